What follows belongs to an exercise in optimizing a design on an open flow for small area and a short achievable clock period; a production flow would make more cautious choices.
At most, simulation tests tie the RTL to the original design; equivalence was not proved.
Runs are listed by start time; runs that overlapped did not see each other's results, and the first one shown may already differ from the original design.
Not every run is shown, and edits may drop behaviour that the tests do not exercise.
Only the layout flow was run in runs 4 to 9; the RTL was not checked for function there.

`flow/design.v`:
```
module nn #(parameter SIZE = 32) (
    input [SIZE-1:0] input_1,
    input [SIZE-1:0] input_2,
    input clk,
    input resetn,
    input enable,
    output reg [SIZE-1:0] final_output,
    output reg total_ovf,
    output reg total_zero,
    output reg [2:0] ovf_fsm_stage,
    output reg [2:0] zero_fsm_stage
);
    localparam [4:0] S_PRE = 5'd0, S_IN = 5'd1, S_OUT = 5'd2, S_POST = 5'd3,
                     S_IDLE = 5'd4, S_DEACT = 5'd8, S_LOAD = 5'd15;
    reg [4:0] st, nst;
    wire loaded = final_output[2];
    always @(*) begin
        case (st)
            S_DEACT: nst = enable ? (loaded ? S_PRE : S_LOAD) : S_DEACT;
            S_IDLE:  nst = enable ? S_PRE : S_DEACT;
            S_PRE:   nst = S_IN;
            S_IN:    nst = S_OUT;
            S_OUT:   nst = S_POST;
            S_POST:  nst = S_IDLE;
            default: nst = st + 5'd1;
        endcase
    end
    always @(posedge clk or negedge resetn)
        if (!resetn) st <= S_DEACT;
        else         st <= nst;
    reg signed [29:0] X;
    reg signed [30:0] Y;
    reg zxy;
    wire zin = ~|input_1[31:2] | ~|input_2[31:1];
    always @(posedge clk) begin
        zxy <= zin;
        if (st == S_PRE) begin
            X <= input_1[31:2];
            Y <= input_2[31:1];
        end
    end
    wire x3 = (X >= -30'sd357913940) && (X <= 30'sd357913941);
    wire y3 = (Y >= -31'sd429496729) && (Y <= 31'sd429496729);
    wire x4 = (X >= -30'sd44739242)  && (X <= 30'sd44739243);
    wire y4 = (Y >= -31'sd42949672)  && (Y <= 31'sd42949673);
    wire xq = (X >= -30'sd59652322)  && (X <= 30'sd59652324);
    wire yq = (Y >= -31'sd107374181) && (Y <= 31'sd107374183);
    wire signed [27:0] c = $signed(X[26:0]) + $signed(Y[26:0]);
    wire signed [33:0] s = ($signed(c) <<< 5) + ($signed(c) <<< 4) + ($signed(Y[26:0]) <<< 1) - 34'sd67;
    wire s_ok32 = (s[33:31] == 3'b000) || (s[33:31] == 3'b111);
    wire s_ok30 = (s[33:29] == 5'b00000) || (s[33:29] == 5'b11111);
    wire signed [31:0] v = ($signed(X[26:0]) <<< 3) + $signed(X[26:0])
                         - ($signed(Y[27:0]) <<< 2) - $signed(Y[27:0]) - 32'sd2;
    wire v_ok = (v[31:29] == 3'b000) || (v[31:29] == 3'b111);
    reg qovf, qzero;
    wire ovf3 = ~(x3 & y3);
    wire quirk = ~ovf_fsm_stage[2];    
    wire ovf4 = quirk ? qovf : ~(x4 & y4 & s_ok32);
    wire zero4 = quirk & qzero;         
    wire ovf5 = total_ovf | ~s_ok30;
    always @(posedge clk or negedge resetn) begin
        if (!resetn) begin
            total_ovf <= 1'b0;
            total_zero <= 1'b0;
            ovf_fsm_stage <= 3'd7;
            zero_fsm_stage <= 3'd7;
            final_output <= 0;
            qovf <= 1'b0;
            qzero <= 1'b1;
        end else begin
            case (st)
                S_DEACT: if (enable) begin
                    total_ovf <= 1'b0; total_zero <= 1'b0;
                    ovf_fsm_stage <= 3'd7; zero_fsm_stage <= 3'd7;
                end
                S_PRE: if (zin) begin
                    total_zero <= 1'b1; zero_fsm_stage <= 3'd2;
                end
                S_IN: if (ovf3) begin
                    total_ovf <= 1'b1; ovf_fsm_stage <= 3'd3;
                end else begin
                    if (zxy) begin total_zero <= 1'b1; zero_fsm_stage <= 3'd3; end
                    qovf <= ~(xq & yq & v_ok);
                    qzero <= 1'b0;
                end
                S_OUT: if (ovf4) begin
                    total_ovf <= 1'b1; ovf_fsm_stage <= 3'd4;
                end else if (zero4) begin
                    total_zero <= 1'b1; zero_fsm_stage <= 3'd4;
                end
                S_POST: if (ovf5) begin
                    total_ovf <= 1'b1; ovf_fsm_stage <= 3'd5;
                    final_output <= 32'hffffffff;
                end else begin
                    final_output <= {s[29:0], 2'b00};
                end
                default: ;
            endcase
        end
    end
endmodule
```
`flow/run.sh`:
```
#!/bin/bash
# synth_recipe.tcl (not shown) runs the flow's synth.tcl, then flattens the netlist and writes it again
# the make line also repeats each setting of config.mk as NAME=value (left out here)
make -C /OpenROAD-flow-scripts/flow DESIGN_CONFIG=/design/flow/config.mk WORK_HOME=/design/flow/orfs CLKGATE_MAP_FILE= SYNTH_SCRIPT=/design/flow/synth_recipe.tcl finish
```
`flow/constraint.sdc`:
```
create_clock -name core_clock -period 21.0 [get_ports {clk}]
set_input_delay 4.2000 -clock core_clock [delete_from_list [all_inputs] [get_ports {clk}]]
set_output_delay 4.2000 -clock core_clock [all_outputs]
set_load 0.01 [all_outputs]
```
`flow/config.mk`:
```
export PLATFORM = sky130hd
export DESIGN_NAME = nn
export DESIGN_NICKNAME = nn
export VERILOG_FILES = /design/flow/design.v
export SDC_FILE = /design/flow/constraint.sdc
export NUM_CORES = 4
export LEC_CHECK = 0
export CAP_MARGIN = 20
export CORE_MARGIN = 2
export CORE_UTILIZATION = 40
export SLEW_MARGIN = 20
```
==> flow_summary.yaml, run 1 <==
worst_setup_path:
  endpoint_kind: "register"
  worstSetupPathType: "reg2reg"
  cp_max_fo: 29
  arrival_ns: 7.87
  critPathLaunchType: "register"
  critPathRequiredTime_ns: 21.25
  slowest_delay_ns: 0.70
  slowest_stage: "edfxtp_1"
  r2r_cells: 28
detailed_routing:
  drcViolationCount: 0
  wl_per_cell_um: 18.6
  drt_pass1_iterations: 6
  met2WireLength_mm: 14.0
  wl_met3_mm: 1.43
  via_per_inst: 5.70
  top_layer_used: "met4"
  drt_iter0_drc: 617
  finalWirelength_mm: 30.7
  dr_total_vias: 9400
  routedLengthMet1_mm: 14.7
  ant_nets: 0
sta:
  final-setup-viol-count: 0
  worst_clock_skew_ns: 0.0181
  tns_ns: 0
  post-route-period-util: 0.363
  clock.fmax_mhz: 131
  slew_violations: 0
  period_minus_slack_ns: 7.62
  worst_pin_slew_ns: 0.895
  rsz0062_at_grt: "no"
  finalHoldViolCount: 0
  setup_ws_ns: 13.38
  maxSlewHeadroom: 0.398
grt:
  grt_max_degree: 66
  grt_pass1_wl_mm: 49.9
  grt_overflow_total: 0
  antenna_found_initial: 0
  grt_use_total: 0.208
  grt_pass1_vias: 9607
placement:
  hpwl_mm: 25.0
  place.port_buffers: 103
  pre_cts_ws_ns: 13.46
  place_congestion: 0.899
  dp_cells: 1632
logic_synthesis:
  synth_top_area_share: 0.161
  synth_nets: 1453
  synth_cells: 1176
  ys_seq_elements: 108
  async_flop_share: 0.426
  mappedNetlistArea_mm2: 0.0114
  yosysTopAreaCell: "edfxtp_1"
  synth_edf_count: 61
  synth_cell_types: 79
  ys_seq_area_frac: 0.265
  yosys_warnings: 1
  synthTopCellsByArea: "edfxtp_1 (16%), fa_1 (14%), ha_1 (14%), dfrtp_1 (8.4%), inv_1 (3.9%)"
  synth_top_flop_cell: "edfxtp_1"
  synth.avg_cell_area_um2: 9.67
layout:
  stdcell_count: 1648
  diodes: 0
  final_util: 0.471
  mostFrequentLayoutCells: "ha_1 (128), inv_1 (117), clkdlybuf4s50_1 (102), fa_1 (82), a21oi_1 (79)"
  mostFrequentLayoutCell: "ha_1"
  fin_nets: 1542
  syn_to_final_growth_pct: 15.2
  drive_gt1_frac: 0.0394
floorplanning:
  die-area_mm2: 0.0298
  coreArea_mm2: 0.0279
  die_y_um: 173
  rows: 61
  start_util: 0.408
  die_w_um: 173
  io_pins: 107
min_path:
  hp-class: "reg2reg"
  whs_path_depth: 1
cts:
  numClockSinks: 108
  clkTransAtPathRegs_ns: 0.08
  insertion_delay_ns: 0.37
  cts_made_buffers: 9
  htreeDepth: 3
  tritoncts: "built"
  cts_buffer_depth: 2
  hold_buffers: 0
  root_buffer: "clkbuf_16"
  post_cts_buffers: 0
  ctsResizeCount: 0
run_status:
  status: "complete, no violations"
job:
  max_cap_viol_count: 0
==> worst paths after layout <==
check,start,end,slack [ns]
worst max-delay path,Y[0],final_output[14],13.38
worst min-delay path,qzero,qzero,0.50
worst max register to register,Y[0],final_output[14],13.38
worst min register to register,qzero,qzero,0.50
max in group asynchronous,resetn,final_output[13],16.74
min in group asynchronous,resetn,final_output[1],3.84
==> worst max-delay path, delay by kind of cell, from the launching register on <==
family          cells  cell delay [ns]
xor+xnor            1             0.12
flops               1             0.70
buf+inv             4             0.46
compound gates     14             3.84
simple gates        4             0.48
fa+ha+maj           5             1.87
==> synth_stat cells (24+ instances only) <==
library cell,number
ha_1,128
inv_1,117
fa_1,82
a21oi_1,79
nand2_1,68
edfxtp_1,61
o21ai_0,59
nor2_1,46
dfrtp_1,38
nand3_1,35
nor3_1,33
nand4_1,31
nor4_1,31
o22a_1,30
xnor2_1,27
a21o_1,25
clkbuf_1,24
xor2_1,24
==> area by class of cell <==
class,count,area (µm²)
clock buffer,9,225
clock inverter,7,82.6
fill,2726,14800
inverter,117,439
multi-input combinational,922,7820
sequential,108,3010
tap,378,473
timing repair buffer,107,1060
==> routing by layer <==
layer	vias up	track usage
li1	4575	-
met1	4501	0.290
met2	284	0.342
met3	40	0.0226
met4	0	0.0595
met5	-	0
==> through the flow <==
| stage | hold slack (ns) | instance area, µm² |
|---|---|---|
| finish | 0.498 | 13100 |
| global route | 0.506 | 13100 |
| CTS | 0.498 | 13100 |
| detailed placement | 0.486 | 12800 |
| global placement | 0.480 | 12800 |
| floorplan | 0.474 | 11400 |
==> sequential cells by signal, summed over array words and instances (netlist names) <==
register        cells
zxy                 1
st                  5
Y                  31
X                  30
ovf_fsm_stage       3
qzero               1
total_ovf           1
zero_fsm_stage      3
total_zero          1
final_output       31
qovf                1
==> cell families (layout without fill, tap and decap cells) <==
group	count (synthesis)	count (layout)	share of synthesized area
AO/OA/AOI/OAI	325	325	0.198
XOR/XNOR	51	51	0.0393
adder cells (fa/ha/maj)	210	210	0.285
buffers and inverters	146	240	0.0492
flip-flops	108	108	0.265
multiplexers	5	5	0.00550
AND/OR/NAND/NOR	331	331	0.158
Power of run 1 is left out: the tool's default activity adds up to more than one toggle a clock period on the data nets, which glitch-free logic cannot reach.
==> run 2: changes to the inputs <==
==> flow/flow/run.sh (new file) <==
#!/bin/bash
# Standard layout, with timing repair aimed below the clock period.
export SETUP_SLACK_MARGIN=15
bash standard.sh > standard.log 2>&1
==> flow/standard.sh (new file) <==
#!/bin/bash
# synth_recipe.tcl (not shown) runs the flow's synth.tcl, then flattens the netlist and writes it again
# the make line also repeats each setting of config.mk as NAME=value (left out here)
make -C /OpenROAD-flow-scripts/flow DESIGN_CONFIG=/design/flow/config.mk WORK_HOME=/design/flow/orfs CLKGATE_MAP_FILE= SYNTH_SCRIPT=/design/flow/synth_recipe.tcl "${@:-finish}"
removed: flow/run.sh
==> run 2 against run 1 <==
  * Clock skew decreased by 0.00098 ns
  * Non-clock buffer count is 57 higher
  * Critical path depth down 5
  * Synthesized cell count is the same
  * First-iteration DRC count grew 17%
  * Largest cell class unchanged
  * Utilization increased by 3.5 points
  * Routed wire length rose by 7.6%
  * Fmax grew 21%
  * Setup slack improved by 1.3 ns
  * Design area rose by 7.4%
  * Critical path type unchanged
  * Cell count up 3.5%
  * Die area is the same
==> flow_summary.yaml, run 2 <==
run_status:
  status: "complete, no violations"
sta:
  maxSlewHeadroom: 0.473
  rsz0062_at_grt: "yes"
  post-route-period-util: 0.300
  clock.fmax_mhz: 159
  worst_clock_skew_ns: 0.0171
  worst_pin_slew_ns: 0.791
  tns_ns: 0
  period_minus_slack_ns: 6.31
  slew_violations: 0
  final-setup-viol-count: 0
  finalHoldViolCount: 0
grt:
  grt_max_degree: 66
  grt_overflow_total: 0
  grt_pass1_wl_mm: 52.5
  grt_pass1_vias: 9690
  antenna_found_initial: 0
  grt_use_total: 0.222
detailed_routing:
  finalWirelength_mm: 33.0
  met2WireLength_mm: 14.6
  ant_nets: 0
  via_per_inst: 5.72
  drt_iter0_drc: 721
  routedLengthMet1_mm: 15.4
  drt_pass1_iterations: 5
  drcViolationCount: 0
  top_layer_used: "met4"
  wl_met3_mm: 2.09
  dr_total_vias: 9760
  wl_per_cell_um: 19.4
layout:
  diodes: 0
  syn_to_final_growth_pct: 23.8
  multi_input_area_mm2: 0.00834
  mostFrequentLayoutCells: "inv_1 (109), ha_1 (104), clkdlybuf4s50_1 (102), fa_1 (80), a21oi_1 (73)"
  fin_nets: 1599
  mostFrequentLayoutCell: "inv_1"
  fill_cells: 2582
  top_regs: "Y (31), final_output (31), X (30)"
  drive_gt1_frac: 0.138
  seq_area_mm2: 0.00301
placement:
  hpwl_mm: 25.4
  place.port_buffers: 103
  place_congestion: 0.893
floorplanning:
  die_w_um: 173
  die_y_um: 173
  start_util: 0.408
  coreArea_mm2: 0.0279
  die-area_mm2: 0.0298
  rows: 61
  io_pins: 107
cts:
  numClockSinks: 108
  cts_buffer_depth: 2
  hold_buffers: 0
  root_buffer: "clkbuf_16"
  cts_made_buffers: 9
  htreeDepth: 3
  clkTransAtPathRegs_ns: 0.09
  tritoncts: "built"
  insertion_delay_ns: 0.38
logic_synthesis:
  async_flop_share: 0.426
  yosysMostFrequentCell: "ha_1"
  yosysTopAreaCell: "edfxtp_1"
  synth_cell_types: 79
  synthTopCellsByCount: "ha_1 (128), inv_1 (117), fa_1 (82)"
  synthTopCellsByArea: "edfxtp_1 (16%), fa_1 (14%), ha_1 (14%), dfrtp_1 (8.4%), inv_1 (3.9%)"
  synth_top_family_by_area: "adder cells"
  synth.avg_cell_area_um2: 9.67
  ys_seq_elements: 108
  muxShareOfSynthArea: 0.00550
  synth_edf_count: 61
  yosys_warnings: 1
  synth_cells: 1176
  yosys.area_share.simple: 0.158
  synth_nets: 1453
  synthXorXnorAreaFrac: 0.0393
  synth_top_area_share: 0.161
  synth_compound_area_frac: 0.198
  mappedNetlistArea_mm2: 0.0114
  ys_seq_area_frac: 0.265
  synthAdderAreaFrac: 0.285
  synth_top_flop_cell: "edfxtp_1"
worst_setup_path:
  cp_max_fo: 7
  rrSetupSlack_ns: 14.69
  crit_top_cell: "ha_4"
  arrival_ns: 6.61
  worstSetupPathType: "reg2reg"
  slowest_delay_ns: 0.58
  slowest_stage: "edfxtp_1"
  endpoint_kind: "register"
  critPathRequiredTime_ns: 21.31
  path_cells: "ha_4 -> and3_4 -> a21boi_0 -> nor2_2 -> a41oi_2 -> o2111ai_2 -> nand3_2 -> a211o_1 -> a21oi_2 -> xor2_2 -> ha_4 -> fa_1 -> inv_2 -> ha_4 -> nand4_1 -> nor4_2 -> o311a_1 -> a211oi_4 -> or3_4 -> and2_4 -> o31a_1 -> o311ai_4 -> mux2_4"
  critPathLaunchType: "register"
min_path:
  hp-class: "reg2reg"
job:
  max_cap_viol_count: 0
## run 2: metal layers
layer	vias to the layer above	global-route usage
met5	-	0
met4	0	0.0726
met3	50	0.0374
met2	337	0.351
met1	4694	0.311
li1	4679	-
## run 2: cell families (layout without fill, tap and decap cells)
family	Yosys count	in the layout
simple gates	331	331
compound gates	325	325
fa+ha+maj	210	210
buf+inv	146	297
flops	108	108
xor+xnor	51	51
mux	5	5
## run 2: path summary, 6_finish.rpt
check                            from                to  depth (start not counted)
min in group asynchronous      resetn   final_output[1]                          1
min reg2reg                total_zero        total_zero                          1
min                        total_zero        total_zero                          1
max reg2reg                      Y[9]  ovf_fsm_stage[0]                         23
max in group asynchronous      resetn   final_output[7]                          1
max                              Y[9]  ovf_fsm_stage[0]                         23
## run 2: layout make-up
cell class | count | area share
clock buffers | 9 | 0.0160
clock inverters | 7 | 0.00604
inverters | 117 | 0.0312
multi-input cells | 922 | 0.592
flip-flops and latches | 108 | 0.214
well taps | 378 | 0.0336
repair buffers | 164 | 0.107
## run 2: stage by stage
stage | hold WS [ns] | utilization | instances | setup WS (ns) | area, µm²
after floorplan | 0.474 | - | 1176 | 15.00 | 11600
after global placement | 0.481 | 0.467 | 1632 | 14.03 | 13000
after detailed placement | 0.485 | 0.467 | 1632 | 13.95 | 13000
after CTS | 0.510 | 0.494 | 1679 | 14.66 | 13800
after global routing | 0.524 | 0.506 | 1705 | 14.43 | 14100
final | 0.503 | 0.506 | 1705 | 14.69 | 14100
## run 2: critical path: cells and delay by family, from the launching register on
kind,cells,cell delay [ns]
buffers and inverters,1,0.06
XOR/XNOR,1,0.26
multiplexers,1,0.34
AND/OR/NAND/NOR,7,1.60
adder cells (fa/ha/maj),4,1.37
flip-flops,1,0.58
AO/OA/AOI/OAI,9,2.01
## run 2: repair_timing
action,in CTS,in global routing
resized for setup,43,24
setup buffers,31,26
pin swaps,32,31
endpoints found under the hold margin,0,0
gates cloned,0,0
setup endpoints to repair,38,38
Power of run 2 is left out for the same reason.
==> run 3: changes to the inputs <==
==> flow/flow/run.sh (replaced) <==
#!/bin/bash
# Standard layout, with timing repair aimed below the clock period.
export SETUP_SLACK_MARGIN=16.5
bash standard.sh > standard.log 2>&1
==> run 3 against run 2 <==
  * Synthesized cell count did not move
  * Design area rose by 3.1%
  * Fmax rose by 0.20%
  * Critical path type unchanged
  * Largest cell class unchanged
  * Highest routed layer unchanged
==> flow_summary.yaml, run 3 <==
run_status:
  status: "complete, no violations"
grt:
  use_met2: 0.353
  use_met1: 0.315
  grt_most_used_layer: "met2"
  use_met3: 0.0446
  grt_use_total: 0.222
  antenna_found_initial: 0
  grt_pass1_vias: 9923
  grt_max_degree: 65
  grt_overflow_total: 0
  grt_pass1_wl_mm: 53.0
worst_setup_path:
  worstSetupPathType: "reg2reg"
  critPathRequiredTime_ns: 21.30
  crit_top_cell: "buf_4"
  slowest_delay_ns: 0.53
  arrival_ns: 6.60
  worst-path-buf-inv: 5
  endpoint_kind: "register"
  cp_top_family: "compound AO/OA/AOI/OAI gates"
  slowest_stage: "fa_1"
  cp_max_fo: 9
  critPathLaunchType: "register"
detailed_routing:
  wl_per_cell_um: 18.7
  drcViolationCount: 0
  finalWirelength_mm: 33.0
  drt_pass1_iterations: 6
  drt_iter0_drc: 698
  dr_total_vias: 9940
  ant_nets: 0
  via_per_inst: 5.65
sta:
  worst_pin_slew_ns: 0.781
  final-setup-viol-count: 0
  tns_ns: 0
  maxSlewHeadroom: 0.480
  post-route-period-util: 0.300
  finalHoldViolCount: 0
  period_minus_slack_ns: 6.29
  clock.fmax_mhz: 159
  worst_clock_skew_ns: 0.0206
  rsz0062_at_grt: "yes"
  slew_violations: 0
logic_synthesis:
  synth_cell_types: 79
  synthTopCellsByCount: "ha_1 (128), inv_1 (117), fa_1 (82)"
  ys_seq_area_frac: 0.265
  synth_top_flop_cell: "edfxtp_1"
  async_flop_share: 0.426
  synth_top_area_share: 0.161
  synth_edf_count: 61
  synthTopCellsByArea: "edfxtp_1 (16%), fa_1 (14%), ha_1 (14%), dfrtp_1 (8.4%), inv_1 (3.9%)"
  synth_nets: 1453
  yosysTopAreaCell: "edfxtp_1"
  synth_cells: 1176
  yosys_warnings: 1
  synth.avg_cell_area_um2: 9.67
  mappedNetlistArea_mm2: 0.0114
  ys_seq_elements: 108
  yosysMostFrequentCell: "ha_1"
cts:
  insertion_delay_ns: 0.38
  cts_made_buffers: 9
  tritoncts: "built"
  root_buffer: "clkbuf_16"
  cts_buffer_depth: 2
  htreeDepth: 3
  clkTransAtPathRegs_ns: 0.08
  numClockSinks: 108
layout:
  mostFrequentLayoutCell: "buf_4"
  mostFrequentLayoutCells: "buf_4 (111), inv_1 (109), ha_1 (105), fa_1 (79), a21oi_1 (72)"
  drive_gt1_frac: 0.226
  fin_nets: 1654
  top_regs: "Y (31), final_output (31), X (30)"
  diodes: 0
  syn_to_final_growth_pct: 27.6
placement:
  hpwl_mm: 25.1
  place.port_buffers: 103
  place_congestion: 0.920
floorplanning:
  die-area_mm2: 0.0298
  io_pins: 107
  coreArea_mm2: 0.0279
  die_w_um: 173
  die_y_um: 173
  start_util: 0.408
  rows: 61
min_path:
  hp-class: "reg2reg"
job:
  max_cap_viol_count: 0
[run 3: cell counts after synthesis]
No cell type changed its count.
[run 3: layout make-up]
type	count	area (µm²)
well taps	378	473
multi-input cells	922	8560
repair buffers	219	1730
clock inverters	7	82.6
clock buffers	9	225
inverters	117	443
flip-flops and latches	108	3010
fillers	2582	13300
[run 3: per-stage QoR]
stage	setup slack, ns	hold WS [ns]	utilization	area, µm²	cells
CTS	14.73	0.508	0.504	14000	1715
global route	14.39	0.519	0.521	14500	1760
global placement	14.07	0.480	0.471	13100	1633
detailed placement	14.10	0.482	0.471	13100	1633
finish	14.71	0.500	0.521	14500	1760
floorplan	15.03	0.474	-	11800	1176
[run 3: cell families (layout without fill, tap and decap cells)]
group,count (synthesis),count (layout),synth area share
and+or+nand+nor,331,331,0.158
muxes,5,5,0.00550
adders and majority gates,210,210,0.285
AOI/OAI and AO/OA,325,325,0.198
buffers and inverters,146,352,0.0492
DFF,108,108,0.265
xor gates and xnor gates,51,51,0.0393
[run 3: path summary, 6_finish.rpt]
check                                 startpoint          endpoint  slack, ns  depth (start not counted)
worst min register to register  final_output[18]  final_output[18]       0.50                          1
worst min-delay path            final_output[18]  final_output[18]       0.50                          1
min in group asynchronous                 resetn  final_output[10]       3.92                          2
worst max-delay path                        X[0]  ovf_fsm_stage[1]      14.71                         29
max in group asynchronous                 resetn  final_output[14]      16.67                          2
worst max register to register              X[0]  ovf_fsm_stage[1]      14.71                         29
[run 3: repair_timing]
item                                    4_1_cts  5_1_grt
endpoints found under the setup margin      125       83
hold buffers                                  0        0
buffers inserted                             66       45
cloned                                        0        0
resized for setup                           348       33
pin swaps                                    57       31
[run 3: routing by layer]
metal  vias to the layer above  part of all wire  routed length (µm)
met3                        41             0.061                2010
met5                         -                 0                   0
met1                      4778              0.47               15700
met4                         0             0.016                 530
met2                       355              0.45               14800
li1                       4766                 -                   -
Power of run 3 is left out for the same reason.
==> run 4: changes to the inputs <==
==> flow/design.v (replaced) <==
module nn #(parameter SIZE = 32) (
    input [SIZE-1:0] input_1,
    input [SIZE-1:0] input_2,
    input clk,
    input resetn,
    input enable,
    output [SIZE-1:0] final_output,
    output reg total_ovf,
    output reg total_zero,
    output [2:0] ovf_fsm_stage,
    output [2:0] zero_fsm_stage
);
    reg [2:0] ostg_n, zstg_n;
    assign ovf_fsm_stage = ~ostg_n;
    assign zero_fsm_stage = ~zstg_n;
    localparam [4:0] S_PRE = 5'd0, S_IN = 5'd1, S_OUT = 5'd2, S_POST = 5'd3,
                     S_IDLE = 5'd4, S_DEACT = 5'd8, S_LOAD = 5'd15;
    reg [4:0] st, nst;
    reg [28:0] fo_hi;    
    reg fo_2;            
    reg fo_lo;           
    assign final_output = {fo_hi, fo_2, fo_lo, fo_lo};
    always @(*) begin
        case (st)
            S_DEACT: nst = enable ? (fo_2 ? S_PRE : S_LOAD) : S_DEACT;
            S_IDLE:  nst = enable ? S_PRE : S_DEACT;
            S_PRE:   nst = S_IN;
            S_IN:    nst = S_OUT;
            S_OUT:   nst = S_POST;
            S_POST:  nst = S_IDLE;
            default: nst = st + 5'd1;
        endcase
    end
    always @(posedge clk or negedge resetn)
        if (!resetn) st <= S_DEACT;
        else         st <= nst;
    reg signed [29:0] X;
    reg signed [30:0] Y;
    reg zxy;
    wire zin = ~|input_1[31:2] | ~|input_2[31:1];
    always @(posedge clk) begin
        zxy <= zin;
        if (st == S_PRE) begin
            X <= input_1[31:2];
            Y <= input_2[31:1];
        end
    end
    wire x3, y3, x4, y4, xq, yq;
    assign x3 = (~X[29] | (X[28] | (X[27] & (X[26] | (X[25] & (X[24] | (X[23] & (X[22] | (X[21] & (X[20] | (X[19] & (X[18] | (X[17] & (X[16] | (X[15] & (X[14] | (X[13] & (X[12] | (X[11] & (X[10] | (X[9] & (X[8] | (X[7] & (X[6] | (X[5] & (X[4] | (X[3] & (X[2] & (X[1] | (X[0] | 1'b1))))))))))))))))))))))))))))))
        & (X[29] | (~X[28] | (~X[27] & (~X[26] | (~X[25] & (~X[24] | (~X[23] & (~X[22] | (~X[21] & (~X[20] | (~X[19] & (~X[18] | (~X[17] & (~X[16] | (~X[15] & (~X[14] | (~X[13] & (~X[12] | (~X[11] & (~X[10] | (~X[9] & (~X[8] | (~X[7] & (~X[6] | (~X[5] & (~X[4] | (~X[3] & (~X[2] | (~X[1] & (~X[0] | 1'b1))))))))))))))))))))))))))))));
    assign y3 = (~Y[30] | (Y[29] & (Y[28] | (Y[27] | (Y[26] & (Y[25] & (Y[24] | (Y[23] | (Y[22] & (Y[21] & (Y[20] | (Y[19] | (Y[18] & (Y[17] & (Y[16] | (Y[15] | (Y[14] & (Y[13] & (Y[12] | (Y[11] | (Y[10] & (Y[9] & (Y[8] | (Y[7] | (Y[6] & (Y[5] & (Y[4] | (Y[3] | (Y[2] & (Y[1] & (Y[0] & 1'b1)))))))))))))))))))))))))))))))
        & (Y[30] | (~Y[29] & (~Y[28] | (~Y[27] | (~Y[26] & (~Y[25] & (~Y[24] | (~Y[23] | (~Y[22] & (~Y[21] & (~Y[20] | (~Y[19] | (~Y[18] & (~Y[17] & (~Y[16] | (~Y[15] | (~Y[14] & (~Y[13] & (~Y[12] | (~Y[11] | (~Y[10] & (~Y[9] & (~Y[8] | (~Y[7] | (~Y[6] & (~Y[5] & (~Y[4] | (~Y[3] | (~Y[2] & (~Y[1] & (~Y[0] | 1'b1)))))))))))))))))))))))))))))));
    assign x4 = (~X[29] | (X[28] & (X[27] & (X[26] & (X[25] | (X[24] & (X[23] | (X[22] & (X[21] | (X[20] & (X[19] | (X[18] & (X[17] | (X[16] & (X[15] | (X[14] & (X[13] | (X[12] & (X[11] | (X[10] & (X[9] | (X[8] & (X[7] | (X[6] & (X[5] | (X[4] & (X[3] | (X[2] & (X[1] & (X[0] | 1'b1))))))))))))))))))))))))))))))
        & (X[29] | (~X[28] & (~X[27] & (~X[26] & (~X[25] | (~X[24] & (~X[23] | (~X[22] & (~X[21] | (~X[20] & (~X[19] | (~X[18] & (~X[17] | (~X[16] & (~X[15] | (~X[14] & (~X[13] | (~X[12] & (~X[11] | (~X[10] & (~X[9] | (~X[8] & (~X[7] | (~X[6] & (~X[5] | (~X[4] & (~X[3] | (~X[2] & (~X[1] | (~X[0] | 1'b1))))))))))))))))))))))))))))));
    assign y4 = (~Y[30] | (Y[29] & (Y[28] & (Y[27] & (Y[26] & (Y[25] | (Y[24] & (Y[23] | (Y[22] & (Y[21] & (Y[20] & (Y[19] | (Y[18] | (Y[17] | (Y[16] | (Y[15] & (Y[14] | (Y[13] & (Y[12] | (Y[11] | (Y[10] | (Y[9] & (Y[8] & (Y[7] & (Y[6] & (Y[5] | (Y[4] & (Y[3] & (Y[2] | (Y[1] | (Y[0] | 1'b1)))))))))))))))))))))))))))))))
        & (Y[30] | (~Y[29] & (~Y[28] & (~Y[27] & (~Y[26] & (~Y[25] | (~Y[24] & (~Y[23] | (~Y[22] & (~Y[21] & (~Y[20] & (~Y[19] | (~Y[18] | (~Y[17] | (~Y[16] | (~Y[15] & (~Y[14] | (~Y[13] & (~Y[12] | (~Y[11] | (~Y[10] | (~Y[9] & (~Y[8] & (~Y[7] & (~Y[6] & (~Y[5] | (~Y[4] & (~Y[3] | (~Y[2] & (~Y[1] & (~Y[0] | 1'b1)))))))))))))))))))))))))))))));
    assign xq = (~X[29] | (X[28] & (X[27] & (X[26] & (X[25] | (X[24] | (X[23] | (X[22] & (X[21] & (X[20] & (X[19] | (X[18] | (X[17] | (X[16] & (X[15] & (X[14] & (X[13] | (X[12] | (X[11] | (X[10] & (X[9] & (X[8] & (X[7] | (X[6] | (X[5] | (X[4] & (X[3] & (X[2] & (X[1] & (X[0] | 1'b1))))))))))))))))))))))))))))))
        & (X[29] | (~X[28] & (~X[27] & (~X[26] & (~X[25] | (~X[24] | (~X[23] | (~X[22] & (~X[21] & (~X[20] & (~X[19] | (~X[18] | (~X[17] | (~X[16] & (~X[15] & (~X[14] & (~X[13] | (~X[12] | (~X[11] | (~X[10] & (~X[9] & (~X[8] & (~X[7] | (~X[6] | (~X[5] | (~X[4] & (~X[3] & (~X[2] | (~X[1] & (~X[0] & 1'b1))))))))))))))))))))))))))))));
    assign yq = (~Y[30] | (Y[29] & (Y[28] & (Y[27] & (Y[26] | (Y[25] | (Y[24] & (Y[23] & (Y[22] | (Y[21] | (Y[20] & (Y[19] & (Y[18] | (Y[17] | (Y[16] & (Y[15] & (Y[14] | (Y[13] | (Y[12] & (Y[11] & (Y[10] | (Y[9] | (Y[8] & (Y[7] & (Y[6] | (Y[5] | (Y[4] & (Y[3] & (Y[2] | (Y[1] & (Y[0] & 1'b1)))))))))))))))))))))))))))))))
        & (Y[30] | (~Y[29] & (~Y[28] & (~Y[27] & (~Y[26] | (~Y[25] | (~Y[24] & (~Y[23] & (~Y[22] | (~Y[21] | (~Y[20] & (~Y[19] & (~Y[18] | (~Y[17] | (~Y[16] & (~Y[15] & (~Y[14] | (~Y[13] | (~Y[12] & (~Y[11] & (~Y[10] | (~Y[9] | (~Y[8] & (~Y[7] & (~Y[6] | (~Y[5] | (~Y[4] & (~Y[3] & (~Y[2] | (~Y[1] | (~Y[0] | 1'b1)))))))))))))))))))))))))))))));
    wire [26:0] xs = X[26:0];
    wire [26:0] ys = Y[26:0];
    wire [27:0] yv = Y[27:0];
    wire [31:0] wsum;    
    wire [31:0] vsum;    
    wire ok32 = (wsum[31:30] == 2'b00) || (wsum[31:30] == 2'b11);   
    wire ok30 = (wsum[31:28] == 4'h0) || (wsum[31:28] == 4'hf);     
    wire v_ok = (vsum[31:29] == 3'b000) || (vsum[31:29] == 3'b111);
    reg qovf, qzero, ok30r;
    wire ovf3 = ~(x3 & y3);
    wire quirk = ostg_n[2];    
    wire ovf4 = quirk ? qovf : ~(x4 & y4 & ok32);
    wire zero4 = quirk & qzero;         
    wire ovf5 = total_ovf | ~ok30r;
    always @(posedge clk or negedge resetn) begin
        if (!resetn) begin
            total_ovf <= 1'b0;
            total_zero <= 1'b0;
            ostg_n <= 3'd0;
            zstg_n <= 3'd0;
            fo_hi <= 29'd0;
            fo_2 <= 1'b0;
            fo_lo <= 1'b0;
            qovf <= 1'b0;
            qzero <= 1'b1;
        end else begin
            case (st)
                S_DEACT: if (enable) begin
                    total_ovf <= 1'b0; total_zero <= 1'b0;
                    ostg_n <= 3'd0; zstg_n <= 3'd0;
                end
                S_PRE: if (zin) begin
                    total_zero <= 1'b1; zstg_n <= ~3'd2;
                end
                S_IN: if (ovf3) begin
                    total_ovf <= 1'b1; ostg_n <= ~3'd3;
                end else begin
                    if (zxy) begin total_zero <= 1'b1; zstg_n <= ~3'd3; end
                    qovf <= ~(xq & yq & v_ok);
                    qzero <= 1'b0;
                end
                S_OUT: if (ovf4) begin
                    total_ovf <= 1'b1; ostg_n <= ~3'd4;
                end else if (zero4) begin
                    total_zero <= 1'b1; zstg_n <= ~3'd4;
                end
                S_POST: begin
                    fo_2 <= 1'b1;
                    if (ovf5) begin
                        total_ovf <= 1'b1; ostg_n <= ~3'd5;
                        fo_hi <= {29{1'b1}};
                        fo_lo <= 1'b1;
                    end else begin
                        fo_hi <= wsum[28:0];
                        fo_lo <= 1'b0;
                    end
                end
                default: ;
            endcase
        end
    end
    always @(posedge clk)
        if (st == S_OUT) ok30r <= ok30;
  wire wS_1;
  wire wS_2;
  assign wS_1 = xs[0] ^ xs[1];
  assign wS_2 = xs[0] | xs[1];
  wire wS_3;
  wire wS_4;
  wS_fa uwS_3 (xs[1], xs[2], ys[1], wS_3, wS_4);
  wire wS_5;
  wire wS_6;
  assign wS_5 = xs[2] ^ xs[3];
  assign wS_6 = xs[2] | xs[3];
  wire wS_7;
  wire wS_8;
  wS_ha uwS_7 (ys[2], ys[3], wS_7, wS_8);
  wire wS_9;
  wire wS_10;
  assign wS_9 = xs[3] ^ xs[4];
  assign wS_10 = xs[3] | xs[4];
  wire wS_11;
  wire wS_12;
  wS_fa uwS_11 (ys[3], ys[4], ys[7], wS_11, wS_12);
  wire wS_13;
  wire wS_14;
  assign wS_13 = xs[4] ^ xs[5];
  assign wS_14 = xs[4] | xs[5];
  wire wS_15;
  wire wS_16;
  wS_fa uwS_15 (ys[4], ys[5], ys[8], wS_15, wS_16);
  wire wS_17;
  wire wS_18;
  assign wS_17 = xs[5] ^ xs[6];
  assign wS_18 = xs[5] | xs[6];
  wire wS_19;
  wire wS_20;
  wS_fa uwS_19 (ys[5], ys[6], ys[9], wS_19, wS_20);
  wire wS_21;
  wire wS_22;
  assign wS_21 = xs[6] ^ xs[7];
  assign wS_22 = xs[6] | xs[7];
  wire wS_23;
  wire wS_24;
  wS_fa uwS_23 (ys[6], ys[7], ys[10], wS_23, wS_24);
  wire wS_25;
  wire wS_26;
  assign wS_25 = xs[7] ^ xs[8];
  assign wS_26 = xs[7] | xs[8];
  wire wS_27;
  wire wS_28;
  wS_fa uwS_27 (ys[7], ys[8], ys[11], wS_27, wS_28);
  wire wS_29;
  wire wS_30;
  assign wS_29 = xs[8] ^ xs[9];
  assign wS_30 = xs[8] | xs[9];
  wire wS_31;
  wire wS_32;
  wS_fa uwS_31 (ys[8], ys[9], ys[12], wS_31, wS_32);
  wire wS_33;
  wire wS_34;
  assign wS_33 = xs[9] ^ xs[10];
  assign wS_34 = xs[9] | xs[10];
  wire wS_35;
  wire wS_36;
  wS_fa uwS_35 (ys[9], ys[10], ys[13], wS_35, wS_36);
  wire wS_37;
  wire wS_38;
  assign wS_37 = xs[10] ^ xs[11];
  assign wS_38 = xs[10] | xs[11];
  wire wS_39;
  wire wS_40;
  wS_fa uwS_39 (ys[10], ys[11], ys[14], wS_39, wS_40);
  wire wS_41;
  wire wS_42;
  assign wS_41 = xs[11] ^ xs[12];
  assign wS_42 = xs[11] | xs[12];
  wire wS_43;
  wire wS_44;
  wS_fa uwS_43 (ys[11], ys[12], ys[15], wS_43, wS_44);
  wire wS_45;
  wire wS_46;
  assign wS_45 = xs[12] ^ xs[13];
  assign wS_46 = xs[12] | xs[13];
  wire wS_47;
  wire wS_48;
  wS_fa uwS_47 (ys[12], ys[13], ys[16], wS_47, wS_48);
  wire wS_49;
  wire wS_50;
  assign wS_49 = xs[13] ^ xs[14];
  assign wS_50 = xs[13] | xs[14];
  wire wS_51;
  wire wS_52;
  wS_fa uwS_51 (ys[13], ys[14], ys[17], wS_51, wS_52);
  wire wS_53;
  wire wS_54;
  assign wS_53 = xs[14] ^ xs[15];
  assign wS_54 = xs[14] | xs[15];
  wire wS_55;
  wire wS_56;
  wS_fa uwS_55 (ys[14], ys[15], ys[18], wS_55, wS_56);
  wire wS_57;
  wire wS_58;
  assign wS_57 = xs[15] ^ xs[16];
  assign wS_58 = xs[15] | xs[16];
  wire wS_59;
  wire wS_60;
  wS_fa uwS_59 (ys[15], ys[16], ys[19], wS_59, wS_60);
  wire wS_61;
  wire wS_62;
  assign wS_61 = xs[16] ^ xs[17];
  assign wS_62 = xs[16] | xs[17];
  wire wS_63;
  wire wS_64;
  wS_fa uwS_63 (ys[16], ys[17], ys[20], wS_63, wS_64);
  wire wS_65;
  wire wS_66;
  assign wS_65 = xs[17] ^ xs[18];
  assign wS_66 = xs[17] | xs[18];
  wire wS_67;
  wire wS_68;
  wS_fa uwS_67 (ys[17], ys[18], ys[21], wS_67, wS_68);
  wire wS_69;
  wire wS_70;
  assign wS_69 = xs[18] ^ xs[19];
  assign wS_70 = xs[18] | xs[19];
  wire wS_71;
  wire wS_72;
  wS_fa uwS_71 (ys[18], ys[19], ys[22], wS_71, wS_72);
  wire wS_73;
  wire wS_74;
  assign wS_73 = xs[19] ^ xs[20];
  assign wS_74 = xs[19] | xs[20];
  wire wS_75;
  wire wS_76;
  wS_fa uwS_75 (ys[19], ys[20], ys[23], wS_75, wS_76);
  wire wS_77;
  wire wS_78;
  assign wS_77 = xs[20] ^ xs[21];
  assign wS_78 = xs[20] | xs[21];
  wire wS_79;
  wire wS_80;
  wS_fa uwS_79 (ys[20], ys[21], ys[24], wS_79, wS_80);
  wire wS_81;
  wire wS_82;
  assign wS_81 = xs[21] ^ xs[22];
  assign wS_82 = xs[21] | xs[22];
  wire wS_83;
  wire wS_84;
  wS_fa uwS_83 (ys[21], ys[22], ys[25], wS_83, wS_84);
  wire wS_85;
  wire wS_86;
  wS_fa uwS_85 (xs[22], xs[23], ys[22], wS_85, wS_86);
  wire wS_87;
  wire wS_88;
  assign wS_87 = ys[23] ^ ys[26];
  assign wS_88 = ys[23] & ~ys[26];
  wire wS_89;
  wire wS_90;
  assign wS_89 = xs[23] ^ xs[24];
  assign wS_90 = xs[23] | xs[24];
  wire wS_91;
  wire wS_92;
  wS_ha uwS_91 (ys[23], ys[24], wS_91, wS_92);
  wire wS_93;
  wire wS_94;
  assign wS_93 = xs[24] ^ xs[25];
  assign wS_94 = xs[24] | xs[25];
  wire wS_95;
  wire wS_96;
  wS_ha uwS_95 (ys[24], ys[25], wS_95, wS_96);
  wire wS_97;
  wire wS_98;
  assign wS_97 = xs[25] ^ ys[25];
  assign wS_98 = xs[25] | ys[25];
  wire wS_99;
  wire wS_100;
  assign wS_99 = xs[26] ^ ys[26];
  assign wS_100 = xs[26] | ys[26];
  wire wS_101;
  wire wS_102;
  assign wS_101 = xs[0] ^ ys[0];
  assign wS_102 = xs[0] | ys[0];
  wire wS_103;
  wire wS_104;
  wS_fa uwS_103 (ys[0], ys[1], ys[4], wS_103, wS_104);
  wire wS_105;
  wire wS_106;
  wS_fa uwS_105 (ys[2], ys[5], wS_3, wS_105, wS_106);
  wire wS_107;
  wire wS_108;
  wS_fa uwS_107 (ys[6], wS_7, wS_4, wS_107, wS_108);
  wire wS_109;
  wire wS_110;
  wS_fa uwS_109 (wS_11, wS_6, wS_8, wS_109, wS_110);
  wire wS_111;
  wire wS_112;
  wS_fa uwS_111 (wS_15, wS_10, wS_12, wS_111, wS_112);
  wire wS_113;
  wire wS_114;
  wS_fa uwS_113 (wS_19, wS_14, wS_16, wS_113, wS_114);
  wire wS_115;
  wire wS_116;
  wS_fa uwS_115 (wS_23, wS_18, wS_20, wS_115, wS_116);
  wire wS_117;
  wire wS_118;
  wS_fa uwS_117 (wS_27, wS_22, wS_24, wS_117, wS_118);
  wire wS_119;
  wire wS_120;
  wS_fa uwS_119 (wS_31, wS_26, wS_28, wS_119, wS_120);
  wire wS_121;
  wire wS_122;
  wS_fa uwS_121 (wS_35, wS_30, wS_32, wS_121, wS_122);
  wire wS_123;
  wire wS_124;
  wS_fa uwS_123 (wS_39, wS_34, wS_36, wS_123, wS_124);
  wire wS_125;
  wire wS_126;
  wS_fa uwS_125 (wS_43, wS_38, wS_40, wS_125, wS_126);
  wire wS_127;
  wire wS_128;
  wS_fa uwS_127 (wS_47, wS_42, wS_44, wS_127, wS_128);
  wire wS_129;
  wire wS_130;
  wS_fa uwS_129 (wS_51, wS_46, wS_48, wS_129, wS_130);
  wire wS_131;
  wire wS_132;
  wS_fa uwS_131 (wS_55, wS_50, wS_52, wS_131, wS_132);
  wire wS_133;
  wire wS_134;
  wS_fa uwS_133 (wS_59, wS_54, wS_56, wS_133, wS_134);
  wire wS_135;
  wire wS_136;
  wS_fa uwS_135 (wS_63, wS_58, wS_60, wS_135, wS_136);
  wire wS_137;
  wire wS_138;
  wS_fa uwS_137 (wS_67, wS_62, wS_64, wS_137, wS_138);
  wire wS_139;
  wire wS_140;
  wS_fa uwS_139 (wS_71, wS_66, wS_68, wS_139, wS_140);
  wire wS_141;
  wire wS_142;
  wS_fa uwS_141 (wS_75, wS_70, wS_72, wS_141, wS_142);
  wire wS_143;
  wire wS_144;
  wS_fa uwS_143 (wS_79, wS_74, wS_76, wS_143, wS_144);
  wire wS_145;
  wire wS_146;
  wS_fa uwS_145 (wS_83, wS_78, wS_80, wS_145, wS_146);
  wire wS_147;
  wire wS_148;
  wS_fa uwS_147 (wS_85, wS_82, wS_84, wS_147, wS_148);
  wire wS_149;
  wire wS_150;
  wS_fa uwS_149 (wS_91, wS_86, wS_88, wS_149, wS_150);
  wire wS_151;
  wire wS_152;
  wS_fa uwS_151 (wS_95, wS_90, wS_92, wS_151, wS_152);
  wire wS_153;
  wire wS_154;
  wS_fa uwS_153 (wS_99, wS_94, wS_96, wS_153, wS_154);
  wire wS_155;
  wire wS_156;
  wS_fa uwS_155 (~wS_98, xs[26], ys[26], wS_155, wS_156);
  wire wS_157;
  wire wS_158;
  wS_ha uwS_157 (wS_103, wS_102, wS_157, wS_158);
  wire wS_159;
  wire wS_160;
  wS_fa uwS_159 (wS_2, wS_105, wS_104, wS_159, wS_160);
  wire wS_161;
  wire wS_162;
  wS_fa uwS_161 (wS_107, wS_106, ~wS_5, wS_161, wS_162);
  wire wS_163;
  wire wS_164;
  wS_fa uwS_163 (wS_109, wS_108, ~wS_9, wS_163, wS_164);
  wire wS_165;
  wire wS_166;
  wS_fa uwS_165 (wS_111, wS_110, ~wS_13, wS_165, wS_166);
  wire wS_167;
  wire wS_168;
  wS_fa uwS_167 (wS_113, wS_112, ~wS_17, wS_167, wS_168);
  wire wS_169;
  wire wS_170;
  wS_fa uwS_169 (wS_115, wS_114, ~wS_21, wS_169, wS_170);
  wire wS_171;
  wire wS_172;
  wS_fa uwS_171 (wS_117, wS_116, ~wS_25, wS_171, wS_172);
  wire wS_173;
  wire wS_174;
  wS_fa uwS_173 (wS_119, wS_118, ~wS_29, wS_173, wS_174);
  wire wS_175;
  wire wS_176;
  wS_fa uwS_175 (wS_121, wS_120, ~wS_33, wS_175, wS_176);
  wire wS_177;
  wire wS_178;
  wS_fa uwS_177 (wS_123, wS_122, ~wS_37, wS_177, wS_178);
  wire wS_179;
  wire wS_180;
  wS_fa uwS_179 (wS_125, wS_124, ~wS_41, wS_179, wS_180);
  wire wS_181;
  wire wS_182;
  wS_fa uwS_181 (wS_127, wS_126, ~wS_45, wS_181, wS_182);
  wire wS_183;
  wire wS_184;
  wS_fa uwS_183 (wS_129, wS_128, ~wS_49, wS_183, wS_184);
  wire wS_185;
  wire wS_186;
  wS_fa uwS_185 (wS_131, wS_130, ~wS_53, wS_185, wS_186);
  wire wS_187;
  wire wS_188;
  wS_fa uwS_187 (wS_133, wS_132, ~wS_57, wS_187, wS_188);
  wire wS_189;
  wire wS_190;
  wS_fa uwS_189 (wS_135, wS_134, ~wS_61, wS_189, wS_190);
  wire wS_191;
  wire wS_192;
  wS_fa uwS_191 (wS_137, wS_136, ~wS_65, wS_191, wS_192);
  wire wS_193;
  wire wS_194;
  wS_fa uwS_193 (wS_139, wS_138, ~wS_69, wS_193, wS_194);
  wire wS_195;
  wire wS_196;
  wS_fa uwS_195 (wS_141, wS_140, ~wS_73, wS_195, wS_196);
  wire wS_197;
  wire wS_198;
  wS_fa uwS_197 (wS_143, wS_142, ~wS_77, wS_197, wS_198);
  wire wS_199;
  wire wS_200;
  wS_fa uwS_199 (wS_145, wS_144, ~wS_81, wS_199, wS_200);
  wire wS_201;
  wire wS_202;
  wS_fa uwS_201 (wS_147, wS_146, ~wS_87, wS_201, wS_202);
  wire wS_203;
  wire wS_204;
  wS_fa uwS_203 (wS_149, wS_148, ~wS_89, wS_203, wS_204);
  wire wS_205;
  wire wS_206;
  wS_fa uwS_205 (wS_151, wS_150, ~wS_93, wS_205, wS_206);
  wire wS_207;
  wire wS_208;
  wS_fa uwS_207 (wS_153, wS_152, ~wS_97, wS_207, wS_208);
  wire wS_209;
  wire wS_210;
  wS_fa uwS_209 (~wS_154, wS_100, wS_155, wS_209, wS_210);
  wire [31:0] wS_a = {~wS_156, ~wS_209, wS_207, wS_205, wS_203, wS_201, wS_199, wS_197, wS_195, wS_193, wS_191, wS_189, wS_187, wS_185, wS_183, wS_181, wS_179, wS_177, wS_175, wS_173, wS_171, wS_169, wS_167, wS_165, wS_163, wS_161, wS_159, ~wS_1, ys[3], ys[2], ys[1], ys[0]};
  wire [31:0] wS_b = {~wS_210, wS_208, wS_206, wS_204, wS_202, wS_200, wS_198, wS_196, wS_194, wS_192, wS_190, wS_188, wS_186, wS_184, wS_182, wS_180, wS_178, wS_176, wS_174, wS_172, wS_170, wS_168, wS_166, wS_164, wS_162, wS_160, wS_158, wS_157, ~wS_101, 1'b1, 1'b1, 1'b0};
  wire [31:0] wS_p0 = wS_a ^ wS_b;
  wire [31:0] wS_g0 = wS_a & wS_b;
  wire wS_G0_1 = wS_g0[1] | (wS_p0[1] & wS_g0[0]);
  wire wS_P0_1 = wS_p0[1] & wS_p0[0];
  wire wS_G0_3 = wS_g0[3] | (wS_p0[3] & wS_g0[2]);
  wire wS_P0_3 = wS_p0[3] & wS_p0[2];
  wire wS_G0_5 = wS_g0[5] | (wS_p0[5] & wS_g0[4]);
  wire wS_P0_5 = wS_p0[5] & wS_p0[4];
  wire wS_G0_7 = wS_g0[7] | (wS_p0[7] & wS_g0[6]);
  wire wS_P0_7 = wS_p0[7] & wS_p0[6];
  wire wS_G0_9 = wS_g0[9] | (wS_p0[9] & wS_g0[8]);
  wire wS_P0_9 = wS_p0[9] & wS_p0[8];
  wire wS_G0_11 = wS_g0[11] | (wS_p0[11] & wS_g0[10]);
  wire wS_P0_11 = wS_p0[11] & wS_p0[10];
  wire wS_G0_13 = wS_g0[13] | (wS_p0[13] & wS_g0[12]);
  wire wS_P0_13 = wS_p0[13] & wS_p0[12];
  wire wS_G0_15 = wS_g0[15] | (wS_p0[15] & wS_g0[14]);
  wire wS_P0_15 = wS_p0[15] & wS_p0[14];
  wire wS_G0_17 = wS_g0[17] | (wS_p0[17] & wS_g0[16]);
  wire wS_P0_17 = wS_p0[17] & wS_p0[16];
  wire wS_G0_19 = wS_g0[19] | (wS_p0[19] & wS_g0[18]);
  wire wS_P0_19 = wS_p0[19] & wS_p0[18];
  wire wS_G0_21 = wS_g0[21] | (wS_p0[21] & wS_g0[20]);
  wire wS_P0_21 = wS_p0[21] & wS_p0[20];
  wire wS_G0_23 = wS_g0[23] | (wS_p0[23] & wS_g0[22]);
  wire wS_P0_23 = wS_p0[23] & wS_p0[22];
  wire wS_G0_25 = wS_g0[25] | (wS_p0[25] & wS_g0[24]);
  wire wS_P0_25 = wS_p0[25] & wS_p0[24];
  wire wS_G0_27 = wS_g0[27] | (wS_p0[27] & wS_g0[26]);
  wire wS_P0_27 = wS_p0[27] & wS_p0[26];
  wire wS_G0_29 = wS_g0[29] | (wS_p0[29] & wS_g0[28]);
  wire wS_P0_29 = wS_p0[29] & wS_p0[28];
  wire wS_G0_31 = wS_g0[31] | (wS_p0[31] & wS_g0[30]);
  wire wS_P0_31 = wS_p0[31] & wS_p0[30];
  wire wS_G1_3 = wS_G0_3 | (wS_P0_3 & wS_G0_1);
  wire wS_P1_3 = wS_P0_3 & wS_P0_1;
  wire wS_G1_7 = wS_G0_7 | (wS_P0_7 & wS_G0_5);
  wire wS_P1_7 = wS_P0_7 & wS_P0_5;
  wire wS_G1_11 = wS_G0_11 | (wS_P0_11 & wS_G0_9);
  wire wS_P1_11 = wS_P0_11 & wS_P0_9;
  wire wS_G1_15 = wS_G0_15 | (wS_P0_15 & wS_G0_13);
  wire wS_P1_15 = wS_P0_15 & wS_P0_13;
  wire wS_G1_19 = wS_G0_19 | (wS_P0_19 & wS_G0_17);
  wire wS_P1_19 = wS_P0_19 & wS_P0_17;
  wire wS_G1_23 = wS_G0_23 | (wS_P0_23 & wS_G0_21);
  wire wS_P1_23 = wS_P0_23 & wS_P0_21;
  wire wS_G1_27 = wS_G0_27 | (wS_P0_27 & wS_G0_25);
  wire wS_P1_27 = wS_P0_27 & wS_P0_25;
  wire wS_G1_31 = wS_G0_31 | (wS_P0_31 & wS_G0_29);
  wire wS_P1_31 = wS_P0_31 & wS_P0_29;
  wire wS_G2_7 = wS_G1_7 | (wS_P1_7 & wS_G1_3);
  wire wS_P2_7 = wS_P1_7 & wS_P1_3;
  wire wS_G2_15 = wS_G1_15 | (wS_P1_15 & wS_G1_11);
  wire wS_P2_15 = wS_P1_15 & wS_P1_11;
  wire wS_G2_23 = wS_G1_23 | (wS_P1_23 & wS_G1_19);
  wire wS_P2_23 = wS_P1_23 & wS_P1_19;
  wire wS_G2_31 = wS_G1_31 | (wS_P1_31 & wS_G1_27);
  wire wS_P2_31 = wS_P1_31 & wS_P1_27;
  wire wS_G3_15 = wS_G2_15 | (wS_P2_15 & wS_G2_7);
  wire wS_P3_15 = wS_P2_15 & wS_P2_7;
  wire wS_G3_31 = wS_G2_31 | (wS_P2_31 & wS_G2_23);
  wire wS_P3_31 = wS_P2_31 & wS_P2_23;
  wire wS_G4_31 = wS_G3_31 | (wS_P3_31 & wS_G3_15);
  wire wS_P4_31 = wS_P3_31 & wS_P3_15;
  wire wS_G5_23 = wS_G2_23 | (wS_P2_23 & wS_G3_15);
  wire wS_P5_23 = wS_P2_23 & wS_P3_15;
  wire wS_G6_11 = wS_G1_11 | (wS_P1_11 & wS_G2_7);
  wire wS_P6_11 = wS_P1_11 & wS_P2_7;
  wire wS_G6_19 = wS_G1_19 | (wS_P1_19 & wS_G3_15);
  wire wS_P6_19 = wS_P1_19 & wS_P3_15;
  wire wS_G6_27 = wS_G1_27 | (wS_P1_27 & wS_G5_23);
  wire wS_P6_27 = wS_P1_27 & wS_P5_23;
  wire wS_G7_5 = wS_G0_5 | (wS_P0_5 & wS_G1_3);
  wire wS_P7_5 = wS_P0_5 & wS_P1_3;
  wire wS_G7_9 = wS_G0_9 | (wS_P0_9 & wS_G2_7);
  wire wS_P7_9 = wS_P0_9 & wS_P2_7;
  wire wS_G7_13 = wS_G0_13 | (wS_P0_13 & wS_G6_11);
  wire wS_P7_13 = wS_P0_13 & wS_P6_11;
  wire wS_G7_17 = wS_G0_17 | (wS_P0_17 & wS_G3_15);
  wire wS_P7_17 = wS_P0_17 & wS_P3_15;
  wire wS_G7_21 = wS_G0_21 | (wS_P0_21 & wS_G6_19);
  wire wS_P7_21 = wS_P0_21 & wS_P6_19;
  wire wS_G7_25 = wS_G0_25 | (wS_P0_25 & wS_G5_23);
  wire wS_P7_25 = wS_P0_25 & wS_P5_23;
  wire wS_G7_29 = wS_G0_29 | (wS_P0_29 & wS_G6_27);
  wire wS_P7_29 = wS_P0_29 & wS_P6_27;
  wire wS_G8_2 = wS_g0[2] | (wS_p0[2] & wS_G0_1);
  wire wS_P8_2 = wS_p0[2] & wS_P0_1;
  wire wS_G8_4 = wS_g0[4] | (wS_p0[4] & wS_G1_3);
  wire wS_P8_4 = wS_p0[4] & wS_P1_3;
  wire wS_G8_6 = wS_g0[6] | (wS_p0[6] & wS_G7_5);
  wire wS_P8_6 = wS_p0[6] & wS_P7_5;
  wire wS_G8_8 = wS_g0[8] | (wS_p0[8] & wS_G2_7);
  wire wS_P8_8 = wS_p0[8] & wS_P2_7;
  wire wS_G8_10 = wS_g0[10] | (wS_p0[10] & wS_G7_9);
  wire wS_P8_10 = wS_p0[10] & wS_P7_9;
  wire wS_G8_12 = wS_g0[12] | (wS_p0[12] & wS_G6_11);
  wire wS_P8_12 = wS_p0[12] & wS_P6_11;
  wire wS_G8_14 = wS_g0[14] | (wS_p0[14] & wS_G7_13);
  wire wS_P8_14 = wS_p0[14] & wS_P7_13;
  wire wS_G8_16 = wS_g0[16] | (wS_p0[16] & wS_G3_15);
  wire wS_P8_16 = wS_p0[16] & wS_P3_15;
  wire wS_G8_18 = wS_g0[18] | (wS_p0[18] & wS_G7_17);
  wire wS_P8_18 = wS_p0[18] & wS_P7_17;
  wire wS_G8_20 = wS_g0[20] | (wS_p0[20] & wS_G6_19);
  wire wS_P8_20 = wS_p0[20] & wS_P6_19;
  wire wS_G8_22 = wS_g0[22] | (wS_p0[22] & wS_G7_21);
  wire wS_P8_22 = wS_p0[22] & wS_P7_21;
  wire wS_G8_24 = wS_g0[24] | (wS_p0[24] & wS_G5_23);
  wire wS_P8_24 = wS_p0[24] & wS_P5_23;
  wire wS_G8_26 = wS_g0[26] | (wS_p0[26] & wS_G7_25);
  wire wS_P8_26 = wS_p0[26] & wS_P7_25;
  wire wS_G8_28 = wS_g0[28] | (wS_p0[28] & wS_G6_27);
  wire wS_P8_28 = wS_p0[28] & wS_P6_27;
  wire wS_G8_30 = wS_g0[30] | (wS_p0[30] & wS_G7_29);
  wire wS_P8_30 = wS_p0[30] & wS_P7_29;
  wire [31:0] wsum_t;
  assign wsum_t[0] = wS_p0[0];
  assign wsum_t[1] = wS_p0[1] ^ wS_g0[0];
  assign wsum_t[2] = wS_p0[2] ^ wS_G0_1;
  assign wsum_t[3] = wS_p0[3] ^ wS_G8_2;
  assign wsum_t[4] = wS_p0[4] ^ wS_G1_3;
  assign wsum_t[5] = wS_p0[5] ^ wS_G8_4;
  assign wsum_t[6] = wS_p0[6] ^ wS_G7_5;
  assign wsum_t[7] = wS_p0[7] ^ wS_G8_6;
  assign wsum_t[8] = wS_p0[8] ^ wS_G2_7;
  assign wsum_t[9] = wS_p0[9] ^ wS_G8_8;
  assign wsum_t[10] = wS_p0[10] ^ wS_G7_9;
  assign wsum_t[11] = wS_p0[11] ^ wS_G8_10;
  assign wsum_t[12] = wS_p0[12] ^ wS_G6_11;
  assign wsum_t[13] = wS_p0[13] ^ wS_G8_12;
  assign wsum_t[14] = wS_p0[14] ^ wS_G7_13;
  assign wsum_t[15] = wS_p0[15] ^ wS_G8_14;
  assign wsum_t[16] = wS_p0[16] ^ wS_G3_15;
  assign wsum_t[17] = wS_p0[17] ^ wS_G8_16;
  assign wsum_t[18] = wS_p0[18] ^ wS_G7_17;
  assign wsum_t[19] = wS_p0[19] ^ wS_G8_18;
  assign wsum_t[20] = wS_p0[20] ^ wS_G6_19;
  assign wsum_t[21] = wS_p0[21] ^ wS_G8_20;
  assign wsum_t[22] = wS_p0[22] ^ wS_G7_21;
  assign wsum_t[23] = wS_p0[23] ^ wS_G8_22;
  assign wsum_t[24] = wS_p0[24] ^ wS_G5_23;
  assign wsum_t[25] = wS_p0[25] ^ wS_G8_24;
  assign wsum_t[26] = wS_p0[26] ^ wS_G7_25;
  assign wsum_t[27] = wS_p0[27] ^ wS_G8_26;
  assign wsum_t[28] = wS_p0[28] ^ wS_G6_27;
  assign wsum_t[29] = wS_p0[29] ^ wS_G8_28;
  assign wsum_t[30] = wS_p0[30] ^ wS_G7_29;
  assign wsum_t[31] = wS_p0[31] ^ wS_G8_30;
    assign wsum = wsum_t;
  wire vS_1;
  wire vS_2;
  assign vS_1 = xs[23] ^ xs[26];
  assign vS_2 = xs[23] | ~xs[26];
  wire vS_3;
  wire vS_4;
  vS_ha uvS_3 (xs[0], xs[3], vS_3, vS_4);
  wire vS_5;
  wire vS_6;
  vS_fa uvS_5 (xs[1], xs[4], ~yv[2], vS_5, vS_6);
  wire vS_7;
  wire vS_8;
  vS_fa uvS_7 (xs[2], xs[5], ~yv[3], vS_7, vS_8);
  wire vS_9;
  wire vS_10;
  vS_fa uvS_9 (xs[3], xs[6], ~yv[4], vS_9, vS_10);
  wire vS_11;
  wire vS_12;
  vS_fa uvS_11 (xs[4], xs[7], ~yv[5], vS_11, vS_12);
  wire vS_13;
  wire vS_14;
  vS_fa uvS_13 (xs[5], xs[8], ~yv[6], vS_13, vS_14);
  wire vS_15;
  wire vS_16;
  vS_fa uvS_15 (xs[6], xs[9], ~yv[7], vS_15, vS_16);
  wire vS_17;
  wire vS_18;
  vS_fa uvS_17 (xs[7], xs[10], ~yv[8], vS_17, vS_18);
  wire vS_19;
  wire vS_20;
  vS_fa uvS_19 (xs[8], xs[11], ~yv[9], vS_19, vS_20);
  wire vS_21;
  wire vS_22;
  vS_fa uvS_21 (xs[9], xs[12], ~yv[10], vS_21, vS_22);
  wire vS_23;
  wire vS_24;
  vS_fa uvS_23 (xs[10], xs[13], ~yv[11], vS_23, vS_24);
  wire vS_25;
  wire vS_26;
  vS_fa uvS_25 (xs[11], xs[14], ~yv[12], vS_25, vS_26);
  wire vS_27;
  wire vS_28;
  vS_fa uvS_27 (xs[12], xs[15], ~yv[13], vS_27, vS_28);
  wire vS_29;
  wire vS_30;
  vS_fa uvS_29 (xs[13], xs[16], ~yv[14], vS_29, vS_30);
  wire vS_31;
  wire vS_32;
  vS_fa uvS_31 (xs[14], xs[17], ~yv[15], vS_31, vS_32);
  wire vS_33;
  wire vS_34;
  vS_fa uvS_33 (xs[15], xs[18], ~yv[16], vS_33, vS_34);
  wire vS_35;
  wire vS_36;
  vS_fa uvS_35 (xs[16], xs[19], ~yv[17], vS_35, vS_36);
  wire vS_37;
  wire vS_38;
  vS_fa uvS_37 (xs[17], xs[20], ~yv[18], vS_37, vS_38);
  wire vS_39;
  wire vS_40;
  vS_fa uvS_39 (xs[18], xs[21], ~yv[19], vS_39, vS_40);
  wire vS_41;
  wire vS_42;
  vS_fa uvS_41 (xs[19], xs[22], ~yv[20], vS_41, vS_42);
  wire vS_43;
  wire vS_44;
  vS_fa uvS_43 (xs[20], xs[23], ~yv[21], vS_43, vS_44);
  wire vS_45;
  wire vS_46;
  vS_fa uvS_45 (xs[21], xs[24], ~yv[22], vS_45, vS_46);
  wire vS_47;
  wire vS_48;
  vS_fa uvS_47 (xs[22], xs[25], ~yv[23], vS_47, vS_48);
  wire vS_49;
  wire vS_50;
  assign vS_49 = vS_1 ^ yv[24];
  assign vS_50 = vS_1 & ~yv[24];
  wire vS_51;
  wire vS_52;
  vS_fa uvS_51 (xs[24], yv[27], vS_2, vS_51, vS_52);
  wire vS_53;
  wire vS_54;
  assign vS_53 = xs[25] ^ yv[26];
  assign vS_54 = xs[25] | ~yv[26];
  wire vS_55;
  wire vS_56;
  assign vS_55 = yv[27] ^ xs[26];
  assign vS_56 = yv[27] | ~xs[26];
  wire vS_57;
  wire vS_58;
  assign vS_57 = xs[0] ^ yv[0];
  assign vS_58 = xs[0] | ~yv[0];
  wire vS_59;
  wire vS_60;
  assign vS_59 = xs[1] ^ yv[1];
  assign vS_60 = xs[1] | ~yv[1];
  wire vS_61;
  wire vS_62;
  vS_fa uvS_61 (~xs[2], yv[0], yv[2], vS_61, vS_62);
  wire vS_63;
  wire vS_64;
  vS_fa uvS_63 (~vS_3, yv[1], yv[3], vS_63, vS_64);
  wire vS_65;
  wire vS_66;
  vS_fa uvS_65 (vS_5, vS_4, ~yv[4], vS_65, vS_66);
  wire vS_67;
  wire vS_68;
  vS_fa uvS_67 (vS_7, vS_6, ~yv[5], vS_67, vS_68);
  wire vS_69;
  wire vS_70;
  vS_fa uvS_69 (vS_9, vS_8, ~yv[6], vS_69, vS_70);
  wire vS_71;
  wire vS_72;
  vS_fa uvS_71 (vS_11, vS_10, ~yv[7], vS_71, vS_72);
  wire vS_73;
  wire vS_74;
  vS_fa uvS_73 (vS_13, vS_12, ~yv[8], vS_73, vS_74);
  wire vS_75;
  wire vS_76;
  vS_fa uvS_75 (vS_15, vS_14, ~yv[9], vS_75, vS_76);
  wire vS_77;
  wire vS_78;
  vS_fa uvS_77 (vS_17, vS_16, ~yv[10], vS_77, vS_78);
  wire vS_79;
  wire vS_80;
  vS_fa uvS_79 (vS_19, vS_18, ~yv[11], vS_79, vS_80);
  wire vS_81;
  wire vS_82;
  vS_fa uvS_81 (vS_21, vS_20, ~yv[12], vS_81, vS_82);
  wire vS_83;
  wire vS_84;
  vS_fa uvS_83 (vS_23, vS_22, ~yv[13], vS_83, vS_84);
  wire vS_85;
  wire vS_86;
  vS_fa uvS_85 (vS_25, vS_24, ~yv[14], vS_85, vS_86);
  wire vS_87;
  wire vS_88;
  vS_fa uvS_87 (vS_27, vS_26, ~yv[15], vS_87, vS_88);
  wire vS_89;
  wire vS_90;
  vS_fa uvS_89 (vS_29, vS_28, ~yv[16], vS_89, vS_90);
  wire vS_91;
  wire vS_92;
  vS_fa uvS_91 (vS_31, vS_30, ~yv[17], vS_91, vS_92);
  wire vS_93;
  wire vS_94;
  vS_fa uvS_93 (vS_33, vS_32, ~yv[18], vS_93, vS_94);
  wire vS_95;
  wire vS_96;
  vS_fa uvS_95 (vS_35, vS_34, ~yv[19], vS_95, vS_96);
  wire vS_97;
  wire vS_98;
  vS_fa uvS_97 (vS_37, vS_36, ~yv[20], vS_97, vS_98);
  wire vS_99;
  wire vS_100;
  vS_fa uvS_99 (vS_39, vS_38, ~yv[21], vS_99, vS_100);
  wire vS_101;
  wire vS_102;
  vS_fa uvS_101 (vS_41, vS_40, ~yv[22], vS_101, vS_102);
  wire vS_103;
  wire vS_104;
  vS_fa uvS_103 (vS_43, vS_42, ~yv[23], vS_103, vS_104);
  wire vS_105;
  wire vS_106;
  vS_fa uvS_105 (vS_45, vS_44, ~yv[24], vS_105, vS_106);
  wire vS_107;
  wire vS_108;
  vS_fa uvS_107 (vS_47, vS_46, ~yv[25], vS_107, vS_108);
  wire vS_109;
  wire vS_110;
  vS_fa uvS_109 (~vS_48, yv[26], vS_49, vS_109, vS_110);
  wire vS_111;
  wire vS_112;
  vS_fa uvS_111 (vS_51, vS_50, ~yv[25], vS_111, vS_112);
  wire vS_113;
  wire vS_114;
  vS_ha uvS_113 (vS_53, vS_52, vS_113, vS_114);
  wire vS_115;
  wire vS_116;
  vS_ha uvS_115 (vS_55, vS_54, vS_115, vS_116);
  wire [31:0] vS_a = {1'b1, vS_56, vS_115, vS_113, vS_111, ~vS_109, vS_107, vS_105, vS_103, vS_101, vS_99, vS_97, vS_95, vS_93, vS_91, vS_89, vS_87, vS_85, vS_83, vS_81, vS_79, vS_77, vS_75, vS_73, vS_71, vS_69, vS_67, vS_65, ~vS_63, ~vS_61, vS_59, vS_57};
  wire [31:0] vS_b = {1'b0, vS_116, vS_114, vS_112, ~vS_110, vS_108, vS_106, vS_104, vS_102, vS_100, vS_98, vS_96, vS_94, vS_92, vS_90, vS_88, vS_86, vS_84, vS_82, vS_80, vS_78, vS_76, vS_74, vS_72, vS_70, vS_68, vS_66, ~vS_64, ~vS_62, vS_60, vS_58, 1'b0};
  wire [31:0] vS_p0 = vS_a ^ vS_b;
  wire [31:0] vS_g0 = vS_a & vS_b;
  wire vS_G0_1 = vS_g0[1] | (vS_p0[1] & vS_g0[0]);
  wire vS_P0_1 = vS_p0[1] & vS_p0[0];
  wire vS_G0_3 = vS_g0[3] | (vS_p0[3] & vS_g0[2]);
  wire vS_P0_3 = vS_p0[3] & vS_p0[2];
  wire vS_G0_5 = vS_g0[5] | (vS_p0[5] & vS_g0[4]);
  wire vS_P0_5 = vS_p0[5] & vS_p0[4];
  wire vS_G0_7 = vS_g0[7] | (vS_p0[7] & vS_g0[6]);
  wire vS_P0_7 = vS_p0[7] & vS_p0[6];
  wire vS_G0_9 = vS_g0[9] | (vS_p0[9] & vS_g0[8]);
  wire vS_P0_9 = vS_p0[9] & vS_p0[8];
  wire vS_G0_11 = vS_g0[11] | (vS_p0[11] & vS_g0[10]);
  wire vS_P0_11 = vS_p0[11] & vS_p0[10];
  wire vS_G0_13 = vS_g0[13] | (vS_p0[13] & vS_g0[12]);
  wire vS_P0_13 = vS_p0[13] & vS_p0[12];
  wire vS_G0_15 = vS_g0[15] | (vS_p0[15] & vS_g0[14]);
  wire vS_P0_15 = vS_p0[15] & vS_p0[14];
  wire vS_G0_17 = vS_g0[17] | (vS_p0[17] & vS_g0[16]);
  wire vS_P0_17 = vS_p0[17] & vS_p0[16];
  wire vS_G0_19 = vS_g0[19] | (vS_p0[19] & vS_g0[18]);
  wire vS_P0_19 = vS_p0[19] & vS_p0[18];
  wire vS_G0_21 = vS_g0[21] | (vS_p0[21] & vS_g0[20]);
  wire vS_P0_21 = vS_p0[21] & vS_p0[20];
  wire vS_G0_23 = vS_g0[23] | (vS_p0[23] & vS_g0[22]);
  wire vS_P0_23 = vS_p0[23] & vS_p0[22];
  wire vS_G0_25 = vS_g0[25] | (vS_p0[25] & vS_g0[24]);
  wire vS_P0_25 = vS_p0[25] & vS_p0[24];
  wire vS_G0_27 = vS_g0[27] | (vS_p0[27] & vS_g0[26]);
  wire vS_P0_27 = vS_p0[27] & vS_p0[26];
  wire vS_G0_29 = vS_g0[29] | (vS_p0[29] & vS_g0[28]);
  wire vS_P0_29 = vS_p0[29] & vS_p0[28];
  wire vS_G0_31 = vS_g0[31] | (vS_p0[31] & vS_g0[30]);
  wire vS_P0_31 = vS_p0[31] & vS_p0[30];
  wire vS_G1_3 = vS_G0_3 | (vS_P0_3 & vS_G0_1);
  wire vS_P1_3 = vS_P0_3 & vS_P0_1;
  wire vS_G1_7 = vS_G0_7 | (vS_P0_7 & vS_G0_5);
  wire vS_P1_7 = vS_P0_7 & vS_P0_5;
  wire vS_G1_11 = vS_G0_11 | (vS_P0_11 & vS_G0_9);
  wire vS_P1_11 = vS_P0_11 & vS_P0_9;
  wire vS_G1_15 = vS_G0_15 | (vS_P0_15 & vS_G0_13);
  wire vS_P1_15 = vS_P0_15 & vS_P0_13;
  wire vS_G1_19 = vS_G0_19 | (vS_P0_19 & vS_G0_17);
  wire vS_P1_19 = vS_P0_19 & vS_P0_17;
  wire vS_G1_23 = vS_G0_23 | (vS_P0_23 & vS_G0_21);
  wire vS_P1_23 = vS_P0_23 & vS_P0_21;
  wire vS_G1_27 = vS_G0_27 | (vS_P0_27 & vS_G0_25);
  wire vS_P1_27 = vS_P0_27 & vS_P0_25;
  wire vS_G1_31 = vS_G0_31 | (vS_P0_31 & vS_G0_29);
  wire vS_P1_31 = vS_P0_31 & vS_P0_29;
  wire vS_G2_7 = vS_G1_7 | (vS_P1_7 & vS_G1_3);
  wire vS_P2_7 = vS_P1_7 & vS_P1_3;
  wire vS_G2_15 = vS_G1_15 | (vS_P1_15 & vS_G1_11);
  wire vS_P2_15 = vS_P1_15 & vS_P1_11;
  wire vS_G2_23 = vS_G1_23 | (vS_P1_23 & vS_G1_19);
  wire vS_P2_23 = vS_P1_23 & vS_P1_19;
  wire vS_G2_31 = vS_G1_31 | (vS_P1_31 & vS_G1_27);
  wire vS_P2_31 = vS_P1_31 & vS_P1_27;
  wire vS_G3_15 = vS_G2_15 | (vS_P2_15 & vS_G2_7);
  wire vS_P3_15 = vS_P2_15 & vS_P2_7;
  wire vS_G3_31 = vS_G2_31 | (vS_P2_31 & vS_G2_23);
  wire vS_P3_31 = vS_P2_31 & vS_P2_23;
  wire vS_G4_31 = vS_G3_31 | (vS_P3_31 & vS_G3_15);
  wire vS_P4_31 = vS_P3_31 & vS_P3_15;
  wire vS_G5_23 = vS_G2_23 | (vS_P2_23 & vS_G3_15);
  wire vS_P5_23 = vS_P2_23 & vS_P3_15;
  wire vS_G6_11 = vS_G1_11 | (vS_P1_11 & vS_G2_7);
  wire vS_P6_11 = vS_P1_11 & vS_P2_7;
  wire vS_G6_19 = vS_G1_19 | (vS_P1_19 & vS_G3_15);
  wire vS_P6_19 = vS_P1_19 & vS_P3_15;
  wire vS_G6_27 = vS_G1_27 | (vS_P1_27 & vS_G5_23);
  wire vS_P6_27 = vS_P1_27 & vS_P5_23;
  wire vS_G7_5 = vS_G0_5 | (vS_P0_5 & vS_G1_3);
  wire vS_P7_5 = vS_P0_5 & vS_P1_3;
  wire vS_G7_9 = vS_G0_9 | (vS_P0_9 & vS_G2_7);
  wire vS_P7_9 = vS_P0_9 & vS_P2_7;
  wire vS_G7_13 = vS_G0_13 | (vS_P0_13 & vS_G6_11);
  wire vS_P7_13 = vS_P0_13 & vS_P6_11;
  wire vS_G7_17 = vS_G0_17 | (vS_P0_17 & vS_G3_15);
  wire vS_P7_17 = vS_P0_17 & vS_P3_15;
  wire vS_G7_21 = vS_G0_21 | (vS_P0_21 & vS_G6_19);
  wire vS_P7_21 = vS_P0_21 & vS_P6_19;
  wire vS_G7_25 = vS_G0_25 | (vS_P0_25 & vS_G5_23);
  wire vS_P7_25 = vS_P0_25 & vS_P5_23;
  wire vS_G7_29 = vS_G0_29 | (vS_P0_29 & vS_G6_27);
  wire vS_P7_29 = vS_P0_29 & vS_P6_27;
  wire vS_G8_2 = vS_g0[2] | (vS_p0[2] & vS_G0_1);
  wire vS_P8_2 = vS_p0[2] & vS_P0_1;
  wire vS_G8_4 = vS_g0[4] | (vS_p0[4] & vS_G1_3);
  wire vS_P8_4 = vS_p0[4] & vS_P1_3;
  wire vS_G8_6 = vS_g0[6] | (vS_p0[6] & vS_G7_5);
  wire vS_P8_6 = vS_p0[6] & vS_P7_5;
  wire vS_G8_8 = vS_g0[8] | (vS_p0[8] & vS_G2_7);
  wire vS_P8_8 = vS_p0[8] & vS_P2_7;
  wire vS_G8_10 = vS_g0[10] | (vS_p0[10] & vS_G7_9);
  wire vS_P8_10 = vS_p0[10] & vS_P7_9;
  wire vS_G8_12 = vS_g0[12] | (vS_p0[12] & vS_G6_11);
  wire vS_P8_12 = vS_p0[12] & vS_P6_11;
  wire vS_G8_14 = vS_g0[14] | (vS_p0[14] & vS_G7_13);
  wire vS_P8_14 = vS_p0[14] & vS_P7_13;
  wire vS_G8_16 = vS_g0[16] | (vS_p0[16] & vS_G3_15);
  wire vS_P8_16 = vS_p0[16] & vS_P3_15;
  wire vS_G8_18 = vS_g0[18] | (vS_p0[18] & vS_G7_17);
  wire vS_P8_18 = vS_p0[18] & vS_P7_17;
  wire vS_G8_20 = vS_g0[20] | (vS_p0[20] & vS_G6_19);
  wire vS_P8_20 = vS_p0[20] & vS_P6_19;
  wire vS_G8_22 = vS_g0[22] | (vS_p0[22] & vS_G7_21);
  wire vS_P8_22 = vS_p0[22] & vS_P7_21;
  wire vS_G8_24 = vS_g0[24] | (vS_p0[24] & vS_G5_23);
  wire vS_P8_24 = vS_p0[24] & vS_P5_23;
  wire vS_G8_26 = vS_g0[26] | (vS_p0[26] & vS_G7_25);
  wire vS_P8_26 = vS_p0[26] & vS_P7_25;
  wire vS_G8_28 = vS_g0[28] | (vS_p0[28] & vS_G6_27);
  wire vS_P8_28 = vS_p0[28] & vS_P6_27;
  wire vS_G8_30 = vS_g0[30] | (vS_p0[30] & vS_G7_29);
  wire vS_P8_30 = vS_p0[30] & vS_P7_29;
  wire [31:0] vsum_t;
  assign vsum_t[0] = vS_p0[0];
  assign vsum_t[1] = vS_p0[1] ^ vS_g0[0];
  assign vsum_t[2] = vS_p0[2] ^ vS_G0_1;
  assign vsum_t[3] = vS_p0[3] ^ vS_G8_2;
  assign vsum_t[4] = vS_p0[4] ^ vS_G1_3;
  assign vsum_t[5] = vS_p0[5] ^ vS_G8_4;
  assign vsum_t[6] = vS_p0[6] ^ vS_G7_5;
  assign vsum_t[7] = vS_p0[7] ^ vS_G8_6;
  assign vsum_t[8] = vS_p0[8] ^ vS_G2_7;
  assign vsum_t[9] = vS_p0[9] ^ vS_G8_8;
  assign vsum_t[10] = vS_p0[10] ^ vS_G7_9;
  assign vsum_t[11] = vS_p0[11] ^ vS_G8_10;
  assign vsum_t[12] = vS_p0[12] ^ vS_G6_11;
  assign vsum_t[13] = vS_p0[13] ^ vS_G8_12;
  assign vsum_t[14] = vS_p0[14] ^ vS_G7_13;
  assign vsum_t[15] = vS_p0[15] ^ vS_G8_14;
  assign vsum_t[16] = vS_p0[16] ^ vS_G3_15;
  assign vsum_t[17] = vS_p0[17] ^ vS_G8_16;
  assign vsum_t[18] = vS_p0[18] ^ vS_G7_17;
  assign vsum_t[19] = vS_p0[19] ^ vS_G8_18;
  assign vsum_t[20] = vS_p0[20] ^ vS_G6_19;
  assign vsum_t[21] = vS_p0[21] ^ vS_G8_20;
  assign vsum_t[22] = vS_p0[22] ^ vS_G7_21;
  assign vsum_t[23] = vS_p0[23] ^ vS_G8_22;
  assign vsum_t[24] = vS_p0[24] ^ vS_G5_23;
  assign vsum_t[25] = vS_p0[25] ^ vS_G8_24;
  assign vsum_t[26] = vS_p0[26] ^ vS_G7_25;
  assign vsum_t[27] = vS_p0[27] ^ vS_G8_26;
  assign vsum_t[28] = vS_p0[28] ^ vS_G6_27;
  assign vsum_t[29] = vS_p0[29] ^ vS_G8_28;
  assign vsum_t[30] = vS_p0[30] ^ vS_G7_29;
  assign vsum_t[31] = vS_p0[31] ^ vS_G8_30;
    assign vsum = vsum_t;
endmodule
module wS_fa(input a, input b, input c, output s, output co);
  assign s = a ^ b ^ c;
  assign co = (a & b) | (a & c) | (b & c);
endmodule
module wS_ha(input a, input b, output s, output co);
  assign s = a ^ b;
  assign co = a & b;
endmodule
module vS_fa(input a, input b, input c, output s, output co);
  assign s = a ^ b ^ c;
  assign co = (a & b) | (a & c) | (b & c);
endmodule
module vS_ha(input a, input b, output s, output co);
  assign s = a ^ b;
  assign co = a & b;
endmodule
==> flow/flow/run.sh (replaced) <==
#!/bin/bash
# Standard ORFS layout (standard.sh), with two changes to how it is made:
#  - port buffers are sky130_fd_sc_hd__buf_2 instead of the resizer's default pick
#    (a slow delay buffer), so the input and output paths are not padded;
#  - timing repair aims at a setup margin below the clock period, so paths are
#    repaired toward the period the design can reach rather than only to 21 ns.
# Synthesis is the standard one, unchanged. Each tool's log stays under orfs/logs.
set -euo pipefail
bash standard.sh synth > make_synth.log 2>&1
export BUFFER_PORTS_ARGS="-buffer_cell sky130_fd_sc_hd__buf_2"
export SETUP_SLACK_MARGIN=15.5
bash standard.sh > make_layout.log 2>&1
--- a/flow/config.mk
+++ b/flow/config.mk
@@ -9,3 +9,4 @@
 export CORE_MARGIN = 2
 export CORE_UTILIZATION = 40
 export SLEW_MARGIN = 20
+export SYNTH_HIERARCHICAL = 1
==> run 4 against run 3 <==
  * Routed wire length fell by 24%
  * Still clean on timing, DRC and antenna
  * Largest cell class unchanged
  * Setup slack better by 0.52 ns
  * Register-to-register slack gained 0.52 ns
  * Hold slack got worse by 0.010 ns
  * Global-route usage is 1.9 points lower
  * Sequential share of layout area is 4.7 points higher
==> flow_summary.yaml, run 4 <==
layout:
  mostFrequentLayoutCell: "inv_1"
  syn_to_final_growth_pct: 17.6
  mostFrequentLayoutCells: "inv_1 (139), fa_1 (132), ha_1 (99), buf_2 (99), edfxtp_1 (62)"
  largest_register_ffs: 31
  multi_input_area_mm2: 0.00674
  top_regs: "Y (31), X (30), fo_hi (29)"
  seq_area_mm2: 0.00304
  diodes: 0
  drive_gt1_frac: 0.205
  fin_nets: 1337
  fill_cells: 2316
  regMostFlops: "Y"
min_path:
  min_to: "total_zero"
  whs_path_depth: 1
  holdCritStartpoint: "total_zero"
  hp-class: "reg2reg"
logic_synthesis:
  synth_cells: 891
  synth_edf_count: 62
  synth_compound_area_frac: 0.124
  ys_seq_elements: 109
  synthTopCellsByCount: "inv_1 (142), fa_1 (138), ha_1 (103)"
  ys_seq_area_frac: 0.300
  synth_top_area_share: 0.273
  yosys.area_share.simple: 0.0963
  yosysTopAreaCell: "fa_1"
  synth_cell_types: 79
  yosys_warnings: 7
  async_flop_share: 0.422
  yosysMostFrequentCell: "inv_1"
  synthXorXnorAreaFrac: 0.0182
  synthAdderAreaFrac: 0.400
  synthTopCellsByArea: "fa_1 (27%), edfxtp_1 (18%), ha_1 (13%), dfrtp_1 (11%), inv_1 (5.3%)"
  synth_nets: 1199
  synth_top_family_by_area: "adder cells"
  mappedNetlistArea_mm2: 0.0101
  muxShareOfSynthArea: 0.00296
  synth.avg_cell_area_um2: 11.4
  synth_top_flop_cell: "edfxtp_1"
sta:
  rsz0062_at_grt: "yes"
  final-setup-viol-count: 0
  period_minus_slack_ns: 5.78
  post-route-period-util: 0.275
  maxSlewHeadroom: 0.416
  tns_ns: 0
  worst_pin_slew_ns: 0.873
  clock.fmax_mhz: 173
  slew_violations: 0
  worst_clock_skew_ns: 0.00874
  finalHoldViolCount: 0
worst_setup_path:
  critPathLaunchType: "register"
  startpoint: "X[1]"
  slowest_stage: "fa_1"
  rrSetupSlack_ns: 15.22
  endpoint_kind: "register"
  critPathRequiredTime_ns: 21.26
  cp_top_family: "adder cells"
  cp_max_fo: 3
  arrival_ns: 6.03
  worst-path-buf-inv: 1
  r2r-start: "X[1]"
  worstSetupPathType: "reg2reg"
  r2r_end: "total_ovf"
  slowest_delay_ns: 0.55
  path_cells: "fa_1 -> fa_1 -> fa_1 -> ha_1 -> or3_1 -> o221ai_2 -> o22ai_4 -> nand2_2 -> a31oi_4 -> a221o_1 -> a41oi_2 -> a21oi_2 -> fa_2 -> inv_2 -> ha_4 -> nor3_4 -> and4_1 -> a32oi_2 -> a21oi_4 -> nor3_4 -> o21a_1"
  crit_top_cell: "fa_1"
  r2r_cells: 21
cts:
  numClockSinks: 109
  clkTransAtPathRegs_ns: 0.08
  root_buffer: "clkbuf_16"
  cts_buffer_depth: 2
  hold_buffers: 0
  insertion_delay_ns: 0.36
  tritoncts: "built"
  htreeDepth: 3
  cts_made_buffers: 9
floorplanning:
  die_w_um: 163
  rows: 58
  die_y_um: 163
  coreArea_mm2: 0.0250
  io_pins: 107
  die-area_mm2: 0.0266
  start_util: 0.405
detailed_routing:
  wl_met3_mm: 1.15
  via_per_inst: 5.34
  ant_nets: 0
  drt_pass1_iterations: 8
  drcViolationCount: 0
  met2WireLength_mm: 12.7
  top_layer_used: "met4"
  wl_per_cell_um: 18.4
  finalWirelength_mm: 25.2
  dr_total_vias: 7278
  drt_iter0_drc: 405
  routedLengthMet1_mm: 10.7
grt:
  grt_pass1_vias: 8012
  grt_use_total: 0.203
  grt_max_degree: 62
  antenna_found_initial: 0
  grt_overflow_total: 0
  grt_pass1_wl_mm: 41.6
placement:
  place_congestion: 0.900
  hpwl_mm: 20.1
  place.port_buffers: 103
job:
  max_cap_viol_count: 0
run_status:
  status: "complete, no violations"
==> run 4: timing repair <==
| item | 4_1_cts | 5_1_grt |
|---|---|---|
| setup endpoints to repair | 8 | 8 |
| gates resized for setup | 26 | 13 |
| pin swaps | 30 | 13 |
| setup buffers | 31 | 2 |
==> run 4: metrics by stage <==
stage                     setup WS [ns]  hold slack, ns  instances  area (µm²)   util
after floorplan                   15.52           0.489        891       10200      -
after global placement            14.79           0.476       1315       11100  0.442
after detailed placement          14.76           0.479       1315       11100  0.442
after CTS                         15.10           0.496       1362       11800  0.472
after global routing              14.92           0.526       1364       11900  0.476
final                             15.22           0.490       1364       11900  0.476
==> run 4: layout make-up <==
cell class / instances / area share
sequential: 109 / 0.255
timing repair buffer: 139 / 0.0694
tap: 330 / 0.0346
clock inverter: 7 / 0.0122
clock buffer: 9 / 0.0189
inverter: 143 / 0.0450
multi-input combinational: 627 / 0.565
==> run 4: worst max-delay path by stage <==
| stage | end | slack, ns | cells after the start |
|---|---|---|---|
| final | total_ovf | 15.22 | 21 |
| after global placement | total_ovf | 14.79 | 22 |
| after detailed placement | total_ovf | 14.76 | 22 |
| after global routing | ostg_n[0] | 14.92 | 22 |
| after CTS | ostg_n[2] | 15.10 | 22 |
| after floorplan | total_ovf | 15.52 | 21 |
==> run 4: routing by layer <==
metal  up-vias  global-route usage
met4         0              0.0684
li1       3393                   -
met2       203               0.354
met1      3646               0.260
met3        36              0.0310
met5         -                   0
==> run 4: logic make-up after synthesis <==
group,count (synthesis)
AND/OR/NAND/NOR,186
flip-flops,109
buffers and inverters,155
multiplexers,3
AO/OA/AOI/OAI,176
adder cells (fa/ha/maj),241
XOR/XNOR,21
==> run 4: Yosys stat by module, one instance, submodules excluded <==
module	flops+latches	times used	cells	cell area (µm²)
vS_fa	0	49	1	20.0
wS_fa	0	74	1	20.0
nn	109	1	761	7580
wS_ha	0	4	1	12.5
vS_ha	0	3	1	12.5
Power of run 4 is left out for the same reason.
==> run 5: changes to the inputs <==
--- a/flow/config.mk
+++ b/flow/config.mk
@@ -9,4 +9,3 @@
 export CORE_MARGIN = 2
 export CORE_UTILIZATION = 40
 export SLEW_MARGIN = 20
-export SYNTH_HIERARCHICAL = 1
==> run 5 against run 4 <==
  * Synthesized cell count up 13%
  * Hold slack better by 0.00064 ns
  * Cell count up 9.0%
  * Flip-flop and latch count unchanged
  * Design area up 1.9%
  * Fmax down 6.5%
  * Die area up 3.3%
  * Synthesized area up 3.4%
  * First-iteration DRC count down 7.7%
  * Clock skew up 0.0065 ns
  * Via count up 4.4%
==> flow_summary.yaml, run 5 <==
cts:
  htreeDepth: 3
  numClockSinks: 109
  root_buffer: "clkbuf_16"
  cts_made_buffers: 9
  cts_buffer_depth: 2
  clkTransAtPathRegs_ns: 0.08
  tritoncts: "built"
  insertion_delay_ns: 0.36
  hold_buffers: 0
logic_synthesis:
  synth_top_flop_cell: "edfxtp_1"
  ys_seq_area_frac: 0.290
  yosysMostFrequentCell: "inv_1"
  yosys_warnings: 1
  synthTopCellsByArea: "fa_1 (26%), edfxtp_1 (18%), ha_1 (13%), dfrtp_1 (11%), inv_1 (8.9%)"
  synth_top_area_share: 0.264
  synth_nets: 1315
  yosysTopAreaCell: "fa_1"
  ys_seq_elements: 109
  async_flop_share: 0.422
  synth_edf_count: 62
  mappedNetlistArea_mm2: 0.0105
  synth_cell_types: 70
  synth_cells: 1003
  synth.avg_cell_area_um2: 10.4
  synthTopCellsByCount: "inv_1 (249), fa_1 (138), ha_1 (107)"
sta:
  slew_violations: 0
  worst_pin_slew_ns: 0.879
  rsz0062_at_grt: "yes"
  maxSlewHeadroom: 0.414
  finalHoldViolCount: 0
  period_minus_slack_ns: 6.18
  final-setup-viol-count: 0
  tns_ns: 0
  clock.fmax_mhz: 162
  worst_clock_skew_ns: 0.0152
  post-route-period-util: 0.294
detailed_routing:
  via_per_inst: 5.11
  ant_nets: 0
  drt_iter0_drc: 374
  drcViolationCount: 0
  finalWirelength_mm: 24.8
  wl_per_cell_um: 16.7
  drt_pass1_iterations: 7
  dr_total_vias: 7597
layout:
  mostFrequentLayoutCell: "inv_1"
  fin_nets: 1459
  largest_register_ffs: 31
  regMostFlops: "Y"
  syn_to_final_growth_pct: 16.0
  diodes: 0
  top_regs: "Y (31), X (30), fo_hi (29)"
  mostFrequentLayoutCells: "inv_1 (247), fa_1 (137), buf_2 (102), ha_1 (100), edfxtp_1 (62)"
  drive_gt1_frac: 0.174
placement:
  place_congestion: 0.919
  place.port_buffers: 103
  hpwl_mm: 19.7
grt:
  grt_pass1_vias: 7853
  grt_use_total: 0.187
  antenna_found_initial: 0
  grt_overflow_total: 0
  grt_max_degree: 62
  grt_pass1_wl_mm: 41.0
worst_setup_path:
  cp_max_fo: 5
  slowest_stage: "fa_1"
  critPathLaunchType: "register"
  crit_top_cell: "fa_1"
  worstSetupPathType: "reg2reg"
  arrival_ns: 6.43
  critPathRequiredTime_ns: 21.25
  r2r_cells: 26
  slowest_delay_ns: 0.58
  endpoint_kind: "register"
floorplanning:
  start_util: 0.404
  coreArea_mm2: 0.0259
  io_pins: 107
  die_w_um: 166
  die_y_um: 166
  die-area_mm2: 0.0275
  rows: 59
min_path:
  whs_path_depth: 1
  hp-class: "reg2reg"
job:
  max_cap_viol_count: 0
run_status:
  status: "complete, no violations"
## run 5: changes by cell type after synthesis, sizes merged, moves of 5 or more
cell	previous run	this run
o21a	9	4
nand2b	8	3
nand3	13	23
inv	143	250
nand2	32	37
a21oi	54	62
xnor2	18	11
o211ai	10	16
## run 5: repair_timing
| action | in CTS | in global routing |
|---|---|---|
| endpoints found under the hold margin | 0 | 0 |
| pin swaps | 10 | 4 |
| endpoints found under the setup margin | 10 | 5 |
| resized for setup | 14 | 13 |
| buffers inserted | 33 | 6 |
## run 5: area by class of cell
type / instances / area, µm²
sequential: 109 / 3040
fill: 2453 / 13800
inverter: 250 / 938
clock buffer: 11 / 233
multi-input combinational: 633 / 6640
timing repair buffer: 144 / 846
clock inverter: 5 / 35.0
tap: 335 / 419
## run 5: per-stage QoR
step / setup WS, ns / instance area (µm²) / hold slack [ns] / cells / utilization
floorplan: 15.10 / 10500 / 0.466 / 1003 / -
global placement: 14.38 / 11400 / 0.474 / 1432 / 0.440
detailed placement: 14.35 / 11400 / 0.474 / 1432 / 0.440
CTS: 14.75 / 12000 / 0.489 / 1481 / 0.464
global route: 14.48 / 12100 / 0.490 / 1487 / 0.469
finish: 14.82 / 12100 / 0.491 / 1487 / 0.469
## run 5: path summary, 6_finish.rpt
path                             start   endpoint  slack [ns]
worst max-delay path             Y[11]  total_ovf       14.82
worst min-delay path             qzero      qzero        0.49
worst max register to register   Y[11]  total_ovf       14.82
worst min register to register   qzero      qzero        0.49
max in group asynchronous       resetn  fo_hi[11]       16.72
min in group asynchronous       resetn      st[2]        3.83
## run 5: routing by layer
metal  GRT usage  part of all wire
met4      0.0658             0.026
met3      0.0200             0.042
met1       0.288              0.51
met5           0                 0
met2       0.273              0.43
## run 5: kinds of logic (layout without fill, tap and decap cells)
| logic type | Yosys count | count (layout) | share of synthesized area |
|---|---|---|---|
| compound gates | 182 | 182 | 0.117 |
| simple gates | 185 | 185 | 0.0872 |
| xor+xnor | 18 | 18 | 0.0151 |
| flops | 109 | 109 | 0.290 |
| fa+ha+maj | 245 | 245 | 0.392 |
| mux | 3 | 3 | 0.00335 |
| buf+inv | 261 | 410 | 0.0955 |
## run 5: critical path, delay by kind of cell (launching register included)
kind / cells / cell delay, ns
multiplexers: 1 / 0.32
AND/OR/NAND/NOR: 5 / 0.47
adder cells (fa/ha/maj): 6 / 2.44
buffers and inverters: 3 / 0.17
XOR/XNOR: 2 / 0.33
AO/OA/AOI/OAI: 9 / 1.85
flip-flops: 1 / 0.51
Power of run 5 is not shown: the default activity estimate is doubtful for this run.
==> run 6: changes to the inputs <==
==> flow/design.v (replaced) <==
module nn #(parameter SIZE = 32) (
    input [SIZE-1:0] input_1,
    input [SIZE-1:0] input_2,
    input clk,
    input resetn,
    input enable,
    output [SIZE-1:0] final_output,
    output reg total_ovf,
    output reg total_zero,
    output [2:0] ovf_fsm_stage,
    output [2:0] zero_fsm_stage
);
    localparam [4:0] S_PRE = 5'd0, S_IN = 5'd1, S_OUT = 5'd2, S_POST = 5'd3,
                     S_IDLE = 5'd4, S_DEACT = 5'd8, S_LOAD = 5'd15;
    reg [4:0] st, nst;
    reg is_pre;          
    reg md;              
    reg [28:0] fo_hi;    
    reg fo_2;            
    reg fo_lo;           
    assign final_output = {fo_hi, fo_2, fo_lo, fo_lo};
    reg [2:0] ostg_n, zstg_n;
    assign ovf_fsm_stage = ~ostg_n;
    assign zero_fsm_stage = ~zstg_n;
    always @(*) begin
        case (st)
            S_DEACT: nst = enable ? (fo_2 ? S_PRE : S_LOAD) : S_DEACT;
            S_IDLE:  nst = enable ? S_PRE : S_DEACT;
            S_PRE:   nst = S_IN;
            S_IN:    nst = S_OUT;
            S_OUT:   nst = S_POST;
            S_POST:  nst = S_IDLE;
            default: nst = st + 5'd1;
        endcase
    end
    always @(posedge clk or negedge resetn)
        if (!resetn) begin
            st <= S_DEACT;
            is_pre <= 1'b0;
            md <= 1'b0;
        end else begin
            st <= nst;
            is_pre <= (nst == S_PRE);
            md <= (st == S_POST);
        end
    reg signed [29:0] X;
    reg signed [30:0] Y;
    reg zxy;
    wire zin = ~|input_1[31:2] | ~|input_2[31:1];
    always @(posedge clk) begin
        zxy <= zin;
        if (is_pre) begin
            X <= input_1[31:2];
            Y <= input_2[31:1];
        end
    end
    wire x3, y3, x4, y4, xq, yq;
    assign x3 = (~X[29] | (X[28] | (X[27] & (X[26] | (X[25] & (X[24] | (X[23] & (X[22] | (X[21] & (X[20] | (X[19] & (X[18] | (X[17] & (X[16] | (X[15] & (X[14] | (X[13] & (X[12] | (X[11] & (X[10] | (X[9] & (X[8] | (X[7] & (X[6] | (X[5] & (X[4] | (X[3] & (X[2] & (X[1] | (X[0] | 1'b1))))))))))))))))))))))))))))))
        & (X[29] | (~X[28] | (~X[27] & (~X[26] | (~X[25] & (~X[24] | (~X[23] & (~X[22] | (~X[21] & (~X[20] | (~X[19] & (~X[18] | (~X[17] & (~X[16] | (~X[15] & (~X[14] | (~X[13] & (~X[12] | (~X[11] & (~X[10] | (~X[9] & (~X[8] | (~X[7] & (~X[6] | (~X[5] & (~X[4] | (~X[3] & (~X[2] | (~X[1] & (~X[0] | 1'b1))))))))))))))))))))))))))))));
    assign y3 = (~Y[30] | (Y[29] & (Y[28] | (Y[27] | (Y[26] & (Y[25] & (Y[24] | (Y[23] | (Y[22] & (Y[21] & (Y[20] | (Y[19] | (Y[18] & (Y[17] & (Y[16] | (Y[15] | (Y[14] & (Y[13] & (Y[12] | (Y[11] | (Y[10] & (Y[9] & (Y[8] | (Y[7] | (Y[6] & (Y[5] & (Y[4] | (Y[3] | (Y[2] & (Y[1] & (Y[0] & 1'b1)))))))))))))))))))))))))))))))
        & (Y[30] | (~Y[29] & (~Y[28] | (~Y[27] | (~Y[26] & (~Y[25] & (~Y[24] | (~Y[23] | (~Y[22] & (~Y[21] & (~Y[20] | (~Y[19] | (~Y[18] & (~Y[17] & (~Y[16] | (~Y[15] | (~Y[14] & (~Y[13] & (~Y[12] | (~Y[11] | (~Y[10] & (~Y[9] & (~Y[8] | (~Y[7] | (~Y[6] & (~Y[5] & (~Y[4] | (~Y[3] | (~Y[2] & (~Y[1] & (~Y[0] | 1'b1)))))))))))))))))))))))))))))));
    assign x4 = (~X[29] | (X[28] & (X[27] & (X[26] & (X[25] | (X[24] & (X[23] | (X[22] & (X[21] | (X[20] & (X[19] | (X[18] & (X[17] | (X[16] & (X[15] | (X[14] & (X[13] | (X[12] & (X[11] | (X[10] & (X[9] | (X[8] & (X[7] | (X[6] & (X[5] | (X[4] & (X[3] | (X[2] & (X[1] & (X[0] | 1'b1))))))))))))))))))))))))))))))
        & (X[29] | (~X[28] & (~X[27] & (~X[26] & (~X[25] | (~X[24] & (~X[23] | (~X[22] & (~X[21] | (~X[20] & (~X[19] | (~X[18] & (~X[17] | (~X[16] & (~X[15] | (~X[14] & (~X[13] | (~X[12] & (~X[11] | (~X[10] & (~X[9] | (~X[8] & (~X[7] | (~X[6] & (~X[5] | (~X[4] & (~X[3] | (~X[2] & (~X[1] | (~X[0] | 1'b1))))))))))))))))))))))))))))));
    assign y4 = (~Y[30] | (Y[29] & (Y[28] & (Y[27] & (Y[26] & (Y[25] | (Y[24] & (Y[23] | (Y[22] & (Y[21] & (Y[20] & (Y[19] | (Y[18] | (Y[17] | (Y[16] | (Y[15] & (Y[14] | (Y[13] & (Y[12] | (Y[11] | (Y[10] | (Y[9] & (Y[8] & (Y[7] & (Y[6] & (Y[5] | (Y[4] & (Y[3] & (Y[2] | (Y[1] | (Y[0] | 1'b1)))))))))))))))))))))))))))))))
        & (Y[30] | (~Y[29] & (~Y[28] & (~Y[27] & (~Y[26] & (~Y[25] | (~Y[24] & (~Y[23] | (~Y[22] & (~Y[21] & (~Y[20] & (~Y[19] | (~Y[18] | (~Y[17] | (~Y[16] | (~Y[15] & (~Y[14] | (~Y[13] & (~Y[12] | (~Y[11] | (~Y[10] | (~Y[9] & (~Y[8] & (~Y[7] & (~Y[6] & (~Y[5] | (~Y[4] & (~Y[3] | (~Y[2] & (~Y[1] & (~Y[0] | 1'b1)))))))))))))))))))))))))))))));
    assign xq = (~X[29] | (X[28] & (X[27] & (X[26] & (X[25] | (X[24] | (X[23] | (X[22] & (X[21] & (X[20] & (X[19] | (X[18] | (X[17] | (X[16] & (X[15] & (X[14] & (X[13] | (X[12] | (X[11] | (X[10] & (X[9] & (X[8] & (X[7] | (X[6] | (X[5] | (X[4] & (X[3] & (X[2] & (X[1] & (X[0] | 1'b1))))))))))))))))))))))))))))))
        & (X[29] | (~X[28] & (~X[27] & (~X[26] & (~X[25] | (~X[24] | (~X[23] | (~X[22] & (~X[21] & (~X[20] & (~X[19] | (~X[18] | (~X[17] | (~X[16] & (~X[15] & (~X[14] & (~X[13] | (~X[12] | (~X[11] | (~X[10] & (~X[9] & (~X[8] & (~X[7] | (~X[6] | (~X[5] | (~X[4] & (~X[3] & (~X[2] | (~X[1] & (~X[0] & 1'b1))))))))))))))))))))))))))))));
    assign yq = (~Y[30] | (Y[29] & (Y[28] & (Y[27] & (Y[26] | (Y[25] | (Y[24] & (Y[23] & (Y[22] | (Y[21] | (Y[20] & (Y[19] & (Y[18] | (Y[17] | (Y[16] & (Y[15] & (Y[14] | (Y[13] | (Y[12] & (Y[11] & (Y[10] | (Y[9] | (Y[8] & (Y[7] & (Y[6] | (Y[5] | (Y[4] & (Y[3] & (Y[2] | (Y[1] & (Y[0] & 1'b1)))))))))))))))))))))))))))))))
        & (Y[30] | (~Y[29] & (~Y[28] & (~Y[27] & (~Y[26] | (~Y[25] | (~Y[24] & (~Y[23] & (~Y[22] | (~Y[21] | (~Y[20] & (~Y[19] & (~Y[18] | (~Y[17] | (~Y[16] & (~Y[15] & (~Y[14] | (~Y[13] | (~Y[12] & (~Y[11] & (~Y[10] | (~Y[9] | (~Y[8] & (~Y[7] & (~Y[6] | (~Y[5] | (~Y[4] & (~Y[3] & (~Y[2] | (~Y[1] | (~Y[0] | 1'b1)))))))))))))))))))))))))))))));
    wire [26:0] xs = X[26:0];
    wire [27:0] yv = Y[27:0];
    wire [31:0] ssum;             
    wire ok32 = (ssum[31:30] == 2'b00) || (ssum[31:30] == 2'b11);   
    wire ok30 = (ssum[31:28] == 4'h0) || (ssum[31:28] == 4'hf);     
    wire v_ok = (ssum[31:29] == 3'b000) || (ssum[31:29] == 3'b111);
    reg qovf, qzero, ok32r, ok30r, n3;
    wire ovf3 = ~(x3 & y3);
    wire quirk = ostg_n[2];    
    wire ovf4 = quirk ? qovf : ~(x4 & y4 & ok32r);
    wire zero4 = quirk & qzero;         
    wire ovf5 = total_ovf | ~ok30r;
    wire zpre = is_pre & zin;
    always @(posedge clk)
        if (st == S_IN) begin
            ok32r <= ok32;
            ok30r <= ok30;
            n3 <= ~ovf3;
        end
    always @(posedge clk or negedge resetn) begin
        if (!resetn) begin
            total_ovf <= 1'b0;
            total_zero <= 1'b0;
            ostg_n <= 3'd0;
            zstg_n <= 3'd0;
        end else if (zpre) begin
            total_zero <= 1'b1; zstg_n <= ~3'd2;
        end else begin
            case (st)
                S_DEACT: if (enable) begin
                    total_ovf <= 1'b0; total_zero <= 1'b0;
                    ostg_n <= 3'd0; zstg_n <= 3'd0;
                end
                S_IN: if (ovf3) begin
                    total_ovf <= 1'b1; ostg_n <= ~3'd3;
                end else if (zxy) begin
                    total_zero <= 1'b1; zstg_n <= ~3'd3;
                end
                S_OUT: if (ovf4) begin
                    total_ovf <= 1'b1; ostg_n <= ~3'd4;
                end else if (zero4) begin
                    total_zero <= 1'b1; zstg_n <= ~3'd4;
                end
                S_POST: if (ovf5) begin
                    total_ovf <= 1'b1; ostg_n <= ~3'd5;
                end
                default: ;
            endcase
        end
    end
    always @(posedge clk or negedge resetn) begin
        if (!resetn) begin
            fo_hi <= 29'd0;
            fo_2 <= 1'b0;
            fo_lo <= 1'b0;
        end else if (st == S_POST) begin
            fo_2 <= 1'b1;
            fo_hi <= ovf5 ? {29{1'b1}} : ssum[28:0];
            fo_lo <= ovf5;
        end
    end
    always @(posedge clk or negedge resetn) begin
        if (!resetn) begin
            qovf <= 1'b0;
            qzero <= 1'b1;
        end else if (md && n3) begin
            qovf <= ~(xq & yq & v_ok);
            qzero <= 1'b0;
        end
    end
  wire sS_1;
  assign sS_1 = yv[0] ^ md;
  wire sS_2;
  assign sS_2 = md & xs[0];
  wire sS_3;
  assign sS_3 = yv[1] ^ md;
  wire sS_4;
  assign sS_4 = md & xs[1];
  wire sS_5;
  assign sS_5 = yv[2] ^ md;
  wire sS_6;
  assign sS_6 = md & xs[2];
  wire sS_7;
  assign sS_7 = md & ~yv[0];
  wire sS_8;
  assign sS_8 = yv[3] ^ md;
  wire sS_9;
  assign sS_9 = md ? xs[3] : yv[0];
  wire sS_10;
  assign sS_10 = md & ~yv[1];
  wire sS_11;
  assign sS_11 = yv[4] ^ md;
  wire sS_12;
  assign sS_12 = md ? xs[4] : xs[0];
  wire sS_13;
  assign sS_13 = md ? ~yv[2] : yv[0];
  wire sS_14;
  assign sS_14 = ~md & yv[1];
  wire sS_15;
  assign sS_15 = yv[5] ^ md;
  wire sS_16;
  assign sS_16 = md ? xs[5] : xs[1];
  wire sS_17;
  assign sS_17 = md ? ~yv[3] : yv[1];
  wire sS_18;
  assign sS_18 = ~md & yv[2];
  wire sS_19;
  assign sS_19 = yv[6] ^ md;
  wire sS_20;
  assign sS_20 = md ? xs[6] : xs[2];
  wire sS_21;
  assign sS_21 = md ? ~yv[4] : yv[2];
  wire sS_22;
  assign sS_22 = ~md & yv[3];
  wire sS_23;
  assign sS_23 = yv[7] ^ md;
  wire sS_24;
  assign sS_24 = md ? xs[7] : xs[3];
  wire sS_25;
  assign sS_25 = md ? ~yv[5] : yv[3];
  wire sS_26;
  assign sS_26 = ~md & yv[4];
  wire sS_27;
  assign sS_27 = yv[8] ^ md;
  wire sS_28;
  assign sS_28 = md ? xs[8] : xs[4];
  wire sS_29;
  assign sS_29 = md ? ~yv[6] : yv[4];
  wire sS_30;
  assign sS_30 = ~md & yv[5];
  wire sS_31;
  assign sS_31 = yv[9] ^ md;
  wire sS_32;
  assign sS_32 = md ? xs[9] : xs[5];
  wire sS_33;
  assign sS_33 = md ? ~yv[7] : yv[5];
  wire sS_34;
  assign sS_34 = ~md & yv[6];
  wire sS_35;
  assign sS_35 = yv[10] ^ md;
  wire sS_36;
  assign sS_36 = md ? xs[10] : xs[6];
  wire sS_37;
  assign sS_37 = md ? ~yv[8] : yv[6];
  wire sS_38;
  assign sS_38 = ~md & yv[7];
  wire sS_39;
  assign sS_39 = yv[11] ^ md;
  wire sS_40;
  assign sS_40 = md ? xs[11] : xs[7];
  wire sS_41;
  assign sS_41 = md ? ~yv[9] : yv[7];
  wire sS_42;
  assign sS_42 = ~md & yv[8];
  wire sS_43;
  assign sS_43 = yv[12] ^ md;
  wire sS_44;
  assign sS_44 = md ? xs[12] : xs[8];
  wire sS_45;
  assign sS_45 = md ? ~yv[10] : yv[8];
  wire sS_46;
  assign sS_46 = ~md & yv[9];
  wire sS_47;
  assign sS_47 = yv[13] ^ md;
  wire sS_48;
  assign sS_48 = md ? xs[13] : xs[9];
  wire sS_49;
  assign sS_49 = md ? ~yv[11] : yv[9];
  wire sS_50;
  assign sS_50 = ~md & yv[10];
  wire sS_51;
  assign sS_51 = yv[14] ^ md;
  wire sS_52;
  assign sS_52 = md ? xs[14] : xs[10];
  wire sS_53;
  assign sS_53 = md ? ~yv[12] : yv[10];
  wire sS_54;
  assign sS_54 = ~md & yv[11];
  wire sS_55;
  assign sS_55 = yv[15] ^ md;
  wire sS_56;
  assign sS_56 = md ? xs[15] : xs[11];
  wire sS_57;
  assign sS_57 = md ? ~yv[13] : yv[11];
  wire sS_58;
  assign sS_58 = ~md & yv[12];
  wire sS_59;
  assign sS_59 = yv[16] ^ md;
  wire sS_60;
  assign sS_60 = md ? xs[16] : xs[12];
  wire sS_61;
  assign sS_61 = md ? ~yv[14] : yv[12];
  wire sS_62;
  assign sS_62 = ~md & yv[13];
  wire sS_63;
  assign sS_63 = yv[17] ^ md;
  wire sS_64;
  assign sS_64 = md ? xs[17] : xs[13];
  wire sS_65;
  assign sS_65 = md ? ~yv[15] : yv[13];
  wire sS_66;
  assign sS_66 = ~md & yv[14];
  wire sS_67;
  assign sS_67 = yv[18] ^ md;
  wire sS_68;
  assign sS_68 = md ? xs[18] : xs[14];
  wire sS_69;
  assign sS_69 = md ? ~yv[16] : yv[14];
  wire sS_70;
  assign sS_70 = ~md & yv[15];
  wire sS_71;
  assign sS_71 = yv[19] ^ md;
  wire sS_72;
  assign sS_72 = md ? xs[19] : xs[15];
  wire sS_73;
  assign sS_73 = md ? ~yv[17] : yv[15];
  wire sS_74;
  assign sS_74 = ~md & yv[16];
  wire sS_75;
  assign sS_75 = yv[20] ^ md;
  wire sS_76;
  assign sS_76 = md ? xs[20] : xs[16];
  wire sS_77;
  assign sS_77 = md ? ~yv[18] : yv[16];
  wire sS_78;
  assign sS_78 = ~md & yv[17];
  wire sS_79;
  assign sS_79 = yv[21] ^ md;
  wire sS_80;
  assign sS_80 = md ? xs[21] : xs[17];
  wire sS_81;
  assign sS_81 = md ? ~yv[19] : yv[17];
  wire sS_82;
  assign sS_82 = ~md & yv[18];
  wire sS_83;
  assign sS_83 = yv[22] ^ md;
  wire sS_84;
  assign sS_84 = md ? xs[22] : xs[18];
  wire sS_85;
  assign sS_85 = md ? ~yv[20] : yv[18];
  wire sS_86;
  assign sS_86 = ~md & yv[19];
  wire sS_87;
  assign sS_87 = yv[23] ^ md;
  wire sS_88;
  assign sS_88 = md ? xs[23] : xs[19];
  wire sS_89;
  assign sS_89 = md ? ~yv[21] : yv[19];
  wire sS_90;
  assign sS_90 = ~md & yv[20];
  wire sS_91;
  assign sS_91 = yv[24] ^ md;
  wire sS_92;
  assign sS_92 = md ? xs[24] : xs[20];
  wire sS_93;
  assign sS_93 = md ? ~yv[22] : yv[20];
  wire sS_94;
  assign sS_94 = ~md & yv[21];
  wire sS_95;
  assign sS_95 = yv[25] ^ md;
  wire sS_96;
  assign sS_96 = md ? xs[25] : xs[21];
  wire sS_97;
  assign sS_97 = md ? ~yv[23] : yv[21];
  wire sS_98;
  assign sS_98 = ~md & yv[22];
  wire sS_99;
  assign sS_99 = yv[26] ^ md;
  wire sS_100;
  assign sS_100 = md ? ~xs[26] : xs[22];
  wire sS_101;
  assign sS_101 = md ? ~yv[24] : yv[22];
  wire sS_102;
  assign sS_102 = ~md & yv[23];
  wire sS_103;
  assign sS_103 = yv[27] ^ md;
  wire sS_104;
  assign sS_104 = md ? ~yv[25] : xs[23];
  wire sS_105;
  assign sS_105 = ~md & yv[23];
  wire sS_106;
  assign sS_106 = ~md & yv[24];
  wire sS_107;
  assign sS_107 = md ? ~yv[26] : xs[24];
  wire sS_108;
  assign sS_108 = ~md & yv[24];
  wire sS_109;
  assign sS_109 = ~md & yv[25];
  wire sS_110;
  assign sS_110 = md ? yv[27] : xs[25];
  wire sS_111;
  assign sS_111 = ~md & yv[25];
  wire sS_112;
  assign sS_112 = ~md & yv[26];
  wire sS_113;
  assign sS_113 = ~md & ~xs[26];
  wire sS_114;
  assign sS_114 = ~md & yv[26];
  wire sS_115;
  assign sS_115 = ~md & ~yv[27];
  wire sS_116;
  assign sS_116 = ~md & ~yv[27];
  wire sS_117;
  wire sS_118;
  sS_ha usS_117 (xs[0], sS_8, sS_117, sS_118);
  wire sS_119;
  wire sS_120;
  sS_fa usS_119 (xs[1], sS_11, sS_12, sS_119, sS_120);
  wire sS_121;
  wire sS_122;
  sS_ha usS_121 (sS_13, sS_14, sS_121, sS_122);
  wire sS_123;
  wire sS_124;
  sS_fa usS_123 (xs[2], sS_15, sS_16, sS_123, sS_124);
  wire sS_125;
  wire sS_126;
  sS_ha usS_125 (sS_17, sS_18, sS_125, sS_126);
  wire sS_127;
  wire sS_128;
  sS_fa usS_127 (xs[3], sS_19, sS_20, sS_127, sS_128);
  wire sS_129;
  wire sS_130;
  sS_fa usS_129 (sS_21, sS_22, ~md, sS_129, sS_130);
  wire sS_131;
  wire sS_132;
  sS_fa usS_131 (xs[4], sS_23, sS_24, sS_131, sS_132);
  wire sS_133;
  wire sS_134;
  sS_fa usS_133 (sS_25, sS_26, ~md, sS_133, sS_134);
  wire sS_135;
  wire sS_136;
  sS_fa usS_135 (xs[5], sS_27, sS_28, sS_135, sS_136);
  wire sS_137;
  wire sS_138;
  sS_fa usS_137 (sS_29, sS_30, ~md, sS_137, sS_138);
  wire sS_139;
  wire sS_140;
  sS_fa usS_139 (xs[6], sS_31, sS_32, sS_139, sS_140);
  wire sS_141;
  wire sS_142;
  sS_fa usS_141 (sS_33, sS_34, ~md, sS_141, sS_142);
  wire sS_143;
  wire sS_144;
  sS_fa usS_143 (xs[7], sS_35, sS_36, sS_143, sS_144);
  wire sS_145;
  wire sS_146;
  sS_fa usS_145 (sS_37, sS_38, ~md, sS_145, sS_146);
  wire sS_147;
  wire sS_148;
  sS_fa usS_147 (xs[8], sS_39, sS_40, sS_147, sS_148);
  wire sS_149;
  wire sS_150;
  sS_fa usS_149 (sS_41, sS_42, ~md, sS_149, sS_150);
  wire sS_151;
  wire sS_152;
  sS_fa usS_151 (xs[9], sS_43, sS_44, sS_151, sS_152);
  wire sS_153;
  wire sS_154;
  sS_fa usS_153 (sS_45, sS_46, ~md, sS_153, sS_154);
  wire sS_155;
  wire sS_156;
  sS_fa usS_155 (xs[10], sS_47, sS_48, sS_155, sS_156);
  wire sS_157;
  wire sS_158;
  sS_fa usS_157 (sS_49, sS_50, ~md, sS_157, sS_158);
  wire sS_159;
  wire sS_160;
  sS_fa usS_159 (xs[11], sS_51, sS_52, sS_159, sS_160);
  wire sS_161;
  wire sS_162;
  sS_fa usS_161 (sS_53, sS_54, ~md, sS_161, sS_162);
  wire sS_163;
  wire sS_164;
  sS_fa usS_163 (xs[12], sS_55, sS_56, sS_163, sS_164);
  wire sS_165;
  wire sS_166;
  sS_fa usS_165 (sS_57, sS_58, ~md, sS_165, sS_166);
  wire sS_167;
  wire sS_168;
  sS_fa usS_167 (xs[13], sS_59, sS_60, sS_167, sS_168);
  wire sS_169;
  wire sS_170;
  sS_fa usS_169 (sS_61, sS_62, ~md, sS_169, sS_170);
  wire sS_171;
  wire sS_172;
  sS_fa usS_171 (xs[14], sS_63, sS_64, sS_171, sS_172);
  wire sS_173;
  wire sS_174;
  sS_fa usS_173 (sS_65, sS_66, ~md, sS_173, sS_174);
  wire sS_175;
  wire sS_176;
  sS_fa usS_175 (xs[15], sS_67, sS_68, sS_175, sS_176);
  wire sS_177;
  wire sS_178;
  sS_fa usS_177 (sS_69, sS_70, ~md, sS_177, sS_178);
  wire sS_179;
  wire sS_180;
  sS_fa usS_179 (xs[16], sS_71, sS_72, sS_179, sS_180);
  wire sS_181;
  wire sS_182;
  sS_fa usS_181 (sS_73, sS_74, ~md, sS_181, sS_182);
  wire sS_183;
  wire sS_184;
  sS_fa usS_183 (xs[17], sS_75, sS_76, sS_183, sS_184);
  wire sS_185;
  wire sS_186;
  sS_fa usS_185 (sS_77, sS_78, ~md, sS_185, sS_186);
  wire sS_187;
  wire sS_188;
  sS_fa usS_187 (xs[18], sS_79, sS_80, sS_187, sS_188);
  wire sS_189;
  wire sS_190;
  sS_fa usS_189 (sS_81, sS_82, ~md, sS_189, sS_190);
  wire sS_191;
  wire sS_192;
  sS_fa usS_191 (xs[19], sS_83, sS_84, sS_191, sS_192);
  wire sS_193;
  wire sS_194;
  sS_fa usS_193 (sS_85, sS_86, ~md, sS_193, sS_194);
  wire sS_195;
  wire sS_196;
  sS_fa usS_195 (xs[20], sS_87, sS_88, sS_195, sS_196);
  wire sS_197;
  wire sS_198;
  sS_fa usS_197 (sS_89, sS_90, ~md, sS_197, sS_198);
  wire sS_199;
  wire sS_200;
  sS_fa usS_199 (xs[21], sS_91, sS_92, sS_199, sS_200);
  wire sS_201;
  wire sS_202;
  sS_fa usS_201 (sS_93, sS_94, ~md, sS_201, sS_202);
  wire sS_203;
  wire sS_204;
  sS_fa usS_203 (xs[22], sS_95, sS_96, sS_203, sS_204);
  wire sS_205;
  wire sS_206;
  sS_fa usS_205 (sS_97, sS_98, ~md, sS_205, sS_206);
  wire sS_207;
  wire sS_208;
  assign sS_207 = xs[23] ^ sS_99;
  assign sS_208 = xs[23] | sS_99;
  wire sS_209;
  wire sS_210;
  sS_fa usS_209 (sS_100, sS_101, sS_102, sS_209, sS_210);
  wire sS_211;
  wire sS_212;
  sS_fa usS_211 (xs[24], sS_104, sS_105, sS_211, sS_212);
  wire sS_213;
  wire sS_214;
  assign sS_213 = sS_106 ^ sS_103;
  assign sS_214 = sS_106 & ~sS_103;
  wire sS_215;
  wire sS_216;
  assign sS_215 = xs[25] ^ sS_107;
  assign sS_216 = xs[25] | sS_107;
  wire sS_217;
  wire sS_218;
  sS_ha usS_217 (sS_108, sS_109, sS_217, sS_218);
  wire sS_219;
  wire sS_220;
  sS_fa usS_219 (sS_110, sS_111, sS_112, sS_219, sS_220);
  wire sS_221;
  wire sS_222;
  assign sS_221 = md ^ xs[26];
  assign sS_222 = md & ~xs[26];
  wire sS_223;
  wire sS_224;
  sS_fa usS_223 (sS_113, sS_114, sS_115, sS_223, sS_224);
  wire sS_225;
  wire sS_226;
  sS_ha usS_225 (sS_5, sS_6, sS_225, sS_226);
  wire sS_227;
  wire sS_228;
  sS_fa usS_227 (sS_9, sS_10, sS_117, sS_227, sS_228);
  wire sS_229;
  wire sS_230;
  sS_fa usS_229 (sS_119, sS_121, sS_118, sS_229, sS_230);
  wire sS_231;
  wire sS_232;
  sS_fa usS_231 (sS_123, sS_125, sS_120, sS_231, sS_232);
  wire sS_233;
  wire sS_234;
  sS_fa usS_233 (sS_127, sS_129, sS_124, sS_233, sS_234);
  wire sS_235;
  wire sS_236;
  sS_fa usS_235 (sS_131, sS_133, sS_128, sS_235, sS_236);
  wire sS_237;
  wire sS_238;
  sS_fa usS_237 (sS_135, sS_137, sS_132, sS_237, sS_238);
  wire sS_239;
  wire sS_240;
  sS_fa usS_239 (sS_139, sS_141, sS_136, sS_239, sS_240);
  wire sS_241;
  wire sS_242;
  sS_fa usS_241 (sS_143, sS_145, sS_140, sS_241, sS_242);
  wire sS_243;
  wire sS_244;
  sS_fa usS_243 (sS_147, sS_149, sS_144, sS_243, sS_244);
  wire sS_245;
  wire sS_246;
  sS_fa usS_245 (sS_151, sS_153, sS_148, sS_245, sS_246);
  wire sS_247;
  wire sS_248;
  sS_fa usS_247 (sS_155, sS_157, sS_152, sS_247, sS_248);
  wire sS_249;
  wire sS_250;
  sS_fa usS_249 (sS_159, sS_161, sS_156, sS_249, sS_250);
  wire sS_251;
  wire sS_252;
  sS_fa usS_251 (sS_163, sS_165, sS_160, sS_251, sS_252);
  wire sS_253;
  wire sS_254;
  sS_fa usS_253 (sS_167, sS_169, sS_164, sS_253, sS_254);
  wire sS_255;
  wire sS_256;
  sS_fa usS_255 (sS_171, sS_173, sS_168, sS_255, sS_256);
  wire sS_257;
  wire sS_258;
  sS_fa usS_257 (sS_175, sS_177, sS_172, sS_257, sS_258);
  wire sS_259;
  wire sS_260;
  sS_fa usS_259 (sS_179, sS_181, sS_176, sS_259, sS_260);
  wire sS_261;
  wire sS_262;
  sS_fa usS_261 (sS_183, sS_185, sS_180, sS_261, sS_262);
  wire sS_263;
  wire sS_264;
  sS_fa usS_263 (sS_187, sS_189, sS_184, sS_263, sS_264);
  wire sS_265;
  wire sS_266;
  sS_fa usS_265 (sS_191, sS_193, sS_188, sS_265, sS_266);
  wire sS_267;
  wire sS_268;
  sS_fa usS_267 (sS_195, sS_197, sS_192, sS_267, sS_268);
  wire sS_269;
  wire sS_270;
  sS_fa usS_269 (sS_199, sS_201, sS_196, sS_269, sS_270);
  wire sS_271;
  wire sS_272;
  sS_fa usS_271 (sS_203, sS_205, sS_200, sS_271, sS_272);
  wire sS_273;
  wire sS_274;
  sS_fa usS_273 (sS_209, sS_204, sS_206, sS_273, sS_274);
  wire sS_275;
  wire sS_276;
  sS_fa usS_275 (sS_211, sS_208, sS_210, sS_275, sS_276);
  wire sS_277;
  wire sS_278;
  sS_fa usS_277 (sS_217, sS_212, sS_214, sS_277, sS_278);
  wire sS_279;
  wire sS_280;
  sS_fa usS_279 (sS_219, sS_216, sS_218, sS_279, sS_280);
  wire sS_281;
  wire sS_282;
  sS_fa usS_281 (sS_223, sS_220, sS_222, sS_281, sS_282);
  wire sS_283;
  wire sS_284;
  assign sS_283 = sS_116 ^ sS_224;
  assign sS_284 = sS_116 | sS_224;
  wire sS_285;
  wire sS_286;
  sS_ha usS_285 (sS_1, sS_2, sS_285, sS_286);
  wire sS_287;
  wire sS_288;
  assign sS_287 = sS_3 ^ sS_4;
  assign sS_288 = sS_3 | sS_4;
  wire sS_289;
  wire sS_290;
  sS_fa usS_289 (sS_7, sS_225, ~md, sS_289, sS_290);
  wire sS_291;
  wire sS_292;
  sS_fa usS_291 (sS_227, sS_226, ~md, sS_291, sS_292);
  wire sS_293;
  wire sS_294;
  sS_fa usS_293 (sS_229, sS_228, ~md, sS_293, sS_294);
  wire sS_295;
  wire sS_296;
  sS_fa usS_295 (sS_122, sS_231, sS_230, sS_295, sS_296);
  wire sS_297;
  wire sS_298;
  sS_fa usS_297 (sS_126, sS_233, sS_232, sS_297, sS_298);
  wire sS_299;
  wire sS_300;
  sS_fa usS_299 (sS_130, sS_235, sS_234, sS_299, sS_300);
  wire sS_301;
  wire sS_302;
  sS_fa usS_301 (sS_134, sS_237, sS_236, sS_301, sS_302);
  wire sS_303;
  wire sS_304;
  sS_fa usS_303 (sS_138, sS_239, sS_238, sS_303, sS_304);
  wire sS_305;
  wire sS_306;
  sS_fa usS_305 (sS_142, sS_241, sS_240, sS_305, sS_306);
  wire sS_307;
  wire sS_308;
  sS_fa usS_307 (sS_146, sS_243, sS_242, sS_307, sS_308);
  wire sS_309;
  wire sS_310;
  sS_fa usS_309 (sS_150, sS_245, sS_244, sS_309, sS_310);
  wire sS_311;
  wire sS_312;
  sS_fa usS_311 (sS_154, sS_247, sS_246, sS_311, sS_312);
  wire sS_313;
  wire sS_314;
  sS_fa usS_313 (sS_158, sS_249, sS_248, sS_313, sS_314);
  wire sS_315;
  wire sS_316;
  sS_fa usS_315 (sS_162, sS_251, sS_250, sS_315, sS_316);
  wire sS_317;
  wire sS_318;
  sS_fa usS_317 (sS_166, sS_253, sS_252, sS_317, sS_318);
  wire sS_319;
  wire sS_320;
  sS_fa usS_319 (sS_170, sS_255, sS_254, sS_319, sS_320);
  wire sS_321;
  wire sS_322;
  sS_fa usS_321 (sS_174, sS_257, sS_256, sS_321, sS_322);
  wire sS_323;
  wire sS_324;
  sS_fa usS_323 (sS_178, sS_259, sS_258, sS_323, sS_324);
  wire sS_325;
  wire sS_326;
  sS_fa usS_325 (sS_182, sS_261, sS_260, sS_325, sS_326);
  wire sS_327;
  wire sS_328;
  sS_fa usS_327 (sS_186, sS_263, sS_262, sS_327, sS_328);
  wire sS_329;
  wire sS_330;
  sS_fa usS_329 (sS_190, sS_265, sS_264, sS_329, sS_330);
  wire sS_331;
  wire sS_332;
  sS_fa usS_331 (sS_194, sS_267, sS_266, sS_331, sS_332);
  wire sS_333;
  wire sS_334;
  sS_fa usS_333 (sS_198, sS_269, sS_268, sS_333, sS_334);
  wire sS_335;
  wire sS_336;
  sS_fa usS_335 (sS_202, sS_271, sS_270, sS_335, sS_336);
  wire sS_337;
  wire sS_338;
  sS_fa usS_337 (sS_273, sS_272, ~sS_207, sS_337, sS_338);
  wire sS_339;
  wire sS_340;
  sS_fa usS_339 (sS_275, sS_274, ~sS_213, sS_339, sS_340);
  wire sS_341;
  wire sS_342;
  sS_fa usS_341 (sS_277, sS_276, ~sS_215, sS_341, sS_342);
  wire sS_343;
  wire sS_344;
  sS_fa usS_343 (sS_279, sS_278, ~sS_221, sS_343, sS_344);
  wire sS_345;
  wire sS_346;
  sS_fa usS_345 (sS_281, sS_280, ~md, sS_345, sS_346);
  wire sS_347;
  wire sS_348;
  assign sS_347 = sS_282 ^ sS_283;
  assign sS_348 = sS_282 & ~sS_283;
  wire [31:0] sS_a = {~sS_347, sS_345, sS_343, sS_341, sS_339, sS_337, sS_335, sS_333, sS_331, sS_329, sS_327, sS_325, sS_323, sS_321, sS_319, sS_317, sS_315, sS_313, sS_311, sS_309, sS_307, sS_305, sS_303, sS_301, sS_299, sS_297, sS_295, sS_293, sS_291, sS_289, ~sS_287, md};
  wire [31:0] sS_b = {sS_346, sS_344, sS_342, sS_340, sS_338, sS_336, sS_334, sS_332, sS_330, sS_328, sS_326, sS_324, sS_322, sS_320, sS_318, sS_316, sS_314, sS_312, sS_310, sS_308, sS_306, sS_304, sS_302, sS_300, sS_298, sS_296, sS_294, sS_292, sS_290, sS_288, sS_286, sS_285};
  wire [31:0] sS_p0 = sS_a ^ sS_b;
  wire [31:0] sS_g0 = sS_a & sS_b;
  wire sS_G0_1 = sS_g0[1] | (sS_p0[1] & sS_g0[0]);
  wire sS_P0_1 = sS_p0[1] & sS_p0[0];
  wire sS_G0_3 = sS_g0[3] | (sS_p0[3] & sS_g0[2]);
  wire sS_P0_3 = sS_p0[3] & sS_p0[2];
  wire sS_G0_5 = sS_g0[5] | (sS_p0[5] & sS_g0[4]);
  wire sS_P0_5 = sS_p0[5] & sS_p0[4];
  wire sS_G0_7 = sS_g0[7] | (sS_p0[7] & sS_g0[6]);
  wire sS_P0_7 = sS_p0[7] & sS_p0[6];
  wire sS_G0_9 = sS_g0[9] | (sS_p0[9] & sS_g0[8]);
  wire sS_P0_9 = sS_p0[9] & sS_p0[8];
  wire sS_G0_11 = sS_g0[11] | (sS_p0[11] & sS_g0[10]);
  wire sS_P0_11 = sS_p0[11] & sS_p0[10];
  wire sS_G0_13 = sS_g0[13] | (sS_p0[13] & sS_g0[12]);
  wire sS_P0_13 = sS_p0[13] & sS_p0[12];
  wire sS_G0_15 = sS_g0[15] | (sS_p0[15] & sS_g0[14]);
  wire sS_P0_15 = sS_p0[15] & sS_p0[14];
  wire sS_G0_17 = sS_g0[17] | (sS_p0[17] & sS_g0[16]);
  wire sS_P0_17 = sS_p0[17] & sS_p0[16];
  wire sS_G0_19 = sS_g0[19] | (sS_p0[19] & sS_g0[18]);
  wire sS_P0_19 = sS_p0[19] & sS_p0[18];
  wire sS_G0_21 = sS_g0[21] | (sS_p0[21] & sS_g0[20]);
  wire sS_P0_21 = sS_p0[21] & sS_p0[20];
  wire sS_G0_23 = sS_g0[23] | (sS_p0[23] & sS_g0[22]);
  wire sS_P0_23 = sS_p0[23] & sS_p0[22];
  wire sS_G0_25 = sS_g0[25] | (sS_p0[25] & sS_g0[24]);
  wire sS_P0_25 = sS_p0[25] & sS_p0[24];
  wire sS_G0_27 = sS_g0[27] | (sS_p0[27] & sS_g0[26]);
  wire sS_P0_27 = sS_p0[27] & sS_p0[26];
  wire sS_G0_29 = sS_g0[29] | (sS_p0[29] & sS_g0[28]);
  wire sS_P0_29 = sS_p0[29] & sS_p0[28];
  wire sS_G0_31 = sS_g0[31] | (sS_p0[31] & sS_g0[30]);
  wire sS_P0_31 = sS_p0[31] & sS_p0[30];
  wire sS_G1_3 = sS_G0_3 | (sS_P0_3 & sS_G0_1);
  wire sS_P1_3 = sS_P0_3 & sS_P0_1;
  wire sS_G1_7 = sS_G0_7 | (sS_P0_7 & sS_G0_5);
  wire sS_P1_7 = sS_P0_7 & sS_P0_5;
  wire sS_G1_11 = sS_G0_11 | (sS_P0_11 & sS_G0_9);
  wire sS_P1_11 = sS_P0_11 & sS_P0_9;
  wire sS_G1_15 = sS_G0_15 | (sS_P0_15 & sS_G0_13);
  wire sS_P1_15 = sS_P0_15 & sS_P0_13;
  wire sS_G1_19 = sS_G0_19 | (sS_P0_19 & sS_G0_17);
  wire sS_P1_19 = sS_P0_19 & sS_P0_17;
  wire sS_G1_23 = sS_G0_23 | (sS_P0_23 & sS_G0_21);
  wire sS_P1_23 = sS_P0_23 & sS_P0_21;
  wire sS_G1_27 = sS_G0_27 | (sS_P0_27 & sS_G0_25);
  wire sS_P1_27 = sS_P0_27 & sS_P0_25;
  wire sS_G1_31 = sS_G0_31 | (sS_P0_31 & sS_G0_29);
  wire sS_P1_31 = sS_P0_31 & sS_P0_29;
  wire sS_G2_7 = sS_G1_7 | (sS_P1_7 & sS_G1_3);
  wire sS_P2_7 = sS_P1_7 & sS_P1_3;
  wire sS_G2_15 = sS_G1_15 | (sS_P1_15 & sS_G1_11);
  wire sS_P2_15 = sS_P1_15 & sS_P1_11;
  wire sS_G2_23 = sS_G1_23 | (sS_P1_23 & sS_G1_19);
  wire sS_P2_23 = sS_P1_23 & sS_P1_19;
  wire sS_G2_31 = sS_G1_31 | (sS_P1_31 & sS_G1_27);
  wire sS_P2_31 = sS_P1_31 & sS_P1_27;
  wire sS_G3_15 = sS_G2_15 | (sS_P2_15 & sS_G2_7);
  wire sS_P3_15 = sS_P2_15 & sS_P2_7;
  wire sS_G3_31 = sS_G2_31 | (sS_P2_31 & sS_G2_23);
  wire sS_P3_31 = sS_P2_31 & sS_P2_23;
  wire sS_G4_31 = sS_G3_31 | (sS_P3_31 & sS_G3_15);
  wire sS_P4_31 = sS_P3_31 & sS_P3_15;
  wire sS_G5_23 = sS_G2_23 | (sS_P2_23 & sS_G3_15);
  wire sS_P5_23 = sS_P2_23 & sS_P3_15;
  wire sS_G6_11 = sS_G1_11 | (sS_P1_11 & sS_G2_7);
  wire sS_P6_11 = sS_P1_11 & sS_P2_7;
  wire sS_G6_19 = sS_G1_19 | (sS_P1_19 & sS_G3_15);
  wire sS_P6_19 = sS_P1_19 & sS_P3_15;
  wire sS_G6_27 = sS_G1_27 | (sS_P1_27 & sS_G5_23);
  wire sS_P6_27 = sS_P1_27 & sS_P5_23;
  wire sS_G7_5 = sS_G0_5 | (sS_P0_5 & sS_G1_3);
  wire sS_P7_5 = sS_P0_5 & sS_P1_3;
  wire sS_G7_9 = sS_G0_9 | (sS_P0_9 & sS_G2_7);
  wire sS_P7_9 = sS_P0_9 & sS_P2_7;
  wire sS_G7_13 = sS_G0_13 | (sS_P0_13 & sS_G6_11);
  wire sS_P7_13 = sS_P0_13 & sS_P6_11;
  wire sS_G7_17 = sS_G0_17 | (sS_P0_17 & sS_G3_15);
  wire sS_P7_17 = sS_P0_17 & sS_P3_15;
  wire sS_G7_21 = sS_G0_21 | (sS_P0_21 & sS_G6_19);
  wire sS_P7_21 = sS_P0_21 & sS_P6_19;
  wire sS_G7_25 = sS_G0_25 | (sS_P0_25 & sS_G5_23);
  wire sS_P7_25 = sS_P0_25 & sS_P5_23;
  wire sS_G7_29 = sS_G0_29 | (sS_P0_29 & sS_G6_27);
  wire sS_P7_29 = sS_P0_29 & sS_P6_27;
  wire sS_G8_2 = sS_g0[2] | (sS_p0[2] & sS_G0_1);
  wire sS_P8_2 = sS_p0[2] & sS_P0_1;
  wire sS_G8_4 = sS_g0[4] | (sS_p0[4] & sS_G1_3);
  wire sS_P8_4 = sS_p0[4] & sS_P1_3;
  wire sS_G8_6 = sS_g0[6] | (sS_p0[6] & sS_G7_5);
  wire sS_P8_6 = sS_p0[6] & sS_P7_5;
  wire sS_G8_8 = sS_g0[8] | (sS_p0[8] & sS_G2_7);
  wire sS_P8_8 = sS_p0[8] & sS_P2_7;
  wire sS_G8_10 = sS_g0[10] | (sS_p0[10] & sS_G7_9);
  wire sS_P8_10 = sS_p0[10] & sS_P7_9;
  wire sS_G8_12 = sS_g0[12] | (sS_p0[12] & sS_G6_11);
  wire sS_P8_12 = sS_p0[12] & sS_P6_11;
  wire sS_G8_14 = sS_g0[14] | (sS_p0[14] & sS_G7_13);
  wire sS_P8_14 = sS_p0[14] & sS_P7_13;
  wire sS_G8_16 = sS_g0[16] | (sS_p0[16] & sS_G3_15);
  wire sS_P8_16 = sS_p0[16] & sS_P3_15;
  wire sS_G8_18 = sS_g0[18] | (sS_p0[18] & sS_G7_17);
  wire sS_P8_18 = sS_p0[18] & sS_P7_17;
  wire sS_G8_20 = sS_g0[20] | (sS_p0[20] & sS_G6_19);
  wire sS_P8_20 = sS_p0[20] & sS_P6_19;
  wire sS_G8_22 = sS_g0[22] | (sS_p0[22] & sS_G7_21);
  wire sS_P8_22 = sS_p0[22] & sS_P7_21;
  wire sS_G8_24 = sS_g0[24] | (sS_p0[24] & sS_G5_23);
  wire sS_P8_24 = sS_p0[24] & sS_P5_23;
  wire sS_G8_26 = sS_g0[26] | (sS_p0[26] & sS_G7_25);
  wire sS_P8_26 = sS_p0[26] & sS_P7_25;
  wire sS_G8_28 = sS_g0[28] | (sS_p0[28] & sS_G6_27);
  wire sS_P8_28 = sS_p0[28] & sS_P6_27;
  wire sS_G8_30 = sS_g0[30] | (sS_p0[30] & sS_G7_29);
  wire sS_P8_30 = sS_p0[30] & sS_P7_29;
  wire [31:0] ssum_t;
  assign ssum_t[0] = sS_p0[0];
  assign ssum_t[1] = sS_p0[1] ^ sS_g0[0];
  assign ssum_t[2] = sS_p0[2] ^ sS_G0_1;
  assign ssum_t[3] = sS_p0[3] ^ sS_G8_2;
  assign ssum_t[4] = sS_p0[4] ^ sS_G1_3;
  assign ssum_t[5] = sS_p0[5] ^ sS_G8_4;
  assign ssum_t[6] = sS_p0[6] ^ sS_G7_5;
  assign ssum_t[7] = sS_p0[7] ^ sS_G8_6;
  assign ssum_t[8] = sS_p0[8] ^ sS_G2_7;
  assign ssum_t[9] = sS_p0[9] ^ sS_G8_8;
  assign ssum_t[10] = sS_p0[10] ^ sS_G7_9;
  assign ssum_t[11] = sS_p0[11] ^ sS_G8_10;
  assign ssum_t[12] = sS_p0[12] ^ sS_G6_11;
  assign ssum_t[13] = sS_p0[13] ^ sS_G8_12;
  assign ssum_t[14] = sS_p0[14] ^ sS_G7_13;
  assign ssum_t[15] = sS_p0[15] ^ sS_G8_14;
  assign ssum_t[16] = sS_p0[16] ^ sS_G3_15;
  assign ssum_t[17] = sS_p0[17] ^ sS_G8_16;
  assign ssum_t[18] = sS_p0[18] ^ sS_G7_17;
  assign ssum_t[19] = sS_p0[19] ^ sS_G8_18;
  assign ssum_t[20] = sS_p0[20] ^ sS_G6_19;
  assign ssum_t[21] = sS_p0[21] ^ sS_G8_20;
  assign ssum_t[22] = sS_p0[22] ^ sS_G7_21;
  assign ssum_t[23] = sS_p0[23] ^ sS_G8_22;
  assign ssum_t[24] = sS_p0[24] ^ sS_G5_23;
  assign ssum_t[25] = sS_p0[25] ^ sS_G8_24;
  assign ssum_t[26] = sS_p0[26] ^ sS_G7_25;
  assign ssum_t[27] = sS_p0[27] ^ sS_G8_26;
  assign ssum_t[28] = sS_p0[28] ^ sS_G6_27;
  assign ssum_t[29] = sS_p0[29] ^ sS_G8_28;
  assign ssum_t[30] = sS_p0[30] ^ sS_G7_29;
  assign ssum_t[31] = sS_p0[31] ^ sS_G8_30;
    assign ssum = ssum_t;
endmodule
module sS_fa(input a, input b, input c, output s, output co);
  assign s = a ^ b ^ c;
  assign co = (a & b) | (a & c) | (b & c);
endmodule
module sS_ha(input a, input b, output s, output co);
  assign s = a ^ b;
  assign co = a & b;
endmodule
==> run 6 against run 5 <==
  * Register-to-register slack gained 0.24 ns
  * Synthesized cell count shrank 4.1%
  * Utilization grew 2.1 points
  * Global-route usage grew 1.4 points
  * Cell count shrank 3.8%
  * Synthesized area shrank 2.4%
  * Design area grew 1.3%
  * Routed wire length grew 3.9%
  * Critical path depth shrank 1
==> flow_summary.yaml, run 6 <==
run_status:
  status: "complete, no violations"
layout:
  drive_gt1_frac: 0.233
  mostFrequentLayoutCells: "inv_1 (159), buf_2 (101), fa_1 (95), ha_1 (84), edfxtp_1 (64)"
  top_regs: "Y (31), X (30), fo_hi (29)"
  regMostFlops: "Y"
  diodes: 0
  mostFrequentLayoutCell: "inv_1"
  fin_nets: 1351
  syn_to_final_growth_pct: 20.4
  fill_cells: 2332
  largest_register_ffs: 31
  seq_area_mm2: 0.00315
  multi_input_area_mm2: 0.00665
  final_area_mm2: 0.0123
worst_setup_path:
  startpoint: "md"
  cp_top_family: "adder cells"
  arrival_ns: 6.09
  cp_max_fo: 7
  slowest_stage: "fa_2"
  endpoint_kind: "register"
  worstSetupPathType: "reg2reg"
  r2r_end: "ok30r"
  rrSetupSlack_ns: 15.07
  r2r-start: "md"
  critPathLaunchType: "register"
  critPathRequiredTime_ns: 21.16
  worst-path-buf-inv: 5
  r2r_cells: 25
  slowest_delay_ns: 0.56
sta:
  rsz0062_at_grt: "yes"
  tns_ns: 0
  period_minus_slack_ns: 5.93
  finalHoldViolCount: 0
  clock.fmax_mhz: 169
  slew_violations: 0
  post-route-period-util: 0.283
  worst_pin_slew_ns: 1.09
  worst_clock_skew_ns: 0.0136
  maxSlewHeadroom: 0.267
  final-setup-viol-count: 0
min_path:
  holdCritStartpoint: "qzero"
  whs_path_depth: 1
  hp-class: "reg2reg"
  min_to: "qzero"
grt:
  grt_use_total: 0.200
  grt_pass1_wl_mm: 41.4
  grt_pass1_vias: 7703
  antenna_found_initial: 0
  grt_max_degree: 63
  grt_overflow_total: 0
logic_synthesis:
  async_flop_share: 0.425
  mappedNetlistArea_mm2: 0.0102
  yosys_warnings: 1
  synth.avg_cell_area_um2: 10.6
  synth_top_flop_cell: "edfxtp_1"
  synth_top_area_share: 0.194
  synth_cells: 962
  ys_seq_elements: 113
  synth_edf_count: 64
  synth_nets: 1225
  synthTopCellsByCount: "inv_1 (165), fa_1 (99), ha_1 (97)"
  ys_seq_area_frac: 0.308
  synth_cell_types: 76
  yosysTopAreaCell: "fa_1"
  yosysMostFrequentCell: "inv_1"
  synthTopCellsByArea: "fa_1 (19%), edfxtp_1 (19%), ha_1 (12%), dfrtp_1 (11%), inv_1 (6.1%)"
floorplanning:
  die-area_mm2: 0.0268
  start_util: 0.407
  rows: 58
  die_y_um: 164
  die_w_um: 164
  coreArea_mm2: 0.0251
  io_pins: 107
detailed_routing:
  dr_total_vias: 7434
  finalWirelength_mm: 25.7
  via_per_inst: 5.19
  drt_iter0_drc: 546
  wl_per_cell_um: 18.0
  drcViolationCount: 0
  ant_nets: 0
  drt_pass1_iterations: 5
cts:
  cts_made_buffers: 17
  root_buffer: "clkbuf_16"
  clkTransAtPathRegs_ns: 0.06
  cts_buffer_depth: 2
  htreeDepth: 4
  hold_buffers: 0
  numClockSinks: 113
  tritoncts: "built"
  insertion_delay_ns: 0.42
placement:
  hpwl_mm: 19.1
  place.port_buffers: 103
  place_area_mm2: 0.0112
  place_congestion: 0.881
job:
  max_cap_viol_count: 0
[run 6: cell types whose count changed in the layout (fill, tap and decap cells not counted), sizes merged, moves of 8 or more]
cell    before  now
nor2        54   64
mux2i        2   21
buf        144  130
nand3       23   15
ha         107   97
a21oi       62   50
inv        251  170
xnor2       11   32
fa         138   99
clkbuf      11   24
mux2         1   22
nand2       37   28
[run 6: cell families (layout without fill, tap and decap cells)]
kind of cell | Yosys count | in the layout | synth area share
AOI/OAI and AO/OA | 173 | 173 | 0.119
xor gates and xnor gates | 40 | 40 | 0.0343
adders and majority gates | 196 | 196 | 0.313
buffers and inverters | 193 | 332 | 0.0754
DFF | 113 | 113 | 0.308
muxes | 43 | 43 | 0.0448
and+or+nand+nor | 204 | 204 | 0.106
[run 6: area by class of cell]
type | instances | share of cell area
timing repair inverter | 2 | 0.00142
inverter | 167 | 0.0523
multi-input combinational | 656 | 0.541
sequential | 113 | 0.256
clock buffer | 24 | 0.0417
tap | 330 | 0.0336
timing repair buffer | 131 | 0.0685
clock inverter | 8 | 0.00610
[run 6: worst max path at each step]
stage | to | slack [ns] | depth (start not counted)
5_1_grt | qovf | 14.79 | 25
3_3_place_gp | qovf | 14.13 | 27
3_5_place_dp | qovf | 14.08 | 27
6_report | ok30r | 15.07 | 25
4_1_cts | qovf | 15.07 | 25
2_1_floorplan | ok32r | 15.18 | 26
[run 6: layer usage]
metal / vias to the layer above / wire [µm] / global-route usage
met3: 25 / 1120 / 0.0311
li1: 3577 / - / -
met4: 0 / 280 / 0.0467
met5: - / 0 / 0
met1: 3617 / 13000 / 0.302
met2: 215 / 11400 / 0.303
[run 6: what timing repair did]
item                       CTS  global route
pin swaps                   18            14
setup endpoints to repair   21             9
resized for setup           38             9
buffers inserted            15             7
hold endpoints to repair     0             0
gates cloned                 5             0
[run 6: per-stage QoR]
step	instances	utilization	setup slack, ns	hold WS, ns
after floorplan	962	-	15.18	0.473
after global placement	1372	0.446	14.13	0.480
after detailed placement	1372	0.446	14.08	0.483
after CTS	1424	0.486	15.07	0.491
after global routing	1431	0.490	14.79	0.509
final	1431	0.490	15.07	0.490
[run 6: worst register-to-register path, cell delays in order, from the launching register on]
cell and delay (ns):
dfrtp_2 0.44, buf_16 0.17, mux2_4 0.32, fa_1 0.53, inv_1 0.05, fa_1 0.47
inv_1 0.05, fa_2 0.57, ha_4 0.21, o21a_1 0.19, o211ai_2 0.20, nor3_2 0.08
a211o_4 0.37, a2111oi_4 0.34, o311a_1 0.24, o21bai_1 0.09, a21oi_2 0.16, fa_2 0.21
xor2_1 0.17, xnor2_1 0.15, xnor2_1 0.12, buf_4 0.14, buf_4 0.12, ha_1 0.17
nand2b_1 0.07, o21ai_1 0.05
Power of run 6 is not shown: default switching activity piles up to over one toggle a cycle in this logic, so the estimate is an artifact.
==> run 7: changes to the inputs <==
--- a/flow/config.mk
+++ b/flow/config.mk
@@ -9,3 +9,4 @@
 export CORE_MARGIN = 2
 export CORE_UTILIZATION = 40
 export SLEW_MARGIN = 20
+export SYNTH_HIERARCHICAL = 1
==> run 7 against run 6 <==
  * Still clean
  * Global-route usage grew 1.2 points
  * Via count fell by 2.8%
  * Design area up 1.1%
  * Non-clock buffer count grew 31
  * Count of clock-buffer cells in the layout is 5 lower
  * Die area down 6.4%
  * Synthesized cell count shrank 13%
  * Cell count fell by 7.2%
  * Register-to-register slack better by 0.05 ns
==> flow_summary.yaml, run 7 <==
run_status:
  status: "complete, no violations"
sta:
  maxSlewHeadroom: 0.345
  slew_violations: 0
  post-route-period-util: 0.280
  tns_ns: 0
  rsz0062_at_grt: "yes"
  worst_pin_slew_ns: 0.981
  final-setup-viol-count: 0
  clock.fmax_mhz: 170
  finalHoldViolCount: 0
  worst_clock_skew_ns: 0.0142
  period_minus_slack_ns: 5.89
  setup_ws_ns: 15.11
worst_setup_path:
  cp_max_fo: 4
  endpoint_kind: "register"
  slowest_delay_ns: 0.54
  critPathRequiredTime_ns: 21.17
  slowest_stage: "fa_1"
  startpoint: "md"
  r2r-start: "md"
  path_cells: "buf_12 -> buf_12 -> buf_12 -> mux2_4 -> fa_1 -> fa_1 -> fa_1 -> ha_1 -> nand4_1 -> a211oi_2 -> o211ai_1 -> nand3_1 -> o31a_1 -> a31o_1 -> a31oi_2 -> o21a_1 -> fa_2 -> xnor2_2 -> xnor2_2 -> xnor2_2 -> inv_2 -> ha_4 -> nand3_2 -> o21ai_2"
  arrival_ns: 6.06
  worstSetupPathType: "reg2reg"
  critPathLaunchType: "register"
cts:
  root_buffer: "clkbuf_16"
  cts_buffer_depth: 2
  insertion_delay_ns: 0.43
  cts_made_buffers: 17
  clkTransAtPathRegs_ns: 0.06
  numClockSinks: 113
  tritoncts: "built"
  htreeDepth: 4
placement:
  place_congestion: 0.840
  place.port_buffers: 103
  pre_cts_ws_ns: 14.07
  hpwl_mm: 18.1
layout:
  largest_register_ffs: 31
  diodes: 0
  syn_to_final_growth_pct: 30.4
  regMostFlops: "Y"
  fin_nets: 1258
  drive_gt1_frac: 0.321
  mostFrequentLayoutCells: "fa_1 (99), buf_2 (99), inv_1 (65), edfxtp_1 (64), nor2_1 (57)"
  final_util: 0.530
  top_regs: "Y (31), X (30), fo_hi (29)"
  fill_cells: 2029
detailed_routing:
  wl_per_cell_um: 19.4
  drt_pass1_iterations: 5
  via_per_inst: 5.44
  drt_iter0_drc: 445
  finalWirelength_mm: 25.7
  drcViolationCount: 0
  ant_nets: 0
  dr_total_vias: 7224
logic_synthesis:
  yosys_warnings: 7
  mappedNetlistArea_mm2: 0.00954
  synth_top_flop_cell: "edfxtp_1"
  yosysMostFrequentCell: "fa_1"
  synth_edf_count: 64
  synth_nets: 1099
  synth_cell_types: 69
  synth.avg_cell_area_um2: 11.4
  ys_seq_area_frac: 0.330
  yosysTopAreaCell: "fa_1"
  synth_top_area_share: 0.250
  synth_cells: 837
  ys_seq_elements: 113
  synthTopCellsByCount: "fa_1 (119), ha_1 (76), inv_1 (69)"
  async_flop_share: 0.425
  synthTopCellsByArea: "fa_1 (25%), edfxtp_1 (20%), dfrtp_1 (12%), ha_1 (10%), a21oi_1 (2.8%)"
grt:
  grt_use_total: 0.212
  grt_overflow_total: 0
  antenna_found_initial: 0
  grt_pass1_vias: 7285
  grt_pass1_wl_mm: 40.1
  grt_max_degree: 63
job:
  max_cap_viol_count: 0
floorplanning:
  start_util: 0.407
  coreArea_mm2: 0.0235
  io_pins: 107
  rows: 56
  die_w_um: 158
  die-area_mm2: 0.0251
  die_y_um: 158
min_path:
  hp-class: "reg2reg"
  holdCritStartpoint: "qzero"
[run 7: changes by cell type after synthesis, moves of 9 or more]
cell,previous run,this run
xnor2_1,32,17
ha_1,97,76
nand2_1,28,46
o21ai_0,28,37
fa_1,99,119
inv_1,165,69
mux2i_1,21,3
[run 7: logic make-up (layout without fill, tap and decap cells)]
logic type / after synthesis / count (layout) / share of synthesized area
compound gates: 198 / 198 / 0.141
xor+xnor: 19 / 19 / 0.0174
fa+ha+maj: 195 / 195 / 0.349
buf+inv: 93 / 265 / 0.0379
flops: 113 / 113 / 0.330
mux: 23 / 23 / 0.0267
simple gates: 196 / 196 / 0.0986
[run 7: critical path, delay by kind of cell (launching register included)]
| family | cells | cell delay [ns] |
|---|---|---|
| muxes | 1 | 0.31 |
| and+or+nand+nor | 3 | 0.36 |
| AOI/OAI and AO/OA | 7 | 1.13 |
| xor gates and xnor gates | 3 | 0.56 |
| buffers and inverters | 4 | 0.49 |
| DFF | 1 | 0.44 |
| adders and majority gates | 6 | 2.34 |
[run 7: final timing paths]
kind / end / slack (ns) / cells past startpoint
max in group asynchronous: is_pre / 16.67 / 2
hold / removal: qzero / 0.49 / 1
min in group asynchronous: fo_hi[2] / 3.85 / 2
setup reg to reg: ok30r / 15.11 / 24
setup / recovery: ok30r / 15.11 / 24
hold reg to reg: qzero / 0.49 / 1
[run 7: final cells by class]
cell class	instances	area, µm²	share of cell area
clock buffers	19	443	0.0356
clock inverters	13	160	0.0129
inverters	69	275	0.0221
multi-input cells	631	6760	0.543
flip-flops and latches	113	3150	0.253
well taps	319	399	0.0321
repair buffers	162	1220	0.0983
repair inverters	2	36.3	0.00292
[run 7: metrics by stage]
| step | instances | hold slack, ns | area (µm²) |
|---|---|---|---|
| after global routing | 1328 | 0.510 | 12400 |
| after floorplan | 837 | 0.471 | 9940 |
| after detailed placement | 1239 | 0.486 | 10800 |
| after global placement | 1239 | 0.486 | 10800 |
| after CTS | 1320 | 0.498 | 12100 |
| final | 1328 | 0.493 | 12400 |
[run 7: Yosys stat by module (local to each module, per instance)]
module	area, µm²	flops+latches	cells inside
sS_ha	12.5	0	1
nn	7410	113	728
sS_fa	20.0	0	1
[run 7: repair_timing]
action                                  CTS  global route
pin swaps                                44            59
endpoints found under the setup margin   21            19
hold buffers                              0             0
setup buffers                            43             8
gates cloned                              6             0
gates resized for setup                  56            64
[run 7: layer usage]
metal / global-route usage / up-vias / routed length (µm)
met4: 0.0622 / 0 / 482
met5: 0 / - / 0
li1: - / 3345 / -
met1: 0.323 / 3594 / 12600
met2: 0.312 / 251 / 11100
met3: 0.0332 / 34 / 1550
Power of run 7 is left out for the same reason.
==> run 8: changes to the inputs <==
==> flow/design.v (replaced) <==
module nn #(parameter SIZE = 32) (
    input [SIZE-1:0] input_1,
    input [SIZE-1:0] input_2,
    input clk,
    input resetn,
    input enable,
    output [SIZE-1:0] final_output,
    output reg total_ovf,
    output reg total_zero,
    output [2:0] ovf_fsm_stage,
    output [2:0] zero_fsm_stage
);
    localparam [4:0] S_PRE = 5'd0, S_IN = 5'd1, S_OUT = 5'd2, S_POST = 5'd3,
                     S_IDLE = 5'd4, S_DEACT = 5'd8, S_LOAD = 5'd15;
    reg [4:0] st, nst;
    reg is_pre;          
    reg [28:0] fo_hi;    
    reg fo_2;            
    reg fo_lo;           
    assign final_output = {fo_hi, fo_2, fo_lo, fo_lo};
    reg [2:0] ostg_n, zstg_n;
    assign ovf_fsm_stage = ~ostg_n;
    assign zero_fsm_stage = ~zstg_n;
    always @(*) begin
        case (st)
            S_DEACT: nst = enable ? (fo_2 ? S_PRE : S_LOAD) : S_DEACT;
            S_IDLE:  nst = enable ? S_PRE : S_DEACT;
            S_PRE:   nst = S_IN;
            S_IN:    nst = S_OUT;
            S_OUT:   nst = S_POST;
            S_POST:  nst = S_IDLE;
            default: nst = st + 5'd1;
        endcase
    end
    always @(posedge clk or negedge resetn)
        if (!resetn) begin
            st <= S_DEACT;
            is_pre <= 1'b0;
        end else begin
            st <= nst;
            is_pre <= (nst == S_PRE);
        end
    reg signed [29:0] X;
    reg signed [30:0] Y;
    reg zxy;
    wire zin = ~|input_1[31:2] | ~|input_2[31:1];
    always @(posedge clk) begin
        zxy <= zin;
        if (is_pre) begin
            X <= input_1[31:2];
            Y <= input_2[31:1];
        end
    end
    wire x3, y3, x4, y4, xq, yq;
    assign x3 = (~X[29] | (X[28] | (X[27] & (X[26] | (X[25] & (X[24] | (X[23] & (X[22] | (X[21] & (X[20] | (X[19] & (X[18] | (X[17] & (X[16] | (X[15] & (X[14] | (X[13] & (X[12] | (X[11] & (X[10] | (X[9] & (X[8] | (X[7] & (X[6] | (X[5] & (X[4] | (X[3] & (X[2] & (X[1] | (X[0] | 1'b1))))))))))))))))))))))))))))))
        & (X[29] | (~X[28] | (~X[27] & (~X[26] | (~X[25] & (~X[24] | (~X[23] & (~X[22] | (~X[21] & (~X[20] | (~X[19] & (~X[18] | (~X[17] & (~X[16] | (~X[15] & (~X[14] | (~X[13] & (~X[12] | (~X[11] & (~X[10] | (~X[9] & (~X[8] | (~X[7] & (~X[6] | (~X[5] & (~X[4] | (~X[3] & (~X[2] | (~X[1] & (~X[0] | 1'b1))))))))))))))))))))))))))))));
    assign y3 = (~Y[30] | (Y[29] & (Y[28] | (Y[27] | (Y[26] & (Y[25] & (Y[24] | (Y[23] | (Y[22] & (Y[21] & (Y[20] | (Y[19] | (Y[18] & (Y[17] & (Y[16] | (Y[15] | (Y[14] & (Y[13] & (Y[12] | (Y[11] | (Y[10] & (Y[9] & (Y[8] | (Y[7] | (Y[6] & (Y[5] & (Y[4] | (Y[3] | (Y[2] & (Y[1] & (Y[0] & 1'b1)))))))))))))))))))))))))))))))
        & (Y[30] | (~Y[29] & (~Y[28] | (~Y[27] | (~Y[26] & (~Y[25] & (~Y[24] | (~Y[23] | (~Y[22] & (~Y[21] & (~Y[20] | (~Y[19] | (~Y[18] & (~Y[17] & (~Y[16] | (~Y[15] | (~Y[14] & (~Y[13] & (~Y[12] | (~Y[11] | (~Y[10] & (~Y[9] & (~Y[8] | (~Y[7] | (~Y[6] & (~Y[5] & (~Y[4] | (~Y[3] | (~Y[2] & (~Y[1] & (~Y[0] | 1'b1)))))))))))))))))))))))))))))));
    assign x4 = (~X[29] | (X[28] & (X[27] & (X[26] & (X[25] | (X[24] & (X[23] | (X[22] & (X[21] | (X[20] & (X[19] | (X[18] & (X[17] | (X[16] & (X[15] | (X[14] & (X[13] | (X[12] & (X[11] | (X[10] & (X[9] | (X[8] & (X[7] | (X[6] & (X[5] | (X[4] & (X[3] | (X[2] & (X[1] & (X[0] | 1'b1))))))))))))))))))))))))))))))
        & (X[29] | (~X[28] & (~X[27] & (~X[26] & (~X[25] | (~X[24] & (~X[23] | (~X[22] & (~X[21] | (~X[20] & (~X[19] | (~X[18] & (~X[17] | (~X[16] & (~X[15] | (~X[14] & (~X[13] | (~X[12] & (~X[11] | (~X[10] & (~X[9] | (~X[8] & (~X[7] | (~X[6] & (~X[5] | (~X[4] & (~X[3] | (~X[2] & (~X[1] | (~X[0] | 1'b1))))))))))))))))))))))))))))));
    assign y4 = (~Y[30] | (Y[29] & (Y[28] & (Y[27] & (Y[26] & (Y[25] | (Y[24] & (Y[23] | (Y[22] & (Y[21] & (Y[20] & (Y[19] | (Y[18] | (Y[17] | (Y[16] | (Y[15] & (Y[14] | (Y[13] & (Y[12] | (Y[11] | (Y[10] | (Y[9] & (Y[8] & (Y[7] & (Y[6] & (Y[5] | (Y[4] & (Y[3] & (Y[2] | (Y[1] | (Y[0] | 1'b1)))))))))))))))))))))))))))))))
        & (Y[30] | (~Y[29] & (~Y[28] & (~Y[27] & (~Y[26] & (~Y[25] | (~Y[24] & (~Y[23] | (~Y[22] & (~Y[21] & (~Y[20] & (~Y[19] | (~Y[18] | (~Y[17] | (~Y[16] | (~Y[15] & (~Y[14] | (~Y[13] & (~Y[12] | (~Y[11] | (~Y[10] | (~Y[9] & (~Y[8] & (~Y[7] & (~Y[6] & (~Y[5] | (~Y[4] & (~Y[3] | (~Y[2] & (~Y[1] & (~Y[0] | 1'b1)))))))))))))))))))))))))))))));
    assign xq = (~X[29] | (X[28] & (X[27] & (X[26] & (X[25] | (X[24] | (X[23] | (X[22] & (X[21] & (X[20] & (X[19] | (X[18] | (X[17] | (X[16] & (X[15] & (X[14] & (X[13] | (X[12] | (X[11] | (X[10] & (X[9] & (X[8] & (X[7] | (X[6] | (X[5] | (X[4] & (X[3] & (X[2] & (X[1] & (X[0] | 1'b1))))))))))))))))))))))))))))))
        & (X[29] | (~X[28] & (~X[27] & (~X[26] & (~X[25] | (~X[24] | (~X[23] | (~X[22] & (~X[21] & (~X[20] & (~X[19] | (~X[18] | (~X[17] | (~X[16] & (~X[15] & (~X[14] & (~X[13] | (~X[12] | (~X[11] | (~X[10] & (~X[9] & (~X[8] & (~X[7] | (~X[6] | (~X[5] | (~X[4] & (~X[3] & (~X[2] | (~X[1] & (~X[0] & 1'b1))))))))))))))))))))))))))))));
    assign yq = (~Y[30] | (Y[29] & (Y[28] & (Y[27] & (Y[26] | (Y[25] | (Y[24] & (Y[23] & (Y[22] | (Y[21] | (Y[20] & (Y[19] & (Y[18] | (Y[17] | (Y[16] & (Y[15] & (Y[14] | (Y[13] | (Y[12] & (Y[11] & (Y[10] | (Y[9] | (Y[8] & (Y[7] & (Y[6] | (Y[5] | (Y[4] & (Y[3] & (Y[2] | (Y[1] & (Y[0] & 1'b1)))))))))))))))))))))))))))))))
        & (Y[30] | (~Y[29] & (~Y[28] & (~Y[27] & (~Y[26] | (~Y[25] | (~Y[24] & (~Y[23] & (~Y[22] | (~Y[21] | (~Y[20] & (~Y[19] & (~Y[18] | (~Y[17] | (~Y[16] & (~Y[15] & (~Y[14] | (~Y[13] | (~Y[12] & (~Y[11] & (~Y[10] | (~Y[9] | (~Y[8] & (~Y[7] & (~Y[6] | (~Y[5] | (~Y[4] & (~Y[3] & (~Y[2] | (~Y[1] | (~Y[0] | 1'b1)))))))))))))))))))))))))))))));
    wire [26:0] xs = X[26:0];
    wire [27:0] yv = Y[27:0];
    wire [31:0] ssum;             
    wire [31:0] vsum;             
    wire ok32 = (ssum[31:30] == 2'b00) || (ssum[31:30] == 2'b11);   
    wire ok30 = (ssum[31:28] == 4'h0) || (ssum[31:28] == 4'hf);     
    wire v_ok = (vsum[31:29] == 3'b000) || (vsum[31:29] == 3'b111);
    reg qovf, qzero, ok32r, ok30r;
    wire ovf3 = ~(x3 & y3);
    wire quirk = ostg_n[2];    
    wire ovf4 = quirk ? qovf : ~(x4 & y4 & ok32r);
    wire zero4 = quirk & qzero;         
    wire ovf5 = total_ovf | ~ok30r;
    wire zpre = is_pre & zin;
    always @(posedge clk)
        if (st == S_IN) begin
            ok32r <= ok32;
            ok30r <= ok30;
        end
    always @(posedge clk or negedge resetn) begin
        if (!resetn) begin
            total_ovf <= 1'b0;
            total_zero <= 1'b0;
            ostg_n <= 3'd0;
            zstg_n <= 3'd0;
        end else if (zpre) begin
            total_zero <= 1'b1; zstg_n <= ~3'd2;
        end else begin
            case (st)
                S_DEACT: if (enable) begin
                    total_ovf <= 1'b0; total_zero <= 1'b0;
                    ostg_n <= 3'd0; zstg_n <= 3'd0;
                end
                S_IN: if (ovf3) begin
                    total_ovf <= 1'b1; ostg_n <= ~3'd3;
                end else if (zxy) begin
                    total_zero <= 1'b1; zstg_n <= ~3'd3;
                end
                S_OUT: if (ovf4) begin
                    total_ovf <= 1'b1; ostg_n <= ~3'd4;
                end else if (zero4) begin
                    total_zero <= 1'b1; zstg_n <= ~3'd4;
                end
                S_POST: if (ovf5) begin
                    total_ovf <= 1'b1; ostg_n <= ~3'd5;
                end
                default: ;
            endcase
        end
    end
    always @(posedge clk or negedge resetn) begin
        if (!resetn) begin
            fo_hi <= 29'd0;
            fo_2 <= 1'b0;
            fo_lo <= 1'b0;
        end else if (st == S_POST) begin
            fo_2 <= 1'b1;
            fo_hi <= ovf5 ? {29{1'b1}} : ssum[28:0];
            fo_lo <= ovf5;
        end
    end
    always @(posedge clk or negedge resetn) begin
        if (!resetn) begin
            qovf <= 1'b0;
            qzero <= 1'b1;
        end else if (st == S_IN && !ovf3) begin
            qovf <= ~(xq & yq & v_ok);
            qzero <= 1'b0;
        end
    end
  wire wS_1;
  wire wS_2;
  assign wS_1 = xs[0] ^ xs[1];
  assign wS_2 = xs[0] | xs[1];
  wire wS_3;
  wire wS_4;
  wS_fa uwS_3 (xs[1], xs[2], yv[1], wS_3, wS_4);
  wire wS_5;
  wire wS_6;
  assign wS_5 = xs[2] ^ xs[3];
  assign wS_6 = xs[2] | xs[3];
  wire wS_7;
  wire wS_8;
  wS_ha uwS_7 (yv[2], yv[3], wS_7, wS_8);
  wire wS_9;
  wire wS_10;
  assign wS_9 = xs[3] ^ xs[4];
  assign wS_10 = xs[3] | xs[4];
  wire wS_11;
  wire wS_12;
  wS_fa uwS_11 (yv[3], yv[4], yv[7], wS_11, wS_12);
  wire wS_13;
  wire wS_14;
  assign wS_13 = xs[4] ^ xs[5];
  assign wS_14 = xs[4] | xs[5];
  wire wS_15;
  wire wS_16;
  wS_fa uwS_15 (yv[4], yv[5], yv[8], wS_15, wS_16);
  wire wS_17;
  wire wS_18;
  assign wS_17 = xs[5] ^ xs[6];
  assign wS_18 = xs[5] | xs[6];
  wire wS_19;
  wire wS_20;
  wS_fa uwS_19 (yv[5], yv[6], yv[9], wS_19, wS_20);
  wire wS_21;
  wire wS_22;
  assign wS_21 = xs[6] ^ xs[7];
  assign wS_22 = xs[6] | xs[7];
  wire wS_23;
  wire wS_24;
  wS_fa uwS_23 (yv[6], yv[7], yv[10], wS_23, wS_24);
  wire wS_25;
  wire wS_26;
  assign wS_25 = xs[7] ^ xs[8];
  assign wS_26 = xs[7] | xs[8];
  wire wS_27;
  wire wS_28;
  wS_fa uwS_27 (yv[7], yv[8], yv[11], wS_27, wS_28);
  wire wS_29;
  wire wS_30;
  assign wS_29 = xs[8] ^ xs[9];
  assign wS_30 = xs[8] | xs[9];
  wire wS_31;
  wire wS_32;
  wS_fa uwS_31 (yv[8], yv[9], yv[12], wS_31, wS_32);
  wire wS_33;
  wire wS_34;
  assign wS_33 = xs[9] ^ xs[10];
  assign wS_34 = xs[9] | xs[10];
  wire wS_35;
  wire wS_36;
  wS_fa uwS_35 (yv[9], yv[10], yv[13], wS_35, wS_36);
  wire wS_37;
  wire wS_38;
  assign wS_37 = xs[10] ^ xs[11];
  assign wS_38 = xs[10] | xs[11];
  wire wS_39;
  wire wS_40;
  wS_fa uwS_39 (yv[10], yv[11], yv[14], wS_39, wS_40);
  wire wS_41;
  wire wS_42;
  assign wS_41 = xs[11] ^ xs[12];
  assign wS_42 = xs[11] | xs[12];
  wire wS_43;
  wire wS_44;
  wS_fa uwS_43 (yv[11], yv[12], yv[15], wS_43, wS_44);
  wire wS_45;
  wire wS_46;
  assign wS_45 = xs[12] ^ xs[13];
  assign wS_46 = xs[12] | xs[13];
  wire wS_47;
  wire wS_48;
  wS_fa uwS_47 (yv[12], yv[13], yv[16], wS_47, wS_48);
  wire wS_49;
  wire wS_50;
  assign wS_49 = xs[13] ^ xs[14];
  assign wS_50 = xs[13] | xs[14];
  wire wS_51;
  wire wS_52;
  wS_fa uwS_51 (yv[13], yv[14], yv[17], wS_51, wS_52);
  wire wS_53;
  wire wS_54;
  assign wS_53 = xs[14] ^ xs[15];
  assign wS_54 = xs[14] | xs[15];
  wire wS_55;
  wire wS_56;
  wS_fa uwS_55 (yv[14], yv[15], yv[18], wS_55, wS_56);
  wire wS_57;
  wire wS_58;
  assign wS_57 = xs[15] ^ xs[16];
  assign wS_58 = xs[15] | xs[16];
  wire wS_59;
  wire wS_60;
  wS_fa uwS_59 (yv[15], yv[16], yv[19], wS_59, wS_60);
  wire wS_61;
  wire wS_62;
  assign wS_61 = xs[16] ^ xs[17];
  assign wS_62 = xs[16] | xs[17];
  wire wS_63;
  wire wS_64;
  wS_fa uwS_63 (yv[16], yv[17], yv[20], wS_63, wS_64);
  wire wS_65;
  wire wS_66;
  assign wS_65 = xs[17] ^ xs[18];
  assign wS_66 = xs[17] | xs[18];
  wire wS_67;
  wire wS_68;
  wS_fa uwS_67 (yv[17], yv[18], yv[21], wS_67, wS_68);
  wire wS_69;
  wire wS_70;
  assign wS_69 = xs[18] ^ xs[19];
  assign wS_70 = xs[18] | xs[19];
  wire wS_71;
  wire wS_72;
  wS_fa uwS_71 (yv[18], yv[19], yv[22], wS_71, wS_72);
  wire wS_73;
  wire wS_74;
  assign wS_73 = xs[19] ^ xs[20];
  assign wS_74 = xs[19] | xs[20];
  wire wS_75;
  wire wS_76;
  wS_fa uwS_75 (yv[19], yv[20], yv[23], wS_75, wS_76);
  wire wS_77;
  wire wS_78;
  assign wS_77 = xs[20] ^ xs[21];
  assign wS_78 = xs[20] | xs[21];
  wire wS_79;
  wire wS_80;
  wS_fa uwS_79 (yv[20], yv[21], yv[24], wS_79, wS_80);
  wire wS_81;
  wire wS_82;
  assign wS_81 = xs[21] ^ xs[22];
  assign wS_82 = xs[21] | xs[22];
  wire wS_83;
  wire wS_84;
  wS_fa uwS_83 (yv[21], yv[22], yv[25], wS_83, wS_84);
  wire wS_85;
  wire wS_86;
  assign wS_85 = xs[22] ^ xs[23];
  assign wS_86 = xs[22] | xs[23];
  wire wS_87;
  wire wS_88;
  wS_fa uwS_87 (yv[22], yv[23], yv[26], wS_87, wS_88);
  wire wS_89;
  wire wS_90;
  wS_fa uwS_89 (xs[23], xs[24], yv[23], wS_89, wS_90);
  wire wS_91;
  wire wS_92;
  assign wS_91 = yv[24] ^ yv[27];
  assign wS_92 = yv[24] & ~yv[27];
  wire wS_93;
  wire wS_94;
  assign wS_93 = xs[24] ^ xs[25];
  assign wS_94 = xs[24] | xs[25];
  wire wS_95;
  wire wS_96;
  wS_ha uwS_95 (yv[24], yv[25], wS_95, wS_96);
  wire wS_97;
  wire wS_98;
  wS_fa uwS_97 (xs[25], yv[25], yv[26], wS_97, wS_98);
  wire wS_99;
  wire wS_100;
  assign wS_99 = yv[26] ^ xs[26];
  assign wS_100 = yv[26] | ~xs[26];
  wire wS_101;
  wire wS_102;
  assign wS_101 = xs[0] ^ yv[0];
  assign wS_102 = xs[0] | yv[0];
  wire wS_103;
  wire wS_104;
  wS_fa uwS_103 (yv[0], yv[1], yv[4], wS_103, wS_104);
  wire wS_105;
  wire wS_106;
  wS_fa uwS_105 (yv[2], yv[5], wS_3, wS_105, wS_106);
  wire wS_107;
  wire wS_108;
  wS_fa uwS_107 (yv[6], wS_7, wS_4, wS_107, wS_108);
  wire wS_109;
  wire wS_110;
  wS_fa uwS_109 (wS_11, wS_6, wS_8, wS_109, wS_110);
  wire wS_111;
  wire wS_112;
  wS_fa uwS_111 (wS_15, wS_10, wS_12, wS_111, wS_112);
  wire wS_113;
  wire wS_114;
  wS_fa uwS_113 (wS_19, wS_14, wS_16, wS_113, wS_114);
  wire wS_115;
  wire wS_116;
  wS_fa uwS_115 (wS_23, wS_18, wS_20, wS_115, wS_116);
  wire wS_117;
  wire wS_118;
  wS_fa uwS_117 (wS_27, wS_22, wS_24, wS_117, wS_118);
  wire wS_119;
  wire wS_120;
  wS_fa uwS_119 (wS_31, wS_26, wS_28, wS_119, wS_120);
  wire wS_121;
  wire wS_122;
  wS_fa uwS_121 (wS_35, wS_30, wS_32, wS_121, wS_122);
  wire wS_123;
  wire wS_124;
  wS_fa uwS_123 (wS_39, wS_34, wS_36, wS_123, wS_124);
  wire wS_125;
  wire wS_126;
  wS_fa uwS_125 (wS_43, wS_38, wS_40, wS_125, wS_126);
  wire wS_127;
  wire wS_128;
  wS_fa uwS_127 (wS_47, wS_42, wS_44, wS_127, wS_128);
  wire wS_129;
  wire wS_130;
  wS_fa uwS_129 (wS_51, wS_46, wS_48, wS_129, wS_130);
  wire wS_131;
  wire wS_132;
  wS_fa uwS_131 (wS_55, wS_50, wS_52, wS_131, wS_132);
  wire wS_133;
  wire wS_134;
  wS_fa uwS_133 (wS_59, wS_54, wS_56, wS_133, wS_134);
  wire wS_135;
  wire wS_136;
  wS_fa uwS_135 (wS_63, wS_58, wS_60, wS_135, wS_136);
  wire wS_137;
  wire wS_138;
  wS_fa uwS_137 (wS_67, wS_62, wS_64, wS_137, wS_138);
  wire wS_139;
  wire wS_140;
  wS_fa uwS_139 (wS_71, wS_66, wS_68, wS_139, wS_140);
  wire wS_141;
  wire wS_142;
  wS_fa uwS_141 (wS_75, wS_70, wS_72, wS_141, wS_142);
  wire wS_143;
  wire wS_144;
  wS_fa uwS_143 (wS_79, wS_74, wS_76, wS_143, wS_144);
  wire wS_145;
  wire wS_146;
  wS_fa uwS_145 (wS_83, wS_78, wS_80, wS_145, wS_146);
  wire wS_147;
  wire wS_148;
  wS_fa uwS_147 (wS_87, wS_82, wS_84, wS_147, wS_148);
  wire wS_149;
  wire wS_150;
  wS_fa uwS_149 (wS_89, wS_86, wS_88, wS_149, wS_150);
  wire wS_151;
  wire wS_152;
  wS_fa uwS_151 (wS_95, wS_90, wS_92, wS_151, wS_152);
  wire wS_153;
  wire wS_154;
  wS_fa uwS_153 (wS_97, wS_94, wS_96, wS_153, wS_154);
  wire wS_155;
  wire wS_156;
  wS_ha uwS_155 (wS_99, wS_98, wS_155, wS_156);
  wire wS_157;
  wire wS_158;
  assign wS_157 = wS_100 ^ yv[27];
  assign wS_158 = wS_100 | ~yv[27];
  wire wS_159;
  wire wS_160;
  wS_ha uwS_159 (wS_103, wS_102, wS_159, wS_160);
  wire wS_161;
  wire wS_162;
  wS_fa uwS_161 (wS_2, wS_105, wS_104, wS_161, wS_162);
  wire wS_163;
  wire wS_164;
  wS_fa uwS_163 (wS_107, wS_106, ~wS_5, wS_163, wS_164);
  wire wS_165;
  wire wS_166;
  wS_fa uwS_165 (wS_109, wS_108, ~wS_9, wS_165, wS_166);
  wire wS_167;
  wire wS_168;
  wS_fa uwS_167 (wS_111, wS_110, ~wS_13, wS_167, wS_168);
  wire wS_169;
  wire wS_170;
  wS_fa uwS_169 (wS_113, wS_112, ~wS_17, wS_169, wS_170);
  wire wS_171;
  wire wS_172;
  wS_fa uwS_171 (wS_115, wS_114, ~wS_21, wS_171, wS_172);
  wire wS_173;
  wire wS_174;
  wS_fa uwS_173 (wS_117, wS_116, ~wS_25, wS_173, wS_174);
  wire wS_175;
  wire wS_176;
  wS_fa uwS_175 (wS_119, wS_118, ~wS_29, wS_175, wS_176);
  wire wS_177;
  wire wS_178;
  wS_fa uwS_177 (wS_121, wS_120, ~wS_33, wS_177, wS_178);
  wire wS_179;
  wire wS_180;
  wS_fa uwS_179 (wS_123, wS_122, ~wS_37, wS_179, wS_180);
  wire wS_181;
  wire wS_182;
  wS_fa uwS_181 (wS_125, wS_124, ~wS_41, wS_181, wS_182);
  wire wS_183;
  wire wS_184;
  wS_fa uwS_183 (wS_127, wS_126, ~wS_45, wS_183, wS_184);
  wire wS_185;
  wire wS_186;
  wS_fa uwS_185 (wS_129, wS_128, ~wS_49, wS_185, wS_186);
  wire wS_187;
  wire wS_188;
  wS_fa uwS_187 (wS_131, wS_130, ~wS_53, wS_187, wS_188);
  wire wS_189;
  wire wS_190;
  wS_fa uwS_189 (wS_133, wS_132, ~wS_57, wS_189, wS_190);
  wire wS_191;
  wire wS_192;
  wS_fa uwS_191 (wS_135, wS_134, ~wS_61, wS_191, wS_192);
  wire wS_193;
  wire wS_194;
  wS_fa uwS_193 (wS_137, wS_136, ~wS_65, wS_193, wS_194);
  wire wS_195;
  wire wS_196;
  wS_fa uwS_195 (wS_139, wS_138, ~wS_69, wS_195, wS_196);
  wire wS_197;
  wire wS_198;
  wS_fa uwS_197 (wS_141, wS_140, ~wS_73, wS_197, wS_198);
  wire wS_199;
  wire wS_200;
  wS_fa uwS_199 (wS_143, wS_142, ~wS_77, wS_199, wS_200);
  wire wS_201;
  wire wS_202;
  wS_fa uwS_201 (wS_145, wS_144, ~wS_81, wS_201, wS_202);
  wire wS_203;
  wire wS_204;
  wS_fa uwS_203 (wS_147, wS_146, ~wS_85, wS_203, wS_204);
  wire wS_205;
  wire wS_206;
  wS_fa uwS_205 (wS_149, wS_148, ~wS_91, wS_205, wS_206);
  wire wS_207;
  wire wS_208;
  wS_fa uwS_207 (wS_151, wS_150, ~wS_93, wS_207, wS_208);
  wire wS_209;
  wire wS_210;
  wS_fa uwS_209 (wS_153, wS_152, ~xs[26], wS_209, wS_210);
  wire wS_211;
  wire wS_212;
  wS_fa uwS_211 (wS_155, wS_154, ~yv[27], wS_211, wS_212);
  wire wS_213;
  wire wS_214;
  wS_ha uwS_213 (wS_157, wS_156, wS_213, wS_214);
  wire [31:0] wS_a = {wS_213, wS_211, wS_209, wS_207, wS_205, wS_203, wS_201, wS_199, wS_197, wS_195, wS_193, wS_191, wS_189, wS_187, wS_185, wS_183, wS_181, wS_179, wS_177, wS_175, wS_173, wS_171, wS_169, wS_167, wS_165, wS_163, wS_161, ~wS_1, yv[3], yv[2], yv[1], yv[0]};
  wire [31:0] wS_b = {wS_212, wS_210, wS_208, wS_206, wS_204, wS_202, wS_200, wS_198, wS_196, wS_194, wS_192, wS_190, wS_188, wS_186, wS_184, wS_182, wS_180, wS_178, wS_176, wS_174, wS_172, wS_170, wS_168, wS_166, wS_164, wS_162, wS_160, wS_159, ~wS_101, 1'b1, 1'b1, 1'b0};
  wire [31:0] wS_p0 = wS_a ^ wS_b;
  wire [31:0] wS_g0 = wS_a & wS_b;
  wire wS_G0_1 = wS_g0[1] | (wS_p0[1] & wS_g0[0]);
  wire wS_P0_1 = wS_p0[1] & wS_p0[0];
  wire wS_G0_3 = wS_g0[3] | (wS_p0[3] & wS_g0[2]);
  wire wS_P0_3 = wS_p0[3] & wS_p0[2];
  wire wS_G0_5 = wS_g0[5] | (wS_p0[5] & wS_g0[4]);
  wire wS_P0_5 = wS_p0[5] & wS_p0[4];
  wire wS_G0_7 = wS_g0[7] | (wS_p0[7] & wS_g0[6]);
  wire wS_P0_7 = wS_p0[7] & wS_p0[6];
  wire wS_G0_9 = wS_g0[9] | (wS_p0[9] & wS_g0[8]);
  wire wS_P0_9 = wS_p0[9] & wS_p0[8];
  wire wS_G0_11 = wS_g0[11] | (wS_p0[11] & wS_g0[10]);
  wire wS_P0_11 = wS_p0[11] & wS_p0[10];
  wire wS_G0_13 = wS_g0[13] | (wS_p0[13] & wS_g0[12]);
  wire wS_P0_13 = wS_p0[13] & wS_p0[12];
  wire wS_G0_15 = wS_g0[15] | (wS_p0[15] & wS_g0[14]);
  wire wS_P0_15 = wS_p0[15] & wS_p0[14];
  wire wS_G0_17 = wS_g0[17] | (wS_p0[17] & wS_g0[16]);
  wire wS_P0_17 = wS_p0[17] & wS_p0[16];
  wire wS_G0_19 = wS_g0[19] | (wS_p0[19] & wS_g0[18]);
  wire wS_P0_19 = wS_p0[19] & wS_p0[18];
  wire wS_G0_21 = wS_g0[21] | (wS_p0[21] & wS_g0[20]);
  wire wS_P0_21 = wS_p0[21] & wS_p0[20];
  wire wS_G0_23 = wS_g0[23] | (wS_p0[23] & wS_g0[22]);
  wire wS_P0_23 = wS_p0[23] & wS_p0[22];
  wire wS_G0_25 = wS_g0[25] | (wS_p0[25] & wS_g0[24]);
  wire wS_P0_25 = wS_p0[25] & wS_p0[24];
  wire wS_G0_27 = wS_g0[27] | (wS_p0[27] & wS_g0[26]);
  wire wS_P0_27 = wS_p0[27] & wS_p0[26];
  wire wS_G0_29 = wS_g0[29] | (wS_p0[29] & wS_g0[28]);
  wire wS_P0_29 = wS_p0[29] & wS_p0[28];
  wire wS_G0_31 = wS_g0[31] | (wS_p0[31] & wS_g0[30]);
  wire wS_P0_31 = wS_p0[31] & wS_p0[30];
  wire wS_G1_3 = wS_G0_3 | (wS_P0_3 & wS_G0_1);
  wire wS_P1_3 = wS_P0_3 & wS_P0_1;
  wire wS_G1_7 = wS_G0_7 | (wS_P0_7 & wS_G0_5);
  wire wS_P1_7 = wS_P0_7 & wS_P0_5;
  wire wS_G1_11 = wS_G0_11 | (wS_P0_11 & wS_G0_9);
  wire wS_P1_11 = wS_P0_11 & wS_P0_9;
  wire wS_G1_15 = wS_G0_15 | (wS_P0_15 & wS_G0_13);
  wire wS_P1_15 = wS_P0_15 & wS_P0_13;
  wire wS_G1_19 = wS_G0_19 | (wS_P0_19 & wS_G0_17);
  wire wS_P1_19 = wS_P0_19 & wS_P0_17;
  wire wS_G1_23 = wS_G0_23 | (wS_P0_23 & wS_G0_21);
  wire wS_P1_23 = wS_P0_23 & wS_P0_21;
  wire wS_G1_27 = wS_G0_27 | (wS_P0_27 & wS_G0_25);
  wire wS_P1_27 = wS_P0_27 & wS_P0_25;
  wire wS_G1_31 = wS_G0_31 | (wS_P0_31 & wS_G0_29);
  wire wS_P1_31 = wS_P0_31 & wS_P0_29;
  wire wS_G2_7 = wS_G1_7 | (wS_P1_7 & wS_G1_3);
  wire wS_P2_7 = wS_P1_7 & wS_P1_3;
  wire wS_G2_15 = wS_G1_15 | (wS_P1_15 & wS_G1_11);
  wire wS_P2_15 = wS_P1_15 & wS_P1_11;
  wire wS_G2_23 = wS_G1_23 | (wS_P1_23 & wS_G1_19);
  wire wS_P2_23 = wS_P1_23 & wS_P1_19;
  wire wS_G2_31 = wS_G1_31 | (wS_P1_31 & wS_G1_27);
  wire wS_P2_31 = wS_P1_31 & wS_P1_27;
  wire wS_G3_15 = wS_G2_15 | (wS_P2_15 & wS_G2_7);
  wire wS_P3_15 = wS_P2_15 & wS_P2_7;
  wire wS_G3_31 = wS_G2_31 | (wS_P2_31 & wS_G2_23);
  wire wS_P3_31 = wS_P2_31 & wS_P2_23;
  wire wS_G4_31 = wS_G3_31 | (wS_P3_31 & wS_G3_15);
  wire wS_P4_31 = wS_P3_31 & wS_P3_15;
  wire wS_G5_23 = wS_G2_23 | (wS_P2_23 & wS_G3_15);
  wire wS_P5_23 = wS_P2_23 & wS_P3_15;
  wire wS_G6_11 = wS_G1_11 | (wS_P1_11 & wS_G2_7);
  wire wS_P6_11 = wS_P1_11 & wS_P2_7;
  wire wS_G6_19 = wS_G1_19 | (wS_P1_19 & wS_G3_15);
  wire wS_P6_19 = wS_P1_19 & wS_P3_15;
  wire wS_G6_27 = wS_G1_27 | (wS_P1_27 & wS_G5_23);
  wire wS_P6_27 = wS_P1_27 & wS_P5_23;
  wire wS_G7_5 = wS_G0_5 | (wS_P0_5 & wS_G1_3);
  wire wS_P7_5 = wS_P0_5 & wS_P1_3;
  wire wS_G7_9 = wS_G0_9 | (wS_P0_9 & wS_G2_7);
  wire wS_P7_9 = wS_P0_9 & wS_P2_7;
  wire wS_G7_13 = wS_G0_13 | (wS_P0_13 & wS_G6_11);
  wire wS_P7_13 = wS_P0_13 & wS_P6_11;
  wire wS_G7_17 = wS_G0_17 | (wS_P0_17 & wS_G3_15);
  wire wS_P7_17 = wS_P0_17 & wS_P3_15;
  wire wS_G7_21 = wS_G0_21 | (wS_P0_21 & wS_G6_19);
  wire wS_P7_21 = wS_P0_21 & wS_P6_19;
  wire wS_G7_25 = wS_G0_25 | (wS_P0_25 & wS_G5_23);
  wire wS_P7_25 = wS_P0_25 & wS_P5_23;
  wire wS_G7_29 = wS_G0_29 | (wS_P0_29 & wS_G6_27);
  wire wS_P7_29 = wS_P0_29 & wS_P6_27;
  wire wS_G8_2 = wS_g0[2] | (wS_p0[2] & wS_G0_1);
  wire wS_P8_2 = wS_p0[2] & wS_P0_1;
  wire wS_G8_4 = wS_g0[4] | (wS_p0[4] & wS_G1_3);
  wire wS_P8_4 = wS_p0[4] & wS_P1_3;
  wire wS_G8_6 = wS_g0[6] | (wS_p0[6] & wS_G7_5);
  wire wS_P8_6 = wS_p0[6] & wS_P7_5;
  wire wS_G8_8 = wS_g0[8] | (wS_p0[8] & wS_G2_7);
  wire wS_P8_8 = wS_p0[8] & wS_P2_7;
  wire wS_G8_10 = wS_g0[10] | (wS_p0[10] & wS_G7_9);
  wire wS_P8_10 = wS_p0[10] & wS_P7_9;
  wire wS_G8_12 = wS_g0[12] | (wS_p0[12] & wS_G6_11);
  wire wS_P8_12 = wS_p0[12] & wS_P6_11;
  wire wS_G8_14 = wS_g0[14] | (wS_p0[14] & wS_G7_13);
  wire wS_P8_14 = wS_p0[14] & wS_P7_13;
  wire wS_G8_16 = wS_g0[16] | (wS_p0[16] & wS_G3_15);
  wire wS_P8_16 = wS_p0[16] & wS_P3_15;
  wire wS_G8_18 = wS_g0[18] | (wS_p0[18] & wS_G7_17);
  wire wS_P8_18 = wS_p0[18] & wS_P7_17;
  wire wS_G8_20 = wS_g0[20] | (wS_p0[20] & wS_G6_19);
  wire wS_P8_20 = wS_p0[20] & wS_P6_19;
  wire wS_G8_22 = wS_g0[22] | (wS_p0[22] & wS_G7_21);
  wire wS_P8_22 = wS_p0[22] & wS_P7_21;
  wire wS_G8_24 = wS_g0[24] | (wS_p0[24] & wS_G5_23);
  wire wS_P8_24 = wS_p0[24] & wS_P5_23;
  wire wS_G8_26 = wS_g0[26] | (wS_p0[26] & wS_G7_25);
  wire wS_P8_26 = wS_p0[26] & wS_P7_25;
  wire wS_G8_28 = wS_g0[28] | (wS_p0[28] & wS_G6_27);
  wire wS_P8_28 = wS_p0[28] & wS_P6_27;
  wire wS_G8_30 = wS_g0[30] | (wS_p0[30] & wS_G7_29);
  wire wS_P8_30 = wS_p0[30] & wS_P7_29;
  wire [31:0] wsum_t;
  assign wsum_t[0] = wS_p0[0];
  assign wsum_t[1] = wS_p0[1] ^ wS_g0[0];
  assign wsum_t[2] = wS_p0[2] ^ wS_G0_1;
  assign wsum_t[3] = wS_p0[3] ^ wS_G8_2;
  assign wsum_t[4] = wS_p0[4] ^ wS_G1_3;
  assign wsum_t[5] = wS_p0[5] ^ wS_G8_4;
  assign wsum_t[6] = wS_p0[6] ^ wS_G7_5;
  assign wsum_t[7] = wS_p0[7] ^ wS_G8_6;
  assign wsum_t[8] = wS_p0[8] ^ wS_G2_7;
  assign wsum_t[9] = wS_p0[9] ^ wS_G8_8;
  assign wsum_t[10] = wS_p0[10] ^ wS_G7_9;
  assign wsum_t[11] = wS_p0[11] ^ wS_G8_10;
  assign wsum_t[12] = wS_p0[12] ^ wS_G6_11;
  assign wsum_t[13] = wS_p0[13] ^ wS_G8_12;
  assign wsum_t[14] = wS_p0[14] ^ wS_G7_13;
  assign wsum_t[15] = wS_p0[15] ^ wS_G8_14;
  assign wsum_t[16] = wS_p0[16] ^ wS_G3_15;
  assign wsum_t[17] = wS_p0[17] ^ wS_G8_16;
  assign wsum_t[18] = wS_p0[18] ^ wS_G7_17;
  assign wsum_t[19] = wS_p0[19] ^ wS_G8_18;
  assign wsum_t[20] = wS_p0[20] ^ wS_G6_19;
  assign wsum_t[21] = wS_p0[21] ^ wS_G8_20;
  assign wsum_t[22] = wS_p0[22] ^ wS_G7_21;
  assign wsum_t[23] = wS_p0[23] ^ wS_G8_22;
  assign wsum_t[24] = wS_p0[24] ^ wS_G5_23;
  assign wsum_t[25] = wS_p0[25] ^ wS_G8_24;
  assign wsum_t[26] = wS_p0[26] ^ wS_G7_25;
  assign wsum_t[27] = wS_p0[27] ^ wS_G8_26;
  assign wsum_t[28] = wS_p0[28] ^ wS_G6_27;
  assign wsum_t[29] = wS_p0[29] ^ wS_G8_28;
  assign wsum_t[30] = wS_p0[30] ^ wS_G7_29;
  assign wsum_t[31] = wS_p0[31] ^ wS_G8_30;
    assign ssum = wsum_t;
  wire vS_1;
  wire vS_2;
  assign vS_1 = xs[23] ^ xs[26];
  assign vS_2 = xs[23] | ~xs[26];
  wire vS_3;
  wire vS_4;
  vS_ha uvS_3 (xs[0], xs[3], vS_3, vS_4);
  wire vS_5;
  wire vS_6;
  vS_fa uvS_5 (xs[1], xs[4], ~yv[2], vS_5, vS_6);
  wire vS_7;
  wire vS_8;
  vS_fa uvS_7 (xs[2], xs[5], ~yv[3], vS_7, vS_8);
  wire vS_9;
  wire vS_10;
  vS_fa uvS_9 (xs[3], xs[6], ~yv[4], vS_9, vS_10);
  wire vS_11;
  wire vS_12;
  vS_fa uvS_11 (xs[4], xs[7], ~yv[5], vS_11, vS_12);
  wire vS_13;
  wire vS_14;
  vS_fa uvS_13 (xs[5], xs[8], ~yv[6], vS_13, vS_14);
  wire vS_15;
  wire vS_16;
  vS_fa uvS_15 (xs[6], xs[9], ~yv[7], vS_15, vS_16);
  wire vS_17;
  wire vS_18;
  vS_fa uvS_17 (xs[7], xs[10], ~yv[8], vS_17, vS_18);
  wire vS_19;
  wire vS_20;
  vS_fa uvS_19 (xs[8], xs[11], ~yv[9], vS_19, vS_20);
  wire vS_21;
  wire vS_22;
  vS_fa uvS_21 (xs[9], xs[12], ~yv[10], vS_21, vS_22);
  wire vS_23;
  wire vS_24;
  vS_fa uvS_23 (xs[10], xs[13], ~yv[11], vS_23, vS_24);
  wire vS_25;
  wire vS_26;
  vS_fa uvS_25 (xs[11], xs[14], ~yv[12], vS_25, vS_26);
  wire vS_27;
  wire vS_28;
  vS_fa uvS_27 (xs[12], xs[15], ~yv[13], vS_27, vS_28);
  wire vS_29;
  wire vS_30;
  vS_fa uvS_29 (xs[13], xs[16], ~yv[14], vS_29, vS_30);
  wire vS_31;
  wire vS_32;
  vS_fa uvS_31 (xs[14], xs[17], ~yv[15], vS_31, vS_32);
  wire vS_33;
  wire vS_34;
  vS_fa uvS_33 (xs[15], xs[18], ~yv[16], vS_33, vS_34);
  wire vS_35;
  wire vS_36;
  vS_fa uvS_35 (xs[16], xs[19], ~yv[17], vS_35, vS_36);
  wire vS_37;
  wire vS_38;
  vS_fa uvS_37 (xs[17], xs[20], ~yv[18], vS_37, vS_38);
  wire vS_39;
  wire vS_40;
  vS_fa uvS_39 (xs[18], xs[21], ~yv[19], vS_39, vS_40);
  wire vS_41;
  wire vS_42;
  vS_fa uvS_41 (xs[19], xs[22], ~yv[20], vS_41, vS_42);
  wire vS_43;
  wire vS_44;
  vS_fa uvS_43 (xs[20], xs[23], ~yv[21], vS_43, vS_44);
  wire vS_45;
  wire vS_46;
  vS_fa uvS_45 (xs[21], xs[24], ~yv[22], vS_45, vS_46);
  wire vS_47;
  wire vS_48;
  vS_fa uvS_47 (xs[22], xs[25], ~yv[23], vS_47, vS_48);
  wire vS_49;
  wire vS_50;
  assign vS_49 = vS_1 ^ yv[24];
  assign vS_50 = vS_1 & ~yv[24];
  wire vS_51;
  wire vS_52;
  vS_fa uvS_51 (xs[24], yv[27], vS_2, vS_51, vS_52);
  wire vS_53;
  wire vS_54;
  assign vS_53 = xs[25] ^ yv[26];
  assign vS_54 = xs[25] | ~yv[26];
  wire vS_55;
  wire vS_56;
  assign vS_55 = yv[27] ^ xs[26];
  assign vS_56 = yv[27] | ~xs[26];
  wire vS_57;
  wire vS_58;
  assign vS_57 = xs[0] ^ yv[0];
  assign vS_58 = xs[0] | ~yv[0];
  wire vS_59;
  wire vS_60;
  assign vS_59 = xs[1] ^ yv[1];
  assign vS_60 = xs[1] | ~yv[1];
  wire vS_61;
  wire vS_62;
  vS_fa uvS_61 (~xs[2], yv[0], yv[2], vS_61, vS_62);
  wire vS_63;
  wire vS_64;
  vS_fa uvS_63 (~vS_3, yv[1], yv[3], vS_63, vS_64);
  wire vS_65;
  wire vS_66;
  vS_fa uvS_65 (vS_5, vS_4, ~yv[4], vS_65, vS_66);
  wire vS_67;
  wire vS_68;
  vS_fa uvS_67 (vS_7, vS_6, ~yv[5], vS_67, vS_68);
  wire vS_69;
  wire vS_70;
  vS_fa uvS_69 (vS_9, vS_8, ~yv[6], vS_69, vS_70);
  wire vS_71;
  wire vS_72;
  vS_fa uvS_71 (vS_11, vS_10, ~yv[7], vS_71, vS_72);
  wire vS_73;
  wire vS_74;
  vS_fa uvS_73 (vS_13, vS_12, ~yv[8], vS_73, vS_74);
  wire vS_75;
  wire vS_76;
  vS_fa uvS_75 (vS_15, vS_14, ~yv[9], vS_75, vS_76);
  wire vS_77;
  wire vS_78;
  vS_fa uvS_77 (vS_17, vS_16, ~yv[10], vS_77, vS_78);
  wire vS_79;
  wire vS_80;
  vS_fa uvS_79 (vS_19, vS_18, ~yv[11], vS_79, vS_80);
  wire vS_81;
  wire vS_82;
  vS_fa uvS_81 (vS_21, vS_20, ~yv[12], vS_81, vS_82);
  wire vS_83;
  wire vS_84;
  vS_fa uvS_83 (vS_23, vS_22, ~yv[13], vS_83, vS_84);
  wire vS_85;
  wire vS_86;
  vS_fa uvS_85 (vS_25, vS_24, ~yv[14], vS_85, vS_86);
  wire vS_87;
  wire vS_88;
  vS_fa uvS_87 (vS_27, vS_26, ~yv[15], vS_87, vS_88);
  wire vS_89;
  wire vS_90;
  vS_fa uvS_89 (vS_29, vS_28, ~yv[16], vS_89, vS_90);
  wire vS_91;
  wire vS_92;
  vS_fa uvS_91 (vS_31, vS_30, ~yv[17], vS_91, vS_92);
  wire vS_93;
  wire vS_94;
  vS_fa uvS_93 (vS_33, vS_32, ~yv[18], vS_93, vS_94);
  wire vS_95;
  wire vS_96;
  vS_fa uvS_95 (vS_35, vS_34, ~yv[19], vS_95, vS_96);
  wire vS_97;
  wire vS_98;
  vS_fa uvS_97 (vS_37, vS_36, ~yv[20], vS_97, vS_98);
  wire vS_99;
  wire vS_100;
  vS_fa uvS_99 (vS_39, vS_38, ~yv[21], vS_99, vS_100);
  wire vS_101;
  wire vS_102;
  vS_fa uvS_101 (vS_41, vS_40, ~yv[22], vS_101, vS_102);
  wire vS_103;
  wire vS_104;
  vS_fa uvS_103 (vS_43, vS_42, ~yv[23], vS_103, vS_104);
  wire vS_105;
  wire vS_106;
  vS_fa uvS_105 (vS_45, vS_44, ~yv[24], vS_105, vS_106);
  wire vS_107;
  wire vS_108;
  vS_fa uvS_107 (vS_47, vS_46, ~yv[25], vS_107, vS_108);
  wire vS_109;
  wire vS_110;
  vS_fa uvS_109 (~vS_48, yv[26], vS_49, vS_109, vS_110);
  wire vS_111;
  wire vS_112;
  vS_fa uvS_111 (vS_51, vS_50, ~yv[25], vS_111, vS_112);
  wire vS_113;
  wire vS_114;
  vS_ha uvS_113 (vS_53, vS_52, vS_113, vS_114);
  wire vS_115;
  wire vS_116;
  vS_ha uvS_115 (vS_55, vS_54, vS_115, vS_116);
  wire [31:0] vS_a = {1'b1, vS_56, vS_115, vS_113, vS_111, ~vS_109, vS_107, vS_105, vS_103, vS_101, vS_99, vS_97, vS_95, vS_93, vS_91, vS_89, vS_87, vS_85, vS_83, vS_81, vS_79, vS_77, vS_75, vS_73, vS_71, vS_69, vS_67, vS_65, ~vS_63, ~vS_61, vS_59, vS_57};
  wire [31:0] vS_b = {1'b0, vS_116, vS_114, vS_112, ~vS_110, vS_108, vS_106, vS_104, vS_102, vS_100, vS_98, vS_96, vS_94, vS_92, vS_90, vS_88, vS_86, vS_84, vS_82, vS_80, vS_78, vS_76, vS_74, vS_72, vS_70, vS_68, vS_66, ~vS_64, ~vS_62, vS_60, vS_58, 1'b0};
  wire [31:0] vS_p0 = vS_a ^ vS_b;
  wire [31:0] vS_g0 = vS_a & vS_b;
  wire vS_G0_1 = vS_g0[1] | (vS_p0[1] & vS_g0[0]);
  wire vS_P0_1 = vS_p0[1] & vS_p0[0];
  wire vS_G0_3 = vS_g0[3] | (vS_p0[3] & vS_g0[2]);
  wire vS_P0_3 = vS_p0[3] & vS_p0[2];
  wire vS_G0_5 = vS_g0[5] | (vS_p0[5] & vS_g0[4]);
  wire vS_P0_5 = vS_p0[5] & vS_p0[4];
  wire vS_G0_7 = vS_g0[7] | (vS_p0[7] & vS_g0[6]);
  wire vS_P0_7 = vS_p0[7] & vS_p0[6];
  wire vS_G0_9 = vS_g0[9] | (vS_p0[9] & vS_g0[8]);
  wire vS_P0_9 = vS_p0[9] & vS_p0[8];
  wire vS_G0_11 = vS_g0[11] | (vS_p0[11] & vS_g0[10]);
  wire vS_P0_11 = vS_p0[11] & vS_p0[10];
  wire vS_G0_13 = vS_g0[13] | (vS_p0[13] & vS_g0[12]);
  wire vS_P0_13 = vS_p0[13] & vS_p0[12];
  wire vS_G0_15 = vS_g0[15] | (vS_p0[15] & vS_g0[14]);
  wire vS_P0_15 = vS_p0[15] & vS_p0[14];
  wire vS_G0_17 = vS_g0[17] | (vS_p0[17] & vS_g0[16]);
  wire vS_P0_17 = vS_p0[17] & vS_p0[16];
  wire vS_G0_19 = vS_g0[19] | (vS_p0[19] & vS_g0[18]);
  wire vS_P0_19 = vS_p0[19] & vS_p0[18];
  wire vS_G0_21 = vS_g0[21] | (vS_p0[21] & vS_g0[20]);
  wire vS_P0_21 = vS_p0[21] & vS_p0[20];
  wire vS_G0_23 = vS_g0[23] | (vS_p0[23] & vS_g0[22]);
  wire vS_P0_23 = vS_p0[23] & vS_p0[22];
  wire vS_G0_25 = vS_g0[25] | (vS_p0[25] & vS_g0[24]);
  wire vS_P0_25 = vS_p0[25] & vS_p0[24];
  wire vS_G0_27 = vS_g0[27] | (vS_p0[27] & vS_g0[26]);
  wire vS_P0_27 = vS_p0[27] & vS_p0[26];
  wire vS_G0_29 = vS_g0[29] | (vS_p0[29] & vS_g0[28]);
  wire vS_P0_29 = vS_p0[29] & vS_p0[28];
  wire vS_G0_31 = vS_g0[31] | (vS_p0[31] & vS_g0[30]);
  wire vS_P0_31 = vS_p0[31] & vS_p0[30];
  wire vS_G1_3 = vS_G0_3 | (vS_P0_3 & vS_G0_1);
  wire vS_P1_3 = vS_P0_3 & vS_P0_1;
  wire vS_G1_7 = vS_G0_7 | (vS_P0_7 & vS_G0_5);
  wire vS_P1_7 = vS_P0_7 & vS_P0_5;
  wire vS_G1_11 = vS_G0_11 | (vS_P0_11 & vS_G0_9);
  wire vS_P1_11 = vS_P0_11 & vS_P0_9;
  wire vS_G1_15 = vS_G0_15 | (vS_P0_15 & vS_G0_13);
  wire vS_P1_15 = vS_P0_15 & vS_P0_13;
  wire vS_G1_19 = vS_G0_19 | (vS_P0_19 & vS_G0_17);
  wire vS_P1_19 = vS_P0_19 & vS_P0_17;
  wire vS_G1_23 = vS_G0_23 | (vS_P0_23 & vS_G0_21);
  wire vS_P1_23 = vS_P0_23 & vS_P0_21;
  wire vS_G1_27 = vS_G0_27 | (vS_P0_27 & vS_G0_25);
  wire vS_P1_27 = vS_P0_27 & vS_P0_25;
  wire vS_G1_31 = vS_G0_31 | (vS_P0_31 & vS_G0_29);
  wire vS_P1_31 = vS_P0_31 & vS_P0_29;
  wire vS_G2_7 = vS_G1_7 | (vS_P1_7 & vS_G1_3);
  wire vS_P2_7 = vS_P1_7 & vS_P1_3;
  wire vS_G2_15 = vS_G1_15 | (vS_P1_15 & vS_G1_11);
  wire vS_P2_15 = vS_P1_15 & vS_P1_11;
  wire vS_G2_23 = vS_G1_23 | (vS_P1_23 & vS_G1_19);
  wire vS_P2_23 = vS_P1_23 & vS_P1_19;
  wire vS_G2_31 = vS_G1_31 | (vS_P1_31 & vS_G1_27);
  wire vS_P2_31 = vS_P1_31 & vS_P1_27;
  wire vS_G3_15 = vS_G2_15 | (vS_P2_15 & vS_G2_7);
  wire vS_P3_15 = vS_P2_15 & vS_P2_7;
  wire vS_G3_31 = vS_G2_31 | (vS_P2_31 & vS_G2_23);
  wire vS_P3_31 = vS_P2_31 & vS_P2_23;
  wire vS_G4_31 = vS_G3_31 | (vS_P3_31 & vS_G3_15);
  wire vS_P4_31 = vS_P3_31 & vS_P3_15;
  wire vS_G5_23 = vS_G2_23 | (vS_P2_23 & vS_G3_15);
  wire vS_P5_23 = vS_P2_23 & vS_P3_15;
  wire vS_G6_11 = vS_G1_11 | (vS_P1_11 & vS_G2_7);
  wire vS_P6_11 = vS_P1_11 & vS_P2_7;
  wire vS_G6_19 = vS_G1_19 | (vS_P1_19 & vS_G3_15);
  wire vS_P6_19 = vS_P1_19 & vS_P3_15;
  wire vS_G6_27 = vS_G1_27 | (vS_P1_27 & vS_G5_23);
  wire vS_P6_27 = vS_P1_27 & vS_P5_23;
  wire vS_G7_5 = vS_G0_5 | (vS_P0_5 & vS_G1_3);
  wire vS_P7_5 = vS_P0_5 & vS_P1_3;
  wire vS_G7_9 = vS_G0_9 | (vS_P0_9 & vS_G2_7);
  wire vS_P7_9 = vS_P0_9 & vS_P2_7;
  wire vS_G7_13 = vS_G0_13 | (vS_P0_13 & vS_G6_11);
  wire vS_P7_13 = vS_P0_13 & vS_P6_11;
  wire vS_G7_17 = vS_G0_17 | (vS_P0_17 & vS_G3_15);
  wire vS_P7_17 = vS_P0_17 & vS_P3_15;
  wire vS_G7_21 = vS_G0_21 | (vS_P0_21 & vS_G6_19);
  wire vS_P7_21 = vS_P0_21 & vS_P6_19;
  wire vS_G7_25 = vS_G0_25 | (vS_P0_25 & vS_G5_23);
  wire vS_P7_25 = vS_P0_25 & vS_P5_23;
  wire vS_G7_29 = vS_G0_29 | (vS_P0_29 & vS_G6_27);
  wire vS_P7_29 = vS_P0_29 & vS_P6_27;
  wire vS_G8_2 = vS_g0[2] | (vS_p0[2] & vS_G0_1);
  wire vS_P8_2 = vS_p0[2] & vS_P0_1;
  wire vS_G8_4 = vS_g0[4] | (vS_p0[4] & vS_G1_3);
  wire vS_P8_4 = vS_p0[4] & vS_P1_3;
  wire vS_G8_6 = vS_g0[6] | (vS_p0[6] & vS_G7_5);
  wire vS_P8_6 = vS_p0[6] & vS_P7_5;
  wire vS_G8_8 = vS_g0[8] | (vS_p0[8] & vS_G2_7);
  wire vS_P8_8 = vS_p0[8] & vS_P2_7;
  wire vS_G8_10 = vS_g0[10] | (vS_p0[10] & vS_G7_9);
  wire vS_P8_10 = vS_p0[10] & vS_P7_9;
  wire vS_G8_12 = vS_g0[12] | (vS_p0[12] & vS_G6_11);
  wire vS_P8_12 = vS_p0[12] & vS_P6_11;
  wire vS_G8_14 = vS_g0[14] | (vS_p0[14] & vS_G7_13);
  wire vS_P8_14 = vS_p0[14] & vS_P7_13;
  wire vS_G8_16 = vS_g0[16] | (vS_p0[16] & vS_G3_15);
  wire vS_P8_16 = vS_p0[16] & vS_P3_15;
  wire vS_G8_18 = vS_g0[18] | (vS_p0[18] & vS_G7_17);
  wire vS_P8_18 = vS_p0[18] & vS_P7_17;
  wire vS_G8_20 = vS_g0[20] | (vS_p0[20] & vS_G6_19);
  wire vS_P8_20 = vS_p0[20] & vS_P6_19;
  wire vS_G8_22 = vS_g0[22] | (vS_p0[22] & vS_G7_21);
  wire vS_P8_22 = vS_p0[22] & vS_P7_21;
  wire vS_G8_24 = vS_g0[24] | (vS_p0[24] & vS_G5_23);
  wire vS_P8_24 = vS_p0[24] & vS_P5_23;
  wire vS_G8_26 = vS_g0[26] | (vS_p0[26] & vS_G7_25);
  wire vS_P8_26 = vS_p0[26] & vS_P7_25;
  wire vS_G8_28 = vS_g0[28] | (vS_p0[28] & vS_G6_27);
  wire vS_P8_28 = vS_p0[28] & vS_P6_27;
  wire vS_G8_30 = vS_g0[30] | (vS_p0[30] & vS_G7_29);
  wire vS_P8_30 = vS_p0[30] & vS_P7_29;
  wire [31:0] vsum_t;
  assign vsum_t[0] = vS_p0[0];
  assign vsum_t[1] = vS_p0[1] ^ vS_g0[0];
  assign vsum_t[2] = vS_p0[2] ^ vS_G0_1;
  assign vsum_t[3] = vS_p0[3] ^ vS_G8_2;
  assign vsum_t[4] = vS_p0[4] ^ vS_G1_3;
  assign vsum_t[5] = vS_p0[5] ^ vS_G8_4;
  assign vsum_t[6] = vS_p0[6] ^ vS_G7_5;
  assign vsum_t[7] = vS_p0[7] ^ vS_G8_6;
  assign vsum_t[8] = vS_p0[8] ^ vS_G2_7;
  assign vsum_t[9] = vS_p0[9] ^ vS_G8_8;
  assign vsum_t[10] = vS_p0[10] ^ vS_G7_9;
  assign vsum_t[11] = vS_p0[11] ^ vS_G8_10;
  assign vsum_t[12] = vS_p0[12] ^ vS_G6_11;
  assign vsum_t[13] = vS_p0[13] ^ vS_G8_12;
  assign vsum_t[14] = vS_p0[14] ^ vS_G7_13;
  assign vsum_t[15] = vS_p0[15] ^ vS_G8_14;
  assign vsum_t[16] = vS_p0[16] ^ vS_G3_15;
  assign vsum_t[17] = vS_p0[17] ^ vS_G8_16;
  assign vsum_t[18] = vS_p0[18] ^ vS_G7_17;
  assign vsum_t[19] = vS_p0[19] ^ vS_G8_18;
  assign vsum_t[20] = vS_p0[20] ^ vS_G6_19;
  assign vsum_t[21] = vS_p0[21] ^ vS_G8_20;
  assign vsum_t[22] = vS_p0[22] ^ vS_G7_21;
  assign vsum_t[23] = vS_p0[23] ^ vS_G8_22;
  assign vsum_t[24] = vS_p0[24] ^ vS_G5_23;
  assign vsum_t[25] = vS_p0[25] ^ vS_G8_24;
  assign vsum_t[26] = vS_p0[26] ^ vS_G7_25;
  assign vsum_t[27] = vS_p0[27] ^ vS_G8_26;
  assign vsum_t[28] = vS_p0[28] ^ vS_G6_27;
  assign vsum_t[29] = vS_p0[29] ^ vS_G8_28;
  assign vsum_t[30] = vS_p0[30] ^ vS_G7_29;
  assign vsum_t[31] = vS_p0[31] ^ vS_G8_30;
    assign vsum = vsum_t;
endmodule
module wS_fa(input a, input b, input c, output s, output co);
  assign s = a ^ b ^ c;
  assign co = (a & b) | (a & c) | (b & c);
endmodule
module wS_ha(input a, input b, output s, output co);
  assign s = a ^ b;
  assign co = a & b;
endmodule
module vS_fa(input a, input b, input c, output s, output co);
  assign s = a ^ b ^ c;
  assign co = (a & b) | (a & c) | (b & c);
endmodule
module vS_ha(input a, input b, output s, output co);
  assign s = a ^ b;
  assign co = a & b;
endmodule
==> run 8 against run 7 <==
  * Sequential share of layout area increased by 0.72 points
  * Count of clock-buffer cells in the layout is 10 lower
  * Largest cell class unchanged
  * Clock skew is 0.0028 ns higher
  * Routed wire length shrank 3.2%
  * Global-route usage decreased by 1.5 points
  * Utilization decreased by 5.6 points
  * Critical path depth down 16
  * Still clean on timing, DRC and antenna
  * Non-clock buffer count fell by 24
  * Flip-flop and latch count is 2 lower
  * Register-to-register slack gained 0.55 ns
==> flow_summary.yaml, run 8 <==
run_status:
  status: "complete, no violations"
logic_synthesis:
  synth_top_area_share: 0.274
  synth_cells: 891
  ys_seq_elements: 111
  synth_cell_types: 67
  synth.avg_cell_area_um2: 11.4
  yosysTopAreaCell: "fa_1"
  synth_top_flop_cell: "edfxtp_1"
  ys_seq_area_frac: 0.304
  async_flop_share: 0.423
  synthTopCellsByCount: "inv_1 (141), fa_1 (139), ha_1 (103)"
  mappedNetlistArea_mm2: 0.0102
  synth_nets: 1200
  yosysMostFrequentCell: "inv_1"
  synthTopCellsByArea: "fa_1 (27%), edfxtp_1 (19%), ha_1 (13%), dfrtp_1 (11%), inv_1 (5.2%)"
  yosys_warnings: 7
  synth_edf_count: 63
detailed_routing:
  finalWirelength_mm: 24.9
  drt_pass1_iterations: 5
  drcViolationCount: 0
  ant_nets: 0
  drt_iter0_drc: 397
  via_per_inst: 5.34
  wl_per_cell_um: 18.3
  dr_total_vias: 7279
grt:
  grt_overflow_total: 0
  grt_use_total: 0.197
  grt_pass1_vias: 7565
  grt_max_degree: 63
  grt_pass1_wl_mm: 40.5
  antenna_found_initial: 0
floorplanning:
  rows: 58
  coreArea_mm2: 0.0250
  start_util: 0.406
  io_pins: 107
  die-area_mm2: 0.0267
  die_y_um: 163
  die_w_um: 163
min_path:
  hp-class: "reg2reg"
layout:
  seq_area_mm2: 0.00309
  largest_register_ffs: 31
  drive_gt1_frac: 0.191
  mostFrequentLayoutCells: "inv_1 (141), fa_1 (134), buf_2 (99), ha_1 (97), edfxtp_1 (63)"
  stdcell_count: 1364
  top_regs: "Y (31), X (30), fo_hi (29)"
  syn_to_final_growth_pct: 17.0
  diodes: 0
  fill_cells: 2275
  multi_input_area_mm2: 0.00674
  regMostFlops: "Y"
  mostFrequentLayoutCell: "inv_1"
  fin_nets: 1338
sta:
  tns_ns: 0
  post-route-period-util: 0.265
  worst_pin_slew_ns: 1.04
  clock.fmax_mhz: 180
  worst_clock_skew_ns: 0.0170
  final-setup-viol-count: 0
  maxSlewHeadroom: 0.303
  finalHoldViolCount: 0
  period_minus_slack_ns: 5.57
  slew_violations: 0
  rsz0062_at_grt: "yes"
worst_setup_path:
  critPathLaunchType: "primary input"
  critPathRequiredTime_ns: 21.26
  endpoint_kind: "register"
  arrival_ns: 5.82
  worstSetupPathType: "in2reg"
  cp_max_fo: 6
cts:
  numClockSinks: 111
  root_buffer: "clkbuf_16"
  clkTransAtPathRegs_ns: 0.09
  htreeDepth: 3
  cts_buffer_depth: 2
  insertion_delay_ns: 0.38
  cts_made_buffers: 9
  tritoncts: "built"
placement:
  place_congestion: 0.846
  place.port_buffers: 103
  dp_cells: 1316
  hpwl_mm: 19.9
job:
  max_cap_viol_count: 0
run 8: changes by cell type after synthesis, moves of 7 or more:
| cell | before | now |
|---|---|---|
| a21o_1 | 18 | 10 |
| clkbuf_1 | 17 | 8 |
| mux2_2 | 20 | 0 |
| ha_1 | 76 | 103 |
| inv_1 | 69 | 141 |
| a21oi_1 | 54 | 42 |
| nor2_1 | 60 | 41 |
| fa_1 | 119 | 139 |
| nand2_1 | 46 | 32 |
| o21ai_0 | 37 | 21 |
| nor2b_1 | 1 | 8 |
run 8: what timing repair did:
| action | in CTS | in global routing |
|---|---|---|
| buffers inserted | 16 | 16 |
| cloned | 0 | 0 |
| resized for setup | 20 | 23 |
| hold buffers | 0 | 0 |
| endpoints found under the setup margin | 10 | 7 |
| pin swaps | 12 | 27 |
run 8: worst max-delay path: stages:
cell,delay [ns]
buf_2,0.11
nor4_2,0.29
nand4_1,0.32
o22ai_2,0.33
nand2_2,0.16
o2111ai_4,0.17
a211oi_4,0.09
mux2i_1,0.15
run 8: cells by family (layout without fill, tap and decap cells):
| kind of cell | Yosys count | count (layout) | share of synthesized area |
|---|---|---|---|
| multiplexers | 2 | 2 | 0.00197 |
| AND/OR/NAND/NOR | 187 | 187 | 0.0961 |
| XOR/XNOR | 21 | 21 | 0.0181 |
| buffers and inverters | 154 | 297 | 0.0580 |
| adder cells (fa/ha/maj) | 242 | 242 | 0.401 |
| AO/OA/AOI/OAI | 174 | 174 | 0.121 |
| flip-flops | 111 | 111 | 0.304 |
run 8: cell type report:
cell class | instances | share of cell area
Tap cell | 330 | 0.0347
Clock inverter | 7 | 0.00611
Multi-Input combinational cell | 626 | 0.567
Timing Repair Buffer | 138 | 0.0682
Clock buffer | 9 | 0.0189
Inverter | 143 | 0.0452
Sequential cell | 111 | 0.260
run 8: modules after synthesis, one instance, submodules excluded:
module / cell area (µm²) / copies in the design / cells
wS_ha: 12.5 / 5 / 1
vS_fa: 20.0 / 49 / 1
nn: 7580 / 1 / 759
vS_ha: 12.5 / 3 / 1
wS_fa: 20.0 / 75 / 1
run 8: worst paths after layout:
check,end,from,cells past startpoint,slack (ns)
max,ostg_n[2],input_2[10],8,15.43
min,qzero,qzero,1,0.49
max reg2reg,ok30r,Y[11],20,15.66
min reg2reg,qzero,qzero,1,0.49
max in group asynchronous,is_pre,resetn,2,16.59
min in group asynchronous,fo_hi[3],resetn,2,3.90
run 8: layer usage:
layer	global-route usage	routed length, µm	share of wire	vias up
met5	0	0	0	-
met2	0.306	11400	0.46	168
li1	-	-	-	3414
met4	0.0716	554	0.022	0
met3	0.0226	967	0.039	30
met1	0.285	12000	0.48	3667
run 8: through the flow:
step	utilization	setup slack (ns)	hold slack, ns	cell area, µm²
floorplan	-	15.50	0.466	10200
global placement	0.442	14.39	0.473	11100
finish	0.475	15.43	0.488	11900
global route	0.475	15.38	0.490	11900
CTS	0.464	15.46	0.488	11600
detailed placement	0.442	14.37	0.476	11100
Power of run 8 is not shown: the default activity estimate is doubtful for this run.
==> run 9: changes to the inputs <==
--- a/flow/flow/run.sh
+++ b/flow/flow/run.sh
@@ -8,5 +8,5 @@
 set -euo pipefail
 bash standard.sh synth > make_synth.log 2>&1
 export BUFFER_PORTS_ARGS="-buffer_cell sky130_fd_sc_hd__buf_2"
-export SETUP_SLACK_MARGIN=15.5
+export SETUP_SLACK_MARGIN=15.8
 bash standard.sh > make_layout.log 2>&1
==> run 9 against run 8 <==
  * Fmax is 0.41% higher
  * Non-clock buffer count is 21 higher
  * Register-to-register slack better by 0.02 ns
  * Largest cell class unchanged
  * Critical path depth stayed put
  * Die area stayed put
  * Via count is 2.4% higher
  * Critical path type unchanged
  * Synthesized area stayed put
  * First-iteration DRC count is 16% higher
  * Global-route usage is 0.90 points higher
  * Utilization is 0.81 points higher
  * Clock skew is 0.0033 ns higher
==> flow_summary.yaml, run 9 <==
worst_setup_path:
  worstSetupPathType: "in2reg"
  startpoint: "input_2[1]"
  cp_max_fo: 5
  cp.depth: 8
  r2r-start: "Y[8]"
  slowest_delay_ns: 0.36
  arrival_ns: 5.81
  critPathLaunchType: "primary input"
  critPathRequiredTime_ns: 21.27
  worst-path-buf-inv: 1
  cp_top_family: "simple AND/OR/NAND/NOR gates"
  slowest_stage: "nor4_4"
  rrSetupSlack_ns: 15.68
  r2r_cells: 20
  r2r_end: "ok30r"
  endpoint_kind: "register"
  path_cells: "buf_8 -> nor4_4 -> nand4_1 -> o22ai_2 -> nand2_2 -> o2111ai_4 -> a211oi_4 -> a2bb2oi_1"
placement:
  hpwl_mm: 20.2
  place_congestion: 0.884
  place.port_buffers: 103
sta:
  tns_ns: 0
  worst_clock_skew_ns: 0.0203
  slew_violations: 0
  finalHoldViolCount: 0
  rsz0062_at_grt: "yes"
  worst_pin_slew_ns: 0.854
  maxSlewHeadroom: 0.429
  final-setup-viol-count: 0
  period_minus_slack_ns: 5.54
  clock.fmax_mhz: 180
  post-route-period-util: 0.264
layout:
  mostFrequentLayoutCell: "inv_1"
  fin_nets: 1359
  syn_to_final_growth_pct: 19.0
  largest_register_ffs: 31
  fill_cells: 2329
  diodes: 0
  multi_input_area_mm2: 0.00676
  mostFrequentLayoutCells: "inv_1 (137), fa_1 (132), buf_2 (100), ha_1 (96), edfxtp_1 (63)"
  regMostFlops: "Y"
  seq_area_mm2: 0.00309
  drive_gt1_frac: 0.216
  top_regs: "Y (31), X (30), fo_hi (29)"
detailed_routing:
  via_per_inst: 5.38
  drcViolationCount: 0
  wl_per_cell_um: 18.8
  finalWirelength_mm: 26.1
  drt_iter0_drc: 462
  dr_total_vias: 7457
  ant_nets: 0
  drt_pass1_iterations: 5
cts:
  htreeDepth: 3
  root_buffer: "clkbuf_16"
  numClockSinks: 111
  cts_made_buffers: 9
  tritoncts: "built"
  insertion_delay_ns: 0.38
  clkTransAtPathRegs_ns: 0.09
  cts_buffer_depth: 2
min_path:
  whs_path_depth: 1
  min_to: "qzero"
  hp-class: "reg2reg"
  holdCritStartpoint: "qzero"
floorplanning:
  die_y_um: 163
  coreArea_mm2: 0.0250
  die-area_mm2: 0.0267
  start_util: 0.406
  io_pins: 107
  rows: 58
  die_w_um: 163
logic_synthesis:
  synthTopCellsByCount: "inv_1 (141), fa_1 (139), ha_1 (103)"
  async_flop_share: 0.423
  synth_cells: 891
  synthTopCellsByArea: "fa_1 (27%), edfxtp_1 (19%), ha_1 (13%), dfrtp_1 (11%), inv_1 (5.2%)"
  yosysTopAreaCell: "fa_1"
  synth_edf_count: 63
  ys_seq_elements: 111
  synth_top_area_share: 0.274
  synth_cell_types: 67
  mappedNetlistArea_mm2: 0.0102
  ys_seq_area_frac: 0.304
  synth.avg_cell_area_um2: 11.4
  yosysMostFrequentCell: "inv_1"
  yosys_warnings: 7
  synth_top_flop_cell: "edfxtp_1"
  synth_nets: 1200
grt:
  grt_use_total: 0.206
  grt_pass1_vias: 7652
  antenna_found_initial: 0
  grt_pass1_wl_mm: 41.9
  grt_overflow_total: 0
  grt_max_degree: 63
job:
  max_cap_viol_count: 0
run_status:
  status: "complete, no violations"
[run 9: cell counts after synthesis]
Identical to the previous run, type by type.
[run 9: worst max-delay path by stage]
stage / end / slack [ns]
floorplan: total_ovf / 15.57
global placement: total_ovf / 14.34
detailed placement: total_ovf / 14.32
CTS: ostg_n[1] / 15.40
global route: ostg_n[1] / 15.36
finish: ostg_n[1] / 15.46
[run 9: repair_timing]
item | CTS | global route
hold buffers | 0 | 0
gates cloned | 0 | 0
buffers inserted | 35 | 17
endpoints found under the setup margin | 13 | 15
resized for setup | 34 | 10
pin swaps | 36 | 25
[run 9: stage by stage]
stage                     hold WS, ns  setup slack [ns]  area (µm²)   util  std cells
after floorplan                 0.466             15.57       10200      -        891
after global placement          0.475             14.34       11100  0.444       1317
after detailed placement        0.478             14.32       11100  0.444       1317
after CTS                       0.491             15.40       11900  0.477       1368
after global routing            0.501             15.36       12100  0.483       1385
final                           0.488             15.46       12100  0.483       1385
[run 9: worst reg2reg max path: stages, from the launching register on]
cell and delay (ns):
edfxtp_1 0.47, buf_4 0.18, fa_1 0.47, fa_1 0.54
fa_1 0.47, ha_4 0.30, o21a_1 0.17, o2111ai_2 0.15
o22ai_4 0.22, nand2_2 0.11, a31oi_4 0.21, a221o_1 0.24
a41oi_2 0.15, a211o_1 0.31, fa_2 0.36, xnor2_2 0.18
xor2_1 0.21, inv_1 0.07, ha_1 0.18, nand3_1 0.07
o21ai_1 0.06
[run 9: cells by family (layout without fill, tap and decap cells)]
family,after synthesis,in the layout,share of synthesized area
buffers and inverters,154,318,0.0580
AND/OR/NAND/NOR,187,187,0.0961
AO/OA/AOI/OAI,174,174,0.121
multiplexers,2,2,0.00197
adder cells (fa/ha/maj),242,242,0.401
flip-flops,111,111,0.304
XOR/XNOR,21,21,0.0181
[run 9: routing by layer]
metal | track usage | up-vias | part of all wire
met1 | 0.298 | 3738 | 0.47
met4 | 0.0708 | 0 | 0.022
met5 | 0 | - | 0
met3 | 0.0343 | 34 | 0.053
li1 | - | 3459 | -
met2 | 0.314 | 226 | 0.45
[run 9: Yosys stat by module (local to each module, per instance)]
module	flops+latches	times used
nn	111	1
vS_fa	0	49
wS_fa	0	75
wS_ha	0	5
vS_ha	0	3
[run 9: final cells by class]
class | count | area share
clock buffer | 10 | 0.0207
timing repair buffer | 159 | 0.0793
multi-input combinational | 626 | 0.559
tap | 330 | 0.0342
sequential | 111 | 0.256
inverter | 143 | 0.0444
clock inverter | 6 | 0.00662
Power of run 9 is not shown: the default activity estimate is doubtful for this run.
==> run 10: changes to the inputs <==
--- a/flow/design.v
+++ b/flow/design.v
@@ -21,24 +21,27 @@
     reg [2:0] ostg_n, zstg_n;
     assign ovf_fsm_stage = ~ostg_n;
     assign zero_fsm_stage = ~zstg_n;
+    reg [4:0] nst0, nst1;
     always @(*) begin
         case (st)
-            S_DEACT: nst = enable ? (fo_2 ? S_PRE : S_LOAD) : S_DEACT;
-            S_IDLE:  nst = enable ? S_PRE : S_DEACT;
-            S_PRE:   nst = S_IN;
-            S_IN:    nst = S_OUT;
-            S_OUT:   nst = S_POST;
-            S_POST:  nst = S_IDLE;
-            default: nst = st + 5'd1;
+            S_DEACT: begin nst0 = S_DEACT; nst1 = fo_2 ? S_PRE : S_LOAD; end
+            S_IDLE:  begin nst0 = S_DEACT; nst1 = S_PRE; end
+            S_PRE:   begin nst0 = S_IN;    nst1 = S_IN; end
+            S_IN:    begin nst0 = S_OUT;   nst1 = S_OUT; end
+            S_OUT:   begin nst0 = S_POST;  nst1 = S_POST; end
+            S_POST:  begin nst0 = S_IDLE;  nst1 = S_IDLE; end
+            default: begin nst0 = st + 5'd1; nst1 = st + 5'd1; end
         endcase
     end
+    always @(*) nst = enable ? nst1 : nst0;
+    wire pre0 = (nst0 == S_PRE), pre1 = (nst1 == S_PRE);
     always @(posedge clk or negedge resetn)
         if (!resetn) begin
             st <= S_DEACT;
             is_pre <= 1'b0;
         end else begin
             st <= nst;
-            is_pre <= (nst == S_PRE);
+            is_pre <= enable ? pre1 : pre0;
         end
     reg signed [29:0] X;
     reg signed [30:0] Y;
@@ -77,43 +80,48 @@
     wire ovf4 = quirk ? qovf : ~(x4 & y4 & ok32r);
     wire zero4 = quirk & qzero;         
     wire ovf5 = total_ovf | ~ok30r;
-    wire zpre = is_pre & zin;
-    always @(posedge clk)
-        if (st == S_IN) begin
-            ok32r <= ok32;
-            ok30r <= ok30;
-        end
+    always @(posedge clk) begin
+        ok32r <= ok32;
+        ok30r <= ok30;
+    end
     always @(posedge clk or negedge resetn) begin
         if (!resetn) begin
             total_ovf <= 1'b0;
-            total_zero <= 1'b0;
             ostg_n <= 3'd0;
-            zstg_n <= 3'd0;
-        end else if (zpre) begin
-            total_zero <= 1'b1; zstg_n <= ~3'd2;
         end else begin
             case (st)
                 S_DEACT: if (enable) begin
-                    total_ovf <= 1'b0; total_zero <= 1'b0;
-                    ostg_n <= 3'd0; zstg_n <= 3'd0;
-                end
-                S_IN: if (ovf3) begin
-                    total_ovf <= 1'b1; ostg_n <= ~3'd3;
-                end else if (zxy) begin
-                    total_zero <= 1'b1; zstg_n <= ~3'd3;
-                end
-                S_OUT: if (ovf4) begin
-                    total_ovf <= 1'b1; ostg_n <= ~3'd4;
-                end else if (zero4) begin
-                    total_zero <= 1'b1; zstg_n <= ~3'd4;
-                end
-                S_POST: if (ovf5) begin
-                    total_ovf <= 1'b1; ostg_n <= ~3'd5;
+                    total_ovf <= 1'b0; ostg_n <= 3'd0;
                 end
+                S_IN:   if (ovf3) begin total_ovf <= 1'b1; ostg_n <= ~3'd3; end
+                S_OUT:  if (ovf4) begin total_ovf <= 1'b1; ostg_n <= ~3'd4; end
+                S_POST: if (ovf5) begin total_ovf <= 1'b1; ostg_n <= ~3'd5; end
                 default: ;
             endcase
         end
     end
+    reg tz_o;
+    reg [2:0] zs_o;
+    always @(*) begin
+        tz_o = total_zero;
+        zs_o = zstg_n;
+        case (st)
+            S_DEACT: if (enable) begin tz_o = 1'b0; zs_o = 3'd0; end
+            S_IN:    if (!ovf3 && zxy) begin tz_o = 1'b1; zs_o = ~3'd3; end
+            S_OUT:   if (!ovf4 && zero4) begin tz_o = 1'b1; zs_o = ~3'd4; end
+            default: ;
+        endcase
+    end
+    wire zpre = is_pre & zin;
+    always @(posedge clk or negedge resetn) begin
+        if (!resetn) begin
+            total_zero <= 1'b0;
+            zstg_n <= 3'd0;
+        end else begin
+            total_zero <= zpre | tz_o;
+            zstg_n <= zpre ? ~3'd2 : zs_o;
+        end
+    end
     always @(posedge clk or negedge resetn) begin
         if (!resetn) begin
             fo_hi <= 29'd0;
--- a/flow/flow/run.sh
+++ b/flow/flow/run.sh
@@ -8,5 +8,5 @@
 set -euo pipefail
 bash standard.sh synth > make_synth.log 2>&1
 export BUFFER_PORTS_ARGS="-buffer_cell sky130_fd_sc_hd__buf_2"
-export SETUP_SLACK_MARGIN=15.8
+export SETUP_SLACK_MARGIN=15.5
 bash standard.sh > make_layout.log 2>&1
==> run 10 against run 9 <==
  * Die area is 0.35% lower
  * Routed wire length is 6.6% lower
  * Utilization is 1.8 points lower
  * Highest routed layer unchanged
  * Still clean on timing, DRC and antenna
  * Critical path type unchanged
  * Count of clock-buffer cells in the layout stayed put
  * Non-clock buffer count is 23 lower
  * Critical path depth stayed put
==> flow_summary.yaml, run 10 <==
run_status:
  status: "complete, no violations"
layout:
  diodes: 0
  mostFrequentLayoutCells: "inv_1 (140), fa_1 (134), buf_2 (103), ha_1 (99), edfxtp_1 (61)"
  syn_to_final_growth_pct: 14.9
  regMostFlops: "Y"
  drive_gt1_frac: 0.178
  fin_nets: 1341
  mostFrequentLayoutCell: "inv_1"
  top_regs: "Y (31), X (30), fo_hi (29)"
  largest_register_ffs: 31
  fill_cells: 2368
  stdcell_count: 1367
  final_area_mm2: 0.0116
worst_setup_path:
  startpoint: "input_2[7]"
  r2r_end: "ok30r"
  cp_max_fo: 3
  critPathRequiredTime_ns: 21.28
  critPathLaunchType: "primary input"
  endpoint_kind: "register"
  worstSetupPathType: "in2reg"
  arrival_ns: 5.69
  r2r_cells: 19
  r2r-start: "Y[9]"
  rrSetupSlack_ns: 15.75
grt:
  grt_pass1_wl_mm: 39.3
  grt_pass1_vias: 7260
  grt_use_total: 0.193
  grt_max_degree: 64
  antenna_found_initial: 0
  grt_overflow_total: 0
min_path:
  whs_path_depth: 1
  min_to: "qzero"
  holdCritStartpoint: "qzero"
  hp-class: "reg2reg"
sta:
  worst_pin_slew_ns: 0.901
  clock.fmax_mhz: 185
  maxSlewHeadroom: 0.399
  post-route-period-util: 0.258
  period_minus_slack_ns: 5.41
  hold_ws_ns: 0.487
  worst_clock_skew_ns: 0.0149
  final-setup-viol-count: 0
  slew_violations: 0
  finalHoldViolCount: 0
  rsz0062_at_grt: "yes"
  tns_ns: 0
logic_synthesis:
  muxShareOfSynthArea: 0.00396
  ys_seq_elements: 111
  synthTopCellsByCount: "inv_1 (140), fa_1 (139), ha_1 (103)"
  synth_cell_types: 66
  synth_nets: 1205
  synthAdderAreaFrac: 0.402
  synth_cells: 896
  synth_compound_area_frac: 0.122
  synthXorXnorAreaFrac: 0.0164
  synthTopCellsByArea: "fa_1 (27%), edfxtp_1 (18%), ha_1 (13%), dfrtp_1 (11%), inv_1 (5.2%)"
  ys_seq_area_frac: 0.303
  synth_top_flop_cell: "edfxtp_1"
  yosys_warnings: 7
  synth.avg_cell_area_um2: 11.3
  synth_top_area_share: 0.275
  async_flop_share: 0.423
  synth_edf_count: 61
  synth_top_family_by_area: "adder cells"
  yosysMostFrequentCell: "inv_1"
  mappedNetlistArea_mm2: 0.0101
  yosysTopAreaCell: "fa_1"
  yosys.area_share.simple: 0.0954
placement:
  place_congestion: 0.877
  dp_cells: 1321
  place_area_mm2: 0.0110
  place.port_buffers: 103
  hpwl_mm: 19.6
cts:
  clkTransAtPathRegs_ns: 0.08
  htreeDepth: 3
  insertion_delay_ns: 0.37
  numClockSinks: 111
  cts_buffer_depth: 2
  tritoncts: "built"
  root_buffer: "clkbuf_16"
  hold_buffers: 0
  cts_made_buffers: 9
floorplanning:
  rows: 58
  start_util: 0.404
  io_pins: 107
  die_w_um: 163
  die-area_mm2: 0.0266
  coreArea_mm2: 0.0250
  die_y_um: 163
detailed_routing:
  wl_per_cell_um: 17.8
  dr_total_vias: 7226
  drt_pass1_iterations: 5
  ant_nets: 0
  finalWirelength_mm: 24.4
  via_per_inst: 5.29
  drcViolationCount: 0
  drt_iter0_drc: 543
job:
  max_cap_viol_count: 0
[run 10: cell count changes after synthesis, sizes merged, moves of 4 or more]
| cell | change |
|---|---|
| a21oi | +10 |
| a21o | +5 |
| nor2 | +5 |
| nor2b | -4 |
| o211ai | +6 |
| a211o | -4 |
| o21ai | +13 |
| nand2 | +6 |
[run 10: metrics by stage]
stage	setup WS, ns	utilization
global placement	15.06	0.440
floorplan	15.79	-
CTS	15.49	0.454
finish	15.59	0.465
detailed placement	15.09	0.440
global route	15.45	0.465
[run 10: area by class of cell]
class,count,area (µm²),area share
repair buffers,136,763,0.0656
flip-flops and latches,111,3070,0.264
multi-input cells,634,6580,0.565
well taps,330,413,0.0355
clock inverters,6,53.8,0.00463
inverters,140,526,0.0452
clock buffers,10,229,0.0197
[run 10: what timing repair did]
action / in CTS / in global routing
setup endpoints to repair: 3 / 5
resized for setup: 3 / 17
setup buffers: 6 / 24
hold endpoints to repair: 0 / 0
pin swaps: 0 / 20
[run 10: worst max path at each step]
stage,cells past startpoint,slack (ns),endpoint
floorplan,7,15.79,total_zero
global placement,8,15.06,total_zero
detailed placement,8,15.09,total_zero
CTS,19,15.49,ok30r
global route,19,15.45,ok30r
finish,8,15.59,total_zero
[run 10: cell families after synthesis]
group | Yosys count
XOR/XNOR | 19
AO/OA/AOI/OAI | 181
multiplexers | 4
AND/OR/NAND/NOR | 188
buffers and inverters | 151
flip-flops | 111
adder cells (fa/ha/maj) | 242
[run 10: Yosys stat by module (local to each module, per instance)]
module / cell area [µm²] / times used / cells
nn: 7540 / 1 / 764
vS_fa: 20.0 / 49 / 1
vS_ha: 12.5 / 3 / 1
wS_fa: 20.0 / 75 / 1
wS_ha: 12.5 / 5 / 1
[run 10: layer usage]
metal	global-route usage	wire length [µm]	part of all wire	up-vias
li1	-	-	-	3412
met1	0.289	11800	0.48	3615
met2	0.299	11100	0.46	176
met3	0.0190	1010	0.041	23
met4	0.0539	405	0.017	0
met5	0	0	0	-
[run 10: critical path: stages]
cell	delay, ns
buf_2	0.12
nor4_1	0.37
nand4_1	0.31
o22ai_2	0.31
nand2_1	0.14
nand2_1	0.11
a21oi_1	0.04
o31ai_1	0.08
Power of run 10 is not shown: the default activity estimate is doubtful for this run.
==> run 11: changes to the inputs <==
--- a/flow/config.mk
+++ b/flow/config.mk
@@ -7,6 +7,6 @@
 export LEC_CHECK = 0
 export CAP_MARGIN = 20
 export CORE_MARGIN = 2
-export CORE_UTILIZATION = 40
+export CORE_UTILIZATION = 60
 export SLEW_MARGIN = 20
 export SYNTH_HIERARCHICAL = 1
==> run 11 against run 10 <==
  * Global-route usage rose by 9.1 points
  * Still clean
  * Non-clock buffer count fell by 12
  * Flip-flop and latch count stayed put
==> flow_summary.yaml, run 11 <==
run_status:
  status: "complete, no violations"
floorplanning:
  start_util: 0.613
  die_y_um: 134
  die-area_mm2: 0.0179
  die_w_um: 134
  coreArea_mm2: 0.0165
  io_pins: 107
  rows: 47
logic_synthesis:
  ys_seq_area_frac: 0.303
  synth_cell_types: 66
  yosys_warnings: 7
  synth_edf_count: 61
  synth_nets: 1205
  synthTopCellsByCount: "inv_1 (140), fa_1 (139), ha_1 (103)"
  async_flop_share: 0.423
  synthTopCellsByArea: "fa_1 (27%), edfxtp_1 (18%), ha_1 (13%), dfrtp_1 (11%), inv_1 (5.2%)"
  synth_cells: 896
  yosysMostFrequentCell: "inv_1"
  synth_top_area_share: 0.275
  mappedNetlistArea_mm2: 0.0101
  synth.avg_cell_area_um2: 11.3
  ys_seq_elements: 111
  synth_top_flop_cell: "edfxtp_1"
  yosysTopAreaCell: "fa_1"
cts:
  clkTransAtPathRegs_ns: 0.08
  cts_made_buffers: 9
  insertion_delay_ns: 0.36
  cts_buffer_depth: 2
  root_buffer: "clkbuf_16"
  tritoncts: "built"
  htreeDepth: 3
  hold_buffers: 0
  numClockSinks: 111
placement:
  dp_cells: 1210
  place_congestion: 0.886
  place.port_buffers: 103
  place_area_mm2: 0.0109
  hpwl_mm: 19.5
layout:
  drive_gt1_frac: 0.165
  top_regs: "Y (31), X (30), fo_hi (29)"
  diodes: 0
  mostFrequentLayoutCell: "inv_1"
  fin_nets: 1329
  syn_to_final_growth_pct: 12.9
  stdcell_count: 1245
  regMostFlops: "Y"
  largest_register_ffs: 31
  mostFrequentLayoutCells: "inv_1 (140), fa_1 (138), ha_1 (101), buf_2 (101), edfxtp_1 (61)"
  final_util: 0.692
  final_area_mm2: 0.0114
min_path:
  hp-class: "reg2reg"
  whs_path_depth: 1
  holdCritStartpoint: "qzero"
  min_to: "qzero"
detailed_routing:
  drt_pass1_iterations: 5
  wl_per_cell_um: 19.3
  via_per_inst: 5.92
  ant_nets: 0
  finalWirelength_mm: 24.0
  drt_iter0_drc: 475
  dr_total_vias: 7372
  drcViolationCount: 0
grt:
  grt_overflow_total: 0
  antenna_found_initial: 0
  grt_pass1_wl_mm: 39.4
  grt_use_total: 0.284
  grt_pass1_vias: 7768
  grt_max_degree: 64
job:
  max_cap_viol_count: 0
sta:
  worst_pin_slew_ns: 0.829
  tns_ns: 0
  finalHoldViolCount: 0
  rsz0062_at_grt: "no"
  maxSlewHeadroom: 0.447
  period_minus_slack_ns: 5.39
  final-setup-viol-count: 0
  slew_violations: 0
  post-route-period-util: 0.257
  clock.fmax_mhz: 186
  worst_clock_skew_ns: 0.0122
worst_setup_path:
  critPathLaunchType: "primary input"
  arrival_ns: 5.67
  r2r_cells: 18
  r2r_end: "ok30r"
  critPathRequiredTime_ns: 21.28
  cp_max_fo: 3
  endpoint_kind: "register"
  r2r-start: "Y[16]"
  worstSetupPathType: "in2reg"
  rrSetupSlack_ns: 15.80
## run 11: cell count changes in the layout (fill, tap and decap cells not counted), sizes merged
cell	before	now
buf	136	124
clkinv	1	2
clkinvlp	1	2
inv	144	142
## run 11: cells by family (layout without fill, tap and decap cells)
family / after synthesis / in the layout / synth area share
compound gates: 181 / 181 / 0.122
xor+xnor: 19 / 19 / 0.0164
fa+ha+maj: 242 / 242 / 0.402
buf+inv: 151 / 280 / 0.0571
flops: 111 / 111 / 0.303
mux: 4 / 4 / 0.00396
simple gates: 188 / 188 / 0.0954
## run 11: stage by stage
step	worst slack [ns]	hold WS, ns
3_5_place_dp	14.79	0.472
2_1_floorplan	15.79	0.451
6_report	15.61	0.490
4_1_cts	15.48	0.487
3_3_place_gp	14.78	0.467
5_1_grt	15.47	0.495
## run 11: timing repair
action                     in CTS  in global routing
resized for setup               5                 16
pin swaps                       2                 16
buffers inserted                7                 12
setup endpoints to repair       7                  3
## run 11: worst max path at each step
stage | start | to | slack, ns | cells past startpoint
after global routing | input_2[13] | total_zero | 15.47 | 8
after global placement | input_2[7] | total_zero | 14.78 | 8
after detailed placement | input_2[7] | total_zero | 14.79 | 8
after CTS | input_2[7] | total_zero | 15.48 | 8
after floorplan | input_2[10] | total_zero | 15.79 | 7
final | input_2[13] | total_zero | 15.61 | 8
## run 11: per-layer routing
layer  vias to the layer above  part of all wire  track usage
met5                         -                 0            0
met4                         0             0.026        0.100
met3                        41             0.065       0.0351
met2                       296              0.47        0.463
met1                      3646              0.44        0.399
li1                       3389                 -            -
## run 11: modules after synthesis, one instance, submodules excluded
module | cells inside | flops+latches | area (µm²) | times used
wS_ha | 1 | 0 | 12.5 | 5
nn | 764 | 111 | 7540 | 1
vS_ha | 1 | 0 | 12.5 | 3
wS_fa | 1 | 0 | 20.0 | 75
vS_fa | 1 | 0 | 20.0 | 49
## run 11: worst max-delay path, cell delays in order
cell and delay, ns:
buf_6 0.10, nor4_4 0.33, nand4_1 0.33, o22ai_4 0.35, nand2_2 0.12, nand2_2 0.12
a21oi_2 0.04, o31ai_1 0.07
## run 11: cell type report
cell class / count / area (µm²)
multi-input cells: 634 / 6580
fillers: 1242 / 5100
flip-flops and latches: 111 / 3070
repair buffers: 124 / 698
inverters: 140 / 526
well taps: 220 / 275
clock buffers: 10 / 229
clock inverters: 6 / 45.0
Power of run 11 is not shown: the default activity estimate is doubtful for this run.
==> run 12: changes to the inputs <==
--- a/flow/design.v
+++ b/flow/design.v
@@ -14,6 +14,7 @@
                      S_IDLE = 5'd4, S_DEACT = 5'd8, S_LOAD = 5'd15;
     reg [4:0] st, nst;
     reg is_pre;          
+    reg is_idle;         
     reg [28:0] fo_hi;    
     reg fo_2;            
     reg fo_lo;           
@@ -39,14 +40,17 @@
         if (!resetn) begin
             st <= S_DEACT;
             is_pre <= 1'b0;
+            is_idle <= 1'b0;
         end else begin
             st <= nst;
             is_pre <= enable ? pre1 : pre0;
+            is_idle <= (st == S_POST);
         end
     reg signed [29:0] X;
     reg signed [30:0] Y;
     reg zxy;
-    wire zin = ~|input_1[31:2] | ~|input_2[31:1];
+    wire zin, zpre;
+    nn_zdet ZD (.a(input_1[31:2]), .b(input_2[31:1]), .en(is_pre), .z(zin), .zen(zpre));
     always @(posedge clk) begin
         zxy <= zin;
         if (is_pre) begin
@@ -70,11 +74,11 @@
     wire [26:0] xs = X[26:0];
     wire [27:0] yv = Y[27:0];
     wire [31:0] ssum;             
-    wire [31:0] vsum;             
+    wire [31:29] vsum;
     wire ok32 = (ssum[31:30] == 2'b00) || (ssum[31:30] == 2'b11);   
     wire ok30 = (ssum[31:28] == 4'h0) || (ssum[31:28] == 4'hf);     
     wire v_ok = (vsum[31:29] == 3'b000) || (vsum[31:29] == 3'b111);
-    reg qovf, qzero, ok32r, ok30r;
+    reg qovf, qzero, ok32r, ok30r, n3;
     wire ovf3 = ~(x3 & y3);
     wire quirk = ostg_n[2];    
     wire ovf4 = quirk ? qovf : ~(x4 & y4 & ok32r);
@@ -112,7 +116,6 @@
             default: ;
         endcase
     end
-    wire zpre = is_pre & zin;
     always @(posedge clk or negedge resetn) begin
         if (!resetn) begin
             total_zero <= 1'b0;
@@ -133,11 +136,13 @@
             fo_lo <= ovf5;
         end
     end
+    always @(posedge clk)
+        if (st == S_IN) n3 <= ~ovf3;
     always @(posedge clk or negedge resetn) begin
         if (!resetn) begin
             qovf <= 1'b0;
             qzero <= 1'b1;
-        end else if (st == S_IN && !ovf3) begin
+        end else if (is_idle && n3) begin
             qovf <= ~(xq & yq & v_ok);
             qzero <= 1'b0;
         end
@@ -822,158 +827,51 @@
   wire vS_115;
   wire vS_116;
   vS_ha uvS_115 (vS_55, vS_54, vS_115, vS_116);
-  wire [31:0] vS_a = {1'b1, vS_56, vS_115, vS_113, vS_111, ~vS_109, vS_107, vS_105, vS_103, vS_101, vS_99, vS_97, vS_95, vS_93, vS_91, vS_89, vS_87, vS_85, vS_83, vS_81, vS_79, vS_77, vS_75, vS_73, vS_71, vS_69, vS_67, vS_65, ~vS_63, ~vS_61, vS_59, vS_57};
-  wire [31:0] vS_b = {1'b0, vS_116, vS_114, vS_112, ~vS_110, vS_108, vS_106, vS_104, vS_102, vS_100, vS_98, vS_96, vS_94, vS_92, vS_90, vS_88, vS_86, vS_84, vS_82, vS_80, vS_78, vS_76, vS_74, vS_72, vS_70, vS_68, vS_66, ~vS_64, ~vS_62, vS_60, vS_58, 1'b0};
-  wire [31:0] vS_p0 = vS_a ^ vS_b;
-  wire [31:0] vS_g0 = vS_a & vS_b;
-  wire vS_G0_1 = vS_g0[1] | (vS_p0[1] & vS_g0[0]);
-  wire vS_P0_1 = vS_p0[1] & vS_p0[0];
-  wire vS_G0_3 = vS_g0[3] | (vS_p0[3] & vS_g0[2]);
-  wire vS_P0_3 = vS_p0[3] & vS_p0[2];
-  wire vS_G0_5 = vS_g0[5] | (vS_p0[5] & vS_g0[4]);
-  wire vS_P0_5 = vS_p0[5] & vS_p0[4];
-  wire vS_G0_7 = vS_g0[7] | (vS_p0[7] & vS_g0[6]);
-  wire vS_P0_7 = vS_p0[7] & vS_p0[6];
-  wire vS_G0_9 = vS_g0[9] | (vS_p0[9] & vS_g0[8]);
-  wire vS_P0_9 = vS_p0[9] & vS_p0[8];
-  wire vS_G0_11 = vS_g0[11] | (vS_p0[11] & vS_g0[10]);
-  wire vS_P0_11 = vS_p0[11] & vS_p0[10];
-  wire vS_G0_13 = vS_g0[13] | (vS_p0[13] & vS_g0[12]);
-  wire vS_P0_13 = vS_p0[13] & vS_p0[12];
-  wire vS_G0_15 = vS_g0[15] | (vS_p0[15] & vS_g0[14]);
-  wire vS_P0_15 = vS_p0[15] & vS_p0[14];
-  wire vS_G0_17 = vS_g0[17] | (vS_p0[17] & vS_g0[16]);
-  wire vS_P0_17 = vS_p0[17] & vS_p0[16];
-  wire vS_G0_19 = vS_g0[19] | (vS_p0[19] & vS_g0[18]);
-  wire vS_P0_19 = vS_p0[19] & vS_p0[18];
-  wire vS_G0_21 = vS_g0[21] | (vS_p0[21] & vS_g0[20]);
-  wire vS_P0_21 = vS_p0[21] & vS_p0[20];
-  wire vS_G0_23 = vS_g0[23] | (vS_p0[23] & vS_g0[22]);
-  wire vS_P0_23 = vS_p0[23] & vS_p0[22];
-  wire vS_G0_25 = vS_g0[25] | (vS_p0[25] & vS_g0[24]);
-  wire vS_P0_25 = vS_p0[25] & vS_p0[24];
-  wire vS_G0_27 = vS_g0[27] | (vS_p0[27] & vS_g0[26]);
-  wire vS_P0_27 = vS_p0[27] & vS_p0[26];
-  wire vS_G0_29 = vS_g0[29] | (vS_p0[29] & vS_g0[28]);
-  wire vS_P0_29 = vS_p0[29] & vS_p0[28];
-  wire vS_G0_31 = vS_g0[31] | (vS_p0[31] & vS_g0[30]);
-  wire vS_P0_31 = vS_p0[31] & vS_p0[30];
-  wire vS_G1_3 = vS_G0_3 | (vS_P0_3 & vS_G0_1);
-  wire vS_P1_3 = vS_P0_3 & vS_P0_1;
-  wire vS_G1_7 = vS_G0_7 | (vS_P0_7 & vS_G0_5);
-  wire vS_P1_7 = vS_P0_7 & vS_P0_5;
-  wire vS_G1_11 = vS_G0_11 | (vS_P0_11 & vS_G0_9);
-  wire vS_P1_11 = vS_P0_11 & vS_P0_9;
-  wire vS_G1_15 = vS_G0_15 | (vS_P0_15 & vS_G0_13);
-  wire vS_P1_15 = vS_P0_15 & vS_P0_13;
-  wire vS_G1_19 = vS_G0_19 | (vS_P0_19 & vS_G0_17);
-  wire vS_P1_19 = vS_P0_19 & vS_P0_17;
-  wire vS_G1_23 = vS_G0_23 | (vS_P0_23 & vS_G0_21);
-  wire vS_P1_23 = vS_P0_23 & vS_P0_21;
-  wire vS_G1_27 = vS_G0_27 | (vS_P0_27 & vS_G0_25);
-  wire vS_P1_27 = vS_P0_27 & vS_P0_25;
-  wire vS_G1_31 = vS_G0_31 | (vS_P0_31 & vS_G0_29);
-  wire vS_P1_31 = vS_P0_31 & vS_P0_29;
-  wire vS_G2_7 = vS_G1_7 | (vS_P1_7 & vS_G1_3);
-  wire vS_P2_7 = vS_P1_7 & vS_P1_3;
-  wire vS_G2_15 = vS_G1_15 | (vS_P1_15 & vS_G1_11);
-  wire vS_P2_15 = vS_P1_15 & vS_P1_11;
-  wire vS_G2_23 = vS_G1_23 | (vS_P1_23 & vS_G1_19);
-  wire vS_P2_23 = vS_P1_23 & vS_P1_19;
-  wire vS_G2_31 = vS_G1_31 | (vS_P1_31 & vS_G1_27);
-  wire vS_P2_31 = vS_P1_31 & vS_P1_27;
-  wire vS_G3_15 = vS_G2_15 | (vS_P2_15 & vS_G2_7);
-  wire vS_P3_15 = vS_P2_15 & vS_P2_7;
-  wire vS_G3_31 = vS_G2_31 | (vS_P2_31 & vS_G2_23);
-  wire vS_P3_31 = vS_P2_31 & vS_P2_23;
-  wire vS_G4_31 = vS_G3_31 | (vS_P3_31 & vS_G3_15);
-  wire vS_P4_31 = vS_P3_31 & vS_P3_15;
-  wire vS_G5_23 = vS_G2_23 | (vS_P2_23 & vS_G3_15);
-  wire vS_P5_23 = vS_P2_23 & vS_P3_15;
-  wire vS_G6_11 = vS_G1_11 | (vS_P1_11 & vS_G2_7);
-  wire vS_P6_11 = vS_P1_11 & vS_P2_7;
-  wire vS_G6_19 = vS_G1_19 | (vS_P1_19 & vS_G3_15);
-  wire vS_P6_19 = vS_P1_19 & vS_P3_15;
-  wire vS_G6_27 = vS_G1_27 | (vS_P1_27 & vS_G5_23);
-  wire vS_P6_27 = vS_P1_27 & vS_P5_23;
-  wire vS_G7_5 = vS_G0_5 | (vS_P0_5 & vS_G1_3);
-  wire vS_P7_5 = vS_P0_5 & vS_P1_3;
-  wire vS_G7_9 = vS_G0_9 | (vS_P0_9 & vS_G2_7);
-  wire vS_P7_9 = vS_P0_9 & vS_P2_7;
-  wire vS_G7_13 = vS_G0_13 | (vS_P0_13 & vS_G6_11);
-  wire vS_P7_13 = vS_P0_13 & vS_P6_11;
-  wire vS_G7_17 = vS_G0_17 | (vS_P0_17 & vS_G3_15);
-  wire vS_P7_17 = vS_P0_17 & vS_P3_15;
-  wire vS_G7_21 = vS_G0_21 | (vS_P0_21 & vS_G6_19);
-  wire vS_P7_21 = vS_P0_21 & vS_P6_19;
-  wire vS_G7_25 = vS_G0_25 | (vS_P0_25 & vS_G5_23);
-  wire vS_P7_25 = vS_P0_25 & vS_P5_23;
-  wire vS_G7_29 = vS_G0_29 | (vS_P0_29 & vS_G6_27);
-  wire vS_P7_29 = vS_P0_29 & vS_P6_27;
-  wire vS_G8_2 = vS_g0[2] | (vS_p0[2] & vS_G0_1);
-  wire vS_P8_2 = vS_p0[2] & vS_P0_1;
-  wire vS_G8_4 = vS_g0[4] | (vS_p0[4] & vS_G1_3);
-  wire vS_P8_4 = vS_p0[4] & vS_P1_3;
-  wire vS_G8_6 = vS_g0[6] | (vS_p0[6] & vS_G7_5);
-  wire vS_P8_6 = vS_p0[6] & vS_P7_5;
-  wire vS_G8_8 = vS_g0[8] | (vS_p0[8] & vS_G2_7);
-  wire vS_P8_8 = vS_p0[8] & vS_P2_7;
-  wire vS_G8_10 = vS_g0[10] | (vS_p0[10] & vS_G7_9);
-  wire vS_P8_10 = vS_p0[10] & vS_P7_9;
-  wire vS_G8_12 = vS_g0[12] | (vS_p0[12] & vS_G6_11);
-  wire vS_P8_12 = vS_p0[12] & vS_P6_11;
-  wire vS_G8_14 = vS_g0[14] | (vS_p0[14] & vS_G7_13);
-  wire vS_P8_14 = vS_p0[14] & vS_P7_13;
-  wire vS_G8_16 = vS_g0[16] | (vS_p0[16] & vS_G3_15);
-  wire vS_P8_16 = vS_p0[16] & vS_P3_15;
-  wire vS_G8_18 = vS_g0[18] | (vS_p0[18] & vS_G7_17);
-  wire vS_P8_18 = vS_p0[18] & vS_P7_17;
-  wire vS_G8_20 = vS_g0[20] | (vS_p0[20] & vS_G6_19);
-  wire vS_P8_20 = vS_p0[20] & vS_P6_19;
-  wire vS_G8_22 = vS_g0[22] | (vS_p0[22] & vS_G7_21);
-  wire vS_P8_22 = vS_p0[22] & vS_P7_21;
-  wire vS_G8_24 = vS_g0[24] | (vS_p0[24] & vS_G5_23);
-  wire vS_P8_24 = vS_p0[24] & vS_P5_23;
-  wire vS_G8_26 = vS_g0[26] | (vS_p0[26] & vS_G7_25);
-  wire vS_P8_26 = vS_p0[26] & vS_P7_25;
-  wire vS_G8_28 = vS_g0[28] | (vS_p0[28] & vS_G6_27);
-  wire vS_P8_28 = vS_p0[28] & vS_P6_27;
-  wire vS_G8_30 = vS_g0[30] | (vS_p0[30] & vS_G7_29);
-  wire vS_P8_30 = vS_p0[30] & vS_P7_29;
-  wire [31:0] vsum_t;
-  assign vsum_t[0] = vS_p0[0];
-  assign vsum_t[1] = vS_p0[1] ^ vS_g0[0];
-  assign vsum_t[2] = vS_p0[2] ^ vS_G0_1;
-  assign vsum_t[3] = vS_p0[3] ^ vS_G8_2;
-  assign vsum_t[4] = vS_p0[4] ^ vS_G1_3;
-  assign vsum_t[5] = vS_p0[5] ^ vS_G8_4;
-  assign vsum_t[6] = vS_p0[6] ^ vS_G7_5;
-  assign vsum_t[7] = vS_p0[7] ^ vS_G8_6;
-  assign vsum_t[8] = vS_p0[8] ^ vS_G2_7;
-  assign vsum_t[9] = vS_p0[9] ^ vS_G8_8;
-  assign vsum_t[10] = vS_p0[10] ^ vS_G7_9;
-  assign vsum_t[11] = vS_p0[11] ^ vS_G8_10;
-  assign vsum_t[12] = vS_p0[12] ^ vS_G6_11;
-  assign vsum_t[13] = vS_p0[13] ^ vS_G8_12;
-  assign vsum_t[14] = vS_p0[14] ^ vS_G7_13;
-  assign vsum_t[15] = vS_p0[15] ^ vS_G8_14;
-  assign vsum_t[16] = vS_p0[16] ^ vS_G3_15;
-  assign vsum_t[17] = vS_p0[17] ^ vS_G8_16;
-  assign vsum_t[18] = vS_p0[18] ^ vS_G7_17;
-  assign vsum_t[19] = vS_p0[19] ^ vS_G8_18;
-  assign vsum_t[20] = vS_p0[20] ^ vS_G6_19;
-  assign vsum_t[21] = vS_p0[21] ^ vS_G8_20;
-  assign vsum_t[22] = vS_p0[22] ^ vS_G7_21;
-  assign vsum_t[23] = vS_p0[23] ^ vS_G8_22;
-  assign vsum_t[24] = vS_p0[24] ^ vS_G5_23;
-  assign vsum_t[25] = vS_p0[25] ^ vS_G8_24;
-  assign vsum_t[26] = vS_p0[26] ^ vS_G7_25;
-  assign vsum_t[27] = vS_p0[27] ^ vS_G8_26;
-  assign vsum_t[28] = vS_p0[28] ^ vS_G6_27;
-  assign vsum_t[29] = vS_p0[29] ^ vS_G8_28;
-  assign vsum_t[30] = vS_p0[30] ^ vS_G7_29;
-  assign vsum_t[31] = vS_p0[31] ^ vS_G8_30;
-    assign vsum = vsum_t;
+  wire vS_c1 = (vS_57 & 1'b0) | (vS_57 & 1'b0) | (1'b0 & 1'b0);
+  wire vS_c2 = (vS_59 & vS_58) | (vS_59 & vS_c1) | (vS_58 & vS_c1);
+  wire vS_c3 = (~vS_61 & vS_60) | (~vS_61 & vS_c2) | (vS_60 & vS_c2);
+  wire vS_c4 = (~vS_63 & ~vS_62) | (~vS_63 & vS_c3) | (~vS_62 & vS_c3);
+  wire vS_c5 = (vS_65 & ~vS_64) | (vS_65 & vS_c4) | (~vS_64 & vS_c4);
+  wire vS_c6 = (vS_67 & vS_66) | (vS_67 & vS_c5) | (vS_66 & vS_c5);
+  wire vS_c7 = (vS_69 & vS_68) | (vS_69 & vS_c6) | (vS_68 & vS_c6);
+  wire vS_c8 = (vS_71 & vS_70) | (vS_71 & vS_c7) | (vS_70 & vS_c7);
+  reg vS_cr8;
+  always @(posedge clk) vS_cr8 <= vS_c8;
+  wire vS_c9 = (vS_73 & vS_72) | (vS_73 & vS_cr8) | (vS_72 & vS_cr8);
+  wire vS_c10 = (vS_75 & vS_74) | (vS_75 & vS_c9) | (vS_74 & vS_c9);
+  wire vS_c11 = (vS_77 & vS_76) | (vS_77 & vS_c10) | (vS_76 & vS_c10);
+  wire vS_c12 = (vS_79 & vS_78) | (vS_79 & vS_c11) | (vS_78 & vS_c11);
+  wire vS_c13 = (vS_81 & vS_80) | (vS_81 & vS_c12) | (vS_80 & vS_c12);
+  wire vS_c14 = (vS_83 & vS_82) | (vS_83 & vS_c13) | (vS_82 & vS_c13);
+  wire vS_c15 = (vS_85 & vS_84) | (vS_85 & vS_c14) | (vS_84 & vS_c14);
+  wire vS_c16 = (vS_87 & vS_86) | (vS_87 & vS_c15) | (vS_86 & vS_c15);
+  reg vS_cr16;
+  always @(posedge clk) vS_cr16 <= vS_c16;
+  wire vS_c17 = (vS_89 & vS_88) | (vS_89 & vS_cr16) | (vS_88 & vS_cr16);
+  wire vS_c18 = (vS_91 & vS_90) | (vS_91 & vS_c17) | (vS_90 & vS_c17);
+  wire vS_c19 = (vS_93 & vS_92) | (vS_93 & vS_c18) | (vS_92 & vS_c18);
+  wire vS_c20 = (vS_95 & vS_94) | (vS_95 & vS_c19) | (vS_94 & vS_c19);
+  wire vS_c21 = (vS_97 & vS_96) | (vS_97 & vS_c20) | (vS_96 & vS_c20);
+  wire vS_c22 = (vS_99 & vS_98) | (vS_99 & vS_c21) | (vS_98 & vS_c21);
+  wire vS_c23 = (vS_101 & vS_100) | (vS_101 & vS_c22) | (vS_100 & vS_c22);
+  wire vS_c24 = (vS_103 & vS_102) | (vS_103 & vS_c23) | (vS_102 & vS_c23);
+  reg vS_cr24;
+  always @(posedge clk) vS_cr24 <= vS_c24;
+  wire vS_c25 = (vS_105 & vS_104) | (vS_105 & vS_cr24) | (vS_104 & vS_cr24);
+  wire vS_c26 = (vS_107 & vS_106) | (vS_107 & vS_c25) | (vS_106 & vS_c25);
+  wire vS_c27 = (~vS_109 & vS_108) | (~vS_109 & vS_c26) | (vS_108 & vS_c26);
+  wire vS_c28 = (vS_111 & ~vS_110) | (vS_111 & vS_c27) | (~vS_110 & vS_c27);
+  wire vS_c29 = (vS_113 & vS_112) | (vS_113 & vS_c28) | (vS_112 & vS_c28);
+  wire vS_s29 = vS_115 ^ vS_114 ^ vS_c29;
+  wire vS_c30 = (vS_115 & vS_114) | (vS_115 & vS_c29) | (vS_114 & vS_c29);
+  wire vS_s30 = vS_56 ^ vS_116 ^ vS_c30;
+  wire vS_c31 = (vS_56 & vS_116) | (vS_56 & vS_c30) | (vS_116 & vS_c30);
+  wire vS_s31 = 1'b1 ^ 1'b0 ^ vS_c31;
+    assign vsum = {vS_s31, vS_s30, vS_s29};
+endmodule
+module nn_zdet(input [29:0] a, input [30:0] b, input en, output z, output zen);
+  assign z = ~|a | ~|b;
+  assign zen = en & z;
 endmodule
 module wS_fa(input a, input b, input c, output s, output co);
   assign s = a ^ b ^ c;
==> run 12 against run 11 <==
  * Still clean on timing, DRC and antenna
  * Global-route usage up 0.43 points
  * Critical path depth down 1
  * Flip-flop and latch count up 5
  * Hold slack better by 0.013 ns
  * Die area down 1.8%
  * Count of clock-buffer cells in the layout up 7
  * Synthesized area down 1.8%
  * Routed wire length up 1.5%
  * Clock skew up 0.0057 ns
  * Critical endpoint is now zstg_n[0]
==> flow_summary.yaml, run 12 <==
sta:
  slew_violations: 0
  period_minus_slack_ns: 5.43
  clock.fmax_mhz: 184
  maxSlewHeadroom: 0.417
  worst_pin_slew_ns: 0.869
  tns_ns: 0
  worst_clock_skew_ns: 0.0180
  rsz0062_at_grt: "yes"
  final-setup-viol-count: 0
  finalHoldViolCount: 0
  post-route-period-util: 0.258
logic_synthesis:
  synthXorXnorAreaFrac: 0.0176
  synthTopCellsByArea: "fa_1 (28%), edfxtp_1 (19%), dfrtp_1 (12%), ha_1 (9.4%), inv_1 (5.3%)"
  synthAdderAreaFrac: 0.395
  synth.avg_cell_area_um2: 11.5
  synth_top_family_by_area: "adder cells"
  mappedNetlistArea_mm2: 0.00994
  synth_nets: 1149
  synthTopCellsByCount: "fa_1 (140), inv_1 (139), ha_1 (75)"
  synth_top_flop_cell: "edfxtp_1"
  synth_top_area_share: 0.282
  synth_cells: 867
  synth_edf_count: 62
  ys_seq_area_frac: 0.321
  yosysTopAreaCell: "fa_1"
  synth_compound_area_frac: 0.115
  muxShareOfSynthArea: 0.00302
  synth_cell_types: 66
  ys_seq_elements: 116
  yosys.area_share.simple: 0.0888
  yosys_warnings: 7
  async_flop_share: 0.414
  yosysMostFrequentCell: "fa_1"
worst_setup_path:
  slowest_delay_ns: 0.37
  arrival_ns: 5.76
  cp_max_fo: 5
  cp_top_family: "simple AND/OR/NAND/NOR gates"
  slowest_stage: "nor4_2"
  r2r-start: "Y[10]"
  critPathRequiredTime_ns: 21.33
  endpoint_kind: "register"
  r2r_cells: 20
  worst-path-buf-inv: 1
  worstSetupPathType: "in2reg"
  r2r_end: "ok30r"
  rrSetupSlack_ns: 15.69
  critPathLaunchType: "primary input"
  path_cells: "buf_2 -> nor4_2 -> nand4_1 -> o22ai_2 -> and2_1 -> nor2_1 -> a22oi_1"
cts:
  hold_buffers: 0
  numClockSinks: 116
  htreeDepth: 4
  insertion_delay_ns: 0.43
  tritoncts: "built"
  root_buffer: "clkbuf_16"
  cts_buffer_depth: 2
  clkTransAtPathRegs_ns: 0.06
  cts_made_buffers: 17
layout:
  multi_input_area_mm2: 0.00629
  diodes: 0
  syn_to_final_growth_pct: 16.8
  regMostFlops: "Y"
  seq_area_mm2: 0.00319
  mostFrequentLayoutCells: "inv_1 (139), fa_1 (137), buf_2 (103), ha_1 (71), edfxtp_1 (62)"
  top_regs: "Y (31), X (30), fo_hi (29)"
  fin_nets: 1292
  drive_gt1_frac: 0.204
  largest_register_ffs: 31
  fill_cells: 1228
  mostFrequentLayoutCell: "inv_1"
detailed_routing:
  dr_total_vias: 7409
  wl_per_cell_um: 19.6
  finalWirelength_mm: 24.4
  drcViolationCount: 0
  via_per_inst: 5.96
  drt_iter0_drc: 591
  ant_nets: 0
  drt_pass1_iterations: 5
placement:
  place_congestion: 0.925
  place.port_buffers: 103
  hpwl_mm: 18.4
floorplanning:
  start_util: 0.606
  rows: 47
  coreArea_mm2: 0.0164
  die-area_mm2: 0.0176
  die_w_um: 133
  die_y_um: 133
  io_pins: 107
grt:
  grt_use_total: 0.288
  grt_overflow_total: 0
  grt_pass1_wl_mm: 39.3
  antenna_found_initial: 1
  grt_pass1_vias: 7657
  grt_max_degree: 63
min_path:
  hp-class: "reg2reg"
  holdCritStartpoint: "qzero"
  min_to: "qzero"
  whs_path_depth: 1
run_status:
  status: "complete, no violations"
job:
  max_cap_viol_count: 0
[run 12: cell types whose count changed after synthesis, moves of 5 or more]
cell,delta
o21ai_0,-15
maj3_2,+12
o221ai_1,+5
nand2_1,-14
nor4_1,-6
a21o_1,-6
maj3_1,+5
nor2_1,+6
nor3_1,+7
ha_1,-28
[run 12: worst max path at each step]
stage                           start         to  slack, ns  cells past startpoint
after CTS                        Y[5]      ok30r      15.50                     19
after global routing             Y[9]      ok30r      15.42                     20
final                      input_2[2]  zstg_n[0]      15.57                      7
after global placement    input_1[27]  zstg_n[0]      14.74                      7
after floorplan           input_2[10]  zstg_n[0]      15.73                      6
after detailed placement  input_1[27]  zstg_n[0]      14.78                      7
[run 12: layout make-up]
type                            instances  share of cell area
Clock buffer                           17              0.0367
Clock inverter                         15              0.0114
Inverter                              143              0.0463
Multi-Input combinational cell        597               0.542
Sequential cell                       116               0.275
Tap cell                              220              0.0237
Timing Repair Buffer                  135              0.0654
[run 12: cell families (layout without fill, tap and decap cells)]
| logic type | after synthesis | after routing |
|---|---|---|
| muxes | 3 | 3 |
| adders and majority gates | 232 | 232 |
| xor gates and xnor gates | 20 | 20 |
| buffers and inverters | 154 | 310 |
| DFF | 116 | 116 |
| and+or+nand+nor | 177 | 177 |
| AOI/OAI and AO/OA | 165 | 165 |
[run 12: stage by stage]
stage	hold slack [ns]	cells	area (µm²)	utilization	worst slack, ns
3_3_place_gp	0.483	1181	10700	0.652	14.74
4_1_cts	0.507	1225	11400	0.694	15.50
2_1_floorplan	0.473	867	9940	-	15.73
5_1_grt	0.512	1243	11600	0.707	15.42
6_report	0.503	1243	11600	0.707	15.57
3_5_place_dp	0.497	1181	10700	0.652	14.78
[run 12: metal layers]
layer	routed length (µm)	GRT usage
met1	10800	0.415
met2	11400	0.451
met3	1560	0.0487
met4	577	0.0992
met5	0	0
[run 12: Yosys stat by module, one instance, submodules excluded]
module | cell area (µm²) | cells | copies in the design | flops+latches
nn | 7210 | 713 | 1 | 116
nn_zdet | 146 | 22 | 1 | 0
vS_fa | 20.0 | 1 | 49 | 0
wS_fa | 20.0 | 1 | 75 | 0
vS_ha | 12.5 | 1 | 3 | 0
wS_ha | 12.5 | 1 | 5 | 0
[run 12: worst register-to-register path: stages, from the launching register on]
cell and delay, ns:
edfxtp_1 0.50, buf_4 0.19, fa_1 0.50, fa_1 0.58
fa_2 0.48, ha_1 0.30, and2_1 0.18, a221oi_2 0.28
o21bai_1 0.11, a21oi_2 0.20, a31oi_4 0.13, a221o_1 0.36
a41oi_2 0.25, a211o_1 0.17, fa_2 0.22, xnor2_2 0.12
xor2_1 0.20, inv_1 0.06, ha_1 0.18, nand3_1 0.07
o21ai_0 0.08
[run 12: repair_timing]
| action | CTS | global route |
|---|---|---|
| pin swaps | 1 | 16 |
| resized for setup | 7 | 13 |
| buffers inserted | 12 | 18 |
| endpoints found under the setup margin | 6 | 2 |
Power of run 12 is not shown: the default activity estimate is doubtful for this run.
==> run 13: changes to the inputs <==
--- a/flow/flow/run.sh
+++ b/flow/flow/run.sh
@@ -8,5 +8,5 @@
 set -euo pipefail
 bash standard.sh synth > make_synth.log 2>&1
 export BUFFER_PORTS_ARGS="-buffer_cell sky130_fd_sc_hd__buf_2"
-export SETUP_SLACK_MARGIN=15.5
+export SETUP_SLACK_MARGIN=15.75
 bash standard.sh > make_layout.log 2>&1
==> run 13 against run 12 <==
  * Via count hardly changed
  * First-iteration DRC count is 14% higher
  * Synthesized cell count stayed put
  * Die area stayed put
  * Cell count is 0.32% higher
  * Synthesized area stayed put
  * Sequential share of layout area is 0.35 points lower
  * Critical path depth stayed put
  * Hold slack worse by 0.0062 ns
  * Clock skew is 0.00071 ns lower
  * Utilization is 0.95 points higher
==> flow_summary.yaml, run 13 <==
logic_synthesis:
  synthTopCellsByCount: "fa_1 (140), inv_1 (139), ha_1 (75)"
  synth.avg_cell_area_um2: 11.5
  ys_seq_area_frac: 0.321
  yosysMostFrequentCell: "fa_1"
  yosys_warnings: 7
  synth_top_area_share: 0.282
  ys_seq_elements: 116
  synth_nets: 1149
  synth_edf_count: 62
  synth_cells: 867
  async_flop_share: 0.414
  yosysTopAreaCell: "fa_1"
  mappedNetlistArea_mm2: 0.00994
  synthTopCellsByArea: "fa_1 (28%), edfxtp_1 (19%), dfrtp_1 (12%), ha_1 (9.4%), inv_1 (5.3%)"
  synth_cell_types: 66
  synth_top_flop_cell: "edfxtp_1"
detailed_routing:
  drt_pass1_iterations: 6
  finalWirelength_mm: 24.6
  via_per_inst: 5.94
  ant_nets: 0
  dr_total_vias: 7403
  drcViolationCount: 0
  drt_iter0_drc: 675
  wl_per_cell_um: 19.8
placement:
  hpwl_mm: 18.3
  pre_cts_ws_ns: 14.73
  place.port_buffers: 103
  place_congestion: 0.926
sta:
  maxSlewHeadroom: 0.425
  finalHoldViolCount: 0
  post-route-period-util: 0.249
  rsz0062_at_grt: "yes"
  setup_ws_ns: 15.77
  worst_clock_skew_ns: 0.0173
  worst_pin_slew_ns: 0.857
  clock.fmax_mhz: 191
  tns_ns: 0
  final-setup-viol-count: 0
  slew_violations: 0
  period_minus_slack_ns: 5.23
worst_setup_path:
  r2r-start: "Y[8]"
  arrival_ns: 5.55
  critPathLaunchType: "primary input"
  endpoint_kind: "register"
  worstSetupPathType: "in2reg"
  cp_max_fo: 5
  startpoint: "input_1[3]"
  critPathRequiredTime_ns: 21.33
layout:
  final_util: 0.717
  drive_gt1_frac: 0.228
  largest_register_ffs: 31
  syn_to_final_growth_pct: 18.4
  fin_nets: 1296
  regMostFlops: "Y"
  mostFrequentLayoutCells: "inv_1 (136), fa_1 (135), buf_2 (101), ha_1 (68), edfxtp_1 (62)"
  fill_cells: 1175
  mostFrequentLayoutCell: "inv_1"
  top_regs: "Y (31), X (30), fo_hi (29)"
  diodes: 0
cts:
  numClockSinks: 116
  clkTransAtPathRegs_ns: 0.06
  cts_made_buffers: 17
  tritoncts: "built"
  cts_buffer_depth: 2
  root_buffer: "clkbuf_16"
  insertion_delay_ns: 0.43
  htreeDepth: 4
grt:
  use_met1: 0.425
  grt_use_total: 0.298
  grt_pass1_wl_mm: 40.4
  grt_most_used_layer: "met2"
  antenna_found_initial: 0
  use_met3: 0.0594
  use_met2: 0.455
  grt_overflow_total: 0
  grt_max_degree: 63
  grt_pass1_vias: 7843
job:
  max_cap_viol_count: 0
floorplanning:
  die-area_mm2: 0.0176
  coreArea_mm2: 0.0164
  start_util: 0.606
  rows: 47
  die_y_um: 133
  die_w_um: 133
  io_pins: 107
min_path:
  hp-class: "reg2reg"
  holdCritStartpoint: "qzero"
run_status:
  status: "complete, no violations"
[run 13: changes by cell type in the layout (fill, tap and decap cells not counted), moves of 3 or more]
cell	previous run	this run
buf_6	1	5
inv_2	3	6
ha_4	4	7
ha_1	71	68
nor4_1	18	12
nor4_2	2	7
inv_1	139	136
[run 13: cell type report]
type / instances / area (µm²) / area share
clock buffers: 17 / 425 / 0.0362
clock inverters: 15 / 108 / 0.00915
inverters: 143 / 537 / 0.0456
multi-input cells: 597 / 6420 / 0.546
flip-flops and latches: 116 / 3190 / 0.271
well taps: 220 / 275 / 0.0234
repair buffers: 139 / 810 / 0.0688
[run 13: repair_timing]
item | CTS | global route
buffers inserted | 28 | 6
resized for setup | 33 | 12
pin swaps | 25 | 27
hold buffers | 0 | 0
setup endpoints to repair | 8 | 6
[run 13: critical path, stage by stage]
cell and delay (ns):
buf_6 0.10, nor4_4 0.36, nand4_1 0.24, o22ai_4 0.23, and2_4 0.21, nor2_1 0.05, a22oi_1 0.16
[run 13: per-layer routing]
metal / wire length [µm] / share of wire / vias to the layer above
met1: 11100 / 0.45 / 3661
met4: 667 / 0.027 / 0
met3: 1690 / 0.068 / 57
met5: 0 / 0 / -
met2: 11200 / 0.46 / 346
li1: - / - / 3339
[run 13: path summary, 6_finish.rpt]
check                            end  slack (ns)  depth (start not counted)
setup / recovery           zstg_n[0]       15.77                          7
hold / removal                 qzero        0.50                          1
setup reg to reg               ok30r       15.85                         20
hold reg to reg                qzero        0.50                          1
max in group asynchronous     is_pre       16.68                          2
min in group asynchronous   fo_hi[7]        3.87                          2
[run 13: Yosys stat by module, one instance, submodules excluded]
module	cells	cell area [µm²]	flops+latches	times used
wS_ha	1	12.5	0	5
wS_fa	1	20.0	0	75
nn	713	7210	116	1
vS_ha	1	12.5	0	3
nn_zdet	22	146	0	1
vS_fa	1	20.0	0	49
[run 13: through the flow]
| step | instances | hold slack, ns | area [µm²] |
|---|---|---|---|
| after CTS | 1241 | 0.501 | 11700 |
| after global placement | 1181 | 0.483 | 10700 |
| after global routing | 1247 | 0.513 | 11800 |
| after floorplan | 867 | 0.473 | 9960 |
| final | 1247 | 0.497 | 11800 |
| after detailed placement | 1181 | 0.491 | 10700 |
[run 13: cell families after synthesis]
logic type	after synthesis	share of synthesized area
fa+ha+maj	232	0.395
simple gates	177	0.0888
compound gates	165	0.115
buf+inv	154	0.0593
flops	116	0.321
xor+xnor	20	0.0176
mux	3	0.00302
Power of run 13 is not shown: the default activity estimate is doubtful for this run.
==> run 14: changes to the inputs <==
==> flow/design.v: back to that of run 10 <==
==> flow/flow/run.sh (replaced) <==
#!/bin/bash
# Standard ORFS layout (standard.sh), with changes to how it is made only:
#  - port buffers: buf_1 on inputs, buf_2 on outputs (flow/ports.tcl) instead of
#    the resizer's default pick (a slow delay buffer);
#  - timing repair aims at a setup margin below the clock period, so paths are
#    repaired toward the period the design can reach rather than only to 21 ns.
# Synthesis is the standard one, unchanged. Each tool's log stays under orfs/logs;
# make's own output goes to make_*.log here.
set -euo pipefail
here=$(pwd)
bash standard.sh synth > make_synth.log 2>&1
export DONT_BUFFER_PORTS=1
export PRE_GLOBAL_PLACE_TCL=$here/flow/ports.tcl
export SETUP_SLACK_MARGIN=15.75
bash standard.sh > make_layout.log 2>&1
==> flow/flow/ports.tcl (new file) <==
# Port buffers (sourced before global placement, in place of ORFS's own
# buffer_ports call): every input and output port still gets a buffer.
buffer_ports -inputs -buffer_cell sky130_fd_sc_hd__buf_1
buffer_ports -outputs -buffer_cell sky130_fd_sc_hd__buf_2
--- a/flow/config.mk
+++ b/flow/config.mk
@@ -8,5 +8,8 @@
 export CAP_MARGIN = 20
 export CORE_MARGIN = 2
 export CORE_UTILIZATION = 60
+export CTS_BUF_LIST = sky130_fd_sc_hd__clkbuf_8
+export CTS_CLUSTER_DIAMETER = 100
+export CTS_CLUSTER_SIZE = 40
 export SLEW_MARGIN = 20
 export SYNTH_HIERARCHICAL = 1
==> run 14 against run 13 <==
  * Hold slack lost 0.0049 ns
  * Critical path type unchanged
  * Highest routed layer unchanged
  * Sequential share of layout area grew 1.0 points
  * Design area decreased by 7.2%
  * Setup slack worse by 0.052 ns
  * First-iteration DRC count fell by 25%
  * Non-clock buffer count down 107
  * Clock skew is 0.0011 ns lower
  * Largest cell class unchanged
==> flow_summary.yaml, run 14 <==
floorplanning:
  die_y_um: 134
  die-area_mm2: 0.0179
  die_w_um: 134
  coreArea_mm2: 0.0165
  start_util: 0.613
  io_pins: 107
  rows: 47
cts:
  hold_buffers: 0
  htreeDepth: 3
  insertion_delay_ns: 0.40
  cts_made_buffers: 9
  tritoncts: "built"
  root_buffer: "clkbuf_8"
  numClockSinks: 111
  clkTransAtPathRegs_ns: 0.12
  cts_buffer_depth: 2
grt:
  grt_use_total: 0.284
  grt_pass1_vias: 7572
  grt_max_degree: 64
  grt_overflow_total: 0
  antenna_found_initial: 0
  grt_pass1_wl_mm: 39.0
detailed_routing:
  routedLengthMet1_mm: 10.8
  drcViolationCount: 0
  drt_iter0_drc: 504
  ant_nets: 0
  finalWirelength_mm: 23.9
  wl_per_cell_um: 20.8
  drt_pass1_iterations: 5
  met2WireLength_mm: 11.1
  top_layer_used: "met4"
  dr_total_vias: 7081
  via_per_inst: 6.14
  wl_met3_mm: 1.51
worst_setup_path:
  cp.depth: 7
  critPathRequiredTime_ns: 21.31
  critPathLaunchType: "primary input"
  endpoint: "total_zero"
  r2r_cells: 19
  worstSetupPathType: "in2reg"
  r2r_end: "ok30r"
  rrSetupSlack_ns: 15.92
  cp_max_fo: 3
  worst-path-buf-inv: 0
  arrival_ns: 5.59
  slowest_delay_ns: 0.49
  startpoint: "input_2[23]"
  cp_top_family: "simple AND/OR/NAND/NOR gates"
  r2r-start: "Y[6]"
  endpoint_kind: "register"
  path_cells: "nor4_1 -> nand4_1 -> o22ai_4 -> nand2_2 -> nand2_1 -> a21oi_1 -> o31ai_1"
  slowest_stage: "nor4_1"
layout:
  fill_cells: 1291
  drive_gt1_frac: 0.0857
  mostFrequentLayoutCells: "inv_1 (141), fa_1 (136), ha_1 (100), edfxtp_1 (61), a21oi_1 (50)"
  stdcell_count: 1153
  diodes: 0
  syn_to_final_growth_pct: 7.79
  top_regs: "Y (31), X (30), fo_hi (29)"
  regMostFlops: "Y"
  seq_area_mm2: 0.00307
  fin_nets: 1237
  multi_input_area_mm2: 0.00660
  largest_register_ffs: 31
  mostFrequentLayoutCell: "inv_1"
placement:
  hpwl_mm: 19.2
  pre_cts_ws_ns: 14.73
  place.port_buffers: 103
  dp_cells: 1106
  place_congestion: 0.943
logic_synthesis:
  synth_nets: 1205
  mappedNetlistArea_mm2: 0.0101
  synthTopCellsByArea: "fa_1 (27%), edfxtp_1 (18%), ha_1 (13%), dfrtp_1 (11%), inv_1 (5.2%)"
  ys_seq_area_frac: 0.303
  synth_cell_types: 66
  synth_cells: 896
  yosys_warnings: 7
  yosysTopAreaCell: "fa_1"
  synth_top_area_share: 0.275
  synth_edf_count: 61
  yosysMostFrequentCell: "inv_1"
  synthTopCellsByCount: "inv_1 (140), fa_1 (139), ha_1 (103)"
  ys_seq_elements: 111
  synth_top_flop_cell: "edfxtp_1"
  async_flop_share: 0.423
  synth.avg_cell_area_um2: 11.3
sta:
  setup_ws_ns: 15.72
  period_minus_slack_ns: 5.28
  final-setup-viol-count: 0
  clock.fmax_mhz: 190
  maxSlewHeadroom: 0.465
  rsz0062_at_grt: "yes"
  finalHoldViolCount: 0
  worst_clock_skew_ns: 0.0162
  post-route-period-util: 0.251
  worst_pin_slew_ns: 0.802
  tns_ns: 0
  slew_violations: 0
run_status:
  status: "complete, no violations"
min_path:
  hp-class: "reg2reg"
job:
  max_cap_viol_count: 0
## run 14: repair_timing
item                                    CTS  global route
pin swaps                                18             3
resized for setup                        13             8
setup buffers                            20            11
endpoints found under the setup margin    7             6
## run 14: Yosys stat by module (local to each module, per instance)
module	flops+latches	cells	times used
nn	111	764	1
vS_fa	0	1	49
wS_fa	0	1	75
vS_ha	0	1	3
wS_ha	0	1	5
## run 14: cells by family (layout without fill, tap and decap cells)
kind of cell	Yosys count	after routing	share of synthesized area
AOI/OAI and AO/OA	181	181	0.122
xor gates and xnor gates	19	19	0.0164
adders and majority gates	242	242	0.402
buffers and inverters	151	188	0.0571
DFF	111	111	0.303
muxes	4	4	0.00396
and+or+nand+nor	188	188	0.0954
## run 14: area by class of cell
class	instances	share of cell area
well taps	220	0.0252
clock inverters	7	0.00722
inverters	140	0.0482
flip-flops and latches	111	0.282
multi-input cells	634	0.604
clock buffers	9	0.0114
repair buffers	32	0.0220
## run 14: stage by stage
step / utilization / hold WS, ns / instance area, µm²
floorplan: - / 0.451 / 10100
global placement: 0.627 / 0.472 / 10400
detailed placement: 0.627 / 0.474 / 10400
CTS: 0.653 / 0.491 / 10800
global route: 0.660 / 0.498 / 10900
finish: 0.660 / 0.492 / 10900
## run 14: layer usage
layer,track usage,vias up
met4,0.0810,0
li1,-,3192
met1,0.410,3556
met3,0.0408,37
met2,0.455,296
met5,0,-
## run 14: worst min-delay path by stage
stage / start / endpoint / slack [ns] / cells past startpoint
after floorplan: fo_2 / fo_2 / 0.45 / 1
after global placement: qzero / qzero / 0.47 / 1
after detailed placement: qzero / qzero / 0.47 / 1
after CTS: qzero / qzero / 0.49 / 1
after global routing: qzero / qzero / 0.50 / 1
final: qzero / qzero / 0.49 / 1
Power of run 14 is not shown: the default activity estimate is doubtful for this run.
==> run 15: changes to the inputs <==
==> flow/design.v: back to that of run 12 <==
==> run 15 against run 14 <==
  * Hold slack better by 0.0052 ns
  * Count of clock-buffer cells in the layout is 8 higher
  * Non-clock buffer count is 1 higher
  * First-iteration DRC count is 14% higher
  * Synthesized cell count is 3.2% lower
  * Routed wire length is 2.0% lower
  * Critical path type unchanged
  * Critical endpoint is now zstg_n[0]
==> flow_summary.yaml, run 15 <==
sta:
  worst_pin_slew_ns: 0.831
  clock.fmax_mhz: 193
  setup_ws_ns: 15.81
  finalHoldViolCount: 0
  final-setup-viol-count: 0
  rsz0062_at_grt: "yes"
  post-route-period-util: 0.247
  worst_clock_skew_ns: 0.0281
  slew_violations: 0
  period_minus_slack_ns: 5.19
  tns_ns: 0
  maxSlewHeadroom: 0.442
logic_synthesis:
  synth_nets: 1149
  yosysTopAreaCell: "fa_1"
  synth_top_area_share: 0.282
  yosysMostFrequentCell: "fa_1"
  synth_top_flop_cell: "edfxtp_1"
  synth_cells: 867
  synth_cell_types: 66
  synth_edf_count: 62
  synth.avg_cell_area_um2: 11.5
  mappedNetlistArea_mm2: 0.00994
  async_flop_share: 0.414
  ys_seq_elements: 116
  yosys_warnings: 7
  ys_seq_area_frac: 0.321
  synthTopCellsByCount: "fa_1 (140), inv_1 (139), ha_1 (75)"
  synthTopCellsByArea: "fa_1 (28%), edfxtp_1 (19%), dfrtp_1 (12%), ha_1 (9.4%), inv_1 (5.3%)"
layout:
  largest_register_ffs: 31
  syn_to_final_growth_pct: 10.9
  diodes: 0
  drive_gt1_frac: 0.131
  final_area_mm2: 0.0110
  mostFrequentLayoutCell: "inv_1"
  multi_input_area_mm2: 0.00637
  regMostFlops: "Y"
  fill_cells: 1224
  seq_area_mm2: 0.00319
  fin_nets: 1190
  mostFrequentLayoutCells: "inv_1 (138), fa_1 (133), ha_1 (68), edfxtp_1 (62), nor2_1 (53)"
  top_regs: "Y (31), X (30), fo_hi (29)"
  final_util: 0.671
placement:
  hpwl_mm: 18.1
  place.port_buffers: 103
  pre_cts_ws_ns: 14.82
  place_congestion: 0.902
  place_area_mm2: 0.0102
detailed_routing:
  drt_pass1_iterations: 6
  ant_nets: 0
  dr_total_vias: 6849
  drt_iter0_drc: 576
  via_per_inst: 6.00
  wl_per_cell_um: 20.6
  drcViolationCount: 0
  finalWirelength_mm: 23.5
worst_setup_path:
  critPathRequiredTime_ns: 21.35
  arrival_ns: 5.54
  cp_max_fo: 5
  endpoint_kind: "register"
  critPathLaunchType: "primary input"
  r2r_cells: 19
  worstSetupPathType: "in2reg"
cts:
  cts_made_buffers: 17
  numClockSinks: 116
  cts_buffer_depth: 2
  root_buffer: "clkbuf_8"
  htreeDepth: 4
  clkTransAtPathRegs_ns: 0.08
  insertion_delay_ns: 0.46
  tritoncts: "built"
  hold_buffers: 0
job:
  max_cap_viol_count: 0
grt:
  grt_use_total: 0.281
  antenna_found_initial: 0
  use_met1: 0.409
  grt_pass1_vias: 7415
  grt_pass1_wl_mm: 38.3
  grt_overflow_total: 0
  grt_max_degree: 63
  use_met2: 0.427
  grt_most_used_layer: "met2"
  use_met3: 0.0724
min_path:
  whs_path_depth: 1
  hp-class: "reg2reg"
run_status:
  status: "complete, no violations"
floorplanning:
  die_y_um: 133
  die_w_um: 133
  rows: 47
  start_util: 0.606
  io_pins: 107
  die-area_mm2: 0.0176
  coreArea_mm2: 0.0164
-- run 15: cell count changes in the layout (fill, tap and decap cells not counted), sizes merged, moves of 9 or more --
| cell | before | now |
|---|---|---|
| a21o | 15 | 6 |
| maj3 | 0 | 17 |
| clkinv | 0 | 9 |
| nand2 | 38 | 24 |
| o21ai | 36 | 19 |
| ha | 103 | 75 |
-- run 15: layout make-up --
type                    instances  share of cell area
inverters                     143              0.0487
well taps                     220              0.0250
clock inverters                15              0.0141
repair buffers                 33              0.0232
clock buffers                  17              0.0212
flip-flops and latches        116               0.289
multi-input cells             597               0.578
-- run 15: final timing paths --
check | from | endpoint | slack, ns
max | input_1[2] | zstg_n[0] | 15.81
min reg2reg | qzero | qzero | 0.50
max in group asynchronous | resetn | st[3] | 17.37
min | qzero | qzero | 0.50
max reg2reg | Y[8] | ok30r | 15.84
min in group asynchronous | resetn | fo_hi[6] | 3.42
-- run 15: metrics by stage --
step           hold WS [ns]  cells
6_report              0.497   1141
5_1_grt               0.511   1141
4_1_cts               0.500   1131
3_5_place_dp          0.491   1077
3_3_place_gp          0.483   1077
2_1_floorplan         0.473    867
-- run 15: repair_timing --
action / in CTS / in global routing
hold endpoints to repair: 0 / 0
resized for setup: 12 / 22
buffers inserted: 22 / 10
pin swaps: 6 / 32
endpoints found under the setup margin: 7 / 4
-- run 15: per-layer routing --
layer  up-vias  share of wire
li1       3114              -
met5         -              0
met2       283           0.44
met4         0          0.017
met1      3421           0.46
met3        31          0.076
-- run 15: worst max-delay path, cell delays in order --
cell	delay, ns
nor4_1	0.37
nand4_1	0.26
o22ai_4	0.23
and2_2	0.25
nor2_1	0.05
a22oi_1	0.17
-- run 15: logic make-up (layout without fill, tap and decap cells) --
family / count (synthesis) / after routing / share of synthesized area
mux: 3 / 3 / 0.00302
xor+xnor: 20 / 20 / 0.0176
fa+ha+maj: 232 / 232 / 0.395
buf+inv: 154 / 208 / 0.0593
compound gates: 165 / 165 / 0.115
simple gates: 177 / 177 / 0.0888
flops: 116 / 116 / 0.321
-- run 15: per-module statistics from Yosys, one instance, submodules excluded --
module | times used | flops+latches | cells inside | area [µm²]
wS_ha | 5 | 0 | 1 | 12.5
nn | 1 | 116 | 713 | 7210
vS_ha | 3 | 0 | 1 | 12.5
vS_fa | 49 | 0 | 1 | 20.0
nn_zdet | 1 | 0 | 22 | 146
wS_fa | 75 | 0 | 1 | 20.0
Power of run 15 is not shown: the default activity estimate is doubtful for this run.
==> run 16: changes to the inputs <==
--- a/flow/flow/run.sh
+++ b/flow/flow/run.sh
@@ -11,5 +11,5 @@
 bash standard.sh synth > make_synth.log 2>&1
 export DONT_BUFFER_PORTS=1
 export PRE_GLOBAL_PLACE_TCL=$here/flow/ports.tcl
-export SETUP_SLACK_MARGIN=15.75
+export SETUP_SLACK_MARGIN=15.85
 bash standard.sh > make_layout.log 2>&1
==> run 16 against run 15 <==
  * Count of clock-buffer cells in the layout stayed put
  * Non-clock buffer count is 10 higher
  * Cell count is 0.88% higher
  * Hold slack better by 0.0045 ns
  * Die area stayed put
==> flow_summary.yaml, run 16 <==
placement:
  hpwl_mm: 18.3
  place.port_buffers: 103
  place_congestion: 0.896
  place_area_mm2: 0.0102
layout:
  regMostFlops: "Y"
  final_util: 0.677
  largest_register_ffs: 31
  fin_nets: 1200
  top_regs: "Y (31), X (30), fo_hi (29)"
  syn_to_final_growth_pct: 11.9
  mostFrequentLayoutCells: "fa_1 (135), inv_1 (133), ha_1 (67), edfxtp_1 (62), nor2_1 (53)"
  final_area_mm2: 0.0111
  drive_gt1_frac: 0.150
  mostFrequentLayoutCell: "fa_1"
  diodes: 0
grt:
  grt_pass1_vias: 7608
  grt_use_total: 0.292
  grt_overflow_total: 0
  grt_max_degree: 63
  antenna_found_initial: 0
  grt_pass1_wl_mm: 39.6
cts:
  insertion_delay_ns: 0.45
  numClockSinks: 116
  cts_buffer_depth: 2
  tritoncts: "built"
  htreeDepth: 4
  hold_buffers: 0
  cts_made_buffers: 17
  clkTransAtPathRegs_ns: 0.08
  root_buffer: "clkbuf_8"
logic_synthesis:
  yosys_warnings: 7
  synth_edf_count: 62
  synth_cells: 867
  synthTopCellsByArea: "fa_1 (28%), edfxtp_1 (19%), dfrtp_1 (12%), ha_1 (9.4%), inv_1 (5.3%)"
  ys_seq_area_frac: 0.321
  synth_top_area_share: 0.282
  synth.avg_cell_area_um2: 11.5
  mappedNetlistArea_mm2: 0.00994
  yosysMostFrequentCell: "fa_1"
  yosysTopAreaCell: "fa_1"
  synth_cell_types: 66
  synth_nets: 1149
  synth_top_flop_cell: "edfxtp_1"
  async_flop_share: 0.414
  synthTopCellsByCount: "fa_1 (140), inv_1 (139), ha_1 (75)"
  ys_seq_elements: 116
detailed_routing:
  met2WireLength_mm: 11.1
  wl_per_cell_um: 20.8
  finalWirelength_mm: 24.0
  drt_iter0_drc: 583
  drt_pass1_iterations: 5
  dr_total_vias: 6941
  top_layer_used: "met4"
  via_per_inst: 6.03
  wl_met3_mm: 1.71
  ant_nets: 0
  routedLengthMet1_mm: 10.7
  drcViolationCount: 0
sta:
  slew_violations: 0
  clock.fmax_mhz: 192
  tns_ns: 0
  worst_pin_slew_ns: 0.816
  finalHoldViolCount: 0
  post-route-period-util: 0.248
  maxSlewHeadroom: 0.453
  worst_clock_skew_ns: 0.0284
  rsz0062_at_grt: "yes"
  final-setup-viol-count: 0
  period_minus_slack_ns: 5.21
floorplanning:
  coreArea_mm2: 0.0164
  io_pins: 107
  start_util: 0.606
  die_y_um: 133
  die_w_um: 133
  rows: 47
  die-area_mm2: 0.0176
worst_setup_path:
  worstSetupPathType: "reg2reg"
  rrSetupSlack_ns: 15.79
  critPathLaunchType: "register"
  arrival_ns: 5.52
  endpoint_kind: "register"
  cp_max_fo: 3
  critPathRequiredTime_ns: 21.31
job:
  max_cap_viol_count: 0
run_status:
  status: "complete, no violations"
min_path:
  hp-class: "reg2reg"
-- run 16: cell counts after synthesis --
Identical to the previous run, type by type.
-- run 16: cells by family (layout without fill, tap and decap cells) --
family / Yosys count / after routing / synth area share
AND/OR/NAND/NOR: 177 / 177 / 0.0888
adder cells (fa/ha/maj): 232 / 232 / 0.395
flip-flops: 116 / 116 / 0.321
AO/OA/AOI/OAI: 165 / 165 / 0.115
XOR/XNOR: 20 / 20 / 0.0176
buffers and inverters: 154 / 218 / 0.0593
multiplexers: 3 / 3 / 0.00302
-- run 16: final cells by class --
| cell class | count | area (µm²) |
|---|---|---|
| clock buffer | 17 | 234 |
| clock inverter | 15 | 134 |
| fill | 1226 | 5290 |
| multi-input combinational | 597 | 6410 |
| tap | 220 | 275 |
| sequential | 116 | 3190 |
| timing repair buffer | 43 | 334 |
| inverter | 143 | 537 |
-- run 16: worst paths after layout --
kind	start	endpoint	depth (start not counted)
worst min register to register	qzero	qzero	1
max in group asynchronous	resetn	st[3]	0
worst max-delay path	Y[9]	ok30r	20
worst min-delay path	qzero	qzero	1
min in group asynchronous	resetn	fo_lo	0
worst max register to register	Y[9]	ok30r	20
-- run 16: routing by layer --
layer	GRT usage	vias to the layer above
met5	0	-
met4	0.0920	0
met3	0.0632	30
met2	0.453	249
met1	0.418	3531
li1	-	3131
-- run 16: per-module statistics from Yosys, one instance, submodules excluded --
module   cell area (µm²)  copies in the design
wS_fa               20.0                    75
wS_ha               12.5                     5
nn                  7210                     1
vS_fa               20.0                    49
vS_ha               12.5                     3
nn_zdet              146                     1
-- run 16: per-stage QoR --
stage / worst slack [ns] / hold WS (ns) / instances
finish: 15.79 / 0.501 / 1151
global route: 15.57 / 0.514 / 1151
CTS: 15.81 / 0.501 / 1146
detailed placement: 14.87 / 0.489 / 1077
global placement: 14.90 / 0.483 / 1077
floorplan: 15.77 / 0.473 / 867
-- run 16: repair_timing --
action / CTS / global route
pin swaps: 28 / 24
setup buffers: 37 / 5
endpoints found under the setup margin: 9 / 11
resized for setup: 28 / 16
hold endpoints to repair: 0 / 0
-- run 16: critical path: stages (launching register included) --
cell      delay [ns]
edfxtp_1        0.49
buf_6           0.17
fa_1            0.47
fa_1            0.52
fa_2            0.59
ha_4            0.21
a21o_1          0.18
a221oi_2        0.26
o21bai_1        0.14
a21oi_2         0.23
a31oi_4         0.12
a221o_1         0.39
a41oi_2         0.19
a211o_1         0.18
fa_2            0.22
xnor2_2         0.11
xor2_1          0.22
inv_1           0.11
ha_4            0.17
nand3_2         0.06
o21ai_2         0.05
Power of run 16 is not shown: the default activity estimate is doubtful for this run.
==> run 17: changes to the inputs <==
--- a/flow/flow/run.sh
+++ b/flow/flow/run.sh
@@ -11,5 +11,5 @@
 bash standard.sh synth > make_synth.log 2>&1
 export DONT_BUFFER_PORTS=1
 export PRE_GLOBAL_PLACE_TCL=$here/flow/ports.tcl
-export SETUP_SLACK_MARGIN=15.85
+export SETUP_SLACK_MARGIN=15.65
 bash standard.sh > make_layout.log 2>&1
==> run 17 against run 16 <==
  * Die area is the same
  * Utilization up 0.20 points
  * Design area grew 0.29%
  * Synthesized area stayed put
  * Non-clock buffer count rose by 1
  * Sequential share of layout area decreased by 0.11 points
  * Via count grew 0.98%
  * Routed wire length up 1.5%
  * Register-to-register slack got worse by 0.07 ns
  * Synthesized cell count unchanged
  * Global-route usage about the same
  * Flip-flop and latch count unchanged
  * Critical path type unchanged
  * Highest routed layer is now met5
==> flow_summary.yaml, run 17 <==
run_status:
  status: "complete, no violations"
worst_setup_path:
  crit_top_cell: "fa_1"
  path_cells: "fa_1 -> fa_1 -> fa_1 -> ha_4 -> o21a_1 -> o221ai_1 -> o22ai_2 -> nand2_2 -> a31oi_4 -> a221o_1 -> a41oi_2 -> a211o_1 -> fa_2 -> xnor2_2 -> xor2_1 -> inv_1 -> ha_4 -> nand3_2 -> o21ai_2"
  cp.depth: 19
  worst-path-buf-inv: 1
  r2r_cells: 19
  r2r-start: "X[1]"
  slowest_stage: "fa_1"
  arrival_ns: 5.60
  endpoint_kind: "register"
  cp_top_family: "adder cells"
  worstSetupPathType: "reg2reg"
  r2r_end: "ok30r"
  endpoint: "ok30r"
  critPathRequiredTime_ns: 21.32
  cp_max_fo: 5
  slowest_delay_ns: 0.59
  critPathLaunchType: "register"
  rrSetupSlack_ns: 15.72
  startpoint: "X[1]"
logic_synthesis:
  yosysTopAreaCell: "fa_1"
  yosys_warnings: 7
  synth_top_flop_cell: "edfxtp_1"
  synthTopCellsByArea: "fa_1 (28%), edfxtp_1 (19%), dfrtp_1 (12%), ha_1 (9.4%), inv_1 (5.3%)"
  ys_seq_area_frac: 0.321
  synth_edf_count: 62
  mappedNetlistArea_mm2: 0.00994
  async_flop_share: 0.414
  synth_cells: 867
  ys_seq_elements: 116
  synth.avg_cell_area_um2: 11.5
  yosysMostFrequentCell: "fa_1"
  synth_cell_types: 66
  synth_nets: 1149
  synthTopCellsByCount: "fa_1 (140), inv_1 (139), ha_1 (75)"
  synth_top_area_share: 0.282
layout:
  mostFrequentLayoutCells: "inv_1 (138), fa_1 (133), ha_1 (67), edfxtp_1 (62), nor2_1 (53)"
  top_regs: "Y (31), X (30), fo_hi (29)"
  final_area_mm2: 0.0111
  diodes: 0
  fill_cells: 1220
  multi_input_area_mm2: 0.00638
  mostFrequentLayoutCell: "inv_1"
  seq_area_mm2: 0.00319
  drive_gt1_frac: 0.141
  fin_nets: 1201
  syn_to_final_growth_pct: 12.2
  largest_register_ffs: 31
  regMostFlops: "Y"
floorplanning:
  die-area_mm2: 0.0176
  die_y_um: 133
  coreArea_mm2: 0.0164
  rows: 47
  start_util: 0.606
  die_w_um: 133
  io_pins: 107
cts:
  clkTransAtPathRegs_ns: 0.08
  htreeDepth: 4
  cts_made_buffers: 17
  numClockSinks: 116
  insertion_delay_ns: 0.45
  tritoncts: "built"
  root_buffer: "clkbuf_8"
  hold_buffers: 0
  cts_buffer_depth: 2
sta:
  rsz0062_at_grt: "yes"
  tns_ns: 0
  period_minus_slack_ns: 5.28
  final-setup-viol-count: 0
  maxSlewHeadroom: 0.439
  post-route-period-util: 0.251
  hold_ws_ns: 0.496
  finalHoldViolCount: 0
  worst_clock_skew_ns: 0.0232
  slew_violations: 0
  worst_pin_slew_ns: 0.837
  clock.fmax_mhz: 189
detailed_routing:
  drcViolationCount: 0
  via_per_inst: 6.08
  ant_nets: 0
  wl_per_cell_um: 21.1
  dr_total_vias: 7009
  finalWirelength_mm: 24.3
  drt_pass1_iterations: 4
  drt_iter0_drc: 565
grt:
  grt_overflow_total: 0
  grt_use_total: 0.293
  grt_pass1_wl_mm: 39.5
  grt_max_degree: 63
  antenna_found_initial: 1
  grt_pass1_vias: 7679
min_path:
  hp-class: "reg2reg"
placement:
  hpwl_mm: 18.6
  place_area_mm2: 0.0102
  place_congestion: 0.890
  place.port_buffers: 103
job:
  max_cap_viol_count: 0
==> run 17: cell count changes in the layout (fill, tap and decap cells not counted), moves of 2 or more <==
cell	before	now
nor4_4	4	2
nor4_2	4	1
inv_1	133	138
fa_1	135	133
bufinv_16	1	3
nor4_1	13	18
inv_2	9	4
fa_2	5	7
dfrtp_2	3	1
dfrtp_1	43	45
clkinv_2	4	0
==> run 17: per-layer routing <==
| layer | track usage | vias up | share of wire |
|---|---|---|---|
| met4 | 0.0908 | 2 | 0.018 |
| met5 | 0 | - | 0.00049 |
| met1 | 0.416 | 3522 | 0.45 |
| li1 | - | 3137 | - |
| met2 | 0.452 | 309 | 0.46 |
| met3 | 0.0693 | 39 | 0.067 |
==> run 17: logic make-up after synthesis <==
logic type,synth area share
XOR/XNOR,0.0176
AND/OR/NAND/NOR,0.0888
AO/OA/AOI/OAI,0.115
flip-flops,0.321
buffers and inverters,0.0593
multiplexers,0.00302
adder cells (fa/ha/maj),0.395
==> run 17: cell type report <==
type / count / area share
multi-input cells: 597 / 0.573
inverters: 143 / 0.0482
clock buffers: 18 / 0.0222
repair buffers: 44 / 0.0306
clock inverters: 14 / 0.0158
flip-flops and latches: 116 / 0.286
well taps: 220 / 0.0247
==> run 17: worst min path at each step <==
stage / start / end / slack, ns / depth (start not counted)
after global routing: qzero / qzero / 0.50 / 1
final: qzero / qzero / 0.50 / 1
after CTS: qzero / qzero / 0.50 / 1
after global placement: qzero / qzero / 0.48 / 1
after floorplan: qzero / qzero / 0.47 / 1
after detailed placement: qzero / qzero / 0.49 / 1
==> run 17: per-stage QoR <==
stage,instances,utilization,worst slack [ns]
6_report,1152,0.679,15.72
3_5_place_dp,1077,0.620,14.82
2_1_floorplan,867,-,15.73
4_1_cts,1134,0.664,15.65
5_1_grt,1152,0.679,15.53
3_3_place_gp,1077,0.620,14.86
==> run 17: repair_timing <==
action                     4_1_cts  5_1_grt
setup endpoints to repair        6        3
gates resized for setup         18       21
pin swaps                       18       33
setup buffers                   25       18
==> run 17: per-module statistics from Yosys, one instance, submodules excluded <==
module | copies in the design | cells | flip-flops and latches
nn | 1 | 713 | 116
vS_ha | 3 | 1 | 0
nn_zdet | 1 | 22 | 0
wS_fa | 75 | 1 | 0
wS_ha | 5 | 1 | 0
vS_fa | 49 | 1 | 0
Power of run 17 is not shown: the default activity estimate is doubtful for this run.
==> run 18: changes to the inputs <==
--- a/flow/flow/run.sh
+++ b/flow/flow/run.sh
@@ -11,5 +11,5 @@
 bash standard.sh synth > make_synth.log 2>&1
 export DONT_BUFFER_PORTS=1
 export PRE_GLOBAL_PLACE_TCL=$here/flow/ports.tcl
-export SETUP_SLACK_MARGIN=15.65
+export SETUP_SLACK_MARGIN=15.75
 bash standard.sh > make_layout.log 2>&1
--- a/flow/config.mk
+++ b/flow/config.mk
@@ -7,7 +7,7 @@
 export LEC_CHECK = 0
 export CAP_MARGIN = 20
 export CORE_MARGIN = 2
-export CORE_UTILIZATION = 60
+export CORE_UTILIZATION = 70
 export CTS_BUF_LIST = sky130_fd_sc_hd__clkbuf_8
 export CTS_CLUSTER_DIAMETER = 100
 export CTS_CLUSTER_SIZE = 40
==> run 18 against run 17 <==
  * First-iteration DRC count grew 13%
  * Fmax grew 1.2%
  * Hold slack gained 0.0097 ns
  * Highest routed layer is now met4
==> flow_summary.yaml, run 18 <==
detailed_routing:
  drt_iter0_drc: 640
  finalWirelength_mm: 25.1
  drcViolationCount: 0
  ant_nets: 0
  dr_total_vias: 7166
  via_per_inst: 6.51
  wl_per_cell_um: 22.8
  drt_pass1_iterations: 6
logic_synthesis:
  yosysMostFrequentCell: "fa_1"
  yosysTopAreaCell: "fa_1"
  synth_edf_count: 62
  ys_seq_elements: 116
  synth_cells: 867
  mappedNetlistArea_mm2: 0.00994
  synthTopCellsByArea: "fa_1 (28%), edfxtp_1 (19%), dfrtp_1 (12%), ha_1 (9.4%), inv_1 (5.3%)"
  synth_nets: 1149
  synth_top_flop_cell: "edfxtp_1"
  async_flop_share: 0.414
  synth_top_area_share: 0.282
  synth.avg_cell_area_um2: 11.5
  synth_cell_types: 66
  ys_seq_area_frac: 0.321
  yosys_warnings: 7
  synthTopCellsByCount: "fa_1 (140), inv_1 (139), ha_1 (75)"
job:
  max_cap_viol_count: 0
layout:
  final_util: 0.786
  drive_gt1_frac: 0.127
  fin_nets: 1190
  regMostFlops: "Y"
  mostFrequentLayoutCells: "inv_1 (139), fa_1 (134), ha_1 (70), edfxtp_1 (62), nor2_1 (53)"
  multi_input_area_mm2: 0.00634
  fill_cells: 815
  mostFrequentLayoutCell: "inv_1"
  top_regs: "Y (31), X (30), fo_hi (29)"
  syn_to_final_growth_pct: 9.81
  largest_register_ffs: 31
  diodes: 0
  seq_area_mm2: 0.00319
worst_setup_path:
  arrival_ns: 5.55
  critPathRequiredTime_ns: 21.33
  critPathLaunchType: "register"
  endpoint_kind: "register"
  cp_max_fo: 4
  worstSetupPathType: "reg2reg"
floorplanning:
  rows: 43
  die_y_um: 123
  start_util: 0.716
  die-area_mm2: 0.0152
  coreArea_mm2: 0.0139
  die_w_um: 123
  io_pins: 107
sta:
  slew_violations: 0
  worst_clock_skew_ns: 0.0222
  clock.fmax_mhz: 192
  maxSlewHeadroom: 0.405
  post-route-period-util: 0.248
  final-setup-viol-count: 0
  period_minus_slack_ns: 5.22
  worst_pin_slew_ns: 0.887
  finalHoldViolCount: 0
  rsz0062_at_grt: "yes"
  tns_ns: 0
cts:
  root_buffer: "clkbuf_8"
  insertion_delay_ns: 0.46
  numClockSinks: 116
  cts_made_buffers: 17
  clkTransAtPathRegs_ns: 0.09
  htreeDepth: 4
  tritoncts: "built"
  cts_buffer_depth: 2
placement:
  place.port_buffers: 103
  place_congestion: 0.912
  hpwl_mm: 18.5
min_path:
  hp-class: "reg2reg"
grt:
  antenna_found_initial: 0
  grt_max_degree: 63
  grt_pass1_vias: 7562
  grt_overflow_total: 0
  grt_use_total: 0.348
  grt_pass1_wl_mm: 39.0
run_status:
  status: "complete, no violations"
-- run 18: critical path, stage by stage (launching register included) --
cell and delay [ns]:
edfxtp_1 0.54, buf_6 0.19, fa_1 0.45, fa_1 0.47, fa_1 0.60, ha_1 0.26
and2_1 0.19, a221oi_2 0.27, o21bai_1 0.12, a21oi_2 0.21, a31oi_4 0.11, a221o_1 0.38
a41oi_2 0.20, a211o_1 0.17, fa_2 0.22, xnor2_2 0.12, xor2_1 0.19, inv_1 0.06
ha_1 0.18, nand3_1 0.07, o21ai_0 0.08
-- run 18: per-module statistics from Yosys, one instance, submodules excluded --
module	copies in the design	area, µm²	cells	flip-flops and latches
wS_ha	5	12.5	1	0
vS_ha	3	12.5	1	0
wS_fa	75	20.0	1	0
vS_fa	49	20.0	1	0
nn_zdet	1	146	22	0
nn	1	7210	713	116
-- run 18: through the flow --
| step | hold slack (ns) | cell area [µm²] | setup slack [ns] | cells |
|---|---|---|---|---|
| 2_1_floorplan | 0.473 | 9960 | 15.75 | 867 |
| 3_3_place_gp | 0.482 | 10100 | 14.94 | 1037 |
| 3_5_place_dp | 0.494 | 10100 | 14.90 | 1037 |
| 4_1_cts | 0.507 | 10800 | 15.72 | 1092 |
| 5_1_grt | 0.517 | 10900 | 15.58 | 1101 |
| 6_report | 0.506 | 10900 | 15.78 | 1101 |
-- run 18: path summary, 6_finish.rpt --
path                       endpoint  cells after the start   start  slack (ns)
min in group asynchronous  fo_hi[0]                      0  resetn        3.42
hold / removal                qzero                      1   qzero        0.51
hold reg to reg               qzero                      1   qzero        0.51
setup reg to reg              ok30r                     20    Y[8]       15.78
setup / recovery              ok30r                     20    Y[8]       15.78
max in group asynchronous     st[3]                      0  resetn       17.37
-- run 18: kinds of logic after synthesis --
kind of cell | after synthesis | synth area share
compound gates | 165 | 0.115
xor+xnor | 20 | 0.0176
fa+ha+maj | 232 | 0.395
buf+inv | 154 | 0.0593
flops | 116 | 0.321
mux | 3 | 0.00302
simple gates | 177 | 0.0888
-- run 18: what timing repair did --
item,4_1_cts,5_1_grt
hold buffers,0,0
buffers inserted,23,9
gates resized for setup,12,15
setup endpoints to repair,6,4
pin swaps,4,25
-- run 18: area by class of cell --
| type | instances | area share |
|---|---|---|
| repair buffers | 33 | 0.0234 |
| flip-flops and latches | 116 | 0.292 |
| clock inverters | 15 | 0.0119 |
| clock buffers | 17 | 0.0214 |
| multi-input cells | 597 | 0.581 |
| well taps | 180 | 0.0206 |
| inverters | 143 | 0.0492 |
-- run 18: routing by layer --
metal  vias up  GRT usage  routed length (µm)
li1       3110          -                   -
met1      3547      0.467               10200
met5         -          0                   0
met3        72      0.109                2460
met4         0      0.107                 672
met2       437      0.549               11800
Power of run 18 is not shown: the default activity estimate is doubtful for this run.
==> run 19: changes to the inputs <==
--- a/flow/config.mk
+++ b/flow/config.mk
@@ -7,7 +7,7 @@
 export LEC_CHECK = 0
 export CAP_MARGIN = 20
 export CORE_MARGIN = 2
-export CORE_UTILIZATION = 70
+export CORE_UTILIZATION = 50
 export CTS_BUF_LIST = sky130_fd_sc_hd__clkbuf_8
 export CTS_CLUSTER_DIAMETER = 100
 export CTS_CLUSTER_SIZE = 40
==> run 19 against run 18 <==
  * Synthesized cell count unchanged
  * Fmax shrank 2.3%
  * Utilization down 22 points
  * Setup slack got worse by 0.12 ns
  * Sequential share of layout area down 0.44 points
  * Global-route usage is 11 points lower
  * Flip-flop and latch count unchanged
  * Critical endpoint is now ok32r
  * First-iteration DRC count is 19% lower
  * Hold slack got worse by 0.0080 ns
==> flow_summary.yaml, run 19 <==
floorplanning:
  die_w_um: 145
  rows: 51
  io_pins: 107
  coreArea_mm2: 0.0195
  die-area_mm2: 0.0210
  start_util: 0.511
  die_y_um: 145
run_status:
  status: "complete, no violations"
logic_synthesis:
  yosysTopAreaCell: "fa_1"
  ys_seq_elements: 116
  yosys.area_share.simple: 0.0888
  synthXorXnorAreaFrac: 0.0176
  synthTopCellsByCount: "fa_1 (140), inv_1 (139), ha_1 (75)"
  synth.avg_cell_area_um2: 11.5
  yosysMostFrequentCell: "fa_1"
  synthAdderAreaFrac: 0.395
  synth_top_family_by_area: "adder cells"
  synth_top_area_share: 0.282
  muxShareOfSynthArea: 0.00302
  mappedNetlistArea_mm2: 0.00994
  synthTopCellsByArea: "fa_1 (28%), edfxtp_1 (19%), dfrtp_1 (12%), ha_1 (9.4%), inv_1 (5.3%)"
  yosys_warnings: 7
  ys_seq_area_frac: 0.321
  synth_cells: 867
  synth_compound_area_frac: 0.115
  async_flop_share: 0.414
  synth_cell_types: 66
  synth_top_flop_cell: "edfxtp_1"
  synth_nets: 1149
  synth_edf_count: 62
sta:
  final-setup-viol-count: 0
  post-route-period-util: 0.254
  period_minus_slack_ns: 5.34
  worst_clock_skew_ns: 0.0223
  rsz0062_at_grt: "yes"
  clock.fmax_mhz: 187
  maxSlewHeadroom: 0.395
  finalHoldViolCount: 0
  worst_pin_slew_ns: 0.902
  slew_violations: 0
  tns_ns: 0
layout:
  fin_nets: 1198
  syn_to_final_growth_pct: 11.5
  fill_cells: 1647
  mostFrequentLayoutCell: "inv_1"
  multi_input_area_mm2: 0.00635
  mostFrequentLayoutCells: "inv_1 (140), fa_1 (136), ha_1 (69), edfxtp_1 (62), nor2_1 (53)"
  drive_gt1_frac: 0.132
  stdcell_count: 1194
  largest_register_ffs: 31
  top_regs: "Y (31), X (30), fo_hi (29)"
  seq_area_mm2: 0.00319
  regMostFlops: "Y"
  diodes: 0
worst_setup_path:
  crit_top_cell: "fa_1"
  slowest_stage: "fa_1"
  rrSetupSlack_ns: 15.66
  arrival_ns: 5.68
  path_cells: "buf_4 -> fa_1 -> fa_1 -> fa_1 -> ha_4 -> o21a_1 -> o2111ai_2 -> o22ai_2 -> nand2_2 -> a31oi_4 -> a221o_1 -> a41oi_2 -> a211o_1 -> fa_2 -> xnor2_2 -> xor2_1 -> inv_1 -> ha_2 -> inv_1"
  worstSetupPathType: "reg2reg"
  cp_top_family: "adder cells"
  critPathLaunchType: "register"
  slowest_delay_ns: 0.55
  critPathRequiredTime_ns: 21.34
  cp_max_fo: 4
  endpoint_kind: "register"
  worst-path-buf-inv: 3
detailed_routing:
  via_per_inst: 5.81
  drcViolationCount: 0
  ant_nets: 0
  drt_pass1_iterations: 7
  finalWirelength_mm: 24.1
  dr_total_vias: 6935
  drt_iter0_drc: 518
  wl_per_cell_um: 20.2
cts:
  tritoncts: "built"
  htreeDepth: 4
  numClockSinks: 116
  insertion_delay_ns: 0.45
  cts_made_buffers: 17
  hold_buffers: 0
  cts_buffer_depth: 2
  root_buffer: "clkbuf_8"
  clkTransAtPathRegs_ns: 0.07
grt:
  antenna_found_initial: 0
  grt_overflow_total: 0
  grt_use_total: 0.240
  grt_pass1_vias: 7247
  grt_pass1_wl_mm: 39.4
  grt_max_degree: 63
placement:
  dp_cells: 1122
  hpwl_mm: 18.6
  place_congestion: 0.899
  place.port_buffers: 103
job:
  max_cap_viol_count: 0
min_path:
  hp-class: "reg2reg"
## run 19: cell counts after synthesis
No cell type changed its count.
## run 19: what timing repair did
| item | 4_1_cts | 5_1_grt |
|---|---|---|
| endpoints found under the setup margin | 7 | 4 |
| buffers inserted | 25 | 15 |
| pin swaps | 28 | 18 |
| gates resized for setup | 24 | 7 |
## run 19: kinds of logic (layout without fill, tap and decap cells)
logic type | count (synthesis) | count (layout)
mux | 3 | 3
compound gates | 165 | 165
xor+xnor | 20 | 20
flops | 116 | 116
simple gates | 177 | 177
fa+ha+maj | 232 | 232
buf+inv | 154 | 216
## run 19: path summary, 6_finish.rpt
path                       startpoint   endpoint  cells past startpoint
min in group asynchronous      resetn  fo_hi[10]                      0
max reg2reg                      Y[8]      ok32r                     19
min reg2reg                     qzero      qzero                      1
min                             qzero      qzero                      1
max                              Y[8]      ok32r                     19
max in group asynchronous      resetn      qzero                      0
## run 19: final cells by class
cell class / count / share of cell area
flip-flops and latches: 116 / 0.288
multi-input cells: 597 / 0.573
repair buffers: 41 / 0.0291
well taps: 265 / 0.0299
clock inverters: 15 / 0.0104
clock buffers: 17 / 0.0211
inverters: 143 / 0.0485
## run 19: stage by stage
stage	utilization	setup WS [ns]	area [µm²]	hold slack, ns
floorplan	-	15.75	9960	0.473
global placement	0.527	14.83	10200	0.483
detailed placement	0.527	14.77	10200	0.490
CTS	0.563	15.68	10900	0.501
global route	0.569	15.46	11100	0.504
finish	0.569	15.66	11100	0.498
## run 19: per-module statistics from Yosys, one instance, submodules excluded
module   area, µm²  times used  cells  flip-flops and latches
wS_ha         12.5           5      1                       0
wS_fa         20.0          75      1                       0
nn            7210           1    713                     116
vS_ha         12.5           3      1                       0
nn_zdet        146           1     22                       0
vS_fa         20.0          49      1                       0
## run 19: per-layer routing
| metal | vias up | routed length, µm | GRT usage |
|---|---|---|---|
| met4 | 0 | 518 | 0.0767 |
| met5 | - | 0 | 0 |
| met3 | 38 | 1830 | 0.0528 |
| met2 | 295 | 10600 | 0.350 |
| met1 | 3468 | 11200 | 0.359 |
| li1 | 3134 | - | - |
Power of run 19 is not shown: the default activity estimate is doubtful for this run.
==> run 20: changes to the inputs <==
--- a/flow/flow/run.sh
+++ b/flow/flow/run.sh
@@ -12,4 +12,6 @@
 export DONT_BUFFER_PORTS=1
 export PRE_GLOBAL_PLACE_TCL=$here/flow/ports.tcl
 export SETUP_SLACK_MARGIN=15.75
+# Clock tree without dummy balancing loads.
+export CTS_ARGS="-sink_clustering_enable -repair_clock_nets -sink_clustering_size 40 -sink_clustering_max_diameter 100 -buf_list sky130_fd_sc_hd__clkbuf_8 -root_buf sky130_fd_sc_hd__clkbuf_8 -dont_use_dummy_load"
 bash standard.sh > make_layout.log 2>&1
--- a/flow/config.mk
+++ b/flow/config.mk
@@ -7,7 +7,7 @@
 export LEC_CHECK = 0
 export CAP_MARGIN = 20
 export CORE_MARGIN = 2
-export CORE_UTILIZATION = 50
+export CORE_UTILIZATION = 60
 export CTS_BUF_LIST = sky130_fd_sc_hd__clkbuf_8
 export CTS_CLUSTER_DIAMETER = 100
 export CTS_CLUSTER_SIZE = 40
==> run 20 against run 19 <==
  * Still clean on timing, DRC and antenna
  * Synthesized area unchanged
  * Flip-flop and latch count is the same
  * Register-to-register slack gained 0.16 ns
  * Sequential share of layout area rose by 0.49 points
  * Synthesized cell count stayed put
  * Via count decreased by 1.1%
  * Setup slack better by 0.16 ns
  * Global-route usage increased by 4.2 points
  * Die area fell by 16%
  * Routed wire length shrank 1.4%
  * Utilization up 9.5 points
  * Design area decreased by 1.7%
==> flow_summary.yaml, run 20 <==
grt:
  grt_use_total: 0.281
  grt_max_degree: 63
  grt_pass1_wl_mm: 38.3
  antenna_found_initial: 0
  grt_overflow_total: 0
  grt_pass1_vias: 7410
worst_setup_path:
  slowest_stage: "fa_2"
  arrival_ns: 5.48
  critPathRequiredTime_ns: 21.30
  worstSetupPathType: "reg2reg"
  cp_max_fo: 4
  critPathLaunchType: "register"
  slowest_delay_ns: 0.58
  path_cells: "buf_6 -> fa_1 -> fa_1 -> fa_2 -> ha_4 -> a21o_1 -> a221oi_2 -> o21bai_1 -> a21oi_2 -> a31oi_4 -> a221o_1 -> a41oi_2 -> a211o_1 -> fa_2 -> xnor2_2 -> xor2_1 -> inv_1 -> ha_1 -> nand3_1 -> o21ai_1"
  endpoint_kind: "register"
sta:
  period_minus_slack_ns: 5.18
  tns_ns: 0
  slew_violations: 0
  finalHoldViolCount: 0
  worst_pin_slew_ns: 0.838
  maxSlewHeadroom: 0.438
  worst_clock_skew_ns: 0.0343
  hold_ws_ns: 0.496
  post-route-period-util: 0.247
  clock.fmax_mhz: 193
  rsz0062_at_grt: "yes"
  setup_ws_ns: 15.82
  final-setup-viol-count: 0
logic_synthesis:
  synth.avg_cell_area_um2: 11.5
  yosys_warnings: 7
  synth_cell_types: 66
  synth_top_area_share: 0.282
  ys_seq_area_frac: 0.321
  mappedNetlistArea_mm2: 0.00994
  synth_cells: 867
  yosysMostFrequentCell: "fa_1"
  synthTopCellsByCount: "fa_1 (140), inv_1 (139), ha_1 (75)"
  yosysTopAreaCell: "fa_1"
  synth_top_flop_cell: "edfxtp_1"
  async_flop_share: 0.414
  synth_edf_count: 62
  synth_nets: 1149
  synthTopCellsByArea: "fa_1 (28%), edfxtp_1 (19%), dfrtp_1 (12%), ha_1 (9.4%), inv_1 (5.3%)"
  ys_seq_elements: 116
layout:
  mostFrequentLayoutCells: "inv_1 (139), fa_1 (133), ha_1 (68), edfxtp_1 (62), nor2_1 (53)"
  drive_gt1_frac: 0.120
  diodes: 0
  syn_to_final_growth_pct: 9.62
  mostFrequentLayoutCell: "inv_1"
  top_regs: "Y (31), X (30), fo_hi (29)"
  largest_register_ffs: 31
  regMostFlops: "Y"
  fin_nets: 1191
floorplanning:
  die-area_mm2: 0.0176
  io_pins: 107
  coreArea_mm2: 0.0164
  rows: 47
  start_util: 0.606
  die_y_um: 133
  die_w_um: 133
cts:
  tritoncts: "built"
  root_buffer: "clkbuf_8"
  cts_buffer_depth: 2
  insertion_delay_ns: 0.44
  cts_made_buffers: 17
  numClockSinks: 116
  htreeDepth: 4
  clkTransAtPathRegs_ns: 0.07
detailed_routing:
  finalWirelength_mm: 23.8
  drt_iter0_drc: 592
  drt_pass1_iterations: 5
  wl_per_cell_um: 21.1
  dr_total_vias: 6859
  via_per_inst: 6.09
  ant_nets: 0
  drcViolationCount: 0
placement:
  pre_cts_ws_ns: 14.82
  place.port_buffers: 103
  place_congestion: 0.902
  hpwl_mm: 18.1
run_status:
  status: "complete, no violations"
min_path:
  hp-class: "reg2reg"
job:
  max_cap_viol_count: 0
==> run 20: repair_timing <==
| item | CTS | global route |
|---|---|---|
| buffers inserted | 24 | 9 |
| endpoints found under the setup margin | 7 | 3 |
| gates resized for setup | 13 | 24 |
| pin swaps | 6 | 38 |
| hold buffers | 0 | 0 |
| hold endpoints to repair | 0 | 0 |
==> run 20: critical path: cells and delay by family, from the launching register on <==
kind	cells	cell delay, ns
buffers and inverters	2	0.24
DFF	1	0.52
and+or+nand+nor	1	0.07
AOI/OAI and AO/OA	9	1.71
adders and majority gates	6	2.19
xor gates and xnor gates	2	0.32
==> run 20: worst paths after layout <==
| path | from | endpoint | slack (ns) | cells after the start |
|---|---|---|---|---|
| setup / recovery | Y[9] | ok30r | 15.82 | 20 |
| hold / removal | qzero | qzero | 0.50 | 1 |
| setup reg to reg | Y[9] | ok30r | 15.82 | 20 |
| hold reg to reg | qzero | qzero | 0.50 | 1 |
| max in group asynchronous | resetn | qzero | 17.35 | 0 |
| min in group asynchronous | resetn | fo_hi[6] | 3.44 | 0 |
==> run 20: stage by stage <==
step           std cells   util  cell area, µm²
4_1_cts             1118  0.651           10700
3_5_place_dp        1077  0.621           10200
2_1_floorplan        867      -            9960
6_report            1127  0.664           10900
5_1_grt             1127  0.664           10900
3_3_place_gp        1077  0.621           10200
==> run 20: kinds of logic (layout without fill, tap and decap cells) <==
group	after synthesis	in the layout	synth area share
compound gates	165	165	0.115
fa+ha+maj	232	232	0.395
mux	3	3	0.00302
flops	116	116	0.321
simple gates	177	177	0.0888
xor+xnor	20	20	0.0176
buf+inv	154	194	0.0593
==> run 20: area by class of cell <==
class | count | area, µm²
clock buffer | 17 | 234
fill | 1245 | 5520
inverter | 143 | 537
multi-input combinational | 597 | 6390
sequential | 116 | 3190
tap | 220 | 275
timing repair buffer | 34 | 270
==> run 20: Yosys stat by module (local to each module, per instance) <==
module / area, µm² / flip-flops and latches
vS_fa: 20.0 / 0
vS_ha: 12.5 / 0
wS_fa: 20.0 / 0
wS_ha: 12.5 / 0
nn_zdet: 146 / 0
nn: 7210 / 116
==> run 20: metal layers <==
layer  wire [µm]  track usage  up-vias
met5           0            0        -
met4         453       0.0842        0
met3        1920       0.0713       40
met2       10600        0.424      300
met1       10800        0.408     3426
li1            -            -     3093
Power of run 20 is not shown: the default activity estimate is doubtful for this run.
==> run 21: changes to the inputs <==
--- a/flow/flow/run.sh
+++ b/flow/flow/run.sh
@@ -13,5 +13,5 @@
 export PRE_GLOBAL_PLACE_TCL=$here/flow/ports.tcl
 export SETUP_SLACK_MARGIN=15.75
 # Clock tree without dummy balancing loads.
-export CTS_ARGS="-sink_clustering_enable -repair_clock_nets -sink_clustering_size 40 -sink_clustering_max_diameter 100 -buf_list sky130_fd_sc_hd__clkbuf_8 -root_buf sky130_fd_sc_hd__clkbuf_8 -dont_use_dummy_load"
+export CTS_ARGS="-sink_clustering_enable -repair_clock_nets -sink_clustering_size 40 -sink_clustering_max_diameter 100 -buf_list {sky130_fd_sc_hd__clkbuf_4 sky130_fd_sc_hd__clkbuf_8} -root_buf sky130_fd_sc_hd__clkbuf_8 -dont_use_dummy_load"
 bash standard.sh > make_layout.log 2>&1
==> run 21 against run 20 <==
  * Still clean
  * Via count is the same
  * Fmax did not move
  * Critical path type unchanged
  * Sequential share of layout area is the same
  * Critical endpoint unchanged
  * Die area stayed put
==> flow_summary.yaml, run 21 <==
logic_synthesis:
  synthTopCellsByCount: "fa_1 (140), inv_1 (139), ha_1 (75)"
  yosysMostFrequentCell: "fa_1"
  ys_seq_elements: 116
  yosysTopAreaCell: "fa_1"
  ys_seq_area_frac: 0.321
  synth_top_area_share: 0.282
  synth_nets: 1149
  synth_top_flop_cell: "edfxtp_1"
  synth_cells: 867
  synth_edf_count: 62
  yosys_warnings: 7
  synthTopCellsByArea: "fa_1 (28%), edfxtp_1 (19%), dfrtp_1 (12%), ha_1 (9.4%), inv_1 (5.3%)"
  mappedNetlistArea_mm2: 0.00994
  synth_cell_types: 66
  synth.avg_cell_area_um2: 11.5
  async_flop_share: 0.414
worst_setup_path:
  slowest_stage: "fa_2"
  arrival_ns: 5.48
  path_cells: "buf_6 -> fa_1 -> fa_1 -> fa_2 -> ha_4 -> a21o_1 -> a221oi_2 -> o21bai_1 -> a21oi_2 -> a31oi_4 -> a221o_1 -> a41oi_2 -> a211o_1 -> fa_2 -> xnor2_2 -> xor2_1 -> inv_1 -> ha_1 -> nand3_1 -> o21ai_1"
  critPathLaunchType: "register"
  worstSetupPathType: "reg2reg"
  critPathRequiredTime_ns: 21.30
  endpoint_kind: "register"
  slowest_delay_ns: 0.58
  cp_max_fo: 4
layout:
  largest_register_ffs: 31
  syn_to_final_growth_pct: 9.62
  mostFrequentLayoutCell: "inv_1"
  top_regs: "Y (31), X (30), fo_hi (29)"
  drive_gt1_frac: 0.120
  diodes: 0
  fin_nets: 1191
  regMostFlops: "Y"
  mostFrequentLayoutCells: "inv_1 (139), fa_1 (133), ha_1 (68), edfxtp_1 (62), nor2_1 (53)"
floorplanning:
  die-area_mm2: 0.0176
  io_pins: 107
  start_util: 0.606
  die_y_um: 133
  coreArea_mm2: 0.0164
  rows: 47
  die_w_um: 133
cts:
  cts_buffer_depth: 2
  clkTransAtPathRegs_ns: 0.07
  numClockSinks: 116
  hold_buffers: 0
  cts_made_buffers: 17
  htreeDepth: 4
  root_buffer: "clkbuf_8"
  tritoncts: "built"
  insertion_delay_ns: 0.44
sta:
  period_minus_slack_ns: 5.18
  slew_violations: 0
  post-route-period-util: 0.247
  worst_pin_slew_ns: 0.838
  maxSlewHeadroom: 0.438
  worst_clock_skew_ns: 0.0343
  tns_ns: 0
  rsz0062_at_grt: "yes"
  finalHoldViolCount: 0
  clock.fmax_mhz: 193
  final-setup-viol-count: 0
detailed_routing:
  wl_per_cell_um: 21.1
  drcViolationCount: 0
  drt_pass1_iterations: 5
  dr_total_vias: 6859
  drt_iter0_drc: 592
  finalWirelength_mm: 23.8
  via_per_inst: 6.09
  ant_nets: 0
grt:
  grt_use_total: 0.281
  antenna_found_initial: 0
  grt_pass1_vias: 7410
  grt_overflow_total: 0
  grt_pass1_wl_mm: 38.3
  grt_max_degree: 63
min_path:
  hp-class: "reg2reg"
placement:
  place_congestion: 0.902
  hpwl_mm: 18.1
  place.port_buffers: 103
run_status:
  status: "complete, no violations"
job:
  max_cap_viol_count: 0
[run 21: cell counts in the layout (fill, tap and decap cells not counted)]
Identical to the previous run, type by type.
[run 21: repair_timing]
item	in CTS	in global routing
resized for setup	13	24
pin swaps	6	38
gates cloned	0	0
endpoints found under the setup margin	7	3
buffers inserted	24	9
[run 21: worst max-delay path, delay by kind of cell (launching register included)]
family | cells | cell delay [ns]
flops | 1 | 0.52
buf+inv | 2 | 0.24
compound gates | 9 | 1.71
simple gates | 1 | 0.07
xor+xnor | 2 | 0.32
fa+ha+maj | 6 | 2.19
[run 21: per-module statistics from Yosys, one instance, submodules excluded]
| module | cell area, µm² | flip-flops and latches | cells inside | times used |
|---|---|---|---|---|
| nn | 7210 | 116 | 713 | 1 |
| nn_zdet | 146 | 0 | 22 | 1 |
| vS_fa | 20.0 | 0 | 1 | 49 |
| wS_fa | 20.0 | 0 | 1 | 75 |
| vS_ha | 12.5 | 0 | 1 | 3 |
| wS_ha | 12.5 | 0 | 1 | 5 |
[run 21: layout make-up]
| type | count | area (µm²) |
|---|---|---|
| Clock buffer | 17 | 234 |
| Fill cell | 1245 | 5520 |
| Inverter | 143 | 537 |
| Multi-Input combinational cell | 597 | 6390 |
| Sequential cell | 116 | 3190 |
| Tap cell | 220 | 275 |
| Timing Repair Buffer | 34 | 270 |
[run 21: per-layer routing]
metal / global-route usage / part of all wire
met5: 0 / 0
met1: 0.408 / 0.45
met3: 0.0713 / 0.081
met4: 0.0842 / 0.019
met2: 0.424 / 0.45
[run 21: worst paths after layout]
kind	to	depth (start not counted)	slack, ns	startpoint
max	ok30r	20	15.82	Y[9]
min	qzero	1	0.50	qzero
max reg2reg	ok30r	20	15.82	Y[9]
min reg2reg	qzero	1	0.50	qzero
max in group asynchronous	qzero	0	17.35	resetn
min in group asynchronous	fo_hi[6]	0	3.44	resetn
[run 21: cells by family after synthesis]
| kind of cell | after synthesis | share of synthesized area |
|---|---|---|
| muxes | 3 | 0.00302 |
| AOI/OAI and AO/OA | 165 | 0.115 |
| and+or+nand+nor | 177 | 0.0888 |
| xor gates and xnor gates | 20 | 0.0176 |
| adders and majority gates | 232 | 0.395 |
| buffers and inverters | 154 | 0.0593 |
| DFF | 116 | 0.321 |
[run 21: stage by stage]
step | util | hold slack, ns | area, µm² | setup slack [ns] | cells
global route | 0.664 | 0.510 | 10900 | 15.62 | 1127
detailed placement | 0.621 | 0.491 | 10200 | 14.82 | 1077
CTS | 0.651 | 0.499 | 10700 | 15.74 | 1118
floorplan | - | 0.473 | 9960 | 15.75 | 867
global placement | 0.621 | 0.483 | 10200 | 14.88 | 1077
finish | 0.664 | 0.496 | 10900 | 15.82 | 1127
Power of run 21 is not shown: the default activity estimate is doubtful for this run.
==> run 22: changes to the inputs <==
==> flow/flow/run.sh (replaced) <==
#!/bin/bash
# Standard ORFS layout (standard.sh) at the design's clock period and
# constraints, with changes to how it is made only:
#  - port buffers: every input gets a sky130_fd_sc_hd__buf_1 and every output a
#    sky130_fd_sc_hd__buf_2 (flow/ports.tcl, run before global placement in
#    place of ORFS's own buffer_ports call, whose default pick is a slow delay buffer);
#  - timing repair aims at a setup margin of 15.75 ns, so paths are repaired toward
#    the period the design can reach rather than only to 21 ns;
#  - clock tree: clkbuf_8 buffers (root and leaves) and no dummy balancing loads.
# Synthesis is the standard one, unchanged (bash standard.sh synth). Each tool's
# log stays under orfs/logs; make's own output goes to make_*.log here.
set -euo pipefail
here=$(pwd)
bash standard.sh synth > make_synth.log 2>&1
export DONT_BUFFER_PORTS=1
export PRE_GLOBAL_PLACE_TCL=$here/flow/ports.tcl
export SETUP_SLACK_MARGIN=15.75
export CTS_ARGS="-sink_clustering_enable -repair_clock_nets -sink_clustering_size 40 -sink_clustering_max_diameter 100 -buf_list sky130_fd_sc_hd__clkbuf_8 -root_buf sky130_fd_sc_hd__clkbuf_8 -dont_use_dummy_load"
bash standard.sh > make_layout.log 2>&1
==> run 22 against run 21 <==
  * Highest routed layer unchanged
  * Sequential share of layout area did not move
  * Non-clock buffer count did not move
  * Critical path depth did not move
  * Synthesized area did not move
  * Clock skew did not move
  * Routed wire length did not move
  * Via count did not move
  * Die area did not move
  * Register-to-register slack barely moved
  * Flip-flop and latch count did not move
  * Setup slack did not move
==> flow_summary.yaml, run 22 <==
floorplanning:
  io_pins: 107
  rows: 47
  coreArea_mm2: 0.0164
  die_y_um: 133
  die_w_um: 133
  die-area_mm2: 0.0176
  start_util: 0.606
logic_synthesis:
  yosysMostFrequentCell: "fa_1"
  synth_top_flop_cell: "edfxtp_1"
  synth_nets: 1149
  synth_edf_count: 62
  yosys_warnings: 7
  ys_seq_elements: 116
  synth.avg_cell_area_um2: 11.5
  synth_cell_types: 66
  synthTopCellsByCount: "fa_1 (140), inv_1 (139), ha_1 (75)"
  ys_seq_area_frac: 0.321
  async_flop_share: 0.414
  mappedNetlistArea_mm2: 0.00994
  synth_cells: 867
  synthTopCellsByArea: "fa_1 (28%), edfxtp_1 (19%), dfrtp_1 (12%), ha_1 (9.4%), inv_1 (5.3%)"
  synth_top_area_share: 0.282
  yosysTopAreaCell: "fa_1"
placement:
  hpwl_mm: 18.1
  dp_cells: 1077
  place.port_buffers: 103
  place_congestion: 0.902
  place_area_mm2: 0.0102
worst_setup_path:
  rrSetupSlack_ns: 15.82
  r2r-start: "Y[9]"
  r2r_cells: 20
  arrival_ns: 5.48
  cp_max_fo: 4
  critPathRequiredTime_ns: 21.30
  critPathLaunchType: "register"
  worstSetupPathType: "reg2reg"
  r2r_end: "ok30r"
  worst-path-buf-inv: 2
  slowest_delay_ns: 0.58
  path_cells: "buf_6 -> fa_1 -> fa_1 -> fa_2 -> ha_4 -> a21o_1 -> a221oi_2 -> o21bai_1 -> a21oi_2 -> a31oi_4 -> a221o_1 -> a41oi_2 -> a211o_1 -> fa_2 -> xnor2_2 -> xor2_1 -> inv_1 -> ha_1 -> nand3_1 -> o21ai_1"
  cp_top_family: "adder cells"
  slowest_stage: "fa_2"
  endpoint_kind: "register"
sta:
  worst_pin_slew_ns: 0.838
  hold_ws_ns: 0.496
  rsz0062_at_grt: "yes"
  post-route-period-util: 0.247
  period_minus_slack_ns: 5.18
  finalHoldViolCount: 0
  worst_clock_skew_ns: 0.0343
  slew_violations: 0
  clock.fmax_mhz: 193
  final-setup-viol-count: 0
  maxSlewHeadroom: 0.438
  tns_ns: 0
grt:
  antenna_found_initial: 0
  grt_pass1_wl_mm: 38.3
  grt_overflow_total: 0
  grt_pass1_vias: 7410
  grt_use_total: 0.281
  grt_max_degree: 63
layout:
  fill_cells: 1245
  final_area_mm2: 0.0109
  syn_to_final_growth_pct: 9.62
  diodes: 0
  largest_register_ffs: 31
  mostFrequentLayoutCell: "inv_1"
  stdcell_count: 1127
  regMostFlops: "Y"
  drive_gt1_frac: 0.120
  mostFrequentLayoutCells: "inv_1 (139), fa_1 (133), ha_1 (68), edfxtp_1 (62), nor2_1 (53)"
  fin_nets: 1191
  top_regs: "Y (31), X (30), fo_hi (29)"
detailed_routing:
  wl_per_cell_um: 21.1
  drt_pass1_iterations: 5
  drcViolationCount: 0
  dr_total_vias: 6859
  via_per_inst: 6.09
  finalWirelength_mm: 23.8
  drt_iter0_drc: 592
  ant_nets: 0
cts:
  root_buffer: "clkbuf_8"
  hold_buffers: 0
  cts_made_buffers: 17
  tritoncts: "built"
  numClockSinks: 116
  insertion_delay_ns: 0.44
  clkTransAtPathRegs_ns: 0.07
  htreeDepth: 4
  cts_buffer_depth: 2
run_status:
  status: "complete, no violations"
min_path:
  min_to: "qzero"
  holdCritStartpoint: "qzero"
  hp-class: "reg2reg"
  whs_path_depth: 1
job:
  max_cap_viol_count: 0
==> run 22: how the worst max path moves through the flow <==
stage                     start   endpoint  slack, ns  depth (start not counted)
floorplan           input_2[15]  zstg_n[0]      15.75                          6
global placement     input_1[3]  zstg_n[0]      14.88                          6
detailed placement   input_1[3]  zstg_n[0]      14.82                          6
CTS                        Y[9]      ok30r      15.74                         20
global route              Y[12]      ok30r      15.62                         20
finish                     Y[9]      ok30r      15.82                         20
==> run 22: logic make-up (layout without fill, tap and decap cells) <==
| logic type | after synthesis | count (layout) | synth area share |
|---|---|---|---|
| multiplexers | 3 | 3 | 0.00302 |
| XOR/XNOR | 20 | 20 | 0.0176 |
| flip-flops | 116 | 116 | 0.321 |
| AND/OR/NAND/NOR | 177 | 177 | 0.0888 |
| AO/OA/AOI/OAI | 165 | 165 | 0.115 |
| buffers and inverters | 154 | 194 | 0.0593 |
| adder cells (fa/ha/maj) | 232 | 232 | 0.395 |
==> run 22: per-layer routing <==
metal | track usage | wire length, µm | up-vias
met5 | 0 | 0 | -
met4 | 0.0842 | 453 | 0
met3 | 0.0713 | 1920 | 40
met2 | 0.424 | 10600 | 300
met1 | 0.408 | 10800 | 3426
li1 | - | - | 3093
==> run 22: worst register-to-register path, delay by kind of cell, from the launching register on <==
kind            cells  cell delay [ns]
compound gates      9             1.71
fa+ha+maj           6             2.19
simple gates        1             0.07
flops               1             0.52
xor+xnor            2             0.32
buf+inv             2             0.24
==> run 22: cell type report <==
| class | instances | area, µm² | area share |
|---|---|---|---|
| tap | 220 | 275 | 0.0253 |
| sequential | 116 | 3190 | 0.293 |
| clock buffer | 17 | 234 | 0.0215 |
| timing repair buffer | 34 | 270 | 0.0248 |
| inverter | 143 | 537 | 0.0493 |
| multi-input combinational | 597 | 6390 | 0.587 |
==> run 22: metrics by stage <==
stage	util	worst slack, ns
finish	0.664	15.82
global route	0.664	15.62
global placement	0.621	14.88
floorplan	-	15.75
detailed placement	0.621	14.82
CTS	0.651	15.74
==> run 22: what timing repair did <==
item	4_1_cts	5_1_grt
endpoints found under the setup margin	7	3
gates resized for setup	13	24
setup buffers	24	9
pin swaps	6	38
==> run 22: modules after synthesis, one instance, submodules excluded <==
module | cells inside | area, µm² | flops+latches | times used
nn | 713 | 7210 | 116 | 1
nn_zdet | 22 | 146 | 0 | 1
vS_fa | 1 | 20.0 | 0 | 49
wS_fa | 1 | 20.0 | 0 | 75
vS_ha | 1 | 12.5 | 0 | 3
wS_ha | 1 | 12.5 | 0 | 5
Power of run 22 is not shown: the default activity estimate is doubtful for this run.
==> run 23: changes to the inputs <==
--- a/flow/flow/run.sh
+++ b/flow/flow/run.sh
@@ -14,6 +14,6 @@
 bash standard.sh synth > make_synth.log 2>&1
 export DONT_BUFFER_PORTS=1
 export PRE_GLOBAL_PLACE_TCL=$here/flow/ports.tcl
-export SETUP_SLACK_MARGIN=15.75
+export SETUP_SLACK_MARGIN=15.8
 export CTS_ARGS="-sink_clustering_enable -repair_clock_nets -sink_clustering_size 40 -sink_clustering_max_diameter 100 -buf_list sky130_fd_sc_hd__clkbuf_8 -root_buf sky130_fd_sc_hd__clkbuf_8 -dont_use_dummy_load"
 bash standard.sh > make_layout.log 2>&1
==> run 23 against run 22 <==
  * Fmax decreased by 0.39%
  * Clock skew decreased by 0.0022 ns
  * Hold slack improved by 0.0030 ns
  * Setup slack got worse by 0.020 ns
  * Flip-flop and latch count unchanged
  * Register-to-register slack got worse by 0.02 ns
  * Synthesized area unchanged
  * Global-route usage increased by 0.81 points
  * Non-clock buffer count increased by 6
  * Critical endpoint unchanged
  * Largest cell class unchanged
  * Highest routed layer unchanged
==> flow_summary.yaml, run 23 <==
run_status:
  status: "complete, no violations"
logic_synthesis:
  muxShareOfSynthArea: 0.00302
  yosys_warnings: 7
  synth_top_area_share: 0.282
  synth_cell_types: 66
  synth_compound_area_frac: 0.115
  synthTopCellsByArea: "fa_1 (28%), edfxtp_1 (19%), dfrtp_1 (12%), ha_1 (9.4%), inv_1 (5.3%)"
  synth_top_flop_cell: "edfxtp_1"
  async_flop_share: 0.414
  yosysMostFrequentCell: "fa_1"
  synthAdderAreaFrac: 0.395
  ys_seq_area_frac: 0.321
  synth_top_family_by_area: "adder cells"
  synth_cells: 867
  yosys.area_share.simple: 0.0888
  synth_edf_count: 62
  synthXorXnorAreaFrac: 0.0176
  mappedNetlistArea_mm2: 0.00994
  yosysTopAreaCell: "fa_1"
  synth_nets: 1149
  synthTopCellsByCount: "fa_1 (140), inv_1 (139), ha_1 (75)"
  ys_seq_elements: 116
  synth.avg_cell_area_um2: 11.5
min_path:
  holdCritStartpoint: "qzero"
  hp-class: "reg2reg"
  min_to: "qzero"
  whs_path_depth: 1
worst_setup_path:
  cp_top_family: "adder cells"
  slowest_stage: "fa_1"
  r2r-start: "Y[12]"
  worst-path-buf-inv: 3
  path_cells: "buf_4 -> fa_1 -> fa_1 -> fa_1 -> ha_1 -> inv_1 -> o21bai_1 -> a21oi_2 -> a31oi_4 -> a221o_1 -> a41oi_2 -> a211o_1 -> fa_2 -> xnor2_2 -> xor2_1 -> inv_1 -> ha_4 -> nand3_2 -> o21ai_2"
  cp_max_fo: 4
  crit_top_cell: "fa_1"
  endpoint_kind: "register"
  slowest_delay_ns: 0.57
  critPathRequiredTime_ns: 21.30
  rrSetupSlack_ns: 15.80
  r2r_cells: 19
  r2r_end: "ok30r"
  arrival_ns: 5.50
  critPathLaunchType: "register"
  worstSetupPathType: "reg2reg"
cts:
  clkTransAtPathRegs_ns: 0.09
  tritoncts: "built"
  root_buffer: "clkbuf_8"
  numClockSinks: 116
  htreeDepth: 4
  hold_buffers: 0
  cts_buffer_depth: 2
  cts_made_buffers: 17
  insertion_delay_ns: 0.45
sta:
  hold_ws_ns: 0.499
  clock.fmax_mhz: 192
  period_minus_slack_ns: 5.20
  worst_pin_slew_ns: 0.841
  maxSlewHeadroom: 0.436
  final-setup-viol-count: 0
  worst_clock_skew_ns: 0.0321
  tns_ns: 0
  slew_violations: 0
  rsz0062_at_grt: "yes"
  post-route-period-util: 0.248
  finalHoldViolCount: 0
floorplanning:
  io_pins: 107
  die_y_um: 133
  coreArea_mm2: 0.0164
  die_w_um: 133
  start_util: 0.606
  rows: 47
  die-area_mm2: 0.0176
layout:
  diodes: 0
  mostFrequentLayoutCells: "inv_1 (136), fa_1 (134), ha_1 (67), edfxtp_1 (62), nor2_1 (53)"
  fill_cells: 1261
  top_regs: "Y (31), X (30), fo_hi (29)"
  seq_area_mm2: 0.00319
  regMostFlops: "Y"
  fin_nets: 1197
  largest_register_ffs: 31
  syn_to_final_growth_pct: 10.3
  mostFrequentLayoutCell: "inv_1"
  multi_input_area_mm2: 0.00642
  drive_gt1_frac: 0.129
detailed_routing:
  dr_total_vias: 6902
  drcViolationCount: 0
  finalWirelength_mm: 24.0
  ant_nets: 0
  drt_pass1_iterations: 5
  wl_per_cell_um: 21.2
  via_per_inst: 6.09
  drt_iter0_drc: 561
grt:
  grt_pass1_wl_mm: 39.1
  grt_overflow_total: 0
  grt_pass1_vias: 7470
  grt_max_degree: 63
  grt_use_total: 0.289
  antenna_found_initial: 0
job:
  max_cap_viol_count: 0
placement:
  place.port_buffers: 103
  place_congestion: 0.896
  hpwl_mm: 18.3
[run 23: area by class of cell]
class | instances | area share
well taps | 220 | 0.0251
flip-flops and latches | 116 | 0.291
inverters | 143 | 0.0490
repair buffers | 40 | 0.0281
clock buffers | 17 | 0.0213
multi-input cells | 597 | 0.586
[run 23: worst max path at each step]
stage,startpoint,endpoint,slack (ns),depth (start not counted)
floorplan,input_2[15],zstg_n[0],15.77,6
global placement,input_1[3],zstg_n[0],14.90,6
detailed placement,input_1[3],zstg_n[0],14.87,6
CTS,X[1],ok30r,15.78,19
global route,Y[12],ok30r,15.59,19
finish,Y[12],ok30r,15.80,19
[run 23: logic make-up after synthesis]
kind of cell | Yosys count
multiplexers | 3
buffers and inverters | 154
AND/OR/NAND/NOR | 177
adder cells (fa/ha/maj) | 232
XOR/XNOR | 20
flip-flops | 116
AO/OA/AOI/OAI | 165
[run 23: timing repair]
action,4_1_cts,5_1_grt
setup endpoints to repair,8,2
gates resized for setup,21,19
pin swaps,17,34
setup buffers,29,10
[run 23: layer usage]
metal	up-vias	part of all wire	track usage
met5	-	0	0
met4	0	0.023	0.0944
met3	35	0.064	0.0586
met2	278	0.46	0.444
met1	3480	0.45	0.419
li1	3109	-	-
[run 23: Yosys stat by module, one instance, submodules excluded]
module	area, µm²	cells inside
vS_ha	12.5	1
wS_fa	20.0	1
wS_ha	12.5	1
nn	7210	713
nn_zdet	146	22
vS_fa	20.0	1
[run 23: per-stage QoR]
step                      cells   util  setup slack [ns]  instance area (µm²)
after floorplan             867      -             15.77                 9980
after global placement     1077  0.622             14.90                10200
after detailed placement   1077  0.622             14.87                10200
after CTS                  1123  0.658             15.78                10800
after global routing       1133  0.668             15.59                11000
final                      1133  0.668             15.80                11000
Power of run 23 is not shown: the default activity estimate is doubtful for this run.
==> run 24: changes to the inputs <==
--- a/flow/flow/run.sh
+++ b/flow/flow/run.sh
@@ -14,6 +14,6 @@
 bash standard.sh synth > make_synth.log 2>&1
 export DONT_BUFFER_PORTS=1
 export PRE_GLOBAL_PLACE_TCL=$here/flow/ports.tcl
-export SETUP_SLACK_MARGIN=15.8
+export SETUP_SLACK_MARGIN=15.7
 export CTS_ARGS="-sink_clustering_enable -repair_clock_nets -sink_clustering_size 40 -sink_clustering_max_diameter 100 -buf_list sky130_fd_sc_hd__clkbuf_8 -root_buf sky130_fd_sc_hd__clkbuf_8 -dont_use_dummy_load"
 bash standard.sh > make_layout.log 2>&1
==> run 24 against run 23 <==
  * Sequential share of layout area up 0.23 points
  * Synthesized area is the same
  * Routed wire length increased by 0.18%
  * Utilization decreased by 0.53 points
  * Fmax down 2.3%
  * Setup slack worse by 0.12 ns
  * Via count is 0.96% higher
  * Critical path depth up 1
  * Synthesized cell count unchanged
  * Critical path type unchanged
  * Highest routed layer is now met5
==> flow_summary.yaml, run 24 <==
worst_setup_path:
  arrival_ns: 5.64
  r2r_end: "ok30r"
  r2r-start: "Y[8]"
  critPathRequiredTime_ns: 21.32
  cp.depth: 20
  r2r_cells: 20
  rrSetupSlack_ns: 15.68
  worstSetupPathType: "reg2reg"
  critPathLaunchType: "register"
  endpoint_kind: "register"
  path_cells: "buf_4 -> fa_1 -> fa_1 -> fa_2 -> ha_4 -> nand2_1 -> o211a_1 -> o22ai_2 -> nand2_2 -> a31oi_4 -> a221o_1 -> a41oi_2 -> a211o_1 -> fa_2 -> xnor2_2 -> xor2_1 -> inv_1 -> ha_4 -> nand3_1 -> o21ai_2"
  cp_top_family: "adder cells"
  cp_max_fo: 4
  slowest_delay_ns: 0.57
  worst-path-buf-inv: 2
  slowest_stage: "fa_1"
detailed_routing:
  via_per_inst: 6.17
  drcViolationCount: 0
  dr_total_vias: 6968
  drt_pass1_iterations: 5
  drt_iter0_drc: 470
  ant_nets: 0
  finalWirelength_mm: 24.1
  wl_per_cell_um: 21.3
cts:
  insertion_delay_ns: 0.44
  hold_buffers: 0
  htreeDepth: 4
  tritoncts: "built"
  cts_made_buffers: 17
  clkTransAtPathRegs_ns: 0.07
  root_buffer: "clkbuf_8"
  numClockSinks: 116
  cts_buffer_depth: 2
sta:
  clock.fmax_mhz: 188
  tns_ns: 0
  maxSlewHeadroom: 0.446
  worst_pin_slew_ns: 0.826
  slew_violations: 0
  post-route-period-util: 0.254
  rsz0062_at_grt: "yes"
  final-setup-viol-count: 0
  period_minus_slack_ns: 5.32
  finalHoldViolCount: 0
  worst_clock_skew_ns: 0.0330
logic_synthesis:
  synth_edf_count: 62
  ys_seq_area_frac: 0.321
  synthTopCellsByCount: "fa_1 (140), inv_1 (139), ha_1 (75)"
  async_flop_share: 0.414
  synth_nets: 1149
  synth_cell_types: 66
  synth_cells: 867
  synth_top_area_share: 0.282
  yosysTopAreaCell: "fa_1"
  synth_top_flop_cell: "edfxtp_1"
  synth.avg_cell_area_um2: 11.5
  mappedNetlistArea_mm2: 0.00994
  synthTopCellsByArea: "fa_1 (28%), edfxtp_1 (19%), dfrtp_1 (12%), ha_1 (9.4%), inv_1 (5.3%)"
  yosys_warnings: 7
  yosysMostFrequentCell: "fa_1"
  ys_seq_elements: 116
layout:
  diodes: 0
  mostFrequentLayoutCell: "inv_1"
  syn_to_final_growth_pct: 9.44
  drive_gt1_frac: 0.116
  fin_nets: 1193
  largest_register_ffs: 31
  top_regs: "Y (31), X (30), fo_hi (29)"
  regMostFlops: "Y"
  mostFrequentLayoutCells: "inv_1 (138), fa_1 (135), ha_1 (68), edfxtp_1 (62), nor2_1 (53)"
job:
  max_cap_viol_count: 0
min_path:
  hp-class: "reg2reg"
  min_to: "qzero"
  holdCritStartpoint: "qzero"
  whs_path_depth: 1
floorplanning:
  die_w_um: 133
  die-area_mm2: 0.0176
  die_y_um: 133
  coreArea_mm2: 0.0164
  io_pins: 107
  rows: 47
  start_util: 0.606
grt:
  grt_overflow_total: 0
  grt_max_degree: 63
  antenna_found_initial: 1
  grt_pass1_wl_mm: 39.3
  grt_pass1_vias: 7643
  grt_use_total: 0.292
placement:
  hpwl_mm: 18.6
  place.port_buffers: 103
  place_congestion: 0.890
run_status:
  status: "complete, no violations"
## run 24: cell counts after synthesis
No cell type changed its count.
## run 24: routing by layer
| layer | up-vias | part of all wire | global-route usage | wire length (µm) |
|---|---|---|---|---|
| met5 | - | 0.00054 | 0 | 13 |
| met4 | 2 | 0.021 | 0.0986 | 500 |
| met3 | 44 | 0.071 | 0.0640 | 1700 |
| met2 | 309 | 0.46 | 0.450 | 11100 |
| met1 | 3509 | 0.45 | 0.415 | 10800 |
| li1 | 3104 | - | - | - |
## run 24: cells by family (layout without fill, tap and decap cells)
kind of cell,Yosys count,count (layout),synth area share
buffers and inverters,154,196,0.0593
AOI/OAI and AO/OA,165,165,0.115
xor gates and xnor gates,20,20,0.0176
DFF,116,116,0.321
and+or+nand+nor,177,177,0.0888
muxes,3,3,0.00302
adders and majority gates,232,232,0.395
## run 24: worst max path at each step
stage,from,to,slack [ns]
floorplan,input_2[10],zstg_n[0],15.73
global placement,input_1[3],zstg_n[0],14.86
detailed placement,input_1[3],zstg_n[0],14.82
CTS,Y[8],ok30r,15.66
global route,Y[8],ok30r,15.49
finish,Y[8],ok30r,15.68
## run 24: layout make-up
cell class / count / area [µm²]
Sequential cell: 116 / 3190
Tap cell: 220 / 275
Clock buffer: 17 / 234
Inverter: 143 / 537
Timing Repair Buffer: 36 / 274
Multi-Input combinational cell: 597 / 6370
Fill cell: 1254 / 5530
## run 24: through the flow
| step | utilization | hold WS (ns) | cell area (µm²) | worst slack [ns] | instances |
|---|---|---|---|---|---|
| after CTS | 0.656 | 0.497 | 10800 | 15.66 | 1122 |
| after global routing | 0.663 | 0.502 | 10900 | 15.49 | 1129 |
| after detailed placement | 0.620 | 0.489 | 10200 | 14.82 | 1077 |
| final | 0.663 | 0.495 | 10900 | 15.68 | 1129 |
| after floorplan | - | 0.473 | 9940 | 15.73 | 867 |
| after global placement | 0.620 | 0.483 | 10200 | 14.86 | 1077 |
## run 24: repair_timing
item                       in CTS  in global routing
gates resized for setup        25                  7
cloned                          0                  0
setup buffers                  28                  7
setup endpoints to repair       6                  4
pin swaps                      16                 15
## run 24: per-module statistics from Yosys, one instance, submodules excluded
module   cell area [µm²]  flops+latches
vS_ha               12.5              0
wS_ha               12.5              0
wS_fa               20.0              0
nn                  7210            116
vS_fa               20.0              0
nn_zdet              146              0
Power of run 24 is not shown: the default activity estimate is doubtful for this run.

port drivers added, routing unchanged:
How much do the figures lean on ideal ports? The routed layouts below were timed once more, with nothing changed but the port constraints.
Step 1 sets driving cells, clkbuf_16 on the clock port and buf_2 on the other inputs (assumed; they add their load-dependent delay and slew).
Step 2, shift: input delay + t, output delay - t, t = (earliest + latest rising clock arrival at the registers) / 2. This alone moves slack from input paths to output paths.
Three values: no drivers, after step 1, after step 2; two values: the first two.
| run | shift t [ns] | setup slack, ns | worst setup path at the end | worst register clock-pin slew, ns | pins driven straight from the clock port |
|---|---|---|---|---|---|
| run 1 | 0.413 | 13.376 / 13.376 / 13.376 | register to register | 0.09 / 0.09 | 1 |
| run 2 | 0.418 | 14.695 / 14.695 / 14.405 | input to register | 0.10 / 0.10 | 1 |
| run 3 | 0.415 | 14.707 / 14.707 / 14.707 | register to register | 0.09 / 0.09 | 1 |
| run 4 | 0.405 | 15.224 / 15.224 / 15.165 | input to register | 0.08 / 0.08 | 1 |
| run 5 | 0.399 | 14.825 / 14.825 / 14.825 | register to register | 0.08 / 0.08 | 1 |
| run 6 | 0.465 | 15.067 / 15.067 / 15.048 | input to register | 0.06 / 0.06 | 1 |
| run 7 | 0.472 | 15.113 / 15.113 / 15.085 | input to register | 0.07 / 0.07 | 1 |
| run 8 | 0.417 | 15.434 / 15.461 / 15.044 | input to register | 0.09 / 0.09 | 1 |
| run 9 | 0.411 | 15.456 / 15.458 / 15.047 | input to register | 0.09 / 0.09 | 1 |
| run 10 | 0.411 | 15.591 / 15.615 / 15.204 | input to register | 0.09 / 0.09 | 1 |
| run 11 | 0.402 | 15.610 / 15.625 / 15.222 | input to register | 0.08 / 0.08 | 1 |
| run 12 | 0.467 | 15.572 / 15.594 / 15.127 | input to register | 0.07 / 0.07 | 1 |
| run 13 | 0.464 | 15.775 / 15.747 / 15.323 | input to register | 0.07 / 0.07 | 1 |
| run 14 | 0.432 | 15.723 / 15.730 / 15.298 | input to register | 0.12 / 0.12 | 1 |
| run 15 | 0.482 | 15.815 / 15.807 / 15.325 | input to register | 0.10 / 0.10 | 1 |
| run 16 | 0.476 | 15.794 / 15.794 / 15.381 | input to register | 0.10 / 0.10 | 1 |
| run 17 | 0.469 | 15.719 / 15.719 / 15.317 | input to register | 0.10 / 0.10 | 1 |
| run 18 | 0.490 | 15.783 / 15.761 / 15.335 | input to register | 0.09 / 0.09 | 1 |
| run 19 | 0.487 | 15.662 / 15.662 / 15.336 | input to register | 0.09 / 0.09 | 1 |
| run 20 | 0.465 | 15.821 / 15.789 / 15.384 | input to register | 0.09 / 0.09 | 1 |
| run 21 | 0.465 | 15.821 / 15.789 / 15.384 | input to register | 0.09 / 0.09 | 1 |
| run 22 | 0.465 | 15.821 / 15.789 / 15.384 | input to register | 0.09 / 0.09 | 1 |
| run 23 | 0.472 | 15.800 / 15.790 / 15.318 | input to register | 0.09 / 0.09 | 1 |
| run 24 | 0.458 | 15.676 / 15.676 / 15.304 | input to register | 0.08 / 0.08 | 1 |
After both steps every run listed still meets setup and hold. The setup slack of run 15, which loses most, moves by -0.008 ns with the drivers and by -0.490 ns with both steps.
